This design comes from an exercise in tuning for small area and a short achievable clock period on the open sky130 flow, not from production work. Where RTL was checked, it was by simulation tests only, not by an equivalence proof against the original. Runs are listed by start time; runs that overlapped did not see each other's results, and the first one shown may already differ from the original design. Some runs may be left out. An edit can pass the tests and still lose a function that they never use. No functional check of the RTL was part of runs 2 to 7, 11, 14 to 20, 29, 30, 34, 40 and 43.

==> design/flow/run.sh <==
#!/bin/bash
# synth_recipe.tcl (not shown) runs the flow's synth.tcl, then flattens the netlist and writes it again
# the make line also repeats each setting of config.mk as NAME=value (left out here)
make -C /OpenROAD-flow-scripts/flow DESIGN_CONFIG=/design/flow/config.mk WORK_HOME=/design/flow/orfs CLKGATE_MAP_FILE= SYNTH_SCRIPT=/design/flow/synth_recipe.tcl finish
==> design/flow/config.mk <==
export PLATFORM = sky130hd
export DESIGN_NAME = user_logic
export DESIGN_NICKNAME = user_logic
export VERILOG_FILES = /design/flow/design.v
export SDC_FILE = /design/flow/constraint.sdc
export NUM_CORES = 4
export LEC_CHECK = 0
export CAP_MARGIN = 20
export CORE_MARGIN = 2
export CORE_UTILIZATION = 40
export SLEW_MARGIN = 20
==> design/flow/constraint.sdc <==
create_clock -name core_clock -period 8.5 [get_ports {Bus2IP_Clk}]
set_input_delay 1.7000 -clock core_clock [delete_from_list [all_inputs] [get_ports {Bus2IP_Clk}]]
set_output_delay 1.7000 -clock core_clock [all_outputs]
set_load 0.01 [all_outputs]
==> design/flow/design.v <==
module user_logic
(
  Bus2IP_Clk,                      
  Bus2IP_Reset,                    
  Bus2IP_Data,                     
  Bus2IP_BE,                       
  Bus2IP_RdCE,                     
  Bus2IP_WrCE,                     
  IP2Bus_Data,                     
  IP2Bus_RdAck,                    
  IP2Bus_WrAck,                    
  IP2Bus_Error                     
);  
parameter C_SLV_DWIDTH                   = 32;
parameter C_NUM_REG                      = 3;
input                                     Bus2IP_Clk;
input                                     Bus2IP_Reset;
input      [0 : C_SLV_DWIDTH-1]           Bus2IP_Data;
input      [0 : C_SLV_DWIDTH/8-1]         Bus2IP_BE;
input      [0 : C_NUM_REG-1]              Bus2IP_RdCE;
input      [0 : C_NUM_REG-1]              Bus2IP_WrCE;
output     [0 : C_SLV_DWIDTH-1]           IP2Bus_Data;
output                                    IP2Bus_RdAck;
output                                    IP2Bus_WrAck;
output                                    IP2Bus_Error;
  reg        [0 : C_SLV_DWIDTH-1]           slv_reg0;
  reg        [0 : C_SLV_DWIDTH-1]           slv_reg1;
  reg        [0 : C_SLV_DWIDTH-1]           slv_reg2;
  wire       [0 : 2]                        slv_reg_write_sel;
  wire       [0 : 2]                        slv_reg_read_sel;
  reg        [0 : C_SLV_DWIDTH-1]           slv_ip2bus_data;
  wire                                      slv_read_ack;
  wire                                      slv_write_ack;
  integer                                   byte_index, bit_index;
	reg [0: C_SLV_DWIDTH-1] tmp_reg;
	always @(posedge Bus2IP_Clk) begin
		if (Bus2IP_Reset == 1) begin
			slv_reg2 <= 0;
			tmp_reg <= 0;
			end
		else begin
			tmp_reg <= slv_reg0*slv_reg1;	 
			slv_reg2 <= tmp_reg;		 
			end
		end 
  assign
    slv_reg_write_sel = Bus2IP_WrCE[0:2],
    slv_reg_read_sel  = Bus2IP_RdCE[0:2],
    slv_write_ack     = Bus2IP_WrCE[0] || Bus2IP_WrCE[1] || Bus2IP_WrCE[2],
    slv_read_ack      = Bus2IP_RdCE[0] || Bus2IP_RdCE[1] || Bus2IP_RdCE[2];
  always @( posedge Bus2IP_Clk )
    begin: SLAVE_REG_WRITE_PROC
      if ( Bus2IP_Reset == 1 )
        begin
          slv_reg0 <= 0;
          slv_reg1 <= 0;
        end
      else
        case ( slv_reg_write_sel )
          3'b100 :
            for ( byte_index = 0; byte_index <= (C_SLV_DWIDTH/8)-1; byte_index = byte_index+1 )
              if ( Bus2IP_BE[byte_index] == 1 )
                for ( bit_index = byte_index*8; bit_index <= byte_index*8+7; bit_index = bit_index+1 )
                  slv_reg0[bit_index] <= Bus2IP_Data[bit_index];
          3'b010 :
            for ( byte_index = 0; byte_index <= (C_SLV_DWIDTH/8)-1; byte_index = byte_index+1 )
              if ( Bus2IP_BE[byte_index] == 1 )
                for ( bit_index = byte_index*8; bit_index <= byte_index*8+7; bit_index = bit_index+1 )
                  slv_reg1[bit_index] <= Bus2IP_Data[bit_index];
          default : ;
        endcase
    end  
  always @( slv_reg_read_sel or slv_reg0 or slv_reg1 or slv_reg2 )
    begin: SLAVE_REG_READ_PROC
      case ( slv_reg_read_sel )
        3'b100 : slv_ip2bus_data <= slv_reg0;
        3'b010 : slv_ip2bus_data <= slv_reg1;
        3'b001 : slv_ip2bus_data <= slv_reg2;
        default : slv_ip2bus_data <= 0;
      endcase
    end  
  assign IP2Bus_Data    = slv_ip2bus_data;
  assign IP2Bus_WrAck   = slv_write_ack;
  assign IP2Bus_RdAck   = slv_read_ack;
  assign IP2Bus_Error   = 0;
endmodule
==> summary.md, run 1 <==
| Metric | Value |
|---|---|
| Outcome | `complete, no violations` |
| Dpl cells | `2975` |
| Biggest cell delay along the critical path | `roughly 1.1 ns` |
| Met1 track demand over resource | `32.61%` |
| Count leader, synth | `nand2_1` |
| Setup tns final | `0 ns` |
| M2 GR Usage | `39.59%` |
| Busiest grt layer | `met2` |
| Synth warn | `1` |
| Root Buffer | `clkbuf_16` |
| Worst EP required | `roughly 8.9 ns` |
| Total CTS buffers | `17` |
| Initial Utilization | `40.47%` |
| GRT Util Overall | `between 20% and 30%` |
| Clock latency (worst-skew pair) | `0.44 ns` |
| Clock Sinks | `between 100 and 150` |
| Ratio of cells with drive above 1 in the final layout | `4.113%` |
| Critical path capture point type | `register` |
| Clk slew on worst S/H paths | `0.06 ns` |
| Sequential share of the synthesized area | `between 10% and 20%` |
| Gate Count Post-Synth | `2312` |
| Final hold vios | `0` |
| Number of synthesized flops with an enable pin | `0` |
| Ports | `79` |
| Critical setup path kind | `reg -> reg` |
| First-pass DRT Iterations | `5` |
| Largest net degree at the start of global routing | `100` |
| Critical path depth | `22` |
| # rows | `82` |
| Slew @ Worst Pin | `between 1 and 1.5 ns` |
| Clock skew | `0.009565 ns` |
| DRC Markers | `0` |
| First-pass GRT wire length | `just under 100000 um` |
| CTS tree | `yes` |
| Delay-heaviest family, CP | `adder cells` |
| Final min period | `8.050 ns` |
| Max Cap Violations | `0` |
| Cts repair resizes | `0` |
| Post-Syn Area | `20260 um^2` |
| Nets | `2897` |
| Area of the die | `52480 um^2` |
| Hold WS | `0.4369 ns` |
| Post-synth ARST share | `0%` |
| Die Height | `229.1 um` |
| Grt ovf | `0` |
| Drt first-iter violations | `1139` |
| Worst slew margin | `roughly 20%` |
| Cts-stage hold buffer count | `0` |
| Setup ws final | `between 0.4 and 0.5 ns` |
| Routed wire length | `approximately 60000 um` |
| Vias in the first global route | `~17000` |
| Detailed Place HPWL | `46690 um` |
| Leading area contributor after synthesis | `fa_1` |
| Met3 Use GR | `around 3.7%` |
| RSZ-0062 raised after global routing | `false` |
| Via/cell ratio | `5.147` |
| Max Slew Vio Count | `0` |
| CP Max Fanout | `17` |
| Endpoints failing setup | `0` |
| Library cells used by synthesis | `53` |
| Register-to-Register Path Depth | `22` |
| H-tree depth | `4` |
| Crit path cell chain | `buf_4 > nand2_1 > fa_1 > fa_1 > inv_1 > fa_1 > inv_1 > fa_1 > inv_1 > fa_1 > fa_1 > fa_1 > fa_1 > ha_1 > nand3_1 > nor3_1 > nand3_1 > o21ai_0 > nor2_2 > o211a_1 > or4_1 > a21oi_1` |
| Layout area overhead | `10.15%` |
| Setup Fix Bufs, Post-CTS | `0` |
| Initial antenna violation count | `2` |
| Hold Crit Depth | `1` |
| Syn_area_per_cell | `8.765 um^2` |
| Dpl ws | `0.6102 ns` |
| Post-synth top flop | `dfxtp_1` |
| Worst path slowest cell | `dfxtp_1` |
| Core ar. | `50070 um^2` |
| Synth top area share | `40.31%` |
| WP data arrival | `8.40 ns` |
| Period utilization | `94.70%` |
| Final Non-Filler Cells | `3007` |
| Worst Path Buf+Inv | `4` |
| Number of synthesized register bits | `128` |
| Die Width | `229.1 um` |
| Avg WL per Cell | `20.10 um` |
| Gpl congestion | `0.9249` |
| Clock Path Buffers | `2` |
| CP Launch Type | `register` |
| Hold crit path type | `reg -> reg` |
| Crit path top cell by count | `fa_1` |
| Post-DRT Antenna Nets | `0` |
| Post-synth top cells | `nand2_1 (438), fa_1 (408), inv_1 (406), and2_1 (259), clkbuf_1 (133)` |
| Top cells by area, synth | `fa_1 (40%), dfxtp_1 (13%), nand2_1 (8.1%), and2_1 (8.0%), ha_1 (7.6%)` |
| Routed via count | `15480` |
| FILL cells | `4974` |
| FMAX | `124.2 MHz` |
| Port bufs | `77` |
cell families after synthesis:
| kind of cell | Yosys count | synth area share [%] |
|---|---|---|
| AOI/OAI and AO/OA | 194 | 5.748 |
| xor gates and xnor gates | 81 | 3.606 |
| DFF | 128 | 12.65 |
| buffers and inverters | 547 | 10.26 |
| other | 1 | 0.01851 |
| adders and majority gates | 531 | 47.90 |
| muxes | 10 | 0.5063 |
| and+or+nand+nor | 820 | 19.32 |
layout make-up:
class                           count  area, um^2  share of cell area (%)
Tap cell                          672       840.8                   3.767
Clock buffer                       19       442.9                   1.984
Antenna cell                        1       2.502                 0.01121
Multi-Input combinational cell   1637       15640                   70.07
Sequential cell                   128        2565                   11.49
Clock inverter                     12       112.6                  0.5045
Inverter                          406        1524                   6.827
Timing Repair Buffer              132        1194                   5.348
worst paths after layout:
kind | from | to | slack, ns
setup / recovery | slv_reg1[26] | tmp_reg[0] | 0.45
hold reg to reg | tmp_reg[29] | slv_reg2[29] | 0.44
setup reg to reg | slv_reg1[26] | tmp_reg[0] | 0.45
hold / removal | tmp_reg[29] | slv_reg2[29] | 0.44
cells in the final DEF (no fill, tap or decap), types with 3 or more instances in the layout:
| cell | netlist | final |
|---|---|---|
| a21oi_1 | 81 | 81 |
| xor2_1 | 23 | 23 |
| ha_1 | 123 | 123 |
| clkdlybuf4s50_1 | 0 | 76 |
| inv_1 | 406 | 406 |
| nand3_1 | 8 | 8 |
| a22oi_1 | 32 | 32 |
| clkbuf_16 | 0 | 17 |
| o21bai_1 | 3 | 3 |
| o211ai_1 | 4 | 4 |
| a21o_1 | 11 | 11 |
| mux2i_1 | 8 | 8 |
| clkinv_2 | 0 | 3 |
| a211oi_1 | 3 | 3 |
| and2_1 | 259 | 259 |
| o21ai_0 | 41 | 41 |
| nand2_1 | 438 | 438 |
| nor2_1 | 43 | 43 |
| clkinv_4 | 0 | 4 |
| o31ai_1 | 4 | 4 |
| xnor2_1 | 56 | 56 |
| nor2b_1 | 43 | 41 |
| and3_1 | 5 | 5 |
| or3_1 | 3 | 3 |
| nor3_1 | 8 | 8 |
| fa_1 | 408 | 408 |
| dfxtp_1 | 128 | 126 |
| buf_4 | 1 | 55 |
| nand4_1 | 3 | 3 |
per-layer routing:
layer	vias up	part of all wire (%)
met4	0	3.0
met3	99	7.4
met2	619	47
met5	-	0
li1	6872	-
met1	7888	43
through the flow:
step                      utilization (%)  area [um^2]
after floorplan                         -        20260
after CTS                           44.57        22320
after global placement              43.45        21760
after detailed placement            43.47        21760
final                               44.58        22320
after global routing                44.58        22320
Power of run 1 is not shown: the default activity estimate is doubtful for this run.
--- run 2: outline of the changes from run 1 ---
design/flow/design.v: 86 -> 829 lines; modules unchanged: 0
  user_logic: edited, 86 -> 829 lines, shown in part
==> module user_logic, changes in run 2, first 33 of 896 lines <==
@@ -1,16 +1,16 @@
 module user_logic
 (
-  Bus2IP_Clk,                      
-  Bus2IP_Reset,                    
-  Bus2IP_Data,                     
-  Bus2IP_BE,                       
-  Bus2IP_RdCE,                     
-  Bus2IP_WrCE,                     
-  IP2Bus_Data,                     
-  IP2Bus_RdAck,                    
-  IP2Bus_WrAck,                    
-  IP2Bus_Error                     
-);  
+  Bus2IP_Clk,
+  Bus2IP_Reset,
+  Bus2IP_Data,
+  Bus2IP_BE,
+  Bus2IP_RdCE,
+  Bus2IP_WrCE,
+  IP2Bus_Data,
+  IP2Bus_RdAck,
+  IP2Bus_WrAck,
+  IP2Bus_Error
+);
 parameter C_SLV_DWIDTH                   = 32;
 parameter C_NUM_REG                      = 3;
 input                                     Bus2IP_Clk;
@@ -23,64 +23,807 @@
 output                                    IP2Bus_RdAck;
 output                                    IP2Bus_WrAck;
 output                                    IP2Bus_Error;
-  reg        [0 : C_SLV_DWIDTH-1]           slv_reg0;
--- a/design/flow/config.mk
+++ b/design/flow/config.mk
@@ -5,6 +5,7 @@
 export SDC_FILE = /design/flow/constraint.sdc
 export NUM_CORES = 4
 export LEC_CHECK = 0
+export ABC_AREA = 1
 export CAP_MARGIN = 20
 export CORE_MARGIN = 2
 export CORE_UTILIZATION = 40
==> run 2 against run 1 <==
  * Still clean
  * Area after synthesis shrank 21%
  * Sequential share of layout area rose by 3.1 points
  * Via count decreased by 4.4%
  * Flip-flop and latch count up 1
  * Clock skew rose by 0.0064 ns
  * Final area down 21%
  * Final cell count down 14%
  * Clock-buffer cell count down 1
  * Non-clock buffer count decreased by 27
  * Utilization is 0.10 points lower
  * Routed wire length down 1.5%
  * Die area fell by 20%
  * Critical path type unchanged
  * Largest cell class unchanged
==> summary.md, run 2 <==
| Metric | Value |
|---|---|
| Root Buffer | `clkbuf_16 (unchanged)` |
| # rows | `73 (was 82)` |
| Avg WL per Cell | `23.03 um (was 20.10 um)` |
| Critical path depth | `25 (was 22)` |
| Setup Fix Bufs, Post-CTS | `0 (unchanged)` |
| Critical path capture point type | `register (unchanged)` |
| Sequential share of the synthesized area | `16.07% (was 12.65%)` |
| Critical setup path kind | `reg -> reg (unchanged)` |
| Ports | `79 (unchanged)` |
| Worst path slowest cell | `dfxtp_1 (unchanged)` |
| Layout Utilization | `44.48% (was 44.58%)` |
| FMAX | `132.9 MHz (was 124.2 MHz)` |
| Commonest non-fill, non-tap cell in the layout | `inv_1 (was nand2_1)` |
| Post-synth top cells | `inv_1 (348), nand2_1 (268), xor2_1 (267), o22ai_1 (241), fa_1 (211) (was nand2_1 (438), fa_1 (408), inv_1 (406), and2_1 (259), clkbuf_1 (133))` |
| Most frequent cells in the layout | `inv_1 (348), nand2_1 (268), xor2_1 (267) (was nand2_1 (438), fa_1 (408), inv_1 (406))` |
| Leading area contributor after synthesis | `fa_1 (unchanged)` |
| Via/cell ratio | `5.723 (was 5.147)` |
| Routed via count | `14790 (was 15480)` |
| Gpl congestion | `1.049 (was 0.9249)` |
| CP startpoint | `slv_reg1[22] (was slv_reg1[26])` |
| Library cells used by synthesis | `46 (was 53)` |
| H-tree depth | `4 (unchanged)` |
| Gate Count Post-Synth | `2064 (was 2312)` |
| Total CTS buffers | `17 (unchanged)` |
| Clk slew on worst S/H paths | `0.06 ns (about the same)` |
| Initial Utilization | `40.46% (was 40.47%)` |
| CP Launch Type | `register (unchanged)` |
| Cts-stage hold buffer count | `0 (unchanged)` |
| Synth top area share | `26.28% (was 40.31%)` |
| Crit path top cell by count | `fa_1 (unchanged)` |
| Vias in the first global route | `14650 (was 16860)` |
| Setup slack, reg-to-reg | `0.98 ns (was 0.45 ns)` |
| Final min period | `7.523 ns (was 8.050 ns)` |
| Biggest cell delay along the critical path | `0.88 ns (was 1.11 ns)` |
| Number of synthesized flops with an enable pin | `0 (unchanged)` |
| Die Width | `204.5 um (was 229.1 um)` |
| CP Max Fanout | `21 (was 17)` |
| GRT Util Overall | `29.04% (was 24.05%)` |
| Max Slew Vio Count | `0 (unchanged)` |
| Worst EP required | `8.84 ns (was 8.85 ns)` |
| Number of synthesized register bits | `129 (was 128)` |
| DRC Markers | `0 (unchanged)` |
| Count leader, synth | `inv_1 (was nand2_1)` |
| Detailed Place HPWL | `44980 um (was 46690 um)` |
| Max Cap Violations | `0 (unchanged)` |
| Syn_area_per_cell | `7.788 um^2 (was 8.765 um^2)` |
| Clock Path Buffers | `2 (unchanged)` |
| Clock Sinks | `129 (was 128)` |
| Endpoints failing setup | `0 (unchanged)` |
| Layout area overhead | `9.948% (was 10.15%)` |
| Clock skew | `0.01600 ns (was 0.009565 ns)` |
| HP Start | `tp[16] (was tmp_reg[29])` |
| Die Height | `204.5 um (was 229.1 um)` |
| Worst slew margin | `26.31% (was 20.52%)` |
| First-pass DRT Iterations | `6 (was 5)` |
| Final hold vios | `0 (unchanged)` |
| Nets | `2319 (was 2897)` |
| Clock latency (worst-skew pair) | `0.46 ns (was 0.44 ns)` |
| Slew @ Worst Pin | `1.099 ns (was 1.191 ns)` |
| Core ar. | `39730 um^2 (was 50070 um^2)` |
| Period utilization | `88.51% (was 94.70%)` |
| Area of the die | `41810 um^2 (was 52480 um^2)` |
| CTS tree | `yes (unchanged)` |
| Number of diodes | `0 (was 1)` |
| Post-Syn Area | `16070 um^2 (was 20260 um^2)` |
| First-pass GRT wire length | `89560 um (was 96610 um)` |
| Register-to-Register Path Depth | `25 (was 22)` |
| Setup tns final | `0 ns (unchanged)` |
| Largest net degree at the start of global routing | `65 (was 100)` |
| Post-synth top flop | `dfxtp_1 (unchanged)` |
| Delay-heaviest family, CP | `adder cells (unchanged)` |
| Cts repair resizes | `0 (unchanged)` |
| Synth warn | `1 (unchanged)` |
| Hold crit path type | `reg -> reg (unchanged)` |
| Ratio of cells with drive above 1 in the final layout | `4.320% (was 4.113%)` |
| Outcome | `complete, no violations (unchanged)` |
| Top cells by area, synth | `fa_1 (26%), dfxtp_1 (16%), xor2_1 (15%), o22ai_1 (9.4%), inv_1 (8.1%) (was fa_1 (40%), dfxtp_1 (13%), nand2_1 (8.1%), and2_1 (8.0%), ha_1 (7.6%))` |
| Hold Crit Depth | `2 (was 1)` |
| Initial antenna violation count | `2 (unchanged)` |
| RSZ-0062 raised after global routing | `false (unchanged)` |
| Worst r2r src | `slv_reg1[22] (was slv_reg1[26])` |
| Worst Path Buf+Inv | `4 (unchanged)` |
| Post-DRT Antenna Nets | `0 (unchanged)` |
| WP data arrival | `7.86 ns (was 8.40 ns)` |
| Grt ovf | `0 (unchanged)` |
| Drt first-iter violations | `1606 (was 1139)` |
| Routed wire length | `59530 um (was 60430 um)` |
| Post-synth ARST share | `0% (unchanged)` |
| Port bufs | `77 (unchanged)` |
## run 2: cell count changes in the layout (fill, tap and decap cells not counted), sizes merged, moves of 107 or more
cell / change
xor2: +245
fa: -197
and2: -256
ha: -107
o22ai: +241
nand2: -163
## run 2: final timing paths
kind | to
max | tp[28]
min | slv_reg2[15]
max reg2reg | tp[28]
min reg2reg | slv_reg2[15]
## run 2: cell type report
| type | count | area [um^2] |
|---|---|---|
| timing repair buffer | 105 | 980.9 |
| fill | 3986 | 22060 |
| inverter | 378 | 1424 |
| sequential | 129 | 2582 |
| clock inverter | 13 | 136.4 |
| tap | 525 | 656.9 |
| clock buffer | 18 | 429.2 |
| multi-input combinational | 1417 | 11460 |
## run 2: per-stage QoR
stage | hold slack (ns) | area, um^2 | std cells | setup slack [ns]
final | 0.4061 | 17670 | 2585 | 0.9767
after global routing | 0.4201 | 17670 | 2585 | 0.8066
after CTS | 0.4096 | 17670 | 2585 | 1.214
after detailed placement | 0.3985 | 17110 | 2554 | 1.234
after global placement | 0.3957 | 17110 | 2554 | 1.221
after floorplan | 0.3936 | 16070 | 2064 | 2.579
## run 2: cell families after synthesis
group                      Yosys count  share of synthesized area (%)
AOI/OAI and AO/OA                  457                          17.09
buffers and inverters              518                          12.62
other                                1                        0.02333
and+or+nand+nor                    456                          11.59
xor gates and xnor gates           276                          15.09
adders and majority gates          227                          27.52
DFF                                129                          16.07
## run 2: tightest hold or removal path, delay by kind of cell (launching register included)
kind	cells	cell delay, ns
buffers and inverters	1	0.04
and+or+nand+nor	1	0.03
DFF	1	0.29
## run 2: per-layer routing
layer	routed length (um)	part of all wire, %	track usage [%]
met1	23560	40	37.72
met2	25810	43	43.91
met3	7038	12	8.386
met4	3112	5.2	14.83
met5	7	0.012	0
Power of run 2 is not shown: the default activity estimate is doubtful for this run.
==> run 3: changes to the inputs <==
--- a/design/flow/design.v
+++ b/design/flow/design.v
@@ -803,10 +803,12 @@
   wire x31 = pp0_31 ^ pp1_29 ^ pp2_27 ^ pp3_25 ^ pp4_23 ^ pp5_21 ^ pp6_19 ^ pp7_17 ^ pp8_15 ^ pp9_13 ^ pp10_11 ^ pp11_9 ^ pp12_7 ^ pp13_5 ^ pp14_3 ^ pp15_1 ^ c394 ^ c396 ^ c398 ^ c400 ^ c402 ^ c404 ^ c406 ^ c408 ^ c410 ^ c412 ^ c414 ^ c416 ^ c418 ^ c420;
   wire [31:0] rx = {x31, c392, s391, c338, s337, c288, s287, c242, s241, c200, s199, c162, s161, c128, s127, c98, s97, c72, s71, c50, s49, c32, s31, c18, s17, c8, s7, c2, s1, pp0_2, nc0, pp0_0};
   wire [31:0] ry = {1'b0, s419, 1'b0, s363, 1'b0, s311, 1'b0, s263, 1'b0, s219, 1'b0, s179, 1'b0, s143, 1'b0, s111, 1'b0, s83, 1'b0, s59, 1'b0, s39, 1'b0, s23, 1'b0, s11, 1'b0, s3, 1'b0, pp1_0, pp0_1, 1'b0};
-  reg  [31:0] tp;
-  wire [31:0] psum = tp;
-  always @(posedge Bus2IP_Clk)
-    tp <= rx + ry;
+  reg  [31:0] tx, ty;
+  wire [31:0] psum = tx + ty;
+  always @(posedge Bus2IP_Clk) begin
+    tx <= rx;
+    ty <= ry;
+  end
   wire [31:0] pnext = (Bus2IP_Reset | rst_d) ? 32'd0 : psum;
   always @(posedge Bus2IP_Clk) begin
     rst_d <= Bus2IP_Reset;
==> run 3 against run 2 <==
  * Critical endpoint is now tx[31]
  * Clock-buffer cell count is 1 higher
  * Via count is 0.55% lower
  * Sequential share of layout area is 1.5 points higher
  * Global-route usage is 0.97 points lower
  * Highest routed layer unchanged
  * Flip-flop and latch count is 16 higher
  * Synthesized cell count is 0.29% higher
  * Register-to-register slack better by 1.1 ns
  * Area after synthesis is 2.4% higher
  * Die area is 2.3% higher
==> summary.md, run 3 <==
| Metric | Value |
|---|---|
| Nets | `2317 (was 2319)` |
| Drt first-iter violations | `1516 (was 1606)` |
| Ports | `79 (unchanged)` |
| Sequential share of the synthesized area | `17.64% (was 16.07%)` |
| Slew @ Worst Pin | `1.108 ns (was 1.099 ns)` |
| Cts repair resizes | `0 (unchanged)` |
| Clock Path Buffers | `2 (unchanged)` |
| Gate Count Post-Synth | `2070 (was 2064)` |
| Total CTS buffers | `17 (unchanged)` |
| Gpl congestion | `0.9301 (was 1.049)` |
| Clock latency (worst-skew pair) | `0.46 ns (about the same)` |
| Final min period | `6.423 ns (was 7.523 ns)` |
| Clock Sinks | `145 (was 129)` |
| Core ar. | `40740 um^2 (was 39730 um^2)` |
| Initial antenna violation count | `3 (was 2)` |
| Number of synthesized register bits | `145 (was 129)` |
| Via/cell ratio | `5.678 (was 5.723)` |
| Dpl ws | `2.171 ns (was 1.234 ns)` |
| WP data arrival | `6.77 ns (was 7.86 ns)` |
| Root Buffer | `clkbuf_16 (unchanged)` |
| Register area | `2903 um^2 (was 2582 um^2)` |
| Setup slack, reg-to-reg | `2.08 ns (was 0.98 ns)` |
| Layout area overhead | `9.558% (was 9.948%)` |
| CTS tree | `yes (unchanged)` |
| Count leader, synth | `inv_1 (unchanged)` |
| GRT Util Overall | `28.07% (was 29.04%)` |
| Top cells by area, synth | `fa_1 (26%), dfxtp_1 (18%), xor2_1 (13%), o22ai_1 (9.2%), inv_1 (7.1%) (was fa_1 (26%), dfxtp_1 (16%), xor2_1 (15%), o22ai_1 (9.4%), inv_1 (8.1%))` |
| Grt ovf | `0 (unchanged)` |
| Worst Path Buf+Inv | `5 (was 4)` |
| CP Max Fanout | `26 (was 21)` |
| CP Launch Type | `register (unchanged)` |
| Critical path capture point type | `register (unchanged)` |
| Initial Utilization | `40.39% (was 40.46%)` |
| Period utilization | `75.57% (was 88.51%)` |
| Area of the die | `42770 um^2 (was 41810 um^2)` |
| Final hold vios | `0 (unchanged)` |
| Avg WL per Cell | `22.85 um (was 23.03 um)` |
| Final Non-Filler Cells | `2591 (was 2585)` |
| Port bufs | `77 (unchanged)` |
| Layout Utilization | `44.25% (was 44.48%)` |
| Endpoints failing setup | `0 (unchanged)` |
| Clk slew on worst S/H paths | `0.07 ns (was 0.06 ns)` |
| Clock skew | `0.01078 ns (was 0.01600 ns)` |
| Area of the multi-input gates | `11650 um^2 (was 11460 um^2)` |
| DRC Markers | `0 (unchanged)` |
| Setup Fix Bufs, Post-CTS | `0 (unchanged)` |
| Hold crit path type | `reg -> reg (unchanged)` |
| Library cells used by synthesis | `50 (was 46)` |
| Worst path slowest cell | `dfxtp_1 (unchanged)` |
| Syn_area_per_cell | `7.949 um^2 (was 7.788 um^2)` |
| Die Width | `206.8 um (was 204.5 um)` |
| Ratio of cells with drive above 1 in the final layout | `5.051% (was 4.320%)` |
| First-pass GRT wire length | `88200 um (was 89560 um)` |
| Post-DRT Antenna Nets | `0 (unchanged)` |
| Setup tns final | `0 ns (unchanged)` |
| Worst EP required | `8.85 ns (was 8.84 ns)` |
| Max Cap Violations | `0 (unchanged)` |
| Worst slew margin | `26.05% (was 26.31%)` |
| Setup ws final | `2.077 ns (was 0.9767 ns)` |
| Biggest cell delay along the critical path | `0.78 ns (was 0.88 ns)` |
| Detailed Place HPWL | `45460 um (was 44980 um)` |
| Cts-stage hold buffer count | `0 (unchanged)` |
| Largest net degree at the start of global routing | `67 (was 65)` |
| Crit path cell chain | `inv_2 > nand2_1 > nand2_1 > o22ai_1 > xor2_1 > fa_1 > fa_1 > inv_1 > fa_1 > fa_1 > fa_1 > fa_1 > xor2_1 > nand3b_1 > nand2_1 > inv_1 > nand2_1 > nand2_1 > inv_1 > nand2_1 > nand2_1 > inv_1 > nand2_1 > nand2_1` |
| Post-Syn Area | `16450 um^2 (was 16070 um^2)` |
| # rows | `74 (was 73)` |
| Dpl cells | `2559 (was 2554)` |
| Post-synth top cells | `inv_1 (310), nand2_1 (303), xor2_1 (245), o22ai_1 (242), fa_1 (211) (was inv_1 (348), nand2_1 (268), xor2_1 (267), o22ai_1 (241), fa_1 (211))` |
| FILL cells | `4133 (was 3986)` |
| First-pass DRT Iterations | `8 (was 6)` |
| Synth top area share | `25.67% (was 26.28%)` |
| Outcome | `complete, no violations (unchanged)` |
| Post-synth top flop | `dfxtp_1 (unchanged)` |
| H-tree depth | `4 (unchanged)` |
| Synth warn | `1 (unchanged)` |
| Crit path top cell by count | `nand2_1 (was fa_1)` |
| Critical setup path kind | `reg -> reg (unchanged)` |
| Most frequent cells in the layout | `inv_1 (310), nand2_1 (303), xor2_1 (245) (was inv_1 (348), nand2_1 (268), xor2_1 (267))` |
| Routed wire length | `59200 um (was 59530 um)` |
| Die Height | `206.8 um (was 204.5 um)` |
| RSZ-0062 raised after global routing | `false (unchanged)` |
| Delay-heaviest family, CP | `adder cells (unchanged)` |
| Number of synthesized flops with an enable pin | `0 (unchanged)` |
| Number of diodes | `0 (unchanged)` |
| FMAX | `155.7 MHz (was 132.9 MHz)` |
| Leading area contributor after synthesis | `fa_1 (unchanged)` |
| Max Slew Vio Count | `0 (unchanged)` |
| Post-synth ARST share | `0% (unchanged)` |
| Commonest non-fill, non-tap cell in the layout | `inv_1 (unchanged)` |
| Vias in the first global route | `14370 (was 14650)` |
| Routed via count | `14710 (was 14790)` |
run 3: cell count changes after synthesis, moves of 6 or more:
cell	change
clkinv_1	-6
a21oi_1	-31
inv_1	-38
nand2_1	+35
nor2_1	+18
o211ai_1	+27
o21ai_0	-43
a211oi_1	+58
nand3_1	-8
dfxtp_1	+16
xor2_1	-22
o221ai_1	-25
nand2_2	+7
nand4_1	+11
run 3: final cells by class:
| type | count | area share (%) |
|---|---|---|
| clock buffer | 19 | 2.512 |
| clock inverter | 13 | 0.7773 |
| inverter | 334 | 7.010 |
| multi-input combinational | 1446 | 64.62 |
| sequential | 145 | 16.10 |
| tap | 532 | 3.692 |
| timing repair buffer | 102 | 5.289 |
run 3: routing by layer:
layer	track usage [%]	wire length [um]
met5	0	46
met1	38.01	24870
met2	43.87	26430
met4	10.39	2346
met3	6.405	5501
run 3: per-stage QoR:
stage,area [um^2],hold WS (ns)
2_1_floorplan,16450,0.3936
3_3_place_gp,17430,0.4046
3_5_place_dp,17430,0.4052
4_1_cts,18030,0.4164
5_1_grt,18030,0.4635
6_report,18030,0.4172
run 3: cells by family after synthesis:
logic type / count (synthesis) / synth area share, %
DFF: 145 / 17.64
buffers and inverters: 479 / 11.60
adders and majority gates: 227 / 26.89
AOI/OAI and AO/OA: 446 / 17.22
xor gates and xnor gates: 253 / 13.51
and+or+nand+nor: 519 / 13.12
other: 1 / 0.02279
run 3: final timing paths:
| kind | start | end | cells past startpoint |
|---|---|---|---|
| min | tx[0] | slv_reg2[31] | 2 |
| max | slv_reg1[26] | tx[31] | 24 |
| min reg2reg | tx[0] | slv_reg2[31] | 2 |
| max reg2reg | slv_reg1[26] | tx[31] | 24 |
run 3: worst min-delay path, stage by stage (launching register included):
cell,delay [ns]
dfxtp_1,0.30
inv_1,0.04
nor2_1,0.03
Power of run 3 is not shown: the default activity estimate is doubtful for this run.
==> run 4: too many edits to list; what changed since run 3 <==
design/flow/design.v: 831 -> 1070 lines; modules unchanged: 0
  user_logic: edited, 831 -> 1070 lines, shown in part
==> module user_logic as of run 4, first 34 of 1070 lines <==
module user_logic
(
  Bus2IP_Clk,
  Bus2IP_Reset,
  Bus2IP_Data,
  Bus2IP_BE,
  Bus2IP_RdCE,
  Bus2IP_WrCE,
  IP2Bus_Data,
  IP2Bus_RdAck,
  IP2Bus_WrAck,
  IP2Bus_Error
);
parameter C_SLV_DWIDTH                   = 32;
parameter C_NUM_REG                      = 3;
input                                     Bus2IP_Clk;
input                                     Bus2IP_Reset;
input      [0 : C_SLV_DWIDTH-1]           Bus2IP_Data;
input      [0 : C_SLV_DWIDTH/8-1]         Bus2IP_BE;
input      [0 : C_NUM_REG-1]              Bus2IP_RdCE;
input      [0 : C_NUM_REG-1]              Bus2IP_WrCE;
output     [0 : C_SLV_DWIDTH-1]           IP2Bus_Data;
output                                    IP2Bus_RdAck;
output                                    IP2Bus_WrAck;
output                                    IP2Bus_Error;
  reg  [0:31] slv_reg0;
  reg  [0:31] slv_reg1;
  reg  [0:31] slv_reg2;
  reg         rst_d;
  integer     k;
  always @(posedge Bus2IP_Clk) begin
    if (Bus2IP_Reset) begin
      slv_reg0 <= 0;
      slv_reg1 <= 0;
--- a/design/flow/config.mk
+++ b/design/flow/config.mk
@@ -9,4 +9,5 @@
 export CAP_MARGIN = 20
 export CORE_MARGIN = 2
 export CORE_UTILIZATION = 40
+export SETUP_SLACK_MARGIN = 4
 export SLEW_MARGIN = 20
==> run 4 against run 3 <==
  * Still clean on timing, DRC and antenna
  * Flip-flop and latch count unchanged
  * Synthesized cell count fell by 4.3%
  * Sequential share of layout area fell by 1.3 points
  * Die area decreased by 2.5%
  * Register-to-register slack gained 1.7 ns
  * Final cell count rose by 2.0%
  * Global-route usage increased by 4.1 points
  * Fmax is 35% higher
  * Clock-buffer cell count unchanged
  * Critical path depth is 3 lower
  * Area after synthesis down 2.5%
  * Non-clock buffer count increased by 127
  * Highest routed layer unchanged
==> summary.md, run 4 <==
| Metric | Value |
|---|---|
| Outcome | `complete, no violations (unchanged)` |
| Number of diodes | `0 (unchanged)` |
| Synth top area share | `26.34% (was 25.67%)` |
| Port bufs | `77 (unchanged)` |
| Gate Count Post-Synth | `1981 (was 2070)` |
| Clk slew on worst S/H paths | `0.07 ns (about the same)` |
| Number of synthesized flops with an enable pin | `0 (unchanged)` |
| GRT Util Overall | `32.19% (was 28.07%)` |
| Worst r2r src | `slv_reg0[19] (was slv_reg1[26])` |
| Worst EP required | `8.87 ns (was 8.85 ns)` |
| Die Height | `204.2 um (was 206.8 um)` |
| Detailed Place HPWL | `41530 um (was 45460 um)` |
| Worst slew margin | `41.13% (was 26.05%)` |
| Gpl congestion | `0.9327 (was 0.9301)` |
| Post-synth top flop | `dfxtp_1 (unchanged)` |
| Post-Syn Area | `16040 um^2 (was 16450 um^2)` |
| Area of the multi-input gates | `12460 um^2 (was 11650 um^2)` |
| HP Start | `tx[0] (unchanged)` |
| Critical setup path kind | `reg -> reg (unchanged)` |
| RR Endpoint | `tx[31] (unchanged)` |
| Routed via count | `15920 (was 14710)` |
| CP Max Fanout | `6 (was 26)` |
| Final hold vios | `0 (unchanged)` |
| Top cells by area, synth | `fa_1 (26%), dfxtp_1 (18%), xor2_1 (13%), o22ai_1 (9.5%), nand2_1 (6.6%) (was fa_1 (26%), dfxtp_1 (18%), xor2_1 (13%), o22ai_1 (9.2%), inv_1 (7.1%))` |
| H-tree depth | `4 (unchanged)` |
| DP Area | `17120 um^2 (was 17430 um^2)` |
| Initial Utilization | `40.46% (was 40.39%)` |
| Library cells used by synthesis | `42 (was 50)` |
| Commonest non-fill, non-tap cell in the layout | `nand2_1 (was inv_1)` |
| Period utilization | `56.12% (was 75.57%)` |
| Clock skew | `0.01803 ns (was 0.01078 ns)` |
| Hold WS | `0.4156 ns (was 0.4172 ns)` |
| RSZ-0062 raised after global routing | `true (was false)` |
| Vias in the first global route | `15940 (was 14370)` |
| Final min period | `4.770 ns (was 6.423 ns)` |
| Drt first-iter violations | `2049 (was 1516)` |
| Slew @ Worst Pin | `0.8831 ns (was 1.108 ns)` |
| Grt ovf | `0 (unchanged)` |
| # rows | `73 (was 74)` |
| Routed wire length | `67070 um (was 59200 um)` |
| Most frequent cells in the layout | `nand2_1 (239), xor2_1 (235), o22ai_1 (206) (was inv_1 (310), nand2_1 (303), xor2_1 (245))` |
| Synth warn | `1 (unchanged)` |
| First-pass GRT wire length | `98680 um (was 88200 um)` |
| Via/cell ratio | `6.022 (was 5.678)` |
| CP Launch Type | `register (unchanged)` |
| Layout area overhead | `25.89% (was 9.558%)` |
| Area of the die | `41710 um^2 (was 42770 um^2)` |
| Nets | `2377 (was 2317)` |
| Register-to-Register Path Depth | `21 (was 24)` |
| Max Slew Vio Count | `0 (unchanged)` |
| Endpoint, Worst Hold | `slv_reg2[31] (unchanged)` |
| Number of synthesized register bits | `145 (unchanged)` |
| Clock Sinks | `145 (unchanged)` |
| Leading area contributor after synthesis | `fa_1 (unchanged)` |
| Post-DRT Antenna Nets | `0 (unchanged)` |
| Clock Path Buffers | `2 (unchanged)` |
| Core ar. | `39640 um^2 (was 40740 um^2)` |
| CTS tree | `yes (unchanged)` |
| Clock latency (worst-skew pair) | `0.48 ns (was 0.46 ns)` |
| Register area | `2982 um^2 (was 2903 um^2)` |
| Setup slack, reg-to-reg | `3.73 ns (was 2.08 ns)` |
| WP data arrival | `5.14 ns (was 6.77 ns)` |
| Hold Crit Depth | `2 (unchanged)` |
| Hold crit path type | `reg -> reg (unchanged)` |
| FMAX | `209.6 MHz (was 155.7 MHz)` |
| Endpoints failing setup | `0 (unchanged)` |
| Critical path capture point type | `register (unchanged)` |
| Cts-stage hold buffer count | `0 (unchanged)` |
| Root Buffer | `clkbuf_16 (unchanged)` |
| DRC Markers | `0 (unchanged)` |
| Setup tns final | `0 ns (unchanged)` |
| FILL cells | `3720 (was 4133)` |
| Max Cap Violations | `0 (unchanged)` |
| Count leader, synth | `nand2_1 (was inv_1)` |
| Final instance area | `20190 um^2 (was 18030 um^2)` |
| Ports | `79 (unchanged)` |
| Largest net degree at the start of global routing | `67 (unchanged)` |
| Total CTS buffers | `17 (unchanged)` |
| Post-synth ARST share | `0% (unchanged)` |
| Post-synth top cells | `nand2_1 (280), xor2_1 (246), o22ai_1 (243), inv_1 (232), fa_1 (211) (was inv_1 (310), nand2_1 (303), xor2_1 (245), o22ai_1 (242), fa_1 (211))` |
| Sequential share of the synthesized area | `18.10% (was 17.64%)` |
| First-pass DRT Iterations | `7 (was 8)` |
| Initial antenna violation count | `0 (was 3)` |
| Ratio of cells with drive above 1 in the final layout | `23.18% (was 5.051%)` |
| Die Width | `204.2 um (was 206.8 um)` |
| Avg WL per Cell | `25.38 um (was 22.85 um)` |
| Syn_area_per_cell | `8.095 um^2 (was 7.949 um^2)` |
-- run 4: layout make-up --
cell class	instances	share of cell area, %
Clock buffer	19	2.244
Clock inverter	12	0.6136
Inverter	256	5.962
Multi-Input combinational cell	1442	61.73
Sequential cell	145	14.77
Tap cell	525	3.254
Timing Repair Buffer	229	10.84
Timing Repair inverter	15	0.5888
-- run 4: worst max path at each step --
stage | startpoint | end | slack [ns] | depth (start not counted)
after floorplan | slv_reg1[30] | tx[31] | 3.97 | 24
after global placement | Bus2IP_RdCE[0] | IP2Bus_Data[6] | 2.59 | 7
after detailed placement | slv_reg1[28] | tx[31] | 2.76 | 22
after CTS | slv_reg1[30] | tx[31] | 3.77 | 22
after global routing | slv_reg1[20] | tx[31] | 3.47 | 24
final | slv_reg0[19] | tx[31] | 3.73 | 21
-- run 4: what timing repair did --
item,4_1_cts,5_1_grt
endpoints found under the setup margin,61,41
setup buffers,117,8
gates resized for setup,387,100
pin swaps,99,53
gates cloned,23,1
-- run 4: cell families (layout without fill, tap and decap cells) --
group,count (synthesis),in the layout,synth area share [%]
simple gates,504,507,12.82
compound gates,452,452,17.72
buf+inv,397,531,9.776
xor+xnor,255,255,13.97
fa+ha+maj,227,227,27.59
flops,145,145,18.10
other cells,1,1,0.02338
-- run 4: stage by stage --
step           setup slack, ns  std cells  util [%]
6_report                 3.730       2643     50.93
5_1_grt                  3.468       2643     50.93
4_1_cts                  3.773       2634     49.82
3_5_place_dp             2.757       2463     43.20
3_3_place_gp             2.594       2463     43.20
2_1_floorplan            3.968       1981         -
-- run 4: routing by layer --
layer | up-vias | global-route usage (%) | wire (um)
li1 | 6788 | - | -
met1 | 7669 | 40.10 | 24700
met2 | 1168 | 49.52 | 29760
met3 | 288 | 9.837 | 8461
met4 | 2 | 17.91 | 4058
met5 | - | 1.548 | 82
-- run 4: worst max-delay path, cell delays in order (launching register included) --
cell	delay (ns)
dfxtp_1	0.55
clkinvlp_4	0.26
buf_4	0.22
o22ai_1	0.21
xor2_1	0.28
fa_2	0.27
inv_1	0.06
fa_1	0.54
inv_1	0.06
fa_1	0.52
inv_1	0.05
fa_1	0.46
fa_2	0.37
xnor2_2	0.16
xor2_1	0.21
nand3_1	0.11
nand2_1	0.07
nand2_1	0.05
nand2_2	0.08
inv_1	0.04
nand2_1	0.05
nand2_1	0.04
Power of run 4 is not shown: the default activity estimate is doubtful for this run.
==> run 5: changes to the inputs <==
--- a/design/flow/config.mk
+++ b/design/flow/config.mk
@@ -9,5 +9,4 @@
 export CAP_MARGIN = 20
 export CORE_MARGIN = 2
 export CORE_UTILIZATION = 40
-export SETUP_SLACK_MARGIN = 4
 export SLEW_MARGIN = 20
==> run 5 against run 4 <==
  * Global-route usage fell by 4.6 points
  * Synthesized cell count stayed put
  * Critical path depth rose by 1
  * Largest cell class unchanged
==> summary.md, run 5 <==
| Metric | Value |
|---|---|
| Initial Utilization | `40.46% (unchanged)` |
| Number of synthesized register bits | `145 (unchanged)` |
| Syn_area_per_cell | `8.095 um^2 (unchanged)` |
| First-pass GRT wire length | `85930 um (was 98680 um)` |
| Worst slew margin | `27.06% (was 41.13%)` |
| Gpl congestion | `0.9931 (was 0.9327)` |
| FILL cells | `3967 (was 3720)` |
| Worst path slowest cell | `dfxtp_1 (unchanged)` |
| Routed wire length | `56680 um (was 67070 um)` |
| H-tree depth | `4 (unchanged)` |
| Number of synthesized flops with an enable pin | `0 (unchanged)` |
| Max Cap Violations | `0 (unchanged)` |
| Setup tns final | `0 ns (unchanged)` |
| # rows | `73 (unchanged)` |
| Cts-stage hold buffer count | `0 (unchanged)` |
| Post-Syn Area | `16040 um^2 (unchanged)` |
| Avg WL per Cell | `22.68 um (was 25.38 um)` |
| Initial antenna violation count | `2 (was 0)` |
| First-pass DRT Iterations | `6 (was 7)` |
| Ports | `79 (unchanged)` |
| Commonest non-fill, non-tap cell in the layout | `nand2_1 (unchanged)` |
| Max Slew Vio Count | `0 (unchanged)` |
| Crit path top cell by count | `fa_1` |
| Gate Count Post-Synth | `1981 (unchanged)` |
| Delay-heaviest family, CP | `adder cells (unchanged)` |
| CP Max Fanout | `28 (was 6)` |
| Layout area overhead | `10.10% (was 25.89%)` |
| Largest net degree at the start of global routing | `67 (unchanged)` |
| Sequential share of the synthesized area | `18.10% (unchanged)` |
| Leading area contributor after synthesis | `fa_1 (unchanged)` |
| Top cells by area, synth | `fa_1 (26%), dfxtp_1 (18%), xor2_1 (13%), o22ai_1 (9.5%), nand2_1 (6.6%) (unchanged)` |
| Worst Path Buf+Inv | `4 (was 6)` |
| Grt ovf | `0 (unchanged)` |
| Cts repair resizes | `0 (was 387)` |
| Root Buffer | `clkbuf_16 (unchanged)` |
| Post-synth ARST share | `0% (unchanged)` |
| Nets | `2231 (was 2377)` |
| Most frequent cells in the layout | `nand2_1 (280), xor2_1 (246), o22ai_1 (243) (was nand2_1 (239), xor2_1 (235), o22ai_1 (206))` |
| Biggest cell delay along the critical path | `0.62 ns (was 0.55 ns)` |
| GRT Util Overall | `27.57% (was 32.19%)` |
| FMAX | `164.7 MHz (was 209.6 MHz)` |
| Total CTS buffers | `17 (unchanged)` |
| Register area | `2903 um^2 (was 2982 um^2)` |
| Clock latency (worst-skew pair) | `0.46 ns (was 0.48 ns)` |
| Outcome | `complete, no violations (unchanged)` |
| Final min period | `6.071 ns (was 4.770 ns)` |
| Routed via count | `14470 (was 15920)` |
| Post-DRT Antenna Nets | `0 (unchanged)` |
| CTS tree | `yes (unchanged)` |
| Critical setup path kind | `reg -> reg (unchanged)` |
| Count leader, synth | `nand2_1 (unchanged)` |
| Port bufs | `77 (unchanged)` |
| Period utilization | `71.43% (was 56.12%)` |
| Critical path capture point type | `register (unchanged)` |
| Clock Sinks | `145 (unchanged)` |
| Die Width | `204.2 um (unchanged)` |
| Vias in the first global route | `14220 (was 15940)` |
| Crit path cell chain | `inv_6 > nand2_2 > and2_4 > clkinv_1 > o22ai_1 > xor2_1 > fa_1 > fa_1 > fa_1 > fa_1 > inv_1 > fa_1 > fa_1 > xnor2_1 > xor2_1 > nand3_1 > nand2_1 > nand2_1 > nand2_1 > inv_1 > nand2_1 > nand2_1 (was clkinvlp_4 > buf_4 > o22ai_1 > xor2_1 > fa_2 > inv_1 > fa_1 > inv_1 > fa_1 > inv_1 > fa_1 > fa_2 > xnor2_2 > xor2_1 > nand3_1 > nand2_1 > nand2_1 > nand2_2 > inv_1 > nand2_1 > nand2_1)` |
| CP Launch Type | `register (unchanged)` |
| Clk slew on worst S/H paths | `0.07 ns (about the same)` |
| Synth warn | `1 (unchanged)` |
| Library cells used by synthesis | `42 (unchanged)` |
| Endpoints failing setup | `0 (unchanged)` |
| Core ar. | `39640 um^2 (unchanged)` |
| Synth top area share | `26.34% (unchanged)` |
| Clock skew | `0.01483 ns (was 0.01803 ns)` |
| Slew @ Worst Pin | `1.093 ns (was 0.8831 ns)` |
| RSZ-0062 raised after global routing | `false (was true)` |
| Post-synth top flop | `dfxtp_1 (unchanged)` |
| Die Height | `204.2 um (unchanged)` |
| Area of the multi-input gates | `11570 um^2 (was 12460 um^2)` |
| Setup Fix Bufs, Post-CTS | `0 (was 117)` |
| Worst EP required | `8.85 ns (was 8.87 ns)` |
| Detailed Place HPWL | `41720 um (was 41530 um)` |
| DRC Markers | `0 (unchanged)` |
| Hold crit path type | `reg -> reg (unchanged)` |
| Via/cell ratio | `5.789 (was 6.022)` |
| Clock Path Buffers | `2 (unchanged)` |
| Post-synth top cells | `nand2_1 (280), xor2_1 (246), o22ai_1 (243), inv_1 (232), fa_1 (211) (unchanged)` |
| Area of the die | `41710 um^2 (unchanged)` |
| Drt first-iter violations | `1477 (was 2049)` |
| Final hold vios | `0 (unchanged)` |
| WP data arrival | `6.42 ns (was 5.14 ns)` |
| Ratio of cells with drive above 1 in the final layout | `4.460% (was 23.18%)` |
-- run 5: worst reg2reg max path, cell delays in order (launching register included) --
cell and delay (ns):
dfxtp_1 0.62, inv_6 0.24, nand2_2 0.13, and2_4 0.16, clkinv_1 0.59, o22ai_1 0.40, xor2_1 0.24, fa_1 0.47
fa_1 0.41, fa_1 0.50, fa_1 0.37, inv_1 0.08, fa_1 0.42, fa_1 0.39, xnor2_1 0.26, xor2_1 0.22
nand3_1 0.13, nand2_1 0.08, nand2_1 0.05, nand2_1 0.08, inv_1 0.04, nand2_1 0.05, nand2_1 0.04
-- run 5: final timing paths --
path / startpoint / to / slack (ns) / depth (start not counted)
setup / recovery: slv_reg1[28] / tx[31] / 2.43 / 22
hold / removal: tx[0] / slv_reg2[31] / 0.41 / 2
setup reg to reg: slv_reg1[28] / tx[31] / 2.43 / 22
hold reg to reg: tx[0] / slv_reg2[31] / 0.41 / 2
-- run 5: through the flow --
step                hold WS (ns)  cell area (um^2)  setup slack (ns)  std cells  util, %
finish                    0.4126             17660             2.429       2499    44.54
floorplan                 0.3936             16040             3.636       1981        -
global route              0.4213             17650             1.997       2498    44.53
detailed placement        0.4026             17050             2.522       2465    43.01
CTS                       0.4122             17640             2.494       2497    44.50
global placement          0.4025             17050             2.473       2465    43.01
-- run 5: kinds of logic (layout without fill, tap and decap cells) --
logic type,Yosys count,after routing,synth area share [%]
adders and majority gates,227,227,27.59
and+or+nand+nor,504,504,12.82
buffers and inverters,397,389,9.776
AOI/OAI and AO/OA,452,452,17.72
xor gates and xnor gates,255,255,13.97
DFF,145,145,18.10
other,1,2,0.02338
-- run 5: routing by layer --
metal	GRT usage, %	part of all wire (%)	up-vias
met3	5.309	9.9	187
met4	12.73	4.7	2
met5	0	0.023	-
met2	42.47	45	847
li1	-	-	6482
met1	37.41	41	6948
-- run 5: area by class of cell --
cell class                 instances  area share, %
sequential                       145          16.44
tap                              525          3.720
clock buffer                      19          2.565
antenna                            1        0.01417
inverter                         256          5.542
clock inverter                    13         0.7795
multi-input combinational       1439          65.54
timing repair buffer             101          5.400
Power of run 5 is not shown: the default activity estimate is doubtful for this run.
==> run 6: changes to the inputs <==
--- a/design/flow/config.mk
+++ b/design/flow/config.mk
@@ -9,4 +9,6 @@
 export CAP_MARGIN = 20
 export CORE_MARGIN = 2
 export CORE_UTILIZATION = 40
+export SETUP_SLACK_MARGIN = 4
 export SLEW_MARGIN = 20
+export TNS_END_PERCENT = 5
==> run 6 against run 5 <==
  * Still clean
  * Sequential share of layout area fell by 1.1 points
  * Worst hold slack improved by 0.0086 ns
  * Non-clock buffer count rose by 95
  * Clock-buffer cell count rose by 1
  * Via count rose by 6.6%
  * Final area rose by 9.2%
==> summary.md, run 6 <==
| Metric | Value |
|---|---|
| H-tree depth | `4 (unchanged)` |
| Endpoints failing setup | `0 (unchanged)` |
| Post-synth top cells | `nand2_1 (280), xor2_1 (246), o22ai_1 (243), inv_1 (232), fa_1 (211) (unchanged)` |
| Root Buffer | `clkbuf_16 (unchanged)` |
| Library cells used by synthesis | `42 (unchanged)` |
| Max Cap Violations | `0 (unchanged)` |
| Critical setup path kind | `reg -> reg (unchanged)` |
| CP Launch Type | `register (unchanged)` |
| Largest net degree at the start of global routing | `67 (unchanged)` |
| Worst EP required | `8.86 ns (was 8.85 ns)` |
| RSZ-0062 raised after global routing | `true (was false)` |
| WP data arrival | `5.29 ns (was 6.42 ns)` |
| Final min period | `4.923 ns (was 6.071 ns)` |
| Setup tns final | `0 ns (unchanged)` |
| Layout Utilization | `48.63% (was 44.54%)` |
| FMAX | `203.1 MHz (was 164.7 MHz)` |
| Layout area overhead | `20.20% (was 10.10%)` |
| Most frequent cells in the layout | `nand2_1 (254), xor2_1 (240), o22ai_1 (229) (was nand2_1 (280), xor2_1 (246), o22ai_1 (243))` |
| Vias in the first global route | `15630 (was 14220)` |
| Post-synth top flop | `dfxtp_1 (unchanged)` |
| Avg WL per Cell | `24.77 um (was 22.68 um)` |
| First-pass GRT wire length | `97110 um (was 85930 um)` |
| Clock latency (worst-skew pair) | `0.47 ns (was 0.46 ns)` |
| Routed via count | `15430 (was 14470)` |
| Critical path capture point type | `register (unchanged)` |
| Initial Utilization | `40.46% (unchanged)` |
| CTS tree | `yes (unchanged)` |
| Clk slew on worst S/H paths | `0.07 ns (about the same)` |
| DRC Markers | `0 (unchanged)` |
| Grt ovf | `0 (unchanged)` |
| Cts-stage hold buffer count | `0 (unchanged)` |
| Area of the die | `41710 um^2 (unchanged)` |
| CP Max Fanout | `6 (was 28)` |
| Ratio of cells with drive above 1 in the final layout | `16.39% (was 4.460%)` |
| Slew @ Worst Pin | `0.8864 ns (was 1.093 ns)` |
| FILL cells | `3850 (was 3967)` |
| Core ar. | `39640 um^2 (unchanged)` |
| # rows | `73 (unchanged)` |
| Hold WS | `0.4212 ns (was 0.4126 ns)` |
| GRT Util Overall | `31.38% (was 27.57%)` |
| Top cells by area, synth | `fa_1 (26%), dfxtp_1 (18%), xor2_1 (13%), o22ai_1 (9.5%), nand2_1 (6.6%) (unchanged)` |
| Number of synthesized register bits | `145 (unchanged)` |
| Synth top area share | `26.34% (unchanged)` |
| Post-Syn Area | `16040 um^2 (unchanged)` |
| Sequential share of the synthesized area | `18.10% (unchanged)` |
| Setup ws final | `3.577 ns (was 2.429 ns)` |
| Leading area contributor after synthesis | `fa_1 (unchanged)` |
| Ports | `79 (unchanged)` |
| Synth warn | `1 (unchanged)` |
| Number of synthesized flops with an enable pin | `0 (unchanged)` |
| Outcome | `complete, no violations (unchanged)` |
| Hold crit path type | `reg -> reg (unchanged)` |
| Gpl congestion | `0.9380 (was 0.9931)` |
| Clock Path Buffers | `2 (unchanged)` |
| Die Height | `204.2 um (unchanged)` |
| Drt first-iter violations | `1909 (was 1477)` |
| Post-synth ARST share | `0% (unchanged)` |
| Nets | `2339 (was 2231)` |
| Count leader, synth | `nand2_1 (unchanged)` |
| Dpl ws | `2.795 ns (was 2.522 ns)` |
| Worst slew margin | `40.91% (was 27.06%)` |
| Clock skew | `0.01381 ns (was 0.01483 ns)` |
| Period utilization | `57.91% (was 71.43%)` |
| Gate Count Post-Synth | `1981 (unchanged)` |
| Number of diodes | `0 (was 1)` |
| First-pass DRT Iterations | `7 (was 6)` |
| Max Slew Vio Count | `0 (unchanged)` |
| Syn_area_per_cell | `8.095 um^2 (unchanged)` |
| Commonest non-fill, non-tap cell in the layout | `nand2_1 (unchanged)` |
| Initial antenna violation count | `0 (was 2)` |
| Detailed Place HPWL | `42360 um (was 41720 um)` |
| Total CTS buffers | `17 (unchanged)` |
| Routed wire length | `64550 um (was 56680 um)` |
| Clock Sinks | `145 (unchanged)` |
| Post-DRT Antenna Nets | `0 (unchanged)` |
| Via/cell ratio | `5.919 (was 5.789)` |
| Die Width | `204.2 um (unchanged)` |
| Final hold vios | `0 (unchanged)` |
| Port bufs | `77 (unchanged)` |
run 6: cell count changes in the layout (fill, tap and decap cells not counted), moves of 14 or more:
cell             delta
buf_4              +73
clkinvlp_4         +16
buf_2              +32
inv_1              -18
dfxtp_4            +14
dfxtp_1            -21
o22ai_2            +14
clkdlybuf4s50_1    -37
nand2_1            -26
o22ai_1            -14
nand2_4            +17
run 6: final cells by class:
cell class	count	area [um^2]	share of cell area [%]
repair buffers	196	1851	9.600
inverters	256	1156	5.998
repair inverters	11	78.83	0.4089
clock inverters	12	98.84	0.5128
clock buffers	20	456.7	2.369
multi-input cells	1441	12010	62.33
well taps	525	656.9	3.408
flip-flops and latches	145	2964	15.38
run 6: stage by stage:
stage          instance area (um^2)  instances
6_report                      19280       2606
5_1_grt                       19280       2606
4_1_cts                       19160       2604
3_5_place_dp                  17130       2464
3_3_place_gp                  17130       2464
2_1_floorplan                 16240       1981
run 6: repair_timing:
item | in CTS | in global routing
gates resized for setup | 324 | 20
setup endpoints to repair | 59 | 58
pin swaps | 65 | 9
gates cloned | 20 | 2
endpoints found under the hold margin | 0 | 0
setup buffers | 88 | 0
run 6: kinds of logic (layout without fill, tap and decap cells):
logic type	Yosys count	count (layout)	synth area share, %
fa+ha+maj	227	227	27.59
buf+inv	397	495	9.776
compound gates	452	452	17.72
other cells	1	1	0.02338
simple gates	504	506	12.82
flops	145	145	18.10
xor+xnor	255	255	13.97
run 6: final timing paths:
check / from / end / cells past startpoint / slack (ns)
min reg2reg: tx[0] / slv_reg2[31] / 2 / 0.42
max: slv_reg1[19] / tx[31] / 22 / 3.58
max reg2reg: slv_reg1[19] / tx[31] / 22 / 3.58
min: tx[0] / slv_reg2[31] / 2 / 0.42
run 6: layer usage:
metal / vias to the layer above / wire, um / part of all wire, % / track usage (%)
met5: - / 114 / 0.18 / 1.071
met4: 4 / 3766 / 5.8 / 16.51
met3: 258 / 7061 / 11 / 8.147
met2: 998 / 28720 / 44 / 48.78
met1: 7446 / 24890 / 39 / 39.98
li1: 6720 / - / - / -
run 6: critical path, cell delays in order (launching register included):
cell	delay, ns
dfxtp_2	0.41
inv_1	0.16
nand2_4	0.10
and2_4	0.15
clkinvlp_4	0.17
buf_4	0.20
o22ai_1	0.13
xor2_1	0.21
fa_1	0.53
fa_1	0.49
fa_1	0.51
inv_1	0.05
fa_1	0.46
fa_2	0.37
xnor2_2	0.19
xor2_1	0.23
inv_1	0.07
nand2_1	0.08
nand3_1	0.07
nand2_1	0.09
inv_1	0.04
nand2_1	0.05
nand2_1	0.05
Power of run 6 is not shown: the default activity estimate is doubtful for this run.
==> run 7: changes to the inputs <==
--- a/design/flow/config.mk
+++ b/design/flow/config.mk
@@ -9,6 +9,6 @@
 export CAP_MARGIN = 20
 export CORE_MARGIN = 2
 export CORE_UTILIZATION = 40
-export SETUP_SLACK_MARGIN = 4
+export SETUP_SLACK_MARGIN = 5
 export SLEW_MARGIN = 20
 export TNS_END_PERCENT = 5
==> run 7 against run 6 <==
  * Still clean on timing, DRC and antenna
  * Worst hold slack got worse by 0.0010 ns
  * Non-clock buffer count rose by 36
  * Utilization rose by 1.9 points
  * Final cell count rose by 1.6%
  * Routed wire length rose by 4.8%
  * Fmax rose by 1.5%
  * First-iteration DRC count rose by 5.7%
  * Clock skew rose by 0.0026 ns
  * Global-route usage rose by 1.2 points
  * Critical path depth fell by 10
  * Sequential share of layout area fell by 0.50 points
  * Area after synthesis did not move
  * Critical path type unchanged
  * Largest cell class unchanged
==> summary.md, run 7 <==
| Metric | Value |
|---|---|
| Largest net degree at the start of global routing | `67 (unchanged)` |
| Ratio of cells with drive above 1 in the final layout | `19.60% (was 16.39%)` |
| Commonest non-fill, non-tap cell in the layout | `nand2_1 (unchanged)` |
| Leading area contributor after synthesis | `fa_1 (unchanged)` |
| Routed via count | `15950 (was 15430)` |
| First-pass DRT Iterations | `7 (unchanged)` |
| Clock skew | `0.01639 ns (was 0.01381 ns)` |
| Post-synth top flop | `dfxtp_1 (unchanged)` |
| Setup tns final | `0 ns (unchanged)` |
| Core ar. | `39640 um^2 (unchanged)` |
| Number of diodes | `0 (unchanged)` |
| RR Endpoint | `tx[23] (was tx[31])` |
| Gate Count Post-Synth | `1981 (unchanged)` |
| Max Slew Vio Count | `0 (unchanged)` |
| H-tree depth | `4 (unchanged)` |
| First-pass GRT wire length | `100100 um (was 97110 um)` |
| Die Height | `204.2 um (unchanged)` |
| Syn_area_per_cell | `8.095 um^2 (unchanged)` |
| Post-DRT Antenna Nets | `0 (unchanged)` |
| Root Buffer | `clkbuf_16 (unchanged)` |
| Cts-stage hold buffer count | `0 (unchanged)` |
| Port bufs | `77 (unchanged)` |
| Register-to-Register Path Depth | `12 (was 22)` |
| Clock latency (worst-skew pair) | `0.47 ns (about the same)` |
| Max Cap Violations | `0 (unchanged)` |
| FMAX | `206.1 MHz (was 203.1 MHz)` |
| Nets | `2380 (was 2339)` |
| CP Launch Type | `register (unchanged)` |
| Vias in the first global route | `16070 (was 15630)` |
| Clk slew on worst S/H paths | `0.08 ns (was 0.07 ns)` |
| Avg WL per Cell | `25.55 um (was 24.77 um)` |
| Worst slew margin | `42.32% (was 40.91%)` |
| Slew @ Worst Pin | `0.8652 ns (was 0.8864 ns)` |
| Layout area overhead | `24.83% (was 20.20%)` |
| WP data arrival | `5.25 ns (was 5.29 ns)` |
| Synth top area share | `26.34% (unchanged)` |
| Sequential share of the synthesized area | `18.10% (unchanged)` |
| Top cells by area, synth | `fa_1 (26%), dfxtp_1 (18%), xor2_1 (13%), o22ai_1 (9.5%), nand2_1 (6.6%) (unchanged)` |
| Number of synthesized flops with an enable pin | `0 (unchanged)` |
| Final min period | `4.851 ns (was 4.923 ns)` |
| Die Width | `204.2 um (unchanged)` |
| CP Max Fanout | `10 (was 6)` |
| Initial Utilization | `40.46% (unchanged)` |
| Critical setup path kind | `reg -> reg (unchanged)` |
| Hold crit path type | `reg -> reg (unchanged)` |
| Post-synth top cells | `nand2_1 (280), xor2_1 (246), o22ai_1 (243), inv_1 (232), fa_1 (211) (unchanged)` |
| Period utilization | `57.07% (was 57.91%)` |
| RSZ-0062 raised after global routing | `true (unchanged)` |
| Hold Crit Depth | `2 (unchanged)` |
| Endpoint, Worst Hold | `slv_reg2[31] (unchanged)` |
| Ports | `79 (unchanged)` |
| Critical path capture point type | `register (unchanged)` |
| Total CTS buffers | `17 (unchanged)` |
| Initial antenna violation count | `0 (unchanged)` |
| Routed wire length | `67630 um (was 64550 um)` |
| Area of the die | `41710 um^2 (unchanged)` |
| Clock Path Buffers | `2 (unchanged)` |
| Final hold vios | `0 (unchanged)` |
| Detailed Place HPWL | `42010 um (was 42360 um)` |
| Post-synth ARST share | `0% (unchanged)` |
| Setup slack, reg-to-reg | `3.65 ns (was 3.58 ns)` |
| # rows | `73 (unchanged)` |
| Worst r2r src | `slv_reg0[18] (was slv_reg1[19])` |
| Post-Syn Area | `16040 um^2 (unchanged)` |
| GRT Util Overall | `32.56% (was 31.38%)` |
| HP Start | `tx[0] (unchanged)` |
| Number of synthesized register bits | `145 (unchanged)` |
| Gpl congestion | `0.9286 (was 0.9380)` |
| Worst EP required | `8.90 ns (was 8.86 ns)` |
| CTS tree | `yes (unchanged)` |
| Synth warn | `1 (unchanged)` |
| Library cells used by synthesis | `42 (unchanged)` |
| Drt first-iter violations | `2018 (was 1909)` |
| Most frequent cells in the layout | `nand2_1 (243), xor2_1 (240), o22ai_1 (220) (was nand2_1 (254), xor2_1 (240), o22ai_1 (229))` |
| Clock Sinks | `145 (unchanged)` |
| Via/cell ratio | `6.027 (was 5.919)` |
| Endpoints failing setup | `0 (unchanged)` |
| Grt ovf | `0 (unchanged)` |
| DRC Markers | `0 (unchanged)` |
| Outcome | `complete, no violations (unchanged)` |
| Count leader, synth | `nand2_1 (unchanged)` |
run 7: cell types whose count changed in the layout (fill, tap and decap cells not counted), sizes merged:
cell / previous run / this run
buf: 146 / 165
dlygate4sd2: 2 / 13
clkbuf: 21 / 17
bufinv: 0 / 1
clkdlybuf4s50: 39 / 40
inv: 247 / 244
clkinvlp: 20 / 25
nand2: 289 / 292
clkdlybuf4s15: 3 / 10
bufbuf: 5 / 4
clkinv: 12 / 14
run 7: cell families (layout without fill, tap and decap cells):
| family | count (synthesis) | after routing | synth area share (%) |
|---|---|---|---|
| simple gates | 504 | 509 | 12.82 |
| compound gates | 452 | 452 | 17.72 |
| buf+inv | 397 | 533 | 9.776 |
| xor+xnor | 255 | 255 | 13.97 |
| fa+ha+maj | 227 | 227 | 27.59 |
| flops | 145 | 145 | 18.10 |
| other cells | 1 | 1 | 0.02338 |
run 7: through the flow:
stage          cell area (um^2)  utilization, %  setup slack (ns)  instances  hold slack (ns)
2_1_floorplan             16360               -             3.969       1981           0.3936
3_3_place_gp              17170           43.31             2.587       2461           0.4006
3_5_place_dp              17170           43.31             2.492       2461           0.4071
4_1_cts                   19860           50.10             3.761       2642           0.4175
5_1_grt                   20020           50.50             3.453       2647           0.4317
6_report                  20020           50.50             3.649       2647           0.4202
run 7: what timing repair did:
item | in CTS | in global routing
setup buffers | 124 | 5
gates cloned | 25 | 0
endpoints found under the setup margin | 82 | 68
pin swaps | 72 | 23
gates resized for setup | 323 | 26
run 7: worst max path at each step:
stage                                 end  slack [ns]      startpoint  depth (start not counted)
after CTS                          tx[31]        3.76    slv_reg1[22]                         22
after floorplan                    tx[31]        3.97    slv_reg1[30]                         24
after global placement    IP2Bus_Data[17]        2.59  Bus2IP_RdCE[0]                          7
final                              tx[23]        3.65    slv_reg0[18]                         12
after detailed placement  IP2Bus_Data[17]        2.49  Bus2IP_RdCE[0]                          7
after global routing               tx[31]        3.45     slv_reg0[9]                         19
run 7: cell type report:
class | instances | area, um^2
clock buffer | 17 | 425.4
clock inverter | 15 | 163.9
fill | 3727 | 19620
inverter | 256 | 1171
multi-input combinational | 1444 | 12290
sequential | 145 | 2978
tap | 525 | 656.9
timing repair buffer | 232 | 2242
timing repair inverter | 13 | 86.33
run 7: layer usage:
metal / track usage, % / vias up / routed length, um
li1: - / 6811 / -
met1: 40.43 / 7672 / 24550
met2: 50.62 / 1174 / 30040
met3: 9.694 / 297 / 8659
met4: 18.06 / 0 / 4390
met5: 0 / - / 0
run 7: critical path: stages, from the launching register on:
cell and delay, ns:
dfxtp_1 0.51, clkinvlp_2 0.68, o22ai_1 0.35, xor2_1 0.23, fa_1 0.47, fa_1 0.43
fa_1 0.47, fa_1 0.54, inv_1 0.05, fa_1 0.39, inv_1 0.10, fa_1 0.44
inv_1 0.11
Power of run 7 is not shown: the default activity estimate is doubtful for this run.
==> run 8: too many edits to list; what changed since run 7 <==
design/flow/design.v: 1070 -> 1034 lines; modules unchanged: 0
  user_logic: edited, 1070 -> 1030 lines, shown in part
  fa: new, 4 lines
==> module user_logic as of run 8, first 24 of 1030 lines <==
module user_logic
(
  Bus2IP_Clk,
  Bus2IP_Reset,
  Bus2IP_Data,
  Bus2IP_BE,
  Bus2IP_RdCE,
  Bus2IP_WrCE,
  IP2Bus_Data,
  IP2Bus_RdAck,
  IP2Bus_WrAck,
  IP2Bus_Error
);
parameter C_SLV_DWIDTH                   = 32;
parameter C_NUM_REG                      = 3;
input                                     Bus2IP_Clk;
input                                     Bus2IP_Reset;
input      [0 : C_SLV_DWIDTH-1]           Bus2IP_Data;
input      [0 : C_SLV_DWIDTH/8-1]         Bus2IP_BE;
input      [0 : C_NUM_REG-1]              Bus2IP_RdCE;
input      [0 : C_NUM_REG-1]              Bus2IP_WrCE;
output     [0 : C_SLV_DWIDTH-1]           IP2Bus_Data;
output                                    IP2Bus_RdAck;
output                                    IP2Bus_WrAck;
==> module fa as of run 8 <==
module fa (input a, input b, input c, output s, output co);
  assign s  = a ^ b ^ c;
  assign co = (a & b) | (a & c) | (b & c);
endmodule
--- a/design/flow/config.mk
+++ b/design/flow/config.mk
@@ -9,6 +9,6 @@
 export CAP_MARGIN = 20
 export CORE_MARGIN = 2
 export CORE_UTILIZATION = 40
-export SETUP_SLACK_MARGIN = 5
 export SLEW_MARGIN = 20
-export TNS_END_PERCENT = 5
+export SYNTH_HIERARCHICAL = 1
+export SYNTH_MINIMUM_KEEP_SIZE = 0
==> run 8 against run 7 <==
  * Still clean on timing, DRC and antenna
  * Final cell count down 20%
  * Clock skew down 0.0030 ns
  * Non-clock buffer count down 114
  * Via count down 21%
  * Utilization down 5.1 points
  * Synthesized cell count down 17%
  * Critical path type is now in -> out
==> summary.md, run 8 <==
| Metric | Value |
|---|---|
| Outcome | `complete, no violations (unchanged)` |
| Clock Sinks | `146 (was 145)` |
| Routed via count | `12630 (was 15950)` |
| Endpoints failing setup | `0 (unchanged)` |
| Port bufs | `77 (unchanged)` |
| Worst slew margin | `20.34% (was 42.32%)` |
| Clk slew on worst S/H paths | `0.07 ns (was 0.08 ns)` |
| Count leader, synth | `xor2_1 (was nand2_1)` |
| Gate Count Post-Synth | `1638 (was 1981)` |
| Max Cap Violations | `0 (unchanged)` |
| Met1 track demand over resource | `33.48% (was 40.43%)` |
| DP Area | `16070 um^2 (was 17170 um^2)` |
| Post-Syn Area | `15000 um^2 (was 16040 um^2)` |
| WP data arrival | `4.02 ns (was 5.25 ns)` |
| Die Height | `197.6 um (was 204.2 um)` |
| Total CTS buffers | `17 (unchanged)` |
| Setup tns final | `0 ns (unchanged)` |
| Critical setup path kind | `in -> out (was reg -> reg)` |
| M2 GR Usage | `40.13% (was 50.62%)` |
| Die Width | `197.6 um (was 204.2 um)` |
| Post-synth ARST share | `0% (unchanged)` |
| Synth top area share | `30.97% (was 26.34%)` |
| Clock skew | `0.01343 ns (was 0.01639 ns)` |
| Number of synthesized flops with an enable pin | `0 (unchanged)` |
| Clock Path Buffers | `2 (unchanged)` |
| Worst r2r src | `slv_reg1[14] (was slv_reg0[18])` |
| RSZ-0062 raised after global routing | `false (was true)` |
| Cts repair resizes | `0 (was 323)` |
| Register-to-Register Path Depth | `12 (unchanged)` |
| Post-DRT Antenna Nets | `0 (unchanged)` |
| Final Non-Filler Cells | `2107 (was 2647)` |
| Layout Utilization | `45.43% (was 50.50%)` |
| Synth warn | `7 (was 1)` |
| Met3 Use GR | `7.256% (was 9.694%)` |
| Setup Fix Bufs, Post-CTS | `0 (was 124)` |
| Library cells used by synthesis | `34 (was 42)` |
| Endpoint, Worst Hold | `slv_reg2[31] (unchanged)` |
| Grt ovf | `0 (unchanged)` |
| Drt first-iter violations | `1247 (was 2018)` |
| Routed wire length | `49030 um (was 67630 um)` |
| Vias in the first global route | `12790 (was 16070)` |
| CTS tree | `yes (unchanged)` |
| Final min period | `5.724 ns (was 4.851 ns)` |
| Post-synth top flop | `dfxtp_1 (unchanged)` |
| Clock latency (worst-skew pair) | `0.45 ns (was 0.47 ns)` |
| Critical path capture point type | `output pin (was register)` |
| Number of synthesized register bits | `146 (was 145)` |
| Detailed Place HPWL | `33870 um (was 42010 um)` |
| Ratio of cells with drive above 1 in the final layout | `5.925% (was 19.60%)` |
| Hold Crit Depth | `2 (unchanged)` |
| # rows | `70 (was 73)` |
| Syn_area_per_cell | `9.155 um^2 (was 8.095 um^2)` |
| H-tree depth | `4 (unchanged)` |
| Final hold vios | `0 (unchanged)` |
| RR Endpoint | `tx[29] (was tx[23])` |
| Avg WL per Cell | `23.27 um (was 25.55 um)` |
| First-pass DRT Iterations | `6 (was 7)` |
| Sequential share of the synthesized area | `19.49% (was 18.10%)` |
| CP Launch Type | `input port (was register)` |
| FMAX | `174.7 MHz (was 206.1 MHz)` |
| Leading area contributor after synthesis | `fa_1 (unchanged)` |
| Crit path cell chain | `clkdlybuf4s50_1 > inv_1 > nor3_1 > inv_1 > buf_4 > o221ai_1 > clkdlybuf4s50_1 (was clkinvlp_2 > o22ai_1 > xor2_1 > fa_1 > fa_1 > fa_1 > fa_1 > inv_1 > fa_1 > inv_1 > fa_1 > inv_1)` |
| Final instance area | `16710 um^2 (was 20020 um^2)` |
| Dpl cells | `2073 (was 2461)` |
| Most frequent cells in the layout | `xor2_1 (262), o22ai_1 (255), fa_1 (232) (was nand2_1 (243), xor2_1 (240), o22ai_1 (220))` |
| Busiest grt layer | `met2 (unchanged)` |
| Ports | `79 (unchanged)` |
| Top cells by area, synth | `fa_1 (31%), dfxtp_1 (19%), xor2_1 (15%), o22ai_1 (11%), nand2_1 (3.9%) (was fa_1 (26%), dfxtp_1 (18%), xor2_1 (13%), o22ai_1 (9.5%), nand2_1 (6.6%))` |
| Biggest cell delay along the critical path | `0.62 ns (was 0.68 ns)` |
| First-pass GRT wire length | `75540 um (was 100100 um)` |
| Commonest non-fill, non-tap cell in the layout | `xor2_1 (was nand2_1)` |
| Delay-heaviest family, CP | `buffers and inverters (was adder cells)` |
| Gpl congestion | `0.9207 (was 0.9286)` |
| CP Max Fanout | `22 (was 10)` |
| Cts-stage hold buffer count | `0 (unchanged)` |
| Root Buffer | `clkbuf_16 (unchanged)` |
| Area of the die | `39050 um^2 (was 41710 um^2)` |
| Slew @ Worst Pin | `1.188 ns (was 0.8652 ns)` |
| Core ar. | `36790 um^2 (was 39640 um^2)` |
| Setup slack, reg-to-reg | `3.01 ns (was 3.65 ns)` |
| Post-synth top cells | `xor2_1 (262), o22ai_1 (255), fa_1 (232), nand2_1 (157), dfxtp_1 (146) (was nand2_1 (280), xor2_1 (246), o22ai_1 (243), inv_1 (232), fa_1 (211))` |
| DRC Markers | `0 (unchanged)` |
| Worst Path Buf+Inv | `5 (was 4)` |
| HP Start | `tx[0] (unchanged)` |
| Max Slew Vio Count | `0 (unchanged)` |
| Worst EP required | `6.80 ns (was 8.90 ns)` |
| Worst path slowest cell | `clkdlybuf4s50_1 (was clkinvlp_2)` |
| Period utilization | `67.34% (was 57.07%)` |
| Nets | `1916 (was 2380)` |
| Largest net degree at the start of global routing | `65 (was 67)` |
| Layout area overhead | `11.44% (was 24.83%)` |
| GRT Util Overall | `25.68% (was 32.56%)` |
| Initial Utilization | `40.77% (was 40.46%)` |
| Via/cell ratio | `5.992 (was 6.027)` |
| Initial antenna violation count | `2 (was 0)` |
| Hold crit path type | `reg -> reg (unchanged)` |
==> run 8: cell families (layout without fill, tap and decap cells) <==
kind of cell,Yosys count,after routing,synth area share (%)
AOI/OAI and AO/OA,390,390,17.20
and+or+nand+nor,315,315,8.586
buffers and inverters,275,274,7.025
xor gates and xnor gates,263,263,15.36
adders and majority gates,248,248,32.31
DFF,146,146,19.49
other,1,3,0.02501
==> run 8: stage by stage <==
step                hold WS (ns)  worst slack, ns
global route              0.4693            2.695
detailed placement        0.4047            2.866
CTS                       0.4221            2.858
floorplan                 0.3936            3.836
global placement          0.3958            2.879
finish                    0.4178            2.776
==> run 8: modules after synthesis (local to each module, per instance) <==
| module | times used | area (um^2) | flip-flops and latches |
|---|---|---|---|
| fa | 224 | 20.02 | 0 |
| user_logic | 1 | 10510 | 146 |
==> run 8: metal layers <==
layer | routed length [um] | vias to the layer above
met5 | 8 | -
met4 | 1790 | 2
met3 | 5174 | 130
met2 | 22290 | 724
met1 | 19770 | 6281
li1 | - | 5489
==> run 8: worst max-delay path by stage <==
| stage | startpoint | to | slack, ns | cells after the start |
|---|---|---|---|---|
| finish | Bus2IP_RdCE[1] | IP2Bus_Data[14] | 2.78 | 7 |
| global route | Bus2IP_RdCE[1] | IP2Bus_Data[14] | 2.69 | 7 |
| CTS | Bus2IP_RdCE[1] | IP2Bus_Data[14] | 2.86 | 7 |
| detailed placement | Bus2IP_RdCE[1] | IP2Bus_Data[14] | 2.87 | 7 |
| global placement | Bus2IP_RdCE[1] | IP2Bus_Data[14] | 2.88 | 7 |
| floorplan | slv_reg1[30] | tx[27] | 3.84 | 16 |
==> run 8: cell type report <==
class                           count  area, um^2
Clock inverter                     15       210.2
Antenna cell                        2       5.005
Sequential cell                   146        2925
Fill cell                        3543       20070
Tap cell                          468       585.6
Timing Repair Buffer              118        1074
Inverter                          124       466.7
Clock buffer                       17       425.4
Multi-Input combinational cell   1217       11020
==> run 8: tightest hold or removal path, delay by kind of cell (launching register included) <==
family / cells / cell delay (ns)
DFF: 1 / 0.30
buffers and inverters: 1 / 0.04
and+or+nand+nor: 1 / 0.03
Power of run 8 is not shown: the default activity estimate is doubtful for this run.
==> run 9: changes to the inputs <==
--- a/design/flow/config.mk
+++ b/design/flow/config.mk
@@ -9,6 +9,8 @@
 export CAP_MARGIN = 20
 export CORE_MARGIN = 2
 export CORE_UTILIZATION = 40
+export SETUP_SLACK_MARGIN = 4
 export SLEW_MARGIN = 20
 export SYNTH_HIERARCHICAL = 1
 export SYNTH_MINIMUM_KEEP_SIZE = 0
+export TNS_END_PERCENT = 5
==> run 9 against run 8 <==
  * Still clean
  * Flip-flop and latch count unchanged
  * Final cell count up 3.1%
  * Fmax up 26%
  * First-iteration DRC count up 33%
  * Area after synthesis unchanged
  * Final area up 8.6%
==> summary.md, run 9 <==
| Metric | Value |
|---|---|
| Critical path capture point type | `register (was output pin)` |
| Synth warn | `7 (unchanged)` |
| Syn_area_per_cell | `9.155 um^2 (unchanged)` |
| Grt ovf | `0 (unchanged)` |
| Clock skew | `0.01331 ns (was 0.01343 ns)` |
| # rows | `70 (unchanged)` |
| CTS tree | `yes (unchanged)` |
| Via/cell ratio | `6.076 (was 5.992)` |
| DRC Markers | `0 (unchanged)` |
| Number of synthesized flops with an enable pin | `0 (unchanged)` |
| Register area | `2954 um^2 (was 2925 um^2)` |
| Area of the die | `39050 um^2 (unchanged)` |
| Leading area contributor after synthesis | `fa_1 (unchanged)` |
| Worst slew margin | `36.99% (was 20.34%)` |
| Gpl congestion | `0.8899 (was 0.9207)` |
| Post-Syn Area | `15000 um^2 (unchanged)` |
| Gate Count Post-Synth | `1638 (unchanged)` |
| Final min period | `4.552 ns (was 5.724 ns)` |
| Clock Sinks | `146 (unchanged)` |
| Worst path slowest cell | `inv_1 (was clkdlybuf4s50_1)` |
| GRT Util Overall | `27.40% (was 25.68%)` |
| Commonest non-fill, non-tap cell in the layout | `xor2_1 (unchanged)` |
| Worst EP required | `8.81 ns (was 6.80 ns)` |
| Ports | `79 (unchanged)` |
| Vias in the first global route | `13500 (was 12790)` |
| Total CTS buffers | `17 (unchanged)` |
| Core ar. | `36790 um^2 (unchanged)` |
| Post-synth top cells | `xor2_1 (262), o22ai_1 (255), fa_1 (232), nand2_1 (157), dfxtp_1 (146) (unchanged)` |
| Crit path top cell by count | `fa_1` |
| Die Width | `197.6 um (unchanged)` |
| Final hold vios | `0 (unchanged)` |
| Top cells by area, synth | `fa_1 (31%), dfxtp_1 (19%), xor2_1 (15%), o22ai_1 (11%), nand2_1 (3.9%) (unchanged)` |
| Hold crit path type | `reg -> reg (unchanged)` |
| First-pass DRT Iterations | `6 (unchanged)` |
| Endpoints failing setup | `0 (unchanged)` |
| Number of diodes | `0 (was 2)` |
| RSZ-0062 raised after global routing | `true (was false)` |
| Port bufs | `77 (unchanged)` |
| Nets | `1984 (was 1916)` |
| Cts-stage hold buffer count | `0 (unchanged)` |
| Routed wire length | `54410 um (was 49030 um)` |
| Layout Utilization | `49.36% (was 45.43%)` |
| Library cells used by synthesis | `34 (unchanged)` |
| Layout area overhead | `21.08% (was 11.44%)` |
| Final instance area | `18160 um^2 (was 16710 um^2)` |
| Clock Path Buffers | `2 (unchanged)` |
| Ratio of cells with drive above 1 in the final layout | `17.48% (was 5.925%)` |
| Drt first-iter violations | `1658 (was 1247)` |
| FILL cells | `3331 (was 3543)` |
| Sequential share of the synthesized area | `19.49% (unchanged)` |
| Detailed Place HPWL | `34270 um (was 33870 um)` |
| CP Launch Type | `register (was input port)` |
| Clock latency (worst-skew pair) | `0.45 ns (about the same)` |
| Biggest cell delay along the critical path | `0.58 ns (was 0.62 ns)` |
| Max Cap Violations | `0 (unchanged)` |
| Period utilization | `53.55% (was 67.34%)` |
| Max Slew Vio Count | `0 (unchanged)` |
| Area of the multi-input gates | `11440 um^2 (was 11020 um^2)` |
| Post-DRT Antenna Nets | `0 (unchanged)` |
| Slew @ Worst Pin | `0.9395 ns (was 1.188 ns)` |
| FMAX | `219.7 MHz (was 174.7 MHz)` |
| Die Height | `197.6 um (unchanged)` |
| First-pass GRT wire length | `80250 um (was 75540 um)` |
| Routed via count | `13200 (was 12630)` |
| Count leader, synth | `xor2_1 (unchanged)` |
| DP Area | `16080 um^2 (was 16070 um^2)` |
| Setup tns final | `0 ns (unchanged)` |
| CP Max Fanout | `15 (was 22)` |
| H-tree depth | `4 (unchanged)` |
| Root Buffer | `clkbuf_16 (unchanged)` |
| Number of synthesized register bits | `146 (unchanged)` |
| WP data arrival | `4.87 ns (was 4.02 ns)` |
| Most frequent cells in the layout | `xor2_1 (261), o22ai_1 (242), fa_1 (215) (was xor2_1 (262), o22ai_1 (255), fa_1 (232))` |
| Crit path cell chain | `inv_1 > o22ai_1 > xor2_1 > fa_1 > fa_1 > fa_1 > fa_1 > fa_1 > fa_1 > fa_1 (was clkdlybuf4s50_1 > inv_1 > nor3_1 > inv_1 > buf_4 > o221ai_1 > clkdlybuf4s50_1)` |
| Critical setup path kind | `reg -> reg (was in -> out)` |
| Synth top area share | `30.97% (unchanged)` |
| Post-synth ARST share | `0% (unchanged)` |
| Initial Utilization | `40.77% (unchanged)` |
| Final Non-Filler Cells | `2173 (was 2107)` |
| Avg WL per Cell | `25.04 um (was 23.27 um)` |
| Post-synth top flop | `dfxtp_1 (unchanged)` |
| Outcome | `complete, no violations (unchanged)` |
| Clk slew on worst S/H paths | `0.07 ns (about the same)` |
| Largest net degree at the start of global routing | `66 (was 65)` |
| Initial antenna violation count | `0 (was 2)` |
| Dpl cells | `2074 (was 2073)` |
==> run 9: cell counts after synthesis <==
Identical to the previous run, type by type.
==> run 9: path summary, 6_finish.rpt <==
kind,slack (ns),end,start,depth (start not counted)
worst min register to register,0.41,slv_reg2[31],tx[0],2
worst max register to register,3.95,tx[25],slv_reg0[12],10
worst min-delay path,0.41,slv_reg2[31],tx[0],2
worst max-delay path,3.95,tx[25],slv_reg0[12],10
==> run 9: layout make-up <==
class	instances	area share (%)
Clock buffer	17	2.343
Inverter	124	2.798
Timing Repair Buffer	185	11.30
Tap cell	468	3.225
Sequential cell	146	16.27
Multi-Input combinational cell	1218	63.03
Clock inverter	15	1.034
==> run 9: metal layers <==
layer  GRT usage (%)  vias up  wire length [um]
li1                -     5647                 -
met1           35.89     6516             21710
met2           43.19      872             24660
met3           5.976      169              5610
met4           12.95        0              2434
met5               0        -                 0
==> run 9: critical path: cells and delay by family (launching register included) <==
kind,cells,cell delay [ns]
compound gates,1,0.21
xor+xnor,1,0.20
fa+ha+maj,7,3.13
buf+inv,1,0.58
flops,1,0.30
==> run 9: cells by family (layout without fill, tap and decap cells) <==
kind of cell	Yosys count	in the layout	share of synthesized area, %
XOR/XNOR	263	263	15.36
buffers and inverters	275	341	7.025
adder cells (fa/ha/maj)	248	248	32.31
AO/OA/AOI/OAI	390	390	17.20
AND/OR/NAND/NOR	315	316	8.586
flip-flops	146	146	19.49
other	1	1	0.02501
==> run 9: metrics by stage <==
stage / worst slack (ns) / hold WS [ns]
floorplan: 4.013 / 0.3936
global placement: 2.951 / 0.4003
detailed placement: 2.888 / 0.4066
CTS: 3.665 / 0.4121
global route: 3.856 / 0.4348
finish: 3.948 / 0.4092
==> run 9: Yosys stat by module (local to each module, per instance) <==
module / flops+latches / cell area, um^2 / times used / cells
fa: 0 / 20.02 / 224 / 1
user_logic: 146 / 10510 / 1 / 1414
==> run 9: what timing repair did <==
action	in CTS	in global routing
resized for setup	182	149
cloned	11	5
pin swaps	26	25
setup buffers	47	4
endpoints found under the setup margin	60	49
Power of run 9 is not shown: the default activity estimate is doubtful for this run.
==> run 10: changes to the inputs <==
--- a/design/flow/config.mk
+++ b/design/flow/config.mk
@@ -8,7 +8,7 @@
 export ABC_AREA = 1
 export CAP_MARGIN = 20
 export CORE_MARGIN = 2
-export CORE_UTILIZATION = 40
+export CORE_UTILIZATION = 65
 export SETUP_SLACK_MARGIN = 4
 export SLEW_MARGIN = 20
 export SYNTH_HIERARCHICAL = 1
==> run 10 against run 9 <==
  * Clock skew increased by 0.0013 ns
  * Area after synthesis unchanged
  * Synthesized cell count unchanged
  * Flip-flop and latch count unchanged
  * Final area increased by 1.4%
  * Via count increased by 8.2%
  * Non-clock buffer count increased by 22
  * Die area decreased by 38%
  * Worst hold slack improved by 0.037 ns
  * Critical endpoint is now ty[31]
  * Largest cell class unchanged
  * Highest routed layer is now met5
==> summary.md, run 10 <==
| Metric | Value |
|---|---|
| Outcome | `complete, no violations (unchanged)` |
| Die Height | `155.9 um (was 197.6 um)` |
| Max Cap Violations | `0 (unchanged)` |
| Most frequent cells in the layout | `xor2_1 (256), o22ai_1 (233), fa_1 (211) (was xor2_1 (261), o22ai_1 (242), fa_1 (215))` |
| CP Max Fanout | `10 (was 15)` |
| Library cells used by synthesis | `34 (unchanged)` |
| Core ar. | `22640 um^2 (was 36790 um^2)` |
| First-pass GRT wire length | `78450 um (was 80250 um)` |
| Endpoint, Worst Hold | `slv_reg2[31] (unchanged)` |
| Root Buffer | `clkbuf_16 (unchanged)` |
| Top cells by area, synth | `fa_1 (31%), dfxtp_1 (19%), xor2_1 (15%), o22ai_1 (11%), nand2_1 (3.9%) (unchanged)` |
| RSZ-0062 raised after global routing | `true (unchanged)` |
| Ratio of cells with drive above 1 in the final layout | `20.40% (was 17.48%)` |
| Slew @ Worst Pin | `0.8109 ns (was 0.9395 ns)` |
| Clock Path Buffers | `2 (unchanged)` |
| RR Endpoint | `ty[31] (was tx[25])` |
| Setup slack, reg-to-reg | `3.75 ns (was 3.95 ns)` |
| H-tree depth | `4 (unchanged)` |
| Final instance area | `18410 um^2 (was 18160 um^2)` |
| Period utilization | `55.91% (was 53.55%)` |
| Detailed Place HPWL | `31480 um (was 34270 um)` |
| Port bufs | `77 (unchanged)` |
| Register-to-Register Path Depth | `9 (was 10)` |
| Vias in the first global route | `13300 (was 13500)` |
| Drt first-iter violations | `2400 (was 1658)` |
| Sequential share of the synthesized area | `19.49% (unchanged)` |
| Post-DRT Antenna Nets | `0 (unchanged)` |
| Number of synthesized register bits | `146 (unchanged)` |
| Gate Count Post-Synth | `1638 (unchanged)` |
| Worst slew margin | `45.86% (was 36.99%)` |
| Routed wire length | `56010 um (was 54410 um)` |
| Hold crit path type | `reg -> reg (unchanged)` |
| # rows | `55 (was 70)` |
| Count leader, synth | `xor2_1 (unchanged)` |
| GRT Util Overall | `43.09% (was 27.40%)` |
| CP Launch Type | `register (unchanged)` |
| Initial Utilization | `66.23% (was 40.77%)` |
| Post-synth top cells | `xor2_1 (262), o22ai_1 (255), fa_1 (232), nand2_1 (157), dfxtp_1 (146) (unchanged)` |
| Post-synth top flop | `dfxtp_1 (unchanged)` |
| Initial antenna violation count | `1 (was 0)` |
| Area of the die | `24300 um^2 (was 39050 um^2)` |
| Die Width | `155.9 um (was 197.6 um)` |
| DP Area | `15820 um^2 (was 16080 um^2)` |
| Setup tns final | `0 ns (unchanged)` |
| Cts-stage hold buffer count | `0 (unchanged)` |
| CTS tree | `yes (unchanged)` |
| Total CTS buffers | `17 (unchanged)` |
| Critical setup path kind | `reg -> reg (unchanged)` |
| Routed via count | `14290 (was 13200)` |
| Max Slew Vio Count | `0 (unchanged)` |
| Commonest non-fill, non-tap cell in the layout | `xor2_1 (unchanged)` |
| Post-Syn Area | `15000 um^2 (unchanged)` |
| Clock skew | `0.01456 ns (was 0.01331 ns)` |
| Worst EP required | `8.82 ns (was 8.81 ns)` |
| Endpoints failing setup | `0 (unchanged)` |
| Final min period | `4.752 ns (was 4.552 ns)` |
| DRC Markers | `0 (unchanged)` |
| Clock latency (worst-skew pair) | `0.45 ns (about the same)` |
| Clk slew on worst S/H paths | `0.07 ns (about the same)` |
| Ports | `79 (unchanged)` |
| Post-synth ARST share | `0% (unchanged)` |
| Worst r2r src | `slv_reg0[18] (was slv_reg0[12])` |
| Gpl congestion | `0.9046 (was 0.8899)` |
| Layout area overhead | `22.77% (was 21.08%)` |
| Nets | `2010 (was 1984)` |
| WP data arrival | `5.07 ns (was 4.87 ns)` |
| Synth top area share | `30.97% (unchanged)` |
| Syn_area_per_cell | `9.155 um^2 (unchanged)` |
| Via/cell ratio | `7.090 (was 6.076)` |
| First-pass DRT Iterations | `11 (was 6)` |
| Largest net degree at the start of global routing | `66 (unchanged)` |
| Critical path capture point type | `register (unchanged)` |
| Number of synthesized flops with an enable pin | `0 (unchanged)` |
| Synth warn | `7 (unchanged)` |
| Leading area contributor after synthesis | `fa_1 (unchanged)` |
| FMAX | `210.4 MHz (was 219.7 MHz)` |
| HP Start | `tx[0] (unchanged)` |
| Grt ovf | `0 (unchanged)` |
| Clock Sinks | `146 (unchanged)` |
| Number of diodes | `0 (unchanged)` |
| Avg WL per Cell | `27.79 um (was 25.04 um)` |
| Hold Crit Depth | `2 (unchanged)` |
| Final hold vios | `0 (unchanged)` |
run 10: logic make-up after synthesis:
family	synth area share, %
AOI/OAI and AO/OA	17.20
buffers and inverters	7.025
DFF	19.49
xor gates and xnor gates	15.36
and+or+nand+nor	8.586
other	0.02501
adders and majority gates	32.31
run 10: how the worst max path moves through the flow:
stage	slack (ns)	endpoint	start
2_1_floorplan	4.01	tx[27]	slv_reg1[14]
5_1_grt	3.75	IP2Bus_Data[13]	Bus2IP_RdCE[2]
3_5_place_dp	2.65	IP2Bus_Data[13]	Bus2IP_RdCE[1]
3_3_place_gp	2.76	IP2Bus_Data[14]	Bus2IP_RdCE[1]
4_1_cts	3.93	tx[27]	slv_reg1[14]
6_report	3.75	ty[31]	slv_reg0[18]
run 10: through the flow:
step / hold WS, ns / instances / utilization, % / worst slack, ns
floorplan: 0.3936 / 1638 / - / 4.013
global placement: 0.4135 / 1887 / 69.88 / 2.757
detailed placement: 0.4095 / 1887 / 69.88 / 2.653
CTS: 0.4235 / 1965 / 77.34 / 3.927
global route: 0.4724 / 2015 / 81.32 / 3.749
finish: 0.4464 / 2015 / 81.32 / 3.748
run 10: area by class of cell:
type / instances / area, um^2
flip-flops and latches: 146 / 2959
repair inverters: 5 / 30.03
multi-input cells: 1217 / 11610
clock buffers: 19 / 432.9
repair buffers: 207 / 2333
inverters: 124 / 519.2
fillers: 1351 / 4230
well taps: 285 / 356.6
clock inverters: 12 / 171.4
run 10: per-module statistics from Yosys, one instance, submodules excluded:
module | cells inside | flip-flops and latches | copies in the design
fa | 1 | 0 | 224
user_logic | 1414 | 146 | 1
run 10: layer usage:
layer  global-route usage [%]  wire (um)  vias to the layer above
met5                        0         39                        -
met4                    20.45       4369                        4
met1                    56.82      19280                     6769
li1                         -          -                     5682
met3                    15.11       8503                      426
met2                    63.93      23810                     1405
run 10: worst max-delay path: stages (launching register included):
cell        delay [ns]
dfxtp_1           0.52
clkinvlp_2        0.69
o22ai_1           0.47
xor2_1            0.20
fa_1              0.47
fa_1              0.43
fa_1              0.52
fa_1              0.41
fa_1              0.51
fa_1              0.41
run 10: timing repair:
action,in CTS,in global routing
gates resized for setup,286,107
gates cloned,14,7
setup buffers,33,43
endpoints found under the setup margin,59,47
pin swaps,20,60
hold endpoints to repair,0,0
Power of run 10 is not shown: the default activity estimate is doubtful for this run.
==> run 11: too many edits to list; what changed since run 10 <==
design/flow/design.v: 1034 -> 1162 lines; modules unchanged: 1
  user_logic: edited, 1030 -> 1158 lines, shown in part
==> module user_logic, changes in run 11, first 18 of 793 lines <==
@@ -507,402 +507,530 @@
   wire s125, c126;
   fa us125 (.a(s119), .b(s121), .c(c110), .s(s125), .co(c126));
   wire s127, c128;
-  fa us127 (.a(s123), .b(s125), .c(c112), .s(s127), .co(c128));
+  fa us127 (.a(pp0_18), .b(pp1_16), .c(pp2_14), .s(s127), .co(c128));
   wire s129, c130;
-  fa us129 (.a(pp0_18), .b(pp1_16), .c(pp2_14), .s(s129), .co(c130));
+  fa us129 (.a(pp3_12), .b(pp4_10), .c(pp5_8), .s(s129), .co(c130));
   wire s131, c132;
-  fa us131 (.a(pp3_12), .b(pp4_10), .c(pp5_8), .s(s131), .co(c132));
+  fa us131 (.a(pp6_6), .b(pp7_4), .c(pp8_2), .s(s131), .co(c132));
   wire s133, c134;
-  fa us133 (.a(pp6_6), .b(pp7_4), .c(pp8_2), .s(s133), .co(c134));
+  fa us133 (.a(pp9_0), .b(c114), .c(c116), .s(s133), .co(c134));
   wire s135, c136;
-  fa us135 (.a(pp9_0), .b(c114), .c(c116), .s(s135), .co(c136));
+  fa us135 (.a(c118), .b(s127), .c(s129), .s(s135), .co(c136));
--- a/design/flow/config.mk
+++ b/design/flow/config.mk
@@ -8,8 +8,8 @@
 export ABC_AREA = 1
 export CAP_MARGIN = 20
 export CORE_MARGIN = 2
-export CORE_UTILIZATION = 65
-export SETUP_SLACK_MARGIN = 4
+export CORE_UTILIZATION = 40
+export SETUP_SLACK_MARGIN = 4.5
 export SLEW_MARGIN = 20
 export SYNTH_HIERARCHICAL = 1
 export SYNTH_MINIMUM_KEEP_SIZE = 0
==> run 11 against run 10 <==
  * Sequential share of layout area grew 1.4 points
  * Die area grew 64%
  * Critical path depth shrank 2
  * Final cell count grew 10%
  * Worst setup slack gained 0.27 ns
  * Flip-flop and latch count grew 16
  * Synthesized cell count grew 1.2%
  * Via count shrank 6.5%
  * Register-to-register slack gained 0.62 ns
  * Fmax grew 6.0%
  * Largest cell class unchanged
==> summary.md, run 11 <==
| Metric | Value |
|---|---|
| CP Max Fanout | `8 (was 10)` |
| Detailed Place HPWL | `34900 um (was 31480 um)` |
| DP Area | `16930 um^2 (was 15820 um^2)` |
| Largest net degree at the start of global routing | `67 (was 66)` |
| Critical path capture point type | `output pin (was register)` |
| Area of the multi-input gates | `11820 um^2 (was 11610 um^2)` |
| Die Height | `199.5 um (was 155.9 um)` |
| Routed via count | `13360 (was 14290)` |
| Initial antenna violation count | `2 (was 1)` |
| FMAX | `223.1 MHz (was 210.4 MHz)` |
| Max Cap Violations | `0 (unchanged)` |
| Post-synth top cells | `xor2_1 (262), o22ai_1 (255), fa_1 (232), dfxtp_1 (162), nand2_1 (161) (was xor2_1 (262), o22ai_1 (255), fa_1 (232), nand2_1 (157), dfxtp_1 (146))` |
| Port bufs | `77 (unchanged)` |
| Ports | `79 (unchanged)` |
| Synth top area share | `30.38% (was 30.97%)` |
| Setup tns final | `0 ns (unchanged)` |
| Post-Synth XOR/XNOR Area | `15.07% (was 15.36%)` |
| Post-Synth Simple-Gate Area | `8.453% (was 8.586%)` |
| GRT Util Overall | `27.14% (was 43.09%)` |
| Worst Path Buf+Inv | `5 (was 1)` |
| Drt first-iter violations | `1494 (was 2400)` |
| CTS tree | `yes (unchanged)` |
| Final min period | `4.482 ns (was 4.752 ns)` |
| Worst path slowest cell | `bufinv_16 (was clkinvlp_2)` |
| WP data arrival | `2.78 ns (was 5.07 ns)` |
| Gpl congestion | `0.8854 (was 0.9046)` |
| H-tree depth | `4 (unchanged)` |
| Ratio of cells with drive above 1 in the final layout | `16.17% (was 20.40%)` |
| Number of diodes | `0 (unchanged)` |
| Post-synth ARST share | `0% (unchanged)` |
| First-pass DRT Iterations | `6 (was 11)` |
| Worst slew margin | `30.55% (was 45.86%)` |
| Library cells used by synthesis | `31 (was 34)` |
| Number of synthesized flops with an enable pin | `0 (unchanged)` |
| RSZ-0062 raised after global routing | `true (unchanged)` |
| Root Buffer | `clkbuf_16 (unchanged)` |
| Biggest cell delay along the critical path | `0.24 ns (was 0.69 ns)` |
| Die Width | `199.5 um (was 155.9 um)` |
| Synth warn | `7 (unchanged)` |
| Avg WL per Cell | `24.42 um (was 27.79 um)` |
| Clock latency (worst-skew pair) | `0.46 ns (was 0.45 ns)` |
| Final hold vios | `0 (unchanged)` |
| Crit path cell chain | `buf_8 > inv_4 > nor3_4 > bufinv_16 > buf_16 > o221ai_4 > buf_2 (was clkinvlp_2 > o22ai_1 > xor2_1 > fa_1 > fa_1 > fa_1 > fa_1 > fa_1 > fa_1)` |
| Sequential share of the synthesized area | `21.21% (was 19.49%)` |
| Total CTS buffers | `17 (unchanged)` |
| Area share of fa/ha/maj cells after synthesis | `31.69% (was 32.31%)` |
| Final instance area | `18740 um^2 (was 18410 um^2)` |
| Cts-stage hold buffer count | `0 (unchanged)` |
| Clock Sinks | `162 (was 146)` |
| Register area | `3276 um^2 (was 2959 um^2)` |
| Nets | `1992 (was 2010)` |
| Worst EP required | `6.80 ns (was 8.82 ns)` |
| Max Slew Vio Count | `0 (unchanged)` |
| Period utilization | `52.73% (was 55.91%)` |
| Critical setup path kind | `in -> out (was reg -> reg)` |
| Layout area overhead | `22.54% (was 22.77%)` |
| Vias in the first global route | `13120 (was 13300)` |
| Gate Count Post-Synth | `1658 (was 1638)` |
| CP Launch Type | `input port (was register)` |
| Compound-Gate Fraction of Synth Area | `16.71% (was 17.20%)` |
| Clk slew on worst S/H paths | `0.08 ns (was 0.07 ns)` |
| DRC Markers | `0 (unchanged)` |
| Routed wire length | `54320 um (was 56010 um)` |
| Top cells by area, synth | `fa_1 (30%), dfxtp_1 (21%), xor2_1 (15%), o22ai_1 (10%), nand2_1 (4.0%) (was fa_1 (31%), dfxtp_1 (19%), xor2_1 (15%), o22ai_1 (11%), nand2_1 (3.9%))` |
| Hold WS | `0.4136 ns (was 0.4464 ns)` |
| Outcome | `complete, no violations (unchanged)` |
| First-pass GRT wire length | `80140 um (was 78450 um)` |
| Hold crit path type | `reg -> reg (unchanged)` |
| Most frequent cells in the layout | `xor2_1 (260), o22ai_1 (248), fa_1 (229) (was xor2_1 (256), o22ai_1 (233), fa_1 (211))` |
| Largest registers | `slv_reg0: 32 flops, slv_reg1: 32 flops, slv_reg2: 32 flops` |
| Commonest non-fill, non-tap cell in the layout | `xor2_1 (unchanged)` |
| Number of synthesized register bits | `162 (was 146)` |
| Area of the die | `39800 um^2 (was 24300 um^2)` |
| Syn_area_per_cell | `9.222 um^2 (was 9.155 um^2)` |
| Post-DRT Antenna Nets | `0 (unchanged)` |
| # rows | `71 (was 55)` |
| Core ar. | `37670 um^2 (was 22640 um^2)` |
| Clock skew | `0.01807 ns (was 0.01456 ns)` |
| Clock Path Buffers | `2 (unchanged)` |
| Delay-heaviest family, CP | `buffers and inverters (was adder cells)` |
| Via/cell ratio | `6.008 (was 7.090)` |
| Grt ovf | `0 (unchanged)` |
| Leading area contributor after synthesis | `fa_1 (unchanged)` |
| FILL cells | `3487 (was 1351)` |
| Initial Utilization | `40.59% (was 66.23%)` |
| Post-Syn Area | `15290 um^2 (was 15000 um^2)` |
| Largest family of logic cells by synthesized area | `adder cells (unchanged)` |
| Mux share of post-synthesis cell area | `0% (unchanged)` |
| Endpoints failing setup | `0 (unchanged)` |
| Count leader, synth | `xor2_1 (unchanged)` |
| Post-synth top flop | `dfxtp_1 (unchanged)` |
| Slew @ Worst Pin | `1.035 ns (was 0.8109 ns)` |
## run 11: changes by cell type after synthesis, moves of 2 or more
cell | previous run | this run
dfxtp_1 | 146 | 162
nand3_2 | 2 | 0
nor2_1 | 117 | 121
a21oi_1 | 10 | 8
nand2_2 | 7 | 12
clkbuf_1 | 120 | 118
nand2_4 | 5 | 1
nand3_1 | 20 | 22
nand2_1 | 157 | 161
## run 11: worst paths after layout
path | end | start | slack, ns | depth (start not counted)
setup / recovery | IP2Bus_Data[11] | Bus2IP_RdCE[1] | 4.02 | 7
hold / removal | slv_reg2[31] | t0_0 | 0.41 | 2
setup reg to reg | t29_1 | slv_reg1[6] | 4.37 | 10
hold reg to reg | slv_reg2[31] | t0_0 | 0.41 | 2
## run 11: kinds of logic (layout without fill, tap and decap cells)
kind of cell,count (synthesis),count (layout)
buffers and inverters,274,327
AOI/OAI and AO/OA,386,386
xor gates and xnor gates,263,263
DFF,162,162
other,1,1
adders and majority gates,248,248
and+or+nand+nor,324,326
## run 11: cell type report
cell class	instances	share of cell area (%)
Timing Repair inverter	3	0.08013
Inverter	124	2.978
Clock inverter	15	0.9482
Clock buffer	17	2.270
Tap cell	511	3.412
Timing Repair Buffer	168	9.756
Multi-Input combinational cell	1224	63.07
Sequential cell	162	17.48
## run 11: per-module statistics from Yosys, one instance, submodules excluded
module,flops+latches,cell area [um^2],copies in the design
user_logic,162,10810,1
fa,0,20.02,224
## run 11: tightest hold or removal path, stage by stage (launching register included)
cell	delay, ns
dfxtp_1	0.30
inv_1	0.04
nor2_1	0.03
## run 11: metrics by stage
stage,utilization (%),std cells,worst slack (ns)
after floorplan,-,1658,4.467
after global placement,44.96,2131,2.600
after detailed placement,44.96,2131,2.573
after CTS,47.40,2180,4.008
after global routing,49.74,2224,3.979
final,49.74,2224,4.018
## run 11: per-layer routing
| layer | up-vias | routed length (um) | track usage, % | part of all wire (%) |
|---|---|---|---|---|
| met2 | 875 | 24430 | 42.34 | 45 |
| li1 | 5675 | - | - | - |
| met3 | 197 | 5541 | 6.903 | 10 |
| met5 | - | 12 | 0 | 0.022 |
| met1 | 6613 | 21860 | 36.22 | 40 |
| met4 | 2 | 2468 | 10.37 | 4.5 |
## run 11: timing repair
item                       in CTS  in global routing
pin swaps                       6                 23
buffers inserted               11                 34
setup endpoints to repair      85                 77
hold endpoints to repair        0                  0
gates cloned                    6                 10
resized for setup             188                113
Power of run 11 is not shown: the default activity estimate is doubtful for this run.
==> run 12: changes to the inputs <==
--- a/design/flow/design.v
+++ b/design/flow/design.v
@@ -507,304 +507,312 @@
   wire s125, c126;
   fa us125 (.a(s119), .b(s121), .c(c110), .s(s125), .co(c126));
   wire s127, c128;
-  fa us127 (.a(pp0_18), .b(pp1_16), .c(pp2_14), .s(s127), .co(c128));
+  fa us127 (.a(s123), .b(s125), .c(c112), .s(s127), .co(c128));
   wire s129, c130;
-  fa us129 (.a(pp3_12), .b(pp4_10), .c(pp5_8), .s(s129), .co(c130));
+  fa us129 (.a(pp0_18), .b(pp1_16), .c(pp2_14), .s(s129), .co(c130));
   wire s131, c132;
-  fa us131 (.a(pp6_6), .b(pp7_4), .c(pp8_2), .s(s131), .co(c132));
+  fa us131 (.a(pp3_12), .b(pp4_10), .c(pp5_8), .s(s131), .co(c132));
   wire s133, c134;
-  fa us133 (.a(pp9_0), .b(c114), .c(c116), .s(s133), .co(c134));
+  fa us133 (.a(pp6_6), .b(pp7_4), .c(pp8_2), .s(s133), .co(c134));
   wire s135, c136;
-  fa us135 (.a(c118), .b(s127), .c(s129), .s(s135), .co(c136));
+  fa us135 (.a(pp9_0), .b(c114), .c(c116), .s(s135), .co(c136));
   wire s137, c138;
-  fa us137 (.a(s131), .b(c120), .c(c122), .s(s137), .co(c138));
+  fa us137 (.a(c118), .b(s129), .c(s131), .s(s137), .co(c138));
   wire s139, c140;
-  fa us139 (.a(s133), .b(s135), .c(c124), .s(s139), .co(c140));
+  fa us139 (.a(s133), .b(c120), .c(c122), .s(s139), .co(c140));
   wire s141, c142;
-  fa us141 (.a(pp0_19), .b(pp1_17), .c(pp2_15), .s(s141), .co(c142));
+  fa us141 (.a(s135), .b(s137), .c(c124), .s(s141), .co(c142));
   wire s143, c144;
-  fa us143 (.a(pp3_13), .b(pp4_11), .c(pp5_9), .s(s143), .co(c144));
+  fa us143 (.a(s139), .b(c126), .c(s141), .s(s143), .co(c144));
   wire s145, c146;
-  fa us145 (.a(pp6_7), .b(pp7_5), .c(pp8_3), .s(s145), .co(c146));
+  fa us145 (.a(pp0_19), .b(pp1_17), .c(pp2_15), .s(s145), .co(c146));
   wire s147, c148;
-  fa us147 (.a(nc9), .b(pp9_1), .c(c128), .s(s147), .co(c148));
+  fa us147 (.a(pp3_13), .b(pp4_11), .c(pp5_9), .s(s147), .co(c148));
   wire s149, c150;
-  fa us149 (.a(c130), .b(c132), .c(s141), .s(s149), .co(c150));
+  fa us149 (.a(pp6_7), .b(pp7_5), .c(pp8_3), .s(s149), .co(c150));
   wire s151, c152;
-  fa us151 (.a(s143), .b(s145), .c(c134), .s(s151), .co(c152));
+  fa us151 (.a(nc9), .b(pp9_1), .c(c130), .s(s151), .co(c152));
   wire s153, c154;
-  fa us153 (.a(c136), .b(s147), .c(s149), .s(s153), .co(c154));
+  fa us153 (.a(c132), .b(c134), .c(s145), .s(s153), .co(c154));
   wire s155, c156;
-  fa us155 (.a(c138), .b(s151), .c(s153), .s(s155), .co(c156));
+  fa us155 (.a(s147), .b(s149), .c(c136), .s(s155), .co(c156));
   wire s157, c158;
-  fa us157 (.a(pp0_20), .b(pp1_18), .c(pp2_16), .s(s157), .co(c158));
+  fa us157 (.a(c138), .b(s151), .c(s153), .s(s157), .co(c158));
   wire s159, c160;
-  fa us159 (.a(pp3_14), .b(pp4_12), .c(pp5_10), .s(s159), .co(c160));
+  fa us159 (.a(c140), .b(s155), .c(s157), .s(s159), .co(c160));
   wire s161, c162;
-  fa us161 (.a(pp6_8), .b(pp7_6), .c(pp8_4), .s(s161), .co(c162));
+  fa us161 (.a(c142), .b(s159), .c(c144), .s(s161), .co(c162));
   wire s163, c164;
-  fa us163 (.a(pp9_2), .b(pp10_0), .c(c142), .s(s163), .co(c164));
+  fa us163 (.a(pp0_20), .b(pp1_18), .c(pp2_16), .s(s163), .co(c164));
   wire s165, c166;
-  fa us165 (.a(c144), .b(c146), .c(s157), .s(s165), .co(c166));
+  fa us165 (.a(pp3_14), .b(pp4_12), .c(pp5_10), .s(s165), .co(c166));
   wire s167, c168;
-  fa us167 (.a(s159), .b(s161), .c(c148), .s(s167), .co(c168));
+  fa us167 (.a(pp6_8), .b(pp7_6), .c(pp8_4), .s(s167), .co(c168));
   wire s169, c170;
-  fa us169 (.a(c150), .b(s163), .c(s165), .s(s169), .co(c170));
+  fa us169 (.a(pp9_2), .b(pp10_0), .c(c146), .s(s169), .co(c170));
   wire s171, c172;
-  fa us171 (.a(c152), .b(s167), .c(c154), .s(s171), .co(c172));
+  fa us171 (.a(c148), .b(c150), .c(s163), .s(s171), .co(c172));
   wire s173, c174;
-  fa us173 (.a(pp0_21), .b(pp1_19), .c(pp2_17), .s(s173), .co(c174));
+  fa us173 (.a(s165), .b(s167), .c(c152), .s(s173), .co(c174));
   wire s175, c176;
-  fa us175 (.a(pp3_15), .b(pp4_13), .c(pp5_11), .s(s175), .co(c176));
+  fa us175 (.a(c154), .b(s169), .c(s171), .s(s175), .co(c176));
   wire s177, c178;
-  fa us177 (.a(pp6_9), .b(pp7_7), .c(pp8_5), .s(s177), .co(c178));
+  fa us177 (.a(c156), .b(s173), .c(c158), .s(s177), .co(c178));
   wire s179, c180;
-  fa us179 (.a(pp9_3), .b(nc10), .c(pp10_1), .s(s179), .co(c180));
+  fa us179 (.a(s175), .b(c160), .c(s177), .s(s179), .co(c180));
   wire s181, c182;
-  fa us181 (.a(c158), .b(c160), .c(c162), .s(s181), .co(c182));
+  fa us181 (.a(pp0_21), .b(pp1_19), .c(pp2_17), .s(s181), .co(c182));
   wire s183, c184;
-  fa us183 (.a(s173), .b(s175), .c(s177), .s(s183), .co(c184));
+  fa us183 (.a(pp3_15), .b(pp4_13), .c(pp5_11), .s(s183), .co(c184));
   wire s185, c186;
-  fa us185 (.a(s179), .b(c164), .c(c166), .s(s185), .co(c186));
+  fa us185 (.a(pp6_9), .b(pp7_7), .c(pp8_5), .s(s185), .co(c186));
   wire s187, c188;
-  fa us187 (.a(s181), .b(s183), .c(c168), .s(s187), .co(c188));
+  fa us187 (.a(pp9_3), .b(nc10), .c(pp10_1), .s(s187), .co(c188));
   wire s189, c190;
-  fa us189 (.a(c170), .b(s185), .c(s187), .s(s189), .co(c190));
+  fa us189 (.a(c164), .b(c166), .c(c168), .s(s189), .co(c190));
   wire s191, c192;
-  fa us191 (.a(pp0_22), .b(pp1_20), .c(pp2_18), .s(s191), .co(c192));
+  fa us191 (.a(s181), .b(s183), .c(s185), .s(s191), .co(c192));
   wire s193, c194;
-  fa us193 (.a(pp3_16), .b(pp4_14), .c(pp5_12), .s(s193), .co(c194));
+  fa us193 (.a(s187), .b(c170), .c(c172), .s(s193), .co(c194));
   wire s195, c196;
-  fa us195 (.a(pp6_10), .b(pp7_8), .c(pp8_6), .s(s195), .co(c196));
+  fa us195 (.a(s189), .b(s191), .c(c174), .s(s195), .co(c196));
   wire s197, c198;
-  fa us197 (.a(pp9_4), .b(pp10_2), .c(pp11_0), .s(s197), .co(c198));
+  fa us197 (.a(c176), .b(s193), .c(s195), .s(s197), .co(c198));
   wire s199, c200;
-  fa us199 (.a(c174), .b(c176), .c(c178), .s(s199), .co(c200));
+  fa us199 (.a(pp0_22), .b(pp1_20), .c(pp2_18), .s(s199), .co(c200));
   wire s201, c202;
-  fa us201 (.a(c180), .b(s191), .c(s193), .s(s201), .co(c202));
+  fa us201 (.a(pp3_16), .b(pp4_14), .c(pp5_12), .s(s201), .co(c202));
   wire s203, c204;
-  fa us203 (.a(s195), .b(s197), .c(c182), .s(s203), .co(c204));
+  fa us203 (.a(pp6_10), .b(pp7_8), .c(pp8_6), .s(s203), .co(c204));
   wire s205, c206;
-  fa us205 (.a(c184), .b(s199), .c(s201), .s(s205), .co(c206));
+  fa us205 (.a(pp9_4), .b(pp10_2), .c(pp11_0), .s(s205), .co(c206));
   wire s207, c208;
-  fa us207 (.a(c186), .b(s203), .c(s205), .s(s207), .co(c208));
+  fa us207 (.a(c182), .b(c184), .c(c186), .s(s207), .co(c208));
   wire s209, c210;
-  fa us209 (.a(pp0_23), .b(pp1_21), .c(pp2_19), .s(s209), .co(c210));
+  fa us209 (.a(c188), .b(s199), .c(s201), .s(s209), .co(c210));
   wire s211, c212;
-  fa us211 (.a(pp3_17), .b(pp4_15), .c(pp5_13), .s(s211), .co(c212));
+  fa us211 (.a(s203), .b(s205), .c(c190), .s(s211), .co(c212));
   wire s213, c214;
-  fa us213 (.a(pp6_11), .b(pp7_9), .c(pp8_7), .s(s213), .co(c214));
+  fa us213 (.a(c192), .b(s207), .c(s209), .s(s213), .co(c214));
   wire s215, c216;
-  fa us215 (.a(pp9_5), .b(pp10_3), .c(nc11), .s(s215), .co(c216));
+  fa us215 (.a(c194), .b(s211), .c(s213), .s(s215), .co(c216));
   wire s217, c218;
-  fa us217 (.a(pp11_1), .b(c192), .c(c194), .s(s217), .co(c218));
+  fa us217 (.a(pp0_23), .b(pp1_21), .c(pp2_19), .s(s217), .co(c218));
   wire s219, c220;
-  fa us219 (.a(c196), .b(c198), .c(s209), .s(s219), .co(c220));
+  fa us219 (.a(pp3_17), .b(pp4_15), .c(pp5_13), .s(s219), .co(c220));
   wire s221, c222;
-  fa us221 (.a(s211), .b(s213), .c(s215), .s(s221), .co(c222));
+  fa us221 (.a(pp6_11), .b(pp7_9), .c(pp8_7), .s(s221), .co(c222));
   wire s223, c224;
-  fa us223 (.a(c200), .b(c202), .c(s217), .s(s223), .co(c224));
+  fa us223 (.a(pp9_5), .b(pp10_3), .c(nc11), .s(s223), .co(c224));
   wire s225, c226;
-  fa us225 (.a(s219), .b(s221), .c(c204), .s(s225), .co(c226));
+  fa us225 (.a(pp11_1), .b(c200), .c(c202), .s(s225), .co(c226));
   wire s227, c228;
-  fa us227 (.a(c206), .b(s223), .c(s225), .s(s227), .co(c228));
+  fa us227 (.a(c204), .b(c206), .c(s217), .s(s227), .co(c228));
   wire s229, c230;
-  fa us229 (.a(pp0_24), .b(pp1_22), .c(pp2_20), .s(s229), .co(c230));
+  fa us229 (.a(s219), .b(s221), .c(s223), .s(s229), .co(c230));
   wire s231, c232;
-  fa us231 (.a(pp3_18), .b(pp4_16), .c(pp5_14), .s(s231), .co(c232));
+  fa us231 (.a(c208), .b(c210), .c(s225), .s(s231), .co(c232));
   wire s233, c234;
-  fa us233 (.a(pp6_12), .b(pp7_10), .c(pp8_8), .s(s233), .co(c234));
+  fa us233 (.a(s227), .b(s229), .c(c212), .s(s233), .co(c234));
   wire s235, c236;
-  fa us235 (.a(pp9_6), .b(pp10_4), .c(pp11_2), .s(s235), .co(c236));
+  fa us235 (.a(c214), .b(s231), .c(s233), .s(s235), .co(c236));
   wire s237, c238;
-  fa us237 (.a(pp12_0), .b(c210), .c(c212), .s(s237), .co(c238));
+  fa us237 (.a(pp0_24), .b(pp1_22), .c(pp2_20), .s(s237), .co(c238));
   wire s239, c240;
-  fa us239 (.a(c214), .b(c216), .c(s229), .s(s239), .co(c240));
+  fa us239 (.a(pp3_18), .b(pp4_16), .c(pp5_14), .s(s239), .co(c240));
   wire s241, c242;
-  fa us241 (.a(s231), .b(s233), .c(s235), .s(s241), .co(c242));
+  fa us241 (.a(pp6_12), .b(pp7_10), .c(pp8_8), .s(s241), .co(c242));
   wire s243, c244;
-  fa us243 (.a(c218), .b(c220), .c(c222), .s(s243), .co(c244));
+  fa us243 (.a(pp9_6), .b(pp10_4), .c(pp11_2), .s(s243), .co(c244));
   wire s245, c246;
-  fa us245 (.a(s237), .b(s239), .c(s241), .s(s245), .co(c246));
+  fa us245 (.a(pp12_0), .b(c218), .c(c220), .s(s245), .co(c246));
   wire s247, c248;
-  fa us247 (.a(c224), .b(s243), .c(s245), .s(s247), .co(c248));
+  fa us247 (.a(c222), .b(c224), .c(s237), .s(s247), .co(c248));
   wire s249, c250;
-  fa us249 (.a(pp0_25), .b(pp1_23), .c(pp2_21), .s(s249), .co(c250));
+  fa us249 (.a(s239), .b(s241), .c(s243), .s(s249), .co(c250));
   wire s251, c252;
-  fa us251 (.a(pp3_19), .b(pp4_17), .c(pp5_15), .s(s251), .co(c252));
+  fa us251 (.a(c226), .b(c228), .c(c230), .s(s251), .co(c252));
   wire s253, c254;
-  fa us253 (.a(pp6_13), .b(pp7_11), .c(pp8_9), .s(s253), .co(c254));
+  fa us253 (.a(s245), .b(s247), .c(s249), .s(s253), .co(c254));
   wire s255, c256;
-  fa us255 (.a(pp9_7), .b(pp10_5), .c(pp11_3), .s(s255), .co(c256));
+  fa us255 (.a(c232), .b(s251), .c(s253), .s(s255), .co(c256));
   wire s257, c258;
-  fa us257 (.a(nc12), .b(pp12_1), .c(c230), .s(s257), .co(c258));
+  fa us257 (.a(pp0_25), .b(pp1_23), .c(pp2_21), .s(s257), .co(c258));
   wire s259, c260;
-  fa us259 (.a(c232), .b(c234), .c(c236), .s(s259), .co(c260));
+  fa us259 (.a(pp3_19), .b(pp4_17), .c(pp5_15), .s(s259), .co(c260));
   wire s261, c262;
-  fa us261 (.a(s249), .b(s251), .c(s253), .s(s261), .co(c262));
+  fa us261 (.a(pp6_13), .b(pp7_11), .c(pp8_9), .s(s261), .co(c262));
   wire s263, c264;
-  fa us263 (.a(s255), .b(c238), .c(c240), .s(s263), .co(c264));
+  fa us263 (.a(pp9_7), .b(pp10_5), .c(pp11_3), .s(s263), .co(c264));
   wire s265, c266;
-  fa us265 (.a(c242), .b(s257), .c(s259), .s(s265), .co(c266));
+  fa us265 (.a(nc12), .b(pp12_1), .c(c238), .s(s265), .co(c266));
   wire s267, c268;
-  fa us267 (.a(s261), .b(c244), .c(c246), .s(s267), .co(c268));
+  fa us267 (.a(c240), .b(c242), .c(c244), .s(s267), .co(c268));
   wire s269, c270;
-  fa us269 (.a(s263), .b(s265), .c(c248), .s(s269), .co(c270));
+  fa us269 (.a(s257), .b(s259), .c(s261), .s(s269), .co(c270));
   wire s271, c272;
-  fa us271 (.a(pp0_26), .b(pp1_24), .c(pp2_22), .s(s271), .co(c272));
+  fa us271 (.a(s263), .b(c246), .c(c248), .s(s271), .co(c272));
   wire s273, c274;
-  fa us273 (.a(pp3_20), .b(pp4_18), .c(pp5_16), .s(s273), .co(c274));
+  fa us273 (.a(c250), .b(s265), .c(s267), .s(s273), .co(c274));
   wire s275, c276;
-  fa us275 (.a(pp6_14), .b(pp7_12), .c(pp8_10), .s(s275), .co(c276));
+  fa us275 (.a(s269), .b(c252), .c(c254), .s(s275), .co(c276));
   wire s277, c278;
-  fa us277 (.a(pp9_8), .b(pp10_6), .c(pp11_4), .s(s277), .co(c278));
+  fa us277 (.a(s271), .b(s273), .c(c256), .s(s277), .co(c278));
   wire s279, c280;
-  fa us279 (.a(pp12_2), .b(pp13_0), .c(c250), .s(s279), .co(c280));
+  fa us279 (.a(pp0_26), .b(pp1_24), .c(pp2_22), .s(s279), .co(c280));
   wire s281, c282;
-  fa us281 (.a(c252), .b(c254), .c(c256), .s(s281), .co(c282));
+  fa us281 (.a(pp3_20), .b(pp4_18), .c(pp5_16), .s(s281), .co(c282));
   wire s283, c284;
-  fa us283 (.a(s271), .b(s273), .c(s275), .s(s283), .co(c284));
+  fa us283 (.a(pp6_14), .b(pp7_12), .c(pp8_10), .s(s283), .co(c284));
   wire s285, c286;
-  fa us285 (.a(s277), .b(c258), .c(c260), .s(s285), .co(c286));
+  fa us285 (.a(pp9_8), .b(pp10_6), .c(pp11_4), .s(s285), .co(c286));
   wire s287, c288;
-  fa us287 (.a(c262), .b(s279), .c(s281), .s(s287), .co(c288));
+  fa us287 (.a(pp12_2), .b(pp13_0), .c(c258), .s(s287), .co(c288));
   wire s289, c290;
-  fa us289 (.a(s283), .b(c264), .c(c266), .s(s289), .co(c290));
+  fa us289 (.a(c260), .b(c262), .c(c264), .s(s289), .co(c290));
   wire s291, c292;
-  fa us291 (.a(s285), .b(s287), .c(c268), .s(s291), .co(c292));
+  fa us291 (.a(s279), .b(s281), .c(s283), .s(s291), .co(c292));
   wire s293, c294;
-  fa us293 (.a(pp0_27), .b(pp1_25), .c(pp2_23), .s(s293), .co(c294));
+  fa us293 (.a(s285), .b(c266), .c(c268), .s(s293), .co(c294));
   wire s295, c296;
-  fa us295 (.a(pp3_21), .b(pp4_19), .c(pp5_17), .s(s295), .co(c296));
+  fa us295 (.a(c270), .b(s287), .c(s289), .s(s295), .co(c296));
   wire s297, c298;
-  fa us297 (.a(pp6_15), .b(pp7_13), .c(pp8_11), .s(s297), .co(c298));
+  fa us297 (.a(s291), .b(c272), .c(c274), .s(s297), .co(c298));
   wire s299, c300;
-  fa us299 (.a(pp9_9), .b(pp10_7), .c(pp11_5), .s(s299), .co(c300));
+  fa us299 (.a(s293), .b(s295), .c(c276), .s(s299), .co(c300));
   wire s301, c302;
-  fa us301 (.a(pp12_3), .b(nc13), .c(pp13_1), .s(s301), .co(c302));
+  fa us301 (.a(pp0_27), .b(pp1_25), .c(pp2_23), .s(s301), .co(c302));
   wire s303, c304;
-  fa us303 (.a(c272), .b(c274), .c(c276), .s(s303), .co(c304));
+  fa us303 (.a(pp3_21), .b(pp4_19), .c(pp5_17), .s(s303), .co(c304));
   wire s305, c306;
-  fa us305 (.a(c278), .b(s293), .c(s295), .s(s305), .co(c306));
+  fa us305 (.a(pp6_15), .b(pp7_13), .c(pp8_11), .s(s305), .co(c306));
   wire s307, c308;
-  fa us307 (.a(s297), .b(s299), .c(s301), .s(s307), .co(c308));
+  fa us307 (.a(pp9_9), .b(pp10_7), .c(pp11_5), .s(s307), .co(c308));
   wire s309, c310;
-  fa us309 (.a(c280), .b(c282), .c(c284), .s(s309), .co(c310));
+  fa us309 (.a(pp12_3), .b(nc13), .c(pp13_1), .s(s309), .co(c310));
   wire s311, c312;
-  fa us311 (.a(s303), .b(s305), .c(s307), .s(s311), .co(c312));
+  fa us311 (.a(c280), .b(c282), .c(c284), .s(s311), .co(c312));
   wire s313, c314;
-  fa us313 (.a(c286), .b(c288), .c(s309), .s(s313), .co(c314));
+  fa us313 (.a(c286), .b(s301), .c(s303), .s(s313), .co(c314));
   wire s315, c316;
-  fa us315 (.a(s311), .b(c290), .c(s313), .s(s315), .co(c316));
+  fa us315 (.a(s305), .b(s307), .c(s309), .s(s315), .co(c316));
   wire s317, c318;
-  fa us317 (.a(pp0_28), .b(pp1_26), .c(pp2_24), .s(s317), .co(c318));
+  fa us317 (.a(c288), .b(c290), .c(c292), .s(s317), .co(c318));
   wire s319, c320;
-  fa us319 (.a(pp3_22), .b(pp4_20), .c(pp5_18), .s(s319), .co(c320));
+  fa us319 (.a(s311), .b(s313), .c(s315), .s(s319), .co(c320));
   wire s321, c322;
-  fa us321 (.a(pp6_16), .b(pp7_14), .c(pp8_12), .s(s321), .co(c322));
+  fa us321 (.a(c294), .b(c296), .c(s317), .s(s321), .co(c322));
   wire s323, c324;
-  fa us323 (.a(pp9_10), .b(pp10_8), .c(pp11_6), .s(s323), .co(c324));
+  fa us323 (.a(s319), .b(c298), .c(s321), .s(s323), .co(c324));
   wire s325, c326;
-  fa us325 (.a(pp12_4), .b(pp13_2), .c(pp14_0), .s(s325), .co(c326));
+  fa us325 (.a(pp0_28), .b(pp1_26), .c(pp2_24), .s(s325), .co(c326));
   wire s327, c328;
-  fa us327 (.a(c294), .b(c296), .c(c298), .s(s327), .co(c328));
+  fa us327 (.a(pp3_22), .b(pp4_20), .c(pp5_18), .s(s327), .co(c328));
   wire s329, c330;
-  fa us329 (.a(c300), .b(c302), .c(s317), .s(s329), .co(c330));
+  fa us329 (.a(pp6_16), .b(pp7_14), .c(pp8_12), .s(s329), .co(c330));
   wire s331, c332;
-  fa us331 (.a(s319), .b(s321), .c(s323), .s(s331), .co(c332));
+  fa us331 (.a(pp9_10), .b(pp10_8), .c(pp11_6), .s(s331), .co(c332));
   wire s333, c334;
-  fa us333 (.a(s325), .b(c304), .c(c306), .s(s333), .co(c334));
+  fa us333 (.a(pp12_4), .b(pp13_2), .c(pp14_0), .s(s333), .co(c334));
   wire s335, c336;
-  fa us335 (.a(c308), .b(s327), .c(s329), .s(s335), .co(c336));
+  fa us335 (.a(c302), .b(c304), .c(c306), .s(s335), .co(c336));
   wire s337, c338;
-  fa us337 (.a(s331), .b(c310), .c(c312), .s(s337), .co(c338));
+  fa us337 (.a(c308), .b(c310), .c(s325), .s(s337), .co(c338));
   wire s339, c340;
-  fa us339 (.a(s333), .b(s335), .c(c314), .s(s339), .co(c340));
+  fa us339 (.a(s327), .b(s329), .c(s331), .s(s339), .co(c340));
   wire s341, c342;
-  fa us341 (.a(pp0_29), .b(pp1_27), .c(pp2_25), .s(s341), .co(c342));
+  fa us341 (.a(s333), .b(c312), .c(c314), .s(s341), .co(c342));
   wire s343, c344;
-  fa us343 (.a(pp3_23), .b(pp4_21), .c(pp5_19), .s(s343), .co(c344));
+  fa us343 (.a(c316), .b(s335), .c(s337), .s(s343), .co(c344));
   wire s345, c346;
-  fa us345 (.a(pp6_17), .b(pp7_15), .c(pp8_13), .s(s345), .co(c346));
+  fa us345 (.a(s339), .b(c318), .c(c320), .s(s345), .co(c346));
   wire s347, c348;
-  fa us347 (.a(pp9_11), .b(pp10_9), .c(pp11_7), .s(s347), .co(c348));
+  fa us347 (.a(s341), .b(s343), .c(c322), .s(s347), .co(c348));
   wire s349, c350;
-  fa us349 (.a(pp12_5), .b(pp13_3), .c(nc14), .s(s349), .co(c350));
+  fa us349 (.a(pp0_29), .b(pp1_27), .c(pp2_25), .s(s349), .co(c350));
   wire s351, c352;
-  fa us351 (.a(pp14_1), .b(c318), .c(c320), .s(s351), .co(c352));
+  fa us351 (.a(pp3_23), .b(pp4_21), .c(pp5_19), .s(s351), .co(c352));
   wire s353, c354;
-  fa us353 (.a(c322), .b(c324), .c(c326), .s(s353), .co(c354));
+  fa us353 (.a(pp6_17), .b(pp7_15), .c(pp8_13), .s(s353), .co(c354));
   wire s355, c356;
-  fa us355 (.a(s341), .b(s343), .c(s345), .s(s355), .co(c356));
+  fa us355 (.a(pp9_11), .b(pp10_9), .c(pp11_7), .s(s355), .co(c356));
   wire s357, c358;
-  fa us357 (.a(s347), .b(s349), .c(c328), .s(s357), .co(c358));
+  fa us357 (.a(pp12_5), .b(pp13_3), .c(nc14), .s(s357), .co(c358));
   wire s359, c360;
-  fa us359 (.a(c330), .b(c332), .c(s351), .s(s359), .co(c360));
+  fa us359 (.a(pp14_1), .b(c326), .c(c328), .s(s359), .co(c360));
   wire s361, c362;
-  fa us361 (.a(s353), .b(s355), .c(c334), .s(s361), .co(c362));
+  fa us361 (.a(c330), .b(c332), .c(c334), .s(s361), .co(c362));
   wire s363, c364;
-  fa us363 (.a(s357), .b(c336), .c(s359), .s(s363), .co(c364));
+  fa us363 (.a(s349), .b(s351), .c(s353), .s(s363), .co(c364));
   wire s365, c366;
-  fa us365 (.a(c338), .b(s361), .c(s363), .s(s365), .co(c366));
+  fa us365 (.a(s355), .b(s357), .c(c336), .s(s365), .co(c366));
   wire s367, c368;
-  fa us367 (.a(pp0_30), .b(pp1_28), .c(pp2_26), .s(s367), .co(c368));
+  fa us367 (.a(c338), .b(c340), .c(s359), .s(s367), .co(c368));
   wire s369, c370;
-  fa us369 (.a(pp3_24), .b(pp4_22), .c(pp5_20), .s(s369), .co(c370));
+  fa us369 (.a(s361), .b(s363), .c(c342), .s(s369), .co(c370));
   wire s371, c372;
-  fa us371 (.a(pp6_18), .b(pp7_16), .c(pp8_14), .s(s371), .co(c372));
+  fa us371 (.a(s365), .b(c344), .c(s367), .s(s371), .co(c372));
   wire s373, c374;
-  fa us373 (.a(pp9_12), .b(pp10_10), .c(pp11_8), .s(s373), .co(c374));
+  fa us373 (.a(c346), .b(s369), .c(s371), .s(s373), .co(c374));
   wire s375, c376;
-  fa us375 (.a(pp12_6), .b(pp13_4), .c(pp14_2), .s(s375), .co(c376));
+  fa us375 (.a(pp0_30), .b(pp1_28), .c(pp2_26), .s(s375), .co(c376));
   wire s377, c378;
-  fa us377 (.a(pp15_0), .b(c342), .c(c344), .s(s377), .co(c378));
+  fa us377 (.a(pp3_24), .b(pp4_22), .c(pp5_20), .s(s377), .co(c378));
   wire s379, c380;
-  fa us379 (.a(c346), .b(c348), .c(c350), .s(s379), .co(c380));
+  fa us379 (.a(pp6_18), .b(pp7_16), .c(pp8_14), .s(s379), .co(c380));
   wire s381, c382;
-  fa us381 (.a(s367), .b(s369), .c(s371), .s(s381), .co(c382));
+  fa us381 (.a(pp9_12), .b(pp10_10), .c(pp11_8), .s(s381), .co(c382));
   wire s383, c384;
-  fa us383 (.a(s373), .b(s375), .c(c352), .s(s383), .co(c384));
+  fa us383 (.a(pp12_6), .b(pp13_4), .c(pp14_2), .s(s383), .co(c384));
   wire s385, c386;
-  fa us385 (.a(c354), .b(c356), .c(s377), .s(s385), .co(c386));
+  fa us385 (.a(pp15_0), .b(c350), .c(c352), .s(s385), .co(c386));
   wire s387, c388;
-  fa us387 (.a(s379), .b(s381), .c(c358), .s(s387), .co(c388));
+  fa us387 (.a(c354), .b(c356), .c(c358), .s(s387), .co(c388));
   wire s389, c390;
-  fa us389 (.a(c360), .b(s383), .c(s385), .s(s389), .co(c390));
+  fa us389 (.a(s375), .b(s377), .c(s379), .s(s389), .co(c390));
   wire s391, c392;
-  fa us391 (.a(c362), .b(s387), .c(c364), .s(s391), .co(c392));
-  wire s393;
-  fa us393 (.a(pp0_31), .b(pp1_29), .c(pp2_27), .s(s393), .co());
-  wire s394;
-  fa us394 (.a(pp3_25), .b(pp4_23), .c(pp5_21), .s(s394), .co());
-  wire s395;
-  fa us395 (.a(pp6_19), .b(pp7_17), .c(pp8_15), .s(s395), .co());
-  wire s396;
-  fa us396 (.a(pp9_13), .b(pp10_11), .c(pp11_9), .s(s396), .co());
-  wire s397;
-  fa us397 (.a(pp12_7), .b(pp13_5), .c(pp14_3), .s(s397), .co());
-  wire s398;
-  fa us398 (.a(pp15_1), .b(c368), .c(c370), .s(s398), .co());
-  wire s399;
-  fa us399 (.a(c372), .b(c374), .c(c376), .s(s399), .co());
-  wire s400;
-  fa us400 (.a(s393), .b(s394), .c(s395), .s(s400), .co());
+  fa us391 (.a(s381), .b(s383), .c(c360), .s(s391), .co(c392));
+  wire s393, c394;
+  fa us393 (.a(c362), .b(c364), .c(s385), .s(s393), .co(c394));
+  wire s395, c396;
+  fa us395 (.a(s387), .b(s389), .c(c366), .s(s395), .co(c396));
+  wire s397, c398;
+  fa us397 (.a(c368), .b(s391), .c(s393), .s(s397), .co(c398));
+  wire s399, c400;
+  fa us399 (.a(c370), .b(s395), .c(c372), .s(s399), .co(c400));
   wire s401;
-  fa us401 (.a(s396), .b(s397), .c(c378), .s(s401), .co());
+  fa us401 (.a(pp0_31), .b(pp1_29), .c(pp2_27), .s(s401), .co());
   wire s402;
-  fa us402 (.a(c380), .b(c382), .c(s398), .s(s402), .co());
+  fa us402 (.a(pp3_25), .b(pp4_23), .c(pp5_21), .s(s402), .co());
   wire s403;
-  fa us403 (.a(s399), .b(s400), .c(c384), .s(s403), .co());
+  fa us403 (.a(pp6_19), .b(pp7_17), .c(pp8_15), .s(s403), .co());
   wire s404;
-  fa us404 (.a(c386), .b(s401), .c(s402), .s(s404), .co());
+  fa us404 (.a(pp9_13), .b(pp10_11), .c(pp11_9), .s(s404), .co());
   wire s405;
-  fa us405 (.a(c388), .b(s403), .c(c390), .s(s405), .co());
-  wire x31a = s404;
-  wire x31b = c392;
-  wire x436 = s404 ^ c392;
-  wire x437 = s405 ^ x436;
+  fa us405 (.a(pp12_7), .b(pp13_5), .c(pp14_3), .s(s405), .co());
+  wire s406;
+  fa us406 (.a(pp15_1), .b(c376), .c(c378), .s(s406), .co());
+  wire s407;
+  fa us407 (.a(c380), .b(c382), .c(c384), .s(s407), .co());
+  wire s408;
+  fa us408 (.a(s401), .b(s402), .c(s403), .s(s408), .co());
+  wire s409;
+  fa us409 (.a(s404), .b(s405), .c(c386), .s(s409), .co());
+  wire s410;
+  fa us410 (.a(c388), .b(c390), .c(s406), .s(s410), .co());
+  wire s411;
+  fa us411 (.a(s407), .b(s408), .c(c392), .s(s411), .co());
+  wire s412;
+  fa us412 (.a(c394), .b(s409), .c(s410), .s(s412), .co());
+  wire s413;
+  fa us413 (.a(c396), .b(s411), .c(c398), .s(s413), .co());
+  wire x31a = s412;
+  wire x31b = c400;
+  wire x436 = s412 ^ c400;
+  wire x437 = s413 ^ x436;
   wire x31 = x437;
-  wire [31:0] rx = {x31a, s389, c340, s337, c292, s289, s267, c226, c208, c188, c172, s169, c140, s137, s123, c98, s97, c72, s71, c50, s49, c32, s31, c18, s17, c8, s7, c2, s1, pp0_2, nc0, pp0_0};
-  wire [31:0] ry = {x31b, c366, s365, c316, s315, c270, s269, c228, s227, c190, s189, c156, s155, c126, c112, s111, 1'b0, s83, 1'b0, s59, 1'b0, s39, 1'b0, s23, 1'b0, s11, 1'b0, s3, 1'b0, pp1_0, pp0_1, 1'b0};
+  wire [31:0] rx = {x31a, s397, c348, s345, c300, s297, s275, c234, c216, c196, c178, c162, s161, c128, s127, c98, s97, c72, s71, c50, s49, c32, s31, c18, s17, c8, s7, c2, s1, pp0_2, nc0, pp0_0};
+  wire [31:0] ry = {x31b, c374, s373, c324, s323, c278, s277, c236, s235, c198, c180, s179, 1'b0, s143, 1'b0, s111, 1'b0, s83, 1'b0, s59, 1'b0, s39, 1'b0, s23, 1'b0, s11, 1'b0, s3, 1'b0, pp1_0, pp0_1, 1'b0};
   reg t0_0;
   reg t1_0;
   reg t1_1;
@@ -832,18 +840,14 @@
   reg t16_0;
   reg t16_1;
   reg t17_0;
-  reg t17_1;
-  reg t17_2;
   reg t18_0;
   reg t18_1;
-  reg t18_2;
   reg t19_0;
-  reg t19_1;
   reg t20_0;
   reg t20_1;
-  reg t20_2;
   reg t21_0;
   reg t21_1;
+  reg t21_2;
   reg t22_0;
   reg t22_1;
   reg t22_2;
@@ -897,56 +901,44 @@
     t15_0 <= s97;
     t16_0 <= c98;
     t16_1 <= s111;
-    t17_0 <= s123;
-    t17_1 <= c112;
-    t17_2 <= s125;
-    t18_0 <= s137;
-    t18_1 <= c126;
-    t18_2 <= s139;
-    t19_0 <= c140;
-    t19_1 <= s155;
-    t20_0 <= s169;
-    t20_1 <= c156;
-    t20_2 <= s171;
-    t21_0 <= c172;
-    t21_1 <= s189;
-    t22_0 <= c188;
-    t22_1 <= c190;
-    t22_2 <= s207;
-    t23_0 <= c208;
-    t23_1 <= s227;
-    t24_0 <= c226;
-    t24_1 <= c228;
-    t24_2 <= s247;
-    t25_0 <= s267;
-    t25_1 <= s269;
-    t26_0 <= s289;
-    t26_1 <= c270;
-    t26_2 <= s291;
-    t27_0 <= c292;
-    t27_1 <= s315;
-    t28_0 <= s337;
-    t28_1 <= c316;
-    t28_2 <= s339;
-    t29_0 <= c340;
-    t29_1 <= s365;
-    t30_0 <= s389;
-    t30_1 <= c366;
-    t30_2 <= s391;
-    t31_0 <= s404;
-    t31_1 <= c392;
-    t31_2 <= s405;
+    t17_0 <= s127;
+    t18_0 <= c128;
+    t18_1 <= s143;
+    t19_0 <= s161;
+    t20_0 <= c162;
+    t20_1 <= s179;
+    t21_0 <= c178;
+    t21_1 <= c180;
+    t21_2 <= s197;
+    t22_0 <= c196;
+    t22_1 <= c198;
+    t22_2 <= s215;
+    t23_0 <= c216;
+    t23_1 <= s235;
+    t24_0 <= c234;
+    t24_1 <= c236;
+    t24_2 <= s255;
+    t25_0 <= s275;
+    t25_1 <= s277;
+    t26_0 <= s297;
+    t26_1 <= c278;
+    t26_2 <= s299;
+    t27_0 <= c300;
+    t27_1 <= s323;
+    t28_0 <= s345;
+    t28_1 <= c324;
+    t28_2 <= s347;
+    t29_0 <= c348;
+    t29_1 <= s373;
+    t30_0 <= s397;
+    t30_1 <= c374;
+    t30_2 <= s399;
+    t31_0 <= s412;
+    t31_1 <= c400;
+    t31_2 <= s413;
   end
-  wire s406, c407;
-  fa us406 (.a(t17_0), .b(t17_1), .c(t17_2), .s(s406), .co(c407));
-  wire s408, c409;
-  fa us408 (.a(t18_0), .b(t18_1), .c(t18_2), .s(s408), .co(c409));
-  wire s410, c411;
-  fa us410 (.a(t19_0), .b(t19_1), .c(c409), .s(s410), .co(c411));
-  wire s412, c413;
-  fa us412 (.a(t20_0), .b(t20_1), .c(t20_2), .s(s412), .co(c413));
   wire s414, c415;
-  fa us414 (.a(t21_0), .b(t21_1), .c(c413), .s(s414), .co(c415));
+  fa us414 (.a(t21_0), .b(t21_1), .c(t21_2), .s(s414), .co(c415));
   wire s416, c417;
   fa us416 (.a(t22_0), .b(t22_1), .c(t22_2), .s(s416), .co(c417));
   wire s418, c419;
@@ -1001,14 +993,14 @@
   wire adp15 = t15_0 ^ 1'b0;
   wire adg16_16 = t16_0 & t16_1;
   wire adp16 = t16_0 ^ t16_1;
-  wire adg17_17 = s406 & 1'b0;
-  wire adp17 = s406 ^ 1'b0;
-  wire adg18_18 = c407 & s408;
-  wire adp18 = c407 ^ s408;
-  wire adg19_19 = s410 & 1'b0;
-  wire adp19 = s410 ^ 1'b0;
-  wire adg20_20 = c411 & s412;
-  wire adp20 = c411 ^ s412;
+  wire adg17_17 = t17_0 & 1'b0;
+  wire adp17 = t17_0 ^ 1'b0;
+  wire adg18_18 = t18_0 & t18_1;
+  wire adp18 = t18_0 ^ t18_1;
+  wire adg19_19 = t19_0 & 1'b0;
+  wire adp19 = t19_0 ^ 1'b0;
+  wire adg20_20 = t20_0 & t20_1;
+  wire adp20 = t20_0 ^ t20_1;
   wire adg21_21 = s414 & 1'b0;
   wire adp21 = s414 ^ 1'b0;
   wire adg22_22 = c415 & s416;
--- a/design/flow/config.mk
+++ b/design/flow/config.mk
@@ -9,7 +9,7 @@
 export CAP_MARGIN = 20
 export CORE_MARGIN = 2
 export CORE_UTILIZATION = 40
-export SETUP_SLACK_MARGIN = 4.5
+export SETUP_SLACK_MARGIN = 4
 export SLEW_MARGIN = 20
 export SYNTH_HIERARCHICAL = 1
 export SYNTH_MINIMUM_KEEP_SIZE = 0
==> run 12 against run 11 <==
  * Worst hold slack better by 0.0097 ns
  * Non-clock buffer count is 48 lower
  * Global-route usage down 0.73 points
  * Critical path type unchanged
==> summary.md, run 12 <==
| Metric | Value |
|---|---|
| Count leader, synth | `xor2_1 (unchanged)` |
| Via/cell ratio | `5.905 (was 6.008)` |
| DP Area | `16300 um^2 (was 16930 um^2)` |
| Clock Sinks | `158 (was 162)` |
| DRC Markers | `0 (unchanged)` |
| Final min period | `4.532 ns (was 4.482 ns)` |
| Top cells by area, synth | `fa_1 (30%), dfxtp_1 (21%), xor2_1 (15%), o22ai_1 (10%), nand2_1 (3.9%) (was fa_1 (30%), dfxtp_1 (21%), xor2_1 (15%), o22ai_1 (10%), nand2_1 (4.0%))` |
| Initial antenna violation count | `3 (was 2)` |
| CTS tree | `yes (unchanged)` |
| Layout area overhead | `12.89% (was 22.54%)` |
| CP Launch Type | `input port (unchanged)` |
| Setup tns final | `0 ns (unchanged)` |
| Period utilization | `53.32% (was 52.73%)` |
| RSZ-0062 raised after global routing | `true (unchanged)` |
| Hold Crit Depth | `2 (unchanged)` |
| Clock latency (worst-skew pair) | `0.46 ns (about the same)` |
| Ports | `79 (unchanged)` |
| GRT Util Overall | `26.41% (was 27.14%)` |
| Outcome | `complete, no violations (unchanged)` |
| Total CTS buffers | `17 (unchanged)` |
| Largest net degree at the start of global routing | `66 (was 67)` |
| First-pass DRT Iterations | `8 (was 6)` |
| FMAX | `220.6 MHz (was 223.1 MHz)` |
| Library cells used by synthesis | `34 (was 31)` |
| Post-DRT Antenna Nets | `0 (unchanged)` |
| WP data arrival | `2.83 ns (was 2.78 ns)` |
| Detailed Place HPWL | `33680 um (was 34900 um)` |
| Synth warn | `7 (unchanged)` |
| Gate Count Post-Synth | `1650 (was 1658)` |
| Routed via count | `12770 (was 13360)` |
| Crit path cell chain | `buf_2 > inv_2 > nor3_4 > inv_2 > buf_6 > buf_12 > o221ai_4 > buf_2 (was buf_8 > inv_4 > nor3_4 > bufinv_16 > buf_16 > o221ai_4 > buf_2)` |
| Synth top area share | `30.48% (was 30.38%)` |
| Register-to-Register Path Depth | `13 (was 10)` |
| Post-synth ARST share | `0% (unchanged)` |
| Initial Utilization | `40.55% (was 40.59%)` |
| Post-Syn Area | `15240 um^2 (was 15290 um^2)` |
| Clock Path Buffers | `2 (unchanged)` |
| Avg WL per Cell | `23.50 um (was 24.42 um)` |
| Worst slew margin | `37.95% (was 30.55%)` |
| Die Width | `199.2 um (was 199.5 um)` |
| Grt ovf | `0 (unchanged)` |
| Core ar. | `37580 um^2 (was 37670 um^2)` |
| # rows | `71 (unchanged)` |
| Drt first-iter violations | `1190 (was 1494)` |
| Max Slew Vio Count | `0 (unchanged)` |
| Vias in the first global route | `12940 (was 13120)` |
| Number of synthesized flops with an enable pin | `0 (unchanged)` |
| First-pass GRT wire length | `78090 um (was 80140 um)` |
| CP Max Fanout | `8 (unchanged)` |
| Critical path capture point type | `output pin (unchanged)` |
| Final hold vios | `0 (unchanged)` |
| Hold crit path type | `reg -> reg (unchanged)` |
| Layout Utilization | `45.77% (was 49.74%)` |
| Max Cap Violations | `0 (unchanged)` |
| Die Height | `199.2 um (was 199.5 um)` |
| Nets | `1930 (was 1992)` |
| Clock skew | `0.01487 ns (was 0.01807 ns)` |
| Area of the die | `39670 um^2 (was 39800 um^2)` |
| Worst EP required | `6.80 ns (about the same)` |
| Final instance area | `17200 um^2 (was 18740 um^2)` |
| Post-synth top cells | `xor2_1 (262), o22ai_1 (255), fa_1 (232), dfxtp_1 (158), nand2_1 (157) (was xor2_1 (262), o22ai_1 (255), fa_1 (232), dfxtp_1 (162), nand2_1 (161))` |
| Syn_area_per_cell | `9.234 um^2 (was 9.222 um^2)` |
| Leading area contributor after synthesis | `fa_1 (unchanged)` |
| Critical setup path kind | `in -> out (unchanged)` |
| Routed wire length | `50840 um (was 54320 um)` |
| Most frequent cells in the layout | `xor2_1 (262), o22ai_1 (255), fa_1 (232) (was xor2_1 (260), o22ai_1 (248), fa_1 (229))` |
| Worst path slowest cell | `o221ai_4 (was bufinv_16)` |
| Endpoints failing setup | `0 (unchanged)` |
| Commonest non-fill, non-tap cell in the layout | `xor2_1 (unchanged)` |
| Clk slew on worst S/H paths | `0.07 ns (was 0.08 ns)` |
| Slew @ Worst Pin | `0.9297 ns (was 1.035 ns)` |
| Root Buffer | `clkbuf_16 (unchanged)` |
| Post-synth top flop | `dfxtp_1 (unchanged)` |
| Gpl congestion | `0.8729 (was 0.8854)` |
| Biggest cell delay along the critical path | `0.22 ns (was 0.24 ns)` |
| Port bufs | `77 (unchanged)` |
| Largest registers | `slv_reg0: 32 flops, slv_reg1: 32 flops, slv_reg2: 32 flops (unchanged)` |
| Cts-stage hold buffer count | `0 (unchanged)` |
| Sequential share of the synthesized area | `20.76% (was 21.21%)` |
| Ratio of cells with drive above 1 in the final layout | `9.752% (was 16.17%)` |
| H-tree depth | `4 (unchanged)` |
| Number of synthesized register bits | `158 (was 162)` |
run 12: metrics by stage:
stage          setup slack [ns]  hold WS [ns]  cells
2_1_floorplan             4.341        0.3936   1650
3_3_place_gp              3.037        0.4034   2119
3_5_place_dp              3.034        0.4046   2119
4_1_cts                   3.932        0.4193   2161
5_1_grt                   3.901        0.4449   2162
6_report                  3.968        0.4234   2163
run 12: worst max-delay path, delay by kind of cell:
family | cells | cell delay [ns]
buffers and inverters | 6 | 0.71
AO/OA/AOI/OAI | 1 | 0.22
AND/OR/NAND/NOR | 1 | 0.19
run 12: modules after synthesis, one instance, submodules excluded:
module	area [um^2]	cells	flops+latches
user_logic	10750	1426	158
fa	20.02	1	0
run 12: cell families after synthesis:
| family | Yosys count | share of synthesized area [%] |
|---|---|---|
| AND/OR/NAND/NOR | 315 | 8.450 |
| buffers and inverters | 275 | 6.915 |
| XOR/XNOR | 263 | 15.12 |
| other | 1 | 0.02461 |
| flip-flops | 158 | 20.76 |
| AO/OA/AOI/OAI | 390 | 16.93 |
| adder cells (fa/ha/maj) | 248 | 31.80 |
run 12: layer usage:
metal / share of wire [%] / up-vias / GRT usage, % / wire length [um]
li1: - / 5530 / - / -
met3: 10 / 139 / 6.582 / 5085
met5: 0 / - / 0 / 0
met4: 4.3 / 0 / 11.94 / 2173
met1: 40 / 6307 / 34.23 / 20470
met2: 45 / 796 / 41.68 / 23110
run 12: final timing paths:
path	from	end	slack, ns
setup / recovery	Bus2IP_RdCE[1]	IP2Bus_Data[15]	3.97
hold / removal	t0_0	slv_reg2[31]	0.42
setup reg to reg	slv_reg1[20]	t19_0	4.01
hold reg to reg	t0_0	slv_reg2[31]	0.42
run 12: area by class of cell:
class | count | area [um^2]
fillers | 3632 | 20380
multi-input cells | 1217 | 11200
flip-flops and latches | 158 | 3177
repair buffers | 120 | 1140
well taps | 511 | 639.4
inverters | 124 | 470.5
clock buffers | 21 | 440.4
clock inverters | 11 | 127.6
diodes | 1 | 2.502
run 12: repair_timing:
action | 4_1_cts | 5_1_grt
buffers inserted | 6 | 1
cloned | 4 | 0
hold endpoints to repair | 0 | 0
endpoints found under the setup margin | 68 | 31
gates resized for setup | 191 | 18
pin swaps | 4 | 0
Power of run 12 is not shown: the default activity estimate is doubtful for this run.
==> run 13: changes to the inputs <==
--- a/design/flow/config.mk
+++ b/design/flow/config.mk
@@ -6,11 +6,11 @@
 export NUM_CORES = 4
 export LEC_CHECK = 0
 export ABC_AREA = 1
-export CAP_MARGIN = 20
+export CAP_MARGIN = 0
 export CORE_MARGIN = 2
 export CORE_UTILIZATION = 40
 export SETUP_SLACK_MARGIN = 4
-export SLEW_MARGIN = 20
+export SLEW_MARGIN = 0
 export SYNTH_HIERARCHICAL = 1
 export SYNTH_MINIMUM_KEEP_SIZE = 0
 export TNS_END_PERCENT = 5
==> run 13 against run 12 <==
  * Clock-buffer cell count is the same
  * First-iteration DRC count is the same
  * Via count is the same
  * Fmax is the same
  * Synthesized cell count is the same
  * Critical path depth is the same
  * Largest cell class unchanged
==> summary.md, run 13 <==
| Metric | Value |
|---|---|
| Setup tns final | `0 ns (unchanged)` |
| Outcome | `complete, no violations (unchanged)` |
| FILL cells | `3632 (unchanged)` |
| Setup slack, reg-to-reg | `4.01 ns (about the same)` |
| FMAX | `220.6 MHz (unchanged)` |
| Worst r2r src | `slv_reg1[20] (unchanged)` |
| Slew @ Worst Pin | `0.9297 ns (unchanged)` |
| Post-synth ARST share | `0% (unchanged)` |
| Avg WL per Cell | `23.50 um (unchanged)` |
| H-tree depth | `4 (unchanged)` |
| Gpl congestion | `0.8729 (unchanged)` |
| Post-synth top cells | `xor2_1 (262), o22ai_1 (255), fa_1 (232), dfxtp_1 (158), nand2_1 (157) (unchanged)` |
| HP Start | `t0_0 (unchanged)` |
| CTS tree | `yes (unchanged)` |
| Detailed Place HPWL | `33680 um (unchanged)` |
| Cts-stage hold buffer count | `0 (unchanged)` |
| Die Height | `199.2 um (unchanged)` |
| Clock skew | `0.01487 ns (unchanged)` |
| Layout area overhead | `12.89% (unchanged)` |
| Clock latency (worst-skew pair) | `0.46 ns (about the same)` |
| RR Endpoint | `t19_0 (unchanged)` |
| Critical setup path kind | `in -> out (unchanged)` |
| Die Width | `199.2 um (unchanged)` |
| Hold Crit Depth | `2 (unchanged)` |
| Ratio of cells with drive above 1 in the final layout | `9.752% (unchanged)` |
| Port bufs | `77 (unchanged)` |
| Initial antenna violation count | `3 (unchanged)` |
| DRC Markers | `0 (unchanged)` |
| Crit path cell chain | `buf_2 > inv_2 > nor3_4 > inv_2 > buf_6 > buf_12 > o221ai_4 > buf_2 (unchanged)` |
| Via/cell ratio | `5.905 (unchanged)` |
| Synth top area share | `30.48% (unchanged)` |
| CP Launch Type | `input port (unchanged)` |
| Commonest non-fill, non-tap cell in the layout | `xor2_1 (unchanged)` |
| Final hold vios | `0 (unchanged)` |
| Vias in the first global route | `12940 (unchanged)` |
| Library cells used by synthesis | `34 (unchanged)` |
| Hold crit path type | `reg -> reg (unchanged)` |
| Largest registers | `slv_reg0: 32 flops, slv_reg1: 32 flops, slv_reg2: 32 flops (unchanged)` |
| Most frequent cells in the layout | `xor2_1 (262), o22ai_1 (255), fa_1 (232) (unchanged)` |
| Register-to-Register Path Depth | `13 (unchanged)` |
| Top cells by area, synth | `fa_1 (30%), dfxtp_1 (21%), xor2_1 (15%), o22ai_1 (10%), nand2_1 (3.9%) (unchanged)` |
| Count leader, synth | `xor2_1 (unchanged)` |
| Worst EP required | `6.80 ns (about the same)` |
| Gate Count Post-Synth | `1650 (unchanged)` |
| Total CTS buffers | `17 (unchanged)` |
| First-pass DRT Iterations | `8 (unchanged)` |
| Critical path capture point type | `output pin (unchanged)` |
| Post-synth top flop | `dfxtp_1 (unchanged)` |
| Root Buffer | `clkbuf_16 (unchanged)` |
| RSZ-0062 raised after global routing | `true (unchanged)` |
| WP data arrival | `2.83 ns (about the same)` |
| Grt ovf | `0 (unchanged)` |
| Endpoints failing setup | `0 (unchanged)` |
| Synth warn | `7 (unchanged)` |
| Biggest cell delay along the critical path | `0.22 ns (about the same)` |
| Period utilization | `53.32% (unchanged)` |
| Clock Sinks | `158 (unchanged)` |
| Routed wire length | `50840 um (unchanged)` |
| Leading area contributor after synthesis | `fa_1 (unchanged)` |
| Max Cap Violations | `0 (unchanged)` |
| Clk slew on worst S/H paths | `0.07 ns (about the same)` |
| Largest net degree at the start of global routing | `66 (unchanged)` |
| CP Max Fanout | `8 (unchanged)` |
| Worst slew margin | `37.95% (unchanged)` |
| Final min period | `4.532 ns (unchanged)` |
| Endpoint, Worst Hold | `slv_reg2[31] (unchanged)` |
| Worst path slowest cell | `o221ai_4 (unchanged)` |
| First-pass GRT wire length | `78090 um (unchanged)` |
| Number of synthesized flops with an enable pin | `0 (unchanged)` |
| Number of synthesized register bits | `158 (unchanged)` |
| Drt first-iter violations | `1190 (unchanged)` |
| Area of the die | `39670 um^2 (unchanged)` |
| Core ar. | `37580 um^2 (unchanged)` |
| Routed via count | `12770 (unchanged)` |
| Sequential share of the synthesized area | `20.76% (unchanged)` |
| Post-Syn Area | `15240 um^2 (unchanged)` |
| Syn_area_per_cell | `9.234 um^2 (unchanged)` |
| Initial Utilization | `40.55% (unchanged)` |
| Max Slew Vio Count | `0 (unchanged)` |
| Post-DRT Antenna Nets | `0 (unchanged)` |
| GRT Util Overall | `26.41% (unchanged)` |
| Clock Path Buffers | `2 (unchanged)` |
| Ports | `79 (unchanged)` |
| Nets | `1930 (unchanged)` |
| # rows | `71 (unchanged)` |
[run 13: cell counts in the layout (fill, tap and decap cells not counted)]
Identical to the previous run, type by type.
[run 13: per-module statistics from Yosys (local to each module, per instance)]
module,area (um^2),copies in the design,flops+latches,cells inside
user_logic,10750,1,158,1426
fa,20.02,224,0,1
[run 13: how the worst max path moves through the flow]
| stage | from | to | slack, ns | depth (start not counted) |
|---|---|---|---|---|
| 2_1_floorplan | Bus2IP_RdCE[2] | IP2Bus_Data[10] | 4.34 | 4 |
| 4_1_cts | slv_reg1[28] | t19_0 | 3.93 | 12 |
| 3_3_place_gp | Bus2IP_RdCE[1] | IP2Bus_Data[14] | 3.04 | 7 |
| 3_5_place_dp | Bus2IP_RdCE[1] | IP2Bus_Data[15] | 3.03 | 7 |
| 5_1_grt | slv_reg1[28] | t19_0 | 3.90 | 12 |
| 6_report | Bus2IP_RdCE[1] | IP2Bus_Data[15] | 3.97 | 8 |
[run 13: metal layers]
layer  track usage, %  wire [um]  share of wire (%)
met5                0          0                  0
met1            34.23      20470                 40
met2            41.68      23110                 45
met3            6.582       5085                 10
met4            11.94       2173                4.3
[run 13: metrics by stage]
stage	instances	cell area, um^2	util, %	hold WS (ns)	setup WS (ns)
final	2163	17200	45.77	0.4234	3.968
after CTS	2161	17130	45.60	0.4193	3.932
after detailed placement	2119	16300	43.38	0.4046	3.034
after global routing	2162	17200	45.77	0.4449	3.901
after global placement	2119	16300	43.38	0.4034	3.037
after floorplan	1650	15240	-	0.3936	4.341
[run 13: cells by family after synthesis]
group | Yosys count | share of synthesized area [%]
DFF | 158 | 20.76
buffers and inverters | 275 | 6.915
AOI/OAI and AO/OA | 390 | 16.93
and+or+nand+nor | 315 | 8.450
xor gates and xnor gates | 263 | 15.12
adders and majority gates | 248 | 31.80
other | 1 | 0.02461
[run 13: worst max-delay path: cells and delay by family]
family | cells | cell delay, ns
AOI/OAI and AO/OA | 1 | 0.22
buffers and inverters | 6 | 0.71
and+or+nand+nor | 1 | 0.19
[run 13: layout make-up]
cell class,count,area [um^2],area share (%)
repair buffers,120,1140,6.627
well taps,511,639.4,3.717
diodes,1,2.502,0.01455
clock buffers,21,440.4,2.561
multi-input cells,1217,11200,65.13
inverters,124,470.5,2.735
clock inverters,11,127.6,0.7420
flip-flops and latches,158,3177,18.47
[run 13: what timing repair did]
item                                    4_1_cts  5_1_grt
cloned                                        4        0
gates resized for setup                     191       18
pin swaps                                     4        0
endpoints found under the setup margin       68       31
setup buffers                                 6        1
Power of run 13 is not shown: the default activity estimate is doubtful for this run.
==> run 14: changes to the inputs <==
--- a/design/flow/design.v
+++ b/design/flow/design.v
@@ -1134,15 +1134,9 @@
     for (k = 0; k < 32; k = k + 1)
       slv_reg2[k] <= pnext[31-k];
   end
-  reg [0:31] rdata;
-  always @(*) begin
-    case (Bus2IP_RdCE)
-      3'b100:  rdata = slv_reg0;
-      3'b010:  rdata = slv_reg1;
-      3'b001:  rdata = slv_reg2;
-      default: rdata = 32'd0;
-    endcase
-  end
+  wire rd0 = Bus2IP_RdCE[0], rd1 = Bus2IP_RdCE[1], rd2 = Bus2IP_RdCE[2];
+  wire rdv = (rd0 ^ rd1 ^ rd2) & ~(rd0 & rd1);
+  wire [0:31] rdata = {32{rdv}} & (({32{rd0}} & slv_reg0) | ({32{rd1}} & slv_reg1) | ({32{rd2}} & slv_reg2));
   assign IP2Bus_Data  = rdata;
   assign IP2Bus_RdAck = |Bus2IP_RdCE;
   assign IP2Bus_WrAck = |Bus2IP_WrCE;
--- a/design/flow/config.mk
+++ b/design/flow/config.mk
@@ -6,11 +6,11 @@
 export NUM_CORES = 4
 export LEC_CHECK = 0
 export ABC_AREA = 1
-export CAP_MARGIN = 0
+export CAP_MARGIN = 20
 export CORE_MARGIN = 2
 export CORE_UTILIZATION = 40
 export SETUP_SLACK_MARGIN = 4
-export SLEW_MARGIN = 0
+export SLEW_MARGIN = 20
 export SYNTH_HIERARCHICAL = 1
 export SYNTH_MINIMUM_KEEP_SIZE = 0
 export TNS_END_PERCENT = 5
==> run 14 against run 13 <==
  * Still clean on timing, DRC and antenna
  * Worst setup slack worse by 0.18 ns
  * Utilization up 0.41 points
  * Area after synthesis is 1.2% higher
  * Fmax fell by 3.8%
  * Critical path depth rose by 1
==> summary.md, run 14 <==
| Metric | Value |
|---|---|
| Routed wire length | `52550 um (was 50840 um)` |
| Count leader, synth | `xor2_1 (unchanged)` |
| Endpoints failing setup | `0 (unchanged)` |
| Gpl congestion | `0.8589 (was 0.8729)` |
| WP data arrival | `3.01 ns (was 2.83 ns)` |
| Leading area contributor after synthesis | `fa_1 (unchanged)` |
| Slew @ Worst Pin | `1.063 ns (was 0.9297 ns)` |
| CP Max Fanout | `4 (was 8)` |
| Ratio of cells with drive above 1 in the final layout | `11.29% (was 9.752%)` |
| First-pass GRT wire length | `80910 um (was 78090 um)` |
| Hold crit path type | `reg -> reg (unchanged)` |
| Worst EP required | `6.80 ns (about the same)` |
| First-pass DRT Iterations | `8 (unchanged)` |
| Via/cell ratio | `5.928 (was 5.905)` |
| Vias in the first global route | `13520 (was 12940)` |
| Largest net degree at the start of global routing | `67 (was 66)` |
| Period utilization | `55.43% (was 53.32%)` |
| Nets | `1972 (was 1930)` |
| Die Width | `200.3 um (was 199.2 um)` |
| Clock Sinks | `158 (unchanged)` |
| Post-synth top flop | `dfxtp_1 (unchanged)` |
| Clock Path Buffers | `2 (unchanged)` |
| Max Cap Violations | `0 (unchanged)` |
| Area of the die | `40140 um^2 (was 39670 um^2)` |
| Setup tns final | `0 ns (unchanged)` |
| Synth top area share | `30.12% (was 30.48%)` |
| Critical setup path kind | `in -> out (unchanged)` |
| Number of synthesized flops with an enable pin | `0 (unchanged)` |
| Avg WL per Cell | `23.86 um (was 23.50 um)` |
| Sequential share of the synthesized area | `20.51% (was 20.76%)` |
| # rows | `71 (unchanged)` |
| Clock latency (worst-skew pair) | `0.45 ns (was 0.46 ns)` |
| RSZ-0062 raised after global routing | `true (unchanged)` |
| Synth warn | `7 (unchanged)` |
| Routed via count | `13060 (was 12770)` |
| Worst slew margin | `28.94% (was 37.95%)` |
| Critical path capture point type | `output pin (unchanged)` |
| Library cells used by synthesis | `39 (was 34)` |
| CP Launch Type | `input port (unchanged)` |
| Commonest non-fill, non-tap cell in the layout | `xor2_1 (unchanged)` |
| Max Slew Vio Count | `0 (unchanged)` |
| Layout area overhead | `13.34% (was 12.89%)` |
| Post-DRT Antenna Nets | `0 (unchanged)` |
| Clock skew | `0.01000 ns (was 0.01487 ns)` |
| Outcome | `complete, no violations (unchanged)` |
| CTS tree | `yes (unchanged)` |
| Post-synth ARST share | `0% (unchanged)` |
| Most frequent cells in the layout | `xor2_1 (262), o22ai_1 (247), fa_1 (232) (was xor2_1 (262), o22ai_1 (255), fa_1 (232))` |
| Final min period | `4.712 ns (was 4.532 ns)` |
| Number of diodes | `0 (was 1)` |
| Worst path slowest cell | `ha_4 (was o221ai_4)` |
| Port bufs | `77 (unchanged)` |
| Die Height | `200.3 um (was 199.2 um)` |
| Drt first-iter violations | `1406 (was 1190)` |
| Detailed Place HPWL | `33450 um (was 33680 um)` |
| DRC Markers | `0 (unchanged)` |
| Ports | `79 (unchanged)` |
| Final hold vios | `0 (unchanged)` |
| Gate Count Post-Synth | `1686 (was 1650)` |
| Crit path cell chain | `buf_8 > ha_4 > a21oi_4 > buf_12 > buf_8 > o21ai_4 > buf_12 > a31oi_1 > buf_2 (was buf_2 > inv_2 > nor3_4 > inv_2 > buf_6 > buf_12 > o221ai_4 > buf_2)` |
| Post-synth top cells | `xor2_1 (262), o22ai_1 (247), fa_1 (232), nand2_1 (221), dfxtp_1 (158) (was xor2_1 (262), o22ai_1 (255), fa_1 (232), dfxtp_1 (158), nand2_1 (157))` |
| Initial Utilization | `40.75% (was 40.55%)` |
| Top cells by area, synth | `fa_1 (30%), dfxtp_1 (21%), xor2_1 (15%), o22ai_1 (10%), nand2_1 (5.4%) (was fa_1 (30%), dfxtp_1 (21%), xor2_1 (15%), o22ai_1 (10%), nand2_1 (3.9%))` |
| FMAX | `212.2 MHz (was 220.6 MHz)` |
| GRT Util Overall | `26.12% (was 26.41%)` |
| Syn_area_per_cell | `9.146 um^2 (was 9.234 um^2)` |
| Largest registers | `slv_reg0: 32 flops, slv_reg1: 32 flops, slv_reg2: 32 flops (unchanged)` |
| Number of synthesized register bits | `158 (unchanged)` |
| Initial antenna violation count | `0 (was 3)` |
| H-tree depth | `4 (unchanged)` |
| Grt ovf | `0 (unchanged)` |
| Root Buffer | `clkbuf_16 (unchanged)` |
| Clk slew on worst S/H paths | `0.07 ns (about the same)` |
| Core ar. | `37840 um^2 (was 37580 um^2)` |
| Biggest cell delay along the critical path | `0.25 ns (was 0.22 ns)` |
| Post-Syn Area | `15420 um^2 (was 15240 um^2)` |
| Total CTS buffers | `17 (unchanged)` |
run 14: cell types whose count changed in the layout (fill, tap and decap cells not counted), sizes merged, moves of 29 or more:
| cell | delta |
|---|---|
| a211oi | -29 |
| a31oi | +32 |
| nand2 | +64 |
| nor2 | -30 |
| a21oi | +30 |
| o221ai | -31 |
run 14: metrics by stage:
stage	instances	utilization [%]	instance area (um^2)	hold WS [ns]	worst slack, ns
final	2203	46.18	17480	0.4295	3.788
after global routing	2203	46.18	17480	0.4698	3.782
after CTS	2202	45.89	17370	0.4376	3.858
after detailed placement	2147	43.41	16430	0.4233	2.757
after global placement	2147	43.41	16430	0.4265	2.796
after floorplan	1686	-	15420	0.3936	4.110
run 14: path summary, 6_finish.rpt:
path              cells after the start              to            from  slack (ns)
hold / removal                        2    slv_reg2[31]            t0_0        0.43
hold reg to reg                       2    slv_reg2[31]            t0_0        0.43
setup / recovery                      9  IP2Bus_Data[3]  Bus2IP_RdCE[0]        3.79
setup reg to reg                     11           t19_0    slv_reg1[24]        3.96
run 14: layout make-up:
class | count | area [um^2]
Clock inverter | 12 | 101.3
Timing Repair Buffer | 124 | 1191
Tap cell | 511 | 639.4
Fill cell | 3628 | 20370
Inverter | 95 | 360.3
Sequential cell | 158 | 3173
Clock buffer | 20 | 456.7
Multi-Input combinational cell | 1283 | 11550
run 14: logic make-up (layout without fill, tap and decap cells):
group / Yosys count / after routing / share of synthesized area (%)
XOR/XNOR: 263 / 263 / 14.94
AND/OR/NAND/NOR: 361 / 361 / 9.648
other: 1 / 1 / 0.02432
adder cells (fa/ha/maj): 249 / 249 / 31.50
AO/OA/AOI/OAI: 392 / 394 / 16.11
multiplexers: 14 / 15 / 1.022
flip-flops: 158 / 158 / 20.51
buffers and inverters: 248 / 251 / 6.240
run 14: per-layer routing:
metal | global-route usage, % | routed length, um | vias up
met5 | 0 | 0 | -
met4 | 9.735 | 1512 | 0
met3 | 6.199 | 4994 | 118
met2 | 40.34 | 23750 | 783
met1 | 35.63 | 22300 | 6538
li1 | - | - | 5620
run 14: per-module statistics from Yosys, one instance, submodules excluded:
module | flip-flops and latches | cells inside | area, um^2
user_logic | 158 | 1462 | 10940
fa | 0 | 1 | 20.02
run 14: timing repair:
item | CTS | global route
gates cloned | 4 | 1
setup buffers | 19 | 0
gates resized for setup | 188 | 22
endpoints found under the setup margin | 69 | 53
pin swaps | 4 | 0
hold buffers | 0 | 0
run 14: critical path, delay by kind of cell:
| family | cells | cell delay, ns |
|---|---|---|
| AOI/OAI and AO/OA | 3 | 0.41 |
| adders and majority gates | 1 | 0.25 |
| buffers and inverters | 5 | 0.64 |
Power of run 14 is not shown: the default activity estimate is doubtful for this run.
==> run 15: changes to the inputs <==
--- a/design/flow/design.v
+++ b/design/flow/design.v
@@ -808,31 +808,85 @@
   fa us413 (.a(c396), .b(s411), .c(c398), .s(s413), .co());
   wire x31a = s412;
   wire x31b = c400;
-  wire x436 = s412 ^ c400;
-  wire x437 = s413 ^ x436;
-  wire x31 = x437;
+  wire x438 = s412 ^ c400;
+  wire x439 = s413 ^ x438;
+  wire x31 = x439;
   wire [31:0] rx = {x31a, s397, c348, s345, c300, s297, s275, c234, c216, c196, c178, c162, s161, c128, s127, c98, s97, c72, s71, c50, s49, c32, s31, c18, s17, c8, s7, c2, s1, pp0_2, nc0, pp0_0};
   wire [31:0] ry = {x31b, c374, s373, c324, s323, c278, s277, c236, s235, c198, c180, s179, 1'b0, s143, 1'b0, s111, 1'b0, s83, 1'b0, s59, 1'b0, s39, 1'b0, s23, 1'b0, s11, 1'b0, s3, 1'b0, pp1_0, pp0_1, 1'b0};
+  wire log0_0 = pp0_0 & 1'b0;
+  wire lop0 = pp0_0 ^ 1'b0;
+  wire log1_1 = nc0 & pp0_1;
+  wire lop1 = nc0 ^ pp0_1;
+  wire log2_2 = pp0_2 & pp1_0;
+  wire lop2 = pp0_2 ^ pp1_0;
+  wire log3_3 = s1 & 1'b0;
+  wire lop3 = s1 ^ 1'b0;
+  wire log4_4 = c2 & s3;
+  wire lop4 = c2 ^ s3;
+  wire log5_5 = s7 & 1'b0;
+  wire lop5 = s7 ^ 1'b0;
+  wire log6_6 = c8 & s11;
+  wire lop6 = c8 ^ s11;
+  wire log7_7 = s17 & 1'b0;
+  wire lop7 = s17 ^ 1'b0;
+  wire log8_8 = c18 & s23;
+  wire lop8 = c18 ^ s23;
+  wire log9_9 = s31 & 1'b0;
+  wire lop9 = s31 ^ 1'b0;
+  wire log10_10 = c32 & s39;
+  wire lop10 = c32 ^ s39;
+  wire log11_11 = s49 & 1'b0;
+  wire lop11 = s49 ^ 1'b0;
+  wire log1_0 = log1_1 | (lop1 & log0_0);
+  wire loP1_0 = lop1 & lop0;
+  wire log2_0 = log2_2 | (lop2 & log1_0);
+  wire loP2_0 = lop2 & loP1_0;
+  wire log3_0 = log3_3 | (lop3 & log2_0);
+  wire loP3_0 = lop3 & loP2_0;
+  wire log4_0 = log4_4 | (lop4 & log3_0);
+  wire loP4_0 = lop4 & loP3_0;
+  wire log5_0 = log5_5 | (lop5 & log4_0);
+  wire loP5_0 = lop5 & loP4_0;
+  wire log6_0 = log6_6 | (lop6 & log5_0);
+  wire loP6_0 = lop6 & loP5_0;
+  wire log7_0 = log7_7 | (lop7 & log6_0);
+  wire loP7_0 = lop7 & loP6_0;
+  wire log8_0 = log8_8 | (lop8 & log7_0);
+  wire loP8_0 = lop8 & loP7_0;
+  wire log9_0 = log9_9 | (lop9 & log8_0);
+  wire loP9_0 = lop9 & loP8_0;
+  wire log10_0 = log10_10 | (lop10 & log9_0);
+  wire loP10_0 = lop10 & loP9_0;
+  wire log11_0 = log11_11 | (lop11 & log10_0);
+  wire loP11_0 = lop11 & loP10_0;
+  wire lsum0 = lop0;
+  wire lsum1 = lop1 ^ log0_0;
+  wire lsum2 = lop2 ^ log1_0;
+  wire lsum3 = lop3 ^ log2_0;
+  wire lsum4 = lop4 ^ log3_0;
+  wire lsum5 = lop5 ^ log4_0;
+  wire lsum6 = lop6 ^ log5_0;
+  wire lsum7 = lop7 ^ log6_0;
+  wire lsum8 = lop8 ^ log7_0;
+  wire lsum9 = lop9 ^ log8_0;
+  wire lsum10 = lop10 ^ log9_0;
+  wire lsum11 = lop11 ^ log10_0;
+  wire lcout = log11_0;
   reg t0_0;
   reg t1_0;
-  reg t1_1;
   reg t2_0;
-  reg t2_1;
   reg t3_0;
   reg t4_0;
-  reg t4_1;
   reg t5_0;
   reg t6_0;
-  reg t6_1;
   reg t7_0;
   reg t8_0;
-  reg t8_1;
   reg t9_0;
   reg t10_0;
-  reg t10_1;
   reg t11_0;
   reg t12_0;
   reg t12_1;
+  reg t12_2;
   reg t13_0;
   reg t14_0;
   reg t14_1;
@@ -875,26 +929,21 @@
   reg t31_1;
   reg t31_2;
   always @(posedge Bus2IP_Clk) begin
-    t0_0 <= pp0_0;
-    t1_0 <= nc0;
-    t1_1 <= pp0_1;
-    t2_0 <= pp0_2;
-    t2_1 <= pp1_0;
-    t3_0 <= s1;
-    t4_0 <= c2;
-    t4_1 <= s3;
-    t5_0 <= s7;
-    t6_0 <= c8;
-    t6_1 <= s11;
-    t7_0 <= s17;
-    t8_0 <= c18;
-    t8_1 <= s23;
-    t9_0 <= s31;
-    t10_0 <= c32;
-    t10_1 <= s39;
-    t11_0 <= s49;
+    t0_0 <= lsum0;
+    t1_0 <= lsum1;
+    t2_0 <= lsum2;
+    t3_0 <= lsum3;
+    t4_0 <= lsum4;
+    t5_0 <= lsum5;
+    t6_0 <= lsum6;
+    t7_0 <= lsum7;
+    t8_0 <= lsum8;
+    t9_0 <= lsum9;
+    t10_0 <= lsum10;
+    t11_0 <= lsum11;
     t12_0 <= c50;
     t12_1 <= s59;
+    t12_2 <= lcout;
     t13_0 <= s71;
     t14_0 <= c72;
     t14_1 <= s83;
@@ -938,55 +987,57 @@
     t31_2 <= s413;
   end
   wire s414, c415;
-  fa us414 (.a(t21_0), .b(t21_1), .c(t21_2), .s(s414), .co(c415));
+  fa us414 (.a(t12_0), .b(t12_1), .c(t12_2), .s(s414), .co(c415));
   wire s416, c417;
-  fa us416 (.a(t22_0), .b(t22_1), .c(t22_2), .s(s416), .co(c417));
+  fa us416 (.a(t21_0), .b(t21_1), .c(t21_2), .s(s416), .co(c417));
   wire s418, c419;
-  fa us418 (.a(t23_0), .b(t23_1), .c(c417), .s(s418), .co(c419));
+  fa us418 (.a(t22_0), .b(t22_1), .c(t22_2), .s(s418), .co(c419));
   wire s420, c421;
-  fa us420 (.a(t24_0), .b(t24_1), .c(t24_2), .s(s420), .co(c421));
+  fa us420 (.a(t23_0), .b(t23_1), .c(c419), .s(s420), .co(c421));
   wire s422, c423;
-  fa us422 (.a(t25_0), .b(t25_1), .c(c421), .s(s422), .co(c423));
+  fa us422 (.a(t24_0), .b(t24_1), .c(t24_2), .s(s422), .co(c423));
   wire s424, c425;
-  fa us424 (.a(t26_0), .b(t26_1), .c(t26_2), .s(s424), .co(c425));
+  fa us424 (.a(t25_0), .b(t25_1), .c(c423), .s(s424), .co(c425));
   wire s426, c427;
-  fa us426 (.a(t27_0), .b(t27_1), .c(c425), .s(s426), .co(c427));
+  fa us426 (.a(t26_0), .b(t26_1), .c(t26_2), .s(s426), .co(c427));
   wire s428, c429;
-  fa us428 (.a(t28_0), .b(t28_1), .c(t28_2), .s(s428), .co(c429));
+  fa us428 (.a(t27_0), .b(t27_1), .c(c427), .s(s428), .co(c429));
   wire s430, c431;
-  fa us430 (.a(t29_0), .b(t29_1), .c(c429), .s(s430), .co(c431));
+  fa us430 (.a(t28_0), .b(t28_1), .c(t28_2), .s(s430), .co(c431));
   wire s432, c433;
-  fa us432 (.a(t30_0), .b(t30_1), .c(t30_2), .s(s432), .co(c433));
+  fa us432 (.a(t29_0), .b(t29_1), .c(c431), .s(s432), .co(c433));
   wire s434, c435;
-  fa us434 (.a(t31_0), .b(t31_1), .c(t31_2), .s(s434), .co(c435));
+  fa us434 (.a(t30_0), .b(t30_1), .c(t30_2), .s(s434), .co(c435));
+  wire s436, c437;
+  fa us436 (.a(t31_0), .b(t31_1), .c(t31_2), .s(s436), .co(c437));
   wire adg0_0 = t0_0 & 1'b0;
   wire adp0 = t0_0 ^ 1'b0;
-  wire adg1_1 = t1_0 & t1_1;
-  wire adp1 = t1_0 ^ t1_1;
-  wire adg2_2 = t2_0 & t2_1;
-  wire adp2 = t2_0 ^ t2_1;
+  wire adg1_1 = t1_0 & 1'b0;
+  wire adp1 = t1_0 ^ 1'b0;
+  wire adg2_2 = t2_0 & 1'b0;
+  wire adp2 = t2_0 ^ 1'b0;
   wire adg3_3 = t3_0 & 1'b0;
   wire adp3 = t3_0 ^ 1'b0;
-  wire adg4_4 = t4_0 & t4_1;
-  wire adp4 = t4_0 ^ t4_1;
+  wire adg4_4 = t4_0 & 1'b0;
+  wire adp4 = t4_0 ^ 1'b0;
   wire adg5_5 = t5_0 & 1'b0;
   wire adp5 = t5_0 ^ 1'b0;
-  wire adg6_6 = t6_0 & t6_1;
-  wire adp6 = t6_0 ^ t6_1;
+  wire adg6_6 = t6_0 & 1'b0;
+  wire adp6 = t6_0 ^ 1'b0;
   wire adg7_7 = t7_0 & 1'b0;
   wire adp7 = t7_0 ^ 1'b0;
-  wire adg8_8 = t8_0 & t8_1;
-  wire adp8 = t8_0 ^ t8_1;
+  wire adg8_8 = t8_0 & 1'b0;
+  wire adp8 = t8_0 ^ 1'b0;
   wire adg9_9 = t9_0 & 1'b0;
   wire adp9 = t9_0 ^ 1'b0;
-  wire adg10_10 = t10_0 & t10_1;
-  wire adp10 = t10_0 ^ t10_1;
+  wire adg10_10 = t10_0 & 1'b0;
+  wire adp10 = t10_0 ^ 1'b0;
   wire adg11_11 = t11_0 & 1'b0;
   wire adp11 = t11_0 ^ 1'b0;
-  wire adg12_12 = t12_0 & t12_1;
-  wire adp12 = t12_0 ^ t12_1;
-  wire adg13_13 = t13_0 & 1'b0;
-  wire adp13 = t13_0 ^ 1'b0;
+  wire adg12_12 = s414 & 1'b0;
+  wire adp12 = s414 ^ 1'b0;
+  wire adg13_13 = t13_0 & c415;
+  wire adp13 = t13_0 ^ c415;
   wire adg14_14 = t14_0 & t14_1;
   wire adp14 = t14_0 ^ t14_1;
   wire adg15_15 = t15_0 & 1'b0;
@@ -1001,28 +1052,28 @@
   wire adp19 = t19_0 ^ 1'b0;
   wire adg20_20 = t20_0 & t20_1;
   wire adp20 = t20_0 ^ t20_1;
-  wire adg21_21 = s414 & 1'b0;
-  wire adp21 = s414 ^ 1'b0;
-  wire adg22_22 = c415 & s416;
-  wire adp22 = c415 ^ s416;
-  wire adg23_23 = s418 & 1'b0;
-  wire adp23 = s418 ^ 1'b0;
-  wire adg24_24 = c419 & s420;
-  wire adp24 = c419 ^ s420;
-  wire adg25_25 = s422 & 1'b0;
-  wire adp25 = s422 ^ 1'b0;
-  wire adg26_26 = c423 & s424;
-  wire adp26 = c423 ^ s424;
-  wire adg27_27 = s426 & 1'b0;
-  wire adp27 = s426 ^ 1'b0;
-  wire adg28_28 = c427 & s428;
-  wire adp28 = c427 ^ s428;
-  wire adg29_29 = s430 & 1'b0;
-  wire adp29 = s430 ^ 1'b0;
-  wire adg30_30 = c431 & s432;
-  wire adp30 = c431 ^ s432;
-  wire adg31_31 = c433 & s434;
-  wire adp31 = c433 ^ s434;
+  wire adg21_21 = s416 & 1'b0;
+  wire adp21 = s416 ^ 1'b0;
+  wire adg22_22 = c417 & s418;
+  wire adp22 = c417 ^ s418;
+  wire adg23_23 = s420 & 1'b0;
+  wire adp23 = s420 ^ 1'b0;
+  wire adg24_24 = c421 & s422;
+  wire adp24 = c421 ^ s422;
+  wire adg25_25 = s424 & 1'b0;
+  wire adp25 = s424 ^ 1'b0;
+  wire adg26_26 = c425 & s426;
+  wire adp26 = c425 ^ s426;
+  wire adg27_27 = s428 & 1'b0;
+  wire adp27 = s428 ^ 1'b0;
+  wire adg28_28 = c429 & s430;
+  wire adp28 = c429 ^ s430;
+  wire adg29_29 = s432 & 1'b0;
+  wire adp29 = s432 ^ 1'b0;
+  wire adg30_30 = c433 & s434;
+  wire adp30 = c433 ^ s434;
+  wire adg31_31 = c435 & s436;
+  wire adp31 = c435 ^ s436;
   wire adg1_0 = adg1_1 | (adp1 & adg0_0);
   wire adP1_0 = adp1 & adp0;
   wire adg2_0 = adg2_2 | (adp2 & adg1_0);
@@ -1134,9 +1185,15 @@
     for (k = 0; k < 32; k = k + 1)
       slv_reg2[k] <= pnext[31-k];
   end
-  wire rd0 = Bus2IP_RdCE[0], rd1 = Bus2IP_RdCE[1], rd2 = Bus2IP_RdCE[2];
-  wire rdv = (rd0 ^ rd1 ^ rd2) & ~(rd0 & rd1);
-  wire [0:31] rdata = {32{rdv}} & (({32{rd0}} & slv_reg0) | ({32{rd1}} & slv_reg1) | ({32{rd2}} & slv_reg2));
+  reg [0:31] rdata;
+  always @(*) begin
+    case (Bus2IP_RdCE)
+      3'b100:  rdata = slv_reg0;
+      3'b010:  rdata = slv_reg1;
+      3'b001:  rdata = slv_reg2;
+      default: rdata = 32'd0;
+    endcase
+  end
   assign IP2Bus_Data  = rdata;
   assign IP2Bus_RdAck = |Bus2IP_RdCE;
   assign IP2Bus_WrAck = |Bus2IP_WrCE;
==> run 15 against run 14 <==
  * Critical path type unchanged
  * Die area shrank 2.0%
  * Register-to-register slack gained 0.10 ns
  * Still clean
  * Worst setup slack gained 0.20 ns
  * Final area shrank 1.8%
  * Via count shrank 4.0%
==> summary.md, run 15 <==
| Metric | Value |
|---|---|
| Outcome | `complete, no violations (unchanged)` |
| Final instance area | `17160 um^2 (was 17480 um^2)` |
| Sequential share of the synthesized area | `20.27% (was 20.51%)` |
| Worst slew margin | `31.41% (was 28.94%)` |
| Initial Utilization | `40.41% (was 40.75%)` |
| Crit path cell chain | `buf_2 > inv_2 > nand2_2 > nor2_4 > buf_12 > buf_16 > nand2_1 > o211ai_1 > buf_2 (was buf_8 > ha_4 > a21oi_4 > buf_12 > buf_8 > o21ai_4 > buf_12 > a31oi_1 > buf_2)` |
| First-pass GRT wire length | `74740 um (was 80910 um)` |
| Critical path capture point type | `output pin (unchanged)` |
| Delay-heaviest family, CP | `buffers and inverters (unchanged)` |
| Largest net degree at the start of global routing | `67 (unchanged)` |
| CTS tree | `yes (unchanged)` |
| Final hold vios | `0 (unchanged)` |
| Vias in the first global route | `12480 (was 13520)` |
| Clock Path Buffers | `2 (unchanged)` |
| Clk slew on worst S/H paths | `0.07 ns (about the same)` |
| Routed wire length | `51910 um (was 52550 um)` |
| CP Launch Type | `input port (unchanged)` |
| Number of diodes | `0 (unchanged)` |
| Synth top area share | `31.13% (was 30.12%)` |
| DRC Markers | `0 (unchanged)` |
| Setup tns final | `0 ns (unchanged)` |
| Drt first-iter violations | `1322 (was 1406)` |
| Library cells used by synthesis | `33 (was 39)` |
| Number of synthesized register bits | `153 (was 158)` |
| DP Area | `16100 um^2 (was 16430 um^2)` |
| Synth warn | `7 (unchanged)` |
| FMAX | `221.5 MHz (was 212.2 MHz)` |
| RSZ-0062 raised after global routing | `true (unchanged)` |
| Nets | `1909 (was 1972)` |
| CP startpoint | `Bus2IP_RdCE[0] (unchanged)` |
| Post-synth top flop | `dfxtp_1 (unchanged)` |
| Commonest non-fill, non-tap cell in the layout | `xor2_1 (unchanged)` |
| Worst Path Buf+Inv | `5 (unchanged)` |
| WP data arrival | `2.81 ns (was 3.01 ns)` |
| Biggest cell delay along the critical path | `0.20 ns (was 0.25 ns)` |
| Post-synth top cells | `xor2_1 (256), o22ai_1 (245), fa_1 (235), nand2_1 (184), dfxtp_1 (153) (was xor2_1 (262), o22ai_1 (247), fa_1 (232), nand2_1 (221), dfxtp_1 (158))` |
| Leading area contributor after synthesis | `fa_1 (unchanged)` |
| Worst r2r src | `slv_reg1[24] (unchanged)` |
| CP Max Fanout | `8 (was 4)` |
| First-pass DRT Iterations | `5 (was 8)` |
| Layout Utilization | `45.87% (was 46.18%)` |
| Worst path slowest cell | `buf_2 (was ha_4)` |
| Die Height | `198.4 um (was 200.3 um)` |
| Avg WL per Cell | `24.28 um (was 23.86 um)` |
| Most frequent cells in the layout | `xor2_1 (256), o22ai_1 (245), fa_1 (235) (was xor2_1 (262), o22ai_1 (247), fa_1 (232))` |
| Initial antenna violation count | `0 (unchanged)` |
| H-tree depth | `4 (unchanged)` |
| Port bufs | `77 (unchanged)` |
| Endpoints failing setup | `0 (unchanged)` |
| Via/cell ratio | `5.863 (was 5.928)` |
| Total CTS buffers | `17 (unchanged)` |
| Worst EP required | `6.80 ns (about the same)` |
| HP Start | `t5_0 (was t0_0)` |
| Post-DRT Antenna Nets | `0 (unchanged)` |
| Register-to-Register Path Depth | `11 (unchanged)` |
| Area of the die | `39350 um^2 (was 40140 um^2)` |
| # rows | `71 (unchanged)` |
| Critical setup path kind | `in -> out (unchanged)` |
| Post-synth ARST share | `0% (unchanged)` |
| Slew @ Worst Pin | `1.028 ns (was 1.063 ns)` |
| Routed via count | `12540 (was 13060)` |
| Core ar. | `37400 um^2 (was 37840 um^2)` |
| Detailed Place HPWL | `32640 um (was 33450 um)` |
| Clock skew | `0.01105 ns (was 0.01000 ns)` |
| Clock latency (worst-skew pair) | `0.46 ns (was 0.45 ns)` |
| Die Width | `198.4 um (was 200.3 um)` |
| Max Cap Violations | `0 (unchanged)` |
| Post-Syn Area | `15110 um^2 (was 15420 um^2)` |
| Largest registers | `slv_reg0: 32 flops, slv_reg1: 32 flops, slv_reg2: 32 flops (unchanged)` |
| GRT Util Overall | `25.75% (was 26.12%)` |
| Max Slew Vio Count | `0 (unchanged)` |
| Ratio of cells with drive above 1 in the final layout | `11.06% (was 11.29%)` |
| Crit path top cell by count | `buf_2` |
| Dpl ws | `2.939 ns (was 2.757 ns)` |
| Hold crit path type | `reg -> reg (unchanged)` |
| Root Buffer | `clkbuf_16 (unchanged)` |
| Setup ws final | `3.986 ns (was 3.788 ns)` |
| Grt ovf | `0 (unchanged)` |
| Gpl congestion | `0.8795 (was 0.8589)` |
| Top cells by area, synth | `fa_1 (31%), dfxtp_1 (20%), xor2_1 (15%), o22ai_1 (10%), nand2_1 (4.6%) (was fa_1 (30%), dfxtp_1 (21%), xor2_1 (15%), o22ai_1 (10%), nand2_1 (5.4%))` |
| Setup slack, reg-to-reg | `4.06 ns (was 3.96 ns)` |
| Layout area overhead | `13.53% (was 13.34%)` |
| RR Endpoint | `t19_0 (unchanged)` |
| Gate Count Post-Synth | `1613 (was 1686)` |
| Number of synthesized flops with an enable pin | `0 (unchanged)` |
| Syn_area_per_cell | `9.369 um^2 (was 9.146 um^2)` |
| Clock Sinks | `153 (was 158)` |
| Period utilization | `53.11% (was 55.43%)` |
| Ports | `79 (unchanged)` |
| Count leader, synth | `xor2_1 (unchanged)` |
| Hold Crit Depth | `2 (unchanged)` |
| Endpoint, Worst Hold | `slv_reg2[26] (was slv_reg2[31])` |
| Final min period | `4.514 ns (was 4.712 ns)` |
-- run 15: cell types whose count changed after synthesis, moves of 5 or more --
cell and change:
nand2_2 -7, buf_1 +8, o211ai_1 +32, buf_2 +15, a31oi_1 -32, xor2_1 -6, dfxtp_1 -5, nand2_1 -37
clkbuf_1 -30
-- run 15: cells by family (layout without fill, tap and decap cells) --
family	Yosys count	count (layout)	share of synthesized area, %
other cells	1	1	0.02481
mux	14	16	1.143
flops	153	153	20.27
buf+inv	248	260	6.698
xor+xnor	260	260	15.07
fa+ha+maj	251	251	32.46
simple gates	302	302	7.907
compound gates	384	384	16.43
-- run 15: worst max path at each step --
stage | end | slack, ns | depth (start not counted)
floorplan | t11_0 | 4.24 | 18
global placement | t11_0 | 3.03 | 17
detailed placement | t11_0 | 2.94 | 17
CTS | IP2Bus_Data[8] | 3.91 | 9
global route | t11_0 | 3.91 | 17
finish | IP2Bus_Data[8] | 3.99 | 9
-- run 15: final cells by class --
| cell class | count | area, um^2 |
|---|---|---|
| flip-flops and latches | 153 | 3075 |
| inverters | 98 | 381.6 |
| clock buffers | 18 | 439.2 |
| well taps | 511 | 639.4 |
| repair buffers | 129 | 1314 |
| clock inverters | 14 | 148.9 |
| fillers | 3544 | 20240 |
| multi-input cells | 1214 | 11150 |
| repair inverters | 1 | 5.005 |
-- run 15: worst register-to-register path: cells and delay by family, from the launching register on --
family          cells  cell delay, ns
compound gates      1            0.19
buf+inv             1            0.20
flops               1            0.40
xor+xnor            1            0.22
mux                 1            0.37
simple gates        1            0.35
fa+ha+maj           6            2.59
-- run 15: through the flow --
step                      hold WS, ns  std cells
final                          0.4101       2138
after global routing           0.4202       2138
after detailed placement       0.3989       2080
after global placement         0.3953       2080
after floorplan                0.3936       1613
after CTS                      0.4104       2126
-- run 15: repair_timing --
action,CTS,global route
cloned,6,7
hold buffers,0,0
setup buffers,8,5
endpoints found under the setup margin,76,47
pin swaps,11,9
gates resized for setup,170,34
-- run 15: routing by layer --
| metal | part of all wire [%] | GRT usage [%] |
|---|---|---|
| met1 | 41 | 33.69 |
| met4 | 4.8 | 12.67 |
| met2 | 44 | 38.95 |
| met5 | 0 | 0 |
| met3 | 10 | 7.545 |
-- run 15: per-module statistics from Yosys (local to each module, per instance) --
module / times used / flip-flops and latches / cells inside
fa: 225 / 0 / 1
user_logic: 1 / 153 / 1388
Power of run 15 is not shown: the default activity estimate is doubtful for this run.
==> run 16: changes to the inputs <==
--- a/design/flow/config.mk
+++ b/design/flow/config.mk
@@ -9,7 +9,7 @@
 export CAP_MARGIN = 20
 export CORE_MARGIN = 2
 export CORE_UTILIZATION = 40
-export SETUP_SLACK_MARGIN = 4
+export SETUP_SLACK_MARGIN = 4.25
 export SLEW_MARGIN = 20
 export SYNTH_HIERARCHICAL = 1
 export SYNTH_MINIMUM_KEEP_SIZE = 0
==> run 16 against run 15 <==
  * Sequential share of layout area down 0.13 points
  * Highest routed layer unchanged
  * Area after synthesis unchanged
  * Synthesized cell count unchanged
  * Register-to-register slack better by 0.08 ns
  * Still clean
  * Worst hold slack worse by 0.00082 ns
  * Clock-buffer cell count unchanged
  * Global-route usage up 1.7 points
  * Utilization up 0.44 points
  * Largest cell class unchanged
  * Via count up 1.1%
  * Critical path type is now in -> reg
  * Non-clock buffer count up 11
==> summary.md, run 16 <==
| Metric | Value |
|---|---|
| Via/cell ratio | `5.891 (was 5.863)` |
| Syn_area_per_cell | `9.369 um^2 (unchanged)` |
| Ratio of cells with drive above 1 in the final layout | `12.07% (was 11.06%)` |
| Leading area contributor after synthesis | `fa_1 (unchanged)` |
| Clock Path Buffers | `2 (unchanged)` |
| Synth top area share | `31.13% (unchanged)` |
| Setup slack, reg-to-reg | `4.14 ns (was 4.06 ns)` |
| Count leader, synth | `xor2_1 (unchanged)` |
| Clock skew | `0.01936 ns (was 0.01105 ns)` |
| Sequential share of the synthesized area | `20.27% (unchanged)` |
| Layout area overhead | `14.62% (was 13.53%)` |
| Detailed Place HPWL | `32930 um (was 32640 um)` |
| Die Height | `198.4 um (unchanged)` |
| Ports | `79 (unchanged)` |
| Die Width | `198.4 um (unchanged)` |
| Library cells used by synthesis | `33 (unchanged)` |
| Hold crit path type | `reg -> reg (unchanged)` |
| First-pass DRT Iterations | `5 (unchanged)` |
| Drt first-iter violations | `1347 (was 1322)` |
| Initial antenna violation count | `0 (unchanged)` |
| Most frequent cells in the layout | `xor2_1 (256), o22ai_1 (244), fa_1 (235) (was xor2_1 (256), o22ai_1 (245), fa_1 (235))` |
| Final min period | `4.494 ns (was 4.514 ns)` |
| Total CTS buffers | `17 (unchanged)` |
| CTS tree | `yes (unchanged)` |
| Clock latency (worst-skew pair) | `0.46 ns (about the same)` |
| Clk slew on worst S/H paths | `0.07 ns (about the same)` |
| Critical setup path kind | `in -> reg (was in -> out)` |
| Routed via count | `12670 (was 12540)` |
| Setup tns final | `0 ns (unchanged)` |
| CP Max Fanout | `66 (was 8)` |
| Wire length on met3 | `5676 um (was 5376 um)` |
| Period utilization | `52.88% (was 53.11%)` |
| Top cells by area, synth | `fa_1 (31%), dfxtp_1 (20%), xor2_1 (15%), o22ai_1 (10%), nand2_1 (4.6%) (unchanged)` |
| HP Start | `t8_0 (was t5_0)` |
| CP Launch Type | `input port (unchanged)` |
| H-tree depth | `4 (unchanged)` |
| End of the critical path | `slv_reg2[19] (was IP2Bus_Data[8])` |
| FMAX | `222.5 MHz (was 221.5 MHz)` |
| Area of the die | `39350 um^2 (unchanged)` |
| Register-to-Register Path Depth | `10 (was 11)` |
| Routed wire length | `52240 um (was 51910 um)` |
| # rows | `71 (unchanged)` |
| RSZ-0062 raised after global routing | `true (unchanged)` |
| Port bufs | `77 (unchanged)` |
| Cts-stage hold buffer count | `0 (unchanged)` |
| WP data arrival | `4.78 ns (was 2.81 ns)` |
| Post-synth ARST share | `0% (unchanged)` |
| Worst path slowest cell | `clkinv_1 (was buf_2)` |
| Nets | `1922 (was 1909)` |
| Root Buffer | `clkbuf_16 (unchanged)` |
| GRT Util Overall | `27.41% (was 25.75%)` |
| Slew @ Worst Pin | `1.091 ns (was 1.028 ns)` |
| RR Endpoint | `t19_0 (unchanged)` |
| Crit path top cell by count | `nor2_1 (was buf_2)` |
| Number of diodes | `0 (unchanged)` |
| Post-synth top cells | `xor2_1 (256), o22ai_1 (245), fa_1 (235), nand2_1 (184), dfxtp_1 (153) (unchanged)` |
| Clock Sinks | `153 (unchanged)` |
| Core ar. | `37400 um^2 (unchanged)` |
| Gpl congestion | `0.9105 (was 0.8795)` |
| Post-Syn Area | `15110 um^2 (unchanged)` |
| Endpoints failing setup | `0 (unchanged)` |
| DRC Markers | `0 (unchanged)` |
| First-pass GRT wire length | `79720 um (was 74740 um)` |
| Max Slew Vio Count | `0 (unchanged)` |
| Outcome | `complete, no violations (unchanged)` |
| Gate Count Post-Synth | `1613 (unchanged)` |
| WL met1 | `21210 um (was 21070 um)` |
| Final hold vios | `0 (unchanged)` |
| Commonest non-fill, non-tap cell in the layout | `xor2_1 (unchanged)` |
| Max Cap Violations | `0 (unchanged)` |
| Vias in the first global route | `13090 (was 12480)` |
| Avg WL per Cell | `24.29 um (was 24.28 um)` |
| Post-DRT Antenna Nets | `0 (unchanged)` |
| Top sig layer | `met4 (unchanged)` |
| Largest registers | `slv_reg0: 32 flops, slv_reg1: 32 flops, slv_reg2: 32 flops (unchanged)` |
| Synth warn | `7 (unchanged)` |
| Worst EP required | `8.79 ns (was 6.80 ns)` |
| Number of synthesized flops with an enable pin | `0 (unchanged)` |
| Biggest cell delay along the critical path | `1.10 ns (was 0.20 ns)` |
| Crit path cell chain | `buf_2 > buf_4 > nor2_1 > clkinv_1 > nor2_1 (was buf_2 > inv_2 > nand2_2 > nor2_4 > buf_12 > buf_16 > nand2_1 > o211ai_1 > buf_2)` |
| Grt ovf | `0 (unchanged)` |
| Worst r2r src | `slv_reg1[22] (was slv_reg1[24])` |
| Worst slew margin | `27.18% (was 31.41%)` |
| CP startpoint | `Bus2IP_Reset (was Bus2IP_RdCE[0])` |
| Number of synthesized register bits | `153 (unchanged)` |
| Largest net degree at the start of global routing | `67 (unchanged)` |
| Initial Utilization | `40.41% (unchanged)` |
| Critical path capture point type | `register (was output pin)` |
| DR WL met2 | `22900 um (was 22960 um)` |
| Post-synth top flop | `dfxtp_1 (unchanged)` |
## run 16: changes by cell type in the layout (fill, tap and decap cells not counted), moves of 3 or more
cell       previous run  this run
buf_4                28        40
clkbuf_16            23        17
buf_12                7        13
nand2_4               2         5
## run 16: area by class of cell
cell class	count	area [um^2]
clock buffer	18	439.2
clock inverter	14	158.9
fill	3535	20080
inverter	98	379.1
multi-input combinational	1216	11210
sequential	153	3083
tap	511	639.4
timing repair buffer	140	1410
timing repair inverter	1	5.005
## run 16: per-module statistics from Yosys (local to each module, per instance)
| module | area (um^2) | cells inside | flip-flops and latches |
|---|---|---|---|
| user_logic | 10610 | 1388 | 153 |
| fa | 20.02 | 1 | 0 |
## run 16: through the flow
stage | hold slack [ns] | setup WS (ns) | instance area [um^2] | std cells | util, %
3_3_place_gp | 0.3967 | 3.028 | 16080 | 2077 | 43.00
5_1_grt | 0.4220 | 4.010 | 17320 | 2151 | 46.31
4_1_cts | 0.4115 | 3.976 | 17300 | 2150 | 46.26
3_5_place_dp | 0.4013 | 2.899 | 16080 | 2077 | 43.00
2_1_floorplan | 0.3936 | 4.278 | 15120 | 1613 | -
6_report | 0.4093 | 4.006 | 17320 | 2151 | 46.31
## run 16: what timing repair did
action | in CTS | in global routing
cloned | 11 | 0
buffers inserted | 30 | 1
setup endpoints to repair | 85 | 61
resized for setup | 216 | 9
pin swaps | 14 | 5
## run 16: worst min-delay path by stage
stage                               to  cells past startpoint
after floorplan           slv_reg2[20]                      2
after global placement    slv_reg2[25]                      2
after detailed placement  slv_reg2[26]                      2
after CTS                 slv_reg2[23]                      2
after global routing      slv_reg2[26]                      2
final                     slv_reg2[23]                      2
## run 16: logic make-up (layout without fill, tap and decap cells)
kind of cell	count (synthesis)	after routing	share of synthesized area, %
other	1	1	0.02481
AND/OR/NAND/NOR	302	302	7.907
multiplexers	14	18	1.143
flip-flops	153	153	20.27
AO/OA/AOI/OAI	384	384	16.43
XOR/XNOR	260	260	15.07
adder cells (fa/ha/maj)	251	251	32.46
buffers and inverters	248	271	6.698
## run 16: worst max-delay path, delay by kind of cell
family	cells	cell delay [ns]
buffers and inverters	3	1.52
AND/OR/NAND/NOR	2	1.53
## run 16: routing by layer
layer  track usage [%]  vias to the layer above
li1                  -                     5443
met1             36.48                     6274
met2             41.48                      786
met3             8.104                      168
met4             11.81                        0
met5                 0                        -
Power of run 16 is not shown: the default activity estimate is doubtful for this run.
==> run 17: changes to the inputs <==
--- a/design/flow/config.mk
+++ b/design/flow/config.mk
@@ -9,7 +9,7 @@
 export CAP_MARGIN = 20
 export CORE_MARGIN = 2
 export CORE_UTILIZATION = 40
-export SETUP_SLACK_MARGIN = 4.25
+export SETUP_SLACK_MARGIN = 4.5
 export SLEW_MARGIN = 20
 export SYNTH_HIERARCHICAL = 1
 export SYNTH_MINIMUM_KEEP_SIZE = 0
==> run 17 against run 16 <==
  * Worst setup slack worse by 0.0051 ns
  * Synthesized cell count did not move
  * Worst hold slack improved by 0.0029 ns
  * Die area unchanged
  * Critical path depth increased by 4
  * Final cell count grew 1.3%
  * Final area up 2.8%
  * Non-clock buffer count grew 17
  * Via count up 4.6%
  * Fmax down 0.11%
  * First-iteration DRC count is 30% higher
==> summary.md, run 17 <==
| Metric | Value |
|---|---|
| CP Launch Type | `input port (unchanged)` |
| Outcome | `complete, no violations (unchanged)` |
| Period utilization | `52.94% (was 52.88%)` |
| Initial Utilization | `40.41% (unchanged)` |
| HP Start | `t5_0 (was t8_0)` |
| Grt ovf | `0 (unchanged)` |
| Post-Syn Area | `15110 um^2 (unchanged)` |
| RR Endpoint | `t29_1 (was t19_0)` |
| Setup tns final | `0 ns (unchanged)` |
| Syn_area_per_cell | `9.369 um^2 (unchanged)` |
| Gate Count Post-Synth | `1613 (unchanged)` |
| Die Height | `198.4 um (unchanged)` |
| CTS tree | `yes (unchanged)` |
| Cts-stage hold buffer count | `0 (unchanged)` |
| Clock Sinks | `153 (unchanged)` |
| Most frequent cells in the layout | `xor2_1 (255), o22ai_1 (237), fa_1 (221) (was xor2_1 (256), o22ai_1 (244), fa_1 (235))` |
| Nets | `1949 (was 1922)` |
| Setup ws final | `4.000 ns (was 4.006 ns)` |
| Initial antenna violation count | `0 (unchanged)` |
| # rows | `71 (unchanged)` |
| Port bufs | `77 (unchanged)` |
| Final hold vios | `0 (unchanged)` |
| Max Cap Violations | `0 (unchanged)` |
| Final min period | `4.500 ns (was 4.494 ns)` |
| Largest registers | `slv_reg0: 32 flops, slv_reg1: 32 flops, slv_reg2: 32 flops (unchanged)` |
| CP startpoint | `Bus2IP_RdCE[0] (was Bus2IP_Reset)` |
| Synth warn | `7 (unchanged)` |
| Ports | `79 (unchanged)` |
| Post-DRT Antenna Nets | `0 (unchanged)` |
| Vias in the first global route | `12990 (was 13090)` |
| Detailed Place HPWL | `32860 um (was 32930 um)` |
| Worst path slowest cell | `buf_2 (was clkinv_1)` |
| Register-to-Register Path Depth | `9 (was 10)` |
| Sequential share of the synthesized area | `20.27% (unchanged)` |
| Clock Path Buffers | `2 (unchanged)` |
| Layout area overhead | `17.82% (was 14.62%)` |
| Clk slew on worst S/H paths | `0.07 ns (about the same)` |
| First-pass DRT Iterations | `8 (was 5)` |
| Post-synth top flop | `dfxtp_1 (unchanged)` |
| CP Max Fanout | `8 (was 66)` |
| Root Buffer | `clkbuf_16 (unchanged)` |
| Worst r2r src | `slv_reg1[8] (was slv_reg1[22])` |
| Library cells used by synthesis | `33 (unchanged)` |
| Core ar. | `37400 um^2 (unchanged)` |
| Post-synth top cells | `xor2_1 (256), o22ai_1 (245), fa_1 (235), nand2_1 (184), dfxtp_1 (153) (unchanged)` |
| Routed wire length | `56070 um (was 52240 um)` |
| First-pass GRT wire length | `77650 um (was 79720 um)` |
| Via/cell ratio | `6.083 (was 5.891)` |
| Hold crit path type | `reg -> reg (unchanged)` |
| Total CTS buffers | `17 (unchanged)` |
| Crit path cell chain | `buf_12 > nor2_4 > nand2_2 > inv_4 > buf_12 > buf_16 > nand2_2 > o211ai_1 > buf_2 (was buf_2 > buf_4 > nor2_1 > clkinv_1 > nor2_1)` |
| Delay-heaviest family, CP | `buffers and inverters (was simple AND/OR/NAND/NOR gates)` |
| Avg WL per Cell | `25.74 um (was 24.29 um)` |
| Dpl ws | `2.747 ns (was 2.899 ns)` |
| Hold Crit Depth | `2 (unchanged)` |
| Area of the die | `39350 um^2 (unchanged)` |
| Top cells by area, synth | `fa_1 (31%), dfxtp_1 (20%), xor2_1 (15%), o22ai_1 (10%), nand2_1 (4.6%) (unchanged)` |
| Count leader, synth | `xor2_1 (unchanged)` |
| Largest net degree at the start of global routing | `67 (unchanged)` |
| Worst EP required | `6.80 ns (was 8.79 ns)` |
| Die Width | `198.4 um (unchanged)` |
| Endpoints failing setup | `0 (unchanged)` |
| Post-synth ARST share | `0% (unchanged)` |
| Commonest non-fill, non-tap cell in the layout | `xor2_1 (unchanged)` |
| Ratio of cells with drive above 1 in the final layout | `15.90% (was 12.07%)` |
| GRT Util Overall | `26.54% (was 27.41%)` |
| DRC Markers | `0 (unchanged)` |
| RSZ-0062 raised after global routing | `true (unchanged)` |
| Final Non-Filler Cells | `2178 (was 2151)` |
| Drt first-iter violations | `1748 (was 1347)` |
| Number of synthesized flops with an enable pin | `0 (unchanged)` |
| Biggest cell delay along the critical path | `0.21 ns (was 1.10 ns)` |
| Endpoint, Worst Hold | `slv_reg2[26] (was slv_reg2[23])` |
| FMAX | `222.2 MHz (was 222.5 MHz)` |
| Clock skew | `0.01426 ns (was 0.01936 ns)` |
| Setup slack, reg-to-reg | `4.13 ns (was 4.14 ns)` |
| Slew @ Worst Pin | `0.9523 ns (was 1.091 ns)` |
| Number of synthesized register bits | `153 (unchanged)` |
| Leading area contributor after synthesis | `fa_1 (unchanged)` |
| Max Slew Vio Count | `0 (unchanged)` |
| Number of diodes | `0 (unchanged)` |
| Gpl congestion | `0.8761 (was 0.9105)` |
| Hold WS | `0.4122 ns (was 0.4093 ns)` |
| Critical setup path kind | `in -> out (was in -> reg)` |
| Dpl cells | `2078 (was 2077)` |
| Routed via count | `13250 (was 12670)` |
| Clock latency (worst-skew pair) | `0.46 ns (about the same)` |
| Synth top area share | `31.13% (unchanged)` |
| WP data arrival | `2.80 ns (was 4.78 ns)` |
| Critical path capture point type | `output pin (was register)` |
| Worst Path Buf+Inv | `5 (was 3)` |
| H-tree depth | `4 (unchanged)` |
| Worst slew margin | `36.17% (was 27.18%)` |
-- run 17: worst reg2reg max path, stage by stage, from the launching register on --
cell and delay [ns]:
dfxtp_1 0.93, or2_2 0.25, nand2_1 0.25, o22ai_1 0.31
xor2_1 0.24, fa_1 0.45, fa_1 0.40, fa_1 0.46
fa_1 0.54, fa_1 0.41
-- run 17: cells by family after synthesis --
kind of cell | share of synthesized area (%)
AND/OR/NAND/NOR | 7.907
other | 0.02481
adder cells (fa/ha/maj) | 32.46
buffers and inverters | 6.698
multiplexers | 1.143
XOR/XNOR | 15.07
AO/OA/AOI/OAI | 16.43
flip-flops | 20.27
-- run 17: final cells by class --
cell class	count	area [um^2]
Clock buffer	17	425.4
Clock inverter	15	182.7
Fill cell	3508	19600
Inverter	98	422.9
Multi-Input combinational cell	1222	11410
Sequential cell	153	3093
Tap cell	511	639.4
Timing Repair Buffer	157	1610
Timing Repair inverter	5	25.02
-- run 17: metal layers --
layer	part of all wire, %	global-route usage [%]	routed length [um]	up-vias
met4	7.3	13.95	4095	0
li1	-	-	-	5504
met2	43	41.39	24240	964
met5	0	0	0	-
met3	11	5.748	6321	257
met1	38	34.66	21410	6523
-- run 17: timing repair --
action / CTS / global route
pin swaps: 7 / 17
setup endpoints to repair: 81 / 73
gates resized for setup: 147 / 104
cloned: 7 / 16
buffers inserted: 12 / 33
-- run 17: worst max path at each step --
| stage | to | slack, ns | cells past startpoint |
|---|---|---|---|
| after floorplan | t11_0 | 4.46 | 18 |
| after global placement | IP2Bus_Data[12] | 2.78 | 7 |
| after detailed placement | IP2Bus_Data[12] | 2.75 | 7 |
| after CTS | IP2Bus_Data[12] | 4.01 | 9 |
| after global routing | IP2Bus_Data[12] | 3.99 | 9 |
| final | IP2Bus_Data[14] | 4.00 | 9 |
-- run 17: per-stage QoR --
stage                     utilization [%]  instance area, um^2
final                               47.61                17800
after detailed placement            43.14                16130
after global placement              43.14                16130
after floorplan                         -                15230
after global routing                47.61                17800
after CTS                           45.62                17060
-- run 17: per-module statistics from Yosys, one instance, submodules excluded --
module      flip-flops and latches  area, um^2  copies in the design
fa                               0       20.02                   225
user_logic                     153       10610                     1
Power of run 17 is not shown: the default activity estimate is doubtful for this run.
==> run 18: changes to the inputs <==
--- a/design/flow/design.v
+++ b/design/flow/design.v
@@ -1179,7 +1179,9 @@
   wire adg30_0 = adg30_28 | (adP30_28 & adg27_0);
   wire adP30_0 = adP30_28 & adP27_0;
   wire [31:0] psum = {(adp31 ^ adg30_0), (adp30 ^ adg29_0), (adp29 ^ adg28_0), (adp28 ^ adg27_0), (adp27 ^ adg26_0), (adp26 ^ adg25_0), (adp25 ^ adg24_0), (adp24 ^ adg23_0), (adp23 ^ adg22_0), (adp22 ^ adg21_0), (adp21 ^ adg20_0), (adp20 ^ adg19_0), (adp19 ^ adg18_0), (adp18 ^ adg17_0), (adp17 ^ adg16_0), (adp16 ^ adg15_0), (adp15 ^ adg14_0), (adp14 ^ adg13_0), (adp13 ^ adg12_0), (adp12 ^ adg11_0), (adp11 ^ adg10_0), (adp10 ^ adg9_0), (adp9 ^ adg8_0), (adp8 ^ adg7_0), (adp7 ^ adg6_0), (adp6 ^ adg5_0), (adp5 ^ adg4_0), (adp4 ^ adg3_0), (adp3 ^ adg2_0), (adp2 ^ adg1_0), (adp1 ^ adg0_0), (adp0)};
-  wire [31:0] pnext = (Bus2IP_Reset | rst_d) ? 32'd0 : psum;
+  wire [31:0] pnext = psum;
+  reg r2z;
+  always @(posedge Bus2IP_Clk) r2z <= Bus2IP_Reset | rst_d;
   always @(posedge Bus2IP_Clk) begin
     rst_d <= Bus2IP_Reset;
     for (k = 0; k < 32; k = k + 1)
@@ -1190,7 +1192,7 @@
     case (Bus2IP_RdCE)
       3'b100:  rdata = slv_reg0;
       3'b010:  rdata = slv_reg1;
-      3'b001:  rdata = slv_reg2;
+      3'b001:  rdata = r2z ? 32'd0 : slv_reg2;
       default: rdata = 32'd0;
     endcase
   end
--- a/design/flow/config.mk
+++ b/design/flow/config.mk
@@ -9,7 +9,7 @@
 export CAP_MARGIN = 20
 export CORE_MARGIN = 2
 export CORE_UTILIZATION = 40
-export SETUP_SLACK_MARGIN = 4.5
+export SETUP_SLACK_MARGIN = 4
 export SLEW_MARGIN = 20
 export SYNTH_HIERARCHICAL = 1
 export SYNTH_MINIMUM_KEEP_SIZE = 0
==> run 18 against run 17 <==
  * Clock-buffer cell count up 1
  * Still clean
  * First-iteration DRC count decreased by 11%
  * Utilization is 1.8 points lower
  * Routed wire length fell by 8.0%
  * Largest cell class unchanged
  * Non-clock buffer count is 38 lower
==> summary.md, run 18 <==
| Metric | Value |
|---|---|
| Clock skew | `0.01413 ns (was 0.01426 ns)` |
| Die Width | `197.8 um (was 198.4 um)` |
| Routed via count | `12510 (was 13250)` |
| Clock Sinks | `154 (was 153)` |
| Compound-Gate Fraction of Synth Area | `16.49% (was 16.43%)` |
| Critical path capture point type | `output pin (unchanged)` |
| Leading area contributor after synthesis | `fa_1 (unchanged)` |
| Worst EP required | `6.80 ns (about the same)` |
| Number of synthesized register bits | `154 (was 153)` |
| WP data arrival | `2.84 ns (was 2.80 ns)` |
| Die Height | `197.8 um (was 198.4 um)` |
| Post-synth top cells | `xor2_1 (261), o22ai_1 (245), fa_1 (235), nand2_1 (160), dfxtp_1 (154) (was xor2_1 (256), o22ai_1 (245), fa_1 (235), nand2_1 (184), dfxtp_1 (153))` |
| Synth top area share | `31.31% (was 31.13%)` |
| Number of diodes | `0 (unchanged)` |
| Most frequent cells in the layout | `xor2_1 (261), o22ai_1 (245), fa_1 (235) (was xor2_1 (255), o22ai_1 (237), fa_1 (221))` |
| First-pass GRT wire length | `77420 um (was 77650 um)` |
| Count leader, synth | `xor2_1 (unchanged)` |
| Gate Count Post-Synth | `1573 (was 1613)` |
| Root Buffer | `clkbuf_16 (unchanged)` |
| Nets | `1862 (was 1949)` |
| Critical setup path kind | `in -> out (unchanged)` |
| Vias in the first global route | `12620 (was 12990)` |
| Hold crit path type | `reg -> reg (unchanged)` |
| Top cells by area, synth | `fa_1 (31%), dfxtp_1 (21%), xor2_1 (15%), o22ai_1 (10%), nand2_1 (4.0%) (was fa_1 (31%), dfxtp_1 (20%), xor2_1 (15%), o22ai_1 (10%), nand2_1 (4.6%))` |
| Layout area overhead | `12.13% (was 17.82%)` |
| Mux share of post-synthesis cell area | `1.174% (was 1.143%)` |
| Initial antenna violation count | `0 (unchanged)` |
| Final hold vios | `0 (unchanged)` |
| Routed wire length | `51560 um (was 56070 um)` |
| GRT Util Overall | `26.53% (was 26.54%)` |
| Detailed Place HPWL | `32750 um (was 32860 um)` |
| Final min period | `4.541 ns (was 4.500 ns)` |
| Post-Syn Area | `15020 um^2 (was 15110 um^2)` |
| Setup tns final | `0 ns (unchanged)` |
| # rows | `70 (was 71)` |
| Outcome | `complete, no violations (unchanged)` |
| Cts-stage hold buffer count | `0 (unchanged)` |
| Via/cell ratio | `6.107 (was 6.083)` |
| Ratio of cells with drive above 1 in the final layout | `10.44% (was 15.90%)` |
| CP Launch Type | `input port (unchanged)` |
| Largest net degree at the start of global routing | `39 (was 67)` |
| H-tree depth | `4 (unchanged)` |
| Post-synth ARST share | `0% (unchanged)` |
| First-pass DRT Iterations | `6 (was 8)` |
| Drt first-iter violations | `1558 (was 1748)` |
| Max Cap Violations | `0 (unchanged)` |
| DRC Markers | `0 (unchanged)` |
| Port bufs | `77 (unchanged)` |
| Total CTS buffers | `17 (unchanged)` |
| Initial Utilization | `40.84% (was 40.41%)` |
| Largest family of logic cells by synthesized area | `adder cells (unchanged)` |
| Post-DRT Antenna Nets | `0 (unchanged)` |
| Synth warn | `7 (unchanged)` |
| Slew @ Worst Pin | `1.070 ns (was 0.9523 ns)` |
| Ports | `79 (unchanged)` |
| Endpoints failing setup | `0 (unchanged)` |
| CP Max Fanout | `11 (was 8)` |
| Largest registers | `slv_reg0: 32 flops, slv_reg1: 32 flops, slv_reg2: 32 flops (unchanged)` |
| Number of synthesized flops with an enable pin | `0 (unchanged)` |
| Worst slew margin | `28.61% (was 36.17%)` |
| Area share of fa/ha/maj cells after synthesis | `32.64% (was 32.46%)` |
| FMAX | `220.2 MHz (was 222.2 MHz)` |
| CTS tree | `yes (unchanged)` |
| Clk slew on worst S/H paths | `0.07 ns (about the same)` |
| Avg WL per Cell | `25.17 um (was 25.74 um)` |
| Post-Synth XOR/XNOR Area | `15.33% (was 15.07%)` |
| Gpl congestion | `0.8780 (was 0.8761)` |
| Clock Path Buffers | `2 (unchanged)` |
| Core ar. | `36790 um^2 (was 37400 um^2)` |
| Clock latency (worst-skew pair) | `0.46 ns (about the same)` |
| Period utilization | `53.43% (was 52.94%)` |
| Post-synth top flop | `dfxtp_1 (unchanged)` |
| Syn_area_per_cell | `9.551 um^2 (was 9.369 um^2)` |
| Commonest non-fill, non-tap cell in the layout | `xor2_1 (unchanged)` |
| Area of the die | `39130 um^2 (was 39350 um^2)` |
| Max Slew Vio Count | `0 (unchanged)` |
| Library cells used by synthesis | `32 (was 33)` |
| Sequential share of the synthesized area | `20.52% (was 20.27%)` |
| RSZ-0062 raised after global routing | `true (unchanged)` |
| Post-Synth Simple-Gate Area | `6.637% (was 7.907%)` |
| Grt ovf | `0 (unchanged)` |
-- run 18: timing repair --
action / CTS / global route
cloned: 6 / 4
setup endpoints to repair: 79 / 45
setup buffers: 8 / 3
pin swaps: 2 / 0
resized for setup: 174 / 17
-- run 18: kinds of logic after synthesis --
group	count (synthesis)
AOI/OAI and AO/OA	375
xor gates and xnor gates	263
adders and majority gates	251
buffers and inverters	264
DFF	154
muxes	14
other	1
and+or+nand+nor	251
-- run 18: final timing paths --
| check | startpoint | end | slack (ns) | cells after the start |
|---|---|---|---|---|
| worst max-delay path | Bus2IP_RdCE[0] | IP2Bus_Data[30] | 3.96 | 7 |
| worst min-delay path | t9_0 | slv_reg2[22] | 0.33 | 0 |
| worst max register to register | slv_reg1[28] | t11_0 | 3.96 | 16 |
| worst min register to register | t9_0 | slv_reg2[22] | 0.33 | 0 |
-- run 18: per-module statistics from Yosys (local to each module, per instance) --
module,flops+latches,area (um^2)
fa,0,20.02
user_logic,154,10520
-- run 18: final cells by class --
class	instances	area [um^2]
Timing Repair Buffer	119	1150
Tap cell	468	585.6
Clock inverter	14	157.7
Sequential cell	154	3095
Multi-Input combinational cell	1157	10970
Inverter	116	451.7
Fill cell	3509	19940
Timing Repair inverter	2	10.01
Clock buffer	18	429.2
-- run 18: per-layer routing --
metal | vias up | wire (um) | part of all wire (%) | global-route usage (%)
met3 | 185 | 4664 | 9.0 | 5.076
met4 | 0 | 2536 | 4.9 | 13.90
met5 | - | 0 | 0 | 0
met2 | 804 | 23940 | 46 | 41.97
li1 | 5281 | - | - | -
met1 | 6238 | 20410 | 40 | 34.60
-- run 18: per-stage QoR --
stage,cell area (um^2),setup WS (ns),hold slack [ns],util [%],cells
after global placement,15920,2.819,0.3114,43.27,1993
final,16850,3.959,0.3303,45.80,2048
after global routing,16850,3.857,0.3339,45.80,2048
after detailed placement,15950,2.737,0.3139,43.36,1995
after floorplan,15020,4.244,0.3096,-,1573
after CTS,16700,3.919,0.3304,45.39,2041
-- run 18: worst max-delay path, cell delays in order --
cell and delay [ns]:
dlygate4sd2_1 0.28, inv_1 0.08, nand4_1 0.09, buf_6 0.16, buf_8 0.15, o221ai_1 0.19
buf_2 0.18
Power of run 18 is not shown: the default activity estimate is doubtful for this run.
==> run 19: changes to the inputs <==
--- a/design/flow/config.mk
+++ b/design/flow/config.mk
@@ -9,7 +9,7 @@
 export CAP_MARGIN = 20
 export CORE_MARGIN = 2
 export CORE_UTILIZATION = 40
-export SETUP_SLACK_MARGIN = 4
+export SETUP_SLACK_MARGIN = 4.5
 export SLEW_MARGIN = 20
 export SYNTH_HIERARCHICAL = 1
 export SYNTH_MINIMUM_KEEP_SIZE = 0
==> run 19 against run 18 <==
  * Sequential share of layout area shrank 1.2 points
  * Routed wire length grew 6.2%
  * Flip-flop and latch count is the same
  * Final cell count grew 3.5%
  * Clock skew is essentially flat
  * Worst setup slack gained 0.13 ns
  * Via count grew 4.2%
  * Area after synthesis is the same
  * Critical path depth is the same
  * Final area grew 7.7%
  * Critical endpoint is now IP2Bus_Data[11]
  * Largest cell class unchanged
==> summary.md, run 19 <==
| Metric | Value |
|---|---|
| Outcome | `complete, no violations (unchanged)` |
| First-pass DRT Iterations | `6 (unchanged)` |
| HP Start | `t10_0 (was t9_0)` |
| GRT Util Overall | `26.49% (was 26.53%)` |
| Register-to-Register Path Depth | `17 (was 16)` |
| Setup tns final | `0 ns (unchanged)` |
| CP Launch Type | `input port (unchanged)` |
| Die Height | `197.8 um (unchanged)` |
| Worst path slowest cell | `clkdlybuf4s15_1 (was dlygate4sd2_1)` |
| Initial antenna violation count | `1 (was 0)` |
| Worst EP required | `6.80 ns (about the same)` |
| Routed wire length | `54730 um (was 51560 um)` |
| Worst slew margin | `38.52% (was 28.61%)` |
| Post-Syn Area | `15020 um^2 (unchanged)` |
| Biggest cell delay along the critical path | `0.26 ns (was 0.28 ns)` |
| # rows | `70 (unchanged)` |
| Die Width | `197.8 um (unchanged)` |
| Critical setup path kind | `in -> out (unchanged)` |
| CTS tree | `yes (unchanged)` |
| Gate Count Post-Synth | `1573 (unchanged)` |
| Post-synth top flop | `dfxtp_1 (unchanged)` |
| First-pass GRT wire length | `77670 um (was 77420 um)` |
| Worst r2r src | `slv_reg1[29] (was slv_reg1[28])` |
| Area of the die | `39130 um^2 (unchanged)` |
| Largest registers | `slv_reg0: 32 flops, slv_reg1: 32 flops, slv_reg2: 32 flops (unchanged)` |
| DRC Markers | `0 (unchanged)` |
| Nets | `1932 (was 1862)` |
| Leading area contributor after synthesis | `fa_1 (unchanged)` |
| Number of synthesized flops with an enable pin | `0 (unchanged)` |
| Cts-stage hold buffer count | `0 (unchanged)` |
| Endpoint, Worst Hold | `slv_reg2[21] (was slv_reg2[22])` |
| Clock latency (worst-skew pair) | `0.46 ns (about the same)` |
| Synth top area share | `31.31% (unchanged)` |
| Hold Crit Depth | `0 (unchanged)` |
| H-tree depth | `4 (unchanged)` |
| Vias in the first global route | `12770 (was 12620)` |
| Count leader, synth | `xor2_1 (unchanged)` |
| Clock Sinks | `154 (unchanged)` |
| Post-synth ARST share | `0% (unchanged)` |
| Library cells used by synthesis | `32 (unchanged)` |
| Post-synth top cells | `xor2_1 (261), o22ai_1 (245), fa_1 (235), nand2_1 (160), dfxtp_1 (154) (unchanged)` |
| Final min period | `4.411 ns (was 4.541 ns)` |
| Port bufs | `77 (unchanged)` |
| Ratio of cells with drive above 1 in the final layout | `19.70% (was 10.44%)` |
| Syn_area_per_cell | `9.551 um^2 (unchanged)` |
| Largest net degree at the start of global routing | `67 (was 39)` |
| Critical path capture point type | `output pin (unchanged)` |
| Most frequent cells in the layout | `xor2_1 (258), o22ai_1 (234), fa_1 (221) (was xor2_1 (261), o22ai_1 (245), fa_1 (235))` |
| Crit path top cell by count | `buf_12` |
| Clock Path Buffers | `2 (unchanged)` |
| Core ar. | `36790 um^2 (unchanged)` |
| Root Buffer | `clkbuf_16 (unchanged)` |
| Routed via count | `13030 (was 12510)` |
| Layout area overhead | `20.80% (was 12.13%)` |
| Endpoints failing setup | `0 (unchanged)` |
| Hold crit path type | `reg -> reg (unchanged)` |
| Ports | `79 (unchanged)` |
| Crit path cell chain | `buf_8 > nor3_4 > buf_12 > buf_12 > nand2_1 > o221ai_2 > clkdlybuf4s15_1 (was dlygate4sd2_1 > inv_1 > nand4_1 > buf_6 > buf_8 > o221ai_1 > buf_2)` |
| Grt ovf | `0 (unchanged)` |
| Synth warn | `7 (unchanged)` |
| FILL cells | `3344 (was 3509)` |
| Max Cap Violations | `0 (unchanged)` |
| Top cells by area, synth | `fa_1 (31%), dfxtp_1 (21%), xor2_1 (15%), o22ai_1 (10%), nand2_1 (4.0%) (unchanged)` |
| Number of synthesized register bits | `154 (unchanged)` |
| Max Slew Vio Count | `0 (unchanged)` |
| Final hold vios | `0 (unchanged)` |
| WP data arrival | `2.71 ns (was 2.84 ns)` |
| Commonest non-fill, non-tap cell in the layout | `xor2_1 (unchanged)` |
| Initial Utilization | `40.84% (unchanged)` |
| Gpl congestion | `0.8945 (was 0.8780)` |
| RSZ-0062 raised after global routing | `true (unchanged)` |
| Avg WL per Cell | `25.83 um (was 25.17 um)` |
| Period utilization | `51.90% (was 53.43%)` |
| Slew @ Worst Pin | `0.9212 ns (was 1.070 ns)` |
| Detailed Place HPWL | `33030 um (was 32750 um)` |
| RR Endpoint | `t11_0 (unchanged)` |
| Clk slew on worst S/H paths | `0.06 ns (was 0.07 ns)` |
| Total CTS buffers | `17 (unchanged)` |
| CP Max Fanout | `11 (unchanged)` |
| Drt first-iter violations | `1689 (was 1558)` |
| Setup slack, reg-to-reg | `4.14 ns (was 3.96 ns)` |
| Clock skew | `0.01420 ns (was 0.01413 ns)` |
| Sequential share of the synthesized area | `20.52% (unchanged)` |
| Via/cell ratio | `6.151 (was 6.107)` |
| Post-DRT Antenna Nets | `0 (unchanged)` |
| FMAX | `226.7 MHz (was 220.2 MHz)` |
## run 19: cell counts after synthesis
Identical to the previous run, type by type.
## run 19: what timing repair did
| action | in CTS | in global routing |
|---|---|---|
| pin swaps | 4 | 24 |
| buffers inserted | 16 | 56 |
| gates cloned | 6 | 11 |
| gates resized for setup | 183 | 91 |
| setup endpoints to repair | 84 | 72 |
## run 19: final cells by class
type / count / area (um^2) / share of cell area [%]
diodes: 1 / 2.502 / 0.01379
clock buffers: 20 / 456.7 / 2.516
clock inverters: 12 / 131.4 / 0.7238
inverters: 116 / 474.2 / 2.613
multi-input cells: 1163 / 11490 / 63.28
flip-flops and latches: 154 / 3120 / 17.19
well taps: 468 / 585.6 / 3.226
repair buffers: 184 / 1888 / 10.40
repair inverters: 1 / 5.005 / 0.02757
## run 19: critical path: cells and delay by family
kind,cells,cell delay (ns)
AND/OR/NAND/NOR,2,0.27
buffers and inverters,4,0.66
AO/OA/AOI/OAI,1,0.07
## run 19: worst max-delay path by stage
stage,from,to,slack (ns),cells past startpoint
6_report,Bus2IP_RdCE[2],IP2Bus_Data[11],4.09,7
4_1_cts,Bus2IP_RdCE[1],IP2Bus_Data[14],4.09,9
5_1_grt,Bus2IP_RdCE[2],IP2Bus_Data[29],4.04,8
2_1_floorplan,Bus2IP_RdCE[1],IP2Bus_Data[10],4.46,4
3_3_place_gp,Bus2IP_RdCE[0],IP2Bus_Data[31],2.50,6
3_5_place_dp,Bus2IP_RdCE[0],IP2Bus_Data[31],2.42,6
## run 19: metrics by stage
stage / area, um^2 / utilization [%] / hold slack (ns) / std cells / setup slack [ns]
floorplan: 15290 / - / 0.3096 / 1573 / 4.456
global placement: 16180 / 43.98 / 0.3120 / 1997 / 2.504
detailed placement: 16180 / 43.98 / 0.3128 / 1997 / 2.422
CTS: 17170 / 46.66 / 0.3245 / 2051 / 4.087
global route: 18150 / 49.33 / 0.3266 / 2118 / 4.045
finish: 18150 / 49.34 / 0.3274 / 2119 / 4.089
## run 19: Yosys stat by module (local to each module, per instance)
| module | area, um^2 | flops+latches | times used | cells |
|---|---|---|---|---|
| fa | 20.02 | 0 | 225 | 1 |
| user_logic | 10520 | 154 | 1 | 1348 |
## run 19: cells by family (layout without fill, tap and decap cells)
group	Yosys count	count (layout)	share of synthesized area [%]
AO/OA/AOI/OAI	375	375	16.49
buffers and inverters	264	333	7.179
XOR/XNOR	263	263	15.33
adder cells (fa/ha/maj)	251	251	32.64
AND/OR/NAND/NOR	251	252	6.637
flip-flops	154	154	20.52
multiplexers	14	21	1.174
other	1	2	0.02496
## run 19: layer usage
layer | share of wire (%) | track usage [%]
met5 | 0 | 0
met4 | 4.9 | 10.92
met3 | 10 | 4.088
met2 | 46 | 43.18
met1 | 39 | 35.26
Power of run 19 is not shown: the default activity estimate is doubtful for this run.
--- run 20: outline of the changes from run 19 ---
design/flow/design.v: 1207 -> 1203 lines; modules unchanged: 1
  user_logic: edited, 1203 -> 1199 lines, shown in part
==> module user_logic, changes in run 20, first 19 of 812 lines <==
@@ -507,312 +507,300 @@
   wire s125, c126;
   fa us125 (.a(s119), .b(s121), .c(c110), .s(s125), .co(c126));
   wire s127, c128;
-  fa us127 (.a(s123), .b(s125), .c(c112), .s(s127), .co(c128));
+  fa us127 (.a(pp0_18), .b(pp1_16), .c(pp2_14), .s(s127), .co(c128));
   wire s129, c130;
-  fa us129 (.a(pp0_18), .b(pp1_16), .c(pp2_14), .s(s129), .co(c130));
+  fa us129 (.a(pp3_12), .b(pp4_10), .c(pp5_8), .s(s129), .co(c130));
   wire s131, c132;
-  fa us131 (.a(pp3_12), .b(pp4_10), .c(pp5_8), .s(s131), .co(c132));
+  fa us131 (.a(pp6_6), .b(pp7_4), .c(pp8_2), .s(s131), .co(c132));
   wire s133, c134;
-  fa us133 (.a(pp6_6), .b(pp7_4), .c(pp8_2), .s(s133), .co(c134));
+  fa us133 (.a(pp9_0), .b(c114), .c(c116), .s(s133), .co(c134));
   wire s135, c136;
-  fa us135 (.a(pp9_0), .b(c114), .c(c116), .s(s135), .co(c136));
+  fa us135 (.a(c118), .b(s127), .c(s129), .s(s135), .co(c136));
   wire s137, c138;
--- a/design/flow/config.mk
+++ b/design/flow/config.mk
@@ -9,7 +9,7 @@
 export CAP_MARGIN = 20
 export CORE_MARGIN = 2
 export CORE_UTILIZATION = 40
-export SETUP_SLACK_MARGIN = 4.5
+export SETUP_SLACK_MARGIN = 4
 export SLEW_MARGIN = 20
 export SYNTH_HIERARCHICAL = 1
 export SYNTH_MINIMUM_KEEP_SIZE = 0
==> run 20 against run 19 <==
  * Clock skew down 0.0031 ns
  * Via count down 5.0%
  * Worst hold slack worse by 0.0044 ns
  * Fmax down 2.5%
  * Area after synthesis up 1.1%
  * Synthesized cell count up 1.6%
  * Critical endpoint is now IP2Bus_Data[15]
  * Largest cell class unchanged
==> summary.md, run 20 <==
| Metric | Value |
|---|---|
| Outcome | `complete, no violations (unchanged)` |
| Clock Sinks | `162 (was 154)` |
| Synth warn | `7 (unchanged)` |
| Biggest cell delay along the critical path | `0.18 ns (was 0.26 ns)` |
| # rows | `71 (was 70)` |
| Top cells by area, synth | `fa_1 (31%), dfxtp_1 (21%), xor2_1 (15%), o22ai_1 (10%), nand2_1 (3.8%) (was fa_1 (31%), dfxtp_1 (21%), xor2_1 (15%), o22ai_1 (10%), nand2_1 (4.0%))` |
| Post-Syn Area | `15190 um^2 (was 15020 um^2)` |
| Routed via count | `12380 (was 13030)` |
| DRC Markers | `0 (unchanged)` |
| Commonest non-fill, non-tap cell in the layout | `xor2_1 (unchanged)` |
| RR Endpoint | `t31_2 (was t11_0)` |
| CTS tree | `yes (unchanged)` |
| Synth top area share | `30.83% (was 31.31%)` |
| Most frequent cells in the layout | `xor2_1 (259), o22ai_1 (251), fa_1 (234) (was xor2_1 (258), o22ai_1 (234), fa_1 (221))` |
| Leading area contributor after synthesis | `fa_1 (unchanged)` |
| Sequential share of the synthesized area | `21.35% (was 20.52%)` |
| Die Height | `198.9 um (was 197.8 um)` |
| Final min period | `4.524 ns (was 4.411 ns)` |
| Worst path slowest cell | `buf_2 (was clkdlybuf4s15_1)` |
| Nets | `1880 (was 1932)` |
| First-pass DRT Iterations | `6 (unchanged)` |
| Largest registers | `slv_reg0: 32 flops, slv_reg1: 32 flops, slv_reg2: 32 flops (unchanged)` |
| Number of synthesized register bits | `162 (was 154)` |
| Post-synth ARST share | `0% (unchanged)` |
| Initial Utilization | `40.43% (was 40.84%)` |
| Post-synth top flop | `dfxtp_1 (unchanged)` |
| Crit path cell chain | `buf_6 > inv_4 > nand2_4 > nor3_4 > buf_6 > buf_6 > buf_12 > buf_12 > nand2_4 > o221ai_2 > buf_2 (was buf_8 > nor3_4 > buf_12 > buf_12 > nand2_1 > o221ai_2 > clkdlybuf4s15_1)` |
| Root Buffer | `clkbuf_16 (unchanged)` |
| WP data arrival | `2.82 ns (was 2.71 ns)` |
| CP Launch Type | `input port (unchanged)` |
| CP startpoint | `Bus2IP_RdCE[0] (was Bus2IP_RdCE[2])` |
| End of the critical path | `IP2Bus_Data[15] (was IP2Bus_Data[11])` |
| Ports | `79 (unchanged)` |
| Total CTS buffers | `17 (unchanged)` |
| Register-to-Register Path Depth | `11 (was 17)` |
| Clock latency (worst-skew pair) | `0.45 ns (was 0.46 ns)` |
| Worst r2r src | `slv_reg1[24] (was slv_reg1[29])` |
| Number of synthesized flops with an enable pin | `0 (unchanged)` |
| Vias in the first global route | `12580 (was 12770)` |
| Layout area overhead | `11.76% (was 20.80%)` |
| Critical path depth | `11 (was 7)` |
| CP Max Fanout | `5 (was 11)` |
| Avg WL per Cell | `23.26 um (was 25.83 um)` |
| Core ar. | `37580 um^2 (was 36790 um^2)` |
| Period utilization | `53.23% (was 51.90%)` |
| H-tree depth | `4 (unchanged)` |
| Post-synth top cells | `xor2_1 (259), o22ai_1 (251), fa_1 (234), dfxtp_1 (162), nand2_1 (152) (was xor2_1 (261), o22ai_1 (245), fa_1 (235), nand2_1 (160), dfxtp_1 (154))` |
| Gpl congestion | `0.8527 (was 0.8945)` |
| Syn_area_per_cell | `9.508 um^2 (was 9.551 um^2)` |
| Clock skew | `0.01111 ns (was 0.01420 ns)` |
| Max Cap Violations | `0 (unchanged)` |
| Endpoints failing setup | `0 (unchanged)` |
| Worst EP required | `6.80 ns (about the same)` |
| Count leader, synth | `xor2_1 (unchanged)` |
| Setup tns final | `0 ns (unchanged)` |
| Routed wire length | `49080 um (was 54730 um)` |
| FMAX | `221.0 MHz (was 226.7 MHz)` |
| GRT Util Overall | `25.42% (was 26.49%)` |
| Detailed Place HPWL | `32660 um (was 33030 um)` |
| Slew @ Worst Pin | `1.104 ns (was 0.9212 ns)` |
| Clock Path Buffers | `2 (unchanged)` |
| Critical setup path kind | `in -> out (unchanged)` |
| Setup slack, reg-to-reg | `4.13 ns (was 4.14 ns)` |
| Final hold vios | `0 (unchanged)` |
| Via/cell ratio | `5.868 (was 6.151)` |
| First-pass GRT wire length | `75270 um (was 77670 um)` |
| Initial antenna violation count | `1 (unchanged)` |
| Largest net degree at the start of global routing | `67 (unchanged)` |
| Hold crit path type | `reg -> reg (unchanged)` |
| Clk slew on worst S/H paths | `0.07 ns (was 0.06 ns)` |
| Crit path top cell by count | `buf_6 (was buf_12)` |
| Port bufs | `77 (unchanged)` |
| Post-DRT Antenna Nets | `0 (unchanged)` |
| Grt ovf | `0 (unchanged)` |
| Gate Count Post-Synth | `1598 (was 1573)` |
| Area of the die | `39560 um^2 (was 39130 um^2)` |
| Worst slew margin | `25.97% (was 38.52%)` |
| Critical path capture point type | `output pin (unchanged)` |
| Max Slew Vio Count | `0 (unchanged)` |
| Ratio of cells with drive above 1 in the final layout | `10.58% (was 19.70%)` |
| Delay-heaviest family, CP | `buffers and inverters (unchanged)` |
| Library cells used by synthesis | `34 (was 32)` |
| Die Width | `198.9 um (was 197.8 um)` |
| Drt first-iter violations | `1479 (was 1689)` |
| Worst Path Buf+Inv | `7 (was 4)` |
| RSZ-0062 raised after global routing | `true (unchanged)` |
[run 20: cell types whose count changed after synthesis, sizes merged, moves of 8 or more]
cell,before,now
a211oi,37,67
a21oi,31,2
buf,63,80
clkbuf,85,68
dfxtp,154,162
mux2,14,0
nor2,63,96
or2,15,1
[run 20: kinds of logic (layout without fill, tap and decap cells)]
family          Yosys count  after routing  share of synthesized area (%)
compound gates          378            378                          16.63
xor+xnor                265            265                          15.28
fa+ha+maj               250            250                          32.15
buf+inv                 268            268                          7.222
flops                   162            162                          21.35
other cells               1              2                        0.02468
simple gates            274            274                          7.354
[run 20: worst min path at each step]
stage / start / to / cells past startpoint
floorplan: t7_0 / slv_reg2[24] / 0
global route: t0_0 / slv_reg2[31] / 0
detailed placement: t4_0 / slv_reg2[27] / 0
CTS: t0_0 / slv_reg2[31] / 0
finish: t0_0 / slv_reg2[31] / 0
global placement: t1_0 / slv_reg2[30] / 0
[run 20: final cells by class]
class                   count  area, um^2
diodes                      1       2.502
clock buffers              17       425.4
clock inverters            14       167.7
fillers                  3577       20600
inverters                 120       454.2
multi-input cells        1168       11000
flip-flops and latches    162        3257
well taps                 511       639.4
repair buffers            117        1036
[run 20: routing by layer]
metal	GRT usage (%)	part of all wire [%]	vias to the layer above
met1	33.50	41	6195
met2	42.29	48	702
met4	8.596	3.1	0
met3	4.408	7.9	127
met5	0	0	-
li1	-	-	5357
[run 20: what timing repair did]
action | in CTS | in global routing
endpoints found under the setup margin | 78 | 47
buffers inserted | 10 | 0
resized for setup | 173 | 19
hold buffers | 0 | 0
endpoints found under the hold margin | 0 | 0
pin swaps | 2 | 2
cloned | 4 | 0
[run 20: Yosys stat by module (local to each module, per instance)]
module	copies in the design	flip-flops and latches	cells inside	area, um^2
fa	225	0	1	20.02
user_logic	1	162	1373	10690
[run 20: stage by stage]
step,hold slack (ns),area [um^2],cells,setup slack [ns],utilization [%]
finish,0.3229,16980,2110,3.976,45.19
detailed placement,0.3139,16160,2064,2.617,43.00
global placement,0.3129,16160,2064,2.655,43.00
CTS,0.3207,16920,2109,3.941,45.04
floorplan,0.3096,15190,1598,4.205,-
global route,0.3260,16980,2109,3.945,45.18
Power of run 20 is not shown: the default activity estimate is doubtful for this run.
==> run 21: changes to the inputs <==
--- a/design/flow/design.v
+++ b/design/flow/design.v
@@ -555,252 +555,260 @@
   wire s173, c174;
   fa us173 (.a(c154), .b(s169), .c(c156), .s(s173), .co(c174));
   wire s175, c176;
-  fa us175 (.a(pp0_21), .b(pp1_19), .c(pp2_17), .s(s175), .co(c176));
+  fa us175 (.a(s171), .b(c158), .c(s173), .s(s175), .co(c176));
   wire s177, c178;
-  fa us177 (.a(pp3_15), .b(pp4_13), .c(pp5_11), .s(s177), .co(c178));
+  fa us177 (.a(pp0_21), .b(pp1_19), .c(pp2_17), .s(s177), .co(c178));
   wire s179, c180;
-  fa us179 (.a(pp6_9), .b(pp7_7), .c(pp8_5), .s(s179), .co(c180));
+  fa us179 (.a(pp3_15), .b(pp4_13), .c(pp5_11), .s(s179), .co(c180));
   wire s181, c182;
-  fa us181 (.a(pp9_3), .b(nc10), .c(pp10_1), .s(s181), .co(c182));
+  fa us181 (.a(pp6_9), .b(pp7_7), .c(pp8_5), .s(s181), .co(c182));
   wire s183, c184;
-  fa us183 (.a(c160), .b(c162), .c(c164), .s(s183), .co(c184));
+  fa us183 (.a(pp9_3), .b(nc10), .c(pp10_1), .s(s183), .co(c184));
   wire s185, c186;
-  fa us185 (.a(s175), .b(s177), .c(s179), .s(s185), .co(c186));
+  fa us185 (.a(c160), .b(c162), .c(c164), .s(s185), .co(c186));
   wire s187, c188;
-  fa us187 (.a(s181), .b(c166), .c(c168), .s(s187), .co(c188));
+  fa us187 (.a(s177), .b(s179), .c(s181), .s(s187), .co(c188));
   wire s189, c190;
-  fa us189 (.a(s183), .b(s185), .c(c170), .s(s189), .co(c190));
+  fa us189 (.a(s183), .b(c166), .c(c168), .s(s189), .co(c190));
   wire s191, c192;
-  fa us191 (.a(c172), .b(s187), .c(s189), .s(s191), .co(c192));
+  fa us191 (.a(s185), .b(s187), .c(c170), .s(s191), .co(c192));
   wire s193, c194;
-  fa us193 (.a(pp0_22), .b(pp1_20), .c(pp2_18), .s(s193), .co(c194));
+  fa us193 (.a(c172), .b(s189), .c(s191), .s(s193), .co(c194));
   wire s195, c196;
-  fa us195 (.a(pp3_16), .b(pp4_14), .c(pp5_12), .s(s195), .co(c196));
+  fa us195 (.a(pp0_22), .b(pp1_20), .c(pp2_18), .s(s195), .co(c196));
   wire s197, c198;
-  fa us197 (.a(pp6_10), .b(pp7_8), .c(pp8_6), .s(s197), .co(c198));
+  fa us197 (.a(pp3_16), .b(pp4_14), .c(pp5_12), .s(s197), .co(c198));
   wire s199, c200;
-  fa us199 (.a(pp9_4), .b(pp10_2), .c(pp11_0), .s(s199), .co(c200));
+  fa us199 (.a(pp6_10), .b(pp7_8), .c(pp8_6), .s(s199), .co(c200));
   wire s201, c202;
-  fa us201 (.a(c176), .b(c178), .c(c180), .s(s201), .co(c202));
+  fa us201 (.a(pp9_4), .b(pp10_2), .c(pp11_0), .s(s201), .co(c202));
   wire s203, c204;
-  fa us203 (.a(c182), .b(s193), .c(s195), .s(s203), .co(c204));
+  fa us203 (.a(c178), .b(c180), .c(c182), .s(s203), .co(c204));
   wire s205, c206;
-  fa us205 (.a(s197), .b(s199), .c(c184), .s(s205), .co(c206));
+  fa us205 (.a(c184), .b(s195), .c(s197), .s(s205), .co(c206));
   wire s207, c208;
-  fa us207 (.a(c186), .b(s201), .c(s203), .s(s207), .co(c208));
+  fa us207 (.a(s199), .b(s201), .c(c186), .s(s207), .co(c208));
   wire s209, c210;
-  fa us209 (.a(c188), .b(s205), .c(s207), .s(s209), .co(c210));
+  fa us209 (.a(c188), .b(s203), .c(s205), .s(s209), .co(c210));
   wire s211, c212;
-  fa us211 (.a(pp0_23), .b(pp1_21), .c(pp2_19), .s(s211), .co(c212));
+  fa us211 (.a(c190), .b(s207), .c(s209), .s(s211), .co(c212));
   wire s213, c214;
-  fa us213 (.a(pp3_17), .b(pp4_15), .c(pp5_13), .s(s213), .co(c214));
+  fa us213 (.a(pp0_23), .b(pp1_21), .c(pp2_19), .s(s213), .co(c214));
   wire s215, c216;
-  fa us215 (.a(pp6_11), .b(pp7_9), .c(pp8_7), .s(s215), .co(c216));
+  fa us215 (.a(pp3_17), .b(pp4_15), .c(pp5_13), .s(s215), .co(c216));
   wire s217, c218;
-  fa us217 (.a(pp9_5), .b(pp10_3), .c(nc11), .s(s217), .co(c218));
+  fa us217 (.a(pp6_11), .b(pp7_9), .c(pp8_7), .s(s217), .co(c218));
   wire s219, c220;
-  fa us219 (.a(pp11_1), .b(c194), .c(c196), .s(s219), .co(c220));
+  fa us219 (.a(pp9_5), .b(pp10_3), .c(nc11), .s(s219), .co(c220));
   wire s221, c222;
-  fa us221 (.a(c198), .b(c200), .c(s211), .s(s221), .co(c222));
+  fa us221 (.a(pp11_1), .b(c196), .c(c198), .s(s221), .co(c222));
   wire s223, c224;
-  fa us223 (.a(s213), .b(s215), .c(s217), .s(s223), .co(c224));
+  fa us223 (.a(c200), .b(c202), .c(s213), .s(s223), .co(c224));
   wire s225, c226;
-  fa us225 (.a(c202), .b(c204), .c(s219), .s(s225), .co(c226));
+  fa us225 (.a(s215), .b(s217), .c(s219), .s(s225), .co(c226));
   wire s227, c228;
-  fa us227 (.a(s221), .b(s223), .c(c206), .s(s227), .co(c228));
+  fa us227 (.a(c204), .b(c206), .c(s221), .s(s227), .co(c228));
   wire s229, c230;
-  fa us229 (.a(c208), .b(s225), .c(s227), .s(s229), .co(c230));
+  fa us229 (.a(s223), .b(s225), .c(c208), .s(s229), .co(c230));
   wire s231, c232;
-  fa us231 (.a(pp0_24), .b(pp1_22), .c(pp2_20), .s(s231), .co(c232));
+  fa us231 (.a(c210), .b(s227), .c(s229), .s(s231), .co(c232));
   wire s233, c234;
-  fa us233 (.a(pp3_18), .b(pp4_16), .c(pp5_14), .s(s233), .co(c234));
+  fa us233 (.a(pp0_24), .b(pp1_22), .c(pp2_20), .s(s233), .co(c234));
   wire s235, c236;
-  fa us235 (.a(pp6_12), .b(pp7_10), .c(pp8_8), .s(s235), .co(c236));
+  fa us235 (.a(pp3_18), .b(pp4_16), .c(pp5_14), .s(s235), .co(c236));
   wire s237, c238;
-  fa us237 (.a(pp9_6), .b(pp10_4), .c(pp11_2), .s(s237), .co(c238));
+  fa us237 (.a(pp6_12), .b(pp7_10), .c(pp8_8), .s(s237), .co(c238));
   wire s239, c240;
-  fa us239 (.a(pp12_0), .b(c212), .c(c214), .s(s239), .co(c240));
+  fa us239 (.a(pp9_6), .b(pp10_4), .c(pp11_2), .s(s239), .co(c240));
   wire s241, c242;
-  fa us241 (.a(c216), .b(c218), .c(s231), .s(s241), .co(c242));
+  fa us241 (.a(pp12_0), .b(c214), .c(c216), .s(s241), .co(c242));
   wire s243, c244;
-  fa us243 (.a(s233), .b(s235), .c(s237), .s(s243), .co(c244));
+  fa us243 (.a(c218), .b(c220), .c(s233), .s(s243), .co(c244));
   wire s245, c246;
-  fa us245 (.a(c220), .b(c222), .c(c224), .s(s245), .co(c246));
+  fa us245 (.a(s235), .b(s237), .c(s239), .s(s245), .co(c246));
   wire s247, c248;
-  fa us247 (.a(s239), .b(s241), .c(s243), .s(s247), .co(c248));
+  fa us247 (.a(c222), .b(c224), .c(c226), .s(s247), .co(c248));
   wire s249, c250;
-  fa us249 (.a(c226), .b(s245), .c(s247), .s(s249), .co(c250));
+  fa us249 (.a(s241), .b(s243), .c(s245), .s(s249), .co(c250));
   wire s251, c252;
-  fa us251 (.a(pp0_25), .b(pp1_23), .c(pp2_21), .s(s251), .co(c252));
+  fa us251 (.a(c228), .b(s247), .c(s249), .s(s251), .co(c252));
   wire s253, c254;
-  fa us253 (.a(pp3_19), .b(pp4_17), .c(pp5_15), .s(s253), .co(c254));
+  fa us253 (.a(pp0_25), .b(pp1_23), .c(pp2_21), .s(s253), .co(c254));
   wire s255, c256;
-  fa us255 (.a(pp6_13), .b(pp7_11), .c(pp8_9), .s(s255), .co(c256));
+  fa us255 (.a(pp3_19), .b(pp4_17), .c(pp5_15), .s(s255), .co(c256));
   wire s257, c258;
-  fa us257 (.a(pp9_7), .b(pp10_5), .c(pp11_3), .s(s257), .co(c258));
+  fa us257 (.a(pp6_13), .b(pp7_11), .c(pp8_9), .s(s257), .co(c258));
   wire s259, c260;
-  fa us259 (.a(nc12), .b(pp12_1), .c(c232), .s(s259), .co(c260));
+  fa us259 (.a(pp9_7), .b(pp10_5), .c(pp11_3), .s(s259), .co(c260));
   wire s261, c262;
-  fa us261 (.a(c234), .b(c236), .c(c238), .s(s261), .co(c262));
+  fa us261 (.a(nc12), .b(pp12_1), .c(c234), .s(s261), .co(c262));
   wire s263, c264;
-  fa us263 (.a(s251), .b(s253), .c(s255), .s(s263), .co(c264));
+  fa us263 (.a(c236), .b(c238), .c(c240), .s(s263), .co(c264));
   wire s265, c266;
-  fa us265 (.a(s257), .b(c240), .c(c242), .s(s265), .co(c266));
+  fa us265 (.a(s253), .b(s255), .c(s257), .s(s265), .co(c266));
   wire s267, c268;
-  fa us267 (.a(c244), .b(s259), .c(s261), .s(s267), .co(c268));
+  fa us267 (.a(s259), .b(c242), .c(c244), .s(s267), .co(c268));
   wire s269, c270;
-  fa us269 (.a(s263), .b(c246), .c(c248), .s(s269), .co(c270));
+  fa us269 (.a(c246), .b(s261), .c(s263), .s(s269), .co(c270));
   wire s271, c272;
-  fa us271 (.a(pp0_26), .b(pp1_24), .c(pp2_22), .s(s271), .co(c272));
+  fa us271 (.a(s265), .b(c248), .c(c250), .s(s271), .co(c272));
   wire s273, c274;
-  fa us273 (.a(pp3_20), .b(pp4_18), .c(pp5_16), .s(s273), .co(c274));
+  fa us273 (.a(s267), .b(s269), .c(c252), .s(s273), .co(c274));
   wire s275, c276;
-  fa us275 (.a(pp6_14), .b(pp7_12), .c(pp8_10), .s(s275), .co(c276));
+  fa us275 (.a(pp0_26), .b(pp1_24), .c(pp2_22), .s(s275), .co(c276));
   wire s277, c278;
-  fa us277 (.a(pp9_8), .b(pp10_6), .c(pp11_4), .s(s277), .co(c278));
+  fa us277 (.a(pp3_20), .b(pp4_18), .c(pp5_16), .s(s277), .co(c278));
   wire s279, c280;
-  fa us279 (.a(pp12_2), .b(pp13_0), .c(c252), .s(s279), .co(c280));
+  fa us279 (.a(pp6_14), .b(pp7_12), .c(pp8_10), .s(s279), .co(c280));
   wire s281, c282;
-  fa us281 (.a(c254), .b(c256), .c(c258), .s(s281), .co(c282));
+  fa us281 (.a(pp9_8), .b(pp10_6), .c(pp11_4), .s(s281), .co(c282));
   wire s283, c284;
-  fa us283 (.a(s271), .b(s273), .c(s275), .s(s283), .co(c284));
+  fa us283 (.a(pp12_2), .b(pp13_0), .c(c254), .s(s283), .co(c284));
   wire s285, c286;
-  fa us285 (.a(s277), .b(c260), .c(c262), .s(s285), .co(c286));
+  fa us285 (.a(c256), .b(c258), .c(c260), .s(s285), .co(c286));
   wire s287, c288;
-  fa us287 (.a(c264), .b(s279), .c(s281), .s(s287), .co(c288));
+  fa us287 (.a(s275), .b(s277), .c(s279), .s(s287), .co(c288));
   wire s289, c290;
-  fa us289 (.a(s283), .b(c266), .c(c268), .s(s289), .co(c290));
+  fa us289 (.a(s281), .b(c262), .c(c264), .s(s289), .co(c290));
   wire s291, c292;
-  fa us291 (.a(s285), .b(s287), .c(c270), .s(s291), .co(c292));
+  fa us291 (.a(c266), .b(s283), .c(s285), .s(s291), .co(c292));
   wire s293, c294;
-  fa us293 (.a(pp0_27), .b(pp1_25), .c(pp2_23), .s(s293), .co(c294));
+  fa us293 (.a(s287), .b(c268), .c(c270), .s(s293), .co(c294));
   wire s295, c296;
-  fa us295 (.a(pp3_21), .b(pp4_19), .c(pp5_17), .s(s295), .co(c296));
+  fa us295 (.a(s289), .b(s291), .c(c272), .s(s295), .co(c296));
   wire s297, c298;
-  fa us297 (.a(pp6_15), .b(pp7_13), .c(pp8_11), .s(s297), .co(c298));
+  fa us297 (.a(pp0_27), .b(pp1_25), .c(pp2_23), .s(s297), .co(c298));
   wire s299, c300;
-  fa us299 (.a(pp9_9), .b(pp10_7), .c(pp11_5), .s(s299), .co(c300));
+  fa us299 (.a(pp3_21), .b(pp4_19), .c(pp5_17), .s(s299), .co(c300));
   wire s301, c302;
-  fa us301 (.a(pp12_3), .b(nc13), .c(pp13_1), .s(s301), .co(c302));
+  fa us301 (.a(pp6_15), .b(pp7_13), .c(pp8_11), .s(s301), .co(c302));
   wire s303, c304;
-  fa us303 (.a(c272), .b(c274), .c(c276), .s(s303), .co(c304));
+  fa us303 (.a(pp9_9), .b(pp10_7), .c(pp11_5), .s(s303), .co(c304));
   wire s305, c306;
-  fa us305 (.a(c278), .b(s293), .c(s295), .s(s305), .co(c306));
+  fa us305 (.a(pp12_3), .b(nc13), .c(pp13_1), .s(s305), .co(c306));
   wire s307, c308;
-  fa us307 (.a(s297), .b(s299), .c(s301), .s(s307), .co(c308));
+  fa us307 (.a(c276), .b(c278), .c(c280), .s(s307), .co(c308));
   wire s309, c310;
-  fa us309 (.a(c280), .b(c282), .c(c284), .s(s309), .co(c310));
+  fa us309 (.a(c282), .b(s297), .c(s299), .s(s309), .co(c310));
   wire s311, c312;
-  fa us311 (.a(s303), .b(s305), .c(s307), .s(s311), .co(c312));
+  fa us311 (.a(s301), .b(s303), .c(s305), .s(s311), .co(c312));
   wire s313, c314;
-  fa us313 (.a(c286), .b(c288), .c(s309), .s(s313), .co(c314));
+  fa us313 (.a(c284), .b(c286), .c(c288), .s(s313), .co(c314));
   wire s315, c316;
-  fa us315 (.a(pp0_28), .b(pp1_26), .c(pp2_24), .s(s315), .co(c316));
+  fa us315 (.a(s307), .b(s309), .c(s311), .s(s315), .co(c316));
   wire s317, c318;
-  fa us317 (.a(pp3_22), .b(pp4_20), .c(pp5_18), .s(s317), .co(c318));
+  fa us317 (.a(c290), .b(c292), .c(s313), .s(s317), .co(c318));
   wire s319, c320;
-  fa us319 (.a(pp6_16), .b(pp7_14), .c(pp8_12), .s(s319), .co(c320));
+  fa us319 (.a(s315), .b(c294), .c(s317), .s(s319), .co(c320));
   wire s321, c322;
-  fa us321 (.a(pp9_10), .b(pp10_8), .c(pp11_6), .s(s321), .co(c322));
+  fa us321 (.a(pp0_28), .b(pp1_26), .c(pp2_24), .s(s321), .co(c322));
   wire s323, c324;
-  fa us323 (.a(pp12_4), .b(pp13_2), .c(pp14_0), .s(s323), .co(c324));
+  fa us323 (.a(pp3_22), .b(pp4_20), .c(pp5_18), .s(s323), .co(c324));
   wire s325, c326;
-  fa us325 (.a(c294), .b(c296), .c(c298), .s(s325), .co(c326));
+  fa us325 (.a(pp6_16), .b(pp7_14), .c(pp8_12), .s(s325), .co(c326));
   wire s327, c328;
-  fa us327 (.a(c300), .b(c302), .c(s315), .s(s327), .co(c328));
+  fa us327 (.a(pp9_10), .b(pp10_8), .c(pp11_6), .s(s327), .co(c328));
   wire s329, c330;
-  fa us329 (.a(s317), .b(s319), .c(s321), .s(s329), .co(c330));
+  fa us329 (.a(pp12_4), .b(pp13_2), .c(pp14_0), .s(s329), .co(c330));
   wire s331, c332;
-  fa us331 (.a(s323), .b(c304), .c(c306), .s(s331), .co(c332));
+  fa us331 (.a(c298), .b(c300), .c(c302), .s(s331), .co(c332));
   wire s333, c334;
-  fa us333 (.a(c308), .b(s325), .c(s327), .s(s333), .co(c334));
+  fa us333 (.a(c304), .b(c306), .c(s321), .s(s333), .co(c334));
   wire s335, c336;
-  fa us335 (.a(s329), .b(c310), .c(c312), .s(s335), .co(c336));
+  fa us335 (.a(s323), .b(s325), .c(s327), .s(s335), .co(c336));
   wire s337, c338;
-  fa us337 (.a(s331), .b(s333), .c(c314), .s(s337), .co(c338));
+  fa us337 (.a(s329), .b(c308), .c(c310), .s(s337), .co(c338));
   wire s339, c340;
-  fa us339 (.a(pp0_29), .b(pp1_27), .c(pp2_25), .s(s339), .co(c340));
+  fa us339 (.a(c312), .b(s331), .c(s333), .s(s339), .co(c340));
   wire s341, c342;
-  fa us341 (.a(pp3_23), .b(pp4_21), .c(pp5_19), .s(s341), .co(c342));
+  fa us341 (.a(s335), .b(c314), .c(c316), .s(s341), .co(c342));
   wire s343, c344;
-  fa us343 (.a(pp6_17), .b(pp7_15), .c(pp8_13), .s(s343), .co(c344));
+  fa us343 (.a(s337), .b(s339), .c(c318), .s(s343), .co(c344));
   wire s345, c346;
-  fa us345 (.a(pp9_11), .b(pp10_9), .c(pp11_7), .s(s345), .co(c346));
+  fa us345 (.a(pp0_29), .b(pp1_27), .c(pp2_25), .s(s345), .co(c346));
   wire s347, c348;
-  fa us347 (.a(pp12_5), .b(pp13_3), .c(nc14), .s(s347), .co(c348));
+  fa us347 (.a(pp3_23), .b(pp4_21), .c(pp5_19), .s(s347), .co(c348));
   wire s349, c350;
-  fa us349 (.a(pp14_1), .b(c316), .c(c318), .s(s349), .co(c350));
+  fa us349 (.a(pp6_17), .b(pp7_15), .c(pp8_13), .s(s349), .co(c350));
   wire s351, c352;
-  fa us351 (.a(c320), .b(c322), .c(c324), .s(s351), .co(c352));
+  fa us351 (.a(pp9_11), .b(pp10_9), .c(pp11_7), .s(s351), .co(c352));
   wire s353, c354;
-  fa us353 (.a(s339), .b(s341), .c(s343), .s(s353), .co(c354));
+  fa us353 (.a(pp12_5), .b(pp13_3), .c(nc14), .s(s353), .co(c354));
   wire s355, c356;
-  fa us355 (.a(s345), .b(s347), .c(c326), .s(s355), .co(c356));
+  fa us355 (.a(pp14_1), .b(c322), .c(c324), .s(s355), .co(c356));
   wire s357, c358;
-  fa us357 (.a(c328), .b(c330), .c(s349), .s(s357), .co(c358));
+  fa us357 (.a(c326), .b(c328), .c(c330), .s(s357), .co(c358));
   wire s359, c360;
-  fa us359 (.a(s351), .b(s353), .c(c332), .s(s359), .co(c360));
+  fa us359 (.a(s345), .b(s347), .c(s349), .s(s359), .co(c360));
   wire s361, c362;
-  fa us361 (.a(s355), .b(c334), .c(s357), .s(s361), .co(c362));
+  fa us361 (.a(s351), .b(s353), .c(c332), .s(s361), .co(c362));
   wire s363, c364;
-  fa us363 (.a(pp0_30), .b(pp1_28), .c(pp2_26), .s(s363), .co(c364));
+  fa us363 (.a(c334), .b(c336), .c(s355), .s(s363), .co(c364));
   wire s365, c366;
-  fa us365 (.a(pp3_24), .b(pp4_22), .c(pp5_20), .s(s365), .co(c366));
+  fa us365 (.a(s357), .b(s359), .c(c338), .s(s365), .co(c366));
   wire s367, c368;
-  fa us367 (.a(pp6_18), .b(pp7_16), .c(pp8_14), .s(s367), .co(c368));
+  fa us367 (.a(s361), .b(c340), .c(s363), .s(s367), .co(c368));
   wire s369, c370;
-  fa us369 (.a(pp9_12), .b(pp10_10), .c(pp11_8), .s(s369), .co(c370));
+  fa us369 (.a(c342), .b(s365), .c(s367), .s(s369), .co(c370));
   wire s371, c372;
-  fa us371 (.a(pp12_6), .b(pp13_4), .c(pp14_2), .s(s371), .co(c372));
+  fa us371 (.a(pp0_30), .b(pp1_28), .c(pp2_26), .s(s371), .co(c372));
   wire s373, c374;
-  fa us373 (.a(pp15_0), .b(c340), .c(c342), .s(s373), .co(c374));
+  fa us373 (.a(pp3_24), .b(pp4_22), .c(pp5_20), .s(s373), .co(c374));
   wire s375, c376;
-  fa us375 (.a(c344), .b(c346), .c(c348), .s(s375), .co(c376));
+  fa us375 (.a(pp6_18), .b(pp7_16), .c(pp8_14), .s(s375), .co(c376));
   wire s377, c378;
-  fa us377 (.a(s363), .b(s365), .c(s367), .s(s377), .co(c378));
+  fa us377 (.a(pp9_12), .b(pp10_10), .c(pp11_8), .s(s377), .co(c378));
   wire s379, c380;
-  fa us379 (.a(s369), .b(s371), .c(c350), .s(s379), .co(c380));
+  fa us379 (.a(pp12_6), .b(pp13_4), .c(pp14_2), .s(s379), .co(c380));
   wire s381, c382;
-  fa us381 (.a(c352), .b(c354), .c(s373), .s(s381), .co(c382));
+  fa us381 (.a(pp15_0), .b(c346), .c(c348), .s(s381), .co(c382));
   wire s383, c384;
-  fa us383 (.a(s375), .b(s377), .c(c356), .s(s383), .co(c384));
+  fa us383 (.a(c350), .b(c352), .c(c354), .s(s383), .co(c384));
   wire s385, c386;
-  fa us385 (.a(c358), .b(s379), .c(s381), .s(s385), .co(c386));
+  fa us385 (.a(s371), .b(s373), .c(s375), .s(s385), .co(c386));
   wire s387, c388;
-  fa us387 (.a(c360), .b(s383), .c(c362), .s(s387), .co(c388));
-  wire s389;
-  fa us389 (.a(pp0_31), .b(pp1_29), .c(pp2_27), .s(s389), .co());
-  wire s390;
-  fa us390 (.a(pp3_25), .b(pp4_23), .c(pp5_21), .s(s390), .co());
-  wire s391;
-  fa us391 (.a(pp6_19), .b(pp7_17), .c(pp8_15), .s(s391), .co());
-  wire s392;
-  fa us392 (.a(pp9_13), .b(pp10_11), .c(pp11_9), .s(s392), .co());
-  wire s393;
-  fa us393 (.a(pp12_7), .b(pp13_5), .c(pp14_3), .s(s393), .co());
-  wire s394;
-  fa us394 (.a(pp15_1), .b(c364), .c(c366), .s(s394), .co());
-  wire s395;
-  fa us395 (.a(c368), .b(c370), .c(c372), .s(s395), .co());
-  wire s396;
-  fa us396 (.a(s389), .b(s390), .c(s391), .s(s396), .co());
+  fa us387 (.a(s377), .b(s379), .c(c356), .s(s387), .co(c388));
+  wire s389, c390;
+  fa us389 (.a(c358), .b(c360), .c(s381), .s(s389), .co(c390));
+  wire s391, c392;
+  fa us391 (.a(s383), .b(s385), .c(c362), .s(s391), .co(c392));
+  wire s393, c394;
+  fa us393 (.a(c364), .b(s387), .c(s389), .s(s393), .co(c394));
+  wire s395, c396;
+  fa us395 (.a(c366), .b(s391), .c(c368), .s(s395), .co(c396));
   wire s397;
-  fa us397 (.a(s392), .b(s393), .c(c374), .s(s397), .co());
+  fa us397 (.a(pp0_31), .b(pp1_29), .c(pp2_27), .s(s397), .co());
   wire s398;
-  fa us398 (.a(c376), .b(c378), .c(s394), .s(s398), .co());
+  fa us398 (.a(pp3_25), .b(pp4_23), .c(pp5_21), .s(s398), .co());
   wire s399;
-  fa us399 (.a(s395), .b(s396), .c(c380), .s(s399), .co());
+  fa us399 (.a(pp6_19), .b(pp7_17), .c(pp8_15), .s(s399), .co());
   wire s400;
-  fa us400 (.a(c382), .b(s397), .c(s398), .s(s400), .co());
+  fa us400 (.a(pp9_13), .b(pp10_11), .c(pp11_9), .s(s400), .co());
   wire s401;
-  fa us401 (.a(c384), .b(s399), .c(c386), .s(s401), .co());
-  wire x31a = s400;
-  wire x31b = c388;
-  wire x438 = s400 ^ c388;
-  wire x439 = s401 ^ x438;
+  fa us401 (.a(pp12_7), .b(pp13_5), .c(pp14_3), .s(s401), .co());
+  wire s402;
+  fa us402 (.a(pp15_1), .b(c372), .c(c374), .s(s402), .co());
+  wire s403;
+  fa us403 (.a(c376), .b(c378), .c(c380), .s(s403), .co());
+  wire s404;
+  fa us404 (.a(s397), .b(s398), .c(s399), .s(s404), .co());
+  wire s405;
+  fa us405 (.a(s400), .b(s401), .c(c382), .s(s405), .co());
+  wire s406;
+  fa us406 (.a(c384), .b(c386), .c(s402), .s(s406), .co());
+  wire s407;
+  fa us407 (.a(s403), .b(s404), .c(c388), .s(s407), .co());
+  wire s408;
+  fa us408 (.a(c390), .b(s405), .c(s406), .s(s408), .co());
+  wire s409;
+  fa us409 (.a(c392), .b(s407), .c(c394), .s(s409), .co());
+  wire x31a = s408;
+  wire x31b = c396;
+  wire x438 = s408 ^ c396;
+  wire x439 = s409 ^ x438;
   wire x31 = x439;
-  wire [31:0] rx = {x31a, s385, c336, s335, s311, s289, s265, c228, c210, c190, c174, s171, c140, s141, s123, c98, s97, c72, s71, c50, s49, c32, s31, c18, s17, c8, s7, c2, s1, pp0_2, nc0, pp0_0};
-  wire [31:0] ry = {x31b, s387, s359, s337, c290, s291, s267, s249, s229, s209, s191, c158, s157, 1'b0, s125, s111, 1'b0, s83, 1'b0, s59, 1'b0, s39, 1'b0, s23, 1'b0, s11, 1'b0, s3, 1'b0, pp1_0, pp0_1, 1'b0};
+  wire [31:0] rx = {x31a, s393, c344, s341, c296, s293, s271, c230, c212, c192, c174, s175, c140, s141, s123, c98, s97, c72, s71, c50, s49, c32, s31, c18, s17, c8, s7, c2, s1, pp0_2, nc0, pp0_0};
+  wire [31:0] ry = {x31b, c370, s369, c320, s319, c274, s273, s251, s231, s211, s193, 1'b0, s157, 1'b0, s125, s111, 1'b0, s83, 1'b0, s59, 1'b0, s39, 1'b0, s23, 1'b0, s11, 1'b0, s3, 1'b0, pp1_0, pp0_1, 1'b0};
   wire log0_0 = pp0_0 & 1'b0;
   wire lop0 = pp0_0 ^ 1'b0;
   wire log1_1 = nc0 & pp0_1;
@@ -871,10 +879,9 @@
   reg t19_1;
   reg t19_2;
   reg t20_0;
-  reg t20_1;
-  reg t20_2;
   reg t21_0;
   reg t21_1;
+  reg t21_2;
   reg t22_0;
   reg t22_1;
   reg t22_2;
@@ -885,22 +892,19 @@
   reg t24_2;
   reg t25_0;
   reg t25_1;
-  reg t25_2;
-  reg t25_3;
   reg t26_0;
   reg t26_1;
+  reg t26_2;
   reg t27_0;
   reg t27_1;
-  reg t27_2;
-  reg t27_3;
   reg t28_0;
   reg t28_1;
+  reg t28_2;
   reg t29_0;
   reg t29_1;
-  reg t29_2;
-  reg t29_3;
   reg t30_0;
   reg t30_1;
+  reg t30_2;
   reg t31_0;
   reg t31_1;
   reg t31_2;
@@ -935,75 +939,63 @@
     t19_0 <= c140;
     t19_1 <= s157;
     t19_2 <= c142;
-    t20_0 <= s171;
-    t20_1 <= c158;
-    t20_2 <= s173;
+    t20_0 <= s175;
     t21_0 <= c174;
-    t21_1 <= s191;
-    t22_0 <= c190;
-    t22_1 <= s209;
-    t22_2 <= c192;
-    t23_0 <= c210;
-    t23_1 <= s229;
-    t24_0 <= c228;
-    t24_1 <= s249;
-    t24_2 <= c230;
-    t25_0 <= s265;
-    t25_1 <= s267;
-    t25_2 <= c250;
-    t25_3 <= s269;
-    t26_0 <= s289;
-    t26_1 <= s291;
-    t27_0 <= s311;
-    t27_1 <= c290;
-    t27_2 <= s313;
-    t27_3 <= c292;
-    t28_0 <= s335;
-    t28_1 <= s337;
-    t29_0 <= c336;
-    t29_1 <= s359;
-    t29_2 <= s361;
-    t29_3 <= c338;
-    t30_0 <= s385;
-    t30_1 <= s387;
-    t31_0 <= s400;
-    t31_1 <= c388;
-    t31_2 <= s401;
+    t21_1 <= s193;
+    t21_2 <= c176;
+    t22_0 <= c192;
+    t22_1 <= s211;
+    t22_2 <= c194;
+    t23_0 <= c212;
+    t23_1 <= s231;
+    t24_0 <= c230;
+    t24_1 <= s251;
+    t24_2 <= c232;
+    t25_0 <= s271;
+    t25_1 <= s273;
+    t26_0 <= s293;
+    t26_1 <= c274;
+    t26_2 <= s295;
+    t27_0 <= c296;
+    t27_1 <= s319;
+    t28_0 <= s341;
+    t28_1 <= c320;
+    t28_2 <= s343;
+    t29_0 <= c344;
+    t29_1 <= s369;
+    t30_0 <= s393;
+    t30_1 <= c370;
+    t30_2 <= s395;
+    t31_0 <= s408;
+    t31_1 <= c396;
+    t31_2 <= s409;
   end
-  wire s402, c403;
-  fa us402 (.a(t8_0), .b(t8_1), .c(t8_2), .s(s402), .co(c403));
-  wire s404, c405;
-  fa us404 (.a(t17_0), .b(t17_1), .c(t17_2), .s(s404), .co(c405));
-  wire s406, c407;
-  fa us406 (.a(t19_0), .b(t19_1), .c(t19_2), .s(s406), .co(c407));
-  wire s408, c409;
-  fa us408 (.a(t20_0), .b(t20_1), .c(t20_2), .s(s408), .co(c409));
   wire s410, c411;
-  fa us410 (.a(t21_0), .b(t21_1), .c(c409), .s(s410), .co(c411));
+  fa us410 (.a(t8_0), .b(t8_1), .c(t8_2), .s(s410), .co(c411));
   wire s412, c413;
-  fa us412 (.a(t22_0), .b(t22_1), .c(t22_2), .s(s412), .co(c413));
+  fa us412 (.a(t17_0), .b(t17_1), .c(t17_2), .s(s412), .co(c413));
   wire s414, c415;
-  fa us414 (.a(t23_0), .b(t23_1), .c(c413), .s(s414), .co(c415));
+  fa us414 (.a(t19_0), .b(t19_1), .c(t19_2), .s(s414), .co(c415));
   wire s416, c417;
-  fa us416 (.a(t24_0), .b(t24_1), .c(t24_2), .s(s416), .co(c417));
+  fa us416 (.a(t21_0), .b(t21_1), .c(t21_2), .s(s416), .co(c417));
   wire s418, c419;
-  fa us418 (.a(t25_0), .b(t25_1), .c(t25_2), .s(s418), .co(c419));
+  fa us418 (.a(t22_0), .b(t22_1), .c(t22_2), .s(s418), .co(c419));
   wire s420, c421;
-  fa us420 (.a(t25_3), .b(c417), .c(s418), .s(s420), .co(c421));
+  fa us420 (.a(t23_0), .b(t23_1), .c(c419), .s(s420), .co(c421));
   wire s422, c423;
-  fa us422 (.a(t26_0), .b(t26_1), .c(c419), .s(s422), .co(c423));
+  fa us422 (.a(t24_0), .b(t24_1), .c(t24_2), .s(s422), .co(c423));
   wire s424, c425;
-  fa us424 (.a(t27_0), .b(t27_1), .c(t27_2), .s(s424), .co(c425));
+  fa us424 (.a(t25_0), .b(t25_1), .c(c423), .s(s424), .co(c425));
   wire s426, c427;
-  fa us426 (.a(t27_3), .b(s424), .c(c423), .s(s426), .co(c427));
+  fa us426 (.a(t26_0), .b(t26_1), .c(t26_2), .s(s426), .co(c427));
   wire s428, c429;
-  fa us428 (.a(t28_0), .b(t28_1), .c(c425), .s(s428), .co(c429));
+  fa us428 (.a(t27_0), .b(t27_1), .c(c427), .s(s428), .co(c429));
   wire s430, c431;
-  fa us430 (.a(t29_0), .b(t29_1), .c(t29_2), .s(s430), .co(c431));
+  fa us430 (.a(t28_0), .b(t28_1), .c(t28_2), .s(s430), .co(c431));
   wire s432, c433;
-  fa us432 (.a(t29_3), .b(s430), .c(c429), .s(s432), .co(c433));
+  fa us432 (.a(t29_0), .b(t29_1), .c(c431), .s(s432), .co(c433));
   wire s434, c435;
-  fa us434 (.a(t30_0), .b(t30_1), .c(c431), .s(s434), .co(c435));
+  fa us434 (.a(t30_0), .b(t30_1), .c(t30_2), .s(s434), .co(c435));
   wire s436, c437;
   fa us436 (.a(t31_0), .b(t31_1), .c(t31_2), .s(s436), .co(c437));
   wire adg0_0 = t0_0 & 1'b0;
@@ -1022,10 +1014,10 @@
   wire adp6 = t6_0 ^ 1'b0;
   wire adg7_7 = t7_0 & 1'b0;
   wire adp7 = t7_0 ^ 1'b0;
-  wire adg8_8 = s402 & 1'b0;
-  wire adp8 = s402 ^ 1'b0;
-  wire adg9_9 = t9_0 & c403;
-  wire adp9 = t9_0 ^ c403;
+  wire adg8_8 = s410 & 1'b0;
+  wire adp8 = s410 ^ 1'b0;
+  wire adg9_9 = t9_0 & c411;
+  wire adp9 = t9_0 ^ c411;
   wire adg10_10 = t10_0 & t10_1;
   wire adp10 = t10_0 ^ t10_1;
   wire adg11_11 = t11_0 & 1'b0;
@@ -1040,30 +1032,30 @@
   wire adp15 = t15_0 ^ 1'b0;
   wire adg16_16 = t16_0 & t16_1;
   wire adp16 = t16_0 ^ t16_1;
-  wire adg17_17 = s404 & 1'b0;
-  wire adp17 = s404 ^ 1'b0;
-  wire adg18_18 = t18_0 & c405;
-  wire adp18 = t18_0 ^ c405;
-  wire adg19_19 = s406 & 1'b0;
-  wire adp19 = s406 ^ 1'b0;
-  wire adg20_20 = c407 & s408;
-  wire adp20 = c407 ^ s408;
-  wire adg21_21 = s410 & 1'b0;
-  wire adp21 = s410 ^ 1'b0;
-  wire adg22_22 = c411 & s412;
-  wire adp22 = c411 ^ s412;
-  wire adg23_23 = s414 & 1'b0;
-  wire adp23 = s414 ^ 1'b0;
-  wire adg24_24 = c415 & s416;
-  wire adp24 = c415 ^ s416;
-  wire adg25_25 = s420 & 1'b0;
-  wire adp25 = s420 ^ 1'b0;
-  wire adg26_26 = c421 & s422;
-  wire adp26 = c421 ^ s422;
-  wire adg27_27 = s426 & 1'b0;
-  wire adp27 = s426 ^ 1'b0;
-  wire adg28_28 = c427 & s428;
-  wire adp28 = c427 ^ s428;
+  wire adg17_17 = s412 & 1'b0;
+  wire adp17 = s412 ^ 1'b0;
+  wire adg18_18 = t18_0 & c413;
+  wire adp18 = t18_0 ^ c413;
+  wire adg19_19 = s414 & 1'b0;
+  wire adp19 = s414 ^ 1'b0;
+  wire adg20_20 = t20_0 & c415;
+  wire adp20 = t20_0 ^ c415;
+  wire adg21_21 = s416 & 1'b0;
+  wire adp21 = s416 ^ 1'b0;
+  wire adg22_22 = c417 & s418;
+  wire adp22 = c417 ^ s418;
+  wire adg23_23 = s420 & 1'b0;
+  wire adp23 = s420 ^ 1'b0;
+  wire adg24_24 = c421 & s422;
+  wire adp24 = c421 ^ s422;
+  wire adg25_25 = s424 & 1'b0;
+  wire adp25 = s424 ^ 1'b0;
+  wire adg26_26 = c425 & s426;
+  wire adp26 = c425 ^ s426;
+  wire adg27_27 = s428 & 1'b0;
+  wire adp27 = s428 ^ 1'b0;
+  wire adg28_28 = c429 & s430;
+  wire adp28 = c429 ^ s430;
   wire adg29_29 = s432 & 1'b0;
   wire adp29 = s432 ^ 1'b0;
   wire adg30_30 = c433 & s434;
==> run 21 against run 20 <==
  * Clock skew is 0.0040 ns higher
  * Critical path depth is 1 lower
  * Flip-flop and latch count is 4 lower
  * Critical path type unchanged
  * Final cell count is 0.47% lower
  * Routed wire length is 0.85% higher
  * Critical endpoint is now IP2Bus_Data[10]
==> summary.md, run 21 <==
| Metric | Value |
|---|---|
| Outcome | `complete, no violations (unchanged)` |
| HP Start | `t5_0 (was t0_0)` |
| Hold Crit Depth | `0 (unchanged)` |
| FILL cells | `3541 (was 3577)` |
| Worst EP required | `6.80 ns (about the same)` |
| Endpoint, Worst Hold | `slv_reg2[26] (was slv_reg2[31])` |
| Largest net degree at the start of global routing | `67 (unchanged)` |
| Commonest non-fill, non-tap cell in the layout | `xor2_1 (unchanged)` |
| Drt first-iter violations | `1325 (was 1479)` |
| Top cells by area, synth | `fa_1 (31%), dfxtp_1 (21%), xor2_1 (15%), o22ai_1 (11%), nand2_1 (3.8%) (was fa_1 (31%), dfxtp_1 (21%), xor2_1 (15%), o22ai_1 (10%), nand2_1 (3.8%))` |
| Register area | `3177 um^2 (was 3257 um^2)` |
| Leading area contributor after synthesis | `fa_1 (unchanged)` |
| GRT Util Overall | `25.76% (was 25.42%)` |
| Syn_area_per_cell | `9.470 um^2 (was 9.508 um^2)` |
| Count leader, synth | `xor2_1 (unchanged)` |
| Area of the multi-input gates | `10910 um^2 (was 11000 um^2)` |
| Post-Syn Area | `15090 um^2 (was 15190 um^2)` |
| Number of synthesized register bits | `158 (was 162)` |
| Worst r2r src | `slv_reg1[8] (was slv_reg1[24])` |
| Grt ovf | `0 (unchanged)` |
| Via/cell ratio | `5.848 (was 5.868)` |
| Avg WL per Cell | `23.57 um (was 23.26 um)` |
| Setup slack, reg-to-reg | `4.04 ns (was 4.13 ns)` |
| Post-synth top cells | `xor2_1 (259), o22ai_1 (254), fa_1 (234), dfxtp_1 (158), nand2_1 (152) (was xor2_1 (259), o22ai_1 (251), fa_1 (234), dfxtp_1 (162), nand2_1 (152))` |
| First-pass GRT wire length | `75490 um (was 75270 um)` |
| RR Endpoint | `t29_1 (was t31_2)` |
| WP data arrival | `2.84 ns (was 2.82 ns)` |
| Critical path capture point type | `output pin (unchanged)` |
| Biggest cell delay along the critical path | `0.21 ns (was 0.18 ns)` |
| Number of synthesized flops with an enable pin | `0 (unchanged)` |
| Largest registers | `slv_reg0: 32 flops, slv_reg1: 32 flops, slv_reg2: 32 flops (unchanged)` |
| Max Cap Violations | `0 (unchanged)` |
| Total CTS buffers | `17 (unchanged)` |
| Clk slew on worst S/H paths | `0.08 ns (was 0.07 ns)` |
| Cts-stage hold buffer count | `0 (unchanged)` |
| Initial antenna violation count | `1 (unchanged)` |
| Crit path cell chain | `buf_2 > inv_2 > nand2_2 > nor3_4 > buf_6 > buf_12 > buf_16 > nand2_1 > o221ai_1 > buf_2 (was buf_6 > inv_4 > nand2_4 > nor3_4 > buf_6 > buf_6 > buf_12 > buf_12 > nand2_4 > o221ai_2 > buf_2)` |
| Initial Utilization | `40.36% (was 40.43%)` |
| Post-synth top flop | `dfxtp_1 (unchanged)` |
| Hold crit path type | `reg -> reg (unchanged)` |
| Sequential share of the synthesized area | `20.95% (was 21.35%)` |
| Period utilization | `53.38% (was 53.23%)` |
| Worst slew margin | `34.10% (was 25.97%)` |
| Post-DRT Antenna Nets | `0 (unchanged)` |
| Routed wire length | `49490 um (was 49080 um)` |
| Nets | `1870 (was 1880)` |
| Gate Count Post-Synth | `1594 (was 1598)` |
| Max Slew Vio Count | `0 (unchanged)` |
| Port bufs | `77 (unchanged)` |
| Gpl congestion | `0.8819 (was 0.8527)` |
| CP Max Fanout | `8 (was 5)` |
| Die Width | `198.3 um (was 198.9 um)` |
| Clock Path Buffers | `2 (unchanged)` |
| Detailed Place HPWL | `32900 um (was 32660 um)` |
| Post-synth ARST share | `0% (unchanged)` |
| # rows | `71 (unchanged)` |
| Clock Sinks | `158 (was 162)` |
| Synth warn | `7 (unchanged)` |
| Area of the die | `39310 um^2 (was 39560 um^2)` |
| Most frequent cells in the layout | `xor2_1 (259), o22ai_1 (254), fa_1 (234) (was xor2_1 (259), o22ai_1 (251), fa_1 (234))` |
| H-tree depth | `4 (unchanged)` |
| DRC Markers | `0 (unchanged)` |
| FMAX | `220.4 MHz (was 221.0 MHz)` |
| First-pass DRT Iterations | `5 (was 6)` |
| Delay-heaviest family, CP | `buffers and inverters (unchanged)` |
| Worst path slowest cell | `nor3_4 (was buf_2)` |
| RSZ-0062 raised after global routing | `true (unchanged)` |
| Setup tns final | `0 ns (unchanged)` |
| Clock skew | `0.01512 ns (was 0.01111 ns)` |
| CP startpoint | `Bus2IP_RdCE[0] (unchanged)` |
| Core ar. | `37400 um^2 (was 37580 um^2)` |
| Endpoints failing setup | `0 (unchanged)` |
| Crit path top cell by count | `buf_2 (was buf_6)` |
| CP Launch Type | `input port (unchanged)` |
| Ports | `79 (unchanged)` |
| Vias in the first global route | `12580 (about the same)` |
| Clock latency (worst-skew pair) | `0.46 ns (was 0.45 ns)` |
| Root Buffer | `clkbuf_16 (unchanged)` |
| Critical setup path kind | `in -> out (unchanged)` |
| Ratio of cells with drive above 1 in the final layout | `9.566% (was 10.58%)` |
| Synth top area share | `31.03% (was 30.83%)` |
| Slew @ Worst Pin | `0.9874 ns (was 1.104 ns)` |
| Final hold vios | `0 (unchanged)` |
| Die Height | `198.3 um (was 198.9 um)` |
| CTS tree | `yes (unchanged)` |
| Number of diodes | `0 (was 1)` |
| Library cells used by synthesis | `34 (unchanged)` |
| Routed via count | `12280 (was 12380)` |
| Register-to-Register Path Depth | `10 (was 11)` |
| Final min period | `4.537 ns (was 4.524 ns)` |
| Worst Path Buf+Inv | `6 (was 7)` |
| Layout area overhead | `11.17% (was 11.76%)` |
==> run 21: changes by cell type after synthesis, sizes merged <==
cell / previous run / this run
clkbuf: 68 / 73
dfxtp: 162 / 158
buf: 80 / 75
==> run 21: metal layers <==
layer  routed length [um]  GRT usage, %  part of all wire (%)  vias up
met5                   12             0                 0.024        -
met4                 1816         11.14                   3.7        2
met3                 3858         5.059                   7.8      122
met2                23360         41.39                    47      672
met1                20450         33.85                    41     6156
li1                     -             -                     -     5328
==> run 21: cell families after synthesis <==
group                      share of synthesized area (%)
adders and majority gates                          32.36
DFF                                                20.95
and+or+nand+nor                                    7.402
buffers and inverters                              7.269
xor gates and xnor gates                           15.38
AOI/OAI and AO/OA                                  16.61
other                                            0.02484
==> run 21: Yosys stat by module, one instance, submodules excluded <==
module      flip-flops and latches  cells inside  cell area (um^2)  copies in the design
fa                               0             1             20.02                   225
user_logic                     158          1369             10590                     1
==> run 21: cell type report <==
cell class,count,share of cell area [%]
clock buffers,17,2.535
multi-input cells,1168,65.00
inverters,120,2.692
repair buffers,111,5.921
clock inverters,15,1.111
flip-flops and latches,158,18.93
well taps,511,3.810
==> run 21: timing repair <==
action / 4_1_cts / 5_1_grt
gates cloned: 3 / 0
gates resized for setup: 167 / 10
setup endpoints to repair: 78 / 55
setup buffers: 4 / 2
pin swaps: 2 / 0
==> run 21: metrics by stage <==
stage / hold slack, ns / utilization (%) / instance area, um^2 / worst slack [ns] / instances
after global placement: 0.3150 / 42.89 / 16040 / 3.258 / 2058
after detailed placement: 0.3143 / 42.93 / 16060 / 3.180 / 2059
final: 0.3309 / 44.87 / 16780 / 3.963 / 2100
after floorplan: 0.3096 / - / 15090 / 4.205 / 1594
after global routing: 0.3478 / 44.87 / 16780 / 3.857 / 2100
after CTS: 0.3332 / 44.63 / 16690 / 3.955 / 2098
==> run 21: how the worst max path moves through the flow <==
stage	endpoint	depth (start not counted)	slack, ns
2_1_floorplan	IP2Bus_Data[0]	6	4.20
3_3_place_gp	IP2Bus_Data[30]	8	3.26
3_5_place_dp	IP2Bus_Data[1]	8	3.18
4_1_cts	t29_1	11	3.95
5_1_grt	t29_1	10	3.86
6_report	IP2Bus_Data[10]	10	3.96
Power of run 21 is not shown: the default activity estimate is doubtful for this run.
==> run 22: changes to the inputs <==
==> design/flow/flow/run.sh (new file) <==
#!/bin/bash
# The standard layout, with every input and output port buffered by
# sky130_fd_sc_hd__buf_4 (buffer_ports' -buffer_cell) instead of the cell
# buffer_ports picks by itself. Everything else is the standard flow.
set -euo pipefail
bash standard.sh "BUFFER_PORTS_ARGS=-buffer_cell sky130_fd_sc_hd__buf_4" finish > standard.log 2>&1
==> design/flow/standard.sh (new file) <==
#!/bin/bash
# synth_recipe.tcl (not shown) runs the flow's synth.tcl, then flattens the netlist and writes it again
# the make line also repeats each setting of config.mk as NAME=value (left out here)
make -C /OpenROAD-flow-scripts/flow DESIGN_CONFIG=/design/flow/config.mk WORK_HOME=/design/flow/orfs CLKGATE_MAP_FILE= SYNTH_SCRIPT=/design/flow/synth_recipe.tcl "${@:-finish}"
removed: design/flow/run.sh
==> run 22 against run 21 <==
  * Still clean on timing, DRC and antenna
  * Non-clock buffer count is 2 lower
  * Critical path depth is 4 lower
  * Clock skew is 0.0024 ns lower
  * Area after synthesis stayed put
==> summary.md, run 22 <==
| Metric | Value |
|---|---|
| CP Max Fanout | `31 (was 8)` |
| Worst EP required | `6.80 ns (about the same)` |
| Clock Path Buffers | `2 (unchanged)` |
| Grt ovf | `0 (unchanged)` |
| Initial Utilization | `40.36% (unchanged)` |
| Worst slew margin | `34.61% (was 34.10%)` |
| DRC Markers | `0 (unchanged)` |
| Post-DRT Antenna Nets | `0 (unchanged)` |
| Die Height | `198.3 um (unchanged)` |
| Post-synth top cells | `xor2_1 (259), o22ai_1 (254), fa_1 (234), dfxtp_1 (158), nand2_1 (152) (unchanged)` |
| DP Area | `15860 um^2 (was 16060 um^2)` |
| Root Buffer | `clkbuf_16 (unchanged)` |
| Commonest non-fill, non-tap cell in the layout | `xor2_1 (unchanged)` |
| CTS tree | `yes (unchanged)` |
| Post-synth top flop | `dfxtp_1 (unchanged)` |
| Library cells used by synthesis | `34 (unchanged)` |
| Via/cell ratio | `5.818 (was 5.848)` |
| H-tree depth | `4 (unchanged)` |
| GRT Util Overall | `25.72% (was 25.76%)` |
| FILL cells | `3590 (was 3541)` |
| Synth top area share | `31.03% (unchanged)` |
| Ports | `79 (unchanged)` |
| Port bufs | `77 (unchanged)` |
| Critical setup path kind | `in -> out (unchanged)` |
| Number of synthesized flops with an enable pin | `0 (unchanged)` |
| Largest registers | `slv_reg0: 32 flops, slv_reg1: 32 flops, slv_reg2: 32 flops (unchanged)` |
| Clock latency (worst-skew pair) | `0.46 ns (about the same)` |
| Setup tns final | `0 ns (unchanged)` |
| First-pass GRT wire length | `75870 um (was 75490 um)` |
| Max Slew Vio Count | `0 (unchanged)` |
| Final min period | `4.512 ns (was 4.537 ns)` |
| Period utilization | `53.08% (was 53.38%)` |
| Area of the multi-input gates | `11010 um^2 (was 10910 um^2)` |
| WP data arrival | `2.81 ns (was 2.84 ns)` |
| Register area | `3173 um^2 (was 3177 um^2)` |
| Nets | `1868 (was 1870)` |
| Biggest cell delay along the critical path | `0.30 ns (was 0.21 ns)` |
| Layout area overhead | `11.25% (was 11.17%)` |
| Number of synthesized register bits | `158 (unchanged)` |
| Clk slew on worst S/H paths | `0.08 ns (about the same)` |
| Hold crit path type | `reg -> reg (unchanged)` |
| Clock Sinks | `158 (unchanged)` |
| Crit path top cell by count | `buf_4 (was buf_2)` |
| Post-synth ARST share | `0% (unchanged)` |
| Top cells by area, synth | `fa_1 (31%), dfxtp_1 (21%), xor2_1 (15%), o22ai_1 (11%), nand2_1 (3.8%) (unchanged)` |
| Largest net degree at the start of global routing | `67 (unchanged)` |
| Final instance area | `16790 um^2 (was 16780 um^2)` |
| Worst path slowest cell | `o221ai_4 (was nor3_4)` |
| First-pass DRT Iterations | `7 (was 5)` |
| Vias in the first global route | `12650 (was 12580)` |
| Area of the die | `39310 um^2 (unchanged)` |
| Detailed Place HPWL | `33140 um (was 32900 um)` |
| Die Width | `198.3 um (unchanged)` |
| Ratio of cells with drive above 1 in the final layout | `13.23% (was 9.566%)` |
| Leading area contributor after synthesis | `fa_1 (unchanged)` |
| Drt first-iter violations | `1226 (was 1325)` |
| Slew @ Worst Pin | `0.9797 ns (was 0.9874 ns)` |
| Routed via count | `12210 (was 12280)` |
| CP Launch Type | `input port (unchanged)` |
| Crit path cell chain | `buf_4 > nor2_1 > nand2_1 > buf_4 > o221ai_4 > buf_4 (was buf_2 > inv_2 > nand2_2 > nor3_4 > buf_6 > buf_12 > buf_16 > nand2_1 > o221ai_1 > buf_2)` |
| Clock skew | `0.01271 ns (was 0.01512 ns)` |
| Max Cap Violations | `0 (unchanged)` |
| Total CTS buffers | `17 (unchanged)` |
| Worst Path Buf+Inv | `3 (was 6)` |
| FMAX | `221.6 MHz (was 220.4 MHz)` |
| Gpl congestion | `0.9331 (was 0.8819)` |
| RSZ-0062 raised after global routing | `true (unchanged)` |
| Syn_area_per_cell | `9.470 um^2 (unchanged)` |
| Delay-heaviest family, CP | `buffers and inverters (unchanged)` |
| Outcome | `complete, no violations (unchanged)` |
| Number of diodes | `0 (unchanged)` |
| Critical path capture point type | `output pin (unchanged)` |
| Sequential share of the synthesized area | `20.95% (unchanged)` |
| Gate Count Post-Synth | `1594 (unchanged)` |
| Routed wire length | `48970 um (was 49490 um)` |
| # rows | `71 (unchanged)` |
| Most frequent cells in the layout | `xor2_1 (259), o22ai_1 (254), fa_1 (234) (unchanged)` |
| Synth warn | `7 (unchanged)` |
| Setup slack, reg-to-reg | `4.12 ns (was 4.04 ns)` |
| Endpoints failing setup | `0 (unchanged)` |
| Count leader, synth | `xor2_1 (unchanged)` |
| Avg WL per Cell | `23.34 um (was 23.57 um)` |
| Initial antenna violation count | `0 (was 1)` |
| Final hold vios | `0 (unchanged)` |
| Post-Syn Area | `15090 um^2 (unchanged)` |
| Core ar. | `37400 um^2 (unchanged)` |
-- run 22: worst paths after layout --
path / start / endpoint / cells after the start
min: t0_0 / slv_reg2[31] / 0
max: Bus2IP_RdCE[2] / IP2Bus_Data[14] / 6
max reg2reg: slv_reg1[20] / t29_1 / 12
min reg2reg: t0_0 / slv_reg2[31] / 0
-- run 22: cell type report --
| class | count | share of cell area, % |
|---|---|---|
| clock buffer | 17 | 2.533 |
| clock inverter | 15 | 0.9016 |
| inverter | 120 | 2.712 |
| multi-input combinational | 1168 | 65.54 |
| sequential | 158 | 18.90 |
| tap | 511 | 3.807 |
| timing repair buffer | 109 | 5.611 |
-- run 22: routing by layer --
metal	part of all wire, %	vias to the layer above	global-route usage, %
met4	3.3	0	9.162
met3	8.6	109	5.280
li1	-	5330	-
met1	42	6095	34.78
met2	46	672	40.88
met5	0	-	0
-- run 22: timing repair --
action | in CTS | in global routing
endpoints found under the hold margin | 0 | 0
pin swaps | 3 | 1
cloned | 3 | 0
endpoints found under the setup margin | 56 | 53
gates resized for setup | 40 | 18
hold buffers | 0 | 0
buffers inserted | 4 | 0
-- run 22: metrics by stage --
step | instances | worst slack (ns) | utilization (%) | hold slack (ns)
after floorplan | 1594 | 4.205 | - | 0.3096
after global placement | 2059 | 3.731 | 42.41 | 0.3116
after detailed placement | 2059 | 3.755 | 42.41 | 0.3132
after CTS | 2098 | 3.989 | 44.70 | 0.3315
after global routing | 2098 | 3.946 | 44.90 | 0.3472
final | 2098 | 3.988 | 44.90 | 0.3297
-- run 22: logic make-up after synthesis --
kind of cell / synth area share (%)
compound gates: 16.61
xor+xnor: 15.38
fa+ha+maj: 32.36
buf+inv: 7.269
flops: 20.95
other cells: 0.02484
simple gates: 7.402
-- run 22: modules after synthesis (local to each module, per instance) --
module / times used / cells / area [um^2]
user_logic: 1 / 1369 / 10590
fa: 225 / 1 / 20.02
Power of run 22 is not shown: the default activity estimate is doubtful for this run.
==> run 23: changes to the inputs <==
==> design/flow/flow/run.sh (replaced) <==
#!/bin/bash
# The standard layout, with every input and output port buffered by
# sky130_fd_sc_hd__buf_2 (buffer_ports' -buffer_cell) instead of the cell
# buffer_ports picks by itself. Everything else is the standard flow.
set -euo pipefail
bash standard.sh "BUFFER_PORTS_ARGS=-buffer_cell sky130_fd_sc_hd__buf_2" finish > standard.log 2>&1
==> run 23 against run 22 <==
  * Sequential share of layout area rose by 0.056 points
  * Routed wire length down 0.61%
  * Synthesized cell count stayed put
  * Area after synthesis did not move
  * Flip-flop and latch count did not move
  * Critical path depth rose by 4
  * Utilization is 0.097 points lower
  * Worst hold slack got worse by 0.00072 ns
  * Via count grew 1.5%
  * Global-route usage down 0.40 points
  * First-iteration DRC count up 18%
  * Critical path type unchanged
  * Largest cell class unchanged
==> summary.md, run 23 <==
| Metric | Value |
|---|---|
| Outcome | `complete, no violations (unchanged)` |
| Clk slew on worst S/H paths | `0.07 ns (was 0.08 ns)` |
| Ratio of cells with drive above 1 in the final layout | `13.85% (was 13.23%)` |
| Crit path cell chain | `buf_8 > inv_4 > nand2_4 > nor3_4 > buf_12 > buf_8 > buf_16 > nand2_4 > o221ai_2 > buf_2 (was buf_4 > nor2_1 > nand2_1 > buf_4 > o221ai_4 > buf_4)` |
| FILL cells | `3547 (was 3590)` |
| Die Height | `198.3 um (unchanged)` |
| Hold WS | `0.3289 ns (was 0.3297 ns)` |
| Post-synth top cells | `xor2_1 (259), o22ai_1 (254), fa_1 (234), dfxtp_1 (158), nand2_1 (152) (unchanged)` |
| Final hold vios | `0 (unchanged)` |
| Number of synthesized register bits | `158 (unchanged)` |
| Worst Path Buf+Inv | `6 (was 3)` |
| Ports | `79 (unchanged)` |
| Gate Count Post-Synth | `1594 (unchanged)` |
| Layout Utilization | `44.80% (was 44.90%)` |
| Number of diodes | `0 (unchanged)` |
| DRC Markers | `0 (unchanged)` |
| WP data arrival | `2.80 ns (was 2.81 ns)` |
| Synth warn | `7 (unchanged)` |
| Top cells by area, synth | `fa_1 (31%), dfxtp_1 (21%), xor2_1 (15%), o22ai_1 (11%), nand2_1 (3.8%) (unchanged)` |
| Layout area overhead | `11.01% (was 11.25%)` |
| Grt ovf | `0 (unchanged)` |
| Largest net degree at the start of global routing | `67 (unchanged)` |
| Max Slew Vio Count | `0 (unchanged)` |
| Largest family of logic cells by synthesized area | `adder cells (unchanged)` |
| Compound-Gate Fraction of Synth Area | `16.61% (unchanged)` |
| Critical setup path kind | `in -> out (unchanged)` |
| Post-synth top flop | `dfxtp_1 (unchanged)` |
| Setup tns final | `0 ns (unchanged)` |
| Nets | `1870 (was 1868)` |
| Post-DRT Antenna Nets | `0 (unchanged)` |
| Vias in the first global route | `12540 (was 12650)` |
| Clock Sinks | `158 (unchanged)` |
| Commonest non-fill, non-tap cell in the layout | `xor2_1 (unchanged)` |
| Syn_area_per_cell | `9.470 um^2 (unchanged)` |
| Root Buffer | `clkbuf_16 (unchanged)` |
| Synth top area share | `31.03% (unchanged)` |
| Core ar. | `37400 um^2 (unchanged)` |
| CP Max Fanout | `8 (was 31)` |
| Total CTS buffers | `17 (unchanged)` |
| Gpl congestion | `0.8719 (was 0.9331)` |
| GRT Util Overall | `25.32% (was 25.72%)` |
| FMAX | `222.3 MHz (was 221.6 MHz)` |
| Count leader, synth | `xor2_1 (unchanged)` |
| Slew @ Worst Pin | `1.020 ns (was 0.9797 ns)` |
| Biggest cell delay along the critical path | `0.18 ns (was 0.30 ns)` |
| First-pass DRT Iterations | `6 (was 7)` |
| Post-Synth XOR/XNOR Area | `15.38% (unchanged)` |
| CTS tree | `yes (unchanged)` |
| First-pass GRT wire length | `74800 um (was 75870 um)` |
| Drt first-iter violations | `1451 (was 1226)` |
| Worst EP required | `6.80 ns (about the same)` |
| # rows | `71 (unchanged)` |
| Final instance area | `16760 um^2 (was 16790 um^2)` |
| Routed wire length | `48670 um (was 48970 um)` |
| Initial antenna violation count | `0 (unchanged)` |
| Area share of fa/ha/maj cells after synthesis | `32.36% (unchanged)` |
| Largest registers | `slv_reg0: 32 flops, slv_reg1: 32 flops, slv_reg2: 32 flops (unchanged)` |
| Final min period | `4.499 ns (was 4.512 ns)` |
| Die Width | `198.3 um (unchanged)` |
| Initial Utilization | `40.36% (unchanged)` |
| CP Launch Type | `input port (unchanged)` |
| Endpoints failing setup | `0 (unchanged)` |
| RSZ-0062 raised after global routing | `true (unchanged)` |
| Via/cell ratio | `5.902 (was 5.818)` |
| Mux share of post-synthesis cell area | `0% (unchanged)` |
| Delay-heaviest family, CP | `buffers and inverters (unchanged)` |
| Number of synthesized flops with an enable pin | `0 (unchanged)` |
| Detailed Place HPWL | `32260 um (was 33140 um)` |
| Post-Syn Area | `15090 um^2 (unchanged)` |
| Post-Synth Simple-Gate Area | `7.402% (unchanged)` |
| Leading area contributor after synthesis | `fa_1 (unchanged)` |
| Avg WL per Cell | `23.18 um (was 23.34 um)` |
| Worst path slowest cell | `buf_16 (was o221ai_4)` |
| Hold crit path type | `reg -> reg (unchanged)` |
| Clock Path Buffers | `2 (unchanged)` |
| H-tree depth | `4 (unchanged)` |
| Critical path capture point type | `output pin (unchanged)` |
| Post-synth ARST share | `0% (unchanged)` |
| Max Cap Violations | `0 (unchanged)` |
| Port bufs | `77 (unchanged)` |
| DP Area | `15680 um^2 (was 15860 um^2)` |
| Clock latency (worst-skew pair) | `0.46 ns (about the same)` |
| Routed via count | `12390 (was 12210)` |
| Worst slew margin | `31.58% (was 34.61%)` |
| Clock skew | `0.01427 ns (was 0.01271 ns)` |
| Library cells used by synthesis | `34 (unchanged)` |
| Most frequent cells in the layout | `xor2_1 (259), o22ai_1 (254), fa_1 (234) (unchanged)` |
| Area of the die | `39310 um^2 (unchanged)` |
| Period utilization | `52.93% (was 53.08%)` |
| Sequential share of the synthesized area | `20.95% (unchanged)` |
## run 23: cell counts after synthesis
Identical to the previous run, type by type.
## run 23: final timing paths
| path | from | end | slack [ns] | cells after the start |
|---|---|---|---|---|
| worst max-delay path | Bus2IP_RdCE[0] | IP2Bus_Data[29] | 4.00 | 10 |
| worst min-delay path | t0_0 | slv_reg2[31] | 0.33 | 0 |
| worst max register to register | slv_reg1[22] | t29_1 | 4.12 | 11 |
| worst min register to register | t0_0 | slv_reg2[31] | 0.33 | 0 |
## run 23: timing repair
action / CTS / global route
setup buffers: 5 / 0
pin swaps: 4 / 3
endpoints found under the setup margin: 64 / 52
resized for setup: 56 / 27
hold buffers: 0 / 0
gates cloned: 3 / 0
## run 23: stage by stage
step           worst slack (ns)  cells
6_report                  4.001   2100
5_1_grt                   3.959   2100
4_1_cts                   3.972   2100
3_5_place_dp              3.551   2060
3_3_place_gp              3.658   2060
2_1_floorplan             4.205   1594
## run 23: layer usage
layer / routed length, um / track usage (%)
met1: 19960 / 34.18
met4: 1469 / 8.800
met2: 23020 / 40.84
met5: 0 / 0
met3: 4221 / 4.650
## run 23: per-module statistics from Yosys (local to each module, per instance)
module | cell area (um^2) | cells inside
fa | 20.02 | 1
user_logic | 10590 | 1369
## run 23: worst register-to-register path, delay by kind of cell, from the launching register on
family | cells | cell delay, ns
flops | 1 | 0.49
fa+ha+maj | 5 | 2.35
buf+inv | 2 | 0.42
xor+xnor | 1 | 0.23
simple gates | 2 | 0.44
compound gates | 1 | 0.33
## run 23: cell families (layout without fill, tap and decap cells)
kind of cell / after synthesis / count (layout)
xor gates and xnor gates: 265 / 265
adders and majority gates: 250 / 250
and+or+nand+nor: 274 / 274
other: 1 / 1
AOI/OAI and AO/OA: 378 / 378
DFF: 158 / 158
buffers and inverters: 268 / 263
## run 23: cell type report
type / count / area [um^2] / share of cell area [%]
Multi-Input combinational cell: 1168 / 11090 / 66.18
Timing Repair Buffer: 111 / 804.5 / 4.801
Clock inverter: 12 / 136.4 / 0.8139
Clock buffer: 20 / 456.7 / 2.726
Inverter: 120 / 454.2 / 2.711
Sequential cell: 158 / 3176 / 18.95
Tap cell: 511 / 639.4 / 3.816
Power of run 23 is not shown: the default activity estimate is doubtful for this run.
==> run 24: changes to the inputs <==
--- a/design/flow/config.mk
+++ b/design/flow/config.mk
@@ -9,7 +9,7 @@
 export CAP_MARGIN = 20
 export CORE_MARGIN = 2
 export CORE_UTILIZATION = 40
-export SETUP_SLACK_MARGIN = 4
+export SETUP_SLACK_MARGIN = 4.3
 export SLEW_MARGIN = 20
 export SYNTH_HIERARCHICAL = 1
 export SYNTH_MINIMUM_KEEP_SIZE = 0
==> run 24 against run 23 <==
  * Still clean
  * Worst hold slack better by 0.0020 ns
  * Die area stayed put
  * Non-clock buffer count is 1 higher
  * Sequential share of layout area hardly changed
  * Global-route usage is 0.18 points lower
  * Clock-buffer cell count is 1 lower
  * Final area is 0.34% lower
  * Flip-flop and latch count stayed put
  * Area after synthesis stayed put
  * Synthesized cell count stayed put
  * Critical path depth is 1 lower
  * Via count is 0.51% higher
  * Critical path type unchanged
==> summary.md, run 24 <==
| Metric | Value |
|---|---|
| Outcome | `complete, no violations (unchanged)` |
| Largest registers | `slv_reg0: 32 flops, slv_reg1: 32 flops, slv_reg2: 32 flops (unchanged)` |
| Sequential share of the synthesized area | `20.95% (unchanged)` |
| Most frequent cells in the layout | `xor2_1 (259), o22ai_1 (254), fa_1 (234) (unchanged)` |
| Ports | `79 (unchanged)` |
| CP Launch Type | `input port (unchanged)` |
| First-pass DRT Iterations | `6 (unchanged)` |
| Detailed Place HPWL | `32810 um (was 32260 um)` |
| Register-to-Register Path Depth | `12 (was 11)` |
| Root Buffer | `clkbuf_16 (unchanged)` |
| Number of synthesized register bits | `158 (unchanged)` |
| Layout area overhead | `10.64% (was 11.01%)` |
| Biggest cell delay along the critical path | `0.19 ns (was 0.18 ns)` |
| Clock Path Buffers | `2 (unchanged)` |
| Routed wire length | `49230 um (was 48670 um)` |
| Commonest non-fill, non-tap cell in the layout | `xor2_1 (unchanged)` |
| Endpoints failing setup | `0 (unchanged)` |
| Period utilization | `52.66% (was 52.93%)` |
| GRT Util Overall | `25.14% (was 25.32%)` |
| DRC Markers | `0 (unchanged)` |
| Vias in the first global route | `12830 (was 12540)` |
| Post-DRT Antenna Nets | `0 (unchanged)` |
| Gate Count Post-Synth | `1594 (unchanged)` |
| Clock latency (worst-skew pair) | `0.45 ns (was 0.46 ns)` |
| Via/cell ratio | `5.929 (was 5.902)` |
| Post-Syn Area | `15090 um^2 (unchanged)` |
| WP data arrival | `2.78 ns (was 2.80 ns)` |
| Worst r2r src | `slv_reg1[16] (was slv_reg1[22])` |
| Grt ovf | `0 (unchanged)` |
| Top cells by area, synth | `fa_1 (31%), dfxtp_1 (21%), xor2_1 (15%), o22ai_1 (11%), nand2_1 (3.8%) (unchanged)` |
| Worst path slowest cell | `nor3_4 (was buf_16)` |
| Ratio of cells with drive above 1 in the final layout | `13.52% (was 13.85%)` |
| Initial antenna violation count | `0 (unchanged)` |
| Drt first-iter violations | `1191 (was 1451)` |
| Routed via count | `12460 (was 12390)` |
| Avg WL per Cell | `23.43 um (was 23.18 um)` |
| CTS tree | `yes (unchanged)` |
| Count leader, synth | `xor2_1 (unchanged)` |
| End of the critical path | `IP2Bus_Data[16] (was IP2Bus_Data[29])` |
| Max Cap Violations | `0 (unchanged)` |
| CP Max Fanout | `8 (unchanged)` |
| Total CTS buffers | `17 (unchanged)` |
| Worst EP required | `6.80 ns (about the same)` |
| Cts-stage hold buffer count | `0 (unchanged)` |
| Crit path cell chain | `buf_8 > inv_4 > nand2_4 > nor3_4 > buf_6 > buf_12 > nand2_4 > o221ai_2 > buf_2 (was buf_8 > inv_4 > nand2_4 > nor3_4 > buf_12 > buf_8 > buf_16 > nand2_4 > o221ai_2 > buf_2)` |
| CP startpoint | `Bus2IP_RdCE[0] (unchanged)` |
| Number of synthesized flops with an enable pin | `0 (unchanged)` |
| Crit path top cell by count | `nand2_4` |
| Hold WS | `0.3310 ns (was 0.3289 ns)` |
| Final min period | `4.476 ns (was 4.499 ns)` |
| Final hold vios | `0 (unchanged)` |
| Critical path capture point type | `output pin (unchanged)` |
| Number of diodes | `0 (unchanged)` |
| Post-synth top cells | `xor2_1 (259), o22ai_1 (254), fa_1 (234), dfxtp_1 (158), nand2_1 (152) (unchanged)` |
| Leading area contributor after synthesis | `fa_1 (unchanged)` |
| Setup tns final | `0 ns (unchanged)` |
| Core ar. | `37400 um^2 (unchanged)` |
| Clock skew | `0.009359 ns (was 0.01427 ns)` |
| Nets | `1871 (was 1870)` |
| Clock Sinks | `158 (unchanged)` |
| Gpl congestion | `0.8704 (was 0.8719)` |
| # rows | `71 (unchanged)` |
| Synth warn | `7 (unchanged)` |
| RSZ-0062 raised after global routing | `true (unchanged)` |
| Max Slew Vio Count | `0 (unchanged)` |
| Hold crit path type | `reg -> reg (unchanged)` |
| Clk slew on worst S/H paths | `0.07 ns (about the same)` |
| Area of the die | `39310 um^2 (unchanged)` |
| Initial Utilization | `40.36% (unchanged)` |
| Die Width | `198.3 um (unchanged)` |
| Die Height | `198.3 um (unchanged)` |
| Largest net degree at the start of global routing | `67 (unchanged)` |
| H-tree depth | `4 (unchanged)` |
| RR Endpoint | `t29_1 (unchanged)` |
| Port bufs | `77 (unchanged)` |
| Library cells used by synthesis | `34 (unchanged)` |
| HP Start | `t7_0 (was t0_0)` |
| Worst slew margin | `35.28% (was 31.58%)` |
| Slew @ Worst Pin | `0.9697 ns (was 1.020 ns)` |
| Post-synth top flop | `dfxtp_1 (unchanged)` |
| First-pass GRT wire length | `74890 um (was 74800 um)` |
| Critical setup path kind | `in -> out (unchanged)` |
| Post-synth ARST share | `0% (unchanged)` |
| Layout Utilization | `44.65% (was 44.80%)` |
| Syn_area_per_cell | `9.470 um^2 (unchanged)` |
| Synth top area share | `31.03% (unchanged)` |
| FMAX | `223.4 MHz (was 222.3 MHz)` |
| Setup slack, reg-to-reg | `4.18 ns (was 4.12 ns)` |
-- run 24: cell counts after synthesis --
Identical to the previous run, type by type.
-- run 24: how the worst min path moves through the flow --
| stage | to | cells after the start | slack (ns) |
|---|---|---|---|
| global placement | slv_reg2[27] | 0 | 0.31 |
| detailed placement | slv_reg2[31] | 0 | 0.31 |
| CTS | slv_reg2[24] | 0 | 0.33 |
| floorplan | slv_reg2[24] | 0 | 0.31 |
| global route | slv_reg2[25] | 0 | 0.34 |
| finish | slv_reg2[24] | 0 | 0.33 |
-- run 24: area by class of cell --
| type | instances | area, um^2 |
|---|---|---|
| sequential | 158 | 3169 |
| multi-input combinational | 1168 | 11060 |
| clock inverter | 13 | 153.9 |
| timing repair buffer | 112 | 765.7 |
| inverter | 120 | 457.9 |
| tap | 511 | 639.4 |
| fill | 3588 | 20700 |
| clock buffer | 19 | 452.9 |
-- run 24: per-module statistics from Yosys, one instance, submodules excluded --
| module | cells inside | area (um^2) |
|---|---|---|
| user_logic | 1369 | 10590 |
| fa | 1 | 20.02 |
-- run 24: metal layers --
metal / track usage (%) / part of all wire, % / up-vias
li1: - / - / 5333
met5: 0 / 0 / -
met4: 10.05 / 3.4 / 0
met2: 39.47 / 47 / 729
met3: 4.412 / 8.9 / 125
met1: 34.45 / 41 / 6270
-- run 24: cell families (layout without fill, tap and decap cells) --
logic type / count (synthesis) / count (layout) / synth area share (%)
AO/OA/AOI/OAI: 378 / 378 / 16.61
AND/OR/NAND/NOR: 274 / 274 / 7.402
buffers and inverters: 268 / 264 / 7.269
XOR/XNOR: 265 / 265 / 15.38
adder cells (fa/ha/maj): 250 / 250 / 32.36
flip-flops: 158 / 158 / 20.95
other: 1 / 1 / 0.02484
-- run 24: timing repair --
action,in CTS,in global routing
gates resized for setup,29,44
buffers inserted,0,2
pin swaps,0,3
gates cloned,0,3
setup endpoints to repair,67,54
-- run 24: worst max-delay path, delay by kind of cell --
kind | cells | cell delay, ns
compound gates | 1 | 0.05
buf+inv | 5 | 0.69
simple gates | 3 | 0.30
-- run 24: stage by stage --
| step | instances | setup slack (ns) | cell area, um^2 |
|---|---|---|---|
| finish | 2101 | 4.024 | 16700 |
| global route | 2101 | 3.979 | 16700 |
| CTS | 2096 | 4.052 | 16420 |
| detailed placement | 2064 | 3.797 | 15710 |
| global placement | 2064 | 3.849 | 15710 |
| floorplan | 1594 | 4.388 | 15100 |
Power of run 24 is not shown: the default activity estimate is doubtful for this run.
==> run 25: changes to the inputs <==
--- a/design/flow/config.mk
+++ b/design/flow/config.mk
@@ -9,7 +9,7 @@
 export CAP_MARGIN = 20
 export CORE_MARGIN = 2
 export CORE_UTILIZATION = 40
-export SETUP_SLACK_MARGIN = 4.3
+export SETUP_SLACK_MARGIN = 4.6
 export SLEW_MARGIN = 20
 export SYNTH_HIERARCHICAL = 1
 export SYNTH_MINIMUM_KEEP_SIZE = 0
==> run 25 against run 24 <==
  * Final cell count is 3.2% higher
  * Via count is 5.9% higher
  * Critical path depth is 1 higher
  * Highest routed layer unchanged
  * Largest cell class unchanged
==> summary.md, run 25 <==
| Metric | Value |
|---|---|
| Outcome | `complete, no violations (unchanged)` |
| Post-synth top cells | `xor2_1 (259), o22ai_1 (254), fa_1 (234), dfxtp_1 (158), nand2_1 (152) (unchanged)` |
| Avg WL per Cell | `25.29 um (was 23.43 um)` |
| FMAX | `223.2 MHz (was 223.4 MHz)` |
| Die Height | `198.3 um (unchanged)` |
| Total CTS buffers | `17 (unchanged)` |
| Final min period | `4.479 ns (was 4.476 ns)` |
| CTS tree | `yes (unchanged)` |
| Worst slew margin | `41.90% (was 35.28%)` |
| Slew @ Worst Pin | `0.8691 ns (was 0.9697 ns)` |
| Setup tns final | `0 ns (unchanged)` |
| Worst EP required | `6.80 ns (about the same)` |
| First-pass GRT wire length | `75040 um (was 74890 um)` |
| Mux share of post-synthesis cell area | `0% (unchanged)` |
| DRC Markers | `0 (unchanged)` |
| Top cells by area, synth | `fa_1 (31%), dfxtp_1 (21%), xor2_1 (15%), o22ai_1 (11%), nand2_1 (3.8%) (unchanged)` |
| Largest net degree at the start of global routing | `67 (unchanged)` |
| Largest registers | `slv_reg0: 32 flops, slv_reg1: 32 flops, slv_reg2: 32 flops (unchanged)` |
| Period utilization | `52.70% (was 52.66%)` |
| WP data arrival | `2.78 ns (about the same)` |
| Post-Synth Simple-Gate Area | `7.402% (unchanged)` |
| Max Cap Violations | `0 (unchanged)` |
| Endpoints failing setup | `0 (unchanged)` |
| Number of synthesized register bits | `158 (unchanged)` |
| Sequential share of the synthesized area | `20.95% (unchanged)` |
| Area of the die | `39310 um^2 (unchanged)` |
| Initial antenna violation count | `0 (unchanged)` |
| Clock Path Buffers | `2 (unchanged)` |
| Critical path capture point type | `output pin (unchanged)` |
| GRT Util Overall | `25.46% (was 25.14%)` |
| Synth top area share | `31.03% (unchanged)` |
| Critical setup path kind | `in -> out (unchanged)` |
| Post-DRT Antenna Nets | `0 (unchanged)` |
| Syn_area_per_cell | `9.470 um^2 (unchanged)` |
| CP Max Fanout | `8 (unchanged)` |
| First-pass DRT Iterations | `6 (unchanged)` |
| Area share of fa/ha/maj cells after synthesis | `32.36% (unchanged)` |
| Post-synth top flop | `dfxtp_1 (unchanged)` |
| Drt first-iter violations | `1751 (was 1191)` |
| Clock skew | `0.01544 ns (was 0.009359 ns)` |
| Post-synth ARST share | `0% (unchanged)` |
| RSZ-0062 raised after global routing | `true (unchanged)` |
| Die Width | `198.3 um (unchanged)` |
| Count leader, synth | `xor2_1 (unchanged)` |
| Commonest non-fill, non-tap cell in the layout | `xor2_1 (unchanged)` |
| Most frequent cells in the layout | `xor2_1 (258), o22ai_1 (234), fa_1 (220) (was xor2_1 (259), o22ai_1 (254), fa_1 (234))` |
| Final hold vios | `0 (unchanged)` |
| Hold crit path type | `reg -> reg (unchanged)` |
| CP Launch Type | `input port (unchanged)` |
| Number of diodes | `0 (unchanged)` |
| Max Slew Vio Count | `0 (unchanged)` |
| Post-Syn Area | `15090 um^2 (unchanged)` |
| Root Buffer | `clkbuf_16 (unchanged)` |
| Routed via count | `13200 (was 12460)` |
| Gate Count Post-Synth | `1594 (unchanged)` |
| Post-Synth XOR/XNOR Area | `15.38% (unchanged)` |
| Layout area overhead | `20.86% (was 10.64%)` |
| # rows | `71 (unchanged)` |
| Routed wire length | `54850 um (was 49230 um)` |
| Via/cell ratio | `6.083 (was 5.929)` |
| Clk slew on worst S/H paths | `0.07 ns (about the same)` |
| Clock latency (worst-skew pair) | `0.45 ns (about the same)` |
| Port bufs | `77 (unchanged)` |
| Grt ovf | `0 (unchanged)` |
| Synth warn | `7 (unchanged)` |
| Core ar. | `37400 um^2 (unchanged)` |
| Number of synthesized flops with an enable pin | `0 (unchanged)` |
| Library cells used by synthesis | `34 (unchanged)` |
| H-tree depth | `4 (unchanged)` |
| Detailed Place HPWL | `33120 um (was 32810 um)` |
| Ports | `79 (unchanged)` |
| Largest family of logic cells by synthesized area | `adder cells (unchanged)` |
| Initial Utilization | `40.36% (unchanged)` |
| Vias in the first global route | `12580 (was 12830)` |
| Leading area contributor after synthesis | `fa_1 (unchanged)` |
| Compound-Gate Fraction of Synth Area | `16.61% (unchanged)` |
| Clock Sinks | `158 (unchanged)` |
| Gpl congestion | `0.8780 (was 0.8704)` |
| Nets | `1940 (was 1871)` |
| Ratio of cells with drive above 1 in the final layout | `23.10% (was 13.52%)` |
==> run 25: critical path, stage by stage <==
cell	delay, ns
buf_12	0.12
inv_12	0.05
nand2_4	0.05
nor3_4	0.19
buf_6	0.15
buf_6	0.11
buf_16	0.13
nand2_2	0.06
o221ai_2	0.06
buf_2	0.16
==> run 25: through the flow <==
step / area (um^2) / utilization [%] / cells / setup slack [ns] / hold slack, ns
after floorplan: 15370 / - / 1594 / 4.456 / 0.3096
after global placement: 15900 / 42.50 / 2059 / 3.562 / 0.3148
after detailed placement: 15900 / 42.50 / 2059 / 3.497 / 0.3135
after CTS: 16770 / 44.84 / 2099 / 4.039 / 0.3338
after global routing: 18240 / 48.78 / 2169 / 3.998 / 0.3485
final: 18240 / 48.78 / 2169 / 4.021 / 0.3319
==> run 25: what timing repair did <==
action                     4_1_cts  5_1_grt
buffers inserted                 5       50
hold buffers                     0        0
setup endpoints to repair       81       83
gates resized for setup         45      173
pin swaps                        4       47
gates cloned                     4       20
==> run 25: cell type report <==
| cell class | instances | area (um^2) |
|---|---|---|
| Fill cell | 3417 | 19160 |
| Multi-Input combinational cell | 1178 | 11710 |
| Clock inverter | 14 | 172.7 |
| Tap cell | 511 | 639.4 |
| Timing Repair inverter | 4 | 30.03 |
| Sequential cell | 158 | 3202 |
| Inverter | 120 | 510.5 |
| Timing Repair Buffer | 167 | 1555 |
| Clock buffer | 17 | 425.4 |
==> run 25: per-layer routing <==
| metal | part of all wire (%) | GRT usage, % | up-vias |
|---|---|---|---|
| met5 | 0 | 0 | - |
| met4 | 4.8 | 11.39 | 0 |
| met3 | 11 | 4.718 | 201 |
| met2 | 46 | 40.60 | 969 |
| met1 | 38 | 33.73 | 6532 |
| li1 | - | - | 5493 |
==> run 25: cells by family (layout without fill, tap and decap cells) <==
logic type,count (synthesis),after routing
compound gates,378,378
buf+inv,268,322
flops,158,158
xor+xnor,265,265
other cells,1,1
fa+ha+maj,250,250
simple gates,274,284
==> run 25: final timing paths <==
path / from / endpoint / slack [ns] / depth (start not counted)
worst max-delay path: Bus2IP_RdCE[0] / IP2Bus_Data[4] / 4.02 / 10
worst min-delay path: t5_0 / slv_reg2[26] / 0.33 / 0
worst max register to register: slv_reg1[31] / t18_0 / 4.39 / 11
worst min register to register: t5_0 / slv_reg2[26] / 0.33 / 0
==> run 25: modules after synthesis (local to each module, per instance) <==
module      flops+latches  cell area [um^2]  cells inside
user_logic            158             10590          1369
fa                      0             20.02             1
Power of run 25 is not shown: the default activity estimate is doubtful for this run.
==> run 26: changes to the inputs <==
==> design/flow/flow/run.sh (replaced) <==
#!/bin/bash
# The standard layout, with every input and output port buffered by
# sky130_fd_sc_hd__buf_2 (buffer_ports' -buffer_cell) instead of the cell
# buffer_ports picks by itself, and the buffers ABC put in at synthesis
# removed at floorplan (REMOVE_ABC_BUFFERS) so repair_design re-buffers only
# where needed. Everything else is the standard flow.
set -euo pipefail
bash standard.sh "BUFFER_PORTS_ARGS=-buffer_cell sky130_fd_sc_hd__buf_2" REMOVE_ABC_BUFFERS=1 finish > standard.log 2>&1
--- a/design/flow/config.mk
+++ b/design/flow/config.mk
@@ -9,7 +9,7 @@
 export CAP_MARGIN = 20
 export CORE_MARGIN = 2
 export CORE_UTILIZATION = 40
-export SETUP_SLACK_MARGIN = 4.6
+export SETUP_SLACK_MARGIN = 4
 export SLEW_MARGIN = 20
 export SYNTH_HIERARCHICAL = 1
 export SYNTH_MINIMUM_KEEP_SIZE = 0
==> run 26 against run 25 <==
  * Register-to-register slack worse by 0.23 ns
  * Clock skew down 0.0056 ns
  * Non-clock buffer count shrank 64
  * Worst hold slack got worse by 0.012 ns
  * Die area stayed put
  * First-iteration DRC count shrank 32%
  * Sequential share of layout area is 1.6 points higher
  * Fmax fell by 1.1%
  * Critical path type unchanged
  * Largest cell class unchanged
==> summary.md, run 26 <==
| Metric | Value |
|---|---|
| Count leader, synth | `xor2_1 (unchanged)` |
| HP Start | `t3_0 (was t5_0)` |
| Routed wire length | `46690 um (was 54850 um)` |
| Layout area overhead | `9.574% (was 20.86%)` |
| Largest family of logic cells by synthesized area | `adder cells (unchanged)` |
| Detailed Place HPWL | `31060 um (was 33120 um)` |
| Number of diodes | `0 (unchanged)` |
| Worst slew margin | `30.55% (was 41.90%)` |
| Drt first-iter violations | `1191 (was 1751)` |
| Dpl cells | `2057 (was 2059)` |
| GRT Util Overall | `24.28% (was 25.46%)` |
| Compound-Gate Fraction of Synth Area | `16.61% (unchanged)` |
| Clock skew | `0.009879 ns (was 0.01544 ns)` |
| Largest net degree at the start of global routing | `67 (unchanged)` |
| RSZ-0062 raised after global routing | `true (unchanged)` |
| # rows | `71 (unchanged)` |
| Max Slew Vio Count | `0 (unchanged)` |
| Mux share of post-synthesis cell area | `0% (unchanged)` |
| Number of synthesized flops with an enable pin | `0 (unchanged)` |
| Area share of fa/ha/maj cells after synthesis | `32.36% (unchanged)` |
| Gpl congestion | `0.8823 (was 0.8780)` |
| Grt ovf | `0 (unchanged)` |
| Vias in the first global route | `12420 (was 12580)` |
| CP Launch Type | `input port (unchanged)` |
| Post-synth top flop | `dfxtp_1 (unchanged)` |
| Clk slew on worst S/H paths | `0.06 ns (was 0.07 ns)` |
| Endpoint, Worst Hold | `slv_reg2[28] (was slv_reg2[26])` |
| Library cells used by synthesis | `34 (unchanged)` |
| Crit path cell chain | `buf_8 > inv_4 > nand2_4 > nor3_4 > buf_12 > clkbuf_16 > nand2_4 > o221ai_2 > buf_2 (was buf_12 > inv_12 > nand2_4 > nor3_4 > buf_6 > buf_6 > buf_16 > nand2_2 > o221ai_2 > buf_2)` |
| Ratio of cells with drive above 1 in the final layout | `12.59% (was 23.10%)` |
| Gate Count Post-Synth | `1594 (unchanged)` |
| CTS tree | `yes (unchanged)` |
| Post-Syn Area | `15090 um^2 (unchanged)` |
| Slew @ Worst Pin | `1.035 ns (was 0.8691 ns)` |
| Register-to-Register Path Depth | `12 (was 11)` |
| Met3 Use GR | `5.808% (was 4.718%)` |
| Final Non-Filler Cells | `2092 (was 2169)` |
| Nets | `1862 (was 1940)` |
| Root Buffer | `clkbuf_16 (unchanged)` |
| Final min period | `4.531 ns (was 4.479 ns)` |
| DRC Markers | `0 (unchanged)` |
| Worst path slowest cell | `clkbuf_16 (was nor3_4)` |
| Clock Path Buffers | `2 (unchanged)` |
| Worst Path Buf+Inv | `5 (was 6)` |
| Commonest non-fill, non-tap cell in the layout | `xor2_1 (unchanged)` |
| Area of the die | `39310 um^2 (unchanged)` |
| Via/cell ratio | `5.798 (was 6.083)` |
| WP data arrival | `2.83 ns (was 2.78 ns)` |
| Final hold vios | `0 (unchanged)` |
| Worst EP required | `6.80 ns (about the same)` |
| Avg WL per Cell | `22.32 um (was 25.29 um)` |
| Post-synth top cells | `xor2_1 (259), o22ai_1 (254), fa_1 (234), dfxtp_1 (158), nand2_1 (152) (unchanged)` |
| Met1 track demand over resource | `32.99% (was 33.73%)` |
| FMAX | `220.7 MHz (was 223.2 MHz)` |
| Ports | `79 (unchanged)` |
| Biggest cell delay along the critical path | `0.22 ns (was 0.19 ns)` |
| Synth top area share | `31.03% (unchanged)` |
| Hold crit path type | `reg -> reg (unchanged)` |
| Largest registers | `slv_reg0: 32 flops, slv_reg1: 32 flops, slv_reg2: 32 flops (unchanged)` |
| Crit path top cell by count | `nand2_4 (was buf_6)` |
| Setup slack, reg-to-reg | `4.16 ns (was 4.39 ns)` |
| Endpoints failing setup | `0 (unchanged)` |
| Total CTS buffers | `17 (unchanged)` |
| Worst r2r src | `slv_reg1[24] (was slv_reg1[31])` |
| Core ar. | `37400 um^2 (unchanged)` |
| Post-DRT Antenna Nets | `0 (unchanged)` |
| Post-Synth XOR/XNOR Area | `15.38% (unchanged)` |
| Post-Synth Simple-Gate Area | `7.402% (unchanged)` |
| Number of synthesized register bits | `158 (unchanged)` |
| Clock Sinks | `158 (unchanged)` |
| H-tree depth | `4 (unchanged)` |
| Top cells by area, synth | `fa_1 (31%), dfxtp_1 (21%), xor2_1 (15%), o22ai_1 (11%), nand2_1 (3.8%) (unchanged)` |
| Outcome | `complete, no violations (unchanged)` |
| Critical path capture point type | `output pin (unchanged)` |
| Clock latency (worst-skew pair) | `0.45 ns (about the same)` |
| Synth warn | `7 (unchanged)` |
| Post-synth ARST share | `0% (unchanged)` |
| FILL cells | `3579 (was 3417)` |
| Syn_area_per_cell | `9.470 um^2 (unchanged)` |
| Setup ws final | `3.969 ns (was 4.021 ns)` |
| Leading area contributor after synthesis | `fa_1 (unchanged)` |
| RR Endpoint | `t29_1 (was t18_0)` |
| Dpl ws | `3.174 ns (was 3.497 ns)` |
| First-pass GRT wire length | `72550 um (was 75040 um)` |
| M2 GR Usage | `38.38% (was 40.60%)` |
| Critical setup path kind | `in -> out (unchanged)` |
| Die Width | `198.3 um (unchanged)` |
| Delay-heaviest family, CP | `buffers and inverters (unchanged)` |
| CP Max Fanout | `8 (unchanged)` |
| Initial antenna violation count | `0 (unchanged)` |
| Setup tns final | `0 ns (unchanged)` |
| Busiest grt layer | `met2 (unchanged)` |
| Port bufs | `77 (unchanged)` |
| Period utilization | `53.31% (was 52.70%)` |
| Max Cap Violations | `0 (unchanged)` |
| Most frequent cells in the layout | `xor2_1 (259), o22ai_1 (254), fa_1 (234) (was xor2_1 (258), o22ai_1 (234), fa_1 (220))` |
| Initial Utilization | `40.36% (unchanged)` |
| Routed via count | `12130 (was 13200)` |
| First-pass DRT Iterations | `5 (was 6)` |
| Die Height | `198.3 um (unchanged)` |
| Sequential share of the synthesized area | `20.95% (unchanged)` |
| Hold Crit Depth | `0 (unchanged)` |
==> run 26: changes by cell type in the layout (fill, tap and decap cells not counted), sizes merged <==
| cell | before | now |
|---|---|---|
| clkbuf | 26 | 23 |
| buf | 158 | 102 |
| inv | 114 | 111 |
| clkinvlp | 15 | 5 |
| bufinv | 2 | 1 |
| nand2 | 174 | 164 |
| clkinv | 7 | 13 |
==> run 26: routing by layer <==
metal	vias up	part of all wire [%]	wire length, um
met1	6121	43	20280
met5	-	0	0
met2	600	46	21670
met4	0	2.5	1158
li1	5308	-	-
met3	101	7.7	3584
==> run 26: cells by family (layout without fill, tap and decap cells) <==
kind of cell | after synthesis | in the layout
compound gates | 378 | 378
simple gates | 274 | 274
buf+inv | 268 | 255
xor+xnor | 265 | 265
fa+ha+maj | 250 | 250
flops | 158 | 158
other cells | 1 | 1
==> run 26: how the worst max path moves through the flow <==
stage | start | slack [ns] | cells after the start | to
3_3_place_gp | slv_reg1[31] | 3.30 | 9 | t27_1
5_1_grt | Bus2IP_RdCE[0] | 3.93 | 9 | IP2Bus_Data[8]
2_1_floorplan | Bus2IP_RdCE[0] | 3.14 | 5 | IP2Bus_Data[0]
4_1_cts | Bus2IP_RdCE[0] | 3.96 | 6 | IP2Bus_Data[17]
6_report | Bus2IP_RdCE[0] | 3.97 | 9 | IP2Bus_Data[31]
3_5_place_dp | slv_reg1[31] | 3.17 | 9 | t29_1
==> run 26: Yosys stat by module (local to each module, per instance) <==
module	flops+latches	copies in the design	area [um^2]	cells inside
fa	0	225	20.02	1
user_logic	158	1	10590	1369
==> run 26: final cells by class <==
| class | count | area (um^2) | area share, % |
|---|---|---|---|
| Clock buffer | 22 | 454.2 | 2.746 |
| Clock inverter | 10 | 91.34 | 0.5522 |
| Inverter | 120 | 455.4 | 2.754 |
| Multi-Input combinational cell | 1168 | 11050 | 66.81 |
| Sequential cell | 158 | 3174 | 19.19 |
| Tap cell | 511 | 639.4 | 3.866 |
| Timing Repair Buffer | 103 | 674.4 | 4.077 |
==> run 26: repair_timing <==
action                                  4_1_cts  5_1_grt
gates resized for setup                      18       55
gates cloned                                  0        2
endpoints found under the setup margin       82       47
pin swaps                                     0        2
hold buffers                                  0        0
buffers inserted                              0        1
==> run 26: worst register-to-register path: stages, from the launching register on <==
cell     delay, ns
dfxtp_1       0.32
buf_6         0.33
inv_1         0.19
nand2_1       0.18
nand2_1       0.11
nand2_4       0.28
o22ai_1       0.16
xor2_1        0.24
fa_1          0.48
fa_1          0.48
fa_1          0.50
fa_1          0.52
fa_1          0.42
==> run 26: through the flow <==
stage / utilization [%] / hold slack (ns) / area, um^2
after global placement: 41.86 / 0.3106 / 15650
after CTS: 43.45 / 0.3227 / 16250
after detailed placement: 41.86 / 0.3138 / 15650
after floorplan: - / 0.3096 / 14450
final: 44.22 / 0.3203 / 16540
after global routing: 44.22 / 0.3320 / 16540
Power of run 26 is not shown: the default activity estimate is doubtful for this run.
==> run 27: changes to the inputs <==
--- a/design/flow/design.v
+++ b/design/flow/design.v
@@ -1175,15 +1175,10 @@
     for (k = 0; k < 32; k = k + 1)
       slv_reg2[k] <= pnext[31-k];
   end
-  reg [0:31] rdata;
-  always @(*) begin
-    case (Bus2IP_RdCE)
-      3'b100:  rdata = slv_reg0;
-      3'b010:  rdata = slv_reg1;
-      3'b001:  rdata = r2z ? 32'd0 : slv_reg2;
-      default: rdata = 32'd0;
-    endcase
-  end
+  wire [0:31] rdata;
+  generate for (g = 0; g < 4; g = g + 1) begin : rdm
+    rdmux8 u (.rd(Bus2IP_RdCE), .r0(slv_reg0[g*8 +: 8]), .r1(slv_reg1[g*8 +: 8]), .r2(slv_reg2[g*8 +: 8]), .z2(r2z), .o(rdata[g*8 +: 8]));
+  end endgenerate
   assign IP2Bus_Data  = rdata;
   assign IP2Bus_RdAck = |Bus2IP_RdCE;
   assign IP2Bus_WrAck = |Bus2IP_WrCE;
@@ -1193,3 +1188,9 @@
   assign s  = a ^ b ^ c;
   assign co = (a & b) | (a & c) | (b & c);
 endmodule
+module rdmux8 (input [0:2] rd, input [0:7] r0, input [0:7] r1, input [0:7] r2, input z2, output [0:7] o);
+  wire s0 = rd == 3'b100;
+  wire s1 = rd == 3'b010;
+  wire s2 = rd == 3'b001 && !z2;
+  assign o = ({8{s0}} & r0) | ({8{s1}} & r1) | ({8{s2}} & r2);
+endmodule
--- a/design/flow/config.mk
+++ b/design/flow/config.mk
@@ -9,7 +9,7 @@
 export CAP_MARGIN = 20
 export CORE_MARGIN = 2
 export CORE_UTILIZATION = 40
-export SETUP_SLACK_MARGIN = 4
+export SETUP_SLACK_MARGIN = 4.5
 export SLEW_MARGIN = 20
 export SYNTH_HIERARCHICAL = 1
 export SYNTH_MINIMUM_KEEP_SIZE = 0
==> run 27 against run 26 <==
  * Worst hold slack improved by 0.0086 ns
  * Clock-buffer cell count shrank 4
  * Non-clock buffer count rose by 19
  * Flip-flop and latch count is the same
  * Final cell count grew 4.0%
  * Critical path depth down 3
  * Area after synthesis up 2.8%
  * Utilization rose by 0.87 points
  * Routed wire length rose by 5.6%
  * Fmax grew 5.2%
  * Synthesized cell count grew 2.9%
  * Critical path type unchanged
  * Largest cell class unchanged
==> summary.md, run 27 <==
| Metric | Value |
|---|---|
| Largest net degree at the start of global routing | `67 (unchanged)` |
| Setup tns final | `0 ns (unchanged)` |
| Period utilization | `50.66% (was 53.31%)` |
| Routed wire length | `49290 um (was 46690 um)` |
| Endpoints failing setup | `0 (unchanged)` |
| Root Buffer | `clkbuf_16 (unchanged)` |
| Gpl congestion | `0.8762 (was 0.8823)` |
| Most frequent cells in the layout | `xor2_1 (259), o22ai_1 (237), fa_1 (230) (was xor2_1 (259), o22ai_1 (254), fa_1 (234))` |
| Outcome | `complete, no violations (unchanged)` |
| Clock Sinks | `158 (unchanged)` |
| End of the critical path | `IP2Bus_Data[0] (was IP2Bus_Data[31])` |
| Worst r2r src | `slv_reg1[31] (was slv_reg1[24])` |
| Leading area contributor after synthesis | `fa_1 (unchanged)` |
| Clock latency (worst-skew pair) | `0.47 ns (was 0.45 ns)` |
| Critical setup path kind | `in -> out (unchanged)` |
| Number of synthesized flops with an enable pin | `0 (unchanged)` |
| Initial Utilization | `40.33% (was 40.36%)` |
| CTS tree | `yes (unchanged)` |
| Clock skew | `0.02116 ns (was 0.009879 ns)` |
| DRC Markers | `0 (unchanged)` |
| Die Width | `200.9 um (was 198.3 um)` |
| Hold crit path type | `reg -> reg (unchanged)` |
| Met1 track demand over resource | `32.50% (was 32.99%)` |
| Initial antenna violation count | `0 (unchanged)` |
| CP startpoint | `Bus2IP_RdCE[0] (unchanged)` |
| FMAX | `232.2 MHz (was 220.7 MHz)` |
| Biggest cell delay along the critical path | `0.18 ns (was 0.22 ns)` |
| Max Cap Violations | `0 (unchanged)` |
| Routed via count | `12870 (was 12130)` |
| Clock Path Buffers | `2 (unchanged)` |
| First-pass GRT wire length | `74900 um (was 72550 um)` |
| Library cells used by synthesis | `34 (unchanged)` |
| Area of the die | `40370 um^2 (was 39310 um^2)` |
| Core ar. | `38470 um^2 (was 37400 um^2)` |
| CP Launch Type | `input port (unchanged)` |
| Layout area overhead | `11.82% (was 9.574%)` |
| Setup slack, reg-to-reg | `4.42 ns (was 4.16 ns)` |
| Cts-stage hold buffer count | `0 (unchanged)` |
| Die Height | `200.9 um (was 198.3 um)` |
| GRT Util Overall | `24.25% (was 24.28%)` |
| Final min period | `4.306 ns (was 4.531 ns)` |
| CP Max Fanout | `8 (unchanged)` |
| Ports | `79 (unchanged)` |
| Ratio of cells with drive above 1 in the final layout | `15.09% (was 12.59%)` |
| Avg WL per Cell | `22.66 um (was 22.32 um)` |
| RR Endpoint | `t15_0 (was t29_1)` |
| M2 GR Usage | `38.83% (was 38.38%)` |
| RSZ-0062 raised after global routing | `true (unchanged)` |
| WP data arrival | `2.61 ns (was 2.83 ns)` |
| Grt ovf | `0 (unchanged)` |
| Register-to-Register Path Depth | `8 (was 12)` |
| Worst slew margin | `34.04% (was 30.55%)` |
| H-tree depth | `4 (unchanged)` |
| Post-synth top cells | `xor2_1 (259), o22ai_1 (241), fa_1 (234), dfxtp_1 (158), nand2_1 (129) (was xor2_1 (259), o22ai_1 (254), fa_1 (234), dfxtp_1 (158), nand2_1 (152))` |
| Total CTS buffers | `17 (unchanged)` |
| Post-Syn Area | `15510 um^2 (was 15090 um^2)` |
| Sequential share of the synthesized area | `20.39% (was 20.95%)` |
| Detailed Place HPWL | `32940 um (was 31060 um)` |
| Port bufs | `77 (unchanged)` |
| Drt first-iter violations | `1556 (was 1191)` |
| Via/cell ratio | `5.916 (was 5.798)` |
| Max Slew Vio Count | `0 (unchanged)` |
| Worst path slowest cell | `nor2_4 (was clkbuf_16)` |
| Gate Count Post-Synth | `1640 (was 1594)` |
| First-pass DRT Iterations | `6 (was 5)` |
| Count leader, synth | `xor2_1 (unchanged)` |
| Post-DRT Antenna Nets | `0 (unchanged)` |
| Vias in the first global route | `12750 (was 12420)` |
| Nets | `1939 (was 1862)` |
| Post-synth top flop | `dfxtp_1 (unchanged)` |
| Clk slew on worst S/H paths | `0.07 ns (was 0.06 ns)` |
| # rows | `72 (was 71)` |
| Crit path cell chain | `buf_16 > buf_16 > nor2_4 > nand3_1 > nand3_1 > buf_2 (was buf_8 > inv_4 > nand2_4 > nor3_4 > buf_12 > clkbuf_16 > nand2_4 > o221ai_2 > buf_2)` |
| Slew @ Worst Pin | `0.9884 ns (was 1.035 ns)` |
| Number of synthesized register bits | `158 (unchanged)` |
| Synth top area share | `30.20% (was 31.03%)` |
| Top cells by area, synth | `fa_1 (30%), dfxtp_1 (20%), xor2_1 (15%), o22ai_1 (9.7%), nand3_1 (3.4%) (was fa_1 (31%), dfxtp_1 (21%), xor2_1 (15%), o22ai_1 (11%), nand2_1 (3.8%))` |
| Busiest grt layer | `met2 (unchanged)` |
| Met3 Use GR | `4.123% (was 5.808%)` |
| Worst EP required | `6.80 ns (about the same)` |
| Syn_area_per_cell | `9.459 um^2 (was 9.470 um^2)` |
| Number of diodes | `0 (unchanged)` |
| Synth warn | `7 (unchanged)` |
| Post-synth ARST share | `0% (unchanged)` |
| Critical path capture point type | `output pin (unchanged)` |
| Largest registers | `slv_reg0: 32 flops, slv_reg1: 32 flops, slv_reg2: 32 flops (unchanged)` |
| Commonest non-fill, non-tap cell in the layout | `xor2_1 (unchanged)` |
| Final hold vios | `0 (unchanged)` |
run 27: cell count changes after synthesis, sizes merged, moves of 17 or more:
cell,change
nand3,+94
nand4,+32
inv,-17
nor2,-19
nand2,-33
a21oi,+29
a211oi,-29
o221ai,-31
run 27: what timing repair did:
item | CTS | global route
cloned | 8 | 2
endpoints found under the setup margin | 89 | 59
setup buffers | 20 | 3
pin swaps | 9 | 6
resized for setup | 74 | 16
endpoints found under the hold margin | 0 | 0
run 27: worst min-delay path by stage:
| stage | startpoint | to | slack, ns | cells after the start |
|---|---|---|---|---|
| 2_1_floorplan | t7_0 | slv_reg2[24] | 0.31 | 0 |
| 3_3_place_gp | t3_0 | slv_reg2[28] | 0.31 | 0 |
| 3_5_place_dp | t3_0 | slv_reg2[28] | 0.32 | 0 |
| 4_1_cts | t3_0 | slv_reg2[28] | 0.33 | 0 |
| 5_1_grt | t3_0 | slv_reg2[28] | 0.33 | 0 |
| 6_report | t4_0 | slv_reg2[27] | 0.33 | 0 |
run 27: cell families after synthesis:
logic type / count (synthesis) / share of synthesized area [%]
muxes: 14 / 1.137
other: 1 / 0.02417
buffers and inverters: 244 / 6.832
adders and majority gates: 250 / 31.49
xor gates and xnor gates: 265 / 14.96
AOI/OAI and AO/OA: 346 / 14.42
and+or+nand+nor: 362 / 10.74
DFF: 158 / 20.39
run 27: per-module statistics from Yosys, one instance, submodules excluded:
module / flops+latches / cells inside
fa: 0 / 1
rdmux8: 0 / 39
user_logic: 158 / 1259
run 27: final cells by class:
class	count	area [um^2]
clock inverters	13	130.1
inverters	102	404.1
repair buffers	122	1018
fillers	3660	21120
multi-input cells	1243	11520
clock buffers	18	439.2
flip-flops and latches	158	3183
repair inverters	1	5.005
well taps	518	648.1
run 27: per-stage QoR:
step / instance area (um^2) / setup WS (ns) / cells / hold WS (ns) / utilization, %
3_5_place_dp: 16010 / 3.227 / 2111 / 0.3160 / 41.62
6_report: 17350 / 4.194 / 2175 / 0.3290 / 45.09
4_1_cts: 17200 / 4.141 / 2170 / 0.3325 / 44.72
3_3_place_gp: 16010 / 3.377 / 2111 / 0.3123 / 41.62
2_1_floorplan: 14840 / 3.513 / 1498 / 0.3096 / -
5_1_grt: 17350 / 4.162 / 2175 / 0.3336 / 45.09
run 27: layer usage:
metal	vias to the layer above	wire length [um]
met4	0	1660
met2	728	23200
met1	6451	20180
met3	99	4255
li1	5590	-
met5	-	0
run 27: critical path: cells and delay by family:
family	cells	cell delay, ns
buf+inv	3	0.45
simple gates	3	0.45
Power of run 27 is not shown: the default activity estimate is doubtful for this run.
==> run 28: changes to the inputs <==
--- a/design/flow/design.v
+++ b/design/flow/design.v
@@ -1175,10 +1175,15 @@
     for (k = 0; k < 32; k = k + 1)
       slv_reg2[k] <= pnext[31-k];
   end
-  wire [0:31] rdata;
-  generate for (g = 0; g < 4; g = g + 1) begin : rdm
-    rdmux8 u (.rd(Bus2IP_RdCE), .r0(slv_reg0[g*8 +: 8]), .r1(slv_reg1[g*8 +: 8]), .r2(slv_reg2[g*8 +: 8]), .z2(r2z), .o(rdata[g*8 +: 8]));
-  end endgenerate
+  reg [0:31] rdata;
+  always @(*) begin
+    case (Bus2IP_RdCE)
+      3'b100:  rdata = slv_reg0;
+      3'b010:  rdata = slv_reg1;
+      3'b001:  rdata = r2z ? 32'd0 : slv_reg2;
+      default: rdata = 32'd0;
+    endcase
+  end
   assign IP2Bus_Data  = rdata;
   assign IP2Bus_RdAck = |Bus2IP_RdCE;
   assign IP2Bus_WrAck = |Bus2IP_WrCE;
@@ -1188,9 +1193,3 @@
   assign s  = a ^ b ^ c;
   assign co = (a & b) | (a & c) | (b & c);
 endmodule
-module rdmux8 (input [0:2] rd, input [0:7] r0, input [0:7] r1, input [0:7] r2, input z2, output [0:7] o);
-  wire s0 = rd == 3'b100;
-  wire s1 = rd == 3'b010;
-  wire s2 = rd == 3'b001 && !z2;
-  assign o = ({8{s0}} & r0) | ({8{s1}} & r1) | ({8{s2}} & r2);
-endmodule
--- a/design/flow/config.mk
+++ b/design/flow/config.mk
@@ -9,7 +9,7 @@
 export CAP_MARGIN = 20
 export CORE_MARGIN = 2
 export CORE_UTILIZATION = 40
-export SETUP_SLACK_MARGIN = 4.5
+export SETUP_SLACK_MARGIN = 4.3
 export SLEW_MARGIN = 20
 export SYNTH_HIERARCHICAL = 1
 export SYNTH_MINIMUM_KEEP_SIZE = 0
==> run 28 against run 27 <==
  * Critical path depth up 3
  * Routed wire length down 4.8%
  * Final cell count is 3.7% lower
  * Worst setup slack got worse by 0.18 ns
  * Synthesized cell count decreased by 2.8%
  * Largest cell class unchanged
==> summary.md, run 28 <==
| Metric | Value |
|---|---|
| Outcome | `complete, no violations (unchanged)` |
| Synth warn | `7 (unchanged)` |
| Number of synthesized flops with an enable pin | `0 (unchanged)` |
| Root Buffer | `clkbuf_16 (unchanged)` |
| Busiest grt layer | `met2 (unchanged)` |
| RR Endpoint | `t29_1 (was t15_0)` |
| RSZ-0062 raised after global routing | `true (unchanged)` |
| Total CTS buffers | `17 (unchanged)` |
| Initial Utilization | `40.36% (was 40.33%)` |
| Drt first-iter violations | `1148 (was 1556)` |
| Setup slack, reg-to-reg | `4.19 ns (was 4.42 ns)` |
| Sequential share of the synthesized area | `20.95% (was 20.39%)` |
| First-pass DRT Iterations | `5 (was 6)` |
| Routed via count | `12170 (was 12870)` |
| Die Height | `198.3 um (was 200.9 um)` |
| Commonest non-fill, non-tap cell in the layout | `xor2_1 (unchanged)` |
| Count leader, synth | `xor2_1 (unchanged)` |
| DP Area | `15650 um^2 (was 16010 um^2)` |
| Grt ovf | `0 (unchanged)` |
| Max Cap Violations | `0 (unchanged)` |
| Gate Count Post-Synth | `1594 (was 1640)` |
| Core ar. | `37400 um^2 (was 38470 um^2)` |
| H-tree depth | `4 (unchanged)` |
| Final instance area | `16630 um^2 (was 17350 um^2)` |
| Hold crit path type | `reg -> reg (unchanged)` |
| Critical path capture point type | `output pin (unchanged)` |
| Final min period | `4.490 ns (was 4.306 ns)` |
| Avg WL per Cell | `22.40 um (was 22.66 um)` |
| Cts-stage hold buffer count | `0 (unchanged)` |
| Critical setup path kind | `in -> out (unchanged)` |
| Post-Syn Area | `15090 um^2 (was 15510 um^2)` |
| Met3 Use GR | `5.621% (was 4.123%)` |
| Hold WS | `0.3178 ns (was 0.3290 ns)` |
| Number of diodes | `0 (unchanged)` |
| FMAX | `222.7 MHz (was 232.2 MHz)` |
| M2 GR Usage | `38.65% (was 38.83%)` |
| HP Start | `t3_0 (was t4_0)` |
| Largest registers | `slv_reg0: 32 flops, slv_reg1: 32 flops, slv_reg2: 32 flops (unchanged)` |
| Detailed Place HPWL | `31060 um (was 32940 um)` |
| Largest net degree at the start of global routing | `67 (unchanged)` |
| Worst r2r src | `slv_reg0[23] (was slv_reg1[31])` |
| CTS tree | `yes (unchanged)` |
| Clock latency (worst-skew pair) | `0.45 ns (was 0.47 ns)` |
| Final hold vios | `0 (unchanged)` |
| CP Max Fanout | `8 (unchanged)` |
| Clk slew on worst S/H paths | `0.07 ns (about the same)` |
| Library cells used by synthesis | `34 (unchanged)` |
| Clock Sinks | `158 (unchanged)` |
| Worst slew margin | `29.57% (was 34.04%)` |
| Clock Path Buffers | `2 (unchanged)` |
| Initial antenna violation count | `0 (unchanged)` |
| Gpl congestion | `0.8823 (was 0.8762)` |
| Number of synthesized register bits | `158 (unchanged)` |
| Setup tns final | `0 ns (unchanged)` |
| Post-synth ARST share | `0% (unchanged)` |
| Endpoints failing setup | `0 (unchanged)` |
| Post-synth top cells | `xor2_1 (259), o22ai_1 (254), fa_1 (234), dfxtp_1 (158), nand2_1 (152) (was xor2_1 (259), o22ai_1 (241), fa_1 (234), dfxtp_1 (158), nand2_1 (129))` |
| Routed wire length | `46910 um (was 49290 um)` |
| Slew @ Worst Pin | `1.050 ns (was 0.9884 ns)` |
| Syn_area_per_cell | `9.470 um^2 (was 9.459 um^2)` |
| Post-synth top flop | `dfxtp_1 (unchanged)` |
| Max Slew Vio Count | `0 (unchanged)` |
| Ports | `79 (unchanged)` |
| Vias in the first global route | `12450 (was 12750)` |
| Area of the die | `39310 um^2 (was 40370 um^2)` |
| Register-to-Register Path Depth | `8 (unchanged)` |
| DRC Markers | `0 (unchanged)` |
| Leading area contributor after synthesis | `fa_1 (unchanged)` |
| Most frequent cells in the layout | `xor2_1 (259), o22ai_1 (254), fa_1 (234) (was xor2_1 (259), o22ai_1 (237), fa_1 (230))` |
| Post-DRT Antenna Nets | `0 (unchanged)` |
| Nets | `1864 (was 1939)` |
| Final Non-Filler Cells | `2094 (was 2175)` |
| Worst EP required | `6.80 ns (about the same)` |
| First-pass GRT wire length | `72550 um (was 74900 um)` |
| Hold Crit Depth | `0 (unchanged)` |
| Die Width | `198.3 um (was 200.9 um)` |
| Via/cell ratio | `5.812 (was 5.916)` |
| Dpl cells | `2057 (was 2111)` |
| GRT Util Overall | `24.27% (was 24.25%)` |
| Ratio of cells with drive above 1 in the final layout | `13.20% (was 15.09%)` |
| Synth top area share | `31.03% (was 30.20%)` |
| Top cells by area, synth | `fa_1 (31%), dfxtp_1 (21%), xor2_1 (15%), o22ai_1 (11%), nand2_1 (3.8%) (was fa_1 (30%), dfxtp_1 (20%), xor2_1 (15%), o22ai_1 (9.7%), nand3_1 (3.4%))` |
| # rows | `71 (was 72)` |
| Clock skew | `0.01032 ns (was 0.02116 ns)` |
| WP data arrival | `2.79 ns (was 2.61 ns)` |
| Register area | `3174 um^2 (was 3183 um^2)` |
| FILL cells | `3573 (was 3660)` |
| Layout area overhead | `10.20% (was 11.82%)` |
| Port bufs | `77 (unchanged)` |
| Endpoint, Worst Hold | `slv_reg2[28] (was slv_reg2[27])` |
| CP Launch Type | `input port (unchanged)` |
| Area of the multi-input gates | `11100 um^2 (was 11520 um^2)` |
| Met1 track demand over resource | `32.84% (was 32.50%)` |
| Period utilization | `52.82% (was 50.66%)` |
==> run 28: cell count changes after synthesis, moves of 15 or more <==
cell,change
a211oi_1,+29
a21oi_1,-29
buf_2,+15
nand2_1,+23
nand3_1,-95
nand4_1,-32
nor2_1,+29
o221ai_1,+31
==> run 28: modules after synthesis (local to each module, per instance) <==
module,cell area [um^2],cells inside,flip-flops and latches,times used
fa,20.02,1,0,225
user_logic,10590,1369,158,1
==> run 28: repair_timing <==
| action | 4_1_cts | 5_1_grt |
|---|---|---|
| gates resized for setup | 36 | 54 |
| setup buffers | 0 | 2 |
| gates cloned | 0 | 3 |
| setup endpoints to repair | 89 | 58 |
| pin swaps | 0 | 2 |
==> run 28: cell families after synthesis <==
logic type	Yosys count	synth area share, %
flip-flops	158	20.95
AO/OA/AOI/OAI	378	16.61
adder cells (fa/ha/maj)	250	32.36
AND/OR/NAND/NOR	274	7.402
other	1	0.02484
XOR/XNOR	265	15.38
buffers and inverters	268	7.269
==> run 28: stage by stage <==
step / util [%] / worst slack [ns]
after CTS: 43.66 / 3.964
after global placement: 41.86 / 3.298
final: 44.47 / 4.010
after detailed placement: 41.86 / 3.174
after global routing: 44.47 / 3.957
after floorplan: - / 3.138
==> run 28: final cells by class <==
type	count	share of cell area (%)
inverters	120	2.738
clock buffers	22	2.731
well taps	511	3.844
repair buffers	105	4.310
flip-flops and latches	158	19.08
multi-input cells	1168	66.74
clock inverters	10	0.5491
==> run 28: how the worst max path moves through the flow <==
stage                               from               to  slack, ns  cells after the start
after floorplan           Bus2IP_RdCE[0]   IP2Bus_Data[0]       3.14                      5
after detailed placement    slv_reg1[31]            t29_1       3.17                      9
after global routing      Bus2IP_RdCE[2]   IP2Bus_Data[8]       3.96                      6
final                     Bus2IP_RdCE[0]  IP2Bus_Data[31]       4.01                      9
after global placement      slv_reg1[31]            t27_1       3.30                      9
after CTS                 Bus2IP_RdCE[0]   IP2Bus_Data[5]       3.96                      8
==> run 28: worst max-delay path, cell delays in order <==
cell and delay [ns]:
buf_8 0.10, inv_4 0.05, nand2_4 0.05, nor3_4 0.18
buf_4 0.14, clkbuf_16 0.19, nand2_1 0.08, o221ai_2 0.09
buf_2 0.19
==> run 28: layer usage <==
| metal | routed length [um] | vias up |
|---|---|---|
| li1 | - | 5317 |
| met1 | 20110 | 6104 |
| met2 | 21600 | 637 |
| met3 | 3818 | 112 |
| met4 | 1370 | 0 |
| met5 | 0 | - |
Power of run 28 is not shown: the default activity estimate is doubtful for this run.
==> run 29: changes to the inputs <==
--- a/design/flow/design.v
+++ b/design/flow/design.v
@@ -1175,15 +1175,14 @@
     for (k = 0; k < 32; k = k + 1)
       slv_reg2[k] <= pnext[31-k];
   end
-  reg [0:31] rdata;
-  always @(*) begin
-    case (Bus2IP_RdCE)
-      3'b100:  rdata = slv_reg0;
-      3'b010:  rdata = slv_reg1;
-      3'b001:  rdata = r2z ? 32'd0 : slv_reg2;
-      default: rdata = 32'd0;
-    endcase
-  end
+  wire [0:3] rs0, rs1, rs2;
+  reg  [0:31] rdata;
+  generate for (g = 0; g < 4; g = g + 1) begin : rdd
+    rddec u (.rd(Bus2IP_RdCE), .z2(r2z), .s0(rs0[g]), .s1(rs1[g]), .s2(rs2[g]));
+  end endgenerate
+  always @(*)
+    for (k = 0; k < 32; k = k + 1)
+      rdata[k] = (rs0[k/8] & slv_reg0[k]) | (rs1[k/8] & slv_reg1[k]) | (rs2[k/8] & slv_reg2[k]);
   assign IP2Bus_Data  = rdata;
   assign IP2Bus_RdAck = |Bus2IP_RdCE;
   assign IP2Bus_WrAck = |Bus2IP_WrCE;
@@ -1193,3 +1192,8 @@
   assign s  = a ^ b ^ c;
   assign co = (a & b) | (a & c) | (b & c);
 endmodule
+module rddec (input [0:2] rd, input z2, output s0, output s1, output s2);
+  assign s0 = rd == 3'b100;
+  assign s1 = rd == 3'b010;
+  assign s2 = rd == 3'b001 && !z2;
+endmodule
==> run 29 against run 28 <==
  * Still clean
  * Final cell count is 4.5% higher
  * Non-clock buffer count up 17
  * Routed wire length rose by 5.3%
  * Highest routed layer unchanged
==> summary.md, run 29 <==
| Metric | Value |
|---|---|
| Outcome | `complete, no violations (unchanged)` |
| Initial Utilization | `40.66% (was 40.36%)` |
| Ratio of cells with drive above 1 in the final layout | `17.22% (was 13.20%)` |
| Area of the die | `39870 um^2 (was 39310 um^2)` |
| Clock latency (worst-skew pair) | `0.47 ns (was 0.45 ns)` |
| Nets | `1959 (was 1864)` |
| Clock skew | `0.01680 ns (was 0.01032 ns)` |
| Worst EP required | `6.80 ns (about the same)` |
| Sequential share of the synthesized area | `20.65% (was 20.95%)` |
| Post-DRT Antenna Nets | `0 (unchanged)` |
| Period utilization | `49.84% (was 52.82%)` |
| Synth top area share | `30.59% (was 31.03%)` |
| Worst slew margin | `30.63% (was 29.57%)` |
| Avg WL per Cell | `22.55 um (was 22.40 um)` |
| RSZ-0062 raised after global routing | `true (unchanged)` |
| Die Width | `199.7 um (was 198.3 um)` |
| Largest net degree at the start of global routing | `67 (unchanged)` |
| Grt ovf | `0 (unchanged)` |
| Most frequent cells in the layout | `xor2_1 (258), o22ai_1 (238), fa_1 (233) (was xor2_1 (259), o22ai_1 (254), fa_1 (234))` |
| Vias in the first global route | `12690 (was 12450)` |
| Cts-stage hold buffer count | `0 (unchanged)` |
| First-pass DRT Iterations | `5 (unchanged)` |
| Gate Count Post-Synth | `1665 (was 1594)` |
| Final hold vios | `0 (unchanged)` |
| Root Buffer | `clkbuf_16 (unchanged)` |
| Number of synthesized register bits | `158 (unchanged)` |
| Slew @ Worst Pin | `1.039 ns (was 1.050 ns)` |
| Number of diodes | `0 (unchanged)` |
| Port bufs | `77 (unchanged)` |
| Drt first-iter violations | `1593 (was 1148)` |
| Layout area overhead | `14.50% (was 10.20%)` |
| Clock Sinks | `158 (unchanged)` |
| Detailed Place HPWL | `31780 um (was 31060 um)` |
| Post-synth top flop | `dfxtp_1 (unchanged)` |
| Syn_area_per_cell | `9.199 um^2 (was 9.470 um^2)` |
| Clock Path Buffers | `2 (unchanged)` |
| Largest registers | `slv_reg0: 32 flops, slv_reg1: 32 flops, slv_reg2: 32 flops (unchanged)` |
| Top cells by area, synth | `fa_1 (31%), dfxtp_1 (21%), xor2_1 (15%), o22ai_1 (9.9%), nand2_1 (5.9%) (was fa_1 (31%), dfxtp_1 (21%), xor2_1 (15%), o22ai_1 (11%), nand2_1 (3.8%))` |
| Leading area contributor after synthesis | `fa_1 (unchanged)` |
| Routed wire length | `49370 um (was 46910 um)` |
| First-pass GRT wire length | `74240 um (was 72550 um)` |
| GRT Util Overall | `24.80% (was 24.27%)` |
| Gpl congestion | `0.8994 (was 0.8823)` |
| Initial antenna violation count | `0 (unchanged)` |
| Endpoints failing setup | `0 (unchanged)` |
| Via/cell ratio | `5.812 (about the same)` |
| FMAX | `236.0 MHz (was 222.7 MHz)` |
| H-tree depth | `4 (unchanged)` |
| # rows | `71 (unchanged)` |
| Die Height | `199.7 um (was 198.3 um)` |
| Max Slew Vio Count | `0 (unchanged)` |
| Library cells used by synthesis | `31 (was 34)` |
| Count leader, synth | `xor2_1 (unchanged)` |
| CP Launch Type | `input port (unchanged)` |
| Post-synth top cells | `xor2_1 (259), o22ai_1 (243), nand2_1 (242), fa_1 (234), dfxtp_1 (158) (was xor2_1 (259), o22ai_1 (254), fa_1 (234), dfxtp_1 (158), nand2_1 (152))` |
| Clk slew on worst S/H paths | `0.06 ns (was 0.07 ns)` |
| Final min period | `4.237 ns (was 4.490 ns)` |
| Critical path capture point type | `output pin (unchanged)` |
| DRC Markers | `0 (unchanged)` |
| Total CTS buffers | `17 (unchanged)` |
| Setup tns final | `0 ns (unchanged)` |
| Commonest non-fill, non-tap cell in the layout | `xor2_1 (unchanged)` |
| Core ar. | `37670 um^2 (was 37400 um^2)` |
| Post-synth ARST share | `0% (unchanged)` |
| Routed via count | `12720 (was 12170)` |
| Synth warn | `7 (unchanged)` |
| Post-Syn Area | `15320 um^2 (was 15090 um^2)` |
| Critical setup path kind | `in -> out (unchanged)` |
| CP Max Fanout | `8 (unchanged)` |
| WP data arrival | `2.54 ns (was 2.79 ns)` |
| Ports | `79 (unchanged)` |
| Max Cap Violations | `0 (unchanged)` |
| Hold crit path type | `reg -> reg (unchanged)` |
| Number of synthesized flops with an enable pin | `0 (unchanged)` |
| CTS tree | `yes (unchanged)` |
## run 29: cell types whose count changed in the layout (fill, tap and decap cells not counted), sizes merged, moves of 4 or more
cell / delta
nand2: +79
o221ai: -31
nand3: +30
a211oi: -29
a21oi: +29
mux2: +20
nor2: -19
buf: +15
or2: +14
inv: -8
clkinv: -4
## run 29: repair_timing
item	in CTS	in global routing
gates cloned	2	8
pin swaps	43	40
hold endpoints to repair	0	0
buffers inserted	9	11
resized for setup	112	60
setup endpoints to repair	82	50
## run 29: modules after synthesis (local to each module, per instance)
module      cells inside  cell area (um^2)
user_logic          1400             10660
rddec                 10             37.54
fa                     1             20.02
## run 29: area by class of cell
type                            instances  area, um^2
Clock buffer                           21       470.5
Tap cell                              511       639.4
Inverter                              106       440.4
Sequential cell                       158        3177
Fill cell                            3590       20130
Clock inverter                         11       121.4
Timing Repair Buffer                  122        1094
Multi-Input combinational cell       1260       11590
## run 29: stage by stage
step | instance area (um^2) | hold WS [ns] | cells | setup slack [ns] | utilization [%]
3_5_place_dp | 15870 | 0.3121 | 2127 | 3.339 | 42.14
5_1_grt | 17540 | 0.3346 | 2189 | 4.231 | 46.56
2_1_floorplan | 14690 | 0.3096 | 1518 | 3.514 | -
3_3_place_gp | 15870 | 0.3127 | 2127 | 3.363 | 42.14
4_1_cts | 17050 | 0.3270 | 2170 | 4.293 | 45.26
6_report | 17540 | 0.3278 | 2189 | 4.263 | 46.56
## run 29: kinds of logic (layout without fill, tap and decap cells)
kind of cell	count (synthesis)	count (layout)	share of synthesized area [%]
fa+ha+maj	250	250	31.89
compound gates	346	346	14.52
flops	158	158	20.65
other cells	1	1	0.02448
mux	14	20	1.152
buf+inv	253	260	6.715
xor+xnor	265	265	15.15
simple gates	378	378	9.885
## run 29: path summary, 6_finish.rpt
| kind | from | endpoint | slack [ns] | depth (start not counted) |
|---|---|---|---|---|
| setup / recovery | Bus2IP_RdCE[1] | IP2Bus_Data[27] | 4.26 | 7 |
| hold reg to reg | t3_0 | slv_reg2[28] | 0.33 | 0 |
| setup reg to reg | slv_reg1[16] | t29_1 | 4.32 | 10 |
| hold / removal | t3_0 | slv_reg2[28] | 0.33 | 0 |
## run 29: layer usage
metal  GRT usage [%]  share of wire [%]  vias up
li1                -                  -     5516
met1           33.43                 41     6388
met2           39.13                 47      696
met3           4.169                8.4      123
met4           11.17                3.9        0
met5               0                  0        -
## run 29: critical path: stages
cell and delay, ns:
buf_16 0.13, inv_4 0.06, nand2_1 0.08, nor2_4 0.22, nand2_1 0.11, nand3_1 0.10
buf_2 0.13
Power of run 29 is not shown: the default activity estimate is doubtful for this run.
==> run 30: too many edits to list; what changed since run 29 <==
design/flow/design.v: 1199 -> 1204 lines; modules unchanged: 1
  user_logic: edited, 1190 -> 1194 lines, shown in part
  rdmux8: new, 6 lines
  removed: rddec
==> module user_logic, changes in run 30, first 19 of 639 lines <==
@@ -555,260 +555,252 @@
   wire s173, c174;
   fa us173 (.a(c154), .b(s169), .c(c156), .s(s173), .co(c174));
   wire s175, c176;
-  fa us175 (.a(s171), .b(c158), .c(s173), .s(s175), .co(c176));
+  fa us175 (.a(pp0_21), .b(pp1_19), .c(pp2_17), .s(s175), .co(c176));
   wire s177, c178;
-  fa us177 (.a(pp0_21), .b(pp1_19), .c(pp2_17), .s(s177), .co(c178));
+  fa us177 (.a(pp3_15), .b(pp4_13), .c(pp5_11), .s(s177), .co(c178));
   wire s179, c180;
-  fa us179 (.a(pp3_15), .b(pp4_13), .c(pp5_11), .s(s179), .co(c180));
+  fa us179 (.a(pp6_9), .b(pp7_7), .c(pp8_5), .s(s179), .co(c180));
   wire s181, c182;
-  fa us181 (.a(pp6_9), .b(pp7_7), .c(pp8_5), .s(s181), .co(c182));
+  fa us181 (.a(pp9_3), .b(nc10), .c(pp10_1), .s(s181), .co(c182));
   wire s183, c184;
-  fa us183 (.a(pp9_3), .b(nc10), .c(pp10_1), .s(s183), .co(c184));
+  fa us183 (.a(c160), .b(c162), .c(c164), .s(s183), .co(c184));
   wire s185, c186;
==> module rdmux8 as of run 30 <==
module rdmux8 (input [0:2] rd, input [0:7] r0, input [0:7] r1, input [0:7] r2, input z2, output [0:7] o);
  wire s0 = rd == 3'b100;
  wire s1 = rd == 3'b010;
  wire s2 = rd == 3'b001 && !z2;
  assign o = ({8{s0}} & r0) | ({8{s1}} & r1) | ({8{s2}} & r2);
endmodule
==> run 30 against run 29 <==
  * Still clean
  * Synthesized cell count fell by 1.3%
  * Die area rose by 2.0%
  * Via count rose by 0.37%
  * Sequential share of layout area rose by 0.82 points
  * First-iteration DRC count fell by 6.0%
  * Final cell count fell by 0.96%
  * Critical path type unchanged
  * Fmax fell by 0.43%
  * Utilization fell by 2.0 points
==> summary.md, run 30 <==
| Metric | Value |
|---|---|
| Post-Syn Area | `15630 um^2 (was 15320 um^2)` |
| Number of synthesized flops with an enable pin | `0 (unchanged)` |
| Setup tns final | `0 ns (unchanged)` |
| Worst slew margin | `31.01% (was 30.63%)` |
| Clock latency (worst-skew pair) | `0.45 ns (was 0.47 ns)` |
| Total CTS buffers | `17 (unchanged)` |
| Number of synthesized register bits | `162 (was 158)` |
| Gate Count Post-Synth | `1644 (was 1665)` |
| Vias in the first global route | `12980 (was 12690)` |
| Post-Synth Simple-Gate Area | `10.66% (was 9.885%)` |
| CP Launch Type | `input port (unchanged)` |
| Endpoints failing setup | `0 (unchanged)` |
| WP data arrival | `2.55 ns (was 2.54 ns)` |
| Synth top area share | `29.97% (was 30.59%)` |
| Area of the multi-input gates | `11450 um^2 (was 11590 um^2)` |
| HP Start | `t5_0 (was t3_0)` |
| RR Endpoint | `t28_1 (was t29_1)` |
| Initial Utilization | `40.45% (was 40.66%)` |
| Die Width | `201.7 um (was 199.7 um)` |
| Critical path depth | `5 (was 7)` |
| Number of diodes | `0 (unchanged)` |
| FMAX | `235.0 MHz (was 236.0 MHz)` |
| Post-synth top cells | `xor2_1 (259), o22ai_1 (237), fa_1 (234), dfxtp_1 (162), nand2_1 (129) (was xor2_1 (259), o22ai_1 (243), nand2_1 (242), fa_1 (234), dfxtp_1 (158))` |
| Ports | `79 (unchanged)` |
| Layout area overhead | `10.07% (was 14.50%)` |
| Root Buffer | `clkbuf_16 (unchanged)` |
| Initial antenna violation count | `0 (unchanged)` |
| Syn_area_per_cell | `9.508 um^2 (was 9.199 um^2)` |
| First-pass DRT Iterations | `5 (unchanged)` |
| Drt first-iter violations | `1497 (was 1593)` |
| Top cells by area, synth | `fa_1 (30%), dfxtp_1 (21%), xor2_1 (15%), o22ai_1 (9.5%), nand3_1 (3.4%) (was fa_1 (31%), dfxtp_1 (21%), xor2_1 (15%), o22ai_1 (9.9%), nand2_1 (5.9%))` |
| Nets | `1931 (was 1959)` |
| Post-Synth XOR/XNOR Area | `14.85% (was 15.15%)` |
| Biggest cell delay along the critical path | `0.28 ns (was 0.22 ns)` |
| Die Height | `201.7 um (was 199.7 um)` |
| Clock skew | `0.01719 ns (was 0.01680 ns)` |
| Hold Crit Depth | `0 (unchanged)` |
| Hold crit path type | `reg -> reg (unchanged)` |
| Commonest non-fill, non-tap cell in the layout | `xor2_1 (unchanged)` |
| Max Slew Vio Count | `0 (unchanged)` |
| Clock Path Buffers | `2 (unchanged)` |
| Area of the die | `40670 um^2 (was 39870 um^2)` |
| Compound-Gate Fraction of Synth Area | `14.47% (was 14.52%)` |
| Largest net degree at the start of global routing | `67 (unchanged)` |
| Slew @ Worst Pin | `1.034 ns (was 1.039 ns)` |
| Critical path capture point type | `output pin (unchanged)` |
| Gpl congestion | `0.8769 (was 0.8994)` |
| First-pass GRT wire length | `74920 um (was 74240 um)` |
| H-tree depth | `4 (unchanged)` |
| Post-synth top flop | `dfxtp_1 (unchanged)` |
| CTS tree | `yes (unchanged)` |
| Clock Sinks | `162 (was 158)` |
| Synth warn | `7 (unchanged)` |
| Final hold vios | `0 (unchanged)` |
| Setup slack, reg-to-reg | `4.28 ns (was 4.32 ns)` |
| Post-synth ARST share | `0% (unchanged)` |
| Detailed Place HPWL | `33460 um (was 31780 um)` |
| Port bufs | `77 (unchanged)` |
| Crit path top cell by count | `nand3_1 (was nand2_1)` |
| Area share of fa/ha/maj cells after synthesis | `31.25% (was 31.89%)` |
| Largest family of logic cells by synthesized area | `adder cells (unchanged)` |
| Avg WL per Cell | `22.76 um (was 22.55 um)` |
| Max Cap Violations | `0 (unchanged)` |
| Final min period | `4.255 ns (was 4.237 ns)` |
| Routed wire length | `49340 um (was 49370 um)` |
| Largest registers | `slv_reg0: 32 flops, slv_reg1: 32 flops, slv_reg2: 32 flops (unchanged)` |
| CP Max Fanout | `21 (was 8)` |
| GRT Util Overall | `23.75% (was 24.80%)` |
| Register-to-Register Path Depth | `9 (was 10)` |
| Sequential share of the synthesized area | `20.75% (was 20.65%)` |
| FILL cells | `3662 (was 3590)` |
| # rows | `72 (was 71)` |
| Crit path cell chain | `buf_16 > nor2_2 > nand3_1 > nand3_1 > buf_2 (was buf_16 > inv_4 > nand2_1 > nor2_4 > nand2_1 > nand3_1 > buf_2)` |
| Library cells used by synthesis | `34 (was 31)` |
| RSZ-0062 raised after global routing | `true (unchanged)` |
| Worst r2r src | `slv_reg1[26] (was slv_reg1[16])` |
| Mux share of post-synthesis cell area | `1.129% (was 1.152%)` |
| Leading area contributor after synthesis | `fa_1 (unchanged)` |
| Count leader, synth | `xor2_1 (unchanged)` |
| Critical setup path kind | `in -> out (unchanged)` |
| Worst EP required | `6.80 ns (about the same)` |
| Outcome | `complete, no violations (unchanged)` |
| Endpoint, Worst Hold | `slv_reg2[26] (was slv_reg2[28])` |
| Worst path slowest cell | `nor2_2 (was nor2_4)` |
| Period utilization | `50.06% (was 49.84%)` |
| Delay-heaviest family, CP | `simple AND/OR/NAND/NOR gates (unchanged)` |
| Register area | `3258 um^2 (was 3177 um^2)` |
| Core ar. | `38650 um^2 (was 37670 um^2)` |
| Clk slew on worst S/H paths | `0.07 ns (was 0.06 ns)` |
| Via/cell ratio | `5.890 (was 5.812)` |
| Ratio of cells with drive above 1 in the final layout | `13.94% (was 17.22%)` |
| Most frequent cells in the layout | `xor2_1 (259), o22ai_1 (237), fa_1 (234) (was xor2_1 (258), o22ai_1 (238), fa_1 (233))` |
| Worst Path Buf+Inv | `2 (was 3)` |
| Grt ovf | `0 (unchanged)` |
| DRC Markers | `0 (unchanged)` |
| Post-DRT Antenna Nets | `0 (unchanged)` |
| Routed via count | `12770 (was 12720)` |
run 30: changes by cell type in the layout (fill, tap and decap cells not counted), sizes merged, moves of 5 or more:
cell / before / now
nand2: 243 / 131
nand3: 41 / 105
nand4: 0 / 32
buf: 118 / 109
clkinv: 9 / 14
inv: 103 / 98
mux2: 20 / 15
run 30: metrics by stage:
step / worst slack, ns / area (um^2) / std cells / util (%) / hold WS [ns]
after floorplan: 3.592 / 14940 / 1502 / - / 0.3096
after global placement: 3.433 / 16120 / 2116 / 41.72 / 0.3122
after detailed placement: 3.295 / 16120 / 2116 / 41.72 / 0.3121
after CTS: 4.180 / 16860 / 2150 / 43.62 / 0.3284
after global routing: 4.204 / 17210 / 2168 / 44.52 / 0.3405
final: 4.245 / 17210 / 2168 / 44.52 / 0.3282
run 30: worst max-delay path by stage:
stage,end,slack (ns),startpoint
6_report,IP2Bus_Data[15],4.25,Bus2IP_RdCE[0]
5_1_grt,t30_1,4.20,slv_reg1[20]
4_1_cts,IP2Bus_Data[30],4.18,Bus2IP_RdCE[0]
3_5_place_dp,t28_1,3.30,slv_reg1[31]
3_3_place_gp,t28_1,3.43,slv_reg1[31]
2_1_floorplan,t15_0,3.59,slv_reg1[30]
run 30: repair_timing:
action / in CTS / in global routing
gates cloned: 1 / 4
gates resized for setup: 34 / 31
hold buffers: 0 / 0
setup endpoints to repair: 91 / 47
buffers inserted: 1 / 14
pin swaps: 1 / 5
endpoints found under the hold margin: 0 / 0
run 30: cell type report:
| class | count | share of cell area, % |
|---|---|---|
| multi-input combinational | 1239 | 66.55 |
| sequential | 162 | 18.94 |
| timing repair buffer | 114 | 4.989 |
| tap | 518 | 3.767 |
| clock buffer | 18 | 2.553 |
| inverter | 102 | 2.320 |
| clock inverter | 14 | 0.8581 |
| timing repair inverter | 1 | 0.02909 |
run 30: modules after synthesis (local to each module, per instance):
module,cell area (um^2),flip-flops and latches,times used,cells inside
fa,20.02,0,225,1
user_logic,10230,162,1,1263
rdmux8,224.0,0,4,39
run 30: kinds of logic (layout without fill, tap and decap cells):
family                   count (synthesis)  count (layout)
AO/OA/AOI/OAI                          346             346
XOR/XNOR                               265             265
adder cells (fa/ha/maj)                250             250
buffers and inverters                  244             249
flip-flops                             162             162
multiplexers                            14              15
other                                    1               1
AND/OR/NAND/NOR                        362             362
run 30: routing by layer:
metal  vias to the layer above  track usage (%)  wire (um)
met5                         -                0          0
met4                         0            10.40       1923
met1                      6465            31.07      20180
met3                       115            4.568       3701
li1                       5574                -          -
met2                       616            38.37      23540
Power of run 30 is not shown: the default activity estimate is doubtful for this run.
==> run 31: changes to the inputs <==
==> design/flow/design.v: back to that of run 27 <==
--- a/design/flow/config.mk
+++ b/design/flow/config.mk
@@ -9,6 +9,7 @@
 export CAP_MARGIN = 20
 export CORE_MARGIN = 2
 export CORE_UTILIZATION = 40
+export PLACE_DENSITY = 0.7
 export SETUP_SLACK_MARGIN = 4.3
 export SLEW_MARGIN = 20
 export SYNTH_HIERARCHICAL = 1
==> run 31 against run 30 <==
  * First-iteration DRC count up 8.3%
  * Non-clock buffer count up 6
  * Critical path depth up 1
  * Utilization up 1.0 points
  * Area after synthesis down 0.76%
  * Register-to-register slack better by 0.03 ns
==> summary.md, run 31 <==
| Metric | Value |
|---|---|
| Clock Sinks | `158 (was 162)` |
| H-tree depth | `4 (unchanged)` |
| Initial Utilization | `40.33% (was 40.45%)` |
| Commonest non-fill, non-tap cell in the layout | `xor2_1 (unchanged)` |
| Worst r2r src | `slv_reg1[18] (was slv_reg1[26])` |
| Nets | `1935 (was 1931)` |
| DP Area | `16020 um^2 (was 16120 um^2)` |
| CP startpoint | `Bus2IP_RdCE[2] (was Bus2IP_RdCE[0])` |
| Clk slew on worst S/H paths | `0.06 ns (was 0.07 ns)` |
| Final min period | `4.260 ns (was 4.255 ns)` |
| CTS tree | `yes (unchanged)` |
| Synth warn | `7 (unchanged)` |
| FMAX | `234.7 MHz (was 235.0 MHz)` |
| Routed wire length | `50120 um (was 49340 um)` |
| HP Start | `t7_0 (was t5_0)` |
| Setup tns final | `0 ns (unchanged)` |
| RR Endpoint | `t31_2 (was t28_1)` |
| Final hold vios | `0 (unchanged)` |
| Port bufs | `77 (unchanged)` |
| Critical setup path kind | `in -> out (unchanged)` |
| Final instance area | `17510 um^2 (was 17210 um^2)` |
| GRT Util Overall | `23.98% (was 23.75%)` |
| Clock Path Buffers | `2 (unchanged)` |
| Largest registers | `slv_reg0: 32 flops, slv_reg1: 32 flops, slv_reg2: 32 flops (unchanged)` |
| Max Slew Vio Count | `0 (unchanged)` |
| Area of the die | `40370 um^2 (was 40670 um^2)` |
| Gate Count Post-Synth | `1640 (was 1644)` |
| Drt first-iter violations | `1621 (was 1497)` |
| Final Non-Filler Cells | `2171 (was 2168)` |
| Dpl cells | `2112 (was 2116)` |
| Avg WL per Cell | `23.08 um (was 22.76 um)` |
| CP Max Fanout | `9 (was 21)` |
| Worst slew margin | `25.43% (was 31.01%)` |
| Via/cell ratio | `6.043 (was 5.890)` |
| RSZ-0062 raised after global routing | `true (unchanged)` |
| Register-to-Register Path Depth | `11 (was 9)` |
| Largest net degree at the start of global routing | `67 (unchanged)` |
| CP Launch Type | `input port (unchanged)` |
| Number of diodes | `0 (unchanged)` |
| Library cells used by synthesis | `34 (unchanged)` |
| Hold crit path type | `reg -> reg (unchanged)` |
| Syn_area_per_cell | `9.459 um^2 (was 9.508 um^2)` |
| First-pass GRT wire length | `74980 um (was 74920 um)` |
| Vias in the first global route | `13170 (was 12980)` |
| Root Buffer | `clkbuf_16 (unchanged)` |
| Core ar. | `38470 um^2 (was 38650 um^2)` |
| Grt ovf | `0 (unchanged)` |
| Hold WS | `0.3301 ns (was 0.3282 ns)` |
| Clock skew | `0.01534 ns (was 0.01719 ns)` |
| Post-Syn Area | `15510 um^2 (was 15630 um^2)` |
| DRC Markers | `0 (unchanged)` |
| Routed via count | `13120 (was 12770)` |
| Ports | `79 (unchanged)` |
| Detailed Place HPWL | `32560 um (was 33460 um)` |
| Max Cap Violations | `0 (unchanged)` |
| Initial antenna violation count | `0 (unchanged)` |
| Layout area overhead | `12.87% (was 10.07%)` |
| Die Width | `200.9 um (was 201.7 um)` |
| Die Height | `200.9 um (was 201.7 um)` |
| Number of synthesized flops with an enable pin | `0 (unchanged)` |
| Worst EP required | `6.80 ns (about the same)` |
| Synth top area share | `30.20% (was 29.97%)` |
| Post-DRT Antenna Nets | `0 (unchanged)` |
| First-pass DRT Iterations | `8 (was 5)` |
| Endpoints failing setup | `0 (unchanged)` |
| Slew @ Worst Pin | `1.117 ns (was 1.034 ns)` |
| End of the critical path | `IP2Bus_Data[30] (was IP2Bus_Data[15])` |
| Most frequent cells in the layout | `xor2_1 (258), o22ai_1 (239), fa_1 (234) (was xor2_1 (259), o22ai_1 (237), fa_1 (234))` |
| Top cells by area, synth | `fa_1 (30%), dfxtp_1 (20%), xor2_1 (15%), o22ai_1 (9.7%), nand3_1 (3.4%) (was fa_1 (30%), dfxtp_1 (21%), xor2_1 (15%), o22ai_1 (9.5%), nand3_1 (3.4%))` |
| Period utilization | `50.12% (was 50.06%)` |
| Post-synth top flop | `dfxtp_1 (unchanged)` |
| # rows | `72 (unchanged)` |
| Number of synthesized register bits | `158 (was 162)` |
| Post-synth top cells | `xor2_1 (259), o22ai_1 (241), fa_1 (234), dfxtp_1 (158), nand2_1 (129) (was xor2_1 (259), o22ai_1 (237), fa_1 (234), dfxtp_1 (162), nand2_1 (129))` |
| Clock latency (worst-skew pair) | `0.45 ns (about the same)` |
| Setup slack, reg-to-reg | `4.31 ns (was 4.28 ns)` |
| WP data arrival | `2.56 ns (was 2.55 ns)` |
| Leading area contributor after synthesis | `fa_1 (unchanged)` |
| Post-synth ARST share | `0% (unchanged)` |
| Count leader, synth | `xor2_1 (unchanged)` |
| Outcome | `complete, no violations (unchanged)` |
| Sequential share of the synthesized area | `20.39% (was 20.75%)` |
| Ratio of cells with drive above 1 in the final layout | `15.97% (was 13.94%)` |
| Total CTS buffers | `17 (unchanged)` |
| Critical path capture point type | `output pin (unchanged)` |
| Gpl congestion | `0.9226 (was 0.8769)` |
| Cts-stage hold buffer count | `0 (unchanged)` |
[run 31: cell types whose count changed after synthesis, sizes merged]
cell	change
clkbuf	-2
dfxtp	-4
buf	+2
[run 31: layer usage]
| metal | share of wire (%) | wire length (um) | track usage [%] |
|---|---|---|---|
| met1 | 37 | 18380 | 30.08 |
| met2 | 46 | 23000 | 38.25 |
| met3 | 11 | 5367 | 4.951 |
| met4 | 6.7 | 3365 | 14.29 |
| met5 | 0 | 0 | 0 |
[run 31: repair_timing]
action                                  4_1_cts  5_1_grt
cloned                                        3        7
setup buffers                                 3       15
endpoints found under the setup margin       86       53
pin swaps                                     4       24
resized for setup                            59       65
[run 31: worst min path at each step]
| stage | endpoint | depth (start not counted) | slack (ns) |
|---|---|---|---|
| finish | slv_reg2[24] | 0 | 0.33 |
| floorplan | slv_reg2[24] | 0 | 0.31 |
| global placement | slv_reg2[29] | 0 | 0.31 |
| global route | slv_reg2[31] | 0 | 0.33 |
| detailed placement | slv_reg2[30] | 0 | 0.32 |
| CTS | slv_reg2[31] | 0 | 0.33 |
[run 31: final cells by class]
cell class,instances,area (um^2)
clock buffers,18,429.2
clock inverters,13,156.4
fillers,3544,20960
inverters,102,406.6
multi-input cells,1241,11620
flip-flops and latches,158,3181
well taps,518,648.1
repair buffers,120,1061
repair inverters,1,7.507
[run 31: cell families after synthesis]
group,count (synthesis),synth area share [%]
compound gates,346,14.42
xor+xnor,265,14.96
fa+ha+maj,250,31.49
buf+inv,244,6.832
flops,158,20.39
mux,14,1.137
other cells,1,0.02417
simple gates,362,10.74
[run 31: through the flow]
step	setup slack (ns)	util [%]
finish	4.240	45.52
global placement	3.343	41.64
global route	4.207	45.52
CTS	4.275	44.03
floorplan	3.513	-
detailed placement	3.248	41.64
[run 31: worst max-delay path, cell delays in order]
cell and delay (ns):
buf_16 0.14, inv_6 0.06, nor2_4 0.26, nand3_2 0.13, nand3_1 0.12, buf_2 0.14
[run 31: per-module statistics from Yosys (local to each module, per instance)]
module / cells inside / times used / cell area (um^2) / flip-flops and latches
user_logic: 1259 / 1 / 10110 / 158
fa: 1 / 225 / 20.02 / 0
rdmux8: 39 / 4 / 224.0 / 0
Power of run 31 is not shown: the default activity estimate is doubtful for this run.
==> run 32: changes to the inputs <==
--- a/design/flow/config.mk
+++ b/design/flow/config.mk
@@ -9,7 +9,6 @@
 export CAP_MARGIN = 20
 export CORE_MARGIN = 2
 export CORE_UTILIZATION = 40
-export PLACE_DENSITY = 0.7
 export SETUP_SLACK_MARGIN = 4.3
 export SLEW_MARGIN = 20
 export SYNTH_HIERARCHICAL = 1
==> run 32 against run 31 <==
  * Still clean on timing, DRC and antenna
  * Area after synthesis unchanged
  * Final area down 2.8%
  * Global-route usage down 0.48 points
  * Utilization down 1.3 points
  * Sequential share of layout area up 0.51 points
  * Clock-buffer cell count unchanged
  * Via count down 4.2%
  * Synthesized cell count unchanged
  * Worst hold slack worse by 0.0011 ns
  * Die area unchanged
  * Worst setup slack worse by 0.038 ns
  * Largest cell class unchanged
==> summary.md, run 32 <==
| Metric | Value |
|---|---|
| WP data arrival | `2.60 ns (was 2.56 ns)` |
| Crit path cell chain | `buf_16 > buf_16 > nor2_4 > nand3_1 > nand3_1 > buf_2 (was buf_16 > inv_6 > nor2_4 > nand3_2 > nand3_1 > buf_2)` |
| Most frequent cells in the layout | `xor2_1 (259), o22ai_1 (241), fa_1 (234) (was xor2_1 (258), o22ai_1 (239), fa_1 (234))` |
| Met1 track demand over resource | `31.22% (was 30.08%)` |
| Post-DRT Antenna Nets | `0 (unchanged)` |
| Top cells by area, synth | `fa_1 (30%), dfxtp_1 (20%), xor2_1 (15%), o22ai_1 (9.7%), nand3_1 (3.4%) (unchanged)` |
| Avg WL per Cell | `22.20 um (was 23.08 um)` |
| Nets | `1920 (was 1935)` |
| Met3 Use GR | `3.961% (was 4.951%)` |
| Setup ws final | `4.202 ns (was 4.240 ns)` |
| Critical setup path kind | `in -> out (unchanged)` |
| Routed wire length | `47870 um (was 50120 um)` |
| Max Slew Vio Count | `0 (unchanged)` |
| Worst Path Buf+Inv | `3 (unchanged)` |
| Cts-stage hold buffer count | `0 (unchanged)` |
| Post-synth ARST share | `0% (unchanged)` |
| Final hold vios | `0 (unchanged)` |
| Post-Syn Area | `15510 um^2 (unchanged)` |
| Dpl ws | `3.227 ns (was 3.248 ns)` |
| Worst path slowest cell | `nor2_4 (unchanged)` |
| Worst r2r src | `slv_reg1[28] (was slv_reg1[18])` |
| Number of synthesized register bits | `158 (unchanged)` |
| Post-synth top flop | `dfxtp_1 (unchanged)` |
| Clock skew | `0.01943 ns (was 0.01534 ns)` |
| Slew @ Worst Pin | `1.118 ns (was 1.117 ns)` |
| Port bufs | `77 (unchanged)` |
| DRC Markers | `0 (unchanged)` |
| GRT Util Overall | `23.50% (was 23.98%)` |
| Synth top area share | `30.20% (unchanged)` |
| Number of diodes | `0 (unchanged)` |
| M2 GR Usage | `38.07% (was 38.25%)` |
| Biggest cell delay along the critical path | `0.18 ns (was 0.26 ns)` |
| Library cells used by synthesis | `34 (unchanged)` |
| Ports | `79 (unchanged)` |
| Sequential share of the synthesized area | `20.39% (unchanged)` |
| Initial antenna violation count | `0 (unchanged)` |
| Commonest non-fill, non-tap cell in the layout | `xor2_1 (unchanged)` |
| Syn_area_per_cell | `9.459 um^2 (unchanged)` |
| Register-to-Register Path Depth | `9 (was 11)` |
| Grt ovf | `0 (unchanged)` |
| Synth warn | `7 (unchanged)` |
| Clock Sinks | `158 (unchanged)` |
| FMAX | `232.6 MHz (was 234.7 MHz)` |
| Delay-heaviest family, CP | `simple AND/OR/NAND/NOR gates (unchanged)` |
| Endpoint, Worst Hold | `slv_reg2[27] (was slv_reg2[24])` |
| Endpoints failing setup | `0 (unchanged)` |
| Die Width | `200.9 um (unchanged)` |
| Die Height | `200.9 um (unchanged)` |
| Number of synthesized flops with an enable pin | `0 (unchanged)` |
| Period utilization | `50.57% (was 50.12%)` |
| Clock Path Buffers | `2 (unchanged)` |
| # rows | `72 (unchanged)` |
| Largest net degree at the start of global routing | `67 (unchanged)` |
| Final min period | `4.298 ns (was 4.260 ns)` |
| HP Start | `t4_0 (was t7_0)` |
| CTS tree | `yes (unchanged)` |
| Count leader, synth | `xor2_1 (unchanged)` |
| Root Buffer | `clkbuf_16 (unchanged)` |
| Routed via count | `12570 (was 13120)` |
| Ratio of cells with drive above 1 in the final layout | `13.13% (was 15.97%)` |
| Setup slack, reg-to-reg | `4.25 ns (was 4.31 ns)` |
| Gate Count Post-Synth | `1640 (unchanged)` |
| Layout area overhead | `9.695% (was 12.87%)` |
| Drt first-iter violations | `1505 (was 1621)` |
| Total CTS buffers | `17 (unchanged)` |
| RSZ-0062 raised after global routing | `true (unchanged)` |
| Setup tns final | `0 ns (unchanged)` |
| Vias in the first global route | `12570 (was 13170)` |
| Via/cell ratio | `5.830 (was 6.043)` |
| Gpl congestion | `0.8762 (was 0.9226)` |
| Max Cap Violations | `0 (unchanged)` |
| Post-synth top cells | `xor2_1 (259), o22ai_1 (241), fa_1 (234), dfxtp_1 (158), nand2_1 (129) (unchanged)` |
| CP Max Fanout | `8 (was 9)` |
| Core ar. | `38470 um^2 (unchanged)` |
| RR Endpoint | `t27_1 (was t31_2)` |
| Detailed Place HPWL | `32940 um (was 32560 um)` |
| First-pass DRT Iterations | `6 (was 8)` |
| Area of the die | `40370 um^2 (unchanged)` |
| Hold Crit Depth | `0 (unchanged)` |
| First-pass GRT wire length | `72900 um (was 74980 um)` |
| Leading area contributor after synthesis | `fa_1 (unchanged)` |
| Critical path capture point type | `output pin (unchanged)` |
| Clk slew on worst S/H paths | `0.07 ns (was 0.06 ns)` |
| Outcome | `complete, no violations (unchanged)` |
| Worst EP required | `6.80 ns (about the same)` |
| Initial Utilization | `40.33% (unchanged)` |
| Hold WS | `0.3290 ns (was 0.3301 ns)` |
| Worst slew margin | `25.38% (was 25.43%)` |
| Hold crit path type | `reg -> reg (unchanged)` |
| CP Launch Type | `input port (unchanged)` |
| Largest registers | `slv_reg0: 32 flops, slv_reg1: 32 flops, slv_reg2: 32 flops (unchanged)` |
| H-tree depth | `4 (unchanged)` |
| Busiest grt layer | `met2 (unchanged)` |
| Clock latency (worst-skew pair) | `0.47 ns (was 0.45 ns)` |
| Layout Utilization | `44.24% (was 45.52%)` |
[run 32: cell types whose count changed in the layout (fill, tap and decap cells not counted), sizes merged]
cell / previous run / this run
mux2: 17 / 14
bufinv: 2 / 1
clkinvlp: 7 / 6
bufbuf: 2 / 1
buf: 114 / 104
clkinv: 9 / 12
inv: 98 / 97
clkbuf: 22 / 21
[run 32: worst max-delay path by stage]
stage / from / to / slack [ns] / cells past startpoint
after floorplan: slv_reg1[30] / t27_1 / 3.51 / 8
after global placement: slv_reg1[31] / t27_1 / 3.38 / 9
after detailed placement: slv_reg1[31] / t27_1 / 3.23 / 9
after CTS: Bus2IP_RdCE[0] / IP2Bus_Data[3] / 4.14 / 6
after global routing: Bus2IP_RdCE[0] / IP2Bus_Data[30] / 4.16 / 6
final: Bus2IP_RdCE[0] / IP2Bus_Data[0] / 4.20 / 6
[run 32: routing by layer]
layer  part of all wire, %  vias up
met5                     0        -
met1                    41     6314
li1                      -     5540
met3                   8.2       85
met2                    47      630
met4                   3.3        0
[run 32: Yosys stat by module, one instance, submodules excluded]
module	area (um^2)	cells inside	flops+latches
user_logic	10110	1259	158
rdmux8	224.0	39	0
fa	20.02	1	0
[run 32: final cells by class]
class	count	area, um^2
clock inverters	13	130.1
repair buffers	108	828.3
inverters	102	400.4
well taps	518	648.1
flip-flops and latches	158	3178
clock buffers	18	439.2
fillers	3693	21450
repair inverters	1	5.005
multi-input cells	1238	11390
[run 32: logic make-up after synthesis]
logic type / share of synthesized area, %
AND/OR/NAND/NOR: 10.74
AO/OA/AOI/OAI: 14.42
adder cells (fa/ha/maj): 31.49
flip-flops: 20.39
other: 0.02417
buffers and inverters: 6.832
multiplexers: 1.137
XOR/XNOR: 14.96
[run 32: per-stage QoR]
stage,instances,cell area (um^2)
floorplan,1498,14840
global placement,2111,16010
detailed placement,2111,16010
CTS,2146,16810
global route,2156,17020
finish,2156,17020
[run 32: timing repair]
item / in CTS / in global routing
gates cloned: 2 / 2
gates resized for setup: 41 / 19
endpoints found under the setup margin: 87 / 55
setup buffers: 2 / 8
pin swaps: 0 / 6
Power of run 32 is not shown: the default activity estimate is doubtful for this run.
==> run 33: changes to the inputs <==
--- a/design/flow/config.mk
+++ b/design/flow/config.mk
@@ -8,7 +8,7 @@
 export ABC_AREA = 1
 export CAP_MARGIN = 20
 export CORE_MARGIN = 2
-export CORE_UTILIZATION = 40
+export CORE_UTILIZATION = 30
 export SETUP_SLACK_MARGIN = 4.3
 export SLEW_MARGIN = 20
 export SYNTH_HIERARCHICAL = 1
==> run 33 against run 32 <==
  * Worst setup slack got worse by 0.13 ns
  * Critical path type unchanged
  * Clock-buffer cell count shrank 1
  * Still clean
  * Non-clock buffer count up 1
  * Via count up 0.89%
  * Area after synthesis stayed put
  * Critical endpoint is now IP2Bus_Data[11]
  * First-iteration DRC count is 23% lower
  * Synthesized cell count unchanged
  * Die area up 33%
==> summary.md, run 33 <==
| Metric | Value |
|---|---|
| First-pass GRT wire length | `75710 um (was 72900 um)` |
| Largest net degree at the start of global routing | `67 (unchanged)` |
| Crit path top cell by count | `buf_12` |
| Total CTS buffers | `17 (unchanged)` |
| Crit path cell chain | `buf_12 > buf_12 > buf_12 > nor2_4 > nand3_2 > nand3_2 > buf_6 (was buf_16 > buf_16 > nor2_4 > nand3_1 > nand3_1 > buf_2)` |
| Post-DRT Antenna Nets | `0 (unchanged)` |
| RSZ-0062 raised after global routing | `true (unchanged)` |
| CP Launch Type | `input port (unchanged)` |
| Avg WL per Cell | `21.72 um (was 22.20 um)` |
| Post-Syn Area | `15510 um^2 (unchanged)` |
| First-pass DRT Iterations | `5 (was 6)` |
| Routed wire length | `50390 um (was 47870 um)` |
| Cts-stage hold buffer count | `0 (unchanged)` |
| Dpl ws | `3.184 ns (was 3.227 ns)` |
| Top cells by area, synth | `fa_1 (30%), dfxtp_1 (20%), xor2_1 (15%), o22ai_1 (9.7%), nand3_1 (3.4%) (unchanged)` |
| Setup ws final | `4.074 ns (was 4.202 ns)` |
| Gate Count Post-Synth | `1640 (unchanged)` |
| Synth warn | `7 (unchanged)` |
| Critical path capture point type | `output pin (unchanged)` |
| Port bufs | `77 (unchanged)` |
| GRT Util Overall | `18.57% (was 23.50%)` |
| Post-synth ARST share | `0% (unchanged)` |
| Root Buffer | `clkbuf_16 (unchanged)` |
| Initial Utilization | `30.30% (was 40.33%)` |
| Library cells used by synthesis | `34 (unchanged)` |
| Nets | `1921 (was 1920)` |
| Clock latency (worst-skew pair) | `0.47 ns (about the same)` |
| Layout area overhead | `11.48% (was 9.695%)` |
| Clock skew | `0.01149 ns (was 0.01943 ns)` |
| Syn_area_per_cell | `9.459 um^2 (unchanged)` |
| Area of the die | `53540 um^2 (was 40370 um^2)` |
| Clk slew on worst S/H paths | `0.06 ns (was 0.07 ns)` |
| Post-synth top flop | `dfxtp_1 (unchanged)` |
| Setup tns final | `0 ns (unchanged)` |
| FMAX | `225.9 MHz (was 232.6 MHz)` |
| Period utilization | `52.07% (was 50.57%)` |
| Die Width | `231.4 um (was 200.9 um)` |
| Core ar. | `51200 um^2 (was 38470 um^2)` |
| Worst path slowest cell | `nor2_4 (unchanged)` |
| Number of synthesized flops with an enable pin | `0 (unchanged)` |
| Final min period | `4.426 ns (was 4.298 ns)` |
| # rows | `83 (was 72)` |
| Worst Path Buf+Inv | `4 (was 3)` |
| Outcome | `complete, no violations (unchanged)` |
| Most frequent cells in the layout | `xor2_1 (259), o22ai_1 (241), fa_1 (234) (unchanged)` |
| Routed via count | `12680 (was 12570)` |
| Detailed Place HPWL | `34140 um (was 32940 um)` |
| CTS tree | `yes (unchanged)` |
| Number of synthesized register bits | `158 (unchanged)` |
| Die Height | `231.4 um (was 200.9 um)` |
| Count leader, synth | `xor2_1 (unchanged)` |
| WP data arrival | `2.73 ns (was 2.60 ns)` |
| Biggest cell delay along the critical path | `0.25 ns (was 0.18 ns)` |
| Synth top area share | `30.20% (unchanged)` |
| Sequential share of the synthesized area | `20.39% (unchanged)` |
| Endpoints failing setup | `0 (unchanged)` |
| Via/cell ratio | `5.466 (was 5.830)` |
| Max Slew Vio Count | `0 (unchanged)` |
| Post-synth top cells | `xor2_1 (259), o22ai_1 (241), fa_1 (234), dfxtp_1 (158), nand2_1 (129) (unchanged)` |
| Ports | `79 (unchanged)` |
| H-tree depth | `4 (unchanged)` |
| Gpl congestion | `0.8747 (was 0.8762)` |
| Number of diodes | `0 (unchanged)` |
| Grt ovf | `0 (unchanged)` |
| Worst slew margin | `21.12% (was 25.38%)` |
| DRC Markers | `0 (unchanged)` |
| Max Cap Violations | `0 (unchanged)` |
| Clock Sinks | `158 (unchanged)` |
| Drt first-iter violations | `1161 (was 1505)` |
| Leading area contributor after synthesis | `fa_1 (unchanged)` |
| Initial antenna violation count | `0 (unchanged)` |
| Slew @ Worst Pin | `1.182 ns (was 1.118 ns)` |
| Critical setup path kind | `in -> out (unchanged)` |
| Final hold vios | `0 (unchanged)` |
| Vias in the first global route | `13080 (was 12570)` |
| Hold crit path type | `reg -> reg (unchanged)` |
| Worst EP required | `6.80 ns (about the same)` |
| Largest registers | `slv_reg0: 32 flops, slv_reg1: 32 flops, slv_reg2: 32 flops (unchanged)` |
| Ratio of cells with drive above 1 in the final layout | `14.15% (was 13.13%)` |
| Commonest non-fill, non-tap cell in the layout | `xor2_1 (unchanged)` |
| Clock Path Buffers | `2 (unchanged)` |
| CP Max Fanout | `8 (unchanged)` |
| Delay-heaviest family, CP | `simple AND/OR/NAND/NOR gates (unchanged)` |
run 33: metrics by stage:
step                      hold WS (ns)  area (um^2)  utilization (%)  cells
after global placement          0.3125        16220            31.68   2274
after CTS                       0.3322        17050            33.30   2312
after floorplan                 0.3096        14840                -   1498
after global routing            0.3349        17290            33.78   2320
after detailed placement        0.3139        16220            31.68   2274
final                           0.3297        17290            33.78   2320
run 33: logic make-up after synthesis:
| group | after synthesis | synth area share (%) |
|---|---|---|
| other | 1 | 0.02417 |
| and+or+nand+nor | 362 | 10.74 |
| adders and majority gates | 250 | 31.49 |
| xor gates and xnor gates | 265 | 14.96 |
| muxes | 14 | 1.137 |
| DFF | 158 | 20.39 |
| AOI/OAI and AO/OA | 346 | 14.42 |
| buffers and inverters | 244 | 6.832 |
run 33: final cells by class:
cell class,instances,area [um^2]
Fill cell,5156,33910
Clock inverter,15,205.2
Clock buffer,17,425.4
Sequential cell,158,3178
Inverter,102,395.4
Timing Repair inverter,1,5.005
Timing Repair Buffer,109,783.3
Multi-Input combinational cell,1238,11450
Tap cell,680,850.8
run 33: routing by layer:
layer | wire length [um] | vias to the layer above | track usage (%)
li1 | - | 5538 | -
met1 | 19880 | 6388 | 23.21
met2 | 24660 | 646 | 31.43
met3 | 3791 | 109 | 3.260
met4 | 2049 | 0 | 7.944
met5 | 0 | - | 0
run 33: worst register-to-register path: stages, from the launching register on:
cell and delay [ns]:
dfxtp_2 0.34, buf_4 0.48, mux2_4 0.50, o22ai_1 0.22, xor2_1 0.21, fa_1 0.46
fa_1 0.50, fa_1 0.53, fa_1 0.43, fa_1 0.45
run 33: per-module statistics from Yosys, one instance, submodules excluded:
| module | flip-flops and latches | cells | copies in the design |
|---|---|---|---|
| user_logic | 158 | 1259 | 1 |
| fa | 0 | 1 | 225 |
| rdmux8 | 0 | 39 | 4 |
run 33: repair_timing:
item                       CTS  global route
buffers inserted             5             6
setup endpoints to repair   88            49
resized for setup           39            26
pin swaps                    0             3
cloned                       1             2
run 33: final timing paths:
kind	start	endpoint	slack (ns)	cells after the start
worst max-delay path	Bus2IP_RdCE[0]	IP2Bus_Data[11]	4.07	7
worst min-delay path	t6_0	slv_reg2[25]	0.33	0
worst max register to register	slv_reg1[26]	t27_1	4.25	9
worst min register to register	t6_0	slv_reg2[25]	0.33	0
Power of run 33 is not shown: the default activity estimate is doubtful for this run.
==> run 34: changes to the inputs <==
--- a/design/flow/design.v
+++ b/design/flow/design.v
@@ -825,20 +825,48 @@
   wire lop6 = c8 ^ s11;
   wire log7_7 = s17 & 1'b0;
   wire lop7 = s17 ^ 1'b0;
+  wire log8_8 = c18 & s23;
+  wire lop8 = c18 ^ s23;
+  wire log9_9 = s31 & 1'b0;
+  wire lop9 = s31 ^ 1'b0;
+  wire log10_10 = c32 & s39;
+  wire lop10 = c32 ^ s39;
+  wire log11_11 = s49 & 1'b0;
+  wire lop11 = s49 ^ 1'b0;
   wire log1_0 = log1_1 | (lop1 & log0_0);
   wire loP1_0 = lop1 & lop0;
   wire log2_0 = log2_2 | (lop2 & log1_0);
   wire loP2_0 = lop2 & loP1_0;
   wire log3_0 = log3_3 | (lop3 & log2_0);
   wire loP3_0 = lop3 & loP2_0;
+  wire log5_4 = log5_5 | (lop5 & log4_4);
+  wire loP5_4 = lop5 & lop4;
+  wire log6_4 = log6_6 | (lop6 & log5_4);
+  wire loP6_4 = lop6 & loP5_4;
+  wire log7_4 = log7_7 | (lop7 & log6_4);
+  wire loP7_4 = lop7 & loP6_4;
+  wire log9_8 = log9_9 | (lop9 & log8_8);
+  wire loP9_8 = lop9 & lop8;
+  wire log10_8 = log10_10 | (lop10 & log9_8);
+  wire loP10_8 = lop10 & loP9_8;
+  wire log11_8 = log11_11 | (lop11 & log10_8);
+  wire loP11_8 = lop11 & loP10_8;
+  wire log7_0 = log7_4 | (loP7_4 & log3_0);
+  wire loP7_0 = loP7_4 & loP3_0;
+  wire log11_0 = log11_8 | (loP11_8 & log7_0);
+  wire loP11_0 = loP11_8 & loP7_0;
   wire log4_0 = log4_4 | (lop4 & log3_0);
   wire loP4_0 = lop4 & loP3_0;
-  wire log5_0 = log5_5 | (lop5 & log4_0);
-  wire loP5_0 = lop5 & loP4_0;
-  wire log6_0 = log6_6 | (lop6 & log5_0);
-  wire loP6_0 = lop6 & loP5_0;
-  wire log7_0 = log7_7 | (lop7 & log6_0);
-  wire loP7_0 = lop7 & loP6_0;
+  wire log5_0 = log5_4 | (loP5_4 & log3_0);
+  wire loP5_0 = loP5_4 & loP3_0;
+  wire log6_0 = log6_4 | (loP6_4 & log3_0);
+  wire loP6_0 = loP6_4 & loP3_0;
+  wire log8_0 = log8_8 | (lop8 & log7_0);
+  wire loP8_0 = lop8 & loP7_0;
+  wire log9_0 = log9_8 | (loP9_8 & log7_0);
+  wire loP9_0 = loP9_8 & loP7_0;
+  wire log10_0 = log10_8 | (loP10_8 & log7_0);
+  wire loP10_0 = loP10_8 & loP7_0;
   wire lsum0 = lop0;
   wire lsum1 = lop1 ^ log0_0;
   wire lsum2 = lop2 ^ log1_0;
@@ -847,7 +875,11 @@
   wire lsum5 = lop5 ^ log4_0;
   wire lsum6 = lop6 ^ log5_0;
   wire lsum7 = lop7 ^ log6_0;
-  wire lcout = log7_0;
+  wire lsum8 = lop8 ^ log7_0;
+  wire lsum9 = lop9 ^ log8_0;
+  wire lsum10 = lop10 ^ log9_0;
+  wire lsum11 = lop11 ^ log10_0;
+  wire lcout = log11_0;
   reg t0_0;
   reg t1_0;
   reg t2_0;
@@ -857,14 +889,12 @@
   reg t6_0;
   reg t7_0;
   reg t8_0;
-  reg t8_1;
-  reg t8_2;
   reg t9_0;
   reg t10_0;
-  reg t10_1;
   reg t11_0;
   reg t12_0;
   reg t12_1;
+  reg t12_2;
   reg t13_0;
   reg t14_0;
   reg t14_1;
@@ -917,15 +947,13 @@
     t5_0 <= lsum5;
     t6_0 <= lsum6;
     t7_0 <= lsum7;
-    t8_0 <= c18;
-    t8_1 <= s23;
-    t8_2 <= lcout;
-    t9_0 <= s31;
-    t10_0 <= c32;
-    t10_1 <= s39;
-    t11_0 <= s49;
+    t8_0 <= lsum8;
+    t9_0 <= lsum9;
+    t10_0 <= lsum10;
+    t11_0 <= lsum11;
     t12_0 <= c50;
     t12_1 <= s59;
+    t12_2 <= lcout;
     t13_0 <= s71;
     t14_0 <= c72;
     t14_1 <= s83;
@@ -971,7 +999,7 @@
     t31_2 <= s409;
   end
   wire s410, c411;
-  fa us410 (.a(t8_0), .b(t8_1), .c(t8_2), .s(s410), .co(c411));
+  fa us410 (.a(t12_0), .b(t12_1), .c(t12_2), .s(s410), .co(c411));
   wire s412, c413;
   fa us412 (.a(t17_0), .b(t17_1), .c(t17_2), .s(s412), .co(c413));
   wire s414, c415;
@@ -1014,18 +1042,18 @@
   wire adp6 = t6_0 ^ 1'b0;
   wire adg7_7 = t7_0 & 1'b0;
   wire adp7 = t7_0 ^ 1'b0;
-  wire adg8_8 = s410 & 1'b0;
-  wire adp8 = s410 ^ 1'b0;
-  wire adg9_9 = t9_0 & c411;
-  wire adp9 = t9_0 ^ c411;
-  wire adg10_10 = t10_0 & t10_1;
-  wire adp10 = t10_0 ^ t10_1;
+  wire adg8_8 = t8_0 & 1'b0;
+  wire adp8 = t8_0 ^ 1'b0;
+  wire adg9_9 = t9_0 & 1'b0;
+  wire adp9 = t9_0 ^ 1'b0;
+  wire adg10_10 = t10_0 & 1'b0;
+  wire adp10 = t10_0 ^ 1'b0;
   wire adg11_11 = t11_0 & 1'b0;
   wire adp11 = t11_0 ^ 1'b0;
-  wire adg12_12 = t12_0 & t12_1;
-  wire adp12 = t12_0 ^ t12_1;
-  wire adg13_13 = t13_0 & 1'b0;
-  wire adp13 = t13_0 ^ 1'b0;
+  wire adg12_12 = s410 & 1'b0;
+  wire adp12 = s410 ^ 1'b0;
+  wire adg13_13 = t13_0 & c411;
+  wire adp13 = t13_0 ^ c411;
   wire adg14_14 = t14_0 & t14_1;
   wire adp14 = t14_0 ^ t14_1;
   wire adg15_15 = t15_0 & 1'b0;
--- a/design/flow/config.mk
+++ b/design/flow/config.mk
@@ -8,7 +8,8 @@
 export ABC_AREA = 1
 export CAP_MARGIN = 20
 export CORE_MARGIN = 2
-export CORE_UTILIZATION = 30
+export CORE_UTILIZATION = 40
+export CTS_BUF_LIST = sky130_fd_sc_hd__clkbuf_4 sky130_fd_sc_hd__clkbuf_8
 export SETUP_SLACK_MARGIN = 4.3
 export SLEW_MARGIN = 20
 export SYNTH_HIERARCHICAL = 1
==> run 34 against run 33 <==
  * Register-to-register slack better by 0.07 ns
  * Die area shrank 24%
  * Global-route usage is 5.7 points higher
  * Sequential share of layout area rose by 0.052 points
  * Non-clock buffer count rose by 1
  * First-iteration DRC count grew 35%
  * Routed wire length barely moved
  * Area after synthesis rose by 0.27%
==> summary.md, run 34 <==
| Metric | Value |
|---|---|
| Area of the die | `40480 um^2 (was 53540 um^2)` |
| Routed wire length | `50440 um (was 50390 um)` |
| Die Height | `201.2 um (was 231.4 um)` |
| Largest registers | `slv_reg0: 32 flops, slv_reg1: 32 flops, slv_reg2: 32 flops (unchanged)` |
| Initial antenna violation count | `0 (unchanged)` |
| First-pass GRT wire length | `76010 um (was 75710 um)` |
| Commonest non-fill, non-tap cell in the layout | `xor2_1 (unchanged)` |
| WP data arrival | `2.54 ns (was 2.73 ns)` |
| Worst slew margin | `22.33% (was 21.12%)` |
| Synth warn | `7 (unchanged)` |
| Area of the multi-input gates | `11610 um^2 (was 11450 um^2)` |
| Post-synth top cells | `xor2_1 (261), fa_1 (233), o22ai_1 (230), dfxtp_1 (156), nand2_1 (135) (was xor2_1 (259), o22ai_1 (241), fa_1 (234), dfxtp_1 (158), nand2_1 (129))` |
| Post-DRT Antenna Nets | `0 (unchanged)` |
| Count leader, synth | `xor2_1 (unchanged)` |
| Die Width | `201.2 um (was 231.4 um)` |
| Avg WL per Cell | `23.31 um (was 21.72 um)` |
| FMAX | `235.9 MHz (was 225.9 MHz)` |
| Top cells by area, synth | `fa_1 (30%), dfxtp_1 (20%), xor2_1 (15%), o22ai_1 (9.3%), nand3_1 (3.5%) (was fa_1 (30%), dfxtp_1 (20%), xor2_1 (15%), o22ai_1 (9.7%), nand3_1 (3.4%))` |
| Clock Path Buffers | `2 (unchanged)` |
| Detailed Place HPWL | `33160 um (was 34140 um)` |
| Largest net degree at the start of global routing | `67 (unchanged)` |
| Clock skew | `0.01301 ns (was 0.01149 ns)` |
| Final hold vios | `0 (unchanged)` |
| Library cells used by synthesis | `34 (unchanged)` |
| Core ar. | `38560 um^2 (was 51200 um^2)` |
| Gate Count Post-Synth | `1640 (unchanged)` |
| Leading area contributor after synthesis | `fa_1 (unchanged)` |
| Via/cell ratio | `5.982 (was 5.466)` |
| Critical path capture point type | `output pin (unchanged)` |
| Post-synth ARST share | `0% (unchanged)` |
| FILL cells | `3808 (was 5156)` |
| Initial Utilization | `40.34% (was 30.30%)` |
| DP Area | `16030 um^2 (was 16220 um^2)` |
| Final Non-Filler Cells | `2164 (was 2320)` |
| Most frequent cells in the layout | `xor2_1 (261), fa_1 (233), o22ai_1 (230) (was xor2_1 (259), o22ai_1 (241), fa_1 (234))` |
| Ratio of cells with drive above 1 in the final layout | `14.83% (was 14.15%)` |
| Register area | `3141 um^2 (was 3178 um^2)` |
| Syn_area_per_cell | `9.485 um^2 (was 9.459 um^2)` |
| Final min period | `4.239 ns (was 4.426 ns)` |
| Max Cap Violations | `0 (unchanged)` |
| Hold crit path type | `reg -> reg (unchanged)` |
| CP Launch Type | `input port (unchanged)` |
| Endpoints failing setup | `0 (unchanged)` |
| Number of synthesized register bits | `156 (was 158)` |
| RSZ-0062 raised after global routing | `true (unchanged)` |
| Drt first-iter violations | `1566 (was 1161)` |
| Ports | `79 (unchanged)` |
| DRC Markers | `0 (unchanged)` |
| Worst EP required | `6.80 ns (about the same)` |
| H-tree depth | `4 (unchanged)` |
| Slew @ Worst Pin | `1.164 ns (was 1.182 ns)` |
| CP Max Fanout | `21 (was 8)` |
| Synth top area share | `29.99% (was 30.20%)` |
| Dpl cells | `2110 (was 2274)` |
| GRT Util Overall | `24.29% (was 18.57%)` |
| Setup tns final | `0 ns (unchanged)` |
| Vias in the first global route | `13040 (was 13080)` |
| Clk slew on worst S/H paths | `0.10 ns (was 0.06 ns)` |
| Period utilization | `49.87% (was 52.07%)` |
| Gpl congestion | `0.8802 (was 0.8747)` |
| # rows | `72 (was 83)` |
| Outcome | `complete, no violations (unchanged)` |
| Max Slew Vio Count | `0 (unchanged)` |
| Port bufs | `77 (unchanged)` |
| CTS tree | `yes (unchanged)` |
| Clock Sinks | `156 (was 158)` |
| Routed via count | `12950 (was 12680)` |
| Root Buffer | `clkbuf_8 (was clkbuf_16)` |
| Grt ovf | `0 (unchanged)` |
| Total CTS buffers | `17 (unchanged)` |
| Layout area overhead | `9.548% (was 11.48%)` |
| Post-Syn Area | `15550 um^2 (was 15510 um^2)` |
| Post-synth top flop | `dfxtp_1 (unchanged)` |
| First-pass DRT Iterations | `6 (was 5)` |
| Clock latency (worst-skew pair) | `0.52 ns (was 0.47 ns)` |
| Critical setup path kind | `in -> out (unchanged)` |
| Number of synthesized flops with an enable pin | `0 (unchanged)` |
| Nets | `1925 (was 1921)` |
| Final instance area | `17040 um^2 (was 17290 um^2)` |
| Sequential share of the synthesized area | `20.08% (was 20.39%)` |
-- run 34: per-stage QoR --
stage          util [%]  hold WS [ns]  setup slack (ns)
2_1_floorplan         -        0.3096             3.513
4_1_cts           43.31        0.3333             4.208
3_3_place_gp      41.59        0.3104             3.358
6_report          44.19        0.3324             4.261
5_1_grt           44.19        0.3324             4.217
3_5_place_dp      41.59        0.3121             3.265
-- run 34: timing repair --
action / CTS / global route
buffers inserted: 5 / 9
pin swaps: 3 / 11
cloned: 1 / 6
endpoints found under the setup margin: 86 / 51
hold buffers: 0 / 0
resized for setup: 48 / 40
-- run 34: layer usage --
| layer | part of all wire (%) | track usage, % | up-vias | routed length, um |
|---|---|---|---|---|
| met2 | 44 | 37.21 | 770 | 22440 |
| met4 | 3.6 | 9.165 | 0 | 1828 |
| met3 | 9.9 | 4.859 | 129 | 4999 |
| met5 | 0 | 0 | - | 0 |
| li1 | - | - | 5588 | - |
| met1 | 42 | 34.01 | 6459 | 21170 |
-- run 34: final timing paths --
check | end | slack [ns] | cells after the start | start
setup / recovery | IP2Bus_Data[0] | 4.26 | 5 | Bus2IP_RdCE[0]
hold / removal | slv_reg2[30] | 0.33 | 0 | t1_0
setup reg to reg | t29_1 | 4.32 | 10 | slv_reg1[22]
hold reg to reg | slv_reg2[30] | 0.33 | 0 | t1_0
-- run 34: area by class of cell --
type                    instances  share of cell area [%]
multi-input cells            1251                   68.14
flip-flops and latches        156                   18.43
repair buffers                110                   4.934
well taps                     518                   3.804
inverters                      95                   2.203
clock buffers                  17                   1.373
clock inverters                15                   1.057
repair inverters                1                 0.04406
diodes                          1                 0.01469
-- run 34: logic make-up after synthesis --
group,Yosys count,synth area share [%]
flops,156,20.08
other cells,1,0.02411
mux,14,1.134
compound gates,347,14.89
fa+ha+maj,249,31.27
buf+inv,237,6.701
simple gates,370,10.92
xor+xnor,266,14.98
-- run 34: critical path: stages --
cell	delay [ns]
buf_16	0.16
nor2_4	0.27
nand3_2	0.14
nand3_1	0.11
buf_2	0.14
-- run 34: Yosys stat by module (local to each module, per instance) --
module | area (um^2) | copies in the design
rdmux8 | 224.0 | 4
fa | 20.02 | 225
user_logic | 10150 | 1
Power of run 34 is not shown: the default activity estimate is doubtful for this run.
==> run 35: changes to the inputs <==
==> design/flow/design.v: back to that of run 27 <==
==> run 35 against run 34 <==
  * First-iteration DRC count shrank 3.4%
  * Clock-buffer cell count is 1 higher
  * Fmax shrank 1.1%
  * Synthesized cell count stayed put
  * Via count decreased by 3.1%
==> summary.md, run 35 <==
| Metric | Value |
|---|---|
| Setup slack, reg-to-reg | `4.26 ns (was 4.32 ns)` |
| Initial Utilization | `40.33% (was 40.34%)` |
| Number of diodes | `0 (was 1)` |
| WP data arrival | `2.59 ns (was 2.54 ns)` |
| First-pass GRT wire length | `72460 um (was 76010 um)` |
| RR Endpoint | `t27_1 (was t29_1)` |
| Sequential share of the synthesized area | `20.39% (was 20.08%)` |
| Max Slew Vio Count | `0 (unchanged)` |
| Gpl congestion | `0.8762 (was 0.8802)` |
| First-pass DRT Iterations | `6 (unchanged)` |
| Largest net degree at the start of global routing | `67 (unchanged)` |
| Largest registers | `slv_reg0: 32 flops, slv_reg1: 32 flops, slv_reg2: 32 flops (unchanged)` |
| Hold WS | `0.3346 ns (was 0.3324 ns)` |
| Initial antenna violation count | `0 (unchanged)` |
| Clk slew on worst S/H paths | `0.08 ns (was 0.10 ns)` |
| Worst r2r src | `slv_reg1[31] (was slv_reg1[22])` |
| Final min period | `4.287 ns (was 4.239 ns)` |
| Library cells used by synthesis | `34 (unchanged)` |
| Layout area overhead | `8.348% (was 9.548%)` |
| Leading area contributor after synthesis | `fa_1 (unchanged)` |
| Setup ws final | `4.213 ns (was 4.261 ns)` |
| Clock latency (worst-skew pair) | `0.52 ns (about the same)` |
| Clock Sinks | `158 (was 156)` |
| FILL cells | `3717 (was 3808)` |
| Root Buffer | `clkbuf_8 (unchanged)` |
| Critical path capture point type | `output pin (unchanged)` |
| Die Height | `200.9 um (was 201.2 um)` |
| Post-synth ARST share | `0% (unchanged)` |
| CP Max Fanout | `8 (was 21)` |
| Total CTS buffers | `17 (unchanged)` |
| Die Width | `200.9 um (was 201.2 um)` |
| Count leader, synth | `xor2_1 (unchanged)` |
| Detailed Place HPWL | `32940 um (was 33160 um)` |
| # rows | `72 (unchanged)` |
| Endpoint, Worst Hold | `slv_reg2[29] (was slv_reg2[30])` |
| Post-Syn Area | `15510 um^2 (was 15550 um^2)` |
| GRT Util Overall | `23.33% (was 24.29%)` |
| DRC Markers | `0 (unchanged)` |
| Routed wire length | `47480 um (was 50440 um)` |
| Number of synthesized register bits | `158 (was 156)` |
| CP Launch Type | `input port (unchanged)` |
| H-tree depth | `4 (unchanged)` |
| Vias in the first global route | `12480 (was 13040)` |
| Max Cap Violations | `0 (unchanged)` |
| Top cells by area, synth | `fa_1 (30%), dfxtp_1 (20%), xor2_1 (15%), o22ai_1 (9.7%), nand3_1 (3.4%) (was fa_1 (30%), dfxtp_1 (20%), xor2_1 (15%), o22ai_1 (9.3%), nand3_1 (3.5%))` |
| Synth top area share | `30.20% (was 29.99%)` |
| Gate Count Post-Synth | `1640 (unchanged)` |
| Period utilization | `50.44% (was 49.87%)` |
| Post-synth top cells | `xor2_1 (259), o22ai_1 (241), fa_1 (234), dfxtp_1 (158), nand2_1 (129) (was xor2_1 (261), fa_1 (233), o22ai_1 (230), dfxtp_1 (156), nand2_1 (135))` |
| Endpoints failing setup | `0 (unchanged)` |
| Syn_area_per_cell | `9.459 um^2 (was 9.485 um^2)` |
| Critical setup path kind | `in -> out (unchanged)` |
| Port bufs | `77 (unchanged)` |
| Avg WL per Cell | `22.05 um (was 23.31 um)` |
| FMAX | `233.3 MHz (was 235.9 MHz)` |
| CTS tree | `yes (unchanged)` |
| Worst slew margin | `26.08% (was 22.33%)` |
| HP Start | `t2_0 (was t1_0)` |
| Dpl cells | `2111 (was 2110)` |
| Clock Path Buffers | `2 (unchanged)` |
| Ratio of cells with drive above 1 in the final layout | `13.15% (was 14.83%)` |
| Final hold vios | `0 (unchanged)` |
| Outcome | `complete, no violations (unchanged)` |
| Most frequent cells in the layout | `xor2_1 (259), o22ai_1 (241), fa_1 (234) (was xor2_1 (261), fa_1 (233), o22ai_1 (230))` |
| Slew @ Worst Pin | `1.108 ns (was 1.164 ns)` |
| Final Non-Filler Cells | `2153 (was 2164)` |
| Drt first-iter violations | `1512 (was 1566)` |
| Post-DRT Antenna Nets | `0 (unchanged)` |
| Post-synth top flop | `dfxtp_1 (unchanged)` |
| Hold Crit Depth | `0 (unchanged)` |
| Area of the die | `40370 um^2 (was 40480 um^2)` |
| Setup tns final | `0 ns (unchanged)` |
| Number of synthesized flops with an enable pin | `0 (unchanged)` |
| Routed via count | `12540 (was 12950)` |
| Synth warn | `7 (unchanged)` |
| Dpl ws | `3.227 ns (was 3.265 ns)` |
| Commonest non-fill, non-tap cell in the layout | `xor2_1 (unchanged)` |
| Nets | `1917 (was 1925)` |
| Hold crit path type | `reg -> reg (unchanged)` |
| Register-to-Register Path Depth | `9 (was 10)` |
| Worst EP required | `6.80 ns (about the same)` |
| Grt ovf | `0 (unchanged)` |
| Core ar. | `38470 um^2 (was 38560 um^2)` |
| Via/cell ratio | `5.824 (was 5.982)` |
| Clock skew | `0.03150 ns (was 0.01301 ns)` |
| RSZ-0062 raised after global routing | `true (unchanged)` |
| Ports | `79 (unchanged)` |
[run 35: changes by cell type after synthesis, moves of 2 or more]
cell | previous run | this run
inv_1 | 81 | 88
dfxtp_1 | 156 | 158
nand2_2 | 0 | 2
xor2_1 | 261 | 259
o21ai_0 | 19 | 21
nand2_1 | 135 | 129
o22ai_1 | 230 | 241
o22ai_2 | 25 | 14
o21bai_1 | 2 | 0
nand3_1 | 109 | 105
[run 35: logic make-up after synthesis]
family	after synthesis	synth area share, %
flip-flops	158	20.39
multiplexers	14	1.137
buffers and inverters	244	6.832
other	1	0.02417
AO/OA/AOI/OAI	346	14.42
XOR/XNOR	265	14.96
AND/OR/NAND/NOR	362	10.74
adder cells (fa/ha/maj)	250	31.49
[run 35: modules after synthesis, one instance, submodules excluded]
module / times used / flip-flops and latches / cells / area [um^2]
fa: 225 / 0 / 1 / 20.02
rdmux8: 4 / 0 / 39 / 224.0
user_logic: 1 / 158 / 1259 / 10110
[run 35: worst max path at each step]
stage | from | slack [ns] | cells past startpoint | endpoint
after global placement | slv_reg1[31] | 3.38 | 9 | t27_1
after floorplan | slv_reg1[30] | 3.51 | 8 | t27_1
after CTS | Bus2IP_RdCE[0] | 4.14 | 6 | IP2Bus_Data[3]
after global routing | slv_reg1[18] | 4.17 | 10 | t29_1
after detailed placement | slv_reg1[31] | 3.23 | 9 | t27_1
final | Bus2IP_RdCE[0] | 4.21 | 6 | IP2Bus_Data[1]
[run 35: timing repair]
item / 4_1_cts / 5_1_grt
hold buffers: 0 / 0
setup endpoints to repair: 87 / 55
gates resized for setup: 41 / 22
pin swaps: 0 / 14
gates cloned: 2 / 2
setup buffers: 2 / 5
[run 35: layout make-up]
type	count	area [um^2]	share of cell area, %
clock buffers	18	247.7	1.474
clock inverters	13	130.1	0.7742
inverters	102	400.4	2.382
multi-input cells	1238	11410	67.87
flip-flops and latches	158	3178	18.91
well taps	518	648.1	3.856
repair buffers	105	790.8	4.705
repair inverters	1	5.005	0.02978
[run 35: worst max-delay path, stage by stage]
cell	delay, ns
buf_16	0.13
buf_16	0.17
nor2_4	0.19
nand3_1	0.13
nand3_1	0.11
buf_2	0.15
[run 35: per-layer routing]
metal | share of wire [%] | track usage [%]
met2 | 47 | 37.84
met4 | 2.9 | 8.730
met3 | 7.9 | 4.010
met1 | 42 | 31.27
met5 | 0 | 0
[run 35: metrics by stage]
stage	area (um^2)	utilization, %
after floorplan	14840	-
after global placement	16010	41.62
after detailed placement	16010	41.62
after CTS	16620	43.21
after global routing	16810	43.69
final	16810	43.69
Power of run 35 is not shown: the default activity estimate is doubtful for this run.
==> run 36: changes to the inputs <==
==> design/flow/flow/run.sh (replaced) <==
#!/bin/bash
# The standard layout, with every input and output port buffered by
# sky130_fd_sc_hd__buf_1 (buffer_ports' -buffer_cell) instead of the cell
# buffer_ports picks by itself, and the buffers ABC put in at synthesis
# removed at floorplan (REMOVE_ABC_BUFFERS) so repair_design re-buffers only
# where needed. Everything else is the standard flow.
set -euo pipefail
bash standard.sh "BUFFER_PORTS_ARGS=-buffer_cell sky130_fd_sc_hd__buf_1" REMOVE_ABC_BUFFERS=1 finish > standard.log 2>&1
==> run 36 against run 35 <==
  * Fmax is 2.5% lower
  * Critical endpoint is now IP2Bus_Data[9]
  * Highest routed layer unchanged
  * Die area stayed put
  * First-iteration DRC count is 2.5% higher
==> summary.md, run 36 <==
| Metric | Value |
|---|---|
| Initial antenna violation count | `0 (unchanged)` |
| Nets | `1951 (was 1917)` |
| Avg WL per Cell | `22.97 um (was 22.05 um)` |
| Final min period | `4.397 ns (was 4.287 ns)` |
| Setup tns final | `0 ns (unchanged)` |
| Via/cell ratio | `5.871 (was 5.824)` |
| RSZ-0062 raised after global routing | `true (unchanged)` |
| Grt ovf | `0 (unchanged)` |
| Core ar. | `38470 um^2 (unchanged)` |
| Hold crit path type | `reg -> reg (unchanged)` |
| # rows | `72 (unchanged)` |
| DRC Markers | `0 (unchanged)` |
| Post-synth ARST share | `0% (unchanged)` |
| Drt first-iter violations | `1550 (was 1512)` |
| Endpoints failing setup | `0 (unchanged)` |
| First-pass DRT Iterations | `9 (was 6)` |
| Synth top area share | `30.20% (unchanged)` |
| Sequential share of the synthesized area | `20.39% (unchanged)` |
| Ports | `79 (unchanged)` |
| Leading area contributor after synthesis | `fa_1 (unchanged)` |
| Setup ws final | `4.103 ns (was 4.213 ns)` |
| Slew @ Worst Pin | `1.095 ns (was 1.108 ns)` |
| Count leader, synth | `xor2_1 (unchanged)` |
| Post-synth top flop | `dfxtp_1 (unchanged)` |
| Worst r2r src | `slv_reg1[30] (was slv_reg1[31])` |
| DP Area | `15960 um^2 (was 16010 um^2)` |
| Ratio of cells with drive above 1 in the final layout | `14.15% (was 13.15%)` |
| Gpl congestion | `0.8846 (was 0.8762)` |
| Clock Path Buffers | `2 (unchanged)` |
| Port bufs | `77 (unchanged)` |
| Clock latency (worst-skew pair) | `0.50 ns (was 0.52 ns)` |
| First-pass GRT wire length | `75190 um (was 72460 um)` |
| Commonest non-fill, non-tap cell in the layout | `xor2_1 (unchanged)` |
| Library cells used by synthesis | `34 (unchanged)` |
| Clock skew | `0.02694 ns (was 0.03150 ns)` |
| FILL cells | `3661 (was 3717)` |
| Clock Sinks | `158 (unchanged)` |
| CTS tree | `yes (unchanged)` |
| Total CTS buffers | `17 (unchanged)` |
| Post-DRT Antenna Nets | `0 (unchanged)` |
| FMAX | `227.4 MHz (was 233.3 MHz)` |
| Post-Syn Area | `15510 um^2 (unchanged)` |
| WP data arrival | `2.70 ns (was 2.59 ns)` |
| Worst slew margin | `26.89% (was 26.08%)` |
| CP Max Fanout | `8 (unchanged)` |
| Area of the die | `40370 um^2 (unchanged)` |
| Max Cap Violations | `0 (unchanged)` |
| Top cells by area, synth | `fa_1 (30%), dfxtp_1 (20%), xor2_1 (15%), o22ai_1 (9.7%), nand3_1 (3.4%) (unchanged)` |
| Post-synth top cells | `xor2_1 (259), o22ai_1 (241), fa_1 (234), dfxtp_1 (158), nand2_1 (129) (unchanged)` |
| Clk slew on worst S/H paths | `0.09 ns (was 0.08 ns)` |
| Largest registers | `slv_reg0: 32 flops, slv_reg1: 32 flops, slv_reg2: 32 flops (unchanged)` |
| Largest net degree at the start of global routing | `67 (unchanged)` |
| Outcome | `complete, no violations (unchanged)` |
| Hold WS | `0.3355 ns (was 0.3346 ns)` |
| Period utilization | `51.73% (was 50.44%)` |
| Worst EP required | `6.80 ns (about the same)` |
| Routed via count | `12840 (was 12540)` |
| HP Start | `t7_0 (was t2_0)` |
| Die Height | `200.9 um (unchanged)` |
| Layout area overhead | `12.20% (was 8.348%)` |
| Die Width | `200.9 um (unchanged)` |
| Critical path capture point type | `output pin (unchanged)` |
| Number of diodes | `0 (unchanged)` |
| Vias in the first global route | `12710 (was 12480)` |
| Root Buffer | `clkbuf_8 (unchanged)` |
| GRT Util Overall | `24.31% (was 23.33%)` |
| Area of the multi-input gates | `11700 um^2 (was 11410 um^2)` |
| CP startpoint | `Bus2IP_RdCE[1] (was Bus2IP_RdCE[0])` |
| Gate Count Post-Synth | `1640 (unchanged)` |
| Number of synthesized register bits | `158 (unchanged)` |
| Dpl ws | `3.514 ns (was 3.227 ns)` |
| Number of synthesized flops with an enable pin | `0 (unchanged)` |
| Detailed Place HPWL | `33090 um (was 32940 um)` |
| Most frequent cells in the layout | `xor2_1 (257), o22ai_1 (232), fa_1 (228) (was xor2_1 (259), o22ai_1 (241), fa_1 (234))` |
| H-tree depth | `4 (unchanged)` |
| Critical setup path kind | `in -> out (unchanged)` |
| Final hold vios | `0 (unchanged)` |
| CP Launch Type | `input port (unchanged)` |
| Synth warn | `7 (unchanged)` |
| Initial Utilization | `40.33% (unchanged)` |
| Final instance area | `17410 um^2 (was 16810 um^2)` |
| Routed wire length | `50210 um (was 47480 um)` |
| Register area | `3181 um^2 (was 3178 um^2)` |
| Max Slew Vio Count | `0 (unchanged)` |
| Syn_area_per_cell | `9.459 um^2 (unchanged)` |
==> run 36: critical path: stages <==
cell       delay, ns
clkbuf_16       0.13
buf_12          0.14
buf_12          0.15
nor2_4          0.17
nand3_1         0.14
nand3_1         0.11
buf_1           0.15
==> run 36: per-module statistics from Yosys (local to each module, per instance) <==
module | times used | flops+latches | cells inside
fa | 225 | 0 | 1
user_logic | 1 | 158 | 1259
rdmux8 | 4 | 0 | 39
==> run 36: final cells by class <==
class                           instances  area share (%)
Inverter                              102           2.243
Sequential cell                       158           18.27
Clock inverter                         11          0.9058
Tap cell                              518           3.724
Clock buffer                           19           1.466
Multi-Input combinational cell       1244           67.24
Timing Repair Buffer                  134           6.146
==> run 36: timing repair <==
item / 4_1_cts / 5_1_grt
hold buffers: 0 / 0
setup endpoints to repair: 78 / 60
hold endpoints to repair: 0 / 0
pin swaps: 6 / 16
cloned: 3 / 6
setup buffers: 7 / 23
gates resized for setup: 65 / 84
==> run 36: logic make-up (layout without fill, tap and decap cells) <==
group / after synthesis / count (layout) / synth area share, %
buffers and inverters: 244 / 266 / 6.832
muxes: 14 / 20 / 1.137
and+or+nand+nor: 362 / 362 / 10.74
AOI/OAI and AO/OA: 346 / 346 / 14.42
adders and majority gates: 250 / 250 / 31.49
other: 1 / 1 / 0.02417
DFF: 158 / 158 / 20.39
xor gates and xnor gates: 265 / 265 / 14.96
==> run 36: metal layers <==
layer	track usage (%)	wire [um]	up-vias
li1	-	-	5605
met1	31.38	19630	6360
met2	38.80	23300	701
met3	4.773	4437	169
met4	12.51	2846	0
met5	0	0	-
==> run 36: worst paths after layout <==
check | slack [ns] | cells after the start | endpoint
worst max register to register | 4.29 | 11 | t20_0
worst min register to register | 0.34 | 0 | slv_reg2[24]
worst min-delay path | 0.34 | 0 | slv_reg2[24]
worst max-delay path | 4.10 | 7 | IP2Bus_Data[9]
==> run 36: through the flow <==
stage / utilization, % / instances
3_5_place_dp: 41.49 / 2117
4_1_cts: 43.74 / 2157
5_1_grt: 45.25 / 2186
2_1_floorplan: - / 1498
3_3_place_gp: 41.49 / 2117
6_report: 45.25 / 2186
Power of run 36 is not shown: the default activity estimate is doubtful for this run.
==> run 37: changes to the inputs <==
==> design/flow/flow/run.sh (replaced) <==
#!/bin/bash
# The standard layout, with every input and output port buffered by
# sky130_fd_sc_hd__buf_2 (buffer_ports' -buffer_cell) instead of the cell
# buffer_ports picks by itself, and the buffers ABC put in at synthesis
# removed at floorplan (REMOVE_ABC_BUFFERS) so repair_design re-buffers only
# where needed. Everything else is the standard flow.
set -euo pipefail
bash standard.sh "BUFFER_PORTS_ARGS=-buffer_cell sky130_fd_sc_hd__buf_2" REMOVE_ABC_BUFFERS=1 finish > standard.log 2>&1
--- a/design/flow/config.mk
+++ b/design/flow/config.mk
@@ -10,7 +10,7 @@
 export CORE_MARGIN = 2
 export CORE_UTILIZATION = 40
 export CTS_BUF_LIST = sky130_fd_sc_hd__clkbuf_4 sky130_fd_sc_hd__clkbuf_8
-export SETUP_SLACK_MARGIN = 4.3
+export SETUP_SLACK_MARGIN = 4.2
 export SLEW_MARGIN = 20
 export SYNTH_HIERARCHICAL = 1
 export SYNTH_MINIMUM_KEEP_SIZE = 0
==> run 37 against run 36 <==
  * Routed wire length decreased by 6.3%
  * Clock-buffer cell count decreased by 1
  * Still clean on timing, DRC and antenna
  * Critical path depth decreased by 2
  * Fmax about the same
  * Via count decreased by 2.8%
  * Final area decreased by 4.2%
  * Clock skew increased by 0.0020 ns
  * Final cell count decreased by 1.6%
  * Critical endpoint is now IP2Bus_Data[3]
  * Worst setup slack about the same
  * Non-clock buffer count decreased by 30
  * Register-to-register slack got worse by 0.05 ns
==> summary.md, run 37 <==
| Metric | Value |
|---|---|
| Largest net degree at the start of global routing | `67 (unchanged)` |
| First-pass GRT wire length | `72190 um (was 75190 um)` |
| Post-synth top flop | `dfxtp_1 (unchanged)` |
| Die Height | `200.9 um (unchanged)` |
| Layout Utilization | `43.37% (was 45.25%)` |
| GRT Util Overall | `23.21% (was 24.31%)` |
| Max Slew Vio Count | `0 (unchanged)` |
| Number of synthesized register bits | `158 (unchanged)` |
| Gpl congestion | `0.8762 (was 0.8846)` |
| Synth warn | `7 (unchanged)` |
| Clock latency (worst-skew pair) | `0.52 ns (was 0.50 ns)` |
| WP data arrival | `2.70 ns (about the same)` |
| Ports | `79 (unchanged)` |
| Area of the die | `40370 um^2 (unchanged)` |
| Max Cap Violations | `0 (unchanged)` |
| Total CTS buffers | `17 (unchanged)` |
| Leading area contributor after synthesis | `fa_1 (unchanged)` |
| Grt ovf | `0 (unchanged)` |
| Worst EP required | `6.80 ns (about the same)` |
| FMAX | `227.5 MHz (was 227.4 MHz)` |
| Clock Sinks | `158 (unchanged)` |
| Synth top area share | `30.20% (unchanged)` |
| CTS tree | `yes (unchanged)` |
| Most frequent cells in the layout | `xor2_1 (259), o22ai_1 (241), fa_1 (234) (was xor2_1 (257), o22ai_1 (232), fa_1 (228))` |
| Endpoints failing setup | `0 (unchanged)` |
| FILL cells | `3739 (was 3661)` |
| Avg WL per Cell | `21.87 um (was 22.97 um)` |
| Final hold vios | `0 (unchanged)` |
| Cts-stage hold buffer count | `0 (unchanged)` |
| Post-synth top cells | `xor2_1 (259), o22ai_1 (241), fa_1 (234), dfxtp_1 (158), nand2_1 (129) (unchanged)` |
| Layout area overhead | `7.541% (was 12.20%)` |
| First-pass DRT Iterations | `7 (was 9)` |
| Nets | `1916 (was 1951)` |
| Number of diodes | `0 (unchanged)` |
| Core ar. | `38470 um^2 (unchanged)` |
| Setup slack, reg-to-reg | `4.24 ns (was 4.29 ns)` |
| Top cells by area, synth | `fa_1 (30%), dfxtp_1 (20%), xor2_1 (15%), o22ai_1 (9.7%), nand3_1 (3.4%) (unchanged)` |
| Post-synth ARST share | `0% (unchanged)` |
| Syn_area_per_cell | `9.459 um^2 (unchanged)` |
| Routed via count | `12480 (was 12840)` |
| Clk slew on worst S/H paths | `0.08 ns (was 0.09 ns)` |
| Outcome | `complete, no violations (unchanged)` |
| Post-Syn Area | `15510 um^2 (unchanged)` |
| Post-DRT Antenna Nets | `0 (unchanged)` |
| Initial antenna violation count | `0 (unchanged)` |
| CP Max Fanout | `41 (was 8)` |
| Worst slew margin | `26.73% (was 26.89%)` |
| Dpl ws | `3.227 ns (was 3.514 ns)` |
| Area of the multi-input gates | `11360 um^2 (was 11700 um^2)` |
| RSZ-0062 raised after global routing | `true (unchanged)` |
| Slew @ Worst Pin | `1.098 ns (was 1.095 ns)` |
| Period utilization | `51.72% (was 51.73%)` |
| Sequential share of the synthesized area | `20.39% (unchanged)` |
| # rows | `72 (unchanged)` |
| Count leader, synth | `xor2_1 (unchanged)` |
| Port bufs | `77 (unchanged)` |
| Setup ws final | `4.104 ns (was 4.103 ns)` |
| CP Launch Type | `input port (unchanged)` |
| Clock Path Buffers | `2 (unchanged)` |
| Gate Count Post-Synth | `1640 (unchanged)` |
| DRC Markers | `0 (unchanged)` |
| Die Width | `200.9 um (unchanged)` |
| Final min period | `4.396 ns (was 4.397 ns)` |
| Number of synthesized flops with an enable pin | `0 (unchanged)` |
| Drt first-iter violations | `1525 (was 1550)` |
| Critical setup path kind | `in -> out (unchanged)` |
| Ratio of cells with drive above 1 in the final layout | `12.79% (was 14.15%)` |
| Vias in the first global route | `12480 (was 12710)` |
| Critical path capture point type | `output pin (unchanged)` |
| Largest registers | `slv_reg0: 32 flops, slv_reg1: 32 flops, slv_reg2: 32 flops (unchanged)` |
| Clock skew | `0.02896 ns (was 0.02694 ns)` |
| Via/cell ratio | `5.798 (was 5.871)` |
| Commonest non-fill, non-tap cell in the layout | `xor2_1 (unchanged)` |
| Register area | `3178 um^2 (was 3181 um^2)` |
| Routed wire length | `47070 um (was 50210 um)` |
| Initial Utilization | `40.33% (unchanged)` |
| Detailed Place HPWL | `32940 um (was 33090 um)` |
| Root Buffer | `clkbuf_8 (unchanged)` |
| H-tree depth | `4 (unchanged)` |
| Library cells used by synthesis | `34 (unchanged)` |
| Hold crit path type | `reg -> reg (unchanged)` |
| Setup tns final | `0 ns (unchanged)` |
==> run 37: cell counts after synthesis <==
No cell type changed its count.
==> run 37: Yosys stat by module (local to each module, per instance) <==
module	copies in the design	area, um^2	cells inside	flip-flops and latches
rdmux8	4	224.0	39	0
fa	225	20.02	1	0
user_logic	1	10110	1259	158
==> run 37: cells by family (layout without fill, tap and decap cells) <==
group | count (synthesis) | after routing | share of synthesized area [%]
buffers and inverters | 244 | 238 | 6.832
adders and majority gates | 250 | 250 | 31.49
xor gates and xnor gates | 265 | 265 | 14.96
DFF | 158 | 158 | 20.39
AOI/OAI and AO/OA | 346 | 346 | 14.42
and+or+nand+nor | 362 | 362 | 10.74
other | 1 | 1 | 0.02417
muxes | 14 | 14 | 1.137
==> run 37: worst paths after layout <==
path / startpoint / to / cells past startpoint
worst max-delay path: Bus2IP_RdCE[1] / IP2Bus_Data[3] / 5
worst min-delay path: t2_0 / slv_reg2[29] / 0
worst max register to register: slv_reg1[22] / t29_1 / 10
worst min register to register: t2_0 / slv_reg2[29] / 0
==> run 37: metal layers <==
metal,share of wire (%),track usage [%],vias to the layer above
met1,42,31.15,6253
met4,3.0,8.228,0
li1,-,-,5523
met3,7.3,3.961,106
met5,0,0,-
met2,48,37.85,596
==> run 37: per-stage QoR <==
step	instances	cell area, um^2	hold WS (ns)
global route	2152	16680	0.3411
floorplan	1498	14840	0.3096
global placement	2111	16010	0.3123
CTS	2145	16580	0.3383
finish	2152	16680	0.3345
detailed placement	2111	16010	0.3160
==> run 37: layout make-up <==
class | count | share of cell area [%]
Clock buffer | 18 | 1.485
Clock inverter | 13 | 0.7800
Inverter | 102 | 2.325
Multi-Input combinational cell | 1238 | 68.12
Sequential cell | 158 | 19.05
Tap cell | 518 | 3.885
Timing Repair Buffer | 104 | 4.328
Timing Repair inverter | 1 | 0.03000
==> run 37: worst max-delay path, cell delays in order <==
cell	delay, ns
buf_6	0.20
nor2_2	0.31
nand3_1	0.14
nand3_1	0.14
buf_2	0.15
==> run 37: what timing repair did <==
action | 4_1_cts | 5_1_grt
setup endpoints to repair | 84 | 51
buffers inserted | 2 | 6
cloned | 1 | 1
resized for setup | 32 | 10
endpoints found under the hold margin | 0 | 0
Power of run 37 is not shown: the default activity estimate is doubtful for this run.
==> run 38: changes to the inputs <==
--- a/design/flow/config.mk
+++ b/design/flow/config.mk
@@ -10,7 +10,8 @@
 export CORE_MARGIN = 2
 export CORE_UTILIZATION = 40
 export CTS_BUF_LIST = sky130_fd_sc_hd__clkbuf_4 sky130_fd_sc_hd__clkbuf_8
-export SETUP_SLACK_MARGIN = 4.2
+export CTS_CLUSTER_SIZE = 30
+export SETUP_SLACK_MARGIN = 4.3
 export SLEW_MARGIN = 20
 export SYNTH_HIERARCHICAL = 1
 export SYNTH_MINIMUM_KEEP_SIZE = 0
==> run 38 against run 37 <==
  * Worst hold slack about the same
  * Utilization is 0.33 points higher
  * Register-to-register slack improved by 0.02 ns
  * Final cell count barely moved
  * Area after synthesis is the same
  * Final area increased by 0.75%
  * Clock skew rose by 0.0025 ns
  * Non-clock buffer count up 1
  * Sequential share of layout area fell by 0.14 points
  * Flip-flop and latch count unchanged
  * Critical endpoint is now IP2Bus_Data[1]
  * Largest cell class unchanged
==> summary.md, run 38 <==
| Metric | Value |
|---|---|
| Outcome | `complete, no violations (unchanged)` |
| Critical setup path kind | `in -> out (unchanged)` |
| Layout area overhead | `8.348% (was 7.541%)` |
| Number of synthesized register bits | `158 (unchanged)` |
| RSZ-0062 raised after global routing | `true (unchanged)` |
| FMAX | `233.3 MHz (was 227.5 MHz)` |
| Worst slew margin | `26.08% (was 26.73%)` |
| Delay-heaviest family, CP | `buffers and inverters (was simple AND/OR/NAND/NOR gates)` |
| Drt first-iter violations | `1512 (was 1525)` |
| Detailed Place HPWL | `32940 um (unchanged)` |
| GRT Util Overall | `23.33% (was 23.21%)` |
| Clk slew on worst S/H paths | `0.08 ns (about the same)` |
| Final min period | `4.287 ns (was 4.396 ns)` |
| Grt ovf | `0 (unchanged)` |
| Setup tns final | `0 ns (unchanged)` |
| CP Max Fanout | `8 (was 41)` |
| WP data arrival | `2.59 ns (was 2.70 ns)` |
| Avg WL per Cell | `22.05 um (was 21.87 um)` |
| Worst EP required | `6.80 ns (about the same)` |
| Port bufs | `77 (unchanged)` |
| Cts-stage hold buffer count | `0 (unchanged)` |
| Leading area contributor after synthesis | `fa_1 (unchanged)` |
| DRC Markers | `0 (unchanged)` |
| Clock Sinks | `158 (unchanged)` |
| Die Height | `200.9 um (unchanged)` |
| Post-synth top flop | `dfxtp_1 (unchanged)` |
| Max Cap Violations | `0 (unchanged)` |
| Number of diodes | `0 (unchanged)` |
| Post-Syn Area | `15510 um^2 (unchanged)` |
| Initial Utilization | `40.33% (unchanged)` |
| H-tree depth | `4 (unchanged)` |
| Biggest cell delay along the critical path | `0.19 ns (was 0.31 ns)` |
| Worst Path Buf+Inv | `3 (was 2)` |
| First-pass GRT wire length | `72460 um (was 72190 um)` |
| Via/cell ratio | `5.824 (was 5.798)` |
| Largest net degree at the start of global routing | `67 (unchanged)` |
| Worst path slowest cell | `nor2_4 (was nor2_2)` |
| Area of the multi-input gates | `11410 um^2 (was 11360 um^2)` |
| Max Slew Vio Count | `0 (unchanged)` |
| Clock skew | `0.03150 ns (was 0.02896 ns)` |
| Initial antenna violation count | `0 (unchanged)` |
| Core ar. | `38470 um^2 (unchanged)` |
| Clock Path Buffers | `2 (unchanged)` |
| Gate Count Post-Synth | `1640 (unchanged)` |
| Post-synth ARST share | `0% (unchanged)` |
| Die Width | `200.9 um (unchanged)` |
| Period utilization | `50.44% (was 51.72%)` |
| CP Launch Type | `input port (unchanged)` |
| Endpoints failing setup | `0 (unchanged)` |
| Routed via count | `12540 (was 12480)` |
| Nets | `1917 (was 1916)` |
| Root Buffer | `clkbuf_8 (unchanged)` |
| Routed wire length | `47480 um (was 47070 um)` |
| Post-synth top cells | `xor2_1 (259), o22ai_1 (241), fa_1 (234), dfxtp_1 (158), nand2_1 (129) (unchanged)` |
| Area of the die | `40370 um^2 (unchanged)` |
| Vias in the first global route | `12480 (about the same)` |
| Clock latency (worst-skew pair) | `0.52 ns (about the same)` |
| Register area | `3178 um^2 (unchanged)` |
| Total CTS buffers | `17 (unchanged)` |
| Commonest non-fill, non-tap cell in the layout | `xor2_1 (unchanged)` |
| Count leader, synth | `xor2_1 (unchanged)` |
| Most frequent cells in the layout | `xor2_1 (259), o22ai_1 (241), fa_1 (234) (unchanged)` |
| Post-DRT Antenna Nets | `0 (unchanged)` |
| Ratio of cells with drive above 1 in the final layout | `13.15% (was 12.79%)` |
| Largest registers | `slv_reg0: 32 flops, slv_reg1: 32 flops, slv_reg2: 32 flops (unchanged)` |
| Critical path capture point type | `output pin (unchanged)` |
| Sequential share of the synthesized area | `20.39% (unchanged)` |
| Top cells by area, synth | `fa_1 (30%), dfxtp_1 (20%), xor2_1 (15%), o22ai_1 (9.7%), nand3_1 (3.4%) (unchanged)` |
| Final hold vios | `0 (unchanged)` |
| Number of synthesized flops with an enable pin | `0 (unchanged)` |
| Synth warn | `7 (unchanged)` |
| Syn_area_per_cell | `9.459 um^2 (unchanged)` |
| Ports | `79 (unchanged)` |
| Hold crit path type | `reg -> reg (unchanged)` |
| Library cells used by synthesis | `34 (unchanged)` |
| Crit path cell chain | `buf_16 > buf_16 > nor2_4 > nand3_1 > nand3_1 > buf_2 (was buf_6 > nor2_2 > nand3_1 > nand3_1 > buf_2)` |
| Gpl congestion | `0.8762 (unchanged)` |
| # rows | `72 (unchanged)` |
| Synth top area share | `30.20% (unchanged)` |
| FILL cells | `3717 (was 3739)` |
| First-pass DRT Iterations | `6 (was 7)` |
| CTS tree | `yes (unchanged)` |
| Slew @ Worst Pin | `1.108 ns (was 1.098 ns)` |
run 38: changes by cell type in the layout (fill, tap and decap cells not counted), moves of 3 or more:
cell / delta
buf_6: -4
nor2_4: +4
nor2_2: -4
nand3_2: +3
nand3_1: -3
run 38: worst paths after layout:
check | start | endpoint | slack [ns] | depth (start not counted)
min | t2_0 | slv_reg2[29] | 0.33 | 0
max reg2reg | slv_reg1[31] | t27_1 | 4.26 | 9
max | Bus2IP_RdCE[0] | IP2Bus_Data[1] | 4.21 | 6
min reg2reg | t2_0 | slv_reg2[29] | 0.33 | 0
run 38: kinds of logic after synthesis:
| group | Yosys count | share of synthesized area, % |
|---|---|---|
| compound gates | 346 | 14.42 |
| other cells | 1 | 0.02417 |
| xor+xnor | 265 | 14.96 |
| fa+ha+maj | 250 | 31.49 |
| flops | 158 | 20.39 |
| simple gates | 362 | 10.74 |
| mux | 14 | 1.137 |
| buf+inv | 244 | 6.832 |
run 38: per-module statistics from Yosys, one instance, submodules excluded:
module      cells inside  flip-flops and latches  area, um^2
user_logic          1259                     158       10110
fa                     1                       0       20.02
rdmux8                39                       0       224.0
run 38: layout make-up:
type,count,area share [%]
Clock buffer,18,1.474
Clock inverter,13,0.7742
Inverter,102,2.382
Multi-Input combinational cell,1238,67.87
Sequential cell,158,18.91
Tap cell,518,3.856
Timing Repair Buffer,105,4.705
Timing Repair inverter,1,0.02978
run 38: what timing repair did:
item / in CTS / in global routing
endpoints found under the hold margin: 0 / 0
gates resized for setup: 41 / 22
buffers inserted: 2 / 5
endpoints found under the setup margin: 87 / 55
gates cloned: 2 / 2
pin swaps: 0 / 14
run 38: metal layers:
metal,track usage [%],wire (um),up-vias
li1,-,-,5533
met1,31.27,19820,6316
met2,37.84,22510,601
met3,4.010,3753,90
met4,8.730,1394,0
met5,0,0,-
run 38: per-stage QoR:
stage / cell area (um^2) / utilization [%] / instances / hold slack, ns / setup WS, ns
after global routing: 16810 / 43.69 / 2153 / 0.3411 / 4.175
final: 16810 / 43.69 / 2153 / 0.3346 / 4.213
after detailed placement: 16010 / 41.62 / 2111 / 0.3160 / 3.227
after CTS: 16620 / 43.21 / 2146 / 0.3383 / 4.141
after global placement: 16010 / 41.62 / 2111 / 0.3123 / 3.377
after floorplan: 14840 / - / 1498 / 0.3096 / 3.513
Power of run 38 is not shown: the default activity estimate is doubtful for this run.
==> run 39: changes to the inputs <==
--- a/design/flow/config.mk
+++ b/design/flow/config.mk
@@ -10,8 +10,7 @@
 export CORE_MARGIN = 2
 export CORE_UTILIZATION = 40
 export CTS_BUF_LIST = sky130_fd_sc_hd__clkbuf_4 sky130_fd_sc_hd__clkbuf_8
-export CTS_CLUSTER_SIZE = 30
-export SETUP_SLACK_MARGIN = 4.3
+export SETUP_SLACK_MARGIN = 4.4
 export SLEW_MARGIN = 20
 export SYNTH_HIERARCHICAL = 1
 export SYNTH_MINIMUM_KEEP_SIZE = 0
==> run 39 against run 38 <==
  * Utilization up 0.28 points
  * Fmax down 0.48%
  * Worst setup slack worse by 0.021 ns
  * First-iteration DRC count up 4.2%
  * Flip-flop and latch count unchanged
  * Critical path depth unchanged
  * Synthesized cell count unchanged
  * Non-clock buffer count up 4
  * Critical path type unchanged
  * Critical endpoint unchanged
  * Largest cell class unchanged
  * Highest routed layer unchanged
==> summary.md, run 39 <==
| Metric | Value |
|---|---|
| CP Launch Type | `input port (unchanged)` |
| FMAX | `232.1 MHz (was 233.3 MHz)` |
| Slew @ Worst Pin | `1.142 ns (was 1.108 ns)` |
| Delay-heaviest family, CP | `buffers and inverters (unchanged)` |
| WP data arrival | `2.61 ns (was 2.59 ns)` |
| Worst r2r src | `slv_reg1[28] (was slv_reg1[31])` |
| Setup ws final | `4.192 ns (was 4.213 ns)` |
| Clock Sinks | `158 (unchanged)` |
| Worst path slowest cell | `nor2_4 (unchanged)` |
| Cts-stage hold buffer count | `0 (unchanged)` |
| Die Height | `200.9 um (unchanged)` |
| Clock Path Buffers | `2 (unchanged)` |
| Nets | `1923 (was 1917)` |
| Worst Path Buf+Inv | `3 (unchanged)` |
| Avg WL per Cell | `22.17 um (was 22.05 um)` |
| Crit path cell chain | `buf_16 > buf_16 > nor2_4 > nand3_1 > nand3_1 > buf_2 (unchanged)` |
| Ports | `79 (unchanged)` |
| Via/cell ratio | `5.860 (was 5.824)` |
| First-pass GRT wire length | `73420 um (was 72460 um)` |
| Sequential share of the synthesized area | `20.39% (unchanged)` |
| HP Start | `t1_0 (was t2_0)` |
| Biggest cell delay along the critical path | `0.19 ns (about the same)` |
| Most frequent cells in the layout | `xor2_1 (259), o22ai_1 (241), fa_1 (234) (unchanged)` |
| Worst EP required | `6.80 ns (about the same)` |
| First-pass DRT Iterations | `5 (was 6)` |
| Port bufs | `77 (unchanged)` |
| Hold crit path type | `reg -> reg (unchanged)` |
| Commonest non-fill, non-tap cell in the layout | `xor2_1 (unchanged)` |
| Vias in the first global route | `12570 (was 12480)` |
| Number of synthesized flops with an enable pin | `0 (unchanged)` |
| Post-synth ARST share | `0% (unchanged)` |
| Setup tns final | `0 ns (unchanged)` |
| Largest registers | `slv_reg0: 32 flops, slv_reg1: 32 flops, slv_reg2: 32 flops (unchanged)` |
| Core ar. | `38470 um^2 (unchanged)` |
| Layout area overhead | `9.050% (was 8.348%)` |
| Max Cap Violations | `0 (unchanged)` |
| Ratio of cells with drive above 1 in the final layout | `13.65% (was 13.15%)` |
| Outcome | `complete, no violations (unchanged)` |
| CP startpoint | `Bus2IP_RdCE[0] (unchanged)` |
| Detailed Place HPWL | `32940 um (unchanged)` |
| # rows | `72 (unchanged)` |
| Number of synthesized register bits | `158 (unchanged)` |
| Drt first-iter violations | `1575 (was 1512)` |
| RSZ-0062 raised after global routing | `true (unchanged)` |
| Top cells by area, synth | `fa_1 (30%), dfxtp_1 (20%), xor2_1 (15%), o22ai_1 (9.7%), nand3_1 (3.4%) (unchanged)` |
| Worst slew margin | `23.81% (was 26.08%)` |
| Synth warn | `7 (unchanged)` |
| Post-synth top cells | `xor2_1 (259), o22ai_1 (241), fa_1 (234), dfxtp_1 (158), nand2_1 (129) (unchanged)` |
| H-tree depth | `4 (unchanged)` |
| Root Buffer | `clkbuf_8 (unchanged)` |
| GRT Util Overall | `23.65% (was 23.33%)` |
| Setup slack, reg-to-reg | `4.34 ns (was 4.26 ns)` |
| Number of diodes | `0 (unchanged)` |
| Synth top area share | `30.20% (unchanged)` |
| Final min period | `4.308 ns (was 4.287 ns)` |
| Endpoints failing setup | `0 (unchanged)` |
| Critical path capture point type | `output pin (unchanged)` |
| Clock skew | `0.03041 ns (was 0.03150 ns)` |
| Library cells used by synthesis | `34 (unchanged)` |
| Post-synth top flop | `dfxtp_1 (unchanged)` |
| Critical setup path kind | `in -> out (unchanged)` |
| Period utilization | `50.68% (was 50.44%)` |
| Post-Syn Area | `15510 um^2 (unchanged)` |
| Grt ovf | `0 (unchanged)` |
| DRC Markers | `0 (unchanged)` |
| Area of the die | `40370 um^2 (unchanged)` |
| Gate Count Post-Synth | `1640 (unchanged)` |
| Initial Utilization | `40.33% (unchanged)` |
| Count leader, synth | `xor2_1 (unchanged)` |
| CP Max Fanout | `11 (was 8)` |
| Routed via count | `12650 (was 12540)` |
| Final hold vios | `0 (unchanged)` |
| Largest net degree at the start of global routing | `67 (unchanged)` |
| Total CTS buffers | `17 (unchanged)` |
| Routed wire length | `47870 um (was 47480 um)` |
| Clk slew on worst S/H paths | `0.09 ns (was 0.08 ns)` |
| Leading area contributor after synthesis | `fa_1 (unchanged)` |
| Dpl ws | `3.227 ns (unchanged)` |
| Max Slew Vio Count | `0 (unchanged)` |
| Post-DRT Antenna Nets | `0 (unchanged)` |
| Layout Utilization | `43.98% (was 43.69%)` |
| Clock latency (worst-skew pair) | `0.51 ns (was 0.52 ns)` |
| Die Width | `200.9 um (unchanged)` |
| CTS tree | `yes (unchanged)` |
| Gpl congestion | `0.8762 (unchanged)` |
| Syn_area_per_cell | `9.459 um^2 (unchanged)` |
| Initial antenna violation count | `0 (unchanged)` |
==> run 39: area by class of cell <==
| type | instances | area [um^2] |
|---|---|---|
| Clock inverter | 13 | 130.1 |
| Inverter | 102 | 404.1 |
| Timing Repair Buffer | 109 | 860.8 |
| Timing Repair inverter | 1 | 5.005 |
| Sequential cell | 158 | 3181 |
| Fill cell | 3714 | 21550 |
| Multi-Input combinational cell | 1240 | 11440 |
| Tap cell | 518 | 648.1 |
| Clock buffer | 18 | 247.7 |
==> run 39: worst paths after layout <==
path	end	cells after the start
setup / recovery	IP2Bus_Data[1]	6
hold / removal	slv_reg2[30]	0
setup reg to reg	t27_1	9
hold reg to reg	slv_reg2[30]	0
==> run 39: logic make-up (layout without fill, tap and decap cells) <==
kind of cell    count (synthesis)  after routing  synth area share (%)
fa+ha+maj                     250            250                 31.49
other cells                     1              1               0.02417
mux                            14             16                 1.137
compound gates                346            346                 14.42
xor+xnor                      265            265                 14.96
simple gates                  362            362                 10.74
buf+inv                       244            243                 6.832
flops                         158            158                 20.39
==> run 39: metal layers <==
| layer | track usage, % | up-vias | share of wire [%] |
|---|---|---|---|
| li1 | - | 5554 | - |
| met1 | 31.79 | 6351 | 41 |
| met2 | 38.32 | 646 | 47 |
| met3 | 4.123 | 101 | 8.4 |
| met4 | 8.571 | 0 | 3.1 |
| met5 | 0 | - | 0 |
==> run 39: worst register-to-register path, delay by kind of cell (launching register included) <==
kind,cells,cell delay (ns)
fa+ha+maj,5,2.38
flops,1,0.62
mux,1,0.45
xor+xnor,1,0.21
compound gates,1,0.20
simple gates,1,0.18
==> run 39: per-module statistics from Yosys, one instance, submodules excluded <==
module,cells,area (um^2)
user_logic,1259,10110
rdmux8,39,224.0
fa,1,20.02
==> run 39: what timing repair did <==
action	CTS	global route
pin swaps	0	13
endpoints found under the setup margin	88	51
gates cloned	4	1
buffers inserted	9	3
gates resized for setup	53	20
==> run 39: metrics by stage <==
| step | instances | hold WS [ns] | area (um^2) |
|---|---|---|---|
| CTS | 2155 | 0.3383 | 16780 |
| global placement | 2111 | 0.3123 | 16010 |
| floorplan | 1498 | 0.3096 | 14840 |
| global route | 2159 | 0.3411 | 16920 |
| detailed placement | 2111 | 0.3160 | 16010 |
| finish | 2159 | 0.3346 | 16920 |
Power of run 39 is not shown: the default activity estimate is doubtful for this run.
==> run 40: changes to the inputs <==
--- a/design/flow/design.v
+++ b/design/flow/design.v
@@ -1068,104 +1068,104 @@
   wire adP2_0 = adp2 & adP1_0;
   wire adg3_0 = adg3_3 | (adp3 & adg2_0);
   wire adP3_0 = adp3 & adP2_0;
-  wire adg5_4 = adg5_5 | (adp5 & adg4_4);
-  wire adP5_4 = adp5 & adp4;
-  wire adg6_4 = adg6_6 | (adp6 & adg5_4);
-  wire adP6_4 = adp6 & adP5_4;
-  wire adg7_4 = adg7_7 | (adp7 & adg6_4);
-  wire adP7_4 = adp7 & adP6_4;
+  wire adg4_0 = adg4_4 | (adp4 & adg3_0);
+  wire adP4_0 = adp4 & adP3_0;
+  wire adg5_0 = adg5_5 | (adp5 & adg4_0);
+  wire adP5_0 = adp5 & adP4_0;
+  wire adg6_0 = adg6_6 | (adp6 & adg5_0);
+  wire adP6_0 = adp6 & adP5_0;
+  wire adg7_0 = adg7_7 | (adp7 & adg6_0);
+  wire adP7_0 = adp7 & adP6_0;
   wire adg9_8 = adg9_9 | (adp9 & adg8_8);
   wire adP9_8 = adp9 & adp8;
   wire adg10_8 = adg10_10 | (adp10 & adg9_8);
   wire adP10_8 = adp10 & adP9_8;
   wire adg11_8 = adg11_11 | (adp11 & adg10_8);
   wire adP11_8 = adp11 & adP10_8;
-  wire adg13_12 = adg13_13 | (adp13 & adg12_12);
-  wire adP13_12 = adp13 & adp12;
-  wire adg14_12 = adg14_14 | (adp14 & adg13_12);
-  wire adP14_12 = adp14 & adP13_12;
-  wire adg15_12 = adg15_15 | (adp15 & adg14_12);
-  wire adP15_12 = adp15 & adP14_12;
+  wire adg12_8 = adg12_12 | (adp12 & adg11_8);
+  wire adP12_8 = adp12 & adP11_8;
+  wire adg13_8 = adg13_13 | (adp13 & adg12_8);
+  wire adP13_8 = adp13 & adP12_8;
+  wire adg14_8 = adg14_14 | (adp14 & adg13_8);
+  wire adP14_8 = adp14 & adP13_8;
+  wire adg15_8 = adg15_15 | (adp15 & adg14_8);
+  wire adP15_8 = adp15 & adP14_8;
   wire adg17_16 = adg17_17 | (adp17 & adg16_16);
   wire adP17_16 = adp17 & adp16;
   wire adg18_16 = adg18_18 | (adp18 & adg17_16);
   wire adP18_16 = adp18 & adP17_16;
   wire adg19_16 = adg19_19 | (adp19 & adg18_16);
   wire adP19_16 = adp19 & adP18_16;
-  wire adg21_20 = adg21_21 | (adp21 & adg20_20);
-  wire adP21_20 = adp21 & adp20;
-  wire adg22_20 = adg22_22 | (adp22 & adg21_20);
-  wire adP22_20 = adp22 & adP21_20;
-  wire adg23_20 = adg23_23 | (adp23 & adg22_20);
-  wire adP23_20 = adp23 & adP22_20;
+  wire adg20_16 = adg20_20 | (adp20 & adg19_16);
+  wire adP20_16 = adp20 & adP19_16;
+  wire adg21_16 = adg21_21 | (adp21 & adg20_16);
+  wire adP21_16 = adp21 & adP20_16;
+  wire adg22_16 = adg22_22 | (adp22 & adg21_16);
+  wire adP22_16 = adp22 & adP21_16;
+  wire adg23_16 = adg23_23 | (adp23 & adg22_16);
+  wire adP23_16 = adp23 & adP22_16;
   wire adg25_24 = adg25_25 | (adp25 & adg24_24);
   wire adP25_24 = adp25 & adp24;
   wire adg26_24 = adg26_26 | (adp26 & adg25_24);
   wire adP26_24 = adp26 & adP25_24;
   wire adg27_24 = adg27_27 | (adp27 & adg26_24);
   wire adP27_24 = adp27 & adP26_24;
-  wire adg29_28 = adg29_29 | (adp29 & adg28_28);
-  wire adP29_28 = adp29 & adp28;
-  wire adg30_28 = adg30_30 | (adp30 & adg29_28);
-  wire adP30_28 = adp30 & adP29_28;
-  wire adg31_28 = adg31_31 | (adp31 & adg30_28);
-  wire adP31_28 = adp31 & adP30_28;
-  wire adg7_0 = adg7_4 | (adP7_4 & adg3_0);
-  wire adP7_0 = adP7_4 & adP3_0;
-  wire adg11_0 = adg11_8 | (adP11_8 & adg7_0);
-  wire adP11_0 = adP11_8 & adP7_0;
-  wire adg15_0 = adg15_12 | (adP15_12 & adg11_0);
-  wire adP15_0 = adP15_12 & adP11_0;
-  wire adg19_0 = adg19_16 | (adP19_16 & adg15_0);
-  wire adP19_0 = adP19_16 & adP15_0;
-  wire adg23_0 = adg23_20 | (adP23_20 & adg19_0);
-  wire adP23_0 = adP23_20 & adP19_0;
-  wire adg27_0 = adg27_24 | (adP27_24 & adg23_0);
-  wire adP27_0 = adP27_24 & adP23_0;
-  wire adg31_0 = adg31_28 | (adP31_28 & adg27_0);
-  wire adP31_0 = adP31_28 & adP27_0;
-  wire adg4_0 = adg4_4 | (adp4 & adg3_0);
-  wire adP4_0 = adp4 & adP3_0;
-  wire adg5_0 = adg5_4 | (adP5_4 & adg3_0);
-  wire adP5_0 = adP5_4 & adP3_0;
-  wire adg6_0 = adg6_4 | (adP6_4 & adg3_0);
-  wire adP6_0 = adP6_4 & adP3_0;
+  wire adg28_24 = adg28_28 | (adp28 & adg27_24);
+  wire adP28_24 = adp28 & adP27_24;
+  wire adg29_24 = adg29_29 | (adp29 & adg28_24);
+  wire adP29_24 = adp29 & adP28_24;
+  wire adg30_24 = adg30_30 | (adp30 & adg29_24);
+  wire adP30_24 = adp30 & adP29_24;
+  wire adg31_24 = adg31_31 | (adp31 & adg30_24);
+  wire adP31_24 = adp31 & adP30_24;
+  wire adg15_0 = adg15_8 | (adP15_8 & adg7_0);
+  wire adP15_0 = adP15_8 & adP7_0;
+  wire adg23_0 = adg23_16 | (adP23_16 & adg15_0);
+  wire adP23_0 = adP23_16 & adP15_0;
+  wire adg31_0 = adg31_24 | (adP31_24 & adg23_0);
+  wire adP31_0 = adP31_24 & adP23_0;
   wire adg8_0 = adg8_8 | (adp8 & adg7_0);
   wire adP8_0 = adp8 & adP7_0;
   wire adg9_0 = adg9_8 | (adP9_8 & adg7_0);
   wire adP9_0 = adP9_8 & adP7_0;
   wire adg10_0 = adg10_8 | (adP10_8 & adg7_0);
   wire adP10_0 = adP10_8 & adP7_0;
-  wire adg12_0 = adg12_12 | (adp12 & adg11_0);
-  wire adP12_0 = adp12 & adP11_0;
-  wire adg13_0 = adg13_12 | (adP13_12 & adg11_0);
-  wire adP13_0 = adP13_12 & adP11_0;
-  wire adg14_0 = adg14_12 | (adP14_12 & adg11_0);
-  wire adP14_0 = adP14_12 & adP11_0;
+  wire adg11_0 = adg11_8 | (adP11_8 & adg7_0);
+  wire adP11_0 = adP11_8 & adP7_0;
+  wire adg12_0 = adg12_8 | (adP12_8 & adg7_0);
+  wire adP12_0 = adP12_8 & adP7_0;
+  wire adg13_0 = adg13_8 | (adP13_8 & adg7_0);
+  wire adP13_0 = adP13_8 & adP7_0;
+  wire adg14_0 = adg14_8 | (adP14_8 & adg7_0);
+  wire adP14_0 = adP14_8 & adP7_0;
   wire adg16_0 = adg16_16 | (adp16 & adg15_0);
   wire adP16_0 = adp16 & adP15_0;
   wire adg17_0 = adg17_16 | (adP17_16 & adg15_0);
   wire adP17_0 = adP17_16 & adP15_0;
   wire adg18_0 = adg18_16 | (adP18_16 & adg15_0);
   wire adP18_0 = adP18_16 & adP15_0;
-  wire adg20_0 = adg20_20 | (adp20 & adg19_0);
-  wire adP20_0 = adp20 & adP19_0;
-  wire adg21_0 = adg21_20 | (adP21_20 & adg19_0);
-  wire adP21_0 = adP21_20 & adP19_0;
-  wire adg22_0 = adg22_20 | (adP22_20 & adg19_0);
-  wire adP22_0 = adP22_20 & adP19_0;
+  wire adg19_0 = adg19_16 | (adP19_16 & adg15_0);
+  wire adP19_0 = adP19_16 & adP15_0;
+  wire adg20_0 = adg20_16 | (adP20_16 & adg15_0);
+  wire adP20_0 = adP20_16 & adP15_0;
+  wire adg21_0 = adg21_16 | (adP21_16 & adg15_0);
+  wire adP21_0 = adP21_16 & adP15_0;
+  wire adg22_0 = adg22_16 | (adP22_16 & adg15_0);
+  wire adP22_0 = adP22_16 & adP15_0;
   wire adg24_0 = adg24_24 | (adp24 & adg23_0);
   wire adP24_0 = adp24 & adP23_0;
   wire adg25_0 = adg25_24 | (adP25_24 & adg23_0);
   wire adP25_0 = adP25_24 & adP23_0;
   wire adg26_0 = adg26_24 | (adP26_24 & adg23_0);
   wire adP26_0 = adP26_24 & adP23_0;
-  wire adg28_0 = adg28_28 | (adp28 & adg27_0);
-  wire adP28_0 = adp28 & adP27_0;
-  wire adg29_0 = adg29_28 | (adP29_28 & adg27_0);
-  wire adP29_0 = adP29_28 & adP27_0;
-  wire adg30_0 = adg30_28 | (adP30_28 & adg27_0);
-  wire adP30_0 = adP30_28 & adP27_0;
+  wire adg27_0 = adg27_24 | (adP27_24 & adg23_0);
+  wire adP27_0 = adP27_24 & adP23_0;
+  wire adg28_0 = adg28_24 | (adP28_24 & adg23_0);
+  wire adP28_0 = adP28_24 & adP23_0;
+  wire adg29_0 = adg29_24 | (adP29_24 & adg23_0);
+  wire adP29_0 = adP29_24 & adP23_0;
+  wire adg30_0 = adg30_24 | (adP30_24 & adg23_0);
+  wire adP30_0 = adP30_24 & adP23_0;
   wire [31:0] psum = {(adp31 ^ adg30_0), (adp30 ^ adg29_0), (adp29 ^ adg28_0), (adp28 ^ adg27_0), (adp27 ^ adg26_0), (adp26 ^ adg25_0), (adp25 ^ adg24_0), (adp24 ^ adg23_0), (adp23 ^ adg22_0), (adp22 ^ adg21_0), (adp21 ^ adg20_0), (adp20 ^ adg19_0), (adp19 ^ adg18_0), (adp18 ^ adg17_0), (adp17 ^ adg16_0), (adp16 ^ adg15_0), (adp15 ^ adg14_0), (adp14 ^ adg13_0), (adp13 ^ adg12_0), (adp12 ^ adg11_0), (adp11 ^ adg10_0), (adp10 ^ adg9_0), (adp9 ^ adg8_0), (adp8 ^ adg7_0), (adp7 ^ adg6_0), (adp6 ^ adg5_0), (adp5 ^ adg4_0), (adp4 ^ adg3_0), (adp3 ^ adg2_0), (adp2 ^ adg1_0), (adp1 ^ adg0_0), (adp0)};
   wire [31:0] pnext = psum;
   reg r2z;
--- a/design/flow/config.mk
+++ b/design/flow/config.mk
@@ -10,7 +10,7 @@
 export CORE_MARGIN = 2
 export CORE_UTILIZATION = 40
 export CTS_BUF_LIST = sky130_fd_sc_hd__clkbuf_4 sky130_fd_sc_hd__clkbuf_8
-export SETUP_SLACK_MARGIN = 4.4
+export SETUP_SLACK_MARGIN = 4.3
 export SLEW_MARGIN = 20
 export SYNTH_HIERARCHICAL = 1
 export SYNTH_MINIMUM_KEEP_SIZE = 0
==> run 40 against run 39 <==
  * Clock skew decreased by 0.0089 ns
  * Synthesized cell count decreased by 0.30%
  * Area after synthesis increased by 3.6%
  * Die area increased by 3.6%
  * Flip-flop and latch count unchanged
  * Largest cell class unchanged
==> summary.md, run 40 <==
| Metric | Value |
|---|---|
| Vias in the first global route | `12590 (was 12570)` |
| H-tree depth | `4 (unchanged)` |
| Core ar. | `39730 um^2 (was 38470 um^2)` |
| Register-to-Register Path Depth | `8 (was 9)` |
| Setup tns final | `0 ns (unchanged)` |
| Critical path capture point type | `output pin (unchanged)` |
| Critical setup path kind | `in -> out (unchanged)` |
| CP Launch Type | `input port (unchanged)` |
| Clk slew on worst S/H paths | `0.08 ns (was 0.09 ns)` |
| Post-synth ARST share | `0% (unchanged)` |
| CP Max Fanout | `21 (was 11)` |
| RR Endpoint | `t18_0 (was t27_1)` |
| Nets | `1941 (was 1923)` |
| Largest net degree at the start of global routing | `67 (unchanged)` |
| CTS tree | `yes (unchanged)` |
| First-pass GRT wire length | `74760 um (was 73420 um)` |
| Cts-stage hold buffer count | `0 (unchanged)` |
| Hold Crit Depth | `0 (unchanged)` |
| First-pass DRT Iterations | `7 (was 5)` |
| Ratio of cells with drive above 1 in the final layout | `20.17% (was 13.65%)` |
| Period utilization | `49.71% (was 50.68%)` |
| Initial antenna violation count | `0 (unchanged)` |
| Max Cap Violations | `0 (unchanged)` |
| Setup slack, reg-to-reg | `4.35 ns (was 4.34 ns)` |
| Gpl congestion | `0.9023 (was 0.8762)` |
| Routed via count | `12920 (was 12650)` |
| Gate Count Post-Synth | `1635 (was 1640)` |
| Area of the die | `41810 um^2 (was 40370 um^2)` |
| Via/cell ratio | `5.909 (was 5.860)` |
| Endpoint, Worst Hold | `slv_reg2[24] (was slv_reg2[30])` |
| Final min period | `4.226 ns (was 4.308 ns)` |
| Outcome | `complete, no violations (unchanged)` |
| Die Width | `204.5 um (was 200.9 um)` |
| Endpoints failing setup | `0 (unchanged)` |
| Post-synth top cells | `xor2_1 (260), fa_1 (233), dfxtp_1 (158), o22ai_1 (155), nand2_1 (125) (was xor2_1 (259), o22ai_1 (241), fa_1 (234), dfxtp_1 (158), nand2_1 (129))` |
| # rows | `73 (was 72)` |
| Avg WL per Cell | `23.66 um (was 22.17 um)` |
| Clock Sinks | `158 (unchanged)` |
| DRC Markers | `0 (unchanged)` |
| HP Start | `t7_0 (was t1_0)` |
| Worst EP required | `6.80 ns (about the same)` |
| Clock skew | `0.02155 ns (was 0.03041 ns)` |
| Synth top area share | `29.01% (was 30.20%)` |
| Layout area overhead | `10.48% (was 9.050%)` |
| Die Height | `204.5 um (was 200.9 um)` |
| Syn_area_per_cell | `9.833 um^2 (was 9.459 um^2)` |
| Clock Path Buffers | `2 (unchanged)` |
| Count leader, synth | `xor2_1 (unchanged)` |
| Worst r2r src | `slv_reg1[31] (was slv_reg1[28])` |
| Root Buffer | `clkbuf_8 (unchanged)` |
| Area of the multi-input gates | `11970 um^2 (was 11440 um^2)` |
| Post-DRT Antenna Nets | `0 (unchanged)` |
| Initial Utilization | `40.46% (was 40.33%)` |
| Clock latency (worst-skew pair) | `0.52 ns (was 0.51 ns)` |
| Register area | `3181 um^2 (unchanged)` |
| Grt ovf | `0 (unchanged)` |
| Total CTS buffers | `17 (unchanged)` |
| Max Slew Vio Count | `0 (unchanged)` |
| Number of synthesized flops with an enable pin | `0 (unchanged)` |
| Ports | `79 (unchanged)` |
| Hold crit path type | `reg -> reg (unchanged)` |
| Port bufs | `77 (unchanged)` |
| RSZ-0062 raised after global routing | `true (unchanged)` |
| WP data arrival | `2.53 ns (was 2.61 ns)` |
| Most frequent cells in the layout | `xor2_1 (258), fa_1 (233), o22ai_1 (154) (was xor2_1 (259), o22ai_1 (241), fa_1 (234))` |
| Number of synthesized register bits | `158 (unchanged)` |
| Top cells by area, synth | `fa_1 (29%), dfxtp_1 (20%), xor2_1 (14%), o22ai_2 (7.8%), o22ai_1 (6.0%) (was fa_1 (30%), dfxtp_1 (20%), xor2_1 (15%), o22ai_1 (9.7%), nand3_1 (3.4%))` |
| GRT Util Overall | `23.83% (was 23.65%)` |
| Library cells used by synthesis | `37 (was 34)` |
| Drt first-iter violations | `1255 (was 1575)` |
| Final hold vios | `0 (unchanged)` |
| Synth warn | `7 (unchanged)` |
| Leading area contributor after synthesis | `fa_1 (unchanged)` |
| CP startpoint | `Bus2IP_RdCE[1] (was Bus2IP_RdCE[0])` |
| Post-Syn Area | `16080 um^2 (was 15510 um^2)` |
| FMAX | `236.6 MHz (was 232.1 MHz)` |
| Detailed Place HPWL | `33370 um (was 32940 um)` |
| Slew @ Worst Pin | `1.159 ns (was 1.142 ns)` |
| Commonest non-fill, non-tap cell in the layout | `xor2_1 (unchanged)` |
| Post-synth top flop | `dfxtp_1 (unchanged)` |
| Number of diodes | `0 (unchanged)` |
| FILL cells | `3806 (was 3714)` |
| Largest registers | `slv_reg0: 32 flops, slv_reg1: 32 flops, slv_reg2: 32 flops (unchanged)` |
| Sequential share of the synthesized area | `19.67% (was 20.39%)` |
| Worst slew margin | `22.66% (was 23.81%)` |
| Routed wire length | `51710 um (was 47870 um)` |
run 40: cell types whose count changed after synthesis, moves of 5 or more:
cell and change:
buf_1 +5, buf_2 -10, o22ai_1 -86, clkbuf_1 -10
o22ai_2 +86, or2_2 -6, nand3_1 +11, buf_6 +9
buf_4 +5
run 40: final cells by class:
cell class                      instances  share of cell area (%)
Timing Repair inverter                  1                 0.02818
Multi-Input combinational cell       1239                   67.39
Timing Repair Buffer                  133                   6.312
Clock inverter                         13                  0.9932
Clock buffer                           19                   1.472
Tap cell                              525                   3.698
Sequential cell                       158                   17.91
Inverter                               98                   2.198
run 40: what timing repair did:
| item | 4_1_cts | 5_1_grt |
|---|---|---|
| gates resized for setup | 28 | 57 |
| endpoints found under the hold margin | 0 | 0 |
| cloned | 2 | 8 |
| buffers inserted | 3 | 25 |
| pin swaps | 0 | 10 |
| endpoints found under the setup margin | 85 | 62 |
run 40: logic make-up after synthesis:
kind of cell / Yosys count / synth area share (%)
simple gates: 370 / 10.68
compound gates: 341 / 17.08
xor+xnor: 262 / 14.27
fa+ha+maj: 249 / 30.26
buf+inv: 241 / 6.989
flops: 158 / 19.67
mux: 13 / 1.027
other cells: 1 / 0.02333
run 40: worst max path at each step:
stage	endpoint	slack, ns	cells after the start
floorplan	t27_1	3.48	10
global placement	t27_1	3.16	9
detailed placement	t20_0	3.52	10
CTS	IP2Bus_WrAck	4.14	4
global route	t29_1	4.19	10
finish	IP2Bus_Data[30]	4.27	5
run 40: Yosys stat by module (local to each module, per instance):
| module | flops+latches | cells inside |
|---|---|---|
| user_logic | 158 | 1254 |
| fa | 0 | 1 |
| rdmux8 | 0 | 39 |
run 40: routing by layer:
metal  part of all wire [%]  global-route usage (%)
met1                     40                   31.37
met2                     47                   37.66
met3                    7.5                   3.922
met4                    5.1                   12.60
met5                      0                       0
run 40: worst max-delay path, stage by stage:
cell     delay [ns]
buf_16         0.17
nor2_2         0.25
nand3_1        0.16
nand3_1        0.11
buf_2          0.13
run 40: per-stage QoR:
stage	setup slack [ns]	cells	hold WS, ns	utilization, %	area, um^2
after global routing	4.191	2186	0.3482	44.70	17760
after detailed placement	3.524	2116	0.3178	41.63	16540
after CTS	4.140	2153	0.3375	43.15	17150
after global placement	3.160	2115	0.3147	41.59	16520
after floorplan	3.481	1492	0.3096	-	15320
final	4.274	2186	0.3327	44.70	17760
Power of run 40 is not shown: the default activity estimate is doubtful for this run.
==> run 41: changes to the inputs <==
==> design/flow/design.v: back to that of run 27 <==
--- a/design/flow/config.mk
+++ b/design/flow/config.mk
@@ -14,4 +14,4 @@
 export SLEW_MARGIN = 20
 export SYNTH_HIERARCHICAL = 1
 export SYNTH_MINIMUM_KEEP_SIZE = 0
-export TNS_END_PERCENT = 5
+export TNS_END_PERCENT = 20
==> run 41 against run 40 <==
  * Still clean
  * Clock skew is 0.0089 ns higher
  * Final cell count down 1.6%
  * Final area down 4.9%
  * Fmax down 1.4%
  * Via count is 2.6% lower
  * Flip-flop and latch count unchanged
  * Utilization decreased by 0.81 points
  * Routed wire length down 8.0%
  * Worst setup slack got worse by 0.061 ns
  * Non-clock buffer count down 29
  * Register-to-register slack lost 0.08 ns
  * Critical path type unchanged
  * Highest routed layer unchanged
==> summary.md, run 41 <==
| Metric | Value |
|---|---|
| Layout area overhead | `8.848% (was 10.48%)` |
| FILL cells | `3710 (was 3806)` |
| Dpl cells | `2111 (was 2116)` |
| Number of synthesized register bits | `158 (unchanged)` |
| Worst EP required | `6.80 ns (about the same)` |
| Syn_area_per_cell | `9.459 um^2 (was 9.833 um^2)` |
| Post-synth top cells | `xor2_1 (259), o22ai_1 (241), fa_1 (234), dfxtp_1 (158), nand2_1 (129) (was xor2_1 (260), fa_1 (233), dfxtp_1 (158), o22ai_1 (155), nand2_1 (125))` |
| Period utilization | `50.44% (was 49.71%)` |
| Post-synth top flop | `dfxtp_1 (unchanged)` |
| CP Max Fanout | `8 (was 21)` |
| Clock Path Buffers | `2 (unchanged)` |
| First-pass GRT wire length | `72510 um (was 74760 um)` |
| Final Non-Filler Cells | `2152 (was 2186)` |
| GRT Util Overall | `23.35% (was 23.83%)` |
| Clock skew | `0.03041 ns (was 0.02155 ns)` |
| FMAX | `233.3 MHz (was 236.6 MHz)` |
| Top sig layer | `met4 (unchanged)` |
| Post-synth ARST share | `0% (unchanged)` |
| Via/cell ratio | `5.845 (was 5.909)` |
| Cts-stage hold buffer count | `0 (unchanged)` |
| First-pass DRT Iterations | `6 (was 7)` |
| WP data arrival | `2.59 ns (was 2.53 ns)` |
| # rows | `72 (was 73)` |
| Wire length on met3 | `3913 um (was 3892 um)` |
| Port bufs | `77 (unchanged)` |
| Die Width | `200.9 um (was 204.5 um)` |
| Critical path capture point type | `output pin (unchanged)` |
| Top cells by area, synth | `fa_1 (30%), dfxtp_1 (20%), xor2_1 (15%), o22ai_1 (9.7%), nand3_1 (3.4%) (was fa_1 (29%), dfxtp_1 (20%), xor2_1 (14%), o22ai_2 (7.8%), o22ai_1 (6.0%))` |
| Commonest non-fill, non-tap cell in the layout | `xor2_1 (unchanged)` |
| Grt ovf | `0 (unchanged)` |
| Core ar. | `38470 um^2 (was 39730 um^2)` |
| Leading area contributor after synthesis | `fa_1 (unchanged)` |
| Avg WL per Cell | `22.10 um (was 23.66 um)` |
| RSZ-0062 raised after global routing | `true (unchanged)` |
| Die Height | `200.9 um (was 204.5 um)` |
| Clk slew on worst S/H paths | `0.08 ns (about the same)` |
| Biggest cell delay along the critical path | `0.19 ns (was 0.25 ns)` |
| Synth warn | `7 (unchanged)` |
| Slew @ Worst Pin | `1.133 ns (was 1.159 ns)` |
| Outcome | `complete, no violations (unchanged)` |
| Number of diodes | `0 (unchanged)` |
| Largest net degree at the start of global routing | `67 (unchanged)` |
| Setup tns final | `0 ns (unchanged)` |
| Initial Utilization | `40.33% (was 40.46%)` |
| Nets | `1916 (was 1941)` |
| Vias in the first global route | `12510 (was 12590)` |
| Total CTS buffers | `17 (unchanged)` |
| Synth top area share | `30.20% (was 29.01%)` |
| Final min period | `4.287 ns (was 4.226 ns)` |
| Clock Sinks | `158 (unchanged)` |
| Endpoints failing setup | `0 (unchanged)` |
| Ratio of cells with drive above 1 in the final layout | `13.71% (was 20.17%)` |
| Root Buffer | `clkbuf_8 (unchanged)` |
| Critical setup path kind | `in -> out (unchanged)` |
| Initial antenna violation count | `0 (unchanged)` |
| Detailed Place HPWL | `32940 um (was 33370 um)` |
| Most frequent cells in the layout | `xor2_1 (259), o22ai_1 (241), fa_1 (234) (was xor2_1 (258), fa_1 (233), o22ai_1 (154))` |
| Number of synthesized flops with an enable pin | `0 (unchanged)` |
| Max Cap Violations | `0 (unchanged)` |
| Largest registers | `slv_reg0: 32 flops, slv_reg1: 32 flops, slv_reg2: 32 flops (unchanged)` |
| Area of the die | `40370 um^2 (was 41810 um^2)` |
| Post-Syn Area | `15510 um^2 (was 16080 um^2)` |
| CP Launch Type | `input port (unchanged)` |
| Max Slew Vio Count | `0 (unchanged)` |
| H-tree depth | `4 (unchanged)` |
| Crit path top cell by count | `buf_16 (was nand3_1)` |
| Sequential share of the synthesized area | `20.39% (was 19.67%)` |
| Worst path slowest cell | `nor2_4 (was nor2_2)` |
| WL met1 | `19540 um (was 20940 um)` |
| Hold crit path type | `reg -> reg (unchanged)` |
| Library cells used by synthesis | `34 (was 37)` |
| Routed wire length | `47570 um (was 51710 um)` |
| Gate Count Post-Synth | `1640 (was 1635)` |
| DR WL met2 | `22880 um (was 24240 um)` |
| Post-DRT Antenna Nets | `0 (unchanged)` |
| Drt first-iter violations | `1472 (was 1255)` |
| DRC Markers | `0 (unchanged)` |
| Count leader, synth | `xor2_1 (unchanged)` |
| Layout Utilization | `43.89% (was 44.70%)` |
| Final hold vios | `0 (unchanged)` |
| Crit path cell chain | `buf_16 > buf_16 > nor2_4 > nand3_2 > nand3_1 > buf_2 (was buf_16 > nor2_2 > nand3_1 > nand3_1 > buf_2)` |
| Clock latency (worst-skew pair) | `0.52 ns (about the same)` |
| Routed via count | `12580 (was 12920)` |
| Ports | `79 (unchanged)` |
| CTS tree | `yes (unchanged)` |
| Worst slew margin | `24.39% (was 22.66%)` |
| Gpl congestion | `0.8762 (was 0.9023)` |
run 41: changes by cell type after synthesis, moves of 6 or more:
cell / previous run / this run
or2_2: 2 / 8
o22ai_1: 155 / 241
buf_2: 26 / 36
clkbuf_1: 60 / 70
o22ai_2: 100 / 14
nand3_1: 116 / 105
buf_6: 21 / 12
run 41: layout make-up:
class / instances / area (um^2) / share of cell area (%)
Clock buffer: 18 / 247.7 / 1.467
Clock inverter: 13 / 130.1 / 0.7707
Inverter: 102 / 404.1 / 2.393
Multi-Input combinational cell: 1238 / 11450 / 67.83
Sequential cell: 158 / 3178 / 18.82
Tap cell: 518 / 648.1 / 3.838
Timing Repair Buffer: 104 / 819.5 / 4.854
Timing Repair inverter: 1 / 5.005 / 0.02964
run 41: timing repair:
action	in CTS	in global routing
hold endpoints to repair	0	0
resized for setup	41	38
pin swaps	0	27
setup buffers	4	2
cloned	2	2
setup endpoints to repair	87	48
run 41: through the flow:
step	hold slack, ns	worst slack (ns)	area, um^2
global placement	0.3123	3.377	16010
CTS	0.3383	4.141	16640
detailed placement	0.3160	3.227	16010
finish	0.3348	4.213	16880
floorplan	0.3096	3.513	14840
global route	0.3411	4.175	16880
run 41: Yosys stat by module, one instance, submodules excluded:
module	cells inside	cell area, um^2	copies in the design	flops+latches
user_logic	1259	10110	1	158
rdmux8	39	224.0	4	0
fa	1	20.02	225	0
run 41: cell families after synthesis:
group	count (synthesis)	share of synthesized area, %
DFF	158	20.39
and+or+nand+nor	362	10.74
other	1	0.02417
AOI/OAI and AO/OA	346	14.42
muxes	14	1.137
buffers and inverters	244	6.832
xor gates and xnor gates	265	14.96
adders and majority gates	250	31.49
run 41: final timing paths:
| path | from | slack [ns] | cells past startpoint | to |
|---|---|---|---|---|
| hold / removal | t2_0 | 0.33 | 0 | slv_reg2[29] |
| hold reg to reg | t2_0 | 0.33 | 0 | slv_reg2[29] |
| setup / recovery | Bus2IP_RdCE[0] | 4.21 | 6 | IP2Bus_Data[0] |
| setup reg to reg | slv_reg1[26] | 4.27 | 9 | t27_1 |
run 41: routing by layer:
| metal | global-route usage [%] | vias to the layer above |
|---|---|---|
| met3 | 4.026 | 80 |
| met5 | 0 | - |
| met1 | 31.31 | 6302 |
| met4 | 8.704 | 0 |
| li1 | - | 5535 |
| met2 | 37.85 | 661 |
run 41: worst max-delay path: cells and delay by family:
kind | cells | cell delay (ns)
buffers and inverters | 3 | 0.45
AND/OR/NAND/NOR | 3 | 0.43
Power of run 41 is not shown: the default activity estimate is doubtful for this run.
==> run 42: changes to the inputs <==
--- a/design/flow/config.mk
+++ b/design/flow/config.mk
@@ -10,8 +10,9 @@
 export CORE_MARGIN = 2
 export CORE_UTILIZATION = 40
 export CTS_BUF_LIST = sky130_fd_sc_hd__clkbuf_4 sky130_fd_sc_hd__clkbuf_8
+export GPL_ROUTABILITY_DRIVEN = 0
 export SETUP_SLACK_MARGIN = 4.3
 export SLEW_MARGIN = 20
 export SYNTH_HIERARCHICAL = 1
 export SYNTH_MINIMUM_KEEP_SIZE = 0
-export TNS_END_PERCENT = 20
+export TNS_END_PERCENT = 5
==> run 42 against run 41 <==
  * Routed wire length decreased by 0.19%
  * Synthesized cell count unchanged
  * Utilization decreased by 0.20 points
  * Final area decreased by 0.46%
  * Sequential share of layout area increased by 0.087 points
  * Via count decreased by 0.30%
  * Register-to-register slack about the same
  * First-iteration DRC count increased by 2.7%
  * Critical path type unchanged
  * Highest routed layer unchanged
==> summary.md, run 42 <==
| Metric | Value |
|---|---|
| Slew @ Worst Pin | `1.108 ns (was 1.133 ns)` |
| CP Max Fanout | `8 (unchanged)` |
| Avg WL per Cell | `22.05 um (was 22.10 um)` |
| Endpoints failing setup | `0 (unchanged)` |
| Die Width | `200.9 um (unchanged)` |
| Worst slew margin | `26.08% (was 24.39%)` |
| Compound-Gate Fraction of Synth Area | `14.42% (unchanged)` |
| Number of diodes | `0 (unchanged)` |
| Ratio of cells with drive above 1 in the final layout | `13.15% (was 13.71%)` |
| H-tree depth | `4 (unchanged)` |
| Final hold vios | `0 (unchanged)` |
| Hold WS | `0.3346 ns (was 0.3348 ns)` |
| Via/cell ratio | `5.824 (was 5.845)` |
| # rows | `72 (unchanged)` |
| Post-synth ARST share | `0% (unchanged)` |
| Mux share of post-synthesis cell area | `1.137% (unchanged)` |
| Wire length on met3 | `3753 um (was 3913 um)` |
| Commonest non-fill, non-tap cell in the layout | `xor2_1 (unchanged)` |
| DR WL met2 | `22510 um (was 22880 um)` |
| Root Buffer | `clkbuf_8 (unchanged)` |
| Largest registers | `slv_reg0: 32 flops, slv_reg1: 32 flops, slv_reg2: 32 flops (unchanged)` |
| Area of the die | `40370 um^2 (unchanged)` |
| Critical path capture point type | `output pin (unchanged)` |
| First-pass DRT Iterations | `6 (unchanged)` |
| Layout area overhead | `8.348% (was 8.848%)` |
| First-pass GRT wire length | `72460 um (was 72510 um)` |
| Max Cap Violations | `0 (unchanged)` |
| Core ar. | `38470 um^2 (unchanged)` |
| Ports | `79 (unchanged)` |
| Detailed Place HPWL | `32940 um (unchanged)` |
| Post-Synth XOR/XNOR Area | `14.96% (unchanged)` |
| Routed via count | `12540 (was 12580)` |
| Port bufs | `77 (unchanged)` |
| WL met1 | `19820 um (was 19540 um)` |
| CTS tree | `yes (unchanged)` |
| Clock latency (worst-skew pair) | `0.52 ns (about the same)` |
| Clock Sinks | `158 (unchanged)` |
| Sequential share of the synthesized area | `20.39% (unchanged)` |
| Outcome | `complete, no violations (unchanged)` |
| Post-synth top flop | `dfxtp_1 (unchanged)` |
| Post-synth top cells | `xor2_1 (259), o22ai_1 (241), fa_1 (234), dfxtp_1 (158), nand2_1 (129) (unchanged)` |
| Nets | `1917 (was 1916)` |
| Area share of fa/ha/maj cells after synthesis | `31.49% (unchanged)` |
| Die Height | `200.9 um (unchanged)` |
| Library cells used by synthesis | `34 (unchanged)` |
| Clk slew on worst S/H paths | `0.08 ns (about the same)` |
| Routed wire length | `47480 um (was 47570 um)` |
| Top sig layer | `met4 (unchanged)` |
| FILL cells | `3717 (was 3710)` |
| Post-Synth Simple-Gate Area | `10.74% (unchanged)` |
| Syn_area_per_cell | `9.459 um^2 (unchanged)` |
| RSZ-0062 raised after global routing | `true (unchanged)` |
| Most frequent cells in the layout | `xor2_1 (259), o22ai_1 (241), fa_1 (234) (unchanged)` |
| GRT Util Overall | `23.33% (was 23.35%)` |
| Hold crit path type | `reg -> reg (unchanged)` |
| Setup tns final | `0 ns (unchanged)` |
| Post-DRT Antenna Nets | `0 (unchanged)` |
| Critical setup path kind | `in -> out (unchanged)` |
| Largest family of logic cells by synthesized area | `adder cells (unchanged)` |
| Post-Syn Area | `15510 um^2 (unchanged)` |
| Initial Utilization | `40.33% (unchanged)` |
| Total CTS buffers | `17 (unchanged)` |
| DRC Markers | `0 (unchanged)` |
| WP data arrival | `2.59 ns (about the same)` |
| Drt first-iter violations | `1512 (was 1472)` |
| Max Slew Vio Count | `0 (unchanged)` |
| Number of synthesized register bits | `158 (unchanged)` |
| Leading area contributor after synthesis | `fa_1 (unchanged)` |
| Largest net degree at the start of global routing | `67 (unchanged)` |
| Synth top area share | `30.20% (unchanged)` |
| Clock Path Buffers | `2 (unchanged)` |
| Initial antenna violation count | `0 (unchanged)` |
| Count leader, synth | `xor2_1 (unchanged)` |
| FMAX | `233.3 MHz (about the same)` |
| Grt ovf | `0 (unchanged)` |
| Clock skew | `0.03150 ns (was 0.03041 ns)` |
| Period utilization | `50.44% (about the same)` |
| Top cells by area, synth | `fa_1 (30%), dfxtp_1 (20%), xor2_1 (15%), o22ai_1 (9.7%), nand3_1 (3.4%) (unchanged)` |
| CP Launch Type | `input port (unchanged)` |
| Worst EP required | `6.80 ns (about the same)` |
| Gate Count Post-Synth | `1640 (unchanged)` |
| Final min period | `4.287 ns (about the same)` |
| Number of synthesized flops with an enable pin | `0 (unchanged)` |
| Synth warn | `7 (unchanged)` |
| Vias in the first global route | `12480 (was 12510)` |
## run 42: cell counts after synthesis
Identical to the previous run, type by type.
## run 42: modules after synthesis (local to each module, per instance)
module | copies in the design | cells inside | flops+latches | area [um^2]
fa | 225 | 1 | 0 | 20.02
user_logic | 1 | 1259 | 158 | 10110
rdmux8 | 4 | 39 | 0 | 224.0
## run 42: routing by layer
metal / global-route usage [%] / vias up
li1: - / 5533
met1: 31.27 / 6316
met2: 37.84 / 601
met3: 4.010 / 90
met4: 8.730 / 0
met5: 0 / -
## run 42: path summary, 6_finish.rpt
kind	from	end	slack, ns	cells after the start
hold / removal	t2_0	slv_reg2[29]	0.33	0
hold reg to reg	t2_0	slv_reg2[29]	0.33	0
setup reg to reg	slv_reg1[31]	t27_1	4.26	9
setup / recovery	Bus2IP_RdCE[0]	IP2Bus_Data[1]	4.21	6
## run 42: through the flow
step                setup slack, ns  util (%)  instances  cell area (um^2)
floorplan                     3.513         -       1498             14840
global placement              3.377     41.62       2111             16010
detailed placement            3.227     41.62       2111             16010
CTS                           4.141     43.21       2146             16620
global route                  4.175     43.69       2153             16810
finish                        4.213     43.69       2153             16810
## run 42: kinds of logic after synthesis
group | after synthesis
AND/OR/NAND/NOR | 362
AO/OA/AOI/OAI | 346
XOR/XNOR | 265
adder cells (fa/ha/maj) | 250
buffers and inverters | 244
flip-flops | 158
multiplexers | 14
other | 1
## run 42: final cells by class
type	instances	area (um^2)	share of cell area, %
Timing Repair Buffer	105	790.8	4.705
Clock inverter	13	130.1	0.7742
Tap cell	518	648.1	3.856
Sequential cell	158	3178	18.91
Clock buffer	18	247.7	1.474
Timing Repair inverter	1	5.005	0.02978
Multi-Input combinational cell	1238	11410	67.87
Inverter	102	400.4	2.382
## run 42: timing repair
action / 4_1_cts / 5_1_grt
endpoints found under the setup margin: 87 / 55
cloned: 2 / 2
pin swaps: 0 / 14
setup buffers: 2 / 5
gates resized for setup: 41 / 22
hold buffers: 0 / 0
## run 42: worst max-delay path, stage by stage
cell,delay (ns)
buf_16,0.13
buf_16,0.17
nor2_4,0.19
nand3_1,0.13
nand3_1,0.11
buf_2,0.15
Power of run 42 is not shown: the default activity estimate is doubtful for this run.
==> run 43: changes to the inputs <==
==> design/flow/design.v: back to that of run 30 <==
--- a/design/flow/config.mk
+++ b/design/flow/config.mk
@@ -10,7 +10,6 @@
 export CORE_MARGIN = 2
 export CORE_UTILIZATION = 40
 export CTS_BUF_LIST = sky130_fd_sc_hd__clkbuf_4 sky130_fd_sc_hd__clkbuf_8
-export GPL_ROUTABILITY_DRIVEN = 0
 export SETUP_SLACK_MARGIN = 4.3
 export SLEW_MARGIN = 20
 export SYNTH_HIERARCHICAL = 1
==> run 43 against run 42 <==
  * Routed wire length rose by 4.2%
  * Clock skew fell by 0.0038 ns
  * Utilization rose by 0.19 points
  * Non-clock buffer count rose by 2
  * Global-route usage rose by 0.34 points
  * Largest cell class unchanged
  * Sequential share of layout area rose by 0.30 points
  * Register-to-register slack improved by 0.04 ns
  * Worst setup slack improved by 0.032 ns
  * Fmax rose by 0.76%
  * First-iteration DRC count fell by 1.5%
==> summary.md, run 43 <==
| Metric | Value |
|---|---|
| Clock Sinks | `162 (was 158)` |
| Number of synthesized register bits | `162 (was 158)` |
| Critical path depth | `5 (was 6)` |
| Drt first-iter violations | `1490 (was 1512)` |
| Worst path slowest cell | `nor2_2 (was nor2_4)` |
| Register-to-Register Path Depth | `11 (was 9)` |
| Leading area contributor after synthesis | `fa_1 (unchanged)` |
| Post-synth top cells | `xor2_1 (259), o22ai_1 (237), fa_1 (234), dfxtp_1 (162), nand2_1 (129) (was xor2_1 (259), o22ai_1 (241), fa_1 (234), dfxtp_1 (158), nand2_1 (129))` |
| Vias in the first global route | `12940 (was 12480)` |
| Period utilization | `50.06% (was 50.44%)` |
| Slew @ Worst Pin | `1.005 ns (was 1.108 ns)` |
| Crit path top cell by count | `nand3_1` |
| Routed via count | `12760 (was 12540)` |
| Post-DRT Antenna Nets | `0 (unchanged)` |
| Max Cap Violations | `0 (unchanged)` |
| CP Launch Type | `input port (unchanged)` |
| HP Start | `t7_0 (was t2_0)` |
| FMAX | `235.0 MHz (was 233.3 MHz)` |
| Most frequent cells in the layout | `xor2_1 (259), o22ai_1 (237), fa_1 (234) (was xor2_1 (259), o22ai_1 (241), fa_1 (234))` |
| RR Endpoint | `t31_2 (was t27_1)` |
| First-pass DRT Iterations | `11 (was 6)` |
| Layout area overhead | `8.493% (was 8.348%)` |
| First-pass GRT wire length | `74730 um (was 72460 um)` |
| Clock skew | `0.02770 ns (was 0.03150 ns)` |
| Sequential share of the synthesized area | `20.75% (was 20.39%)` |
| Initial antenna violation count | `0 (unchanged)` |
| Post-synth ARST share | `0% (unchanged)` |
| CP Max Fanout | `21 (was 8)` |
| Top cells by area, synth | `fa_1 (30%), dfxtp_1 (21%), xor2_1 (15%), o22ai_1 (9.5%), nand3_1 (3.4%) (was fa_1 (30%), dfxtp_1 (20%), xor2_1 (15%), o22ai_1 (9.7%), nand3_1 (3.4%))` |
| Compound-Gate Fraction of Synth Area | `14.47% (was 14.42%)` |
| Root Buffer | `clkbuf_8 (unchanged)` |
| Outcome | `complete, no violations (unchanged)` |
| Clock Path Buffers | `2 (unchanged)` |
| DP Area | `16120 um^2 (was 16010 um^2)` |
| Library cells used by synthesis | `34 (unchanged)` |
| Synth warn | `7 (unchanged)` |
| Die Width | `201.7 um (was 200.9 um)` |
| Initial Utilization | `40.45% (was 40.33%)` |
| Delay-heaviest family, CP | `simple AND/OR/NAND/NOR gates (was buffers and inverters)` |
| Area of the die | `40670 um^2 (was 40370 um^2)` |
| Grt ovf | `0 (unchanged)` |
| Worst Path Buf+Inv | `2 (was 3)` |
| Worst r2r src | `slv_reg1[20] (was slv_reg1[31])` |
| Count leader, synth | `xor2_1 (unchanged)` |
| Total CTS buffers | `17 (unchanged)` |
| CTS tree | `yes (unchanged)` |
| Die Height | `201.7 um (was 200.9 um)` |
| Post-Syn Area | `15630 um^2 (was 15510 um^2)` |
| Post-Synth Simple-Gate Area | `10.66% (was 10.74%)` |
| Commonest non-fill, non-tap cell in the layout | `xor2_1 (unchanged)` |
| Setup slack, reg-to-reg | `4.30 ns (was 4.26 ns)` |
| Post-synth top flop | `dfxtp_1 (unchanged)` |
| Endpoints failing setup | `0 (unchanged)` |
| Detailed Place HPWL | `33460 um (was 32940 um)` |
| Avg WL per Cell | `22.89 um (was 22.05 um)` |
| Max Slew Vio Count | `0 (unchanged)` |
| WP data arrival | `2.55 ns (was 2.59 ns)` |
| Via/cell ratio | `5.906 (was 5.824)` |
| DRC Markers | `0 (unchanged)` |
| Gpl congestion | `0.8769` |
| Crit path cell chain | `buf_16 > nor2_2 > nand3_1 > nand3_1 > buf_2 (was buf_16 > buf_16 > nor2_4 > nand3_1 > nand3_1 > buf_2)` |
| Final hold vios | `0 (unchanged)` |
| Endpoint, Worst Hold | `slv_reg2[24] (was slv_reg2[29])` |
| GRT Util Overall | `23.67% (was 23.33%)` |
| Syn_area_per_cell | `9.508 um^2 (was 9.459 um^2)` |
| Core ar. | `38650 um^2 (was 38470 um^2)` |
| Ports | `79 (unchanged)` |
| Critical setup path kind | `in -> out (unchanged)` |
| Cts-stage hold buffer count | `0 (unchanged)` |
| Largest net degree at the start of global routing | `67 (unchanged)` |
| Setup tns final | `0 ns (unchanged)` |
| Ratio of cells with drive above 1 in the final layout | `13.51% (was 13.15%)` |
| Hold crit path type | `reg -> reg (unchanged)` |
| Port bufs | `77 (unchanged)` |
| Final instance area | `16960 um^2 (was 16810 um^2)` |
| # rows | `72 (unchanged)` |
| Layout Utilization | `43.88% (was 43.69%)` |
| Number of synthesized flops with an enable pin | `0 (unchanged)` |
| Nets | `1924 (was 1917)` |
| Largest family of logic cells by synthesized area | `adder cells (unchanged)` |
| Final min period | `4.255 ns (was 4.287 ns)` |
| Synth top area share | `29.97% (was 30.20%)` |
| Worst EP required | `6.80 ns (about the same)` |
| Worst slew margin | `32.91% (was 26.08%)` |
| RSZ-0062 raised after global routing | `true (unchanged)` |
| Number of diodes | `0 (unchanged)` |
| Biggest cell delay along the critical path | `0.28 ns (was 0.19 ns)` |
| Clock latency (worst-skew pair) | `0.49 ns (was 0.52 ns)` |
| Setup ws final | `4.245 ns (was 4.213 ns)` |
| Critical path capture point type | `output pin (unchanged)` |
| Post-Synth XOR/XNOR Area | `14.85% (was 14.96%)` |
| Clk slew on worst S/H paths | `0.09 ns (was 0.08 ns)` |
| Area share of fa/ha/maj cells after synthesis | `31.25% (was 31.49%)` |
| Mux share of post-synthesis cell area | `1.129% (was 1.137%)` |
| Gate Count Post-Synth | `1644 (was 1640)` |
| Dpl ws | `3.295 ns (was 3.227 ns)` |
| Hold Crit Depth | `0 (unchanged)` |
| Largest registers | `slv_reg0: 32 flops, slv_reg1: 32 flops, slv_reg2: 32 flops (unchanged)` |
| Routed wire length | `49480 um (was 47480 um)` |
| H-tree depth | `4 (unchanged)` |
==> run 43: layer usage <==
layer	vias to the layer above	global-route usage (%)	part of all wire (%)	routed length [um]
met5	-	0	0	0
met4	0	9.900	4.1	2039
met3	119	4.325	7.5	3719
met2	651	38.53	48	23770
met1	6430	31.05	40	19940
li1	5562	-	-	-
==> run 43: stage by stage <==
| stage | hold WS (ns) | instances |
|---|---|---|
| 6_report | 0.3344 | 2161 |
| 5_1_grt | 0.3475 | 2161 |
| 4_1_cts | 0.3354 | 2150 |
| 3_5_place_dp | 0.3121 | 2116 |
| 3_3_place_gp | 0.3122 | 2116 |
| 2_1_floorplan | 0.3096 | 1502 |
==> run 43: worst max-delay path by stage <==
stage | to | slack (ns) | from
floorplan | t15_0 | 3.59 | slv_reg1[30]
global placement | t28_1 | 3.43 | slv_reg1[31]
detailed placement | t28_1 | 3.30 | slv_reg1[31]
CTS | IP2Bus_Data[30] | 4.18 | Bus2IP_RdCE[0]
global route | t30_1 | 4.21 | slv_reg1[20]
finish | IP2Bus_Data[15] | 4.25 | Bus2IP_RdCE[0]
==> run 43: area by class of cell <==
cell class	instances	area, um^2
inverter	102	399.1
tap	518	648.1
sequential	162	3258
timing repair buffer	107	808.3
fill	3698	21690
timing repair inverter	1	5.005
clock inverter	14	147.6
multi-input combinational	1239	11440
clock buffer	18	247.7
==> run 43: Yosys stat by module (local to each module, per instance) <==
module,copies in the design,flops+latches,area (um^2),cells inside
user_logic,1,162,10230,1263
rdmux8,4,0,224.0,39
fa,225,0,20.02,1
==> run 43: kinds of logic (layout without fill, tap and decap cells) <==
family	Yosys count	count (layout)
multiplexers	14	15
buffers and inverters	244	242
AND/OR/NAND/NOR	362	362
adder cells (fa/ha/maj)	250	250
AO/OA/AOI/OAI	346	346
other	1	1
XOR/XNOR	265	265
flip-flops	162	162
==> run 43: what timing repair did <==
item	CTS	global route
buffers inserted	1	6
pin swaps	1	5
cloned	1	5
gates resized for setup	34	30
setup endpoints to repair	91	47
Power of run 43 is not shown: the default activity estimate is doubtful for this run.

static timing again, ports no longer ideal:
The results above use ideal ports. As a check the final layouts listed here were re-extracted and re-timed, cells and wires unchanged. Step 1, drivers: a clkbuf_16 drives Bus2IP_Clk and a buf_2 each remaining input, both assumed. Step 2, shift: input delay + t, output delay - t, t = (earliest + latest rising clock arrival at the registers) / 2. This alone moves slack from input paths to output paths. a / b / c = ideal / step 1 / step 2; a / b = the first two.
run	t, ns	slack for setup (ns)	worst setup path after step 2	cell pins on the clock port's net
run 1	0.481	0.450 / 0.450 / 0.450	register to register	1
run 2	0.508	0.977 / 0.977 / 0.977	register to register	1
run 3	0.509	2.077 / 2.077 / 2.077	register to register	1
run 4	0.528	3.730 / 3.730 / 3.730	register to register	1
run 5	0.508	2.429 / 2.429 / 2.429	register to register	1
run 6	0.520	3.577 / 3.577 / 3.577	register to register	1
run 7	0.516	3.649 / 3.649 / 3.649	register to register	1
run 8	0.504	2.776 / 2.752 / 2.752	input to output	1
run 9	0.497	3.948 / 3.948 / 3.948	register to register	1
run 10	0.492	3.748 / 3.748 / 3.748	register to register	1
run 11	0.508	4.018 / 3.964 / 3.964	input to output	1
run 12	0.502	3.968 / 3.947 / 3.947	input to output	1
run 13	0.502	3.968 / 3.947 / 3.947	input to output	1
run 14	0.496	3.788 / 3.749 / 3.749	input to output	1
run 15	0.509	3.986 / 3.966 / 3.966	input to output	1
run 16	0.502	4.006 / 4.009 / 3.536	input to register	1
run 17	0.503	4.000 / 3.953 / 3.953	input to output	1
run 18	0.507	3.959 / 3.941 / 3.941	input to output	1
run 19	0.499	4.089 / 4.046 / 4.046	input to output	1
run 20	0.504	3.976 / 3.943 / 3.943	input to output	1
run 21	0.508	3.963 / 3.942 / 3.942	input to output	1
run 22	0.506	3.988 / 3.961 / 3.961	input to output	1
run 23	0.500	4.001 / 3.960 / 3.960	input to output	1
run 24	0.501	4.024 / 3.985 / 3.985	input to output	1
run 25	0.497	4.021 / 3.966 / 3.966	input to output	1
run 26	0.501	3.969 / 3.929 / 3.929	input to output	1
run 27	0.505	4.194 / 4.062 / 4.062	input to output	1
run 28	0.505	4.010 / 3.971 / 3.971	input to output	1
run 29	0.506	4.263 / 4.155 / 4.155	input to output	1
run 30	0.494	4.245 / 4.070 / 4.070	input to output	1
run 31	0.494	4.240 / 4.025 / 4.025	input to output	1
run 32	0.508	4.202 / 4.072 / 4.072	input to output	1
run 33	0.514	4.074 / 4.026 / 4.026	input to output	1
run 34	0.568	4.261 / 4.045 / 4.045	input to output	1
run 35	0.550	4.213 / 4.092 / 4.092	input to output	1
run 36	0.536	4.103 / 4.064 / 4.064	input to output	1
run 37	0.550	4.104 / 4.070 / 4.070	input to output	1
run 38	0.550	4.213 / 4.092 / 4.092	input to output	1
run 39	0.542	4.192 / 4.116 / 4.116	input to output	1
run 40	0.561	4.274 / 4.048 / 4.048	input to output	1
run 41	0.551	4.213 / 4.081 / 4.081	input to output	1
run 42	0.550	4.213 / 4.092 / 4.092	input to output	1
run 43	0.526	4.245 / 4.077 / 4.077	input to output	1
After both steps every run listed still meets setup and hold. The setup slack of run 16, which loses most, moves by +0.003 ns with the drivers and by -0.470 ns with both steps.
